Background: an optimization exercise with open tools, aiming at small area, a short achievable clock period and few clock cycles per item. Do not read the settings as production practice. Where RTL was checked, it was by simulation tests only, not by an equivalence proof against the original. The runs stand in the order in which they began. Some may have run side by side, so a run need not build on the results above it, and the first need not be the original design. Not every run is shown, and edits may drop behaviour that the tests do not exercise. Function not checked in runs 3 to 5, 8 to 11 and 17: the RTL went through the layout flow alone.

**design/flow/config.mk**
```make
export PLATFORM = sky130hd
export DESIGN_NAME = CONV
export DESIGN_NICKNAME = CONV
export VERILOG_FILES = /design/flow/design.v
export SDC_FILE = /design/flow/constraint.sdc
export NUM_CORES = 4
export LEC_CHECK = 0
export CAP_MARGIN = 20
export CORE_MARGIN = 2
export CORE_UTILIZATION = 40
export SLEW_MARGIN = 20
```
**design/flow/constraint.sdc**
```tcl
create_clock -name core_clock -period 8.0 [get_ports {clk}]
set_input_delay 1.6000 -clock core_clock [delete_from_list [all_inputs] [get_ports {clk}]]
set_output_delay 1.6000 -clock core_clock [all_outputs]
set_load 0.01 [all_outputs]
```
**design/flow/design.v**
```verilog
module  CONV(
	input				clk,
	input				rst_n,
	input 				mode,
	input       		in_valid,
	output reg			out_valid,
	output 		[13:0] 	AWADDR,
	output		 [7:0] 	AWLEN,
	output 				AWVALID,
	input 				AWREADY,
	output reg  [31:0]	WDATA,
	output 				WVALID,
	input 				WREADY,
	output 		[13:0] 	ARADDR,
	output 		 [7:0] 	ARLEN,
	output 				ARVALID,
	input 				ARREADY,
	input		[31:0] 	RDATA,
	input 				RVALID,
	output reg			RREADY
);
localparam WEIGHT1 	= 20'hABC2E;
localparam WEIGHT2 	= 20'hB52E2;
localparam WEIGHT3 	= 20'hAF5C4;
localparam WEIGHT4 	= 20'hE5518;
localparam WEIGHT5 	= 20'h71650;
localparam WEIGHT6 	= 20'hA938B;
localparam WEIGHT7 	= 20'h5251F;
localparam WEIGHT8 	= 20'h7DFC0;
localparam WEIGHT9 	= 20'hEB885;
localparam BIAS 	= 16'h1310;
localparam IDLE 	= 4'd0;
localparam CONV_K1 	= 4'd1;
localparam CONV_K2 	= 4'd2;
localparam CONV_K3 	= 4'd3;
localparam CONV_K4 	= 4'd4;
localparam CONV_K5 	= 4'd5;
localparam CONV_K6 	= 4'd6;
localparam CONV_K7 	= 4'd7;
localparam CONV_K8 	= 4'd8;
localparam CONV_K9 	= 4'd9;
localparam RELU 	= 4'd10;
localparam MUL 		= 4'd11;
localparam READ 	= 4'd12;
localparam WRITE_L0 = 4'd13;
localparam POOL 	= 4'd14;
localparam WRITE_L1 = 4'd15;
reg  		 [3:0] 	state_r, state_w, state_tmp;
reg  		 [5:0]	cnt_x, cnt_y;
reg					mode_;
wire 			 	is_up, is_down, is_left, is_right;
wire 				skip_mul;
wire 		[11:0] 	P1, P2, P3, P4, P5, P6, P7, P8, P9;
wire 		[15:0]  data_in;
wire 		[19:0] 	weight;
reg  signed	[35:0] 	product;
reg 				mul_fin;
reg  signed [36:0]	conv_result;
wire 		[31:0]	relu_result;
reg 		[31:0] 	max_pool_result;
wire 				update_mp_result;
assign is_up 	= (cnt_y == 6'd0  || (cnt_y == 6'd1  && mode_));
assign is_down 	= (cnt_y == 6'd63 || (cnt_y == 6'd62 && mode_));
assign is_left 	= (cnt_x == 6'd0  || (cnt_x == 6'd1  && mode_));
assign is_right = (cnt_x == 6'd63 || (cnt_x == 6'd62 && mode_));
assign skip_mul   = (state_tmp == CONV_K1 && (is_up || is_left)) 	||
					(state_tmp == CONV_K2 && (is_up))				||
					(state_tmp == CONV_K3 && (is_up || is_right)) 	||
					(state_tmp == CONV_K4 && (is_left))				||
					(state_tmp == CONV_K6 && (is_right)) 			||
					(state_tmp == CONV_K7 && (is_down || is_left)) 	||
					(state_tmp == CONV_K8 && (is_down)) 			||
					(state_tmp == CONV_K9 && (is_down || is_right));
assign P1 = (mode_ == 1'b0) ? {cnt_y, cnt_x} - 7'd65 : {cnt_y, cnt_x} - 8'd130;
assign P2 = (mode_ == 1'b0) ? {cnt_y, cnt_x} - 7'd64 : {cnt_y, cnt_x} - 8'd128;
assign P3 = (mode_ == 1'b0) ? {cnt_y, cnt_x} - 6'd63 : {cnt_y, cnt_x} - 7'd126;
assign P4 = (mode_ == 1'b0) ? {cnt_y, cnt_x} - 1'd1  : {cnt_y, cnt_x} - 2'd2  ;
assign P5 = (mode_ == 1'b0) ? {cnt_y, cnt_x}		 : {cnt_y, cnt_x}         ;
assign P6 = (mode_ == 1'b0) ? {cnt_y, cnt_x} + 1'd1	 : {cnt_y, cnt_x} + 2'd2  ;
assign P7 = (mode_ == 1'b0) ? {cnt_y, cnt_x} + 6'd63 : {cnt_y, cnt_x} + 7'd126;
assign P8 = (mode_ == 1'b0) ? {cnt_y, cnt_x} + 7'd64 : {cnt_y, cnt_x} + 8'd128;
assign P9 = (mode_ == 1'b0) ? {cnt_y, cnt_x} + 7'd65 : {cnt_y, cnt_x} + 8'd130;
assign data_in = RDATA[31:16];
assign weight = (state_tmp == CONV_K1) ? WEIGHT1 :
				(state_tmp == CONV_K2) ? WEIGHT2 :
				(state_tmp == CONV_K3) ? WEIGHT3 :
				(state_tmp == CONV_K4) ? WEIGHT4 :
				(state_tmp == CONV_K5) ? WEIGHT5 :
				(state_tmp == CONV_K6) ? WEIGHT6 :
				(state_tmp == CONV_K7) ? WEIGHT7 :
				(state_tmp == CONV_K8) ? WEIGHT8 :
				(state_tmp == CONV_K9) ? WEIGHT9 : 20'd0;
assign ARADDR = (state_tmp == CONV_K1) ? P1 :
				(state_tmp == CONV_K2) ? P2 :
				(state_tmp == CONV_K3) ? P3 :
				(state_tmp == CONV_K4) ? P4 :
				(state_tmp == CONV_K5) ? P5 :
				(state_tmp == CONV_K6) ? P6 :
				(state_tmp == CONV_K7) ? P7 :
				(state_tmp == CONV_K8) ? P8 :
				(state_tmp == CONV_K9) ? P9 : 14'd0;
assign ARLEN = 8'd0;
assign ARVALID = (state_r == READ) && (~skip_mul) && (state_tmp != RELU);
assign AWADDR = (state_r == POOL) ? {4'b1000, cnt_y[5:1], cnt_x[5:1]} : {1'b1, cnt_y, cnt_x};
assign AWLEN = 8'd0;
assign AWVALID = (state_r == RELU || state_r == POOL);
assign WVALID = (state_r == WRITE_L0 || state_r == WRITE_L1);
assign relu_result = (conv_result[36]) ? 32'd0 : conv_result[31:0];
assign update_mp_result = ((WDATA > max_pool_result) && WVALID);
always @(*) begin
	case(state_r)
		IDLE: 		state_w = (in_valid) ? READ : IDLE;
		READ: 		state_w = (ARREADY && ~skip_mul) ? state_tmp : READ;
		CONV_K1: 	state_w = (skip_mul) ? READ : ((RVALID) ? MUL : CONV_K1); 
		CONV_K2: 	state_w = (skip_mul) ? READ : ((RVALID) ? MUL : CONV_K2);
		CONV_K3: 	state_w = (skip_mul) ? READ : ((RVALID) ? MUL : CONV_K3);
		CONV_K4: 	state_w = (skip_mul) ? READ : ((RVALID) ? MUL : CONV_K4);
		CONV_K5: 	state_w = (skip_mul) ? READ : ((RVALID) ? MUL : CONV_K5);
		CONV_K6: 	state_w = (skip_mul) ? READ : ((RVALID) ? MUL : CONV_K6);
		CONV_K7: 	state_w = (skip_mul) ? READ : ((RVALID) ? MUL : CONV_K7);
		CONV_K8: 	state_w = (skip_mul) ? READ : ((RVALID) ? MUL : CONV_K8);
		CONV_K9: 	state_w = (skip_mul) ? RELU : ((RVALID) ? MUL : CONV_K9);
		MUL: 		state_w = (state_tmp == CONV_K9) ? RELU : READ;
		RELU: 		state_w = (AWREADY) ? WRITE_L0 : RELU;
		WRITE_L0: 	state_w = (WREADY) ? ((cnt_x[0] && cnt_y[0]) ? POOL : READ) : WRITE_L0;
		POOL: 		state_w = (AWREADY) ? WRITE_L1 : POOL;
		WRITE_L1: 	state_w = (WREADY) ? ((cnt_x[5:1] == 5'd31 && cnt_y[5:1] == 5'd31) ? IDLE : READ) : WRITE_L1;
	endcase
end
always @(posedge clk or negedge rst_n) begin
	if (!rst_n)	state_r <= IDLE;
	else 		state_r <= state_w;
end
always @(posedge clk or negedge rst_n) begin
	if (!rst_n)								state_tmp <= CONV_K1;
	else if (state_r == RELU)				state_tmp <= CONV_K1;
	else if (state_r == MUL) 				state_tmp <= state_tmp + 4'd1;
	else if (state_r == READ && skip_mul) 	state_tmp <= state_tmp + 4'd1;
end
always @(posedge clk or negedge rst_n) begin
	if (!rst_n)	begin
		cnt_x <= 6'd0;
		cnt_y <= 6'd0;
	end
	else if (state_r == WRITE_L0 && WREADY) begin
		cnt_x <= {cnt_x[5:1], cnt_x[0] + 1'd1};
		cnt_y <= (cnt_x[0]) ? {cnt_y[5:1], cnt_y[0] + 1'd1} : cnt_y;
	end
	else if (state_r == WRITE_L1 && WREADY) begin
		cnt_x <= {cnt_x[5:1] + 5'd1, cnt_x[0]};
		cnt_y <= (cnt_x[5:1] == 5'd31) ? {cnt_y[5:1] + 1'd1, cnt_y[0]} : cnt_y;
	end
end
always @(posedge clk or negedge rst_n) begin
	if (!rst_n)			RREADY <= 1'b0;
	else if (ARVALID)	RREADY <= 1'b1;
	else if (RVALID) 	RREADY <= 1'b0;
end
always @(posedge clk or negedge rst_n) begin
	if (!rst_n)					product <= 36'd0;
	else if (state_w == MUL)	product <= $signed(data_in) * $signed(weight);
end
always @(posedge clk or negedge rst_n) begin
	if (!rst_n)					mul_fin <= 1'b0;
	else if (state_w == MUL) 	mul_fin <= 1'b1;
	else 						mul_fin <= 1'b0;
end
always @(posedge clk or negedge rst_n) begin
	if (!rst_n)					conv_result <= BIAS;
	else if (WVALID && WREADY) 	conv_result <= BIAS;
	else if (mul_fin) 			conv_result <= conv_result + product;
end
always @(posedge clk or negedge rst_n) begin
	if (!rst_n)								max_pool_result <= 32'd0;
	else if (state_r == WRITE_L1 && WREADY) max_pool_result <= 32'd0;
	else if (update_mp_result) 				max_pool_result <= WDATA;
end
always @(posedge clk or negedge rst_n) begin
	if (!rst_n)						WDATA <= 32'd0;
	else if (state_w == WRITE_L0)	WDATA <= relu_result;
	else if (state_w == WRITE_L1)	WDATA <= max_pool_result;
	else 							WDATA <= WDATA;
end
always @(posedge clk or negedge rst_n) begin
	if (!rst_n)							out_valid <= 1'b0;
	else if (WREADY && state_w == IDLE) out_valid <= 1'b1;
	else 								out_valid <= 1'b0;
end
always @(posedge clk or negedge rst_n) begin
	if (!rst_n)			mode_ <= 1'b0;
	else if (in_valid) 	mode_ <= mode;
	else 				mode_ <= mode_;
end
endmodule
```
**design/flow/run.sh**
```bash
#!/bin/bash
# synth_recipe.tcl (not shown) runs the flow's synth.tcl, then flattens the netlist and writes it again
# the make line also repeats each setting of config.mk as NAME=value (left out here)
make -C /OpenROAD-flow-scripts/flow DESIGN_CONFIG=/design/flow/config.mk WORK_HOME=/design/flow/orfs CLKGATE_MAP_FILE= SYNTH_SCRIPT=/design/flow/synth_recipe.tcl finish
```
==> results of run 1 <==
timing repair:
action / 4_1_cts / 5_1_grt
endpoints found under the hold margin: 0 / 0
resized for setup: 9 / 43
pin swaps: 2 / 17
setup endpoints to repair: 4 / 14
setup buffers: 0 / 5
hold buffers: 0 / 0
critical path, delay by kind of cell, from the launching register on:
| family | cells | cell delay [ns] |
|---|---|---|
| simple gates | 5 | 0.86 |
| fa+ha+maj | 8 | 3.63 |
| flops | 1 | 0.58 |
| buf+inv | 10 | 1.25 |
| xor+xnor | 1 | 0.20 |
| compound gates | 5 | 1.10 |
per-stage QoR:
step / hold WS (ns) / TNS, ns / instances
6_report: 0.483 / 0 / 3852
5_1_grt: 0.511 / -0.0228 / 3851
4_1_cts: 0.489 / 0 / 3846
3_5_place_dp: 0.472 / -2.08 / 3814
3_3_place_gp: 0.470 / -1.16 / 3814
2_1_floorplan: 0.456 / 0 / 2899
cells by family after synthesis:
kind of cell | after synthesis
adders and majority gates | 498
muxes | 33
DFF | 161
xor gates and xnor gates | 98
other | 1
AOI/OAI and AO/OA | 618
buffers and inverters | 640
and+or+nand+nor | 833
cell type report:
type                    count  area [um2]  share of cell area
diodes                      1        2.50           0.0000898
clock buffers              17         425              0.0153
clock inverters            15         188             0.00673
inverters                 479        1800              0.0645
multi-input cells        2098       17900               0.641
flip-flops and latches    161        4040               0.145
well taps                 782         978              0.0351
repair buffers            299        2570              0.0922
cell usage after synthesis (65+ instances only):
cell type / count
dfrtp_1: 156
xnor2_1: 65
nor2_1: 157
fa_1: 319
nand2_1: 295
ha_1: 179
a21oi_1: 227
inv_1: 474
nand3_1: 65
o21ai_0: 172
and2_1: 149
clkbuf_1: 100
flip-flops by register name, indices dropped and copies added, names as in the netlist:
register,flops
product,36
out_valid,1
mode_,1
cnt_y,6
state_tmp,4
RREADY,1
state_r,4
conv_result,37
mul_fin,1
max_pool_result,32
WDATA,32
cnt_x,6
worst paths after layout:
kind                            cells after the start    startpoint            to
worst min register to register                      1        RREADY        RREADY
worst max-delay path                               29  state_tmp[0]   product[34]
min in group asynchronous                           1         rst_n      cnt_x[3]
max in group asynchronous                           2         rst_n  state_tmp[1]
worst min-delay path                                1        RREADY        RREADY
worst max register to register                     29  state_tmp[0]   product[34]
metal layers:
| layer | vias up | track usage |
|---|---|---|
| met5 | - | 0 |
| met4 | 0 | 0.0814 |
| met3 | 124 | 0.0275 |
| met2 | 650 | 0.381 |
| met1 | 10271 | 0.311 |
| li1 | 9680 | - |
==> flow_summary_export.csv, run 1 <==
group,metric,value,unit
outcome,outcome,"timing/DRC/antenna clean",
routing,vias,20725,
placement,dp_hpwl,56300,um
sta,worst_pin_slew,0.984,ns
sta,slew_violations,0,
routing,routed_wirelength,69800,um
clocking,clock_path_buffers,2,
synth,synth_top_family_by_area,"adder cells",
clocking,cts_made_buffers,17,
sta,setup_viol,0,
routing,viasPerCell,5.38,
final_layout,nets,3594,
placement,portBuffers,86,
synth,synthTopCellsByArea,"fa_1, dfrtp_1, ha_1",
final_layout,fillerInstances,5868,
die,core-area,60000,um2
clocking,cts.sink_count,161,
synth,synth_area,24200,um2
final_layout,final_cell_mix,"inv_1, fa_1, nand2_1, a21oi_1, buf_4",
sta,hold_violations,0,
global_routing,grt_max_degree,87,
final_layout,syn2layout_area_growth,15.3,%
final_layout,final_util,0.464,
die,ios,121,
sta,maxSlewHeadroom,0.344,
global_routing,grt_usage,0.230,
placement,placed_area,27000,um2
synth,avgSynthCellArea,8.39,um2
synth,netlist_instances,2882,
clocking,clock_latency,0.45,ns
routing,firstDrtPassIters,5,
synth,ys_seq_elements,161,
routing,ant_nets,0,
global_routing,grt_pass1_vias,21559,
worst_setup_path,crit_slowest_cell,"dfstp_2",
synth,async_reset_ff_frac,1.00,
sta,fmax,129,MHz
final_layout,mostFrequentLayoutCell,"inv_1",
global_routing,grt_pass1_wl,115000,um
synth,synthMuxAreaShare,0.0142,
run,drv_cap,0,
synth,synth-simple-area-share,0.168,
worst_setup_path,worstSetupPathType,"flip-flop to flip-flop",
clocking,ctsHtreeMaxLevel,4,
clocking,clockRootBuffer,"clkbuf_16",
die,fp-row-count,90,
synth,synthDistinctLibCells,80,
routing,highest_layer,"met4",
synth,synth_edf_count,0,
placement,place_ws,-0.247,ns
synth,synth_compound_area_frac,0.153,
synth,synthFlopType,"dfrtp_1",
min_path,hp-class,"flip-flop to flip-flop",
global_routing,overflow,0,
synth,synth_area_leader_cell,"fa_1",
worst_setup_path,max_stage_delay,0.58,ns
die,fp.dieH,250,um
global_routing,antenna_found_initial,2,
worst_setup_path,end_kind,"flip-flop",
synth,yosysWarningCount,1,
die,initial_core_util,0.403,
synth,synthAdderAreaFrac,0.357,
die,die-area,62400,um2
worst_setup_path,worstPathMaxFanout,12,
final_layout,design_area,27900,um2
worst_setup_path,crit_arrival,8.07,ns
clocking,cts.clk_slew.worst_paths,0.08,ns
routing,drc_errors,0,
worst_setup_path,cp-start-kind,"flip-flop",
routing,initialDrtViolationCount,1302,
die,chipWidth,250,um
synth,ys_seq_area_frac,0.167,
synth,synth_xor_area_frac,0.0355,
worst_setup_path,critPathRequiredTime,8.33,ns
routing,wl_met2,32800,um
sta,skew,0.0181,ns
routing,wl_met1,30900,um
clocking,cts_tree,"done",
final_layout,drive_above_1_share,0.105,
worst_setup_path,rrSetupSlack,0.26,ns
sta,fin_crit,7.74,ns
sta,finalWorstSetupSlack,0.262,ns
routing,avgRoutedWirePerCell,18.1,um
placement,gp_congestion,0.951,
synth,synth_top_area_frac,0.264,
sta,min_period_over_period,0.967,
routing,wl_met3,3820,um
Testbench counts, summed over its fixed seeds: cycles 1,756,983, images 12.
Power of run 1 is not shown: default switching activity piles up to over one toggle a cycle in this logic, so the estimate is an artifact.
==> run 2, diff against run 1 <==
==> design/flow/design.v (replaced) <==
module  CONV(
	input				clk,
	input				rst_n,
	input 				mode,
	input       		in_valid,
	output reg			out_valid,
	output 		[13:0] 	AWADDR,
	output		 [7:0] 	AWLEN,
	output 				AWVALID,
	input 				AWREADY,
	output reg  [31:0]	WDATA,
	output 				WVALID,
	input 				WREADY,
	output 		[13:0] 	ARADDR,
	output 		 [7:0] 	ARLEN,
	output 				ARVALID,
	input 				ARREADY,
	input		[31:0] 	RDATA,
	input 				RVALID,
	output reg			RREADY
);
reg			mode_r;
wire [5:0]	dd = mode_r ? 6'd2 : 6'd1;
reg			ar_on;
reg  [5:0]	ar_y, ar_c;
reg  [1:0]	ar_e;		 
wire		ar_v0n = (ar_y == 6'd0) || (mode_r && ar_y == 6'd1);
wire		ar_v2  = !((ar_y == 6'd63) || (mode_r && ar_y == 6'd62));
wire		ar_v3  = ar_y[0] && ((!ar_c[0] && ar_c != 6'd0) || ar_c == 6'd63);
wire		ar_lastc = (ar_c == 6'd63);
wire		ar_lasty = (ar_y == 6'd63);
wire [5:0]	ar_y1 = ar_y + 6'd1;
wire		ar_nv0n = (ar_y1 == 6'd0) || (mode_r && ar_y1 == 6'd1);
wire		ar_newcol = (ar_e == 2'd3) || (ar_e == 2'd2 && !ar_v3) || (ar_e == 2'd1 && !ar_v2 && !ar_v3);
wire [5:0]	ar_row = (ar_e == 2'd0) ? ar_y - dd : (ar_e == 2'd2) ? ar_y + dd : ar_y;
wire [4:0]	ar_rbx = ar_c[0] ? 5'd31 : ar_c[5:1] - 5'd1;
assign ARADDR = (ar_e == 2'd3) ? {4'b1000, ar_y[5:1], ar_rbx} : {2'b00, ar_row, ar_c};
assign ARLEN = 8'd0;
assign ARVALID = ar_on;
always @(posedge clk or negedge rst_n) begin
	if (!rst_n) begin
		ar_on <= 1'b0; ar_y <= 6'd0; ar_c <= 6'd0; ar_e <= 2'd1;
	end else if (in_valid) begin
		ar_on <= 1'b1; ar_y <= 6'd0; ar_c <= 6'd0; ar_e <= 2'd1;
	end else if (ar_on && ARREADY) begin
		if (ar_newcol) begin
			if (ar_lastc) begin
				ar_c <= 6'd0;
				if (ar_lasty) ar_on <= 1'b0;
				else begin ar_y <= ar_y1; ar_e <= ar_nv0n ? 2'd1 : 2'd0; end
			end else begin
				ar_c <= ar_c + 6'd1;
				ar_e <= ar_v0n ? 2'd1 : 2'd0;
			end
		end else if (ar_e == 2'd0) ar_e <= 2'd1;
		else if (ar_e == 2'd1 && ar_v2) ar_e <= 2'd2;
		else ar_e <= 2'd3;
	end
end
reg			rs_on;
reg  [5:0]	rs_y, rs_c;
reg  [1:0]	rs_e;
wire		rs_v0n = (rs_y == 6'd0) || (mode_r && rs_y == 6'd1);
wire		rs_v2  = !((rs_y == 6'd63) || (mode_r && rs_y == 6'd62));
wire		rs_v3  = rs_y[0] && ((!rs_c[0] && rs_c != 6'd0) || rs_c == 6'd63);
wire		rs_lastc = (rs_c == 6'd63);
wire		rs_lasty = (rs_y == 6'd63);
wire [5:0]	rs_y1 = rs_y + 6'd1;
wire		rs_nv0n = (rs_y1 == 6'd0) || (mode_r && rs_y1 == 6'd1);
wire		rs_newcol = (rs_e == 2'd3) || (rs_e == 2'd2 && !rs_v3) || (rs_e == 2'd1 && !rs_v2 && !rs_v3);
wire		rs_colend = (rs_e == 2'd2) || (rs_e == 2'd1 && !rs_v2);
reg			c5f;		 
reg  [11:0]	p_n;		 
wire		e_y_odd_x_even = p_n[6] && !p_n[0];
reg			tmpf;		 
reg  [31:0]	tmp;
reg  [287:0] win;		 
always @(*) RREADY = rs_on && ((rs_e == 2'd3) ? !tmpf : !c5f);
wire		r_acc = RVALID && RREADY;
always @(posedge clk or negedge rst_n) begin
	if (!rst_n) begin
		rs_on <= 1'b0; rs_y <= 6'd0; rs_c <= 6'd0; rs_e <= 2'd1;
	end else if (in_valid) begin
		rs_on <= 1'b1; rs_y <= 6'd0; rs_c <= 6'd0; rs_e <= 2'd1;
	end else if (r_acc) begin
		if (rs_newcol) begin
			if (rs_lastc) begin
				rs_c <= 6'd0;
				if (rs_lasty) rs_on <= 1'b0;
				else begin rs_y <= rs_y1; rs_e <= rs_nv0n ? 2'd1 : 2'd0; end
			end else begin
				rs_c <= rs_c + 6'd1;
				rs_e <= rs_v0n ? 2'd1 : 2'd0;
			end
		end else if (rs_e == 2'd0) rs_e <= 2'd1;
		else if (rs_e == 2'd1 && rs_v2) rs_e <= 2'd2;
		else rs_e <= 2'd3;
	end
end
always @(posedge clk) begin
	if (r_acc && rs_e == 2'd3) tmp <= RDATA;
end
reg  [1:0]	pc;			 
reg  [1:0]	ph;			 
reg			act;		 
reg  [1:0]	j;			 
reg  [11:0]	e_n;		 
reg  [1:0]	rmask, cmask;	 
reg  [26-1:0] T;
reg			Tv, Tfirst, Tlast;
reg  [36:0]	acc;
reg			rv;			 
wire		push;
wire		frz = rv && !push && Tv && Tfirst;
wire		phantom = !rs_on && !c5f && (ph != 2'd2) && (pc == 2'd2);
wire		shift = !frz && (c5f || phantom) && (!act || j == 2'd0);
wire		start_out = shift && (pc == 2'd2);
wire [11:0]	e_n1 = e_n + 12'd1;
always @(posedge clk or negedge rst_n) begin
	if (!rst_n) c5f <= 1'b0;
	else if (in_valid) c5f <= 1'b0;
	else if (shift) c5f <= 1'b0;
	else if (r_acc && rs_e != 2'd3 && rs_colend) c5f <= 1'b1;
end
always @(posedge clk or negedge rst_n) begin
	if (!rst_n) tmpf <= 1'b0;
	else if (in_valid) tmpf <= 1'b0;
	else if (r_acc && rs_e == 2'd3) tmpf <= 1'b1;
	else if (push && e_y_odd_x_even) tmpf <= 1'b0;
end
always @(posedge clk) begin
	if (shift) win[239:0] <= win[287:48];
	if (r_acc && rs_e == 2'd0) win[255:240] <= RDATA[31:16];
	if (r_acc && rs_e == 2'd1) win[271:256] <= RDATA[31:16];
	if (r_acc && rs_e == 2'd2) win[287:272] <= RDATA[31:16];
end
always @(posedge clk or negedge rst_n) begin
	if (!rst_n) begin
		pc <= 2'd0; ph <= 2'd0; act <= 1'b0; j <= 2'd3; e_n <= 12'hfff;
		rmask <= 2'd0; cmask <= 2'd0; Tv <= 1'b0; Tfirst <= 1'b0; Tlast <= 1'b0;
	end else if (in_valid) begin
		pc <= 2'd0; ph <= 2'd0; act <= 1'b0; j <= 2'd3; e_n <= 12'hfff; Tv <= 1'b0;
	end else if (!frz) begin
		if (shift && pc != 2'd2) pc <= pc + 2'd1;
		if (shift && phantom) ph <= ph + 2'd1;
		Tv <= act;
		Tfirst <= (j == 2'd3);
		Tlast <= (j == 2'd0);
		if (act) begin
			j <= j - 2'd1;
			if (j == 2'd0) act <= start_out;
		end else if (start_out) begin
			act <= 1'b1;
		end
		if (start_out) begin
			j <= 2'd3;
			e_n <= e_n1;
			rmask[0] <= (e_n1[11:6] == 6'd0) || (mode_r && e_n1[11:6] == 6'd1);
			rmask[1] <= (e_n1[11:6] == 6'd63) || (mode_r && e_n1[11:6] == 6'd62);
			cmask[0] <= (e_n1[5:0] == 6'd0) || (mode_r && e_n1[5:0] == 6'd1);
			cmask[1] <= (e_n1[5:0] == 6'd63) || (mode_r && e_n1[5:0] == 6'd62);
		end
	end
end
wire [15:0] p0 = mode_r ? win[16*(0*3+0) +: 16] : win[16*(1*3+0) +: 16];
wire [15:0] p1 = win[16*(2*3+0) +: 16];
wire [15:0] p2 = mode_r ? win[16*(4*3+0) +: 16] : win[16*(3*3+0) +: 16];
wire [15:0] p3 = mode_r ? win[16*(0*3+1) +: 16] : win[16*(1*3+1) +: 16];
wire [15:0] p4 = win[16*(2*3+1) +: 16];
wire [15:0] p5 = mode_r ? win[16*(4*3+1) +: 16] : win[16*(3*3+1) +: 16];
wire [15:0] p6 = mode_r ? win[16*(0*3+2) +: 16] : win[16*(1*3+2) +: 16];
wire [15:0] p7 = win[16*(2*3+2) +: 16];
wire [15:0] p8 = mode_r ? win[16*(4*3+2) +: 16] : win[16*(3*3+2) +: 16];
wire m0 = rmask[0] | cmask[0], m1 = rmask[0], m2 = rmask[0] | cmask[1];
wire m3 = cmask[0], m5 = cmask[1];
wire m6 = rmask[1] | cmask[0], m7 = rmask[1], m8 = rmask[1] | cmask[1];
function [3:0] dig;
	input [15:0] p;
	input [1:0] jj;
	input mm;
	begin
		case (jj)
			2'd3: dig = mm ? 4'b1000 : {~p[15], p[14:12]};
			2'd2: dig = mm ? 4'b0000 : p[11:8];
			2'd1: dig = mm ? 4'b0000 : p[7:4];
			default: dig = mm ? 4'b0000 : p[3:0];
		endcase
	end
endfunction
wire [3:0] dg0 = dig(p0, j, m0);
wire [3:0] dg1 = dig(p1, j, m1);
wire [3:0] dg2 = dig(p2, j, m2);
wire [3:0] dg3 = dig(p3, j, m3);
wire [3:0] dg4 = dig(p4, j, 1'b0);
wire [3:0] dg5 = dig(p5, j, m5);
wire [3:0] dg6 = dig(p6, j, m6);
wire [3:0] dg7 = dig(p7, j, m7);
wire [3:0] dg8 = dig(p8, j, m8);
wire [26-1:0] tree = 26'd80
      + ({22'd0, ~dg0} << 1)
      + ({22'd0, ~dg0} << 4)
      + ({22'd0, dg0} << 6)
      + ({22'd0, ~dg0} << 10)
      + ({22'd0, ~dg0} << 14)
      + ({22'd0, ~dg0} << 16)
      + ({22'd0, ~dg0} << 18)
      + ({22'd0, dg1} << 1)
      + ({22'd0, ~dg1} << 5)
      + ({22'd0, ~dg1} << 8)
      + ({22'd0, dg1} << 10)
      + ({22'd0, dg1} << 12)
      + ({22'd0, dg1} << 14)
      + ({22'd0, ~dg1} << 16)
      + ({22'd0, ~dg1} << 18)
      + ({22'd0, dg2} << 2)
      + ({22'd0, ~dg2} << 6)
      + ({22'd0, ~dg2} << 9)
      + ({22'd0, ~dg2} << 11)
      + ({22'd0, ~dg2} << 16)
      + ({22'd0, ~dg2} << 18)
      + ({22'd0, ~dg3} << 3)
      + ({22'd0, dg3} << 5)
      + ({22'd0, dg3} << 8)
      + ({22'd0, dg3} << 10)
      + ({22'd0, dg3} << 12)
      + ({22'd0, dg3} << 14)
      + ({22'd0, ~dg3} << 17)
      + ({22'd0, dg4} << 4)
      + ({22'd0, dg4} << 6)
      + ({22'd0, ~dg4} << 9)
      + ({22'd0, ~dg4} << 11)
      + ({22'd0, dg4} << 13)
      + ({22'd0, ~dg4} << 16)
      + ({22'd0, dg4} << 19)
      + ({22'd0, ~dg5} << 0)
      + ({22'd0, ~dg5} << 2)
      + ({22'd0, dg5} << 4)
      + ({22'd0, ~dg5} << 7)
      + ({22'd0, dg5} << 10)
      + ({22'd0, dg5} << 12)
      + ({22'd0, dg5} << 15)
      + ({22'd0, dg5} << 17)
      + ({22'd0, ~dg5} << 19)
      + ({22'd0, ~dg6} << 0)
      + ({22'd0, dg6} << 5)
      + ({22'd0, dg6} << 8)
      + ({22'd0, dg6} << 10)
      + ({22'd0, dg6} << 13)
      + ({22'd0, dg6} << 16)
      + ({22'd0, dg6} << 18)
      + ({22'd0, ~dg7} << 6)
      + ({22'd0, ~dg7} << 13)
      + ({22'd0, dg7} << 19)
      + ({22'd0, dg8} << 0)
      + ({22'd0, dg8} << 2)
      + ({22'd0, dg8} << 7)
      + ({22'd0, ~dg8} << 11)
      + ({22'd0, ~dg8} << 14)
      + ({22'd0, ~dg8} << 16);
always @(posedge clk) begin
	if (!frz && act) T <= tree;
end
wire [36:0] acc_base = Tfirst ? 37'd6149136 : {acc[32:0], 4'b0000};
always @(posedge clk) begin
	if (!frz && Tv) acc <= acc_base + {{(37-26){1'b0}}, T};
end
reg			wv, pm, wm, fin;
reg  [31:0]	mx;
wire [31:0]	relu = acc[36] ? 32'd0 : acc[31:0];
wire		can_push = !pm && (!wv || WREADY) && !(e_y_odd_x_even && !tmpf);
assign		push = rv && can_push;
wire [31:0]	other = p_n[0] ? mx : tmp;
wire [31:0]	cmpv = (other > relu) ? other : relu;
wire [31:0]	mx_new = (p_n[0] || p_n[6]) ? cmpv : relu;
always @(posedge clk or negedge rst_n) begin
	if (!rst_n) rv <= 1'b0;
	else if (in_valid) rv <= 1'b0;
	else if (!frz && Tv && Tlast) rv <= 1'b1;
	else if (push) rv <= 1'b0;
end
always @(posedge clk) begin
	if (push) begin
		WDATA <= relu;
		mx <= mx_new;
	end else if (wv && WREADY && pm) WDATA <= mx;
end
always @(posedge clk or negedge rst_n) begin
	if (!rst_n) begin
		wv <= 1'b0; pm <= 1'b0; wm <= 1'b0; fin <= 1'b0; p_n <= 12'd0; out_valid <= 1'b0;
	end else begin
		out_valid <= wv && WREADY && wm && fin;
		if (in_valid) begin
			wv <= 1'b0; pm <= 1'b0; wm <= 1'b0; fin <= 1'b0; p_n <= 12'd0;
		end else if (push) begin
			wv <= 1'b1; wm <= 1'b0; pm <= p_n[0]; p_n <= p_n + 12'd1;
			if (p_n == 12'd4095) fin <= 1'b1;
		end else if (wv && WREADY) begin
			if (pm) begin pm <= 1'b0; wm <= 1'b1; end
			else wv <= 1'b0;
		end
	end
end
assign WVALID = wv;
reg			aw_on, aw_l1;
reg  [11:0]	aw_n;
assign AWVALID = aw_on;
assign AWLEN = 8'd0;
assign AWADDR = aw_l1 ? {4'b1000, aw_n[11:7], aw_n[5:1]} : {2'b01, aw_n};
always @(posedge clk or negedge rst_n) begin
	if (!rst_n) begin
		aw_on <= 1'b0; aw_l1 <= 1'b0; aw_n <= 12'd0;
	end else if (in_valid) begin
		aw_on <= 1'b1; aw_l1 <= 1'b0; aw_n <= 12'd0;
	end else if (aw_on && AWREADY) begin
		if (!aw_l1 && aw_n[0]) aw_l1 <= 1'b1;
		else begin
			aw_l1 <= 1'b0;
			aw_n <= aw_n + 12'd1;
			if (aw_n == 12'd4095) aw_on <= 1'b0;
		end
	end
end
always @(posedge clk or negedge rst_n) begin
	if (!rst_n) mode_r <= 1'b0;
	else if (in_valid) mode_r <= mode;
end
endmodule
==> run 2 against run 1 <==
  * Still clean
  * Die area rose by 29%
  * Synthesized area rose by 29%
  * Sequential share of layout area rose by 29 points
  * Global-route usage fell by 3.1 points
  * Worst hold slack got worse by 0.079 ns
  * Cell area rose by 28%
  * Critical path depth fell by 5
  * Highest routed layer unchanged
  * Setup slack improved by 0.13 ns
  * First-iteration DRC count rose by 20%
==> flow_summary_export.csv, run 2 <==
group,metric,value,unit
outcome,outcome,"timing/DRC/antenna clean",
die,fp.dieH,284,um
synth,synth_area,31300,um2
sta,tns,0,ns
worst_setup_path,cp_cell_sequence,"inv_1 -> ha_2 -> buf_4 -> a22o_1 -> mux4_2 -> a32oi_4 -> xor2_1 -> ha_1 -> inv_1 -> fa_1 -> inv_1 -> fa_1 -> inv_1 -> fa_1 -> inv_1 -> fa_1 -> fa_1 -> ha_1 -> a21o_1 -> a211oi_1 -> o21ai_0 -> nor2_1 -> o21bai_1 -> xor2_1",
final_layout,regArea,15600,um2
final_layout,mostFrequentLayoutCell,"edfxtp_1",
synth,synthFlopType,"edfxtp_1",
final_layout,top_regs,"win x288, acc x34",
sta,skew,0.0284,ns
worst_setup_path,worstPathMaxFanout,19,
final_layout,syn2layout_area_growth,14.0,%
sta,worst_pin_slew,1.01,ns
sta,whs,0.404,ns
synth,ys_seq_elements,535,
worst_setup_path,cp-start-kind,"flip-flop",
die,initial_core_util,0.404,
clocking,clockRootBuffer,"clkbuf_16",
routing,avgRoutedWirePerCell,21.3,um
synth,synth_edf_count,444,
routing,ant_nets,0,
worst_setup_path,ff2ff_path_depth,24,
global_routing,grt_pass1_wl,124000,um
worst_setup_path,end_kind,"flip-flop",
min_path,hp-class,"flip-flop to flip-flop",
run,drv_cap,0,
synth,async_reset_ff_frac,0.170,
final_layout,regMostFlops,"win",
min_path,whs_path_depth,0,
global_routing,overflow,0,
die,core-area,77500,um2
clocking,cts_tree,"done",
global_routing,grt_usage,0.199,
sta,slew_violations,0,
final_layout,largest_reg_flops,288,
placement,dp_hpwl,58800,um
worst_setup_path,rrSetupSlack,0.39,ns
placement,gp_congestion,0.946,
clocking,cts_post_setup_buffers_inserted,0,
worst_setup_path,critPathRequiredTime,8.36,ns
placement,portBuffers,103,
final_layout,final_cell_mix,"edfxtp_1, inv_1, fa_1, ha_1, nand2_1",
clocking,clock_latency,0.63,ns
die,fp-row-count,102,
global_routing,grt_pass1_vias,20800,
sta,fin_crit,7.61,ns
synth,synth_area_leader_cell,"edfxtp_1",
sta,maxSlewHeadroom,0.325,
global_routing,antenna_found_initial,1,
placement,place_inst,3624,
synth,synth.most_common_cell,"edfxtp_1",
global_routing,grt_max_degree,109,
final_layout,instances_no_fill,3734,
clocking,clock_path_buffers,3,
die,ios,121,
worst_setup_path,crit_arrival,7.97,ns
synth,yosysWarningCount,1,
routing,initialDrtViolationCount,1562,
sta,setup_viol,0,
sta,fmax,131,MHz
worst_setup_path,worstSetupPathType,"flip-flop to flip-flop",
final_layout,multi_input_area,14200,um2
sta,rsz0062_at_grt,"false",
synth,synthTopCellsByArea,"edfxtp_1, fa_1, ha_1",
clocking,cts.clk_slew.worst_paths,0.06,ns
final_layout,nets,3031,
clocking,ctsResizeCount,0,
clocking,ctsHtreeMaxLevel,2,
routing,vias,20022,
routing,routed_wirelength,79700,um
synth,avgSynthCellArea,12.4,um2
sta,hold_violations,0,
final_layout,fillerInstances,7080,
die,die-area,80500,um2
synth,synth.top_cells.by_count,"edfxtp_1, inv_1, fa_1",
routing,drc_errors,0,
clocking,cts.sink_count,535,
synth,synthDistinctLibCells,91,
final_layout,diodes,0,
routing,firstDrtPassIters,6,
synth,netlist_instances,2522,
worst_setup_path,crit_slowest_cell,"dfstp_2",
sta,min_period_over_period,0.951,
worst_setup_path,max_stage_delay,0.57,ns
die,chipWidth,284,um
clocking,cts_made_buffers,59,
routing,viasPerCell,5.36,
synth,synth_top_area_frac,0.426,
synth,ys_seq_area_frac,0.499,
final_layout,drive_above_1_share,0.107,
clocking,hold_buffers,0,
-- run 2: layout make-up --
| cell class | count | area share |
|---|---|---|
| multi-input combinational | 1610 | 0.397 |
| tap | 1040 | 0.0365 |
| timing repair buffer | 167 | 0.0445 |
| clock inverter | 36 | 0.0111 |
| inverter | 274 | 0.0288 |
| sequential | 535 | 0.438 |
| clock buffer | 72 | 0.0442 |
-- run 2: path summary, 6_finish.rpt --
path                       endpoint      from
hold reg to reg            win[232]  win[280]
setup / recovery              T[23]      j[0]
min in group asynchronous   ar_c[4]     rst_n
setup reg to reg              T[23]      j[0]
max in group asynchronous    p_n[0]     rst_n
hold / removal             win[232]  win[280]
-- run 2: critical path: cells and delay by family (launching register included) --
| kind | cells | cell delay [ns] |
|---|---|---|
| AOI/OAI and AO/OA | 6 | 1.44 |
| xor gates and xnor gates | 2 | 0.37 |
| adders and majority gates | 8 | 3.55 |
| buffers and inverters | 6 | 0.62 |
| DFF | 1 | 0.57 |
| muxes | 1 | 0.53 |
| and+or+nand+nor | 1 | 0.25 |
-- run 2: per-stage QoR --
step           instance area (um2)  setup slack, ns  utilization
6_report                     35700            0.388        0.461
5_1_grt                      35700           0.0813        0.461
4_1_cts                      35600            0.297        0.460
3_5_place_dp                 33700            0.322        0.435
3_3_place_gp                 33700            0.431        0.434
2_1_floorplan                31400            0.732            -
-- run 2: cell families (layout without fill, tap and decap cells) --
group / Yosys count / count (layout) / share of synthesized area
adder cells (fa/ha/maj): 344 / 344 / 0.183
AND/OR/NAND/NOR: 555 / 555 / 0.0900
XOR/XNOR: 83 / 83 / 0.0232
AO/OA/AOI/OAI: 462 / 462 / 0.0981
multiplexers: 149 / 149 / 0.0544
flip-flops: 535 / 535 / 0.499
buffers and inverters: 393 / 549 / 0.0513
other: 1 / 17 / 0.000120
-- run 2: routing by layer --
metal	wire length, um	up-vias	track usage
met1	35900	10228	0.277
met5	0	-	0
li1	-	9207	-
met4	2040	0	0.0544
met3	3610	97	0.0266
met2	38100	490	0.326
Testbench counts for the RTL of run 2, summed over its fixed seeds: cycles 241,174, images 12.
Power of run 2 is not shown: the default activity estimate is doubtful for this run.
==> run 3, diff against run 2 <==
==> design/flow/design.v (replaced) <==
module  CONV(
	input				clk,
	input				rst_n,
	input 				mode,
	input       		in_valid,
	output reg			out_valid,
	output 		[13:0] 	AWADDR,
	output		 [7:0] 	AWLEN,
	output 				AWVALID,
	input 				AWREADY,
	output reg  [31:0]	WDATA,
	output 				WVALID,
	input 				WREADY,
	output 		[13:0] 	ARADDR,
	output 		 [7:0] 	ARLEN,
	output 				ARVALID,
	input 				ARREADY,
	input		[31:0] 	RDATA,
	input 				RVALID,
	output reg			RREADY
);
reg			mode_r;
wire [5:0]	dd = mode_r ? 6'd2 : 6'd1;
reg			ar_on;
reg  [5:0]	ar_y, ar_c;
reg  [1:0]	ar_e;		 
reg  [13:0]	ar_a;
wire		ar_v0n = (ar_y == 6'd0) || (mode_r && ar_y == 6'd1);
wire		ar_v2  = !((ar_y == 6'd63) || (mode_r && ar_y == 6'd62));
wire		ar_v3  = ar_y[0] && ((!ar_c[0] && ar_c != 6'd0) || ar_c == 6'd63);
wire [5:0]	ar_y1 = ar_y + 6'd1;
wire		ar_nv0n = (ar_y1 == 6'd0) || (mode_r && ar_y1 == 6'd1);
wire		ar_newcol = (ar_e == 2'd3) || (ar_e == 2'd2 && !ar_v3) || (ar_e == 2'd1 && !ar_v2 && !ar_v3);
reg  [5:0]	an_y, an_c;
reg  [1:0]	an_e;
reg			an_on;
always @(*) begin
	an_y = ar_y; an_c = ar_c; an_e = ar_e; an_on = ar_on;
	if (ar_newcol) begin
		if (ar_c == 6'd63) begin
			an_c = 6'd0;
			if (ar_y == 6'd63) an_on = 1'b0;
			else begin an_y = ar_y1; an_e = ar_nv0n ? 2'd1 : 2'd0; end
		end else begin
			an_c = ar_c + 6'd1;
			an_e = ar_v0n ? 2'd1 : 2'd0;
		end
	end else if (ar_e == 2'd0) an_e = 2'd1;
	else if (ar_e == 2'd1 && ar_v2) an_e = 2'd2;
	else an_e = 2'd3;
end
wire [5:0]	an_row = (an_e == 2'd0) ? an_y - dd : (an_e == 2'd2) ? an_y + dd : an_y;
wire [4:0]	an_rbx = an_c[0] ? 5'd31 : an_c[5:1] - 5'd1;
wire [13:0]	an_a = (an_e == 2'd3) ? {4'b1000, an_y[5:1], an_rbx} : {2'b00, an_row, an_c};
assign ARADDR = ar_a;
assign ARLEN = 8'd0;
assign ARVALID = ar_on;
always @(posedge clk or negedge rst_n) begin
	if (!rst_n) begin
		ar_on <= 1'b0; ar_y <= 6'd0; ar_c <= 6'd0; ar_e <= 2'd1; ar_a <= 14'd0;
	end else if (in_valid) begin
		ar_on <= 1'b1; ar_y <= 6'd0; ar_c <= 6'd0; ar_e <= 2'd1; ar_a <= 14'd0;
	end else if (ar_on && ARREADY) begin
		ar_on <= an_on; ar_y <= an_y; ar_c <= an_c; ar_e <= an_e; ar_a <= an_a;
	end
end
reg			rs_on;
reg  [5:0]	rs_y, rs_c;
reg  [1:0]	rs_e;
wire		rs_v0n = (rs_y == 6'd0) || (mode_r && rs_y == 6'd1);
wire		rs_v2  = !((rs_y == 6'd63) || (mode_r && rs_y == 6'd62));
wire		rs_v3  = rs_y[0] && ((!rs_c[0] && rs_c != 6'd0) || rs_c == 6'd63);
wire [5:0]	rs_y1 = rs_y + 6'd1;
wire		rs_nv0n = (rs_y1 == 6'd0) || (mode_r && rs_y1 == 6'd1);
wire		rs_newcol = (rs_e == 2'd3) || (rs_e == 2'd2 && !rs_v3) || (rs_e == 2'd1 && !rs_v2 && !rs_v3);
wire		rs_colend = (rs_e == 2'd2) || (rs_e == 2'd1 && !rs_v2);
reg  [5:0]	rn_y, rn_c;
reg  [1:0]	rn_e;
reg			rn_on;
always @(*) begin
	rn_y = rs_y; rn_c = rs_c; rn_e = rs_e; rn_on = rs_on;
	if (rs_newcol) begin
		if (rs_c == 6'd63) begin
			rn_c = 6'd0;
			if (rs_y == 6'd63) rn_on = 1'b0;
			else begin rn_y = rs_y1; rn_e = rs_nv0n ? 2'd1 : 2'd0; end
		end else begin
			rn_c = rs_c + 6'd1;
			rn_e = rs_v0n ? 2'd1 : 2'd0;
		end
	end else if (rs_e == 2'd0) rn_e = 2'd1;
	else if (rs_e == 2'd1 && rs_v2) rn_e = 2'd2;
	else rn_e = 2'd3;
end
reg			c5f;		 
reg  [11:0]	p_n;		 
wire		p_oddeven = p_n[6] && !p_n[0];
reg			tmpf;		 
reg  [31:0]	tmp;
reg  [287:0] win;		 
wire		r_acc = RVALID && RREADY;
wire		r_pix = r_acc && (rs_e != 2'd3);
always @(posedge clk or negedge rst_n) begin
	if (!rst_n) begin
		rs_on <= 1'b0; rs_y <= 6'd0; rs_c <= 6'd0; rs_e <= 2'd1;
	end else if (in_valid) begin
		rs_on <= 1'b1; rs_y <= 6'd0; rs_c <= 6'd0; rs_e <= 2'd1;
	end else if (r_acc) begin
		rs_on <= rn_on; rs_y <= rn_y; rs_c <= rn_c; rs_e <= rn_e;
	end
end
always @(posedge clk) begin
	if (r_acc && rs_e == 2'd3) tmp <= RDATA;
end
reg  [1:0]	pc;			 
reg  [1:0]	ph;			 
reg			act;		 
reg  [1:0]	j;			 
reg  [11:0]	e_n;		 
reg  [1:0]	rmask, cmask;	 
reg			v0, v1;
reg  [1:0]	j0, j1;
reg  [35:0]	dgr;
reg  [26-1:0] ts, tc;
reg  [36:0]	acc;
reg			rv;			 
reg			wv, pm, wm, fin;
wire		can_push_r = !pm && !wv && !(p_oddeven && !tmpf);
wire		frz = rv && v1 && (j1 == 2'd3) && !can_push_r;
wire		phantom = !rs_on && !c5f && (ph != 2'd2) && (pc == 2'd2);
wire		shift = !frz && (c5f || phantom) && (!act || j == 2'd0);
wire		start_out = shift && (pc == 2'd2);
wire [11:0]	e_n1 = e_n + 12'd1;
wire		push;
reg			c5f_n, tmpf_n;
always @(*) begin
	c5f_n = c5f;
	if (shift) c5f_n = 1'b0;
	else if (r_pix && rs_colend) c5f_n = 1'b1;
	tmpf_n = tmpf;
	if (r_acc && rs_e == 2'd3) tmpf_n = 1'b1;
	else if (push && p_oddeven) tmpf_n = 1'b0;
end
wire		rr_n = rn_on && ((rn_e == 2'd3) ? !tmpf_n : !c5f_n);
wire		rr_keep = rs_on && ((rs_e == 2'd3) ? !tmpf_n : !c5f_n);
always @(posedge clk or negedge rst_n) begin
	if (!rst_n) begin
		c5f <= 1'b0; tmpf <= 1'b0; RREADY <= 1'b0;
	end else if (in_valid) begin
		c5f <= 1'b0; tmpf <= 1'b0; RREADY <= 1'b0;
	end else begin
		c5f <= c5f_n; tmpf <= tmpf_n;
		RREADY <= r_acc ? rr_n : rr_keep;
	end
end
always @(posedge clk) begin
	if (shift) win[239:0] <= win[287:48];
	if (r_pix && rs_e == 2'd0) win[255:240] <= RDATA[31:16];
	if (r_pix && rs_e == 2'd1) win[271:256] <= RDATA[31:16];
	if (r_pix && rs_e == 2'd2) win[287:272] <= RDATA[31:16];
end
always @(posedge clk or negedge rst_n) begin
	if (!rst_n) begin
		pc <= 2'd0; ph <= 2'd0; act <= 1'b0; j <= 2'd3; e_n <= 12'hfff;
		rmask <= 2'd0; cmask <= 2'd0; v0 <= 1'b0; v1 <= 1'b0; j0 <= 2'd0; j1 <= 2'd0;
	end else if (in_valid) begin
		pc <= 2'd0; ph <= 2'd0; act <= 1'b0; j <= 2'd3; e_n <= 12'hfff; v0 <= 1'b0; v1 <= 1'b0;
	end else if (!frz) begin
		if (shift && pc != 2'd2) pc <= pc + 2'd1;
		if (shift && phantom) ph <= ph + 2'd1;
		v0 <= act; j0 <= j;
		v1 <= v0; j1 <= j0;
		if (act) begin
			j <= j - 2'd1;
			if (j == 2'd0) act <= start_out;
		end else if (start_out) begin
			act <= 1'b1;
		end
		if (start_out) begin
			j <= 2'd3;
			e_n <= e_n1;
			rmask[0] <= (e_n1[11:6] == 6'd0) || (mode_r && e_n1[11:6] == 6'd1);
			rmask[1] <= (e_n1[11:6] == 6'd63) || (mode_r && e_n1[11:6] == 6'd62);
			cmask[0] <= (e_n1[5:0] == 6'd0) || (mode_r && e_n1[5:0] == 6'd1);
			cmask[1] <= (e_n1[5:0] == 6'd63) || (mode_r && e_n1[5:0] == 6'd62);
		end
	end
end
wire [15:0] p0 = mode_r ? win[16*(0*3+0) +: 16] : win[16*(1*3+0) +: 16];
wire [15:0] p1 = win[16*(2*3+0) +: 16];
wire [15:0] p2 = mode_r ? win[16*(4*3+0) +: 16] : win[16*(3*3+0) +: 16];
wire [15:0] p3 = mode_r ? win[16*(0*3+1) +: 16] : win[16*(1*3+1) +: 16];
wire [15:0] p4 = win[16*(2*3+1) +: 16];
wire [15:0] p5 = mode_r ? win[16*(4*3+1) +: 16] : win[16*(3*3+1) +: 16];
wire [15:0] p6 = mode_r ? win[16*(0*3+2) +: 16] : win[16*(1*3+2) +: 16];
wire [15:0] p7 = win[16*(2*3+2) +: 16];
wire [15:0] p8 = mode_r ? win[16*(4*3+2) +: 16] : win[16*(3*3+2) +: 16];
wire m0 = rmask[0] | cmask[0], m1 = rmask[0], m2 = rmask[0] | cmask[1];
wire m3 = cmask[0], m5 = cmask[1];
wire m6 = rmask[1] | cmask[0], m7 = rmask[1], m8 = rmask[1] | cmask[1];
function [3:0] dig;
	input [15:0] p;
	input [1:0] jj;
	input mm;
	begin
		case (jj)
			2'd3: dig = mm ? 4'b1000 : {~p[15], p[14:12]};
			2'd2: dig = mm ? 4'b0000 : p[11:8];
			2'd1: dig = mm ? 4'b0000 : p[7:4];
			default: dig = mm ? 4'b0000 : p[3:0];
		endcase
	end
endfunction
always @(posedge clk) begin
	if (!frz && act) dgr <= {dig(p8, j, m8), dig(p7, j, m7), dig(p6, j, m6),
	                         dig(p5, j, m5), dig(p4, j, 1'b0), dig(p3, j, m3),
	                         dig(p2, j, m2), dig(p1, j, m1), dig(p0, j, m0)};
end
wire [3:0] dg0 = dgr[3:0], dg1 = dgr[7:4], dg2 = dgr[11:8];
wire [3:0] dg3 = dgr[15:12], dg4 = dgr[19:16], dg5 = dgr[23:20];
wire [3:0] dg6 = dgr[27:24], dg7 = dgr[31:28], dg8 = dgr[35:32];
wire s1 = ~dg0[3] ^ dg1[3];
wire c2 = ~dg0[3] & dg1[3];
wire s3 = ~dg0[0] ^ dg1[2];
wire c4 = ~dg0[0] & dg1[2];
wire s5 = ~dg0[2] ^ ~dg0[0];
wire c6 = ~dg0[2] & ~dg0[0];
wire s7 = ~dg0[3] ^ ~dg0[1];
wire c8 = ~dg0[3] & ~dg0[1];
wire s9 = ~dg0[2] ^ ~dg0[0];
wire c10 = ~dg0[2] & ~dg0[0];
wire s11 = ~dg0[3] ^ ~dg0[1] ^ ~dg1[3];
wire c12 = (~dg0[3] & ~dg0[1]) | (~dg0[3] & ~dg1[3]) | (~dg0[1] & ~dg1[3]);
wire s13 = ~dg1[1] ^ ~dg2[3];
wire c14 = ~dg1[1] & ~dg2[3];
wire s15 = ~dg0[1] ^ ~dg1[0];
wire c16 = ~dg0[1] & ~dg1[0];
wire s17 = ~dg0[2] ^ dg0[0] ^ ~dg1[1];
wire c18 = (~dg0[2] & dg0[0]) | (~dg0[2] & ~dg1[1]) | (dg0[0] & ~dg1[1]);
wire s19 = ~dg2[0] ^ ~dg3[3];
wire c20 = ~dg2[0] & ~dg3[3];
wire s21 = ~dg0[3] ^ dg0[1] ^ ~dg1[2];
wire c22 = (~dg0[3] & dg0[1]) | (~dg0[3] & ~dg1[2]) | (dg0[1] & ~dg1[2]);
wire s23 = ~dg2[1] ^ dg3[2] ^ dg4[3];
wire c24 = (~dg2[1] & dg3[2]) | (~dg2[1] & dg4[3]) | (dg3[2] & dg4[3]);
wire s25 = dg4[1] ^ dg5[3];
wire c26 = dg4[1] & dg5[3];
wire s27 = dg0[2] ^ ~dg1[3] ^ ~dg1[0];
wire c28 = (dg0[2] & ~dg1[3]) | (dg0[2] & ~dg1[0]) | (~dg1[3] & ~dg1[0]);
wire s29 = ~dg2[2] ^ dg3[3] ^ dg3[0];
wire c30 = (~dg2[2] & dg3[3]) | (~dg2[2] & dg3[0]) | (dg3[3] & dg3[0]);
wire s31 = dg4[2] ^ ~dg5[1] ^ dg6[3];
wire c32 = (dg4[2] & ~dg5[1]) | (dg4[2] & dg6[3]) | (~dg5[1] & dg6[3]);
wire s33 = dg0[3] ^ ~dg1[1] ^ ~dg2[3];
wire c34 = (dg0[3] & ~dg1[1]) | (dg0[3] & ~dg2[3]) | (~dg1[1] & ~dg2[3]);
wire s35 = ~dg2[0] ^ dg3[1] ^ dg4[3];
wire c36 = (~dg2[0] & dg3[1]) | (~dg2[0] & dg4[3]) | (dg3[1] & dg4[3]);
wire s37 = ~dg4[0] ^ ~dg5[2];
wire c38 = ~dg4[0] & ~dg5[2];
wire s39 = ~dg0[0] ^ ~dg1[2] ^ dg1[0];
wire c40 = (~dg0[0] & ~dg1[2]) | (~dg0[0] & dg1[0]) | (~dg1[2] & dg1[0]);
wire s41 = ~dg2[1] ^ dg3[2] ^ dg3[0];
wire c42 = (~dg2[1] & dg3[2]) | (~dg2[1] & dg3[0]) | (dg3[2] & dg3[0]);
wire s43 = ~dg4[1] ^ ~dg5[3] ^ dg5[0];
wire c44 = (~dg4[1] & ~dg5[3]) | (~dg4[1] & dg5[0]) | (~dg5[3] & dg5[0]);
wire s45 = ~dg0[1] ^ ~dg1[3] ^ dg1[1];
wire c46 = (~dg0[1] & ~dg1[3]) | (~dg0[1] & dg1[1]) | (~dg1[3] & dg1[1]);
wire s47 = ~dg2[2] ^ ~dg2[0] ^ dg3[3];
wire c48 = (~dg2[2] & ~dg2[0]) | (~dg2[2] & dg3[3]) | (~dg2[0] & dg3[3]);
wire s49 = dg3[1] ^ ~dg4[2] ^ ~dg4[0];
wire c50 = (dg3[1] & ~dg4[2]) | (dg3[1] & ~dg4[0]) | (~dg4[2] & ~dg4[0]);
wire s51 = dg5[1] ^ dg6[3];
wire c52 = dg5[1] & dg6[3];
wire s53 = ~dg0[2] ^ dg1[2] ^ dg1[0];
wire c54 = (~dg0[2] & dg1[2]) | (~dg0[2] & dg1[0]) | (dg1[2] & dg1[0]);
wire s55 = ~dg2[3] ^ ~dg2[1] ^ dg3[2];
wire c56 = (~dg2[3] & ~dg2[1]) | (~dg2[3] & dg3[2]) | (~dg2[1] & dg3[2]);
wire s57 = dg3[0] ^ ~dg4[3] ^ ~dg4[1];
wire c58 = (dg3[0] & ~dg4[3]) | (dg3[0] & ~dg4[1]) | (~dg4[3] & ~dg4[1]);
wire s59 = dg5[2] ^ dg5[0] ^ dg6[2];
wire c60 = (dg5[2] & dg5[0]) | (dg5[2] & dg6[2]) | (dg5[0] & dg6[2]);
wire s61 = s1 ^ dg1[1] ^ ~dg2[2];
wire c62 = (s1 & dg1[1]) | (s1 & ~dg2[2]) | (dg1[1] & ~dg2[2]);
wire s63 = dg3[3] ^ dg3[1] ^ ~dg4[2];
wire c64 = (dg3[3] & dg3[1]) | (dg3[3] & ~dg4[2]) | (dg3[1] & ~dg4[2]);
wire s65 = dg4[0] ^ dg5[3] ^ dg5[1];
wire c66 = (dg4[0] & dg5[3]) | (dg4[0] & dg5[1]) | (dg5[3] & dg5[1]);
wire s67 = dg6[3] ^ dg6[0] ^ ~dg7[0];
wire c68 = (dg6[3] & dg6[0]) | (dg6[3] & ~dg7[0]) | (dg6[0] & ~dg7[0]);
wire s69 = c2 ^ s3 ^ dg1[0];
wire c70 = (c2 & s3) | (c2 & dg1[0]) | (s3 & dg1[0]);
wire s71 = ~dg2[3] ^ dg3[2] ^ dg3[0];
wire c72 = (~dg2[3] & dg3[2]) | (~dg2[3] & dg3[0]) | (dg3[2] & dg3[0]);
wire s73 = ~dg4[3] ^ dg4[1] ^ dg5[2];
wire c74 = (~dg4[3] & dg4[1]) | (~dg4[3] & dg5[2]) | (dg4[1] & dg5[2]);
wire s75 = dg6[1] ^ ~dg7[1] ^ ~dg8[3];
wire c76 = (dg6[1] & ~dg7[1]) | (dg6[1] & ~dg8[3]) | (~dg7[1] & ~dg8[3]);
wire s77 = c4 ^ ~dg0[1] ^ dg1[3];
wire c78 = (c4 & ~dg0[1]) | (c4 & dg1[3]) | (~dg0[1] & dg1[3]);
wire s79 = dg1[1] ^ dg3[3] ^ dg3[1];
wire c80 = (dg1[1] & dg3[3]) | (dg1[1] & dg3[1]) | (dg3[3] & dg3[1]);
wire s81 = dg4[2] ^ dg5[3] ^ dg5[0];
wire c82 = (dg4[2] & dg5[3]) | (dg4[2] & dg5[0]) | (dg5[3] & dg5[0]);
wire s83 = dg6[2] ^ ~dg7[2];
wire c84 = dg6[2] & ~dg7[2];
wire s85 = s5 ^ dg1[2] ^ ~dg1[0];
wire c86 = (s5 & dg1[2]) | (s5 & ~dg1[0]) | (dg1[2] & ~dg1[0]);
wire s87 = ~dg2[0] ^ dg3[2] ^ dg4[3];
wire c88 = (~dg2[0] & dg3[2]) | (~dg2[0] & dg4[3]) | (dg3[2] & dg4[3]);
wire s89 = ~dg4[0] ^ dg5[1] ^ dg6[3];
wire c90 = (~dg4[0] & dg5[1]) | (~dg4[0] & dg6[3]) | (dg5[1] & dg6[3]);
wire s91 = dg6[0] ^ ~dg7[3] ^ ~dg8[2];
wire c92 = (dg6[0] & ~dg7[3]) | (dg6[0] & ~dg8[2]) | (~dg7[3] & ~dg8[2]);
wire s93 = c6 ^ s7 ^ dg1[3];
wire c94 = (c6 & s7) | (c6 & dg1[3]) | (s7 & dg1[3]);
wire s95 = ~dg1[1] ^ ~dg2[1] ^ dg3[3];
wire c96 = (~dg1[1] & ~dg2[1]) | (~dg1[1] & dg3[3]) | (~dg2[1] & dg3[3]);
wire s97 = ~dg3[0] ^ ~dg4[1] ^ dg5[2];
wire c98 = (~dg3[0] & ~dg4[1]) | (~dg3[0] & dg5[2]) | (~dg4[1] & dg5[2]);
wire s99 = dg5[0] ^ dg6[1] ^ ~dg8[3];
wire c100 = (dg5[0] & dg6[1]) | (dg5[0] & ~dg8[3]) | (dg6[1] & ~dg8[3]);
wire s101 = c8 ^ s9 ^ ~dg1[2];
wire c102 = (c8 & s9) | (c8 & ~dg1[2]) | (s9 & ~dg1[2]);
wire s103 = ~dg1[0] ^ ~dg2[2] ^ ~dg2[0];
wire c104 = (~dg1[0] & ~dg2[2]) | (~dg1[0] & ~dg2[0]) | (~dg2[2] & ~dg2[0]);
wire s105 = ~dg3[1] ^ ~dg4[2] ^ dg5[3];
wire c106 = (~dg3[1] & ~dg4[2]) | (~dg3[1] & dg5[3]) | (~dg4[2] & dg5[3]);
wire s107 = dg5[1] ^ dg6[2] ^ dg6[0];
wire c108 = (dg5[1] & dg6[2]) | (dg5[1] & dg6[0]) | (dg6[2] & dg6[0]);
wire s109 = c10 ^ s11 ^ s13;
wire c110 = (c10 & s11) | (c10 & s13) | (s11 & s13);
wire s111 = ~dg2[1] ^ ~dg3[2] ^ ~dg4[3];
wire c112 = (~dg2[1] & ~dg3[2]) | (~dg2[1] & ~dg4[3]) | (~dg3[2] & ~dg4[3]);
wire s113 = dg4[0] ^ dg5[2] ^ ~dg5[0];
wire c114 = (dg4[0] & dg5[2]) | (dg4[0] & ~dg5[0]) | (dg5[2] & ~dg5[0]);
wire s115 = dg6[3] ^ dg6[1] ^ dg7[0];
wire c116 = (dg6[3] & dg6[1]) | (dg6[3] & dg7[0]) | (dg6[1] & dg7[0]);
wire s117 = c12 ^ c14 ^ ~dg0[2];
wire c118 = (c12 & c14) | (c12 & ~dg0[2]) | (c14 & ~dg0[2]);
wire s119 = ~dg1[2] ^ ~dg2[2] ^ ~dg3[3];
wire c120 = (~dg1[2] & ~dg2[2]) | (~dg1[2] & ~dg3[3]) | (~dg2[2] & ~dg3[3]);
wire s121 = dg4[1] ^ dg5[3] ^ ~dg5[1];
wire c122 = (dg4[1] & dg5[3]) | (dg4[1] & ~dg5[1]) | (dg5[3] & ~dg5[1]);
wire s123 = ~dg0[3] ^ ~dg1[3];
wire c124 = ~dg0[3] & ~dg1[3];
wire s125 = ~dg0[1] ^ dg1[1] ^ dg2[0];
wire c126 = (~dg0[1] & dg1[1]) | (~dg0[1] & dg2[0]) | (dg1[1] & dg2[0]);
wire s127 = ~dg0[2] ^ dg1[2] ^ dg2[1];
wire c128 = (~dg0[2] & dg1[2]) | (~dg0[2] & dg2[1]) | (dg1[2] & dg2[1]);
wire s129 = ~dg3[0] ^ ~dg5[3] ^ ~dg5[1];
wire c130 = (~dg3[0] & ~dg5[3]) | (~dg3[0] & ~dg5[1]) | (~dg5[3] & ~dg5[1]);
wire s131 = ~dg0[3] ^ ~dg0[0] ^ dg1[3];
wire c132 = (~dg0[3] & ~dg0[0]) | (~dg0[3] & dg1[3]) | (~dg0[0] & dg1[3]);
wire s133 = dg2[2] ^ ~dg3[1] ^ dg4[0];
wire c134 = (dg2[2] & ~dg3[1]) | (dg2[2] & dg4[0]) | (~dg3[1] & dg4[0]);
wire s135 = ~dg5[2] ^ dg5[0];
wire c136 = ~dg5[2] & dg5[0];
wire s137 = s15 ^ dg2[3] ^ ~dg3[2];
wire c138 = (s15 & dg2[3]) | (s15 & ~dg3[2]) | (dg2[3] & ~dg3[2]);
wire s139 = dg3[0] ^ dg4[1] ^ ~dg5[3];
wire c140 = (dg3[0] & dg4[1]) | (dg3[0] & ~dg5[3]) | (dg4[1] & ~dg5[3]);
wire s141 = dg5[1] ^ dg6[0] ^ dg8[3];
wire c142 = (dg5[1] & dg6[0]) | (dg5[1] & dg8[3]) | (dg6[0] & dg8[3]);
wire s143 = c16 ^ s17 ^ s19;
wire c144 = (c16 & s17) | (c16 & s19) | (s17 & s19);
wire s145 = dg3[1] ^ dg4[2] ^ dg4[0];
wire c146 = (dg3[1] & dg4[2]) | (dg3[1] & dg4[0]) | (dg4[2] & dg4[0]);
wire s147 = dg5[2] ^ dg6[1] ^ ~dg7[0];
wire c148 = (dg5[2] & dg6[1]) | (dg5[2] & ~dg7[0]) | (dg6[1] & ~dg7[0]);
wire s149 = c18 ^ c20 ^ s21;
wire c150 = (c18 & c20) | (c18 & s21) | (c20 & s21);
wire s151 = s23 ^ s25 ^ ~dg5[0];
wire c152 = (s23 & s25) | (s23 & ~dg5[0]) | (s25 & ~dg5[0]);
wire s153 = dg6[2] ^ ~dg7[1] ^ dg8[0];
wire c154 = (dg6[2] & ~dg7[1]) | (dg6[2] & dg8[0]) | (~dg7[1] & dg8[0]);
wire s155 = c22 ^ c24 ^ c26;
wire c156 = (c22 & c24) | (c22 & c26) | (c24 & c26);
wire s157 = s27 ^ s29 ^ s31;
wire c158 = (s27 & s29) | (s27 & s31) | (s29 & s31);
wire s159 = dg6[0] ^ ~dg7[2] ^ dg8[1];
wire c160 = (dg6[0] & ~dg7[2]) | (dg6[0] & dg8[1]) | (~dg7[2] & dg8[1]);
wire s161 = c28 ^ c30 ^ c32;
wire c162 = (c28 & c30) | (c28 & c32) | (c30 & c32);
wire s163 = s33 ^ s35 ^ s37;
wire c164 = (s33 & s35) | (s33 & s37) | (s35 & s37);
wire s165 = dg6[1] ^ ~dg7[3] ^ dg8[2];
wire c166 = (dg6[1] & ~dg7[3]) | (dg6[1] & dg8[2]) | (~dg7[3] & dg8[2]);
wire s167 = c34 ^ c36 ^ c38;
wire c168 = (c34 & c36) | (c34 & c38) | (c36 & c38);
wire s169 = s39 ^ s41 ^ s43;
wire c170 = (s39 & s41) | (s39 & s43) | (s41 & s43);
wire s171 = dg6[2] ^ dg6[0] ^ dg8[3];
wire c172 = (dg6[2] & dg6[0]) | (dg6[2] & dg8[3]) | (dg6[0] & dg8[3]);
wire s173 = c40 ^ c42 ^ c44;
wire c174 = (c40 & c42) | (c40 & c44) | (c42 & c44);
wire s175 = s45 ^ s47 ^ s49;
wire c176 = (s45 & s47) | (s45 & s49) | (s47 & s49);
wire s177 = s51 ^ dg6[1] ^ ~dg8[0];
wire c178 = (s51 & dg6[1]) | (s51 & ~dg8[0]) | (dg6[1] & ~dg8[0]);
wire s179 = c46 ^ c48 ^ c50;
wire c180 = (c46 & c48) | (c46 & c50) | (c48 & c50);
wire s181 = c52 ^ s53 ^ s55;
wire c182 = (c52 & s53) | (c52 & s55) | (s53 & s55);
wire s183 = s57 ^ s59 ^ ~dg8[1];
wire c184 = (s57 & s59) | (s57 & ~dg8[1]) | (s59 & ~dg8[1]);
wire s185 = c54 ^ c56 ^ c58;
wire c186 = (c54 & c56) | (c54 & c58) | (c56 & c58);
wire s187 = c60 ^ s61 ^ s63;
wire c188 = (c60 & s61) | (c60 & s63) | (s61 & s63);
wire s189 = s65 ^ s67 ^ ~dg8[2];
wire c190 = (s65 & s67) | (s65 & ~dg8[2]) | (s67 & ~dg8[2]);
wire s191 = c62 ^ c64 ^ c66;
wire c192 = (c62 & c64) | (c62 & c66) | (c64 & c66);
wire s193 = c68 ^ s69 ^ s71;
wire c194 = (c68 & s69) | (c68 & s71) | (s69 & s71);
wire s195 = s73 ^ s75 ^ ~dg8[0];
wire c196 = (s73 & s75) | (s73 & ~dg8[0]) | (s75 & ~dg8[0]);
wire s197 = c70 ^ c72 ^ c74;
wire c198 = (c70 & c72) | (c70 & c74) | (c72 & c74);
wire s199 = c76 ^ s77 ^ s79;
wire c200 = (c76 & s77) | (c76 & s79) | (s77 & s79);
wire s201 = s81 ^ s83 ^ ~dg8[1];
wire c202 = (s81 & s83) | (s81 & ~dg8[1]) | (s83 & ~dg8[1]);
wire s203 = c78 ^ c80 ^ c82;
wire c204 = (c78 & c80) | (c78 & c82) | (c80 & c82);
wire s205 = c84 ^ s85 ^ s87;
wire c206 = (c84 & s85) | (c84 & s87) | (s85 & s87);
wire s207 = s89 ^ s91 ^ ~dg8[0];
wire c208 = (s89 & s91) | (s89 & ~dg8[0]) | (s91 & ~dg8[0]);
wire s209 = c86 ^ c88 ^ c90;
wire c210 = (c86 & c88) | (c86 & c90) | (c88 & c90);
wire s211 = c92 ^ s93 ^ s95;
wire c212 = (c92 & s93) | (c92 & s95) | (s93 & s95);
wire s213 = s97 ^ s99 ^ ~dg8[1];
wire c214 = (s97 & s99) | (s97 & ~dg8[1]) | (s99 & ~dg8[1]);
wire s215 = c94 ^ c96 ^ c98;
wire c216 = (c94 & c96) | (c94 & c98) | (c96 & c98);
wire s217 = c100 ^ s101 ^ s103;
wire c218 = (c100 & s101) | (c100 & s103) | (s101 & s103);
wire s219 = s105 ^ s107 ^ ~dg8[2];
wire c220 = (s105 & s107) | (s105 & ~dg8[2]) | (s107 & ~dg8[2]);
wire s221 = c102 ^ c104 ^ c106;
wire c222 = (c102 & c104) | (c102 & c106) | (c104 & c106);
wire s223 = c108 ^ s109 ^ s111;
wire c224 = (c108 & s109) | (c108 & s111) | (s109 & s111);
wire s225 = s113 ^ s115 ^ ~dg8[3];
wire c226 = (s113 & s115) | (s113 & ~dg8[3]) | (s115 & ~dg8[3]);
wire s227 = c110 ^ c112 ^ c114;
wire c228 = (c110 & c112) | (c110 & c114) | (c112 & c114);
wire s229 = c116 ^ s117 ^ s119;
wire c230 = (c116 & s117) | (c116 & s119) | (s117 & s119);
wire s231 = s121 ^ dg6[2] ^ dg7[1];
wire c232 = (s121 & dg6[2]) | (s121 & dg7[1]) | (dg6[2] & dg7[1]);
wire s233 = c118 ^ c120 ^ c122;
wire c234 = (c118 & c120) | (c118 & c122) | (c120 & c122);
wire s235 = s123 ^ ~dg2[3] ^ dg4[2];
wire c236 = (s123 & ~dg2[3]) | (s123 & dg4[2]) | (~dg2[3] & dg4[2]);
wire s237 = ~dg5[2] ^ dg6[3] ^ dg7[2];
wire c238 = (~dg5[2] & dg6[3]) | (~dg5[2] & dg7[2]) | (dg6[3] & dg7[2]);
wire s239 = c124 ^ dg4[3];
wire c240 = c124 & dg4[3];
wire s241 = ~dg0[0] ^ dg1[0];
wire c242 = ~dg0[0] & dg1[0];
wire s243 = s125 ^ ~dg5[2] ^ ~dg5[0];
wire c244 = (s125 & ~dg5[2]) | (s125 & ~dg5[0]) | (~dg5[2] & ~dg5[0]);
wire s245 = ~dg6[2] ^ dg8[2];
wire c246 = ~dg6[2] & dg8[2];
wire s247 = c126 ^ s127 ^ s129;
wire c248 = (c126 & s127) | (c126 & s129) | (s127 & s129);
wire s249 = ~dg6[3] ^ dg8[3] ^ dg8[1];
wire c250 = (~dg6[3] & dg8[3]) | (~dg6[3] & dg8[1]) | (dg8[3] & dg8[1]);
wire s251 = c128 ^ c130 ^ s131;
wire c252 = (c128 & c130) | (c128 & s131) | (c130 & s131);
wire s253 = s133 ^ s135 ^ dg8[2];
wire c254 = (s133 & s135) | (s133 & dg8[2]) | (s135 & dg8[2]);
wire s255 = c132 ^ c134 ^ c136;
wire c256 = (c132 & c134) | (c132 & c136) | (c134 & c136);
wire s257 = s137 ^ s139 ^ s141;
wire c258 = (s137 & s139) | (s137 & s141) | (s139 & s141);
wire s259 = c138 ^ c140 ^ c142;
wire c260 = (c138 & c140) | (c138 & c142) | (c140 & c142);
wire s261 = s143 ^ s145 ^ s147;
wire c262 = (s143 & s145) | (s143 & s147) | (s145 & s147);
wire s263 = c144 ^ c146 ^ c148;
wire c264 = (c144 & c146) | (c144 & c148) | (c146 & c148);
wire s265 = s149 ^ s151 ^ s153;
wire c266 = (s149 & s151) | (s149 & s153) | (s151 & s153);
wire s267 = c150 ^ c152 ^ c154;
wire c268 = (c150 & c152) | (c150 & c154) | (c152 & c154);
wire s269 = s155 ^ s157 ^ s159;
wire c270 = (s155 & s157) | (s155 & s159) | (s157 & s159);
wire s271 = c156 ^ c158 ^ c160;
wire c272 = (c156 & c158) | (c156 & c160) | (c158 & c160);
wire s273 = s161 ^ s163 ^ s165;
wire c274 = (s161 & s163) | (s161 & s165) | (s163 & s165);
wire s275 = c162 ^ c164 ^ c166;
wire c276 = (c162 & c164) | (c162 & c166) | (c164 & c166);
wire s277 = s167 ^ s169 ^ s171;
wire c278 = (s167 & s169) | (s167 & s171) | (s169 & s171);
wire s279 = c168 ^ c170 ^ c172;
wire c280 = (c168 & c170) | (c168 & c172) | (c170 & c172);
wire s281 = s173 ^ s175 ^ s177;
wire c282 = (s173 & s175) | (s173 & s177) | (s175 & s177);
wire s283 = c174 ^ c176 ^ c178;
wire c284 = (c174 & c176) | (c174 & c178) | (c176 & c178);
wire s285 = s179 ^ s181 ^ s183;
wire c286 = (s179 & s181) | (s179 & s183) | (s181 & s183);
wire s287 = c180 ^ c182 ^ c184;
wire c288 = (c180 & c182) | (c180 & c184) | (c182 & c184);
wire s289 = s185 ^ s187 ^ s189;
wire c290 = (s185 & s187) | (s185 & s189) | (s187 & s189);
wire s291 = c186 ^ c188 ^ c190;
wire c292 = (c186 & c188) | (c186 & c190) | (c188 & c190);
wire s293 = s191 ^ s193 ^ s195;
wire c294 = (s191 & s193) | (s191 & s195) | (s193 & s195);
wire s295 = c192 ^ c194 ^ c196;
wire c296 = (c192 & c194) | (c192 & c196) | (c194 & c196);
wire s297 = s197 ^ s199 ^ s201;
wire c298 = (s197 & s199) | (s197 & s201) | (s199 & s201);
wire s299 = c198 ^ c200 ^ c202;
wire c300 = (c198 & c200) | (c198 & c202) | (c200 & c202);
wire s301 = s203 ^ s205 ^ s207;
wire c302 = (s203 & s205) | (s203 & s207) | (s205 & s207);
wire s303 = c204 ^ c206 ^ c208;
wire c304 = (c204 & c206) | (c204 & c208) | (c206 & c208);
wire s305 = s209 ^ s211 ^ s213;
wire c306 = (s209 & s211) | (s209 & s213) | (s211 & s213);
wire s307 = c210 ^ c212 ^ c214;
wire c308 = (c210 & c212) | (c210 & c214) | (c212 & c214);
wire s309 = s215 ^ s217 ^ s219;
wire c310 = (s215 & s217) | (s215 & s219) | (s217 & s219);
wire s311 = c216 ^ c218 ^ c220;
wire c312 = (c216 & c218) | (c216 & c220) | (c218 & c220);
wire s313 = s221 ^ s223 ^ s225;
wire c314 = (s221 & s223) | (s221 & s225) | (s223 & s225);
wire s315 = c222 ^ c224 ^ c226;
wire c316 = (c222 & c224) | (c222 & c226) | (c224 & c226);
wire s317 = s227 ^ s229 ^ s231;
wire c318 = (s227 & s229) | (s227 & s231) | (s229 & s231);
wire s319 = c228 ^ c230 ^ c232;
wire c320 = (c228 & c230) | (c228 & c232) | (c230 & c232);
wire s321 = s233 ^ s235 ^ s237;
wire c322 = (s233 & s235) | (s233 & s237) | (s235 & s237);
wire s323 = c234 ^ c236 ^ c238;
wire c324 = (c234 & c236) | (c234 & c238) | (c236 & c238);
wire s325 = s239 ^ ~dg5[3] ^ dg7[3];
wire c326 = (s239 & ~dg5[3]) | (s239 & dg7[3]) | (~dg5[3] & dg7[3]);
wire s327 = s241 ^ ~dg5[1];
wire c328 = s241 & ~dg5[1];
wire s329 = c242 ^ s243 ^ s245;
wire c330 = (c242 & s243) | (c242 & s245) | (s243 & s245);
wire s331 = c244 ^ c246 ^ s247;
wire c332 = (c244 & c246) | (c244 & s247) | (c246 & s247);
wire s333 = c248 ^ c250 ^ s251;
wire c334 = (c248 & c250) | (c248 & s251) | (c250 & s251);
wire s335 = c252 ^ c254 ^ s255;
wire c336 = (c252 & c254) | (c252 & s255) | (c254 & s255);
wire s337 = c256 ^ c258 ^ s259;
wire c338 = (c256 & c258) | (c256 & s259) | (c258 & s259);
wire s339 = c260 ^ c262 ^ s263;
wire c340 = (c260 & c262) | (c260 & s263) | (c262 & s263);
wire s341 = c264 ^ c266 ^ s267;
wire c342 = (c264 & c266) | (c264 & s267) | (c266 & s267);
wire s343 = c268 ^ c270 ^ s271;
wire c344 = (c268 & c270) | (c268 & s271) | (c270 & s271);
wire s345 = c272 ^ c274 ^ s275;
wire c346 = (c272 & c274) | (c272 & s275) | (c274 & s275);
wire s347 = c276 ^ c278 ^ s279;
wire c348 = (c276 & c278) | (c276 & s279) | (c278 & s279);
wire s349 = c280 ^ c282 ^ s283;
wire c350 = (c280 & c282) | (c280 & s283) | (c282 & s283);
wire s351 = c284 ^ c286 ^ s287;
wire c352 = (c284 & c286) | (c284 & s287) | (c286 & s287);
wire s353 = c288 ^ c290 ^ s291;
wire c354 = (c288 & c290) | (c288 & s291) | (c290 & s291);
wire s355 = c292 ^ c294 ^ s295;
wire c356 = (c292 & c294) | (c292 & s295) | (c294 & s295);
wire s357 = c296 ^ c298 ^ s299;
wire c358 = (c296 & c298) | (c296 & s299) | (c298 & s299);
wire s359 = c300 ^ c302 ^ s303;
wire c360 = (c300 & c302) | (c300 & s303) | (c302 & s303);
wire s361 = c304 ^ c306 ^ s307;
wire c362 = (c304 & c306) | (c304 & s307) | (c306 & s307);
wire s363 = c308 ^ c310 ^ s311;
wire c364 = (c308 & c310) | (c308 & s311) | (c310 & s311);
wire s365 = c312 ^ c314 ^ s315;
wire c366 = (c312 & c314) | (c312 & s315) | (c314 & s315);
wire s367 = c316 ^ c318 ^ s319;
wire c368 = (c316 & c318) | (c316 & s319) | (c318 & s319);
wire s369 = c320 ^ c322 ^ s323;
wire c370 = (c320 & c322) | (c320 & s323) | (c322 & s323);
wire s371 = c324 ^ c326;
wire c372 = c324 & c326;
wire s373 = ~dg5[0] ^ ~dg6[0];
wire c374 = ~dg5[0] & ~dg6[0];
wire s375 = s327 ^ ~dg6[1] ^ dg8[1];
wire c376 = (s327 & ~dg6[1]) | (s327 & dg8[1]) | (~dg6[1] & dg8[1]);
wire s377 = c328 ^ s329 ^ dg8[0];
wire c378 = (c328 & s329) | (c328 & dg8[0]) | (s329 & dg8[0]);
wire s379 = c330 ^ s331 ^ s249;
wire c380 = (c330 & s331) | (c330 & s249) | (s331 & s249);
wire s381 = c332 ^ s333 ^ s253;
wire c382 = (c332 & s333) | (c332 & s253) | (s333 & s253);
wire s383 = c334 ^ s335 ^ s257;
wire c384 = (c334 & s335) | (c334 & s257) | (s335 & s257);
wire s385 = c336 ^ s337 ^ s261;
wire c386 = (c336 & s337) | (c336 & s261) | (s337 & s261);
wire s387 = c338 ^ s339 ^ s265;
wire c388 = (c338 & s339) | (c338 & s265) | (s339 & s265);
wire s389 = c340 ^ s341 ^ s269;
wire c390 = (c340 & s341) | (c340 & s269) | (s341 & s269);
wire s391 = c342 ^ s343 ^ s273;
wire c392 = (c342 & s343) | (c342 & s273) | (s343 & s273);
wire s393 = c344 ^ s345 ^ s277;
wire c394 = (c344 & s345) | (c344 & s277) | (s345 & s277);
wire s395 = c346 ^ s347 ^ s281;
wire c396 = (c346 & s347) | (c346 & s281) | (s347 & s281);
wire s397 = c348 ^ s349 ^ s285;
wire c398 = (c348 & s349) | (c348 & s285) | (s349 & s285);
wire s399 = c350 ^ s351 ^ s289;
wire c400 = (c350 & s351) | (c350 & s289) | (s351 & s289);
wire s401 = c352 ^ s353 ^ s293;
wire c402 = (c352 & s353) | (c352 & s293) | (s353 & s293);
wire s403 = c354 ^ s355 ^ s297;
wire c404 = (c354 & s355) | (c354 & s297) | (s355 & s297);
wire s405 = c356 ^ s357 ^ s301;
wire c406 = (c356 & s357) | (c356 & s301) | (s357 & s301);
wire s407 = c358 ^ s359 ^ s305;
wire c408 = (c358 & s359) | (c358 & s305) | (s359 & s305);
wire s409 = c360 ^ s361 ^ s309;
wire c410 = (c360 & s361) | (c360 & s309) | (s361 & s309);
wire s411 = c362 ^ s363 ^ s313;
wire c412 = (c362 & s363) | (c362 & s313) | (s363 & s313);
wire s413 = c364 ^ s365 ^ s317;
wire c414 = (c364 & s365) | (c364 & s317) | (s365 & s317);
wire s415 = c366 ^ s367 ^ s321;
wire c416 = (c366 & s367) | (c366 & s321) | (s367 & s321);
wire s417 = c368 ^ s369 ^ s325;
wire c418 = (c368 & s369) | (c368 & s325) | (s369 & s325);
wire s419 = c370 ^ s371 ^ c240;
wire c420 = (c370 & s371) | (c370 & c240) | (s371 & c240);
wire [25:0] tree_s = {1'b0, c420, c418, c416, c414, c412, c410, c408, c406, c404, c402, c400, c398, c396, c394, c392, c390, c388, c386, c384, c382, c380, c378, c376, c374, s373};
wire [25:0] tree_c = {1'b0, c372, s419, s417, s415, s413, s411, s409, s407, s405, s403, s401, s399, s397, s395, s393, s391, s389, s387, s385, s383, s381, s379, s377, s375, dg8[0]};
always @(posedge clk) begin
	if (!frz && v0) begin ts <= tree_s; tc <= tree_c; end
end
wire [3:0]	lnib = (j1 == 2'd2) ? 4'd5 : (j1 == 2'd1) ? 4'd5 : 4'd0;
wire [36:0]	acc_base = (j1 == 2'd3) ? {33'd384326, 4'd5} : {acc[32:0], lnib};
always @(posedge clk) begin
	if (!frz && v1) acc <= acc_base + {{(37-26){1'b0}}, ts} + {{(37-26){1'b0}}, tc};
end
reg  [31:0]	mx;
wire [31:0]	relu = acc[36] ? 32'd0 : acc[31:0];
wire		can_push = !pm && (!wv || WREADY) && !(p_oddeven && !tmpf);
assign		push = rv && can_push;
wire [31:0]	other = p_n[0] ? mx : tmp;
wire [31:0]	cmpv = (other > relu) ? other : relu;
wire [31:0]	mx_new = (p_n[0] || p_n[6]) ? cmpv : relu;
always @(posedge clk or negedge rst_n) begin
	if (!rst_n) rv <= 1'b0;
	else if (in_valid) rv <= 1'b0;
	else if (!frz && v1 && j1 == 2'd0) rv <= 1'b1;
	else if (push) rv <= 1'b0;
end
always @(posedge clk) begin
	if (push) begin
		WDATA <= relu;
		mx <= mx_new;
	end else if (wv && WREADY && pm) WDATA <= mx;
end
always @(posedge clk or negedge rst_n) begin
	if (!rst_n) begin
		wv <= 1'b0; pm <= 1'b0; wm <= 1'b0; fin <= 1'b0; p_n <= 12'd0; out_valid <= 1'b0;
	end else begin
		out_valid <= wv && WREADY && wm && fin;
		if (in_valid) begin
			wv <= 1'b0; pm <= 1'b0; wm <= 1'b0; fin <= 1'b0; p_n <= 12'd0;
		end else if (push) begin
			wv <= 1'b1; wm <= 1'b0; pm <= p_n[0]; p_n <= p_n + 12'd1;
			if (p_n == 12'd4095) fin <= 1'b1;
		end else if (wv && WREADY) begin
			if (pm) begin pm <= 1'b0; wm <= 1'b1; end
			else wv <= 1'b0;
		end
	end
end
assign WVALID = wv;
reg			aw_on, aw_l1;
reg  [11:0]	aw_n;
reg  [13:0]	aw_a;
assign AWVALID = aw_on;
assign AWLEN = 8'd0;
assign AWADDR = aw_a;
wire [11:0]	aw_n1 = aw_n + 12'd1;
always @(posedge clk or negedge rst_n) begin
	if (!rst_n) begin
		aw_on <= 1'b0; aw_l1 <= 1'b0; aw_n <= 12'd0; aw_a <= 14'd0;
	end else if (in_valid) begin
		aw_on <= 1'b1; aw_l1 <= 1'b0; aw_n <= 12'd0; aw_a <= 14'h1000;
	end else if (aw_on && AWREADY) begin
		if (!aw_l1 && aw_n[0]) begin
			aw_l1 <= 1'b1;
			aw_a <= {4'b1000, aw_n[11:7], aw_n[5:1]};
		end else begin
			aw_l1 <= 1'b0;
			aw_n <= aw_n1;
			aw_a <= {2'b01, aw_n1};
			if (aw_n == 12'd4095) aw_on <= 1'b0;
		end
	end
end
always @(posedge clk or negedge rst_n) begin
	if (!rst_n) mode_r <= 1'b0;
	else if (in_valid) mode_r <= mode;
end
endmodule
--- a/design/flow/config.mk
+++ b/design/flow/config.mk
@@ -8,4 +8,5 @@
 export CAP_MARGIN = 20
 export CORE_MARGIN = 2
 export CORE_UTILIZATION = 40
+export SETUP_SLACK_MARGIN = 4.0
 export SLEW_MARGIN = 20
==> run 3 against run 2 <==
  * Highest routed layer is now met5
  * Still clean
  * Cell count up 6.2%
  * Fmax is 96% higher
  * Largest cell class unchanged
  * Utilization rose by 0.15 points
==> flow_summary_export.csv, run 3 <==
group,metric,value,unit
outcome,outcome,"timing/DRC/antenna clean",
final_layout,fillerInstances,7451,
die,initial_core_util,0.404,
routing,drc_errors,0,
clocking,clockRootBuffer,"clkbuf_16",
synth,synth.most_common_cell,"edfxtp_1",
worst_setup_path,path_common_cell,"fa_1",
routing,initialDrtViolationCount,1648,
sta,hold_violations,0,
die,fp-row-count,106,
die,chipWidth,295,um
final_layout,largest_reg_flops,288,
synth,ys_seq_area_frac,0.538,
final_layout,drive_above_1_share,0.125,
sta,fin_crit,3.88,ns
synth,ys_seq_elements,625,
die,die-area,86800,um2
synth,synthDistinctLibCells,101,
sta,worst_pin_slew,1.14,ns
die,fp.dieH,295,um
synth,synthTopCellsByArea,"edfxtp_1, fa_1, dfrtp_1",
synth,netlist_instances,2644,
synth,synth.top_cells.by_count,"edfxtp_1, inv_1, fa_1",
worst_setup_path,worstSetupPathType,"flip-flop to flip-flop",
min_path,hp-class,"flip-flop to flip-flop",
clocking,cts.clk_slew.worst_paths,0.06,ns
routing,routed_wirelength,78300,um
min_path,hold_path_end,"win[219]",
synth,async_reset_ff_frac,0.194,
die,ios,121,
routing,avgRoutedWirePerCell,19.7,um
clocking,clock_latency,0.64,ns
routing,viasPerCell,5.17,
worst_setup_path,cp-start-kind,"flip-flop",
final_layout,mostFrequentLayoutCell,"edfxtp_1",
synth,synth_area_leader_cell,"edfxtp_1",
worst_setup_path,cp.buffers_inverters,5,
min_path,whs_path_depth,0,
worst_setup_path,max_stage_delay,0.63,ns
final_layout,instances_no_fill,3965,
worst_setup_path,worstPathMaxFanout,6,
clocking,hold_buffers,0,
clocking,cts.sink_count,625,
sta,fmax,258,MHz
worst_setup_path,r2r-start,"dgr[22]",
synth,synth_area,33800,um2
global_routing,grt_pass1_vias,21378,
placement,place_inst,3792,
global_routing,overflow,0,
clocking,cts_made_buffers,72,
synth,synth_edf_count,504,
routing,firstDrtPassIters,6,
synth,synth_top_area_frac,0.448,
min_path,worstHoldStart,"win[267]",
final_layout,final_util,0.462,
sta,rsz0062_at_grt,"true",
placement,gp_congestion,0.923,
sta,setup_viol,0,
clocking,cts_tree,"done",
placement,dp_hpwl,55600,um
global_routing,grt_pass1_wl,123000,um
final_layout,diodes,0,
sta,maxSlewHeadroom,0.241,
worst_setup_path,crit_arrival,4.24,ns
worst_setup_path,end_kind,"flip-flop",
worst_setup_path,crit_slowest_cell,"edfxtp_1",
worst_setup_path,ff2ff_path_depth,10,
clocking,ctsHtreeMaxLevel,3,
placement,portBuffers,103,
worst_setup_path,rrSetupSlack,4.12,ns
worst_setup_path,r2r-end,"tc[15]",
sta,slew_violations,0,
sta,tns,0,ns
final_layout,regArea,18200,um2
final_layout,regMostFlops,"win",
worst_setup_path,cp_cell_sequence,"clkinvlp_4 -> buf_4 -> fa_1 -> inv_1 -> fa_1 -> inv_1 -> fa_1 -> fa_1 -> inv_1 -> fa_1",
worst_setup_path,critPathRequiredTime,8.36,ns
routing,ant_nets,0,
run,drv_cap,0,
global_routing,grt_max_degree,209,
sta,skew,0.0506,ns
clocking,clock_path_buffers,3,
routing,vias,20511,
synth,yosysWarningCount,1,
sta,min_period_over_period,0.485,
final_layout,final_cell_mix,"edfxtp_1, inv_1, fa_1, nand2_1, nor2_1",
final_layout,top_regs,"win x288, dgr x36, acc x34",
synth,avgSynthCellArea,12.8,um2
global_routing,antenna_found_initial,1,
die,core-area,83700,um2
final_layout,nets,3141,
final_layout,syn2layout_area_growth,14.5,%
global_routing,grt_usage,0.184,
synth,synthFlopType,"edfxtp_1",
final_layout,multi_input_area,13800,um2
worst_setup_path,critical_path.top_delay_family,"adder cells",
[run 3: changes by cell type in the layout (fill, tap and decap cells not counted), moves of 20 or more]
cell,previous run,this run
mux2_1,36,0
edfxtp_1,444,504
nor2b_1,63,36
ha_1,151,110
mux2i_1,44,17
a222oi_1,18,46
nor2_1,121,149
fa_1,191,215
a221oi_1,24,3
inv_1,271,377
dfrtp_1,73,101
o21ai_0,80,104
o21ai_1,40,13
a21oi_1,118,98
[run 3: per-layer routing]
| metal | wire [um] | track usage |
|---|---|---|
| met4 | 2020 | 0.0511 |
| met5 | 13 | 0 |
| met2 | 38900 | 0.312 |
| met1 | 33700 | 0.245 |
| met3 | 3640 | 0.0287 |
[run 3: stage by stage]
step           hold WS, ns  setup slack (ns)  instance area (um2)
2_1_floorplan        0.400             0.252                33900
3_3_place_gp         0.400              3.34                35900
3_5_place_dp         0.405              3.29                35900
4_1_cts              0.414              4.00                38400
5_1_grt              0.425              3.93                38700
6_report             0.402              4.12                38700
[run 3: kinds of logic after synthesis]
logic type,share of synthesized area
flip-flops,0.538
buffers and inverters,0.0607
AND/OR/NAND/NOR,0.0830
other,0.000111
AO/OA/AOI/OAI,0.0888
multiplexers,0.0400
XOR/XNOR,0.0189
adder cells (fa/ha/maj),0.170
[run 3: how the worst max path moves through the flow]
stage / depth (start not counted) / slack [ns] / start / to
2_1_floorplan: 11 / 0.25 / pc[0] / e_n[4]
3_3_place_gp: 11 / 3.34 / WREADY / p_n[10]
3_5_place_dp: 11 / 3.29 / WREADY / p_n[10]
4_1_cts: 12 / 4.00 / p_n[0] / mx[31]
5_1_grt: 14 / 3.93 / ar_y[0] / ar_a[11]
6_report: 10 / 4.12 / dgr[22] / tc[15]
[run 3: cell type report]
cell class              instances  area share
inverters                     384      0.0376
well taps                    1134      0.0367
repair buffers                161      0.0387
flip-flops and latches        625       0.470
repair inverters                1    0.000194
clock inverters                44      0.0118
multi-input cells            1526       0.356
clock buffers                  90      0.0489
[run 3: worst reg2reg max path, delay by kind of cell (launching register included)]
| kind | cells | cell delay [ns] |
|---|---|---|
| fa+ha+maj | 5 | 2.29 |
| flops | 1 | 0.63 |
| buf+inv | 5 | 0.71 |
[run 3: repair_timing]
item,in CTS,in global routing
buffers inserted,2,34
endpoints found under the setup margin,48,64
resized for setup,19,9
cloned,2,0
pin swaps,4,3
Power of run 3 is not shown: the default activity estimate is doubtful for this run.
==> run 4, diff against run 3 <==
--- a/design/flow/config.mk
+++ b/design/flow/config.mk
@@ -8,5 +8,5 @@
 export CAP_MARGIN = 20
 export CORE_MARGIN = 2
 export CORE_UTILIZATION = 40
-export SETUP_SLACK_MARGIN = 4.0
+export SETUP_SLACK_MARGIN = 5.0
 export SLEW_MARGIN = 20
==> run 4 against run 3 <==
  * Still clean on timing, DRC and antenna
  * Via count grew 4.0%
  * Clock-buffer cell count shrank 4
  * Fmax grew 4.5%
  * Cell area grew 6.5%
  * First-iteration DRC count grew 22%
  * Cell count grew 2.7%
  * Clock skew shrank 0.014 ns
  * Setup slack gained 0.17 ns
  * Flip-flop and latch count is the same
  * Highest routed layer is now met4
==> flow_summary_export.csv, run 4 <==
group,metric,value,unit
outcome,outcome,"timing/DRC/antenna clean",
routing,avgRoutedWirePerCell,20.5,um
die,die-area,86800,um2
sta,skew,0.0367,ns
worst_setup_path,cp-start-kind,"flip-flop",
placement,gp_congestion,0.932,
sta,min_period_over_period,0.464,
placement,portBuffers,103,
routing,vias,21333,
synth,synth_top_area_frac,0.448,
clocking,cts_tree,"done",
global_routing,overflow,0,
global_routing,grt_pass1_wl,128000,um
synth,synth.top_cells.by_count,"edfxtp_1, inv_1, fa_1",
clocking,clockRootBuffer,"clkbuf_16",
routing,initialDrtViolationCount,2004,
final_layout,top_regs,"win x288, dgr x36, acc x34",
placement,placed_area,36600,um2
die,ios,121,
placement,dp_hpwl,55800,um
final_layout,multi_input_area,15000,um2
run,drv_cap,0,
synth,ys_seq_area_frac,0.538,
die,fp.dieH,295,um
final_layout,diodes,0,
synth,synthFlopType,"edfxtp_1",
final_layout,syn2layout_area_growth,21.9,%
final_layout,largest_reg_flops,288,
final_layout,regArea,18200,um2
clocking,cts.sink_count,625,
synth,synth_edf_count,504,
synth,avgSynthCellArea,12.8,um2
sta,fmax,269,MHz
sta,maxSlewHeadroom,0.419,
worst_setup_path,worstPathMaxFanout,3,
die,initial_core_util,0.404,
synth,yosysWarningCount,1,
worst_setup_path,end_kind,"flip-flop",
synth,synth_area_leader_cell,"edfxtp_1",
final_layout,design_area,41200,um2
final_layout,final_cell_mix,"edfxtp_1, inv_1, nand2_1, nor2_1, fa_1",
worst_setup_path,critPathRequiredTime,8.35,ns
final_layout,drive_above_1_share,0.251,
sta,fin_crit,3.71,ns
min_path,hp-class,"flip-flop to flip-flop",
sta,tns,0,ns
clocking,clock_latency,0.63,ns
sta,hold_violations,0,
sta,slew_violations,0,
die,core-area,83700,um2
synth,ys_seq_elements,625,
clocking,ctsHtreeMaxLevel,3,
die,chipWidth,295,um
global_routing,grt_max_degree,95,
routing,firstDrtPassIters,9,
sta,setup_viol,0,
clocking,cts.clk_slew.worst_paths,0.06,ns
final_layout,fillerInstances,7252,
clocking,hold_buffers,0,
global_routing,grt_usage,0.192,
synth,netlist_instances,2644,
final_layout,nets,3253,
sta,worst_pin_slew,0.872,ns
clocking,clock_path_buffers,3,
routing,drc_errors,0,
final_layout,mostFrequentLayoutCell,"edfxtp_1",
synth,async_reset_ff_frac,0.194,
routing,viasPerCell,5.24,
global_routing,antenna_found_initial,1,
global_routing,grt_pass1_vias,22220,
synth,synthTopCellsByArea,"edfxtp_1, fa_1, dfrtp_1",
clocking,cts_made_buffers,71,
routing,routed_wirelength,83600,um
worst_setup_path,worstSetupPathType,"flip-flop to flip-flop",
final_layout,regMostFlops,"win",
synth,synth_area,33800,um2
synth,synthDistinctLibCells,101,
routing,ant_nets,0,
sta,whs,0.404,ns
synth,synth.most_common_cell,"edfxtp_1",
sta,rsz0062_at_grt,"true",
die,fp-row-count,106,
worst_setup_path,crit_arrival,4.07,ns
==> run 4: repair_timing <==
item / in CTS / in global routing
cloned: 10 / 4
buffers inserted: 102 / 37
setup endpoints to repair: 393 / 247
resized for setup: 229 / 80
pin swaps: 73 / 67
==> run 4: layout make-up <==
type	instances	share of cell area
clock inverters	43	0.0129
inverters	384	0.0363
well taps	1134	0.0345
multi-input cells	1528	0.364
repair inverters	1	0.000122
flip-flops and latches	625	0.442
repair buffers	272	0.0652
clock buffers	86	0.0448
==> run 4: layer usage <==
metal	global-route usage	wire, um	up-vias
met4	0.0525	1840	0
met5	0	0	-
met1	0.257	36100	10974
met3	0.0287	4200	87
met2	0.326	41400	559
li1	-	-	9713
==> run 4: cells by family after synthesis <==
group	count (synthesis)	share of synthesized area
AOI/OAI and AO/OA	436	0.0888
buffers and inverters	510	0.0607
muxes	104	0.0400
DFF	625	0.538
xor gates and xnor gates	73	0.0189
and+or+nand+nor	565	0.0830
other	1	0.000111
adders and majority gates	330	0.170
==> run 4: worst max-delay path, cell delays in order, from the launching register on <==
cell      delay (ns)
edfxtp_1        0.47
fa_2            0.50
fa_2            0.54
inv_2           0.04
fa_2            0.53
inv_2           0.04
fa_2            0.33
fa_2            0.53
inv_2           0.04
fa_2            0.42
==> run 4: worst paths after layout <==
check	from	endpoint	cells after the start	slack [ns]
min in group asynchronous	rst_n	aw_a[9]	1	1.01
max	dgr[3]	tc[20]	9	4.29
min reg2reg	win[272]	win[224]	0	0.40
max reg2reg	dgr[3]	tc[20]	9	4.29
max in group asynchronous	rst_n	ar_c[0]	2	5.87
min	win[272]	win[224]	0	0.40
==> run 4: stage by stage <==
stage,util,std cells,worst slack (ns)
detailed placement,0.438,3791,3.48
floorplan,-,2660,0.252
CTS,0.485,4032,4.32
global placement,0.438,3791,3.56
global route,0.492,4073,4.17
finish,0.492,4073,4.29
Power of run 4 is not shown: the default activity estimate is doubtful for this run.
==> run 5, diff against run 4 <==
--- a/design/flow/config.mk
+++ b/design/flow/config.mk
@@ -8,5 +8,5 @@
 export CAP_MARGIN = 20
 export CORE_MARGIN = 2
 export CORE_UTILIZATION = 40
-export SETUP_SLACK_MARGIN = 5.0
+export SETUP_SLACK_MARGIN = 4.6
 export SLEW_MARGIN = 20
==> run 5 against run 4 <==
  * Largest cell class unchanged
  * First-iteration DRC count shrank 19%
  * Setup slack improved by 0.044 ns
  * Clock-buffer cell count up 2
  * Still clean on timing, DRC and antenna
  * Non-clock buffer count decreased by 13
  * Wire length down 2.8%
  * Clock skew rose by 0.0010 ns
==> flow_summary_export.csv, run 5 <==
group,metric,value,unit
final_layout,largest_reg_flops,288,
synth,synthAdderAreaFrac,0.170,
synth,ys_seq_area_frac,0.538,
clocking,ctsHtreeMaxLevel,3,
final_layout,final_cell_mix,"edfxtp_1, inv_1, nand2_1, nor2_1, fa_1",
synth,ys_seq_elements,625,
worst_setup_path,end_kind,"flip-flop",
synth,avgSynthCellArea,12.8,um2
clocking,cts_tree,"done",
sta,rsz0062_at_grt,"true",
die,fp.dieH,295,um
routing,drc_errors,0,
sta,fmax,273,MHz
final_layout,nets,3237,
global_routing,grt_usage,0.188,
synth,synth.most_common_cell,"edfxtp_1",
sta,min_period_over_period,0.458,
clocking,clockRootBuffer,"clkbuf_16",
sta,hold_violations,0,
synth,async_reset_ff_frac,0.194,
clocking,clock_path_buffers,3,
worst_setup_path,worstSetupPathType,"flip-flop to flip-flop",
sta,skew,0.0377,ns
placement,dp_hpwl,56000,um
sta,slew_violations,0,
synth,synthFlopType,"edfxtp_1",
synth,synth_xor_area_frac,0.0189,
clocking,cts.sink_count,625,
clocking,clock_latency,0.62,ns
routing,initialDrtViolationCount,1626,
synth,synthTopCellsByArea,"edfxtp_1, fa_1, dfrtp_1",
routing,firstDrtPassIters,8,
die,core-area,83700,um2
run,drv_cap,0,
die,fp-row-count,106,
worst_setup_path,worstPathMaxFanout,2,
min_path,hp-class,"flip-flop to flip-flop",
die,chipWidth,295,um
final_layout,syn2layout_area_growth,20.5,%
die,initial_core_util,0.404,
synth,synth_top_family_by_area,"adder cells",
final_layout,final_util,0.486,
final_layout,top_regs,"win x288, dgr x36, acc x34",
final_layout,regMostFlops,"win",
synth,synthDistinctLibCells,101,
die,ios,121,
synth,synthMuxAreaShare,0.0400,
clocking,cts_made_buffers,70,
sta,tns,0,ns
synth,synth_area_leader_cell,"edfxtp_1",
final_layout,diodes,0,
outcome,outcome,"timing/DRC/antenna clean",
routing,avgRoutedWirePerCell,20.0,um
synth,yosysWarningCount,1,
final_layout,drive_above_1_share,0.225,
worst_setup_path,critPathRequiredTime,8.35,ns
sta,setup_viol,0,
synth,synth_area,33800,um2
placement,gp_congestion,0.922,
synth,synth_top_area_frac,0.448,
clocking,hold_buffers,0,
routing,ant_nets,0,
global_routing,grt_pass1_wl,125000,um
routing,vias,21116,
sta,maxSlewHeadroom,0.384,
global_routing,grt_max_degree,207,
synth,synth_compound_area_frac,0.0888,
clocking,cts.clk_slew.worst_paths,0.06,ns
synth,synth.top_cells.by_count,"edfxtp_1, inv_1, fa_1",
sta,worst_pin_slew,0.921,ns
placement,portBuffers,103,
synth,synth_edf_count,504,
global_routing,antenna_found_initial,1,
synth,synth-simple-area-share,0.0830,
global_routing,overflow,0,
sta,fin_crit,3.67,ns
worst_setup_path,rrSetupSlack,4.33,ns
worst_setup_path,cp-start-kind,"flip-flop",
die,die-area,86800,um2
routing,routed_wirelength,81200,um
final_layout,mostFrequentLayoutCell,"edfxtp_1",
global_routing,grt_pass1_vias,21772,
synth,netlist_instances,2644,
routing,viasPerCell,5.20,
worst_setup_path,crit_arrival,4.01,ns
[run 5: cell types whose count changed in the layout (fill, tap and decap cells not counted), moves of 6 or more]
cell             change
clkdlybuf4s50_1     +65
dlygate4sd2_1       -64
mux2_2              +27
mux2_4              -27
inv_2               -25
inv_1               +22
buf_6               -13
fa_1                +12
fa_2                -12
dfrtp_1              +7
dfrtp_2              -7
ha_4                 -6
[run 5: worst paths after layout]
path / start / endpoint / cells after the start
max: dgr[7] / tc[20] / 9
min: win[287] / win[239] / 0
max reg2reg: dgr[7] / tc[20] / 9
min reg2reg: win[287] / win[239] / 0
max in group asynchronous: rst_n / ar_y[0] / 2
min in group asynchronous: rst_n / aw_a[10] / 1
[run 5: routing by layer]
metal,up-vias,share of wire,wire [um],global-route usage
li1,9683,-,-,-
met1,10695,0.42,34200,0.250
met2,611,0.49,39900,0.311
met3,125,0.057,4660,0.0331
met4,2,0.031,2510,0.0656
met5,-,0.00020,16,0
[run 5: final cells by class]
class	count	area (um2)
Inverter	384	1510
Tap cell	1134	1420
Multi-Input combinational cell	1526	14600
Timing Repair Buffer	259	2600
Timing Repair inverter	1	5.00
Clock buffer	88	1900
Sequential cell	625	18200
Fill cell	7246	43000
Clock inverter	40	483
[run 5: logic make-up after synthesis]
kind of cell	count (synthesis)
buf+inv	510
mux	104
compound gates	436
other cells	1
xor+xnor	73
flops	625
fa+ha+maj	330
simple gates	565
[run 5: timing repair]
item | CTS | global route
gates cloned | 4 | 3
buffers inserted | 91 | 38
pin swaps | 53 | 78
gates resized for setup | 118 | 142
setup endpoints to repair | 130 | 219
[run 5: per-stage QoR]
step	cell area (um2)	hold slack (ns)	instances	setup slack (ns)
CTS	39700	0.411	4015	4.33
global route	40700	0.417	4057	4.24
global placement	36200	0.401	3792	3.77
floorplan	34200	0.400	2660	0.252
finish	40700	0.411	4057	4.33
detailed placement	36200	0.405	3792	3.52
[run 5: worst max-delay path, stage by stage (launching register included)]
cell	delay, ns
edfxtp_1	0.44
fa_2	0.50
fa_2	0.55
inv_2	0.04
fa_2	0.53
inv_2	0.04
fa_2	0.33
fa_2	0.54
inv_2	0.04
fa_2	0.42
Power of run 5 is not shown: the default activity estimate is doubtful for this run.
==> run 6, diff against run 5 <==
--- a/design/flow/design.v
+++ b/design/flow/design.v
@@ -27,7 +27,7 @@
 reg  [13:0]	ar_a;
 wire		ar_v0n = (ar_y == 6'd0) || (mode_r && ar_y == 6'd1);
 wire		ar_v2  = !((ar_y == 6'd63) || (mode_r && ar_y == 6'd62));
-wire		ar_v3  = ar_y[0] && ((!ar_c[0] && ar_c != 6'd0) || ar_c == 6'd63);
+wire		ar_v3  = ar_y[0] && ar_c[0];
 wire [5:0]	ar_y1 = ar_y + 6'd1;
 wire		ar_nv0n = (ar_y1 == 6'd0) || (mode_r && ar_y1 == 6'd1);
 wire		ar_newcol = (ar_e == 2'd3) || (ar_e == 2'd2 && !ar_v3) || (ar_e == 2'd1 && !ar_v2 && !ar_v3);
@@ -50,8 +50,7 @@
 	else an_e = 2'd3;
 end
 wire [5:0]	an_row = (an_e == 2'd0) ? an_y - dd : (an_e == 2'd2) ? an_y + dd : an_y;
-wire [4:0]	an_rbx = an_c[0] ? 5'd31 : an_c[5:1] - 5'd1;
-wire [13:0]	an_a = (an_e == 2'd3) ? {4'b1000, an_y[5:1], an_rbx} : {2'b00, an_row, an_c};
+wire [13:0]	an_a = (an_e == 2'd3) ? {4'b1000, an_y[5:1], an_c[5:1]} : {2'b00, an_row, an_c};
 assign ARADDR = ar_a;
 assign ARLEN = 8'd0;
 assign ARVALID = ar_on;
@@ -69,7 +68,7 @@
 reg  [1:0]	rs_e;
 wire		rs_v0n = (rs_y == 6'd0) || (mode_r && rs_y == 6'd1);
 wire		rs_v2  = !((rs_y == 6'd63) || (mode_r && rs_y == 6'd62));
-wire		rs_v3  = rs_y[0] && ((!rs_c[0] && rs_c != 6'd0) || rs_c == 6'd63);
+wire		rs_v3  = rs_y[0] && rs_c[0];
 wire [5:0]	rs_y1 = rs_y + 6'd1;
 wire		rs_nv0n = (rs_y1 == 6'd0) || (mode_r && rs_y1 == 6'd1);
 wire		rs_newcol = (rs_e == 2'd3) || (rs_e == 2'd2 && !rs_v3) || (rs_e == 2'd1 && !rs_v2 && !rs_v3);
@@ -93,10 +92,13 @@
 	else rn_e = 2'd3;
 end
 reg			c5f;		 
+reg			f3, f4;		 
 reg  [11:0]	p_n;		 
 wire		p_oddeven = p_n[6] && !p_n[0];
-reg			tmpf;		 
-reg  [31:0]	tmp;
+reg  [1:0]	tmpf;		 
+reg  [31:0]	tmp0, tmp1;
+wire		p_tf = p_n[1] ? tmpf[1] : tmpf[0];
+wire [31:0]	p_tmp = p_n[1] ? tmp1 : tmp0;
 reg  [287:0] win;		 
 wire		r_acc = RVALID && RREADY;
 wire		r_pix = r_acc && (rs_e != 2'd3);
@@ -110,7 +112,8 @@
 	end
 end
 always @(posedge clk) begin
-	if (r_acc && rs_e == 2'd3) tmp <= RDATA;
+	if (r_acc && rs_e == 2'd3 && !rs_c[1]) tmp0 <= RDATA;
+	if (r_acc && rs_e == 2'd3 && rs_c[1]) tmp1 <= RDATA;
 end
 reg  [1:0]	pc;			 
 reg  [1:0]	ph;			 
@@ -125,36 +128,55 @@
 reg  [36:0]	acc;
 reg			rv;			 
 reg			wv, pm, wm, fin;
-wire		can_push_r = !pm && !wv && !(p_oddeven && !tmpf);
+wire		can_push_r = !pm && !wv && !(p_oddeven && !p_tf);
 wire		frz = rv && v1 && (j1 == 2'd3) && !can_push_r;
-wire		phantom = !rs_on && !c5f && (ph != 2'd2) && (pc == 2'd2);
-wire		shift = !frz && (c5f || phantom) && (!act || j == 2'd0);
-wire		start_out = shift && (pc == 2'd2);
+wire [1:0]	pc_need = mode_r ? 2'd2 : 2'd1;
+wire		pc_done = (pc == pc_need);
+wire		col_rdy = mode_r ? c5f : f3;
+wire		q_empty = !c5f && (mode_r || (!f3 && !f4));
+wire		phantom = !rs_on && q_empty && (ph != pc_need) && pc_done;
+wire		shift = !frz && (col_rdy || phantom) && (!act || j == 2'd0);
+wire		start_out = shift && pc_done;
+wire		mv3 = !mode_r && f4 && (!f3 || shift);
+wire		mv4 = !mode_r && c5f && (!f4 || mv3);
+wire		en3 = mode_r ? shift : mv3;
+wire		en4 = mode_r ? shift : mv4;
 wire [11:0]	e_n1 = e_n + 12'd1;
 wire		push;
-reg			c5f_n, tmpf_n;
+reg			c5f_n;
+reg  [1:0]	tmpf_n;
 always @(*) begin
 	c5f_n = c5f;
-	if (shift) c5f_n = 1'b0;
+	if (en4) c5f_n = 1'b0;
 	else if (r_pix && rs_colend) c5f_n = 1'b1;
 	tmpf_n = tmpf;
-	if (r_acc && rs_e == 2'd3) tmpf_n = 1'b1;
-	else if (push && p_oddeven) tmpf_n = 1'b0;
+	if (push && p_oddeven) tmpf_n[p_n[1]] = 1'b0;
+	if (r_acc && rs_e == 2'd3) tmpf_n[rs_c[1]] = 1'b1;
 end
-wire		rr_n = rn_on && ((rn_e == 2'd3) ? !tmpf_n : !c5f_n);
-wire		rr_keep = rs_on && ((rs_e == 2'd3) ? !tmpf_n : !c5f_n);
+wire		f4_n = mv4 ? 1'b1 : (mv3 ? 1'b0 : f4);
+wire		act_n = frz ? act : (act ? ((j == 2'd0) ? start_out : 1'b1) : start_out);
+wire [1:0]	j_n = frz ? j : (start_out ? 2'd3 : (act ? j - 2'd1 : j));
+wire		rv_n = (!frz && v1 && j1 == 2'd0) ? 1'b1 : (push ? 1'b0 : rv);
+wire		c5go_n = mode_r ? ((!act_n || j_n == 2'd0) && !rv_n) : !f4_n;
+wire		c5free_n = !c5f_n || c5go_n;
+wire		rr_n = rn_on && ((rn_e == 2'd3) ? !(rn_c[1] ? tmpf_n[1] : tmpf_n[0]) : c5free_n);
+wire		rr_keep = rs_on && ((rs_e == 2'd3) ? !(rs_c[1] ? tmpf_n[1] : tmpf_n[0]) : c5free_n);
 always @(posedge clk or negedge rst_n) begin
 	if (!rst_n) begin
-		c5f <= 1'b0; tmpf <= 1'b0; RREADY <= 1'b0;
+		c5f <= 1'b0; tmpf <= 2'b00; RREADY <= 1'b0; f3 <= 1'b0; f4 <= 1'b0;
 	end else if (in_valid) begin
-		c5f <= 1'b0; tmpf <= 1'b0; RREADY <= 1'b0;
+		c5f <= 1'b0; tmpf <= 2'b00; RREADY <= 1'b0; f3 <= 1'b0; f4 <= 1'b0;
 	end else begin
 		c5f <= c5f_n; tmpf <= tmpf_n;
+		f3 <= mv3 ? 1'b1 : (shift ? 1'b0 : f3);
+		f4 <= mv4 ? 1'b1 : (mv3 ? 1'b0 : f4);
 		RREADY <= r_acc ? rr_n : rr_keep;
 	end
 end
 always @(posedge clk) begin
-	if (shift) win[239:0] <= win[287:48];
+	if (shift) win[143:0] <= win[191:48];
+	if (en3) win[191:144] <= win[239:192];
+	if (en4) win[239:192] <= win[287:240];
 	if (r_pix && rs_e == 2'd0) win[255:240] <= RDATA[31:16];
 	if (r_pix && rs_e == 2'd1) win[271:256] <= RDATA[31:16];
 	if (r_pix && rs_e == 2'd2) win[287:272] <= RDATA[31:16];
@@ -166,7 +188,7 @@
 	end else if (in_valid) begin
 		pc <= 2'd0; ph <= 2'd0; act <= 1'b0; j <= 2'd3; e_n <= 12'hfff; v0 <= 1'b0; v1 <= 1'b0;
 	end else if (!frz) begin
-		if (shift && pc != 2'd2) pc <= pc + 2'd1;
+		if (shift && !pc_done) pc <= pc + 2'd1;
 		if (shift && phantom) ph <= ph + 2'd1;
 		v0 <= act; j0 <= j;
 		v1 <= v0; j1 <= j0;
@@ -186,15 +208,15 @@
 		end
 	end
 end
-wire [15:0] p0 = mode_r ? win[16*(0*3+0) +: 16] : win[16*(1*3+0) +: 16];
-wire [15:0] p1 = win[16*(2*3+0) +: 16];
-wire [15:0] p2 = mode_r ? win[16*(4*3+0) +: 16] : win[16*(3*3+0) +: 16];
-wire [15:0] p3 = mode_r ? win[16*(0*3+1) +: 16] : win[16*(1*3+1) +: 16];
-wire [15:0] p4 = win[16*(2*3+1) +: 16];
-wire [15:0] p5 = mode_r ? win[16*(4*3+1) +: 16] : win[16*(3*3+1) +: 16];
-wire [15:0] p6 = mode_r ? win[16*(0*3+2) +: 16] : win[16*(1*3+2) +: 16];
-wire [15:0] p7 = win[16*(2*3+2) +: 16];
-wire [15:0] p8 = mode_r ? win[16*(4*3+2) +: 16] : win[16*(3*3+2) +: 16];
+wire [15:0] p0 = win[16*(0*3+0) +: 16];
+wire [15:0] p1 = mode_r ? win[16*(2*3+0) +: 16] : win[16*(1*3+0) +: 16];
+wire [15:0] p2 = mode_r ? win[16*(4*3+0) +: 16] : win[16*(2*3+0) +: 16];
+wire [15:0] p3 = win[16*(0*3+1) +: 16];
+wire [15:0] p4 = mode_r ? win[16*(2*3+1) +: 16] : win[16*(1*3+1) +: 16];
+wire [15:0] p5 = mode_r ? win[16*(4*3+1) +: 16] : win[16*(2*3+1) +: 16];
+wire [15:0] p6 = win[16*(0*3+2) +: 16];
+wire [15:0] p7 = mode_r ? win[16*(2*3+2) +: 16] : win[16*(1*3+2) +: 16];
+wire [15:0] p8 = mode_r ? win[16*(4*3+2) +: 16] : win[16*(2*3+2) +: 16];
 wire m0 = rmask[0] | cmask[0], m1 = rmask[0], m2 = rmask[0] | cmask[1];
 wire m3 = cmask[0], m5 = cmask[1];
 wire m6 = rmask[1] | cmask[0], m7 = rmask[1], m8 = rmask[1] | cmask[1];
@@ -651,9 +673,9 @@
 end
 reg  [31:0]	mx;
 wire [31:0]	relu = acc[36] ? 32'd0 : acc[31:0];
-wire		can_push = !pm && (!wv || WREADY) && !(p_oddeven && !tmpf);
+wire		can_push = !pm && (!wv || WREADY) && !(p_oddeven && !p_tf);
 assign		push = rv && can_push;
-wire [31:0]	other = p_n[0] ? mx : tmp;
+wire [31:0]	other = p_n[0] ? mx : p_tmp;
 wire [31:0]	cmpv = (other > relu) ? other : relu;
 wire [31:0]	mx_new = (p_n[0] || p_n[6]) ? cmpv : relu;
 always @(posedge clk or negedge rst_n) begin
==> run 6 against run 5 <==
  * Cell count rose by 4.1%
  * Register-to-register slack hardly changed
  * Clock skew fell by 0.012 ns
  * Critical endpoint is now tc[17]
  * Setup slack got worse by 0.0059 ns
  * Still clean on timing, DRC and antenna
  * Clock-buffer cell count up 4
  * Critical path type unchanged
  * Sequential share of layout area grew 1.0 points
  * Wire length up 6.2%
  * Non-clock buffer count is 3 higher
  * Global-route usage increased by 0.35 points
==> flow_summary_export.csv, run 6 <==
group,metric,value,unit
worst_setup_path,worstPathMaxFanout,3,
global_routing,grt_usage,0.191,
routing,drc_errors,0,
die,fp-row-count,108,
synth,synth_top_area_frac,0.459,
die,core-area,86900,um2
synth,async_reset_ff_frac,0.188,
global_routing,grt_pass1_wl,133000,um
synth,avgSynthCellArea,12.5,um2
die,die-area,90100,um2
die,chipWidth,300,um
routing,vias,22016,
die,ios,121,
routing,routed_wirelength,86300,um
worst_setup_path,r2r-start,"dgr[16]",
outcome,outcome,"timing/DRC/antenna clean",
synth,synth.top_cells.by_count,"edfxtp_1, inv_1, fa_1",
sta,setup_viol,0,
clocking,cts_made_buffers,72,
clocking,ctsHtreeMaxLevel,3,
synth,synth_area,35100,um2
synth,synth.most_common_cell,"edfxtp_1",
synth,netlist_instances,2799,
routing,ant_nets,0,
routing,firstDrtPassIters,7,
placement,gp_congestion,0.938,
synth,synthTopCellsByArea,"edfxtp_1, fa_1, dfrtp_1",
clocking,clock_latency,0.61,ns
sta,whs,0.405,ns
routing,initialDrtViolationCount,1710,
sta,worst_pin_slew,1.10,ns
global_routing,grt_max_degree,86,
sta,fin_crit,3.67,ns
final_layout,nets,3376,
min_path,hp-class,"flip-flop to flip-flop",
final_layout,regMostFlops,"win",
synth,synth-simple-area-share,0.0845,
worst_setup_path,crit_arrival,4.01,ns
sta,slew_violations,0,
routing,avgRoutedWirePerCell,20.4,um
final_layout,final_cell_mix,"edfxtp_1, inv_1, nand2_1, fa_1, nor2_1",
worst_setup_path,startpoint,"dgr[16]",
synth,ys_seq_elements,660,
final_layout,mostFrequentLayoutCell,"edfxtp_1",
clocking,cts.sink_count,660,
placement,dp_hpwl,58700,um
synth,synth_compound_area_frac,0.0882,
placement,portBuffers,103,
worst_setup_path,cp-start-kind,"flip-flop",
synth,synthMuxAreaShare,0.0383,
final_layout,top_regs,"win x288, dgr x36, acc x34",
synth,synthDistinctLibCells,78,
global_routing,antenna_found_initial,1,
synth,synth_area_leader_cell,"edfxtp_1",
clocking,cts.clk_slew.worst_paths,0.06,ns
clocking,clockRootBuffer,"clkbuf_16",
run,drv_cap,0,
worst_setup_path,worstSetupPathType,"flip-flop to flip-flop",
sta,finalWorstSetupSlack,4.33,ns
sta,skew,0.0257,ns
min_path,hold_path_end,"win[236]",
sta,rsz0062_at_grt,"true",
global_routing,grt_pass1_vias,22858,
sta,tns,0,ns
sta,min_period_over_period,0.459,
worst_setup_path,r2r-end,"tc[17]",
die,initial_core_util,0.404,
synth,yosysWarningCount,1,
min_path,worstHoldStart,"win[284]",
placement,place_ws,3.24,ns
final_layout,syn2layout_area_growth,19.9,%
clocking,cts_tree,"done",
synth,synthAdderAreaFrac,0.162,
worst_setup_path,end_kind,"flip-flop",
routing,viasPerCell,5.21,
die,fp.dieH,300,um
synth,synthFlopType,"edfxtp_1",
worst_setup_path,critPathRequiredTime,8.34,ns
global_routing,overflow,0,
final_layout,diodes,0,
clocking,hold_buffers,0,
sta,maxSlewHeadroom,0.268,
placement,place_inst,3961,
final_layout,drive_above_1_share,0.200,
worst_setup_path,rrSetupSlack,4.33,ns
final_layout,instances_no_fill,4222,
sta,hold_violations,0,
final_layout,largest_reg_flops,288,
synth,synth_xor_area_frac,0.0205,
clocking,clock_path_buffers,3,
min_path,whs_path_depth,0,
synth,ys_seq_area_frac,0.548,
synth,synth_edf_count,536,
worst_setup_path,ff2ff_path_depth,10,
sta,fmax,272,MHz
synth,synth_top_family_by_area,"adder cells",
==> run 6: cells by family after synthesis <==
group | count (synthesis)
AOI/OAI and AO/OA | 480
xor gates and xnor gates | 82
adders and majority gates | 326
buffers and inverters | 518
DFF | 660
muxes | 116
other | 1
and+or+nand+nor | 616
==> run 6: final cells by class <==
type                       instances  area, um2
fill                            7555      44800
clock buffer                      92       1940
clock inverter                    38        415
tap                             1155       1450
sequential                       660      19200
multi-input combinational       1637      15000
inverter                         378       1480
timing repair buffer             262       2590
==> run 6: how the worst max path moves through the flow <==
stage,end,cells past startpoint
final,tc[17],10
after detailed placement,p_n[8],11
after global placement,p_n[8],11
after floorplan,tc[20],9
after CTS,tc[19],11
after global routing,tc[20],9
==> run 6: layer usage <==
| layer | GRT usage | up-vias | wire length (um) |
|---|---|---|---|
| met3 | 0.0264 | 113 | 4020 |
| met1 | 0.256 | 11219 | 37200 |
| met4 | 0.0448 | 2 | 1650 |
| li1 | - | 10152 | - |
| met2 | 0.331 | 530 | 43400 |
| met5 | 0 | - | 13 |
==> run 6: per-stage QoR <==
stage | util | area, um2
final | 0.484 | 42100
after global routing | 0.484 | 42100
after CTS | 0.474 | 41200
after detailed placement | 0.432 | 37500
after global placement | 0.432 | 37500
after floorplan | - | 35400
==> run 6: critical path: stages (launching register included) <==
cell and delay (ns):
edfxtp_1 0.54, buf_6 0.19, buf_8 0.13, fa_1 0.52, inv_1 0.05, fa_1 0.41
fa_1 0.51, inv_1 0.05, fa_2 0.53, inv_2 0.04, fa_2 0.44
==> run 6: timing repair <==
item                       CTS  global route
setup buffers               80            45
hold endpoints to repair     0             0
setup endpoints to repair  381           256
resized for setup          150           131
pin swaps                   71            62
cloned                       3             2
Testbench counts for the RTL of run 6, summed over its fixed seeds: cycles 224,650, images 12.
Power of run 6 is not shown: the default activity estimate is doubtful for this run.
==> run 7, diff against run 6 <==
--- a/design/flow/config.mk
+++ b/design/flow/config.mk
@@ -5,6 +5,7 @@
 export SDC_FILE = /design/flow/constraint.sdc
 export NUM_CORES = 4
 export LEC_CHECK = 0
+export ABC_CLOCK_PERIOD_IN_PS = 3500
 export CAP_MARGIN = 20
 export CORE_MARGIN = 2
 export CORE_UTILIZATION = 40
==> run 7 against run 6 <==
  * Wire length stayed put
  * Global-route usage did not move
  * First-iteration DRC count is the same
  * Largest cell class unchanged
  * Flip-flop and latch count stayed put
  * Clock-buffer cell count unchanged
  * Critical endpoint unchanged
  * Setup slack stayed put
==> flow_summary_export.csv, run 7 <==
group,metric,value,unit
routing,drc_errors,0,
sta,whs,0.405,ns
die,core-area,86900,um2
worst_setup_path,ff2ff_path_depth,10,
clocking,ctsHtreeMaxLevel,3,
clocking,cts.sink_count,660,
placement,dp_hpwl,58700,um
sta,fin_crit,3.67,ns
routing,vias,22016,
synth,ys_seq_area_frac,0.548,
synth,synth.top_cells.by_count,"edfxtp_1, inv_1, fa_1",
die,fp-row-count,108,
routing,avgRoutedWirePerCell,20.4,um
placement,placed_area,37500,um2
placement,gp_congestion,0.938,
clocking,clockRootBuffer,"clkbuf_16",
routing,firstDrtPassIters,7,
final_layout,design_area,42100,um2
sta,worst_pin_slew,1.10,ns
clocking,hold_buffers,0,
die,initial_core_util,0.404,
sta,slew_violations,0,
clocking,cts_made_buffers,72,
sta,min_period_over_period,0.459,
synth,synth_area,35100,um2
die,ios,121,
synth,synthFlopType,"edfxtp_1",
final_layout,nets,3376,
worst_setup_path,cp-start-kind,"flip-flop",
sta,fmax,272,MHz
run,drv_cap,0,
die,fp.dieH,300,um
final_layout,regMostFlops,"win",
synth,synth_area_leader_cell,"edfxtp_1",
clocking,clock_path_buffers,3,
synth,synthTopCellsByArea,"edfxtp_1, fa_1, dfrtp_1",
sta,tns,0,ns
global_routing,grt_pass1_vias,22858,
final_layout,final_cell_mix,"edfxtp_1, inv_1, nand2_1, fa_1, nor2_1",
global_routing,antenna_found_initial,1,
placement,place_ws,3.24,ns
final_layout,top_regs,"win x288, dgr x36, acc x34",
worst_setup_path,end_kind,"flip-flop",
sta,skew,0.0257,ns
worst_setup_path,crit_slowest_cell,"edfxtp_1",
synth,avgSynthCellArea,12.5,um2
global_routing,grt_pass1_wl,133000,um
die,chipWidth,300,um
worst_setup_path,worstSetupPathType,"flip-flop to flip-flop",
placement,portBuffers,103,
synth,synth_top_area_frac,0.459,
worst_setup_path,cp_cell_sequence,"buf_6 -> buf_8 -> fa_1 -> inv_1 -> fa_1 -> fa_1 -> inv_1 -> fa_2 -> inv_2 -> fa_2",
final_layout,syn2layout_area_growth,19.9,%
synth,synth.most_common_cell,"edfxtp_1",
min_path,hp-class,"flip-flop to flip-flop",
outcome,outcome,"timing/DRC/antenna clean",
sta,finalWorstSetupSlack,4.33,ns
sta,rsz0062_at_grt,"true",
sta,setup_viol,0,
clocking,clock_latency,0.61,ns
sta,hold_violations,0,
synth,async_reset_ff_frac,0.188,
worst_setup_path,critPathRequiredTime,8.34,ns
synth,yosysWarningCount,1,
min_path,whs_path_depth,0,
worst_setup_path,path_common_cell,"fa_1",
worst_setup_path,max_stage_delay,0.54,ns
routing,routed_wirelength,86300,um
die,die-area,90100,um2
synth,synthDistinctLibCells,78,
final_layout,drive_above_1_share,0.200,
clocking,cts_tree,"done",
synth,synth_edf_count,536,
final_layout,largest_reg_flops,288,
global_routing,overflow,0,
sta,maxSlewHeadroom,0.268,
synth,netlist_instances,2799,
worst_setup_path,worstPathMaxFanout,3,
routing,viasPerCell,5.21,
worst_setup_path,crit_arrival,4.01,ns
synth,ys_seq_elements,660,
final_layout,mostFrequentLayoutCell,"edfxtp_1",
routing,initialDrtViolationCount,1710,
global_routing,grt_max_degree,86,
routing,ant_nets,0,
clocking,cts.clk_slew.worst_paths,0.06,ns
final_layout,diodes,0,
global_routing,grt_usage,0.191,
[run 7: cell counts after synthesis]
No cell type changed its count.
[run 7: cell type report]
cell class | count | area (um2)
flip-flops and latches | 660 | 19200
repair buffers | 262 | 2590
fillers | 7555 | 44800
clock inverters | 38 | 415
clock buffers | 92 | 1940
inverters | 378 | 1480
multi-input cells | 1637 | 15000
well taps | 1155 | 1450
[run 7: worst max-delay path, delay by kind of cell, from the launching register on]
kind,cells,cell delay [ns]
buf+inv,5,0.46
flops,1,0.54
fa+ha+maj,5,2.41
[run 7: cell families (layout without fill, tap and decap cells)]
kind of cell    count (synthesis)  count (layout)  synth area share
compound gates                480             480            0.0882
other cells                     1              17          0.000107
buf+inv                       518             770            0.0583
xor+xnor                       82              82            0.0205
simple gates                  616             616            0.0845
flops                         660             660             0.548
fa+ha+maj                     326             326             0.162
mux                           116             116            0.0383
[run 7: timing repair]
item	in CTS	in global routing
pin swaps	71	62
setup buffers	80	45
endpoints found under the setup margin	381	256
resized for setup	150	131
cloned	3	2
hold endpoints to repair	0	0
[run 7: final timing paths]
kind,start,end,slack [ns]
max,dgr[16],tc[17],4.33
min,win[284],win[236],0.41
max reg2reg,dgr[16],tc[17],4.33
min reg2reg,win[284],win[236],0.41
max in group asynchronous,rst_n,mode_r,5.77
min in group asynchronous,rst_n,ar_a[0],1.01
[run 7: metal layers]
metal / vias up / global-route usage / wire, um
li1: 10152 / - / -
met1: 11219 / 0.256 / 37200
met2: 530 / 0.331 / 43400
met3: 113 / 0.0264 / 4020
met4: 2 / 0.0448 / 1650
met5: - / 0 / 13
[run 7: stage by stage]
stage / instances / utilization
2_1_floorplan: 2815 / -
3_5_place_dp: 3961 / 0.432
4_1_cts: 4174 / 0.474
5_1_grt: 4222 / 0.484
6_report: 4222 / 0.484
3_3_place_gp: 3960 / 0.432
Power of run 7 is not shown: the default activity estimate is doubtful for this run.
==> run 8, diff against run 7 <==
--- a/design/flow/design.v
+++ b/design/flow/design.v
@@ -123,13 +123,15 @@
 reg  [1:0]	rmask, cmask;	 
 reg			v0, v1;
 reg  [1:0]	j0, j1;
+reg			f1, l1;		 
+reg  [3:0]	n1;			 
 reg  [35:0]	dgr;
 reg  [26-1:0] ts, tc;
 reg  [36:0]	acc;
 reg			rv;			 
 reg			wv, pm, wm, fin;
 wire		can_push_r = !pm && !wv && !(p_oddeven && !p_tf);
-wire		frz = rv && v1 && (j1 == 2'd3) && !can_push_r;
+wire		frz = rv && v1 && f1 && !can_push_r;
 wire [1:0]	pc_need = mode_r ? 2'd2 : 2'd1;
 wire		pc_done = (pc == pc_need);
 wire		col_rdy = mode_r ? c5f : f3;
@@ -156,7 +158,7 @@
 wire		f4_n = mv4 ? 1'b1 : (mv3 ? 1'b0 : f4);
 wire		act_n = frz ? act : (act ? ((j == 2'd0) ? start_out : 1'b1) : start_out);
 wire [1:0]	j_n = frz ? j : (start_out ? 2'd3 : (act ? j - 2'd1 : j));
-wire		rv_n = (!frz && v1 && j1 == 2'd0) ? 1'b1 : (push ? 1'b0 : rv);
+wire		rv_n = (!frz && v1 && l1) ? 1'b1 : (push ? 1'b0 : rv);
 wire		c5go_n = mode_r ? ((!act_n || j_n == 2'd0) && !rv_n) : !f4_n;
 wire		c5free_n = !c5f_n || c5go_n;
 wire		rr_n = rn_on && ((rn_e == 2'd3) ? !(rn_c[1] ? tmpf_n[1] : tmpf_n[0]) : c5free_n);
@@ -192,6 +194,8 @@
 		if (shift && phantom) ph <= ph + 2'd1;
 		v0 <= act; j0 <= j;
 		v1 <= v0; j1 <= j0;
+		f1 <= (j0 == 2'd3); l1 <= (j0 == 2'd0);
+		n1 <= (j0 == 2'd3) ? 4'd5 : (j0 == 2'd2) ? 4'd5 : (j0 == 2'd1) ? 4'd5 : 4'd0;
 		if (act) begin
 			j <= j - 2'd1;
 			if (j == 2'd0) act <= start_out;
@@ -233,28 +237,34 @@
 		endcase
 	end
 endfunction
+wire [3:0] dn0 = dig(p0, j, m0), dn1 = dig(p1, j, m1), dn2 = dig(p2, j, m2);
+wire [3:0] dn3 = dig(p3, j, m3), dn4 = dig(p4, j, 1'b0), dn5 = dig(p5, j, m5);
+wire [3:0] dn6 = dig(p6, j, m6), dn7 = dig(p7, j, m7), dn8 = dig(p8, j, m8);
+wire s1 = ~dn0[3] ^ dn1[3];
+wire c2 = ~dn0[3] & dn1[3];
+wire s3 = ~dn0[0] ^ dn1[2];
+wire c4 = ~dn0[0] & dn1[2];
+wire s5 = ~dn0[2] ^ ~dn0[0];
+wire c6 = ~dn0[2] & ~dn0[0];
+wire s7 = ~dn0[3] ^ ~dn0[1];
+wire c8 = ~dn0[3] & ~dn0[1];
+wire s9 = ~dn0[2] ^ ~dn0[0];
+wire c10 = ~dn0[2] & ~dn0[0];
+wire s11 = ~dn0[3] ^ ~dn0[1] ^ ~dn1[3];
+wire c12 = (~dn0[3] & ~dn0[1]) | (~dn0[3] & ~dn1[3]) | (~dn0[1] & ~dn1[3]);
+wire s13 = ~dn1[1] ^ ~dn2[3];
+wire c14 = ~dn1[1] & ~dn2[3];
+wire [13:0] q1_n = {c14, s13, c12, s11, c10, s9, c8, s7, c6, s5, c4, s3, c2, s1};
+reg  [14-1:0] q1;
 always @(posedge clk) begin
-	if (!frz && act) dgr <= {dig(p8, j, m8), dig(p7, j, m7), dig(p6, j, m6),
-	                         dig(p5, j, m5), dig(p4, j, 1'b0), dig(p3, j, m3),
-	                         dig(p2, j, m2), dig(p1, j, m1), dig(p0, j, m0)};
+	if (!frz && act) begin
+		dgr <= {dn8, dn7, dn6, dn5, dn4, dn3, dn2, dn1, dn0};
+		q1 <= q1_n;
+	end
 end
 wire [3:0] dg0 = dgr[3:0], dg1 = dgr[7:4], dg2 = dgr[11:8];
 wire [3:0] dg3 = dgr[15:12], dg4 = dgr[19:16], dg5 = dgr[23:20];
 wire [3:0] dg6 = dgr[27:24], dg7 = dgr[31:28], dg8 = dgr[35:32];
-wire s1 = ~dg0[3] ^ dg1[3];
-wire c2 = ~dg0[3] & dg1[3];
-wire s3 = ~dg0[0] ^ dg1[2];
-wire c4 = ~dg0[0] & dg1[2];
-wire s5 = ~dg0[2] ^ ~dg0[0];
-wire c6 = ~dg0[2] & ~dg0[0];
-wire s7 = ~dg0[3] ^ ~dg0[1];
-wire c8 = ~dg0[3] & ~dg0[1];
-wire s9 = ~dg0[2] ^ ~dg0[0];
-wire c10 = ~dg0[2] & ~dg0[0];
-wire s11 = ~dg0[3] ^ ~dg0[1] ^ ~dg1[3];
-wire c12 = (~dg0[3] & ~dg0[1]) | (~dg0[3] & ~dg1[3]) | (~dg0[1] & ~dg1[3]);
-wire s13 = ~dg1[1] ^ ~dg2[3];
-wire c14 = ~dg1[1] & ~dg2[3];
 wire s15 = ~dg0[1] ^ ~dg1[0];
 wire c16 = ~dg0[1] & ~dg1[0];
 wire s17 = ~dg0[2] ^ dg0[0] ^ ~dg1[1];
@@ -301,64 +311,64 @@
 wire c58 = (dg3[0] & ~dg4[3]) | (dg3[0] & ~dg4[1]) | (~dg4[3] & ~dg4[1]);
 wire s59 = dg5[2] ^ dg5[0] ^ dg6[2];
 wire c60 = (dg5[2] & dg5[0]) | (dg5[2] & dg6[2]) | (dg5[0] & dg6[2]);
-wire s61 = s1 ^ dg1[1] ^ ~dg2[2];
-wire c62 = (s1 & dg1[1]) | (s1 & ~dg2[2]) | (dg1[1] & ~dg2[2]);
+wire s61 = q1[0] ^ dg1[1] ^ ~dg2[2];
+wire c62 = (q1[0] & dg1[1]) | (q1[0] & ~dg2[2]) | (dg1[1] & ~dg2[2]);
 wire s63 = dg3[3] ^ dg3[1] ^ ~dg4[2];
 wire c64 = (dg3[3] & dg3[1]) | (dg3[3] & ~dg4[2]) | (dg3[1] & ~dg4[2]);
 wire s65 = dg4[0] ^ dg5[3] ^ dg5[1];
 wire c66 = (dg4[0] & dg5[3]) | (dg4[0] & dg5[1]) | (dg5[3] & dg5[1]);
 wire s67 = dg6[3] ^ dg6[0] ^ ~dg7[0];
 wire c68 = (dg6[3] & dg6[0]) | (dg6[3] & ~dg7[0]) | (dg6[0] & ~dg7[0]);
-wire s69 = c2 ^ s3 ^ dg1[0];
-wire c70 = (c2 & s3) | (c2 & dg1[0]) | (s3 & dg1[0]);
+wire s69 = q1[1] ^ q1[2] ^ dg1[0];
+wire c70 = (q1[1] & q1[2]) | (q1[1] & dg1[0]) | (q1[2] & dg1[0]);
 wire s71 = ~dg2[3] ^ dg3[2] ^ dg3[0];
 wire c72 = (~dg2[3] & dg3[2]) | (~dg2[3] & dg3[0]) | (dg3[2] & dg3[0]);
 wire s73 = ~dg4[3] ^ dg4[1] ^ dg5[2];
 wire c74 = (~dg4[3] & dg4[1]) | (~dg4[3] & dg5[2]) | (dg4[1] & dg5[2]);
 wire s75 = dg6[1] ^ ~dg7[1] ^ ~dg8[3];
 wire c76 = (dg6[1] & ~dg7[1]) | (dg6[1] & ~dg8[3]) | (~dg7[1] & ~dg8[3]);
-wire s77 = c4 ^ ~dg0[1] ^ dg1[3];
-wire c78 = (c4 & ~dg0[1]) | (c4 & dg1[3]) | (~dg0[1] & dg1[3]);
+wire s77 = q1[3] ^ ~dg0[1] ^ dg1[3];
+wire c78 = (q1[3] & ~dg0[1]) | (q1[3] & dg1[3]) | (~dg0[1] & dg1[3]);
 wire s79 = dg1[1] ^ dg3[3] ^ dg3[1];
 wire c80 = (dg1[1] & dg3[3]) | (dg1[1] & dg3[1]) | (dg3[3] & dg3[1]);
 wire s81 = dg4[2] ^ dg5[3] ^ dg5[0];
 wire c82 = (dg4[2] & dg5[3]) | (dg4[2] & dg5[0]) | (dg5[3] & dg5[0]);
 wire s83 = dg6[2] ^ ~dg7[2];
 wire c84 = dg6[2] & ~dg7[2];
-wire s85 = s5 ^ dg1[2] ^ ~dg1[0];
-wire c86 = (s5 & dg1[2]) | (s5 & ~dg1[0]) | (dg1[2] & ~dg1[0]);
+wire s85 = q1[4] ^ dg1[2] ^ ~dg1[0];
+wire c86 = (q1[4] & dg1[2]) | (q1[4] & ~dg1[0]) | (dg1[2] & ~dg1[0]);
 wire s87 = ~dg2[0] ^ dg3[2] ^ dg4[3];
 wire c88 = (~dg2[0] & dg3[2]) | (~dg2[0] & dg4[3]) | (dg3[2] & dg4[3]);
 wire s89 = ~dg4[0] ^ dg5[1] ^ dg6[3];
 wire c90 = (~dg4[0] & dg5[1]) | (~dg4[0] & dg6[3]) | (dg5[1] & dg6[3]);
 wire s91 = dg6[0] ^ ~dg7[3] ^ ~dg8[2];
 wire c92 = (dg6[0] & ~dg7[3]) | (dg6[0] & ~dg8[2]) | (~dg7[3] & ~dg8[2]);
-wire s93 = c6 ^ s7 ^ dg1[3];
-wire c94 = (c6 & s7) | (c6 & dg1[3]) | (s7 & dg1[3]);
+wire s93 = q1[5] ^ q1[6] ^ dg1[3];
+wire c94 = (q1[5] & q1[6]) | (q1[5] & dg1[3]) | (q1[6] & dg1[3]);
 wire s95 = ~dg1[1] ^ ~dg2[1] ^ dg3[3];
 wire c96 = (~dg1[1] & ~dg2[1]) | (~dg1[1] & dg3[3]) | (~dg2[1] & dg3[3]);
 wire s97 = ~dg3[0] ^ ~dg4[1] ^ dg5[2];
 wire c98 = (~dg3[0] & ~dg4[1]) | (~dg3[0] & dg5[2]) | (~dg4[1] & dg5[2]);
 wire s99 = dg5[0] ^ dg6[1] ^ ~dg8[3];
 wire c100 = (dg5[0] & dg6[1]) | (dg5[0] & ~dg8[3]) | (dg6[1] & ~dg8[3]);
-wire s101 = c8 ^ s9 ^ ~dg1[2];
-wire c102 = (c8 & s9) | (c8 & ~dg1[2]) | (s9 & ~dg1[2]);
+wire s101 = q1[7] ^ q1[8] ^ ~dg1[2];
+wire c102 = (q1[7] & q1[8]) | (q1[7] & ~dg1[2]) | (q1[8] & ~dg1[2]);
 wire s103 = ~dg1[0] ^ ~dg2[2] ^ ~dg2[0];
 wire c104 = (~dg1[0] & ~dg2[2]) | (~dg1[0] & ~dg2[0]) | (~dg2[2] & ~dg2[0]);
 wire s105 = ~dg3[1] ^ ~dg4[2] ^ dg5[3];
 wire c106 = (~dg3[1] & ~dg4[2]) | (~dg3[1] & dg5[3]) | (~dg4[2] & dg5[3]);
 wire s107 = dg5[1] ^ dg6[2] ^ dg6[0];
 wire c108 = (dg5[1] & dg6[2]) | (dg5[1] & dg6[0]) | (dg6[2] & dg6[0]);
-wire s109 = c10 ^ s11 ^ s13;
-wire c110 = (c10 & s11) | (c10 & s13) | (s11 & s13);
+wire s109 = q1[9] ^ q1[10] ^ q1[12];
+wire c110 = (q1[9] & q1[10]) | (q1[9] & q1[12]) | (q1[10] & q1[12]);
 wire s111 = ~dg2[1] ^ ~dg3[2] ^ ~dg4[3];
 wire c112 = (~dg2[1] & ~dg3[2]) | (~dg2[1] & ~dg4[3]) | (~dg3[2] & ~dg4[3]);
 wire s113 = dg4[0] ^ dg5[2] ^ ~dg5[0];
 wire c114 = (dg4[0] & dg5[2]) | (dg4[0] & ~dg5[0]) | (dg5[2] & ~dg5[0]);
 wire s115 = dg6[3] ^ dg6[1] ^ dg7[0];
 wire c116 = (dg6[3] & dg6[1]) | (dg6[3] & dg7[0]) | (dg6[1] & dg7[0]);
-wire s117 = c12 ^ c14 ^ ~dg0[2];
-wire c118 = (c12 & c14) | (c12 & ~dg0[2]) | (c14 & ~dg0[2]);
+wire s117 = q1[11] ^ q1[13] ^ ~dg0[2];
+wire c118 = (q1[11] & q1[13]) | (q1[11] & ~dg0[2]) | (q1[13] & ~dg0[2]);
 wire s119 = ~dg1[2] ^ ~dg2[2] ^ ~dg3[3];
 wire c120 = (~dg1[2] & ~dg2[2]) | (~dg1[2] & ~dg3[3]) | (~dg2[2] & ~dg3[3]);
 wire s121 = dg4[1] ^ dg5[3] ^ ~dg5[1];
@@ -666,8 +676,7 @@
 always @(posedge clk) begin
 	if (!frz && v0) begin ts <= tree_s; tc <= tree_c; end
 end
-wire [3:0]	lnib = (j1 == 2'd2) ? 4'd5 : (j1 == 2'd1) ? 4'd5 : 4'd0;
-wire [36:0]	acc_base = (j1 == 2'd3) ? {33'd384326, 4'd5} : {acc[32:0], lnib};
+wire [36:0]	acc_base = {f1 ? 33'd384326 : acc[32:0], n1};
 always @(posedge clk) begin
 	if (!frz && v1) acc <= acc_base + {{(37-26){1'b0}}, ts} + {{(37-26){1'b0}}, tc};
 end
@@ -676,12 +685,13 @@
 wire		can_push = !pm && (!wv || WREADY) && !(p_oddeven && !p_tf);
 assign		push = rv && can_push;
 wire [31:0]	other = p_n[0] ? mx : p_tmp;
-wire [31:0]	cmpv = (other > relu) ? other : relu;
+wire		o_gt = acc[36] || (other > acc[31:0]);
+wire [31:0]	cmpv = o_gt ? other : acc[31:0];
 wire [31:0]	mx_new = (p_n[0] || p_n[6]) ? cmpv : relu;
 always @(posedge clk or negedge rst_n) begin
 	if (!rst_n) rv <= 1'b0;
 	else if (in_valid) rv <= 1'b0;
-	else if (!frz && v1 && j1 == 2'd0) rv <= 1'b1;
+	else if (!frz && v1 && l1) rv <= 1'b1;
 	else if (push) rv <= 1'b0;
 end
 always @(posedge clk) begin
--- a/design/flow/config.mk
+++ b/design/flow/config.mk
@@ -5,7 +5,6 @@
 export SDC_FILE = /design/flow/constraint.sdc
 export NUM_CORES = 4
 export LEC_CHECK = 0
-export ABC_CLOCK_PERIOD_IN_PS = 3500
 export CAP_MARGIN = 20
 export CORE_MARGIN = 2
 export CORE_UTILIZATION = 40
==> run 8 against run 7 <==
  * Via count increased by 1.2%
  * Utilization is 0.59 points lower
  * First-iteration DRC count is 3.2% lower
  * Wire length up 1.7%
  * Synthesized area grew 1.4%
==> flow_summary_export.csv, run 8 <==
group,metric,value,unit
outcome,outcome,"timing/DRC/antenna clean",
clocking,cts.clk_slew.worst_paths,0.06,ns
synth,ys_seq_elements,673,
synth,synth_edf_count,551,
global_routing,grt_pass1_wl,135000,um
clocking,cts_made_buffers,74,
routing,firstDrtPassIters,6,
synth,ys_seq_area_frac,0.552,
clocking,clock_path_buffers,3,
worst_setup_path,crit_arrival,3.98,ns
worst_setup_path,worstSetupPathType,"flip-flop to flip-flop",
synth,synth.most_common_cell,"edfxtp_1",
final_layout,final_util,0.478,
final_layout,syn2layout_area_growth,18.6,%
clocking,cts_tree,"done",
global_routing,grt_usage,0.193,
clocking,cts.sink_count,673,
sta,setup_viol,0,
synth,async_reset_ff_frac,0.181,
global_routing,overflow,0,
routing,drc_errors,0,
final_layout,drive_above_1_share,0.183,
final_layout,mostFrequentLayoutCell,"edfxtp_1",
placement,gp_congestion,0.943,
die,core-area,88200,um2
final_layout,regMostFlops,"win",
global_routing,grt_max_degree,82,
synth,synthTopCellsByArea,"edfxtp_1, fa_1, dfrtp_1",
final_layout,top_regs,"win x288, dgr x36, acc x34",
clocking,clock_latency,0.63,ns
synth,avgSynthCellArea,12.7,um2
synth,synth.top_cells.by_count,"edfxtp_1, inv_1, fa_1",
final_layout,final_cell_mix,"edfxtp_1, inv_1, nand2_1, nor2_1, fa_1",
synth,netlist_instances,2808,
routing,viasPerCell,5.26,
global_routing,grt_pass1_vias,22967,
synth,synth_top_area_frac,0.465,
sta,tns,0,ns
sta,worst_pin_slew,0.981,ns
routing,ant_nets,0,
worst_setup_path,worstPathMaxFanout,5,
routing,vias,22285,
worst_setup_path,cp-start-kind,"flip-flop",
routing,routed_wirelength,87700,um
clocking,ctsHtreeMaxLevel,3,
synth,synthFlopType,"edfxtp_1",
die,ios,121,
sta,maxSlewHeadroom,0.343,
sta,rsz0062_at_grt,"true",
synth,yosysWarningCount,1,
run,drv_cap,0,
synth,synth_area_leader_cell,"edfxtp_1",
clocking,clockRootBuffer,"clkbuf_16",
worst_setup_path,critPathRequiredTime,8.37,ns
sta,fin_crit,3.61,ns
die,die-area,91300,um2
routing,avgRoutedWirePerCell,20.7,um
placement,portBuffers,103,
sta,hold_violations,0,
worst_setup_path,end_kind,"flip-flop",
sta,fmax,277,MHz
final_layout,nets,3377,
sta,slew_violations,0,
placement,dp_hpwl,60300,um
final_layout,largest_reg_flops,288,
min_path,hp-class,"flip-flop to flip-flop",
synth,synth_area,35600,um2
sta,min_period_over_period,0.452,
routing,initialDrtViolationCount,1655,
die,chipWidth,302,um
die,initial_core_util,0.403,
synth,synthDistinctLibCells,103,
die,fp.dieH,302,um
sta,skew,0.0406,ns
global_routing,antenna_found_initial,4,
clocking,hold_buffers,0,
die,fp-row-count,109,
-- run 8: cell types whose count changed after synthesis, moves of 30 or more --
cell | before | now
a32o_1 | 0 | 31
mux2_2 | 55 | 25
nor2_1 | 160 | 200
nor2b_1 | 53 | 23
o21ai_0 | 130 | 78
o31ai_1 | 8 | 38
-- run 8: cells by family (layout without fill, tap and decap cells) --
family	after synthesis	in the layout	share of synthesized area
flip-flops	673	673	0.552
AO/OA/AOI/OAI	462	462	0.0935
AND/OR/NAND/NOR	643	644	0.0860
XOR/XNOR	83	83	0.0204
buffers and inverters	532	778	0.0591
multiplexers	88	88	0.0292
adder cells (fa/ha/maj)	326	326	0.160
other	1	21	0.000105
-- run 8: what timing repair did --
action / CTS / global route
pin swaps: 88 / 98
resized for setup: 145 / 122
hold endpoints to repair: 0 / 0
setup endpoints to repair: 308 / 223
buffers inserted: 92 / 28
cloned: 2 / 1
-- run 8: path summary, 6_finish.rpt --
| path | startpoint | endpoint | slack (ns) | depth (start not counted) |
|---|---|---|---|---|
| max in group asynchronous | rst_n | p_n[0] | 5.50 | 2 |
| max reg2reg | f1 | acc[27] | 4.39 | 13 |
| min | win[240] | win[192] | 0.39 | 0 |
| max | f1 | acc[27] | 4.39 | 13 |
| min in group asynchronous | rst_n | ar_c[2] | 1.05 | 1 |
| min reg2reg | win[240] | win[192] | 0.39 | 0 |
-- run 8: metal layers --
layer | track usage | vias up | part of all wire
met4 | 0.0680 | 8 | 0.034
met3 | 0.0334 | 134 | 0.054
met5 | 0 | - | 0.00073
li1 | - | 10246 | -
met1 | 0.250 | 11330 | 0.42
met2 | 0.327 | 567 | 0.49
-- run 8: per-stage QoR --
stage          instances  hold slack, ns  instance area (um2)  setup WS [ns]
5_1_grt             4236           0.400                42200           4.23
6_report            4240           0.388                42200           4.39
3_5_place_dp        3978           0.405                37900           3.70
3_3_place_gp        3978           0.400                37900           3.67
2_1_floorplan       2824           0.400                35900           1.76
4_1_cts             4207           0.379                41500           4.43
-- run 8: layout make-up --
| class | instances | area, um2 |
|---|---|---|
| Fill cell | 7648 | 46000 |
| Multi-Input combinational cell | 1620 | 14700 |
| Clock buffer | 96 | 2010 |
| Inverter | 389 | 1490 |
| Clock inverter | 39 | 367 |
| Timing Repair Buffer | 254 | 2530 |
| Tap cell | 1165 | 1460 |
| Antenna cell | 4 | 10.0 |
| Sequential cell | 673 | 19600 |
-- run 8: critical path, cell delays in order, from the launching register on --
cell and delay (ns):
edfxtp_1 0.43, buf_12 0.18, buf_12 0.13, nor2_4 0.12
fa_1 0.47, ha_4 0.21, nor3_4 0.17, o211ai_1 0.15
a22oi_2 0.31, a21oi_4 0.10, a21bo_4 0.25, a2111oi_4 0.46
nor3_2 0.08, mux2_4 0.31
Power of run 8 is not shown: the default activity estimate is doubtful for this run.
==> run 9, diff against run 8 <==
--- a/design/flow/config.mk
+++ b/design/flow/config.mk
@@ -7,6 +7,7 @@
 export LEC_CHECK = 0
 export CAP_MARGIN = 20
 export CORE_MARGIN = 2
-export CORE_UTILIZATION = 40
+export CORE_UTILIZATION = 60
+export PLACE_DENSITY = 0.75
 export SETUP_SLACK_MARGIN = 4.6
 export SLEW_MARGIN = 20
==> run 9 against run 8 <==
  * Clock skew decreased by 0.015 ns
  * Synthesized cell count unchanged
  * Non-clock buffer count decreased by 16
  * Die area decreased by 33%
  * Largest cell class unchanged
==> flow_summary_export.csv, run 9 <==
group,metric,value,unit
routing,routed_wirelength,83800,um
sta,fmax,278,MHz
synth,synth.most_common_cell,"edfxtp_1",
sta,maxSlewHeadroom,0.271,
clocking,cts.sink_count,673,
worst_setup_path,worstPathMaxFanout,3,
sta,rsz0062_at_grt,"true",
run,drv_cap,0,
final_layout,top_regs,"win x288, dgr x36, acc x34",
die,fp.dieH,247,um
sta,skew,0.0258,ns
sta,slew_violations,0,
synth,synth_area,35600,um2
placement,gp_congestion,0.960,
final_layout,final_cell_mix,"edfxtp_1, inv_1, nand2_1, nor2_1, fa_1",
placement,placed_area,37400,um2
synth,async_reset_ff_frac,0.181,
final_layout,nets,3357,
synth,ys_seq_area_frac,0.552,
final_layout,multi_input_area,14500,um2
sta,whs,0.410,ns
sta,tns,0,ns
final_layout,regMostFlops,"win",
final_layout,fillerInstances,4033,
final_layout,mostFrequentLayoutCell,"edfxtp_1",
final_layout,drive_above_1_share,0.173,
worst_setup_path,crit_arrival,3.95,ns
die,die-area,61300,um2
routing,initialDrtViolationCount,2113,
clocking,cts_tree,"done",
global_routing,grt_usage,0.279,
die,fp-row-count,89,
placement,portBuffers,103,
final_layout,largest_reg_flops,288,
worst_setup_path,cp-start-kind,"flip-flop",
worst_setup_path,end_kind,"flip-flop",
die,ios,121,
sta,fin_crit,3.59,ns
routing,drc_errors,0,
worst_setup_path,critPathRequiredTime,8.35,ns
clocking,cts.clk_slew.worst_paths,0.06,ns
final_layout,regArea,19600,um2
die,initial_core_util,0.605,
sta,setup_viol,0,
routing,viasPerCell,5.88,
die,chipWidth,247,um
routing,firstDrtPassIters,5,
final_layout,design_area,41200,um2
clocking,clock_latency,0.63,ns
clocking,clock_path_buffers,3,
global_routing,antenna_found_initial,2,
clocking,cts_made_buffers,71,
sta,hold_violations,0,
clocking,ctsHtreeMaxLevel,3,
synth,synthDistinctLibCells,103,
global_routing,grt_pass1_vias,22876,
sta,min_period_over_period,0.449,
clocking,hold_buffers,0,
synth,synth_top_area_frac,0.465,
synth,synthTopCellsByArea,"edfxtp_1, fa_1, dfrtp_1",
synth,avgSynthCellArea,12.7,um2
synth,yosysWarningCount,1,
worst_setup_path,worstSetupPathType,"flip-flop to flip-flop",
synth,synthFlopType,"edfxtp_1",
sta,worst_pin_slew,1.09,ns
routing,vias,22458,
min_path,hp-class,"flip-flop to flip-flop",
synth,synth_area_leader_cell,"edfxtp_1",
synth,synth_edf_count,551,
global_routing,grt_pass1_wl,129000,um
placement,dp_hpwl,56700,um
synth,synth.top_cells.by_count,"edfxtp_1, inv_1, fa_1",
routing,ant_nets,0,
synth,ys_seq_elements,673,
outcome,outcome,"timing/DRC/antenna clean",
global_routing,overflow,0,
synth,netlist_instances,2808,
final_layout,syn2layout_area_growth,15.9,%
die,core-area,58800,um2
clocking,clockRootBuffer,"clkbuf_16",
global_routing,grt_max_degree,105,
routing,avgRoutedWirePerCell,21.9,um
run 9: worst paths after layout:
| kind | to | slack, ns | cells past startpoint | start |
|---|---|---|---|---|
| max | acc[19] | 4.41 | 12 | n1[0] |
| min | win[193] | 0.41 | 0 | win[241] |
| max reg2reg | acc[19] | 4.41 | 12 | n1[0] |
| min reg2reg | win[193] | 0.41 | 0 | win[241] |
| max in group asynchronous | mode_r | 5.58 | 2 | rst_n |
| min in group asynchronous | ar_a[3] | 1.07 | 1 | rst_n |
run 9: area by class of cell:
| cell class | count | share of cell area |
|---|---|---|
| diodes | 2 | 0.000121 |
| clock buffers | 85 | 0.0446 |
| clock inverters | 41 | 0.00968 |
| inverters | 389 | 0.0369 |
| multi-input cells | 1619 | 0.353 |
| flip-flops and latches | 673 | 0.476 |
| well taps | 773 | 0.0235 |
| repair buffers | 238 | 0.0564 |
run 9: per-layer routing:
metal / vias to the layer above / GRT usage / part of all wire
li1: 10191 / - / -
met1: 11277 / 0.379 / 0.41
met2: 824 / 0.455 / 0.49
met3: 164 / 0.0494 / 0.067
met4: 2 / 0.100 / 0.035
met5: - / 0 / 0.00019
run 9: what timing repair did:
| item | CTS | global route |
|---|---|---|
| pin swaps | 64 | 63 |
| cloned | 2 | 0 |
| gates resized for setup | 121 | 104 |
| buffers inserted | 76 | 28 |
| setup endpoints to repair | 336 | 107 |
run 9: logic make-up (layout without fill, tap and decap cells):
family	count (synthesis)	count (layout)	share of synthesized area
AOI/OAI and AO/OA	462	462	0.0935
muxes	88	88	0.0292
buffers and inverters	532	753	0.0591
DFF	673	673	0.552
adders and majority gates	326	326	0.160
and+or+nand+nor	643	643	0.0860
xor gates and xnor gates	83	83	0.0204
other	1	19	0.000105
run 9: stage by stage:
step	setup WS (ns)	std cells	utilization
after CTS	4.44	3790	0.693
after detailed placement	3.18	3586	0.637
after global placement	3.25	3586	0.637
after floorplan	1.76	2824	-
final	4.41	3820	0.701
after global routing	4.29	3820	0.701
run 9: worst max-delay path: stages (launching register included):
cell and delay (ns):
edfxtp_1 0.48, fa_1 0.52, fa_2 0.40, a211oi_2 0.23, o211ai_1 0.17, a22oi_2 0.31
a21oi_4 0.10, buf_4 0.15, buf_6 0.12, a221o_1 0.35, a211oi_2 0.24, o21ai_1 0.11
xor2_1 0.16
Power of run 9 is not shown: the default activity estimate is doubtful for this run.
==> run 10, diff against run 9 <==
--- a/design/flow/config.mk
+++ b/design/flow/config.mk
@@ -7,7 +7,6 @@
 export LEC_CHECK = 0
 export CAP_MARGIN = 20
 export CORE_MARGIN = 2
-export CORE_UTILIZATION = 60
-export PLACE_DENSITY = 0.75
-export SETUP_SLACK_MARGIN = 4.6
+export CORE_UTILIZATION = 40
+export SETUP_SLACK_MARGIN = 4.3
 export SLEW_MARGIN = 20
==> run 10 against run 9 <==
  * Via count down 2.8%
  * Non-clock buffer count down 42
  * Sequential share of layout area decreased by 0.067 points
  * Highest routed layer is now met4
  * Still clean on timing, DRC and antenna
  * Cell area up 0.13%
  * Worst hold slack worse by 0.0019 ns
  * Clock-buffer cell count rose by 9
==> flow_summary_export.csv, run 10 <==
group,metric,value,unit
placement,dp_hpwl,58900,um
sta,hold_violations,0,
synth,synth_area,35600,um2
synth,synth.top_cells.by_count,"edfxtp_1, inv_1, fa_1",
clocking,clock_latency,0.64,ns
synth,ys_seq_elements,673,
clocking,clockRootBuffer,"clkbuf_16",
min_path,whs_path_depth,0,
worst_setup_path,crit_slowest_cell,"fa_1",
run,drv_cap,0,
final_layout,regMostFlops,"win",
synth,synth_top_area_frac,0.465,
sta,min_period_over_period,0.467,
min_path,worstHoldStart,"win[277]",
clocking,ctsHtreeMaxLevel,3,
worst_setup_path,max_stage_delay,0.57,ns
outcome,outcome,"timing/DRC/antenna clean",
die,chipWidth,302,um
synth,netlist_instances,2808,
routing,drc_errors,0,
synth,async_reset_ff_frac,0.181,
clocking,cts_made_buffers,76,
worst_setup_path,r2r-start,"n1[0]",
die,fp-row-count,109,
synth,synth.most_common_cell,"edfxtp_1",
global_routing,grt_usage,0.185,
worst_setup_path,ff2ff_path_depth,10,
synth,synthFlopType,"edfxtp_1",
sta,whs,0.408,ns
synth,ys_seq_area_frac,0.552,
die,initial_core_util,0.403,
routing,firstDrtPassIters,6,
die,fp.dieH,302,um
worst_setup_path,cp.depth,10,
global_routing,grt_pass1_vias,22318,
die,core-area,88200,um2
synth,synth_edf_count,551,
placement,portBuffers,103,
sta,setup_viol,0,
final_layout,top_regs,"win x288, dgr x36, acc x34",
placement,gp_congestion,0.902,
worst_setup_path,worstSetupPathType,"flip-flop to flip-flop",
clocking,cts_tree,"done",
sta,slew_violations,0,
worst_setup_path,r2r-end,"acc[31]",
routing,ant_nets,0,
synth,yosysWarningCount,1,
sta,maxSlewHeadroom,0.386,
worst_setup_path,worstPathMaxFanout,4,
sta,fin_crit,3.74,ns
clocking,hold_buffers,0,
final_layout,largest_reg_flops,288,
global_routing,grt_max_degree,79,
worst_setup_path,critPathRequiredTime,8.37,ns
worst_setup_path,cp-start-kind,"flip-flop",
worst_setup_path,rrSetupSlack,4.26,ns
final_layout,diodes,0,
global_routing,overflow,0,
worst_setup_path,critical_path.top_delay_family,"compound AO/OA/AOI/OAI gates",
routing,vias,21827,
final_layout,syn2layout_area_growth,16.1,%
clocking,cts.sink_count,673,
synth,avgSynthCellArea,12.7,um2
sta,skew,0.0449,ns
clocking,cts.clk_slew.worst_paths,0.06,ns
sta,fmax,267,MHz
sta,worst_pin_slew,0.921,ns
sta,rsz0062_at_grt,"true",
worst_setup_path,end_kind,"flip-flop",
synth,synth_area_leader_cell,"edfxtp_1",
routing,avgRoutedWirePerCell,20.3,um
global_routing,grt_pass1_wl,130000,um
synth,synthTopCellsByArea,"edfxtp_1, fa_1, dfrtp_1",
final_layout,drive_above_1_share,0.122,
worst_setup_path,cp.buffers_inverters,0,
routing,initialDrtViolationCount,1666,
die,die-area,91300,um2
clocking,clock_path_buffers,3,
routing,viasPerCell,5.22,
final_layout,mostFrequentLayoutCell,"edfxtp_1",
worst_setup_path,cp_cell_sequence,"fa_1 -> fa_2 -> a211oi_2 -> o211ai_1 -> a22oi_2 -> a21oi_2 -> a21bo_4 -> a2111oi_4 -> nor4_2 -> mux2_1",
final_layout,final_cell_mix,"edfxtp_1, inv_1, fa_1, nand2_1, nor2_1",
synth,synthDistinctLibCells,103,
global_routing,antenna_found_initial,0,
sta,tns,0,ns
worst_setup_path,crit_arrival,4.11,ns
final_layout,final_util,0.468,
final_layout,nets,3320,
die,ios,121,
min_path,hp-class,"flip-flop to flip-flop",
min_path,hold_path_end,"win[229]",
routing,routed_wirelength,84900,um
-- run 10: cell counts after synthesis --
No cell type changed its count.
-- run 10: per-stage QoR --
step	cell area, um2	std cells	worst slack [ns]
global placement	37800	3981	3.55
finish	41300	4180	4.26
CTS	40600	4143	4.31
detailed placement	37800	3981	3.49
global route	41300	4180	4.19
floorplan	35700	2824	1.76
-- run 10: logic make-up after synthesis --
group,after synthesis,synth area share
multiplexers,88,0.0292
AND/OR/NAND/NOR,643,0.0860
buffers and inverters,532,0.0591
adder cells (fa/ha/maj),326,0.160
flip-flops,673,0.552
other,1,0.000105
XOR/XNOR,83,0.0204
AO/OA/AOI/OAI,462,0.0935
-- run 10: routing by layer --
layer	GRT usage	wire, um	vias to the layer above
li1	-	-	10103
met4	0.0632	2430	0
met2	0.302	41100	521
met3	0.0324	4050	128
met1	0.251	37300	11075
met5	0	0	-
-- run 10: what timing repair did --
item	in CTS	in global routing
gates resized for setup	22	70
cloned	0	2
buffers inserted	24	35
pin swaps	3	22
endpoints found under the setup margin	220	116
-- run 10: final cells by class --
class | instances | area (um2)
Timing Repair Buffer | 196 | 1860
Clock buffer | 94 | 2020
Inverter | 389 | 1480
Multi-Input combinational cell | 1619 | 14300
Fill cell | 7862 | 47000
Sequential cell | 673 | 19600
Tap cell | 1165 | 1460
Clock inverter | 44 | 532
-- run 10: worst max path at each step --
stage	from	to
2_1_floorplan	mode_r	win[192]
3_5_place_dp	WREADY	p_n[9]
6_report	n1[0]	acc[31]
5_1_grt	n1[0]	acc[31]
4_1_cts	n1[0]	acc[31]
3_3_place_gp	WREADY	p_n[11]
Power of run 10 is not shown: the default activity estimate is doubtful for this run.
==> run 11, diff against run 10 <==
--- a/design/flow/design.v
+++ b/design/flow/design.v
@@ -27,7 +27,7 @@
 reg  [13:0]	ar_a;
 wire		ar_v0n = (ar_y == 6'd0) || (mode_r && ar_y == 6'd1);
 wire		ar_v2  = !((ar_y == 6'd63) || (mode_r && ar_y == 6'd62));
-wire		ar_v3  = ar_y[0] && ar_c[0];
+wire		ar_v3  = ar_y[0] && ((!ar_c[0] && ar_c != 6'd0) || ar_c == 6'd63);
 wire [5:0]	ar_y1 = ar_y + 6'd1;
 wire		ar_nv0n = (ar_y1 == 6'd0) || (mode_r && ar_y1 == 6'd1);
 wire		ar_newcol = (ar_e == 2'd3) || (ar_e == 2'd2 && !ar_v3) || (ar_e == 2'd1 && !ar_v2 && !ar_v3);
@@ -50,7 +50,7 @@
 	else an_e = 2'd3;
 end
 wire [5:0]	an_row = (an_e == 2'd0) ? an_y - dd : (an_e == 2'd2) ? an_y + dd : an_y;
-wire [13:0]	an_a = (an_e == 2'd3) ? {4'b1000, an_y[5:1], an_c[5:1]} : {2'b00, an_row, an_c};
+wire [13:0]	an_a = (an_e == 2'd3) ? {4'b1000, an_y[5:1], an_c[0] ? 5'd31 : an_c[5:1] - 5'd1} : {2'b00, an_row, an_c};
 assign ARADDR = ar_a;
 assign ARLEN = 8'd0;
 assign ARVALID = ar_on;
@@ -68,7 +68,7 @@
 reg  [1:0]	rs_e;
 wire		rs_v0n = (rs_y == 6'd0) || (mode_r && rs_y == 6'd1);
 wire		rs_v2  = !((rs_y == 6'd63) || (mode_r && rs_y == 6'd62));
-wire		rs_v3  = rs_y[0] && rs_c[0];
+wire		rs_v3  = rs_y[0] && ((!rs_c[0] && rs_c != 6'd0) || rs_c == 6'd63);
 wire [5:0]	rs_y1 = rs_y + 6'd1;
 wire		rs_nv0n = (rs_y1 == 6'd0) || (mode_r && rs_y1 == 6'd1);
 wire		rs_newcol = (rs_e == 2'd3) || (rs_e == 2'd2 && !rs_v3) || (rs_e == 2'd1 && !rs_v2 && !rs_v3);
@@ -95,10 +95,10 @@
 reg			f3, f4;		 
 reg  [11:0]	p_n;		 
 wire		p_oddeven = p_n[6] && !p_n[0];
-reg  [1:0]	tmpf;		 
-reg  [31:0]	tmp0, tmp1;
-wire		p_tf = p_n[1] ? tmpf[1] : tmpf[0];
-wire [31:0]	p_tmp = p_n[1] ? tmp1 : tmp0;
+reg			tmpf;		 
+reg  [31:0]	tmp;
+wire		p_tf = tmpf;
+wire [31:0]	p_tmp = tmp;
 reg  [287:0] win;		 
 wire		r_acc = RVALID && RREADY;
 wire		r_pix = r_acc && (rs_e != 2'd3);
@@ -112,8 +112,7 @@
 	end
 end
 always @(posedge clk) begin
-	if (r_acc && rs_e == 2'd3 && !rs_c[1]) tmp0 <= RDATA;
-	if (r_acc && rs_e == 2'd3 && rs_c[1]) tmp1 <= RDATA;
+	if (r_acc && rs_e == 2'd3) tmp <= RDATA;
 end
 reg  [1:0]	pc;			 
 reg  [1:0]	ph;			 
@@ -127,11 +126,13 @@
 reg  [3:0]	n1;			 
 reg  [35:0]	dgr;
 reg  [26-1:0] ts, tc;
-reg  [36:0]	acc;
+reg  [36:0]	as_, ac_;	 
+reg			s3v;		 
+reg  [31:0]	res;		 
 reg			rv;			 
 reg			wv, pm, wm, fin;
-wire		can_push_r = !pm && !wv && !(p_oddeven && !p_tf);
-wire		frz = rv && v1 && f1 && !can_push_r;
+wire		can_push = !pm && (!wv || WREADY) && !(p_oddeven && !p_tf);
+wire		frz = s3v && rv && !can_push;
 wire [1:0]	pc_need = mode_r ? 2'd2 : 2'd1;
 wire		pc_done = (pc == pc_need);
 wire		col_rdy = mode_r ? c5f : f3;
@@ -146,28 +147,28 @@
 wire [11:0]	e_n1 = e_n + 12'd1;
 wire		push;
 reg			c5f_n;
-reg  [1:0]	tmpf_n;
+reg			tmpf_n;
 always @(*) begin
 	c5f_n = c5f;
 	if (en4) c5f_n = 1'b0;
 	else if (r_pix && rs_colend) c5f_n = 1'b1;
 	tmpf_n = tmpf;
-	if (push && p_oddeven) tmpf_n[p_n[1]] = 1'b0;
-	if (r_acc && rs_e == 2'd3) tmpf_n[rs_c[1]] = 1'b1;
+	if (push && p_oddeven) tmpf_n = 1'b0;
+	if (r_acc && rs_e == 2'd3) tmpf_n = 1'b1;
 end
 wire		f4_n = mv4 ? 1'b1 : (mv3 ? 1'b0 : f4);
 wire		act_n = frz ? act : (act ? ((j == 2'd0) ? start_out : 1'b1) : start_out);
 wire [1:0]	j_n = frz ? j : (start_out ? 2'd3 : (act ? j - 2'd1 : j));
-wire		rv_n = (!frz && v1 && l1) ? 1'b1 : (push ? 1'b0 : rv);
+wire		rv_n = (!frz && s3v) ? 1'b1 : (push ? 1'b0 : rv);
 wire		c5go_n = mode_r ? ((!act_n || j_n == 2'd0) && !rv_n) : !f4_n;
 wire		c5free_n = !c5f_n || c5go_n;
-wire		rr_n = rn_on && ((rn_e == 2'd3) ? !(rn_c[1] ? tmpf_n[1] : tmpf_n[0]) : c5free_n);
-wire		rr_keep = rs_on && ((rs_e == 2'd3) ? !(rs_c[1] ? tmpf_n[1] : tmpf_n[0]) : c5free_n);
+wire		rr_n = rn_on && ((rn_e == 2'd3) ? !tmpf_n : c5free_n);
+wire		rr_keep = rs_on && ((rs_e == 2'd3) ? !tmpf_n : c5free_n);
 always @(posedge clk or negedge rst_n) begin
 	if (!rst_n) begin
-		c5f <= 1'b0; tmpf <= 2'b00; RREADY <= 1'b0; f3 <= 1'b0; f4 <= 1'b0;
+		c5f <= 1'b0; tmpf <= 1'b0; RREADY <= 1'b0; f3 <= 1'b0; f4 <= 1'b0;
 	end else if (in_valid) begin
-		c5f <= 1'b0; tmpf <= 2'b00; RREADY <= 1'b0; f3 <= 1'b0; f4 <= 1'b0;
+		c5f <= 1'b0; tmpf <= 1'b0; RREADY <= 1'b0; f3 <= 1'b0; f4 <= 1'b0;
 	end else begin
 		c5f <= c5f_n; tmpf <= tmpf_n;
 		f3 <= mv3 ? 1'b1 : (shift ? 1'b0 : f3);
@@ -254,8 +255,118 @@
 wire c12 = (~dn0[3] & ~dn0[1]) | (~dn0[3] & ~dn1[3]) | (~dn0[1] & ~dn1[3]);
 wire s13 = ~dn1[1] ^ ~dn2[3];
 wire c14 = ~dn1[1] & ~dn2[3];
-wire [13:0] q1_n = {c14, s13, c12, s11, c10, s9, c8, s7, c6, s5, c4, s3, c2, s1};
-reg  [14-1:0] q1;
+wire s15 = ~dn0[1] ^ ~dn1[0];
+wire c16 = ~dn0[1] & ~dn1[0];
+wire s17 = ~dn0[2] ^ dn0[0] ^ ~dn1[1];
+wire c18 = (~dn0[2] & dn0[0]) | (~dn0[2] & ~dn1[1]) | (dn0[0] & ~dn1[1]);
+wire s19 = ~dn2[0] ^ ~dn3[3];
+wire c20 = ~dn2[0] & ~dn3[3];
+wire s21 = ~dn0[3] ^ dn0[1] ^ ~dn1[2];
+wire c22 = (~dn0[3] & dn0[1]) | (~dn0[3] & ~dn1[2]) | (dn0[1] & ~dn1[2]);
+wire s23 = ~dn2[1] ^ dn3[2] ^ dn4[3];
+wire c24 = (~dn2[1] & dn3[2]) | (~dn2[1] & dn4[3]) | (dn3[2] & dn4[3]);
+wire s25 = dn4[1] ^ dn5[3];
+wire c26 = dn4[1] & dn5[3];
+wire s27 = dn0[2] ^ ~dn1[3] ^ ~dn1[0];
+wire c28 = (dn0[2] & ~dn1[3]) | (dn0[2] & ~dn1[0]) | (~dn1[3] & ~dn1[0]);
+wire s29 = ~dn2[2] ^ dn3[3] ^ dn3[0];
+wire c30 = (~dn2[2] & dn3[3]) | (~dn2[2] & dn3[0]) | (dn3[3] & dn3[0]);
+wire s31 = dn4[2] ^ ~dn5[1] ^ dn6[3];
+wire c32 = (dn4[2] & ~dn5[1]) | (dn4[2] & dn6[3]) | (~dn5[1] & dn6[3]);
+wire s33 = dn0[3] ^ ~dn1[1] ^ ~dn2[3];
+wire c34 = (dn0[3] & ~dn1[1]) | (dn0[3] & ~dn2[3]) | (~dn1[1] & ~dn2[3]);
+wire s35 = ~dn2[0] ^ dn3[1] ^ dn4[3];
+wire c36 = (~dn2[0] & dn3[1]) | (~dn2[0] & dn4[3]) | (dn3[1] & dn4[3]);
+wire s37 = ~dn4[0] ^ ~dn5[2];
+wire c38 = ~dn4[0] & ~dn5[2];
+wire s39 = ~dn0[0] ^ ~dn1[2] ^ dn1[0];
+wire c40 = (~dn0[0] & ~dn1[2]) | (~dn0[0] & dn1[0]) | (~dn1[2] & dn1[0]);
+wire s41 = ~dn2[1] ^ dn3[2] ^ dn3[0];
+wire c42 = (~dn2[1] & dn3[2]) | (~dn2[1] & dn3[0]) | (dn3[2] & dn3[0]);
+wire s43 = ~dn4[1] ^ ~dn5[3] ^ dn5[0];
+wire c44 = (~dn4[1] & ~dn5[3]) | (~dn4[1] & dn5[0]) | (~dn5[3] & dn5[0]);
+wire s45 = ~dn0[1] ^ ~dn1[3] ^ dn1[1];
+wire c46 = (~dn0[1] & ~dn1[3]) | (~dn0[1] & dn1[1]) | (~dn1[3] & dn1[1]);
+wire s47 = ~dn2[2] ^ ~dn2[0] ^ dn3[3];
+wire c48 = (~dn2[2] & ~dn2[0]) | (~dn2[2] & dn3[3]) | (~dn2[0] & dn3[3]);
+wire s49 = dn3[1] ^ ~dn4[2] ^ ~dn4[0];
+wire c50 = (dn3[1] & ~dn4[2]) | (dn3[1] & ~dn4[0]) | (~dn4[2] & ~dn4[0]);
+wire s51 = dn5[1] ^ dn6[3];
+wire c52 = dn5[1] & dn6[3];
+wire s53 = ~dn0[2] ^ dn1[2] ^ dn1[0];
+wire c54 = (~dn0[2] & dn1[2]) | (~dn0[2] & dn1[0]) | (dn1[2] & dn1[0]);
+wire s55 = ~dn2[3] ^ ~dn2[1] ^ dn3[2];
+wire c56 = (~dn2[3] & ~dn2[1]) | (~dn2[3] & dn3[2]) | (~dn2[1] & dn3[2]);
+wire s57 = dn3[0] ^ ~dn4[3] ^ ~dn4[1];
+wire c58 = (dn3[0] & ~dn4[3]) | (dn3[0] & ~dn4[1]) | (~dn4[3] & ~dn4[1]);
+wire s59 = dn5[2] ^ dn5[0] ^ dn6[2];
+wire c60 = (dn5[2] & dn5[0]) | (dn5[2] & dn6[2]) | (dn5[0] & dn6[2]);
+wire s61 = s1 ^ dn1[1] ^ ~dn2[2];
+wire c62 = (s1 & dn1[1]) | (s1 & ~dn2[2]) | (dn1[1] & ~dn2[2]);
+wire s63 = dn3[3] ^ dn3[1] ^ ~dn4[2];
+wire c64 = (dn3[3] & dn3[1]) | (dn3[3] & ~dn4[2]) | (dn3[1] & ~dn4[2]);
+wire s65 = dn4[0] ^ dn5[3] ^ dn5[1];
+wire c66 = (dn4[0] & dn5[3]) | (dn4[0] & dn5[1]) | (dn5[3] & dn5[1]);
+wire s67 = dn6[3] ^ dn6[0] ^ ~dn7[0];
+wire c68 = (dn6[3] & dn6[0]) | (dn6[3] & ~dn7[0]) | (dn6[0] & ~dn7[0]);
+wire s69 = c2 ^ s3 ^ dn1[0];
+wire c70 = (c2 & s3) | (c2 & dn1[0]) | (s3 & dn1[0]);
+wire s71 = ~dn2[3] ^ dn3[2] ^ dn3[0];
+wire c72 = (~dn2[3] & dn3[2]) | (~dn2[3] & dn3[0]) | (dn3[2] & dn3[0]);
+wire s73 = ~dn4[3] ^ dn4[1] ^ dn5[2];
+wire c74 = (~dn4[3] & dn4[1]) | (~dn4[3] & dn5[2]) | (dn4[1] & dn5[2]);
+wire s75 = dn6[1] ^ ~dn7[1] ^ ~dn8[3];
+wire c76 = (dn6[1] & ~dn7[1]) | (dn6[1] & ~dn8[3]) | (~dn7[1] & ~dn8[3]);
+wire s77 = c4 ^ ~dn0[1] ^ dn1[3];
+wire c78 = (c4 & ~dn0[1]) | (c4 & dn1[3]) | (~dn0[1] & dn1[3]);
+wire s79 = dn1[1] ^ dn3[3] ^ dn3[1];
+wire c80 = (dn1[1] & dn3[3]) | (dn1[1] & dn3[1]) | (dn3[3] & dn3[1]);
+wire s81 = dn4[2] ^ dn5[3] ^ dn5[0];
+wire c82 = (dn4[2] & dn5[3]) | (dn4[2] & dn5[0]) | (dn5[3] & dn5[0]);
+wire s83 = dn6[2] ^ ~dn7[2];
+wire c84 = dn6[2] & ~dn7[2];
+wire s85 = s5 ^ dn1[2] ^ ~dn1[0];
+wire c86 = (s5 & dn1[2]) | (s5 & ~dn1[0]) | (dn1[2] & ~dn1[0]);
+wire s87 = ~dn2[0] ^ dn3[2] ^ dn4[3];
+wire c88 = (~dn2[0] & dn3[2]) | (~dn2[0] & dn4[3]) | (dn3[2] & dn4[3]);
+wire s89 = ~dn4[0] ^ dn5[1] ^ dn6[3];
+wire c90 = (~dn4[0] & dn5[1]) | (~dn4[0] & dn6[3]) | (dn5[1] & dn6[3]);
+wire s91 = dn6[0] ^ ~dn7[3] ^ ~dn8[2];
+wire c92 = (dn6[0] & ~dn7[3]) | (dn6[0] & ~dn8[2]) | (~dn7[3] & ~dn8[2]);
+wire s93 = c6 ^ s7 ^ dn1[3];
+wire c94 = (c6 & s7) | (c6 & dn1[3]) | (s7 & dn1[3]);
+wire s95 = ~dn1[1] ^ ~dn2[1] ^ dn3[3];
+wire c96 = (~dn1[1] & ~dn2[1]) | (~dn1[1] & dn3[3]) | (~dn2[1] & dn3[3]);
+wire s97 = ~dn3[0] ^ ~dn4[1] ^ dn5[2];
+wire c98 = (~dn3[0] & ~dn4[1]) | (~dn3[0] & dn5[2]) | (~dn4[1] & dn5[2]);
+wire s99 = dn5[0] ^ dn6[1] ^ ~dn8[3];
+wire c100 = (dn5[0] & dn6[1]) | (dn5[0] & ~dn8[3]) | (dn6[1] & ~dn8[3]);
+wire s101 = c8 ^ s9 ^ ~dn1[2];
+wire c102 = (c8 & s9) | (c8 & ~dn1[2]) | (s9 & ~dn1[2]);
+wire s103 = ~dn1[0] ^ ~dn2[2] ^ ~dn2[0];
+wire c104 = (~dn1[0] & ~dn2[2]) | (~dn1[0] & ~dn2[0]) | (~dn2[2] & ~dn2[0]);
+wire s105 = ~dn3[1] ^ ~dn4[2] ^ dn5[3];
+wire c106 = (~dn3[1] & ~dn4[2]) | (~dn3[1] & dn5[3]) | (~dn4[2] & dn5[3]);
+wire s107 = dn5[1] ^ dn6[2] ^ dn6[0];
+wire c108 = (dn5[1] & dn6[2]) | (dn5[1] & dn6[0]) | (dn6[2] & dn6[0]);
+wire s109 = c10 ^ s11 ^ s13;
+wire c110 = (c10 & s11) | (c10 & s13) | (s11 & s13);
+wire s111 = ~dn2[1] ^ ~dn3[2] ^ ~dn4[3];
+wire c112 = (~dn2[1] & ~dn3[2]) | (~dn2[1] & ~dn4[3]) | (~dn3[2] & ~dn4[3]);
+wire s113 = dn4[0] ^ dn5[2] ^ ~dn5[0];
+wire c114 = (dn4[0] & dn5[2]) | (dn4[0] & ~dn5[0]) | (dn5[2] & ~dn5[0]);
+wire s115 = dn6[3] ^ dn6[1] ^ dn7[0];
+wire c116 = (dn6[3] & dn6[1]) | (dn6[3] & dn7[0]) | (dn6[1] & dn7[0]);
+wire s117 = c12 ^ c14 ^ ~dn0[2];
+wire c118 = (c12 & c14) | (c12 & ~dn0[2]) | (c14 & ~dn0[2]);
+wire s119 = ~dn1[2] ^ ~dn2[2] ^ ~dn3[3];
+wire c120 = (~dn1[2] & ~dn2[2]) | (~dn1[2] & ~dn3[3]) | (~dn2[2] & ~dn3[3]);
+wire s121 = dn4[1] ^ dn5[3] ^ ~dn5[1];
+wire c122 = (dn4[1] & dn5[3]) | (dn4[1] & ~dn5[1]) | (dn5[3] & ~dn5[1]);
+wire s123 = ~dn0[3] ^ ~dn1[3];
+wire c124 = ~dn0[3] & ~dn1[3];
+wire [109:0] q1_n = {c124, s123, c122, c120, c118, s121, s119, s117, c116, c114, c112, c110, s115, s113, s111, s109, c108, c106, c104, c102, s107, s105, s103, s101, c100, c98, c96, c94, s99, s97, s95, s93, c92, c90, c88, c86, s91, s89, s87, s85, c84, c82, c80, c78, s83, s81, s79, s77, c76, c74, c72, c70, s75, s73, s71, s69, c68, c66, c64, c62, s67, s65, s63, s61, c60, c58, c56, c54, s59, s57, s55, s53, c52, c50, c48, c46, s51, s49, s47, s45, c44, c42, c40, s43, s41, s39, c38, c36, c34, s37, s35, s33, c32, c30, c28, s31, s29, s27, c26, c24, c22, s25, s23, s21, c20, c18, s19, s17, c16, s15};
+reg  [110-1:0] q1;
 always @(posedge clk) begin
 	if (!frz && act) begin
 		dgr <= {dn8, dn7, dn6, dn5, dn4, dn3, dn2, dn1, dn0};
@@ -265,116 +376,6 @@
 wire [3:0] dg0 = dgr[3:0], dg1 = dgr[7:4], dg2 = dgr[11:8];
 wire [3:0] dg3 = dgr[15:12], dg4 = dgr[19:16], dg5 = dgr[23:20];
 wire [3:0] dg6 = dgr[27:24], dg7 = dgr[31:28], dg8 = dgr[35:32];
-wire s15 = ~dg0[1] ^ ~dg1[0];
-wire c16 = ~dg0[1] & ~dg1[0];
-wire s17 = ~dg0[2] ^ dg0[0] ^ ~dg1[1];
-wire c18 = (~dg0[2] & dg0[0]) | (~dg0[2] & ~dg1[1]) | (dg0[0] & ~dg1[1]);
-wire s19 = ~dg2[0] ^ ~dg3[3];
-wire c20 = ~dg2[0] & ~dg3[3];
-wire s21 = ~dg0[3] ^ dg0[1] ^ ~dg1[2];
-wire c22 = (~dg0[3] & dg0[1]) | (~dg0[3] & ~dg1[2]) | (dg0[1] & ~dg1[2]);
-wire s23 = ~dg2[1] ^ dg3[2] ^ dg4[3];
-wire c24 = (~dg2[1] & dg3[2]) | (~dg2[1] & dg4[3]) | (dg3[2] & dg4[3]);
-wire s25 = dg4[1] ^ dg5[3];
-wire c26 = dg4[1] & dg5[3];
-wire s27 = dg0[2] ^ ~dg1[3] ^ ~dg1[0];
-wire c28 = (dg0[2] & ~dg1[3]) | (dg0[2] & ~dg1[0]) | (~dg1[3] & ~dg1[0]);
-wire s29 = ~dg2[2] ^ dg3[3] ^ dg3[0];
-wire c30 = (~dg2[2] & dg3[3]) | (~dg2[2] & dg3[0]) | (dg3[3] & dg3[0]);
-wire s31 = dg4[2] ^ ~dg5[1] ^ dg6[3];
-wire c32 = (dg4[2] & ~dg5[1]) | (dg4[2] & dg6[3]) | (~dg5[1] & dg6[3]);
-wire s33 = dg0[3] ^ ~dg1[1] ^ ~dg2[3];
-wire c34 = (dg0[3] & ~dg1[1]) | (dg0[3] & ~dg2[3]) | (~dg1[1] & ~dg2[3]);
-wire s35 = ~dg2[0] ^ dg3[1] ^ dg4[3];
-wire c36 = (~dg2[0] & dg3[1]) | (~dg2[0] & dg4[3]) | (dg3[1] & dg4[3]);
-wire s37 = ~dg4[0] ^ ~dg5[2];
-wire c38 = ~dg4[0] & ~dg5[2];
-wire s39 = ~dg0[0] ^ ~dg1[2] ^ dg1[0];
-wire c40 = (~dg0[0] & ~dg1[2]) | (~dg0[0] & dg1[0]) | (~dg1[2] & dg1[0]);
-wire s41 = ~dg2[1] ^ dg3[2] ^ dg3[0];
-wire c42 = (~dg2[1] & dg3[2]) | (~dg2[1] & dg3[0]) | (dg3[2] & dg3[0]);
-wire s43 = ~dg4[1] ^ ~dg5[3] ^ dg5[0];
-wire c44 = (~dg4[1] & ~dg5[3]) | (~dg4[1] & dg5[0]) | (~dg5[3] & dg5[0]);
-wire s45 = ~dg0[1] ^ ~dg1[3] ^ dg1[1];
-wire c46 = (~dg0[1] & ~dg1[3]) | (~dg0[1] & dg1[1]) | (~dg1[3] & dg1[1]);
-wire s47 = ~dg2[2] ^ ~dg2[0] ^ dg3[3];
-wire c48 = (~dg2[2] & ~dg2[0]) | (~dg2[2] & dg3[3]) | (~dg2[0] & dg3[3]);
-wire s49 = dg3[1] ^ ~dg4[2] ^ ~dg4[0];
-wire c50 = (dg3[1] & ~dg4[2]) | (dg3[1] & ~dg4[0]) | (~dg4[2] & ~dg4[0]);
-wire s51 = dg5[1] ^ dg6[3];
-wire c52 = dg5[1] & dg6[3];
-wire s53 = ~dg0[2] ^ dg1[2] ^ dg1[0];
-wire c54 = (~dg0[2] & dg1[2]) | (~dg0[2] & dg1[0]) | (dg1[2] & dg1[0]);
-wire s55 = ~dg2[3] ^ ~dg2[1] ^ dg3[2];
-wire c56 = (~dg2[3] & ~dg2[1]) | (~dg2[3] & dg3[2]) | (~dg2[1] & dg3[2]);
-wire s57 = dg3[0] ^ ~dg4[3] ^ ~dg4[1];
-wire c58 = (dg3[0] & ~dg4[3]) | (dg3[0] & ~dg4[1]) | (~dg4[3] & ~dg4[1]);
-wire s59 = dg5[2] ^ dg5[0] ^ dg6[2];
-wire c60 = (dg5[2] & dg5[0]) | (dg5[2] & dg6[2]) | (dg5[0] & dg6[2]);
-wire s61 = q1[0] ^ dg1[1] ^ ~dg2[2];
-wire c62 = (q1[0] & dg1[1]) | (q1[0] & ~dg2[2]) | (dg1[1] & ~dg2[2]);
-wire s63 = dg3[3] ^ dg3[1] ^ ~dg4[2];
-wire c64 = (dg3[3] & dg3[1]) | (dg3[3] & ~dg4[2]) | (dg3[1] & ~dg4[2]);
-wire s65 = dg4[0] ^ dg5[3] ^ dg5[1];
-wire c66 = (dg4[0] & dg5[3]) | (dg4[0] & dg5[1]) | (dg5[3] & dg5[1]);
-wire s67 = dg6[3] ^ dg6[0] ^ ~dg7[0];
-wire c68 = (dg6[3] & dg6[0]) | (dg6[3] & ~dg7[0]) | (dg6[0] & ~dg7[0]);
-wire s69 = q1[1] ^ q1[2] ^ dg1[0];
-wire c70 = (q1[1] & q1[2]) | (q1[1] & dg1[0]) | (q1[2] & dg1[0]);
-wire s71 = ~dg2[3] ^ dg3[2] ^ dg3[0];
-wire c72 = (~dg2[3] & dg3[2]) | (~dg2[3] & dg3[0]) | (dg3[2] & dg3[0]);
-wire s73 = ~dg4[3] ^ dg4[1] ^ dg5[2];
-wire c74 = (~dg4[3] & dg4[1]) | (~dg4[3] & dg5[2]) | (dg4[1] & dg5[2]);
-wire s75 = dg6[1] ^ ~dg7[1] ^ ~dg8[3];
-wire c76 = (dg6[1] & ~dg7[1]) | (dg6[1] & ~dg8[3]) | (~dg7[1] & ~dg8[3]);
-wire s77 = q1[3] ^ ~dg0[1] ^ dg1[3];
-wire c78 = (q1[3] & ~dg0[1]) | (q1[3] & dg1[3]) | (~dg0[1] & dg1[3]);
-wire s79 = dg1[1] ^ dg3[3] ^ dg3[1];
-wire c80 = (dg1[1] & dg3[3]) | (dg1[1] & dg3[1]) | (dg3[3] & dg3[1]);
-wire s81 = dg4[2] ^ dg5[3] ^ dg5[0];
-wire c82 = (dg4[2] & dg5[3]) | (dg4[2] & dg5[0]) | (dg5[3] & dg5[0]);
-wire s83 = dg6[2] ^ ~dg7[2];
-wire c84 = dg6[2] & ~dg7[2];
-wire s85 = q1[4] ^ dg1[2] ^ ~dg1[0];
-wire c86 = (q1[4] & dg1[2]) | (q1[4] & ~dg1[0]) | (dg1[2] & ~dg1[0]);
-wire s87 = ~dg2[0] ^ dg3[2] ^ dg4[3];
-wire c88 = (~dg2[0] & dg3[2]) | (~dg2[0] & dg4[3]) | (dg3[2] & dg4[3]);
-wire s89 = ~dg4[0] ^ dg5[1] ^ dg6[3];
-wire c90 = (~dg4[0] & dg5[1]) | (~dg4[0] & dg6[3]) | (dg5[1] & dg6[3]);
-wire s91 = dg6[0] ^ ~dg7[3] ^ ~dg8[2];
-wire c92 = (dg6[0] & ~dg7[3]) | (dg6[0] & ~dg8[2]) | (~dg7[3] & ~dg8[2]);
-wire s93 = q1[5] ^ q1[6] ^ dg1[3];
-wire c94 = (q1[5] & q1[6]) | (q1[5] & dg1[3]) | (q1[6] & dg1[3]);
-wire s95 = ~dg1[1] ^ ~dg2[1] ^ dg3[3];
-wire c96 = (~dg1[1] & ~dg2[1]) | (~dg1[1] & dg3[3]) | (~dg2[1] & dg3[3]);
-wire s97 = ~dg3[0] ^ ~dg4[1] ^ dg5[2];
-wire c98 = (~dg3[0] & ~dg4[1]) | (~dg3[0] & dg5[2]) | (~dg4[1] & dg5[2]);
-wire s99 = dg5[0] ^ dg6[1] ^ ~dg8[3];
-wire c100 = (dg5[0] & dg6[1]) | (dg5[0] & ~dg8[3]) | (dg6[1] & ~dg8[3]);
-wire s101 = q1[7] ^ q1[8] ^ ~dg1[2];
-wire c102 = (q1[7] & q1[8]) | (q1[7] & ~dg1[2]) | (q1[8] & ~dg1[2]);
-wire s103 = ~dg1[0] ^ ~dg2[2] ^ ~dg2[0];
-wire c104 = (~dg1[0] & ~dg2[2]) | (~dg1[0] & ~dg2[0]) | (~dg2[2] & ~dg2[0]);
-wire s105 = ~dg3[1] ^ ~dg4[2] ^ dg5[3];
-wire c106 = (~dg3[1] & ~dg4[2]) | (~dg3[1] & dg5[3]) | (~dg4[2] & dg5[3]);
-wire s107 = dg5[1] ^ dg6[2] ^ dg6[0];
-wire c108 = (dg5[1] & dg6[2]) | (dg5[1] & dg6[0]) | (dg6[2] & dg6[0]);
-wire s109 = q1[9] ^ q1[10] ^ q1[12];
-wire c110 = (q1[9] & q1[10]) | (q1[9] & q1[12]) | (q1[10] & q1[12]);
-wire s111 = ~dg2[1] ^ ~dg3[2] ^ ~dg4[3];
-wire c112 = (~dg2[1] & ~dg3[2]) | (~dg2[1] & ~dg4[3]) | (~dg3[2] & ~dg4[3]);
-wire s113 = dg4[0] ^ dg5[2] ^ ~dg5[0];
-wire c114 = (dg4[0] & dg5[2]) | (dg4[0] & ~dg5[0]) | (dg5[2] & ~dg5[0]);
-wire s115 = dg6[3] ^ dg6[1] ^ dg7[0];
-wire c116 = (dg6[3] & dg6[1]) | (dg6[3] & dg7[0]) | (dg6[1] & dg7[0]);
-wire s117 = q1[11] ^ q1[13] ^ ~dg0[2];
-wire c118 = (q1[11] & q1[13]) | (q1[11] & ~dg0[2]) | (q1[13] & ~dg0[2]);
-wire s119 = ~dg1[2] ^ ~dg2[2] ^ ~dg3[3];
-wire c120 = (~dg1[2] & ~dg2[2]) | (~dg1[2] & ~dg3[3]) | (~dg2[2] & ~dg3[3]);
-wire s121 = dg4[1] ^ dg5[3] ^ ~dg5[1];
-wire c122 = (dg4[1] & dg5[3]) | (dg4[1] & ~dg5[1]) | (dg5[3] & ~dg5[1]);
-wire s123 = ~dg0[3] ^ ~dg1[3];
-wire c124 = ~dg0[3] & ~dg1[3];
 wire s125 = ~dg0[1] ^ dg1[1] ^ dg2[0];
 wire c126 = (~dg0[1] & dg1[1]) | (~dg0[1] & dg2[0]) | (dg1[1] & dg2[0]);
 wire s127 = ~dg0[2] ^ dg1[2] ^ dg2[1];
@@ -387,110 +388,110 @@
 wire c134 = (dg2[2] & ~dg3[1]) | (dg2[2] & dg4[0]) | (~dg3[1] & dg4[0]);
 wire s135 = ~dg5[2] ^ dg5[0];
 wire c136 = ~dg5[2] & dg5[0];
-wire s137 = s15 ^ dg2[3] ^ ~dg3[2];
-wire c138 = (s15 & dg2[3]) | (s15 & ~dg3[2]) | (dg2[3] & ~dg3[2]);
+wire s137 = q1[0] ^ dg2[3] ^ ~dg3[2];
+wire c138 = (q1[0] & dg2[3]) | (q1[0] & ~dg3[2]) | (dg2[3] & ~dg3[2]);
 wire s139 = dg3[0] ^ dg4[1] ^ ~dg5[3];
 wire c140 = (dg3[0] & dg4[1]) | (dg3[0] & ~dg5[3]) | (dg4[1] & ~dg5[3]);
 wire s141 = dg5[1] ^ dg6[0] ^ dg8[3];
 wire c142 = (dg5[1] & dg6[0]) | (dg5[1] & dg8[3]) | (dg6[0] & dg8[3]);
-wire s143 = c16 ^ s17 ^ s19;
-wire c144 = (c16 & s17) | (c16 & s19) | (s17 & s19);
+wire s143 = q1[1] ^ q1[2] ^ q1[3];
+wire c144 = (q1[1] & q1[2]) | (q1[1] & q1[3]) | (q1[2] & q1[3]);
 wire s145 = dg3[1] ^ dg4[2] ^ dg4[0];
 wire c146 = (dg3[1] & dg4[2]) | (dg3[1] & dg4[0]) | (dg4[2] & dg4[0]);
 wire s147 = dg5[2] ^ dg6[1] ^ ~dg7[0];
 wire c148 = (dg5[2] & dg6[1]) | (dg5[2] & ~dg7[0]) | (dg6[1] & ~dg7[0]);
-wire s149 = c18 ^ c20 ^ s21;
-wire c150 = (c18 & c20) | (c18 & s21) | (c20 & s21);
-wire s151 = s23 ^ s25 ^ ~dg5[0];
-wire c152 = (s23 & s25) | (s23 & ~dg5[0]) | (s25 & ~dg5[0]);
+wire s149 = q1[4] ^ q1[5] ^ q1[6];
+wire c150 = (q1[4] & q1[5]) | (q1[4] & q1[6]) | (q1[5] & q1[6]);
+wire s151 = q1[7] ^ q1[8] ^ ~dg5[0];
+wire c152 = (q1[7] & q1[8]) | (q1[7] & ~dg5[0]) | (q1[8] & ~dg5[0]);
 wire s153 = dg6[2] ^ ~dg7[1] ^ dg8[0];
 wire c154 = (dg6[2] & ~dg7[1]) | (dg6[2] & dg8[0]) | (~dg7[1] & dg8[0]);
-wire s155 = c22 ^ c24 ^ c26;
-wire c156 = (c22 & c24) | (c22 & c26) | (c24 & c26);
-wire s157 = s27 ^ s29 ^ s31;
-wire c158 = (s27 & s29) | (s27 & s31) | (s29 & s31);
+wire s155 = q1[9] ^ q1[10] ^ q1[11];
+wire c156 = (q1[9] & q1[10]) | (q1[9] & q1[11]) | (q1[10] & q1[11]);
+wire s157 = q1[12] ^ q1[13] ^ q1[14];
+wire c158 = (q1[12] & q1[13]) | (q1[12] & q1[14]) | (q1[13] & q1[14]);
 wire s159 = dg6[0] ^ ~dg7[2] ^ dg8[1];
 wire c160 = (dg6[0] & ~dg7[2]) | (dg6[0] & dg8[1]) | (~dg7[2] & dg8[1]);
-wire s161 = c28 ^ c30 ^ c32;
-wire c162 = (c28 & c30) | (c28 & c32) | (c30 & c32);
-wire s163 = s33 ^ s35 ^ s37;
-wire c164 = (s33 & s35) | (s33 & s37) | (s35 & s37);
+wire s161 = q1[15] ^ q1[16] ^ q1[17];
+wire c162 = (q1[15] & q1[16]) | (q1[15] & q1[17]) | (q1[16] & q1[17]);
+wire s163 = q1[18] ^ q1[19] ^ q1[20];
+wire c164 = (q1[18] & q1[19]) | (q1[18] & q1[20]) | (q1[19] & q1[20]);
 wire s165 = dg6[1] ^ ~dg7[3] ^ dg8[2];
 wire c166 = (dg6[1] & ~dg7[3]) | (dg6[1] & dg8[2]) | (~dg7[3] & dg8[2]);
-wire s167 = c34 ^ c36 ^ c38;
-wire c168 = (c34 & c36) | (c34 & c38) | (c36 & c38);
-wire s169 = s39 ^ s41 ^ s43;
-wire c170 = (s39 & s41) | (s39 & s43) | (s41 & s43);
+wire s167 = q1[21] ^ q1[22] ^ q1[23];
+wire c168 = (q1[21] & q1[22]) | (q1[21] & q1[23]) | (q1[22] & q1[23]);
+wire s169 = q1[24] ^ q1[25] ^ q1[26];
+wire c170 = (q1[24] & q1[25]) | (q1[24] & q1[26]) | (q1[25] & q1[26]);
 wire s171 = dg6[2] ^ dg6[0] ^ dg8[3];
 wire c172 = (dg6[2] & dg6[0]) | (dg6[2] & dg8[3]) | (dg6[0] & dg8[3]);
-wire s173 = c40 ^ c42 ^ c44;
-wire c174 = (c40 & c42) | (c40 & c44) | (c42 & c44);
-wire s175 = s45 ^ s47 ^ s49;
-wire c176 = (s45 & s47) | (s45 & s49) | (s47 & s49);
-wire s177 = s51 ^ dg6[1] ^ ~dg8[0];
-wire c178 = (s51 & dg6[1]) | (s51 & ~dg8[0]) | (dg6[1] & ~dg8[0]);
-wire s179 = c46 ^ c48 ^ c50;
-wire c180 = (c46 & c48) | (c46 & c50) | (c48 & c50);
-wire s181 = c52 ^ s53 ^ s55;
-wire c182 = (c52 & s53) | (c52 & s55) | (s53 & s55);
-wire s183 = s57 ^ s59 ^ ~dg8[1];
-wire c184 = (s57 & s59) | (s57 & ~dg8[1]) | (s59 & ~dg8[1]);
-wire s185 = c54 ^ c56 ^ c58;
-wire c186 = (c54 & c56) | (c54 & c58) | (c56 & c58);
-wire s187 = c60 ^ s61 ^ s63;
-wire c188 = (c60 & s61) | (c60 & s63) | (s61 & s63);
-wire s189 = s65 ^ s67 ^ ~dg8[2];
-wire c190 = (s65 & s67) | (s65 & ~dg8[2]) | (s67 & ~dg8[2]);
-wire s191 = c62 ^ c64 ^ c66;
-wire c192 = (c62 & c64) | (c62 & c66) | (c64 & c66);
-wire s193 = c68 ^ s69 ^ s71;
-wire c194 = (c68 & s69) | (c68 & s71) | (s69 & s71);
-wire s195 = s73 ^ s75 ^ ~dg8[0];
-wire c196 = (s73 & s75) | (s73 & ~dg8[0]) | (s75 & ~dg8[0]);
-wire s197 = c70 ^ c72 ^ c74;
-wire c198 = (c70 & c72) | (c70 & c74) | (c72 & c74);
-wire s199 = c76 ^ s77 ^ s79;
-wire c200 = (c76 & s77) | (c76 & s79) | (s77 & s79);
-wire s201 = s81 ^ s83 ^ ~dg8[1];
-wire c202 = (s81 & s83) | (s81 & ~dg8[1]) | (s83 & ~dg8[1]);
-wire s203 = c78 ^ c80 ^ c82;
-wire c204 = (c78 & c80) | (c78 & c82) | (c80 & c82);
-wire s205 = c84 ^ s85 ^ s87;
-wire c206 = (c84 & s85) | (c84 & s87) | (s85 & s87);
-wire s207 = s89 ^ s91 ^ ~dg8[0];
-wire c208 = (s89 & s91) | (s89 & ~dg8[0]) | (s91 & ~dg8[0]);
-wire s209 = c86 ^ c88 ^ c90;
-wire c210 = (c86 & c88) | (c86 & c90) | (c88 & c90);
-wire s211 = c92 ^ s93 ^ s95;
-wire c212 = (c92 & s93) | (c92 & s95) | (s93 & s95);
-wire s213 = s97 ^ s99 ^ ~dg8[1];
-wire c214 = (s97 & s99) | (s97 & ~dg8[1]) | (s99 & ~dg8[1]);
-wire s215 = c94 ^ c96 ^ c98;
-wire c216 = (c94 & c96) | (c94 & c98) | (c96 & c98);
-wire s217 = c100 ^ s101 ^ s103;
-wire c218 = (c100 & s101) | (c100 & s103) | (s101 & s103);
-wire s219 = s105 ^ s107 ^ ~dg8[2];
-wire c220 = (s105 & s107) | (s105 & ~dg8[2]) | (s107 & ~dg8[2]);
-wire s221 = c102 ^ c104 ^ c106;
-wire c222 = (c102 & c104) | (c102 & c106) | (c104 & c106);
-wire s223 = c108 ^ s109 ^ s111;
-wire c224 = (c108 & s109) | (c108 & s111) | (s109 & s111);
-wire s225 = s113 ^ s115 ^ ~dg8[3];
-wire c226 = (s113 & s115) | (s113 & ~dg8[3]) | (s115 & ~dg8[3]);
-wire s227 = c110 ^ c112 ^ c114;
-wire c228 = (c110 & c112) | (c110 & c114) | (c112 & c114);
-wire s229 = c116 ^ s117 ^ s119;
-wire c230 = (c116 & s117) | (c116 & s119) | (s117 & s119);
-wire s231 = s121 ^ dg6[2] ^ dg7[1];
-wire c232 = (s121 & dg6[2]) | (s121 & dg7[1]) | (dg6[2] & dg7[1]);
-wire s233 = c118 ^ c120 ^ c122;
-wire c234 = (c118 & c120) | (c118 & c122) | (c120 & c122);
-wire s235 = s123 ^ ~dg2[3] ^ dg4[2];
-wire c236 = (s123 & ~dg2[3]) | (s123 & dg4[2]) | (~dg2[3] & dg4[2]);
+wire s173 = q1[27] ^ q1[28] ^ q1[29];
+wire c174 = (q1[27] & q1[28]) | (q1[27] & q1[29]) | (q1[28] & q1[29]);
+wire s175 = q1[30] ^ q1[31] ^ q1[32];
+wire c176 = (q1[30] & q1[31]) | (q1[30] & q1[32]) | (q1[31] & q1[32]);
+wire s177 = q1[33] ^ dg6[1] ^ ~dg8[0];
+wire c178 = (q1[33] & dg6[1]) | (q1[33] & ~dg8[0]) | (dg6[1] & ~dg8[0]);
+wire s179 = q1[34] ^ q1[35] ^ q1[36];
+wire c180 = (q1[34] & q1[35]) | (q1[34] & q1[36]) | (q1[35] & q1[36]);
+wire s181 = q1[37] ^ q1[38] ^ q1[39];
+wire c182 = (q1[37] & q1[38]) | (q1[37] & q1[39]) | (q1[38] & q1[39]);
+wire s183 = q1[40] ^ q1[41] ^ ~dg8[1];
+wire c184 = (q1[40] & q1[41]) | (q1[40] & ~dg8[1]) | (q1[41] & ~dg8[1]);
+wire s185 = q1[42] ^ q1[43] ^ q1[44];
+wire c186 = (q1[42] & q1[43]) | (q1[42] & q1[44]) | (q1[43] & q1[44]);
+wire s187 = q1[45] ^ q1[46] ^ q1[47];
+wire c188 = (q1[45] & q1[46]) | (q1[45] & q1[47]) | (q1[46] & q1[47]);
+wire s189 = q1[48] ^ q1[49] ^ ~dg8[2];
+wire c190 = (q1[48] & q1[49]) | (q1[48] & ~dg8[2]) | (q1[49] & ~dg8[2]);
+wire s191 = q1[50] ^ q1[51] ^ q1[52];
+wire c192 = (q1[50] & q1[51]) | (q1[50] & q1[52]) | (q1[51] & q1[52]);
+wire s193 = q1[53] ^ q1[54] ^ q1[55];
+wire c194 = (q1[53] & q1[54]) | (q1[53] & q1[55]) | (q1[54] & q1[55]);
+wire s195 = q1[56] ^ q1[57] ^ ~dg8[0];
+wire c196 = (q1[56] & q1[57]) | (q1[56] & ~dg8[0]) | (q1[57] & ~dg8[0]);
+wire s197 = q1[58] ^ q1[59] ^ q1[60];
+wire c198 = (q1[58] & q1[59]) | (q1[58] & q1[60]) | (q1[59] & q1[60]);
+wire s199 = q1[61] ^ q1[62] ^ q1[63];
+wire c200 = (q1[61] & q1[62]) | (q1[61] & q1[63]) | (q1[62] & q1[63]);
+wire s201 = q1[64] ^ q1[65] ^ ~dg8[1];
+wire c202 = (q1[64] & q1[65]) | (q1[64] & ~dg8[1]) | (q1[65] & ~dg8[1]);
+wire s203 = q1[66] ^ q1[67] ^ q1[68];
+wire c204 = (q1[66] & q1[67]) | (q1[66] & q1[68]) | (q1[67] & q1[68]);
+wire s205 = q1[69] ^ q1[70] ^ q1[71];
+wire c206 = (q1[69] & q1[70]) | (q1[69] & q1[71]) | (q1[70] & q1[71]);
+wire s207 = q1[72] ^ q1[73] ^ ~dg8[0];
+wire c208 = (q1[72] & q1[73]) | (q1[72] & ~dg8[0]) | (q1[73] & ~dg8[0]);
+wire s209 = q1[74] ^ q1[75] ^ q1[76];
+wire c210 = (q1[74] & q1[75]) | (q1[74] & q1[76]) | (q1[75] & q1[76]);
+wire s211 = q1[77] ^ q1[78] ^ q1[79];
+wire c212 = (q1[77] & q1[78]) | (q1[77] & q1[79]) | (q1[78] & q1[79]);
+wire s213 = q1[80] ^ q1[81] ^ ~dg8[1];
+wire c214 = (q1[80] & q1[81]) | (q1[80] & ~dg8[1]) | (q1[81] & ~dg8[1]);
+wire s215 = q1[82] ^ q1[83] ^ q1[84];
+wire c216 = (q1[82] & q1[83]) | (q1[82] & q1[84]) | (q1[83] & q1[84]);
+wire s217 = q1[85] ^ q1[86] ^ q1[87];
+wire c218 = (q1[85] & q1[86]) | (q1[85] & q1[87]) | (q1[86] & q1[87]);
+wire s219 = q1[88] ^ q1[89] ^ ~dg8[2];
+wire c220 = (q1[88] & q1[89]) | (q1[88] & ~dg8[2]) | (q1[89] & ~dg8[2]);
+wire s221 = q1[90] ^ q1[91] ^ q1[92];
+wire c222 = (q1[90] & q1[91]) | (q1[90] & q1[92]) | (q1[91] & q1[92]);
+wire s223 = q1[93] ^ q1[94] ^ q1[95];
+wire c224 = (q1[93] & q1[94]) | (q1[93] & q1[95]) | (q1[94] & q1[95]);
+wire s225 = q1[96] ^ q1[97] ^ ~dg8[3];
+wire c226 = (q1[96] & q1[97]) | (q1[96] & ~dg8[3]) | (q1[97] & ~dg8[3]);
+wire s227 = q1[98] ^ q1[99] ^ q1[100];
+wire c228 = (q1[98] & q1[99]) | (q1[98] & q1[100]) | (q1[99] & q1[100]);
+wire s229 = q1[101] ^ q1[102] ^ q1[103];
+wire c230 = (q1[101] & q1[102]) | (q1[101] & q1[103]) | (q1[102] & q1[103]);
+wire s231 = q1[104] ^ dg6[2] ^ dg7[1];
+wire c232 = (q1[104] & dg6[2]) | (q1[104] & dg7[1]) | (dg6[2] & dg7[1]);
+wire s233 = q1[105] ^ q1[106] ^ q1[107];
+wire c234 = (q1[105] & q1[106]) | (q1[105] & q1[107]) | (q1[106] & q1[107]);
+wire s235 = q1[108] ^ ~dg2[3] ^ dg4[2];
+wire c236 = (q1[108] & ~dg2[3]) | (q1[108] & dg4[2]) | (~dg2[3] & dg4[2]);
 wire s237 = ~dg5[2] ^ dg6[3] ^ dg7[2];
 wire c238 = (~dg5[2] & dg6[3]) | (~dg5[2] & dg7[2]) | (dg6[3] & dg7[2]);
-wire s239 = c124 ^ dg4[3];
-wire c240 = c124 & dg4[3];
+wire s239 = q1[109] ^ dg4[3];
+wire c240 = q1[109] & dg4[3];
 wire s241 = ~dg0[0] ^ dg1[0];
 wire c242 = ~dg0[0] & dg1[0];
 wire s243 = s125 ^ ~dg5[2] ^ ~dg5[0];
@@ -676,22 +677,36 @@
 always @(posedge clk) begin
 	if (!frz && v0) begin ts <= tree_s; tc <= tree_c; end
 end
-wire [36:0]	acc_base = {f1 ? 33'd384326 : acc[32:0], n1};
+wire [36:0]	b_s = {f1 ? 33'd384326 : as_[32:0], n1};
+wire [36:0]	b_c = f1 ? 37'd0 : {ac_[32:0], 4'b0000};
+wire [36:0]	e_s = {{(37-26){1'b0}}, ts};
+wire [36:0]	e_c = {{(37-26){1'b0}}, tc};
+wire [36:0]	x1 = b_s ^ b_c ^ e_s;
+wire [36:0]	k1 = {(b_s[35:0] & b_c[35:0]) | (b_s[35:0] & e_s[35:0]) | (b_c[35:0] & e_s[35:0]), 1'b0};
+wire [36:0]	x2 = x1 ^ k1 ^ e_c;
+wire [36:0]	k2 = {(x1[35:0] & k1[35:0]) | (x1[35:0] & e_c[35:0]) | (k1[35:0] & e_c[35:0]), 1'b0};
+always @(posedge clk) begin
+	if (!frz && v1) begin as_ <= x2; ac_ <= k2; end
+end
+wire [36:0]	sum = as_ + ac_;
 always @(posedge clk) begin
-	if (!frz && v1) acc <= acc_base + {{(37-26){1'b0}}, ts} + {{(37-26){1'b0}}, tc};
+	if (!frz && s3v) res <= sum[36] ? 32'd0 : sum[31:0];
+end
+always @(posedge clk or negedge rst_n) begin
+	if (!rst_n) s3v <= 1'b0;
+	else if (in_valid) s3v <= 1'b0;
+	else if (!frz) s3v <= v1 && l1;
 end
 reg  [31:0]	mx;
-wire [31:0]	relu = acc[36] ? 32'd0 : acc[31:0];
-wire		can_push = !pm && (!wv || WREADY) && !(p_oddeven && !p_tf);
+wire [31:0]	relu = res;
 assign		push = rv && can_push;
 wire [31:0]	other = p_n[0] ? mx : p_tmp;
-wire		o_gt = acc[36] || (other > acc[31:0]);
-wire [31:0]	cmpv = o_gt ? other : acc[31:0];
+wire [31:0]	cmpv = (other > res) ? other : res;
 wire [31:0]	mx_new = (p_n[0] || p_n[6]) ? cmpv : relu;
 always @(posedge clk or negedge rst_n) begin
 	if (!rst_n) rv <= 1'b0;
 	else if (in_valid) rv <= 1'b0;
-	else if (!frz && v1 && l1) rv <= 1'b1;
+	else if (!frz && s3v) rv <= 1'b1;
 	else if (push) rv <= 1'b0;
 end
 always @(posedge clk) begin
--- a/design/flow/config.mk
+++ b/design/flow/config.mk
@@ -8,5 +8,5 @@
 export CAP_MARGIN = 20
 export CORE_MARGIN = 2
 export CORE_UTILIZATION = 40
-export SETUP_SLACK_MARGIN = 4.3
+export SETUP_SLACK_MARGIN = 4.6
 export SLEW_MARGIN = 20
==> run 11 against run 10 <==
  * Clock-buffer cell count grew 14
  * Critical path depth up 3
  * Global-route usage is 0.83 points lower
  * Critical path type unchanged
  * Non-clock buffer count down 30
  * Still clean on timing, DRC and antenna
  * Utilization fell by 0.094 points
==> flow_summary_export.csv, run 11 <==
group,metric,value,unit
outcome,outcome,"timing/DRC/antenna clean",
die,core-area,100000,um2
synth,synth_area_leader_cell,"edfxtp_1",
clocking,clockRootBuffer,"clkbuf_16",
worst_setup_path,critical_path.top_delay_family,"simple AND/OR/NAND/NOR gates",
clocking,cts_made_buffers,87,
worst_setup_path,crit_slowest_cell,"dfrtp_2",
global_routing,grt_pass1_wl,139000,um
synth,synth.top_cells.by_count,"edfxtp_1, inv_1, fa_1",
routing,routed_wirelength,92500,um
final_layout,mostFrequentLayoutCell,"edfxtp_1",
placement,gp_congestion,0.828,
synth,synth_top_area_frac,0.507,
clocking,ctsHtreeMaxLevel,3,
final_layout,final_cell_mix,"edfxtp_1, inv_1, fa_1, nand2_1, ha_1",
die,chipWidth,323,um
worst_setup_path,cp.buffers_inverters,5,
synth,netlist_instances,3047,
worst_setup_path,rrSetupSlack,4.62,ns
min_path,worstHoldStart,"win[177]",
clocking,cts_tree,"done",
routing,viasPerCell,5.04,
clocking,cts.clk_slew.worst_paths,0.06,ns
final_layout,multi_input_area,15100,um2
worst_setup_path,ff2ff_path_depth,13,
sta,slew_violations,0,
final_layout,nets,3626,
worst_setup_path,worstSetupPathType,"flip-flop to flip-flop",
sta,hold_violations,0,
sta,maxSlewHeadroom,0.325,
synth,yosysWarningCount,1,
global_routing,grt_max_degree,145,
routing,ant_nets,0,
die,fp.dieH,323,um
final_layout,fillerInstances,8958,
global_routing,overflow,0,
routing,vias,23308,
final_layout,largest_reg_flops,288,
placement,dp_hpwl,64000,um
worst_setup_path,max_stage_delay,0.42,ns
die,die-area,104000,um2
synth,ys_seq_elements,808,
final_layout,drive_above_1_share,0.121,
worst_setup_path,cp_cell_sequence,"buf_12 -> buf_8 -> buf_4 -> mux2_2 -> ha_1 -> nand4_1 -> nor2_2 -> nand4_1 -> or3_4 -> o22ai_4 -> buf_12 -> clkbuf_16 -> mux2_2",
die,ios,121,
clocking,cts.sink_count,808,
sta,min_period_over_period,0.423,
worst_setup_path,crit_arrival,3.77,ns
synth,synth_edf_count,686,
final_layout,regMostFlops,"win",
final_layout,syn2layout_area_growth,15.5,%
sta,fmax,296,MHz
synth,synthFlopType,"edfxtp_1",
synth,synth_area,40600,um2
worst_setup_path,critPathRequiredTime,8.39,ns
synth,async_reset_ff_frac,0.151,
final_layout,top_regs,"win x288, q1 x109, as_ x37",
sta,tns,0,ns
min_path,hold_path_end,"win[129]",
run,drv_cap,0,
final_layout,regArea,23700,um2
sta,fin_crit,3.38,ns
synth,synth.most_common_cell,"edfxtp_1",
min_path,hp-class,"flip-flop to flip-flop",
synth,ys_seq_area_frac,0.583,
die,initial_core_util,0.404,
sta,setup_viol,0,
global_routing,grt_pass1_vias,23555,
worst_setup_path,r2r-start,"p_n[0]",
die,fp-row-count,116,
synth,synthTopCellsByArea,"edfxtp_1, fa_1, dfrtp_1",
min_path,whs_path_depth,0,
worst_setup_path,cp-start-kind,"flip-flop",
sta,whs,0.415,ns
sta,rsz0062_at_grt,"true",
sta,skew,0.0219,ns
clocking,hold_buffers,0,
synth,avgSynthCellArea,13.3,um2
global_routing,antenna_found_initial,7,
placement,portBuffers,103,
routing,avgRoutedWirePerCell,20.0,um
routing,initialDrtViolationCount,1773,
sta,worst_pin_slew,1.01,ns
clocking,clock_path_buffers,3,
worst_setup_path,end_kind,"flip-flop",
worst_setup_path,r2r-end,"mx[8]",
routing,firstDrtPassIters,6,
routing,drc_errors,0,
global_routing,grt_usage,0.177,
clocking,clock_latency,0.65,ns
worst_setup_path,worstPathMaxFanout,10,
synth,synthDistinctLibCells,81,
[run 11: changes by cell type after synthesis, sizes merged, moves of 29 or more]
cell,before,now
ha,109,149
mux2,27,71
o31ai,40,8
a32o,31,2
o21ai,86,140
nand2b,22,55
inv,389,462
edfxtp,551,686
nor2,202,148
[run 11: final cells by class]
cell class | instances | share of cell area
diodes | 1 | 0.0000534
clock buffers | 108 | 0.0506
clock inverters | 48 | 0.0113
inverters | 463 | 0.0379
multi-input cells | 1675 | 0.321
flip-flops and latches | 808 | 0.505
well taps | 1357 | 0.0362
repair buffers | 166 | 0.0377
repair inverters | 1 | 0.000160
[run 11: worst max-delay path by stage]
stage	from	to	slack [ns]	cells after the start
after floorplan	WREADY	rmask[1]	2.20	7
after global placement	WREADY	p_n[8]	2.96	11
after detailed placement	WREADY	p_n[8]	2.93	11
after CTS	ac_[1]	res[27]	4.45	11
after global routing	ac_[1]	res[27]	4.53	11
final	p_n[0]	mx[8]	4.62	13
[run 11: routing by layer]
layer	global-route usage	vias to the layer above	wire, um
met4	0.0539	12	2540
met1	0.237	11706	40200
met3	0.0332	159	4710
met2	0.293	522	45000
li1	-	10909	-
met5	0	-	69
[run 11: cell families (layout without fill, tap and decap cells)]
group | Yosys count | in the layout | share of synthesized area
AO/OA/AOI/OAI | 451 | 454 | 0.0738
flip-flops | 808 | 808 | 0.583
XOR/XNOR | 72 | 72 | 0.0155
other | 1 | 18 | 0.0000923
adder cells (fa/ha/maj) | 385 | 385 | 0.162
AND/OR/NAND/NOR | 635 | 635 | 0.0760
buffers and inverters | 583 | 786 | 0.0559
multiplexers | 112 | 112 | 0.0338
[run 11: what timing repair did]
action / 4_1_cts / 5_1_grt
pin swaps: 3 / 7
buffers inserted: 11 / 15
resized for setup: 55 / 51
setup endpoints to repair: 559 / 524
gates cloned: 5 / 4
[run 11: through the flow]
stage,worst slack [ns],utilization,std cells,cell area (um2)
6_report,4.62,0.467,4627,46900
5_1_grt,4.53,0.467,4626,46900
4_1_cts,4.45,0.463,4607,46500
3_5_place_dp,2.93,0.430,4435,43200
3_3_place_gp,2.96,0.430,4435,43200
2_1_floorplan,2.20,-,3063,40800
Power of run 11 is not shown: the default activity estimate is doubtful for this run.
==> run 12, diff against run 11 <==
--- a/design/flow/design.v
+++ b/design/flow/design.v
@@ -126,13 +126,11 @@
 reg  [3:0]	n1;			 
 reg  [35:0]	dgr;
 reg  [26-1:0] ts, tc;
-reg  [36:0]	as_, ac_;	 
-reg			s3v;		 
-reg  [31:0]	res;		 
+reg  [36:0]	acc;
 reg			rv;			 
 reg			wv, pm, wm, fin;
 wire		can_push = !pm && (!wv || WREADY) && !(p_oddeven && !p_tf);
-wire		frz = s3v && rv && !can_push;
+wire		frz = rv && v1 && f1 && !can_push;
 wire [1:0]	pc_need = mode_r ? 2'd2 : 2'd1;
 wire		pc_done = (pc == pc_need);
 wire		col_rdy = mode_r ? c5f : f3;
@@ -159,7 +157,7 @@
 wire		f4_n = mv4 ? 1'b1 : (mv3 ? 1'b0 : f4);
 wire		act_n = frz ? act : (act ? ((j == 2'd0) ? start_out : 1'b1) : start_out);
 wire [1:0]	j_n = frz ? j : (start_out ? 2'd3 : (act ? j - 2'd1 : j));
-wire		rv_n = (!frz && s3v) ? 1'b1 : (push ? 1'b0 : rv);
+wire		rv_n = (!frz && v1 && l1) ? 1'b1 : (push ? 1'b0 : rv);
 wire		c5go_n = mode_r ? ((!act_n || j_n == 2'd0) && !rv_n) : !f4_n;
 wire		c5free_n = !c5f_n || c5go_n;
 wire		rr_n = rn_on && ((rn_e == 2'd3) ? !tmpf_n : c5free_n);
@@ -255,118 +253,8 @@
 wire c12 = (~dn0[3] & ~dn0[1]) | (~dn0[3] & ~dn1[3]) | (~dn0[1] & ~dn1[3]);
 wire s13 = ~dn1[1] ^ ~dn2[3];
 wire c14 = ~dn1[1] & ~dn2[3];
-wire s15 = ~dn0[1] ^ ~dn1[0];
-wire c16 = ~dn0[1] & ~dn1[0];
-wire s17 = ~dn0[2] ^ dn0[0] ^ ~dn1[1];
-wire c18 = (~dn0[2] & dn0[0]) | (~dn0[2] & ~dn1[1]) | (dn0[0] & ~dn1[1]);
-wire s19 = ~dn2[0] ^ ~dn3[3];
-wire c20 = ~dn2[0] & ~dn3[3];
-wire s21 = ~dn0[3] ^ dn0[1] ^ ~dn1[2];
-wire c22 = (~dn0[3] & dn0[1]) | (~dn0[3] & ~dn1[2]) | (dn0[1] & ~dn1[2]);
-wire s23 = ~dn2[1] ^ dn3[2] ^ dn4[3];
-wire c24 = (~dn2[1] & dn3[2]) | (~dn2[1] & dn4[3]) | (dn3[2] & dn4[3]);
-wire s25 = dn4[1] ^ dn5[3];
-wire c26 = dn4[1] & dn5[3];
-wire s27 = dn0[2] ^ ~dn1[3] ^ ~dn1[0];
-wire c28 = (dn0[2] & ~dn1[3]) | (dn0[2] & ~dn1[0]) | (~dn1[3] & ~dn1[0]);
-wire s29 = ~dn2[2] ^ dn3[3] ^ dn3[0];
-wire c30 = (~dn2[2] & dn3[3]) | (~dn2[2] & dn3[0]) | (dn3[3] & dn3[0]);
-wire s31 = dn4[2] ^ ~dn5[1] ^ dn6[3];
-wire c32 = (dn4[2] & ~dn5[1]) | (dn4[2] & dn6[3]) | (~dn5[1] & dn6[3]);
-wire s33 = dn0[3] ^ ~dn1[1] ^ ~dn2[3];
-wire c34 = (dn0[3] & ~dn1[1]) | (dn0[3] & ~dn2[3]) | (~dn1[1] & ~dn2[3]);
-wire s35 = ~dn2[0] ^ dn3[1] ^ dn4[3];
-wire c36 = (~dn2[0] & dn3[1]) | (~dn2[0] & dn4[3]) | (dn3[1] & dn4[3]);
-wire s37 = ~dn4[0] ^ ~dn5[2];
-wire c38 = ~dn4[0] & ~dn5[2];
-wire s39 = ~dn0[0] ^ ~dn1[2] ^ dn1[0];
-wire c40 = (~dn0[0] & ~dn1[2]) | (~dn0[0] & dn1[0]) | (~dn1[2] & dn1[0]);
-wire s41 = ~dn2[1] ^ dn3[2] ^ dn3[0];
-wire c42 = (~dn2[1] & dn3[2]) | (~dn2[1] & dn3[0]) | (dn3[2] & dn3[0]);
-wire s43 = ~dn4[1] ^ ~dn5[3] ^ dn5[0];
-wire c44 = (~dn4[1] & ~dn5[3]) | (~dn4[1] & dn5[0]) | (~dn5[3] & dn5[0]);
-wire s45 = ~dn0[1] ^ ~dn1[3] ^ dn1[1];
-wire c46 = (~dn0[1] & ~dn1[3]) | (~dn0[1] & dn1[1]) | (~dn1[3] & dn1[1]);
-wire s47 = ~dn2[2] ^ ~dn2[0] ^ dn3[3];
-wire c48 = (~dn2[2] & ~dn2[0]) | (~dn2[2] & dn3[3]) | (~dn2[0] & dn3[3]);
-wire s49 = dn3[1] ^ ~dn4[2] ^ ~dn4[0];
-wire c50 = (dn3[1] & ~dn4[2]) | (dn3[1] & ~dn4[0]) | (~dn4[2] & ~dn4[0]);
-wire s51 = dn5[1] ^ dn6[3];
-wire c52 = dn5[1] & dn6[3];
-wire s53 = ~dn0[2] ^ dn1[2] ^ dn1[0];
-wire c54 = (~dn0[2] & dn1[2]) | (~dn0[2] & dn1[0]) | (dn1[2] & dn1[0]);
-wire s55 = ~dn2[3] ^ ~dn2[1] ^ dn3[2];
-wire c56 = (~dn2[3] & ~dn2[1]) | (~dn2[3] & dn3[2]) | (~dn2[1] & dn3[2]);
-wire s57 = dn3[0] ^ ~dn4[3] ^ ~dn4[1];
-wire c58 = (dn3[0] & ~dn4[3]) | (dn3[0] & ~dn4[1]) | (~dn4[3] & ~dn4[1]);
-wire s59 = dn5[2] ^ dn5[0] ^ dn6[2];
-wire c60 = (dn5[2] & dn5[0]) | (dn5[2] & dn6[2]) | (dn5[0] & dn6[2]);
-wire s61 = s1 ^ dn1[1] ^ ~dn2[2];
-wire c62 = (s1 & dn1[1]) | (s1 & ~dn2[2]) | (dn1[1] & ~dn2[2]);
-wire s63 = dn3[3] ^ dn3[1] ^ ~dn4[2];
-wire c64 = (dn3[3] & dn3[1]) | (dn3[3] & ~dn4[2]) | (dn3[1] & ~dn4[2]);
-wire s65 = dn4[0] ^ dn5[3] ^ dn5[1];
-wire c66 = (dn4[0] & dn5[3]) | (dn4[0] & dn5[1]) | (dn5[3] & dn5[1]);
-wire s67 = dn6[3] ^ dn6[0] ^ ~dn7[0];
-wire c68 = (dn6[3] & dn6[0]) | (dn6[3] & ~dn7[0]) | (dn6[0] & ~dn7[0]);
-wire s69 = c2 ^ s3 ^ dn1[0];
-wire c70 = (c2 & s3) | (c2 & dn1[0]) | (s3 & dn1[0]);
-wire s71 = ~dn2[3] ^ dn3[2] ^ dn3[0];
-wire c72 = (~dn2[3] & dn3[2]) | (~dn2[3] & dn3[0]) | (dn3[2] & dn3[0]);
-wire s73 = ~dn4[3] ^ dn4[1] ^ dn5[2];
-wire c74 = (~dn4[3] & dn4[1]) | (~dn4[3] & dn5[2]) | (dn4[1] & dn5[2]);
-wire s75 = dn6[1] ^ ~dn7[1] ^ ~dn8[3];
-wire c76 = (dn6[1] & ~dn7[1]) | (dn6[1] & ~dn8[3]) | (~dn7[1] & ~dn8[3]);
-wire s77 = c4 ^ ~dn0[1] ^ dn1[3];
-wire c78 = (c4 & ~dn0[1]) | (c4 & dn1[3]) | (~dn0[1] & dn1[3]);
-wire s79 = dn1[1] ^ dn3[3] ^ dn3[1];
-wire c80 = (dn1[1] & dn3[3]) | (dn1[1] & dn3[1]) | (dn3[3] & dn3[1]);
-wire s81 = dn4[2] ^ dn5[3] ^ dn5[0];
-wire c82 = (dn4[2] & dn5[3]) | (dn4[2] & dn5[0]) | (dn5[3] & dn5[0]);
-wire s83 = dn6[2] ^ ~dn7[2];
-wire c84 = dn6[2] & ~dn7[2];
-wire s85 = s5 ^ dn1[2] ^ ~dn1[0];
-wire c86 = (s5 & dn1[2]) | (s5 & ~dn1[0]) | (dn1[2] & ~dn1[0]);
-wire s87 = ~dn2[0] ^ dn3[2] ^ dn4[3];
-wire c88 = (~dn2[0] & dn3[2]) | (~dn2[0] & dn4[3]) | (dn3[2] & dn4[3]);
-wire s89 = ~dn4[0] ^ dn5[1] ^ dn6[3];
-wire c90 = (~dn4[0] & dn5[1]) | (~dn4[0] & dn6[3]) | (dn5[1] & dn6[3]);
-wire s91 = dn6[0] ^ ~dn7[3] ^ ~dn8[2];
-wire c92 = (dn6[0] & ~dn7[3]) | (dn6[0] & ~dn8[2]) | (~dn7[3] & ~dn8[2]);
-wire s93 = c6 ^ s7 ^ dn1[3];
-wire c94 = (c6 & s7) | (c6 & dn1[3]) | (s7 & dn1[3]);
-wire s95 = ~dn1[1] ^ ~dn2[1] ^ dn3[3];
-wire c96 = (~dn1[1] & ~dn2[1]) | (~dn1[1] & dn3[3]) | (~dn2[1] & dn3[3]);
-wire s97 = ~dn3[0] ^ ~dn4[1] ^ dn5[2];
-wire c98 = (~dn3[0] & ~dn4[1]) | (~dn3[0] & dn5[2]) | (~dn4[1] & dn5[2]);
-wire s99 = dn5[0] ^ dn6[1] ^ ~dn8[3];
-wire c100 = (dn5[0] & dn6[1]) | (dn5[0] & ~dn8[3]) | (dn6[1] & ~dn8[3]);
-wire s101 = c8 ^ s9 ^ ~dn1[2];
-wire c102 = (c8 & s9) | (c8 & ~dn1[2]) | (s9 & ~dn1[2]);
-wire s103 = ~dn1[0] ^ ~dn2[2] ^ ~dn2[0];
-wire c104 = (~dn1[0] & ~dn2[2]) | (~dn1[0] & ~dn2[0]) | (~dn2[2] & ~dn2[0]);
-wire s105 = ~dn3[1] ^ ~dn4[2] ^ dn5[3];
-wire c106 = (~dn3[1] & ~dn4[2]) | (~dn3[1] & dn5[3]) | (~dn4[2] & dn5[3]);
-wire s107 = dn5[1] ^ dn6[2] ^ dn6[0];
-wire c108 = (dn5[1] & dn6[2]) | (dn5[1] & dn6[0]) | (dn6[2] & dn6[0]);
-wire s109 = c10 ^ s11 ^ s13;
-wire c110 = (c10 & s11) | (c10 & s13) | (s11 & s13);
-wire s111 = ~dn2[1] ^ ~dn3[2] ^ ~dn4[3];
-wire c112 = (~dn2[1] & ~dn3[2]) | (~dn2[1] & ~dn4[3]) | (~dn3[2] & ~dn4[3]);
-wire s113 = dn4[0] ^ dn5[2] ^ ~dn5[0];
-wire c114 = (dn4[0] & dn5[2]) | (dn4[0] & ~dn5[0]) | (dn5[2] & ~dn5[0]);
-wire s115 = dn6[3] ^ dn6[1] ^ dn7[0];
-wire c116 = (dn6[3] & dn6[1]) | (dn6[3] & dn7[0]) | (dn6[1] & dn7[0]);
-wire s117 = c12 ^ c14 ^ ~dn0[2];
-wire c118 = (c12 & c14) | (c12 & ~dn0[2]) | (c14 & ~dn0[2]);
-wire s119 = ~dn1[2] ^ ~dn2[2] ^ ~dn3[3];
-wire c120 = (~dn1[2] & ~dn2[2]) | (~dn1[2] & ~dn3[3]) | (~dn2[2] & ~dn3[3]);
-wire s121 = dn4[1] ^ dn5[3] ^ ~dn5[1];
-wire c122 = (dn4[1] & dn5[3]) | (dn4[1] & ~dn5[1]) | (dn5[3] & ~dn5[1]);
-wire s123 = ~dn0[3] ^ ~dn1[3];
-wire c124 = ~dn0[3] & ~dn1[3];
-wire [109:0] q1_n = {c124, s123, c122, c120, c118, s121, s119, s117, c116, c114, c112, c110, s115, s113, s111, s109, c108, c106, c104, c102, s107, s105, s103, s101, c100, c98, c96, c94, s99, s97, s95, s93, c92, c90, c88, c86, s91, s89, s87, s85, c84, c82, c80, c78, s83, s81, s79, s77, c76, c74, c72, c70, s75, s73, s71, s69, c68, c66, c64, c62, s67, s65, s63, s61, c60, c58, c56, c54, s59, s57, s55, s53, c52, c50, c48, c46, s51, s49, s47, s45, c44, c42, c40, s43, s41, s39, c38, c36, c34, s37, s35, s33, c32, c30, c28, s31, s29, s27, c26, c24, c22, s25, s23, s21, c20, c18, s19, s17, c16, s15};
-reg  [110-1:0] q1;
+wire [13:0] q1_n = {c14, s13, c12, s11, c10, s9, c8, s7, c6, s5, c4, s3, c2, s1};
+reg  [14-1:0] q1;
 always @(posedge clk) begin
 	if (!frz && act) begin
 		dgr <= {dn8, dn7, dn6, dn5, dn4, dn3, dn2, dn1, dn0};
@@ -376,6 +264,116 @@
 wire [3:0] dg0 = dgr[3:0], dg1 = dgr[7:4], dg2 = dgr[11:8];
 wire [3:0] dg3 = dgr[15:12], dg4 = dgr[19:16], dg5 = dgr[23:20];
 wire [3:0] dg6 = dgr[27:24], dg7 = dgr[31:28], dg8 = dgr[35:32];
+wire s15 = ~dg0[1] ^ ~dg1[0];
+wire c16 = ~dg0[1] & ~dg1[0];
+wire s17 = ~dg0[2] ^ dg0[0] ^ ~dg1[1];
+wire c18 = (~dg0[2] & dg0[0]) | (~dg0[2] & ~dg1[1]) | (dg0[0] & ~dg1[1]);
+wire s19 = ~dg2[0] ^ ~dg3[3];
+wire c20 = ~dg2[0] & ~dg3[3];
+wire s21 = ~dg0[3] ^ dg0[1] ^ ~dg1[2];
+wire c22 = (~dg0[3] & dg0[1]) | (~dg0[3] & ~dg1[2]) | (dg0[1] & ~dg1[2]);
+wire s23 = ~dg2[1] ^ dg3[2] ^ dg4[3];
+wire c24 = (~dg2[1] & dg3[2]) | (~dg2[1] & dg4[3]) | (dg3[2] & dg4[3]);
+wire s25 = dg4[1] ^ dg5[3];
+wire c26 = dg4[1] & dg5[3];
+wire s27 = dg0[2] ^ ~dg1[3] ^ ~dg1[0];
+wire c28 = (dg0[2] & ~dg1[3]) | (dg0[2] & ~dg1[0]) | (~dg1[3] & ~dg1[0]);
+wire s29 = ~dg2[2] ^ dg3[3] ^ dg3[0];
+wire c30 = (~dg2[2] & dg3[3]) | (~dg2[2] & dg3[0]) | (dg3[3] & dg3[0]);
+wire s31 = dg4[2] ^ ~dg5[1] ^ dg6[3];
+wire c32 = (dg4[2] & ~dg5[1]) | (dg4[2] & dg6[3]) | (~dg5[1] & dg6[3]);
+wire s33 = dg0[3] ^ ~dg1[1] ^ ~dg2[3];
+wire c34 = (dg0[3] & ~dg1[1]) | (dg0[3] & ~dg2[3]) | (~dg1[1] & ~dg2[3]);
+wire s35 = ~dg2[0] ^ dg3[1] ^ dg4[3];
+wire c36 = (~dg2[0] & dg3[1]) | (~dg2[0] & dg4[3]) | (dg3[1] & dg4[3]);
+wire s37 = ~dg4[0] ^ ~dg5[2];
+wire c38 = ~dg4[0] & ~dg5[2];
+wire s39 = ~dg0[0] ^ ~dg1[2] ^ dg1[0];
+wire c40 = (~dg0[0] & ~dg1[2]) | (~dg0[0] & dg1[0]) | (~dg1[2] & dg1[0]);
+wire s41 = ~dg2[1] ^ dg3[2] ^ dg3[0];
+wire c42 = (~dg2[1] & dg3[2]) | (~dg2[1] & dg3[0]) | (dg3[2] & dg3[0]);
+wire s43 = ~dg4[1] ^ ~dg5[3] ^ dg5[0];
+wire c44 = (~dg4[1] & ~dg5[3]) | (~dg4[1] & dg5[0]) | (~dg5[3] & dg5[0]);
+wire s45 = ~dg0[1] ^ ~dg1[3] ^ dg1[1];
+wire c46 = (~dg0[1] & ~dg1[3]) | (~dg0[1] & dg1[1]) | (~dg1[3] & dg1[1]);
+wire s47 = ~dg2[2] ^ ~dg2[0] ^ dg3[3];
+wire c48 = (~dg2[2] & ~dg2[0]) | (~dg2[2] & dg3[3]) | (~dg2[0] & dg3[3]);
+wire s49 = dg3[1] ^ ~dg4[2] ^ ~dg4[0];
+wire c50 = (dg3[1] & ~dg4[2]) | (dg3[1] & ~dg4[0]) | (~dg4[2] & ~dg4[0]);
+wire s51 = dg5[1] ^ dg6[3];
+wire c52 = dg5[1] & dg6[3];
+wire s53 = ~dg0[2] ^ dg1[2] ^ dg1[0];
+wire c54 = (~dg0[2] & dg1[2]) | (~dg0[2] & dg1[0]) | (dg1[2] & dg1[0]);
+wire s55 = ~dg2[3] ^ ~dg2[1] ^ dg3[2];
+wire c56 = (~dg2[3] & ~dg2[1]) | (~dg2[3] & dg3[2]) | (~dg2[1] & dg3[2]);
+wire s57 = dg3[0] ^ ~dg4[3] ^ ~dg4[1];
+wire c58 = (dg3[0] & ~dg4[3]) | (dg3[0] & ~dg4[1]) | (~dg4[3] & ~dg4[1]);
+wire s59 = dg5[2] ^ dg5[0] ^ dg6[2];
+wire c60 = (dg5[2] & dg5[0]) | (dg5[2] & dg6[2]) | (dg5[0] & dg6[2]);
+wire s61 = q1[0] ^ dg1[1] ^ ~dg2[2];
+wire c62 = (q1[0] & dg1[1]) | (q1[0] & ~dg2[2]) | (dg1[1] & ~dg2[2]);
+wire s63 = dg3[3] ^ dg3[1] ^ ~dg4[2];
+wire c64 = (dg3[3] & dg3[1]) | (dg3[3] & ~dg4[2]) | (dg3[1] & ~dg4[2]);
+wire s65 = dg4[0] ^ dg5[3] ^ dg5[1];
+wire c66 = (dg4[0] & dg5[3]) | (dg4[0] & dg5[1]) | (dg5[3] & dg5[1]);
+wire s67 = dg6[3] ^ dg6[0] ^ ~dg7[0];
+wire c68 = (dg6[3] & dg6[0]) | (dg6[3] & ~dg7[0]) | (dg6[0] & ~dg7[0]);
+wire s69 = q1[1] ^ q1[2] ^ dg1[0];
+wire c70 = (q1[1] & q1[2]) | (q1[1] & dg1[0]) | (q1[2] & dg1[0]);
+wire s71 = ~dg2[3] ^ dg3[2] ^ dg3[0];
+wire c72 = (~dg2[3] & dg3[2]) | (~dg2[3] & dg3[0]) | (dg3[2] & dg3[0]);
+wire s73 = ~dg4[3] ^ dg4[1] ^ dg5[2];
+wire c74 = (~dg4[3] & dg4[1]) | (~dg4[3] & dg5[2]) | (dg4[1] & dg5[2]);
+wire s75 = dg6[1] ^ ~dg7[1] ^ ~dg8[3];
+wire c76 = (dg6[1] & ~dg7[1]) | (dg6[1] & ~dg8[3]) | (~dg7[1] & ~dg8[3]);
+wire s77 = q1[3] ^ ~dg0[1] ^ dg1[3];
+wire c78 = (q1[3] & ~dg0[1]) | (q1[3] & dg1[3]) | (~dg0[1] & dg1[3]);
+wire s79 = dg1[1] ^ dg3[3] ^ dg3[1];
+wire c80 = (dg1[1] & dg3[3]) | (dg1[1] & dg3[1]) | (dg3[3] & dg3[1]);
+wire s81 = dg4[2] ^ dg5[3] ^ dg5[0];
+wire c82 = (dg4[2] & dg5[3]) | (dg4[2] & dg5[0]) | (dg5[3] & dg5[0]);
+wire s83 = dg6[2] ^ ~dg7[2];
+wire c84 = dg6[2] & ~dg7[2];
+wire s85 = q1[4] ^ dg1[2] ^ ~dg1[0];
+wire c86 = (q1[4] & dg1[2]) | (q1[4] & ~dg1[0]) | (dg1[2] & ~dg1[0]);
+wire s87 = ~dg2[0] ^ dg3[2] ^ dg4[3];
+wire c88 = (~dg2[0] & dg3[2]) | (~dg2[0] & dg4[3]) | (dg3[2] & dg4[3]);
+wire s89 = ~dg4[0] ^ dg5[1] ^ dg6[3];
+wire c90 = (~dg4[0] & dg5[1]) | (~dg4[0] & dg6[3]) | (dg5[1] & dg6[3]);
+wire s91 = dg6[0] ^ ~dg7[3] ^ ~dg8[2];
+wire c92 = (dg6[0] & ~dg7[3]) | (dg6[0] & ~dg8[2]) | (~dg7[3] & ~dg8[2]);
+wire s93 = q1[5] ^ q1[6] ^ dg1[3];
+wire c94 = (q1[5] & q1[6]) | (q1[5] & dg1[3]) | (q1[6] & dg1[3]);
+wire s95 = ~dg1[1] ^ ~dg2[1] ^ dg3[3];
+wire c96 = (~dg1[1] & ~dg2[1]) | (~dg1[1] & dg3[3]) | (~dg2[1] & dg3[3]);
+wire s97 = ~dg3[0] ^ ~dg4[1] ^ dg5[2];
+wire c98 = (~dg3[0] & ~dg4[1]) | (~dg3[0] & dg5[2]) | (~dg4[1] & dg5[2]);
+wire s99 = dg5[0] ^ dg6[1] ^ ~dg8[3];
+wire c100 = (dg5[0] & dg6[1]) | (dg5[0] & ~dg8[3]) | (dg6[1] & ~dg8[3]);
+wire s101 = q1[7] ^ q1[8] ^ ~dg1[2];
+wire c102 = (q1[7] & q1[8]) | (q1[7] & ~dg1[2]) | (q1[8] & ~dg1[2]);
+wire s103 = ~dg1[0] ^ ~dg2[2] ^ ~dg2[0];
+wire c104 = (~dg1[0] & ~dg2[2]) | (~dg1[0] & ~dg2[0]) | (~dg2[2] & ~dg2[0]);
+wire s105 = ~dg3[1] ^ ~dg4[2] ^ dg5[3];
+wire c106 = (~dg3[1] & ~dg4[2]) | (~dg3[1] & dg5[3]) | (~dg4[2] & dg5[3]);
+wire s107 = dg5[1] ^ dg6[2] ^ dg6[0];
+wire c108 = (dg5[1] & dg6[2]) | (dg5[1] & dg6[0]) | (dg6[2] & dg6[0]);
+wire s109 = q1[9] ^ q1[10] ^ q1[12];
+wire c110 = (q1[9] & q1[10]) | (q1[9] & q1[12]) | (q1[10] & q1[12]);
+wire s111 = ~dg2[1] ^ ~dg3[2] ^ ~dg4[3];
+wire c112 = (~dg2[1] & ~dg3[2]) | (~dg2[1] & ~dg4[3]) | (~dg3[2] & ~dg4[3]);
+wire s113 = dg4[0] ^ dg5[2] ^ ~dg5[0];
+wire c114 = (dg4[0] & dg5[2]) | (dg4[0] & ~dg5[0]) | (dg5[2] & ~dg5[0]);
+wire s115 = dg6[3] ^ dg6[1] ^ dg7[0];
+wire c116 = (dg6[3] & dg6[1]) | (dg6[3] & dg7[0]) | (dg6[1] & dg7[0]);
+wire s117 = q1[11] ^ q1[13] ^ ~dg0[2];
+wire c118 = (q1[11] & q1[13]) | (q1[11] & ~dg0[2]) | (q1[13] & ~dg0[2]);
+wire s119 = ~dg1[2] ^ ~dg2[2] ^ ~dg3[3];
+wire c120 = (~dg1[2] & ~dg2[2]) | (~dg1[2] & ~dg3[3]) | (~dg2[2] & ~dg3[3]);
+wire s121 = dg4[1] ^ dg5[3] ^ ~dg5[1];
+wire c122 = (dg4[1] & dg5[3]) | (dg4[1] & ~dg5[1]) | (dg5[3] & ~dg5[1]);
+wire s123 = ~dg0[3] ^ ~dg1[3];
+wire c124 = ~dg0[3] & ~dg1[3];
 wire s125 = ~dg0[1] ^ dg1[1] ^ dg2[0];
 wire c126 = (~dg0[1] & dg1[1]) | (~dg0[1] & dg2[0]) | (dg1[1] & dg2[0]);
 wire s127 = ~dg0[2] ^ dg1[2] ^ dg2[1];
@@ -388,110 +386,110 @@
 wire c134 = (dg2[2] & ~dg3[1]) | (dg2[2] & dg4[0]) | (~dg3[1] & dg4[0]);
 wire s135 = ~dg5[2] ^ dg5[0];
 wire c136 = ~dg5[2] & dg5[0];
-wire s137 = q1[0] ^ dg2[3] ^ ~dg3[2];
-wire c138 = (q1[0] & dg2[3]) | (q1[0] & ~dg3[2]) | (dg2[3] & ~dg3[2]);
+wire s137 = s15 ^ dg2[3] ^ ~dg3[2];
+wire c138 = (s15 & dg2[3]) | (s15 & ~dg3[2]) | (dg2[3] & ~dg3[2]);
 wire s139 = dg3[0] ^ dg4[1] ^ ~dg5[3];
 wire c140 = (dg3[0] & dg4[1]) | (dg3[0] & ~dg5[3]) | (dg4[1] & ~dg5[3]);
 wire s141 = dg5[1] ^ dg6[0] ^ dg8[3];
 wire c142 = (dg5[1] & dg6[0]) | (dg5[1] & dg8[3]) | (dg6[0] & dg8[3]);
-wire s143 = q1[1] ^ q1[2] ^ q1[3];
-wire c144 = (q1[1] & q1[2]) | (q1[1] & q1[3]) | (q1[2] & q1[3]);
+wire s143 = c16 ^ s17 ^ s19;
+wire c144 = (c16 & s17) | (c16 & s19) | (s17 & s19);
 wire s145 = dg3[1] ^ dg4[2] ^ dg4[0];
 wire c146 = (dg3[1] & dg4[2]) | (dg3[1] & dg4[0]) | (dg4[2] & dg4[0]);
 wire s147 = dg5[2] ^ dg6[1] ^ ~dg7[0];
 wire c148 = (dg5[2] & dg6[1]) | (dg5[2] & ~dg7[0]) | (dg6[1] & ~dg7[0]);
-wire s149 = q1[4] ^ q1[5] ^ q1[6];
-wire c150 = (q1[4] & q1[5]) | (q1[4] & q1[6]) | (q1[5] & q1[6]);
-wire s151 = q1[7] ^ q1[8] ^ ~dg5[0];
-wire c152 = (q1[7] & q1[8]) | (q1[7] & ~dg5[0]) | (q1[8] & ~dg5[0]);
+wire s149 = c18 ^ c20 ^ s21;
+wire c150 = (c18 & c20) | (c18 & s21) | (c20 & s21);
+wire s151 = s23 ^ s25 ^ ~dg5[0];
+wire c152 = (s23 & s25) | (s23 & ~dg5[0]) | (s25 & ~dg5[0]);
 wire s153 = dg6[2] ^ ~dg7[1] ^ dg8[0];
 wire c154 = (dg6[2] & ~dg7[1]) | (dg6[2] & dg8[0]) | (~dg7[1] & dg8[0]);
-wire s155 = q1[9] ^ q1[10] ^ q1[11];
-wire c156 = (q1[9] & q1[10]) | (q1[9] & q1[11]) | (q1[10] & q1[11]);
-wire s157 = q1[12] ^ q1[13] ^ q1[14];
-wire c158 = (q1[12] & q1[13]) | (q1[12] & q1[14]) | (q1[13] & q1[14]);
+wire s155 = c22 ^ c24 ^ c26;
+wire c156 = (c22 & c24) | (c22 & c26) | (c24 & c26);
+wire s157 = s27 ^ s29 ^ s31;
+wire c158 = (s27 & s29) | (s27 & s31) | (s29 & s31);
 wire s159 = dg6[0] ^ ~dg7[2] ^ dg8[1];
 wire c160 = (dg6[0] & ~dg7[2]) | (dg6[0] & dg8[1]) | (~dg7[2] & dg8[1]);
-wire s161 = q1[15] ^ q1[16] ^ q1[17];
-wire c162 = (q1[15] & q1[16]) | (q1[15] & q1[17]) | (q1[16] & q1[17]);
-wire s163 = q1[18] ^ q1[19] ^ q1[20];
-wire c164 = (q1[18] & q1[19]) | (q1[18] & q1[20]) | (q1[19] & q1[20]);
+wire s161 = c28 ^ c30 ^ c32;
+wire c162 = (c28 & c30) | (c28 & c32) | (c30 & c32);
+wire s163 = s33 ^ s35 ^ s37;
+wire c164 = (s33 & s35) | (s33 & s37) | (s35 & s37);
 wire s165 = dg6[1] ^ ~dg7[3] ^ dg8[2];
 wire c166 = (dg6[1] & ~dg7[3]) | (dg6[1] & dg8[2]) | (~dg7[3] & dg8[2]);
-wire s167 = q1[21] ^ q1[22] ^ q1[23];
-wire c168 = (q1[21] & q1[22]) | (q1[21] & q1[23]) | (q1[22] & q1[23]);
-wire s169 = q1[24] ^ q1[25] ^ q1[26];
-wire c170 = (q1[24] & q1[25]) | (q1[24] & q1[26]) | (q1[25] & q1[26]);
+wire s167 = c34 ^ c36 ^ c38;
+wire c168 = (c34 & c36) | (c34 & c38) | (c36 & c38);
+wire s169 = s39 ^ s41 ^ s43;
+wire c170 = (s39 & s41) | (s39 & s43) | (s41 & s43);
 wire s171 = dg6[2] ^ dg6[0] ^ dg8[3];
 wire c172 = (dg6[2] & dg6[0]) | (dg6[2] & dg8[3]) | (dg6[0] & dg8[3]);
-wire s173 = q1[27] ^ q1[28] ^ q1[29];
-wire c174 = (q1[27] & q1[28]) | (q1[27] & q1[29]) | (q1[28] & q1[29]);
-wire s175 = q1[30] ^ q1[31] ^ q1[32];
-wire c176 = (q1[30] & q1[31]) | (q1[30] & q1[32]) | (q1[31] & q1[32]);
-wire s177 = q1[33] ^ dg6[1] ^ ~dg8[0];
-wire c178 = (q1[33] & dg6[1]) | (q1[33] & ~dg8[0]) | (dg6[1] & ~dg8[0]);
-wire s179 = q1[34] ^ q1[35] ^ q1[36];
-wire c180 = (q1[34] & q1[35]) | (q1[34] & q1[36]) | (q1[35] & q1[36]);
-wire s181 = q1[37] ^ q1[38] ^ q1[39];
-wire c182 = (q1[37] & q1[38]) | (q1[37] & q1[39]) | (q1[38] & q1[39]);
-wire s183 = q1[40] ^ q1[41] ^ ~dg8[1];
-wire c184 = (q1[40] & q1[41]) | (q1[40] & ~dg8[1]) | (q1[41] & ~dg8[1]);
-wire s185 = q1[42] ^ q1[43] ^ q1[44];
-wire c186 = (q1[42] & q1[43]) | (q1[42] & q1[44]) | (q1[43] & q1[44]);
-wire s187 = q1[45] ^ q1[46] ^ q1[47];
-wire c188 = (q1[45] & q1[46]) | (q1[45] & q1[47]) | (q1[46] & q1[47]);
-wire s189 = q1[48] ^ q1[49] ^ ~dg8[2];
-wire c190 = (q1[48] & q1[49]) | (q1[48] & ~dg8[2]) | (q1[49] & ~dg8[2]);
-wire s191 = q1[50] ^ q1[51] ^ q1[52];
-wire c192 = (q1[50] & q1[51]) | (q1[50] & q1[52]) | (q1[51] & q1[52]);
-wire s193 = q1[53] ^ q1[54] ^ q1[55];
-wire c194 = (q1[53] & q1[54]) | (q1[53] & q1[55]) | (q1[54] & q1[55]);
-wire s195 = q1[56] ^ q1[57] ^ ~dg8[0];
-wire c196 = (q1[56] & q1[57]) | (q1[56] & ~dg8[0]) | (q1[57] & ~dg8[0]);
-wire s197 = q1[58] ^ q1[59] ^ q1[60];
-wire c198 = (q1[58] & q1[59]) | (q1[58] & q1[60]) | (q1[59] & q1[60]);
-wire s199 = q1[61] ^ q1[62] ^ q1[63];
-wire c200 = (q1[61] & q1[62]) | (q1[61] & q1[63]) | (q1[62] & q1[63]);
-wire s201 = q1[64] ^ q1[65] ^ ~dg8[1];
-wire c202 = (q1[64] & q1[65]) | (q1[64] & ~dg8[1]) | (q1[65] & ~dg8[1]);
-wire s203 = q1[66] ^ q1[67] ^ q1[68];
-wire c204 = (q1[66] & q1[67]) | (q1[66] & q1[68]) | (q1[67] & q1[68]);
-wire s205 = q1[69] ^ q1[70] ^ q1[71];
-wire c206 = (q1[69] & q1[70]) | (q1[69] & q1[71]) | (q1[70] & q1[71]);
-wire s207 = q1[72] ^ q1[73] ^ ~dg8[0];
-wire c208 = (q1[72] & q1[73]) | (q1[72] & ~dg8[0]) | (q1[73] & ~dg8[0]);
-wire s209 = q1[74] ^ q1[75] ^ q1[76];
-wire c210 = (q1[74] & q1[75]) | (q1[74] & q1[76]) | (q1[75] & q1[76]);
-wire s211 = q1[77] ^ q1[78] ^ q1[79];
-wire c212 = (q1[77] & q1[78]) | (q1[77] & q1[79]) | (q1[78] & q1[79]);
-wire s213 = q1[80] ^ q1[81] ^ ~dg8[1];
-wire c214 = (q1[80] & q1[81]) | (q1[80] & ~dg8[1]) | (q1[81] & ~dg8[1]);
-wire s215 = q1[82] ^ q1[83] ^ q1[84];
-wire c216 = (q1[82] & q1[83]) | (q1[82] & q1[84]) | (q1[83] & q1[84]);
-wire s217 = q1[85] ^ q1[86] ^ q1[87];
-wire c218 = (q1[85] & q1[86]) | (q1[85] & q1[87]) | (q1[86] & q1[87]);
-wire s219 = q1[88] ^ q1[89] ^ ~dg8[2];
-wire c220 = (q1[88] & q1[89]) | (q1[88] & ~dg8[2]) | (q1[89] & ~dg8[2]);
-wire s221 = q1[90] ^ q1[91] ^ q1[92];
-wire c222 = (q1[90] & q1[91]) | (q1[90] & q1[92]) | (q1[91] & q1[92]);
-wire s223 = q1[93] ^ q1[94] ^ q1[95];
-wire c224 = (q1[93] & q1[94]) | (q1[93] & q1[95]) | (q1[94] & q1[95]);
-wire s225 = q1[96] ^ q1[97] ^ ~dg8[3];
-wire c226 = (q1[96] & q1[97]) | (q1[96] & ~dg8[3]) | (q1[97] & ~dg8[3]);
-wire s227 = q1[98] ^ q1[99] ^ q1[100];
-wire c228 = (q1[98] & q1[99]) | (q1[98] & q1[100]) | (q1[99] & q1[100]);
-wire s229 = q1[101] ^ q1[102] ^ q1[103];
-wire c230 = (q1[101] & q1[102]) | (q1[101] & q1[103]) | (q1[102] & q1[103]);
-wire s231 = q1[104] ^ dg6[2] ^ dg7[1];
-wire c232 = (q1[104] & dg6[2]) | (q1[104] & dg7[1]) | (dg6[2] & dg7[1]);
-wire s233 = q1[105] ^ q1[106] ^ q1[107];
-wire c234 = (q1[105] & q1[106]) | (q1[105] & q1[107]) | (q1[106] & q1[107]);
-wire s235 = q1[108] ^ ~dg2[3] ^ dg4[2];
-wire c236 = (q1[108] & ~dg2[3]) | (q1[108] & dg4[2]) | (~dg2[3] & dg4[2]);
+wire s173 = c40 ^ c42 ^ c44;
+wire c174 = (c40 & c42) | (c40 & c44) | (c42 & c44);
+wire s175 = s45 ^ s47 ^ s49;
+wire c176 = (s45 & s47) | (s45 & s49) | (s47 & s49);
+wire s177 = s51 ^ dg6[1] ^ ~dg8[0];
+wire c178 = (s51 & dg6[1]) | (s51 & ~dg8[0]) | (dg6[1] & ~dg8[0]);
+wire s179 = c46 ^ c48 ^ c50;
+wire c180 = (c46 & c48) | (c46 & c50) | (c48 & c50);
+wire s181 = c52 ^ s53 ^ s55;
+wire c182 = (c52 & s53) | (c52 & s55) | (s53 & s55);
+wire s183 = s57 ^ s59 ^ ~dg8[1];
+wire c184 = (s57 & s59) | (s57 & ~dg8[1]) | (s59 & ~dg8[1]);
+wire s185 = c54 ^ c56 ^ c58;
+wire c186 = (c54 & c56) | (c54 & c58) | (c56 & c58);
+wire s187 = c60 ^ s61 ^ s63;
+wire c188 = (c60 & s61) | (c60 & s63) | (s61 & s63);
+wire s189 = s65 ^ s67 ^ ~dg8[2];
+wire c190 = (s65 & s67) | (s65 & ~dg8[2]) | (s67 & ~dg8[2]);
+wire s191 = c62 ^ c64 ^ c66;
+wire c192 = (c62 & c64) | (c62 & c66) | (c64 & c66);
+wire s193 = c68 ^ s69 ^ s71;
+wire c194 = (c68 & s69) | (c68 & s71) | (s69 & s71);
+wire s195 = s73 ^ s75 ^ ~dg8[0];
+wire c196 = (s73 & s75) | (s73 & ~dg8[0]) | (s75 & ~dg8[0]);
+wire s197 = c70 ^ c72 ^ c74;
+wire c198 = (c70 & c72) | (c70 & c74) | (c72 & c74);
+wire s199 = c76 ^ s77 ^ s79;
+wire c200 = (c76 & s77) | (c76 & s79) | (s77 & s79);
+wire s201 = s81 ^ s83 ^ ~dg8[1];
+wire c202 = (s81 & s83) | (s81 & ~dg8[1]) | (s83 & ~dg8[1]);
+wire s203 = c78 ^ c80 ^ c82;
+wire c204 = (c78 & c80) | (c78 & c82) | (c80 & c82);
+wire s205 = c84 ^ s85 ^ s87;
+wire c206 = (c84 & s85) | (c84 & s87) | (s85 & s87);
+wire s207 = s89 ^ s91 ^ ~dg8[0];
+wire c208 = (s89 & s91) | (s89 & ~dg8[0]) | (s91 & ~dg8[0]);
+wire s209 = c86 ^ c88 ^ c90;
+wire c210 = (c86 & c88) | (c86 & c90) | (c88 & c90);
+wire s211 = c92 ^ s93 ^ s95;
+wire c212 = (c92 & s93) | (c92 & s95) | (s93 & s95);
+wire s213 = s97 ^ s99 ^ ~dg8[1];
+wire c214 = (s97 & s99) | (s97 & ~dg8[1]) | (s99 & ~dg8[1]);
+wire s215 = c94 ^ c96 ^ c98;
+wire c216 = (c94 & c96) | (c94 & c98) | (c96 & c98);
+wire s217 = c100 ^ s101 ^ s103;
+wire c218 = (c100 & s101) | (c100 & s103) | (s101 & s103);
+wire s219 = s105 ^ s107 ^ ~dg8[2];
+wire c220 = (s105 & s107) | (s105 & ~dg8[2]) | (s107 & ~dg8[2]);
+wire s221 = c102 ^ c104 ^ c106;
+wire c222 = (c102 & c104) | (c102 & c106) | (c104 & c106);
+wire s223 = c108 ^ s109 ^ s111;
+wire c224 = (c108 & s109) | (c108 & s111) | (s109 & s111);
+wire s225 = s113 ^ s115 ^ ~dg8[3];
+wire c226 = (s113 & s115) | (s113 & ~dg8[3]) | (s115 & ~dg8[3]);
+wire s227 = c110 ^ c112 ^ c114;
+wire c228 = (c110 & c112) | (c110 & c114) | (c112 & c114);
+wire s229 = c116 ^ s117 ^ s119;
+wire c230 = (c116 & s117) | (c116 & s119) | (s117 & s119);
+wire s231 = s121 ^ dg6[2] ^ dg7[1];
+wire c232 = (s121 & dg6[2]) | (s121 & dg7[1]) | (dg6[2] & dg7[1]);
+wire s233 = c118 ^ c120 ^ c122;
+wire c234 = (c118 & c120) | (c118 & c122) | (c120 & c122);
+wire s235 = s123 ^ ~dg2[3] ^ dg4[2];
+wire c236 = (s123 & ~dg2[3]) | (s123 & dg4[2]) | (~dg2[3] & dg4[2]);
 wire s237 = ~dg5[2] ^ dg6[3] ^ dg7[2];
 wire c238 = (~dg5[2] & dg6[3]) | (~dg5[2] & dg7[2]) | (dg6[3] & dg7[2]);
-wire s239 = q1[109] ^ dg4[3];
-wire c240 = q1[109] & dg4[3];
+wire s239 = c124 ^ dg4[3];
+wire c240 = c124 & dg4[3];
 wire s241 = ~dg0[0] ^ dg1[0];
 wire c242 = ~dg0[0] & dg1[0];
 wire s243 = s125 ^ ~dg5[2] ^ ~dg5[0];
@@ -677,36 +675,21 @@
 always @(posedge clk) begin
 	if (!frz && v0) begin ts <= tree_s; tc <= tree_c; end
 end
-wire [36:0]	b_s = {f1 ? 33'd384326 : as_[32:0], n1};
-wire [36:0]	b_c = f1 ? 37'd0 : {ac_[32:0], 4'b0000};
-wire [36:0]	e_s = {{(37-26){1'b0}}, ts};
-wire [36:0]	e_c = {{(37-26){1'b0}}, tc};
-wire [36:0]	x1 = b_s ^ b_c ^ e_s;
-wire [36:0]	k1 = {(b_s[35:0] & b_c[35:0]) | (b_s[35:0] & e_s[35:0]) | (b_c[35:0] & e_s[35:0]), 1'b0};
-wire [36:0]	x2 = x1 ^ k1 ^ e_c;
-wire [36:0]	k2 = {(x1[35:0] & k1[35:0]) | (x1[35:0] & e_c[35:0]) | (k1[35:0] & e_c[35:0]), 1'b0};
+wire [36:0]	acc_base = {f1 ? 33'd384326 : acc[32:0], n1};
 always @(posedge clk) begin
-	if (!frz && v1) begin as_ <= x2; ac_ <= k2; end
-end
-wire [36:0]	sum = as_ + ac_;
-always @(posedge clk) begin
-	if (!frz && s3v) res <= sum[36] ? 32'd0 : sum[31:0];
-end
-always @(posedge clk or negedge rst_n) begin
-	if (!rst_n) s3v <= 1'b0;
-	else if (in_valid) s3v <= 1'b0;
-	else if (!frz) s3v <= v1 && l1;
+	if (!frz && v1) acc <= acc_base + {{(37-26){1'b0}}, ts} + {{(37-26){1'b0}}, tc};
 end
 reg  [31:0]	mx;
-wire [31:0]	relu = res;
+wire [31:0]	relu = acc[36] ? 32'd0 : acc[31:0];
 assign		push = rv && can_push;
 wire [31:0]	other = p_n[0] ? mx : p_tmp;
-wire [31:0]	cmpv = (other > res) ? other : res;
+wire		o_gt = acc[36] || (other > acc[31:0]);
+wire [31:0]	cmpv = o_gt ? other : acc[31:0];
 wire [31:0]	mx_new = (p_n[0] || p_n[6]) ? cmpv : relu;
 always @(posedge clk or negedge rst_n) begin
 	if (!rst_n) rv <= 1'b0;
 	else if (in_valid) rv <= 1'b0;
-	else if (!frz && s3v) rv <= 1'b1;
+	else if (!frz && v1 && l1) rv <= 1'b1;
 	else if (push) rv <= 1'b0;
 end
 always @(posedge clk) begin
==> run 12 against run 11 <==
  * Setup slack got worse by 0.18 ns
  * Cell count decreased by 11%
  * Critical endpoint is now tc[20]
  * Highest routed layer unchanged
  * Synthesized cell count decreased by 12%
  * Clock-buffer cell count decreased by 12
  * Cell area decreased by 13%
  * Critical path type unchanged
  * Wire length decreased by 10%
==> flow_summary_export.csv, run 12 <==
group,metric,value,unit
clocking,cts.sink_count,640,
worst_setup_path,end_kind,"flip-flop",
die,chipWidth,295,um
synth,synth_area_leader_cell,"edfxtp_1",
sta,skew,0.0400,ns
global_routing,overflow,0,
worst_setup_path,ff2ff_path_depth,9,
clocking,hold_buffers,0,
global_routing,grt_usage,0.191,
synth,synth.most_common_cell,"edfxtp_1",
sta,tns,0,ns
final_layout,regMostFlops,"win",
clocking,cts_made_buffers,71,
clocking,cts_tree,"done",
sta,fin_crit,3.56,ns
routing,vias,21310,
sta,slew_violations,0,
sta,worst_pin_slew,0.987,ns
synth,synth_top_area_frac,0.461,
placement,dp_hpwl,57100,um
worst_setup_path,cp-start-kind,"flip-flop",
sta,hold_violations,0,
synth,avgSynthCellArea,12.6,um2
worst_setup_path,r2r-start,"dgr[22]",
synth,netlist_instances,2680,
final_layout,top_regs,"win x288, dgr x36, acc x34",
sta,fmax,281,MHz
sta,whs,0.406,ns
min_path,hold_path_end,"win[97]",
synth,synthFlopType,"edfxtp_1",
worst_setup_path,critPathRequiredTime,8.33,ns
final_layout,final_cell_mix,"edfxtp_1, inv_1, nand2_1, nor2_1, fa_1",
global_routing,grt_max_degree,94,
synth,synth.top_cells.by_count,"edfxtp_1, inv_1, fa_1",
synth,synthDistinctLibCells,95,
run,drv_cap,0,
synth,ys_seq_elements,640,
placement,gp_congestion,0.927,
routing,ant_nets,0,
routing,avgRoutedWirePerCell,20.2,um
synth,synth_edf_count,519,
global_routing,grt_pass1_wl,127000,um
final_layout,multi_input_area,14100,um2
worst_setup_path,r2r-end,"tc[20]",
synth,async_reset_ff_frac,0.189,
min_path,whs_path_depth,0,
routing,drc_errors,0,
routing,firstDrtPassIters,8,
sta,rsz0062_at_grt,"true",
outcome,outcome,"timing/DRC/antenna clean",
final_layout,largest_reg_flops,288,
final_layout,syn2layout_area_growth,20.2,%
synth,ys_seq_area_frac,0.551,
global_routing,antenna_found_initial,6,
die,fp.dieH,295,um
min_path,hp-class,"flip-flop to flip-flop",
worst_setup_path,rrSetupSlack,4.44,ns
final_layout,mostFrequentLayoutCell,"edfxtp_1",
clocking,clock_latency,0.63,ns
clocking,cts.clk_slew.worst_paths,0.06,ns
routing,routed_wirelength,83000,um
die,fp-row-count,106,
final_layout,regArea,18600,um2
sta,setup_viol,0,
worst_setup_path,crit_arrival,3.90,ns
clocking,ctsHtreeMaxLevel,3,
synth,synth_area,33800,um2
final_layout,nets,3280,
synth,yosysWarningCount,1,
clocking,clock_path_buffers,3,
die,die-area,86800,um2
worst_setup_path,worstSetupPathType,"flip-flop to flip-flop",
final_layout,fillerInstances,7321,
sta,maxSlewHeadroom,0.342,
die,core-area,83700,um2
global_routing,grt_pass1_vias,22072,
sta,min_period_over_period,0.445,
die,ios,121,
clocking,clockRootBuffer,"clkbuf_16",
routing,initialDrtViolationCount,1564,
routing,viasPerCell,5.20,
placement,portBuffers,103,
worst_setup_path,worstPathMaxFanout,4,
synth,synthTopCellsByArea,"edfxtp_1, fa_1, dfrtp_1",
min_path,worstHoldStart,"win[145]",
die,initial_core_util,0.404,
final_layout,drive_above_1_share,0.192,
## run 12: changes by cell type in the layout (fill, tap and decap cells not counted), sizes merged, moves of 19 or more
cell	before	now
edfxtp	686	519
buf	61	151
mux2	71	21
inv	464	416
o21ai	140	93
nand2b	55	11
ha	149	112
o31ai	8	42
o2bb2ai	1	33
nor2	148	172
mux2i	28	51
nor2b	38	18
fa	235	216
## run 12: cell families (layout without fill, tap and decap cells)
group	Yosys count	count (layout)	synth area share
simple gates	551	551	0.0764
compound gates	468	472	0.0967
flops	640	640	0.551
other cells	1	18	0.000111
xor+xnor	79	79	0.0205
buf+inv	539	805	0.0626
fa+ha+maj	329	329	0.170
mux	73	73	0.0228
## run 12: cell type report
type,count,area share
multi-input combinational,1521,0.347
antenna,1,0.0000616
timing repair inverter,1,0.000185
clock inverter,31,0.00724
clock buffer,96,0.0483
tap,1134,0.0349
timing repair buffer,259,0.0644
inverter,418,0.0395
sequential,640,0.459
## run 12: worst max-delay path, cell delays in order, from the launching register on
cell and delay [ns]:
edfxtp_1 0.53, clkinvlp_4 0.27, fa_1 0.57, inv_2 0.05
fa_2 0.52, inv_2 0.04, fa_2 0.34, fa_2 0.54
inv_2 0.04, fa_2 0.39
## run 12: stage by stage
stage	setup slack (ns)	utilization	instances	instance area [um2]
6_report	4.44	0.486	4101	40600
3_3_place_gp	3.11	0.431	3836	36100
3_5_place_dp	3.03	0.431	3836	36100
5_1_grt	4.35	0.486	4100	40600
4_1_cts	4.43	0.474	4045	39700
2_1_floorplan	2.04	-	2696	34000
## run 12: how the worst max path moves through the flow
stage	start	endpoint	slack, ns	cells past startpoint
detailed placement	WREADY	win[30]	3.03	7
finish	dgr[22]	tc[20]	4.44	9
global placement	WREADY	win[22]	3.11	7
CTS	f1	acc[31]	4.43	13
floorplan	WREADY	cmask[0]	2.04	7
global route	f1	acc[31]	4.35	13
## run 12: repair_timing
action                     4_1_cts  5_1_grt
setup buffers                   73       49
pin swaps                       75       81
gates resized for setup        174      132
setup endpoints to repair      390      124
gates cloned                     9        4
## run 12: metal layers
| metal | up-vias | track usage | routed length [um] |
|---|---|---|---|
| li1 | 9801 | - | - |
| met1 | 10837 | 0.248 | 35400 |
| met2 | 536 | 0.332 | 41800 |
| met3 | 124 | 0.0320 | 3920 |
| met4 | 12 | 0.0485 | 1750 |
| met5 | - | 0 | 79 |
Testbench counts for the RTL of run 12, summed over its fixed seeds: cycles 224,425, images 12.
Power of run 12 is not shown: the default activity estimate is doubtful for this run.
==> run 13, diff against run 12 <==
--- a/design/flow/config.mk
+++ b/design/flow/config.mk
@@ -7,6 +7,8 @@
 export LEC_CHECK = 0
 export CAP_MARGIN = 20
 export CORE_MARGIN = 2
-export CORE_UTILIZATION = 40
+export CORE_UTILIZATION = 60
+export CTS_BUF_LIST = sky130_fd_sc_hd__clkbuf_4 sky130_fd_sc_hd__clkbuf_8
+export PLACE_DENSITY = 0.75
 export SETUP_SLACK_MARGIN = 4.6
 export SLEW_MARGIN = 20
==> run 13 against run 12 <==
  * Utilization increased by 23 points
  * Largest cell class unchanged
  * Critical path type unchanged
  * Non-clock buffer count is 39 lower
  * Still clean on timing, DRC and antenna
  * Highest routed layer is now met4
  * Global-route usage increased by 9.1 points
  * Sequential share of layout area grew 1.4 points
==> flow_summary_export.csv, run 13 <==
group,metric,value,unit
outcome,outcome,"timing/DRC/antenna clean",
synth,synthFlopType,"edfxtp_1",
worst_setup_path,critPathRequiredTime,8.41,ns
clocking,cts_made_buffers,102,
synth,synthDistinctLibCells,95,
routing,drc_errors,0,
synth,avgSynthCellArea,12.6,um2
final_layout,regMostFlops,"win",
worst_setup_path,startpoint,"dgr[17]",
clocking,ctsHtreeMaxLevel,3,
clocking,clock_path_buffers,3,
synth,ys_seq_elements,640,
sta,setup_viol,0,
sta,worst_pin_slew,0.886,ns
die,die-area,58200,um2
min_path,worstHoldStart,"win[262]",
sta,maxSlewHeadroom,0.409,
sta,min_period_over_period,0.448,
routing,avgRoutedWirePerCell,21.5,um
clocking,clock_latency,0.74,ns
clocking,clockRootBuffer,"clkbuf_8",
sta,fmax,279,MHz
final_layout,top_regs,"win x288, dgr x36, acc x34",
final_layout,syn2layout_area_growth,16.7,%
final_layout,fillerInstances,3751,
worst_setup_path,ff2ff_path_depth,9,
global_routing,overflow,0,
synth,async_reset_ff_frac,0.189,
min_path,hp-class,"flip-flop to flip-flop",
placement,portBuffers,103,
routing,firstDrtPassIters,6,
synth,synthTopCellsByArea,"edfxtp_1, fa_1, dfrtp_1",
die,core-area,55400,um2
global_routing,grt_usage,0.282,
final_layout,largest_reg_flops,288,
final_layout,multi_input_area,13900,um2
routing,routed_wirelength,80500,um
final_layout,regArea,18600,um2
final_layout,drive_above_1_share,0.193,
synth,yosysWarningCount,1,
die,fp-row-count,86,
min_path,whs_path_depth,0,
die,fp.dieH,241,um
sta,skew,0.0718,ns
sta,rsz0062_at_grt,"true",
synth,synth.top_cells.by_count,"edfxtp_1, inv_1, fa_1",
worst_setup_path,cp-start-kind,"flip-flop",
worst_setup_path,worstPathMaxFanout,5,
global_routing,grt_pass1_vias,21915,
synth,synth.most_common_cell,"edfxtp_1",
run,drv_cap,0,
die,ios,121,
sta,hold_violations,0,
routing,viasPerCell,5.79,
global_routing,antenna_found_initial,1,
routing,vias,21630,
synth,synth_area,33800,um2
sta,slew_violations,0,
final_layout,final_cell_mix,"edfxtp_1, inv_1, nand2_1, nor2_1, fa_1",
clocking,cts.clk_slew.worst_paths,0.06,ns
final_layout,final_util,0.712,
clocking,cts_tree,"done",
sta,fin_crit,3.58,ns
clocking,hold_buffers,0,
die,chipWidth,241,um
sta,tns,0,ns
global_routing,grt_max_degree,69,
final_layout,nets,3271,
worst_setup_path,crit_arrival,3.99,ns
placement,place_ws,2.96,ns
die,initial_core_util,0.610,
sta,whs,0.412,ns
synth,netlist_instances,2680,
placement,gp_congestion,0.942,
synth,synth_top_area_frac,0.461,
synth,synth_area_leader_cell,"edfxtp_1",
worst_setup_path,r2r-start,"dgr[17]",
routing,initialDrtViolationCount,2218,
worst_setup_path,worstSetupPathType,"flip-flop to flip-flop",
global_routing,grt_pass1_wl,123000,um
routing,ant_nets,0,
clocking,cts.sink_count,640,
synth,synth_edf_count,519,
synth,ys_seq_area_frac,0.551,
final_layout,mostFrequentLayoutCell,"edfxtp_1",
worst_setup_path,end_kind,"flip-flop",
sta,finalWorstSetupSlack,4.42,ns
placement,dp_hpwl,55300,um
==> run 13: cell counts after synthesis <==
No cell type changed its count.
==> run 13: logic make-up after synthesis <==
group                      count (synthesis)  synth area share
AOI/OAI and AO/OA                        468            0.0967
xor gates and xnor gates                  79            0.0205
adders and majority gates                329             0.170
buffers and inverters                    539            0.0626
DFF                                      640             0.551
muxes                                     73            0.0228
other                                      1          0.000111
and+or+nand+nor                          551            0.0764
==> run 13: per-layer routing <==
metal	up-vias	share of wire	global-route usage
li1	9791	-	-
met3	172	0.063	0.0431
met4	0	0.036	0.0984
met2	832	0.49	0.465
met1	10835	0.41	0.387
met5	-	0	0
==> run 13: final timing paths <==
check / slack, ns / end
worst min register to register: 0.41 / win[214]
min in group asynchronous: 0.73 / ar_a[13]
worst max-delay path: 4.42 / tc[15]
max in group asynchronous: 6.00 / p_n[0]
worst max register to register: 4.42 / tc[15]
worst min-delay path: 0.41 / win[214]
==> run 13: area by class of cell <==
type                       instances  area share
antenna                            1   0.0000634
clock buffer                     145      0.0441
clock inverter                    44     0.00872
inverter                         418      0.0407
multi-input combinational       1520       0.352
sequential                       640       0.473
tap                              748      0.0237
timing repair buffer             220      0.0581
timing repair inverter             1    0.000190
==> run 13: what timing repair did <==
action	in CTS	in global routing
resized for setup	147	120
setup buffers	69	20
cloned	7	2
setup endpoints to repair	449	117
hold endpoints to repair	0	0
pin swaps	71	65
==> run 13: stage by stage <==
stage	cells	cell area, um2
after global routing	3737	39500
final	3737	39500
after floorplan	2696	34000
after CTS	3712	38800
after detailed placement	3447	35600
after global placement	3447	35600
==> run 13: critical path: stages, from the launching register on <==
cell and delay [ns]:
edfxtp_1 0.40, clkinvlp_4 0.23, fa_1 0.60, inv_2 0.05, fa_2 0.52, inv_2 0.04, fa_2 0.37, fa_2 0.54
inv_2 0.04, fa_2 0.48
Power of run 13 is not shown: the default activity estimate is doubtful for this run.
==> run 14, diff against run 13 <==
--- a/design/flow/config.mk
+++ b/design/flow/config.mk
@@ -7,8 +7,7 @@
 export LEC_CHECK = 0
 export CAP_MARGIN = 20
 export CORE_MARGIN = 2
-export CORE_UTILIZATION = 60
+export CORE_UTILIZATION = 40
 export CTS_BUF_LIST = sky130_fd_sc_hd__clkbuf_4 sky130_fd_sc_hd__clkbuf_8
-export PLACE_DENSITY = 0.75
-export SETUP_SLACK_MARGIN = 4.6
+export SETUP_SLACK_MARGIN = 4.8
 export SLEW_MARGIN = 20
==> run 14 against run 13 <==
  * First-iteration DRC count is 32% lower
  * Die area grew 49%
  * Global-route usage fell by 9.2 points
  * Setup slack better by 0.068 ns
  * Synthesized cell count is the same
  * Critical path depth increased by 5
  * Sequential share of layout area fell by 2.0 points
  * Worst hold slack improved by 0.00074 ns
  * Non-clock buffer count rose by 45
  * Cell count grew 12%
  * Synthesized area did not move
  * Highest routed layer is now met5
==> flow_summary_export.csv, run 14 <==
group,metric,value,unit
synth,synth_edf_count,519,
synth,ys_seq_area_frac,0.551,
global_routing,grt.busiest_layer,"met2",
sta,fin_crit,3.52,ns
die,initial_core_util,0.404,
final_layout,nets,3324,
global_routing,grt_max_degree,68,
final_layout,mostFrequentLayoutCell,"edfxtp_1",
worst_setup_path,cp_cell_sequence,"buf_12 -> buf_12 -> nor2_1 -> fa_1 -> ha_4 -> a21o_1 -> a211o_4 -> o32ai_4 -> buf_12 -> nor3b_4 -> a31oi_4 -> o31ai_1 -> a21oi_1 -> xnor2_1",
die,fp-row-count,106,
routing,viasPerCell,5.14,
worst_setup_path,end_kind,"flip-flop",
sta,min_period_over_period,0.439,
clocking,clockRootBuffer,"clkbuf_8",
global_routing,grt_pass1_vias,22154,
global_routing,antenna_found_initial,1,
routing,ant_nets,0,
synth,avgSynthCellArea,12.6,um2
synth,synth.top_cells.by_count,"edfxtp_1, inv_1, fa_1",
die,ios,121,
worst_setup_path,crit_slowest_cell,"fa_1",
clocking,cts.sink_count,640,
die,fp.dieH,295,um
worst_setup_path,path_common_cell,"buf_12",
synth,synthTopCellsByArea,"edfxtp_1, fa_1, dfrtp_1",
run,drv_cap,0,
synth,netlist_instances,2680,
clocking,ctsHtreeMaxLevel,3,
clocking,clock_path_buffers,3,
final_layout,syn2layout_area_growth,22.0,%
synth,synth_top_area_frac,0.461,
worst_setup_path,cp-start-kind,"flip-flop",
worst_setup_path,cp.buffers_inverters,3,
synth,async_reset_ff_frac,0.189,
final_layout,diodes,0,
sta,tns,0,ns
sta,hold_violations,0,
synth,synth_area,33800,um2
global_routing,grt_util_met3,0.0349,
outcome,outcome,"timing/DRC/antenna clean",
sta,slew_violations,0,
routing,routed_wirelength,83200,um
synth,synth.most_common_cell,"edfxtp_1",
final_layout,largest_reg_flops,288,
routing,firstDrtPassIters,8,
final_layout,drive_above_1_share,0.244,
worst_setup_path,max_stage_delay,0.47,ns
final_layout,top_regs,"win x288, dgr x36, acc x34",
global_routing,met1_usage,0.241,
synth,synth_area_leader_cell,"edfxtp_1",
synth,synthFlopType,"edfxtp_1",
worst_setup_path,crit_arrival,3.94,ns
placement,portBuffers,103,
synth,ys_seq_elements,640,
global_routing,grt_pass1_wl,126000,um
final_layout,regMostFlops,"win",
sta,fmax,284,MHz
worst_setup_path,worstSetupPathType,"flip-flop to flip-flop",
global_routing,overflow,0,
clocking,cts.clk_slew.worst_paths,0.06,ns
clocking,cts_tree,"done",
routing,vias,21464,
routing,initialDrtViolationCount,1508,
clocking,cts_made_buffers,105,
synth,synthDistinctLibCells,95,
die,core-area,83700,um2
placement,dp_hpwl,56600,um
sta,rsz0062_at_grt,"true",
global_routing,grt_util_met2,0.328,
worst_setup_path,worstPathMaxFanout,8,
min_path,hp-class,"flip-flop to flip-flop",
worst_setup_path,critical_path.top_delay_family,"compound AO/OA/AOI/OAI gates",
final_layout,final_cell_mix,"edfxtp_1, inv_1, nand2_1, nor2_1, fa_1",
routing,avgRoutedWirePerCell,19.9,um
placement,gp_congestion,0.915,
sta,setup_viol,0,
clocking,clock_latency,0.72,ns
sta,maxSlewHeadroom,0.297,
routing,drc_errors,0,
sta,worst_pin_slew,1.05,ns
synth,yosysWarningCount,1,
sta,skew,0.0471,ns
global_routing,grt_usage,0.190,
die,die-area,86800,um2
worst_setup_path,critPathRequiredTime,8.43,ns
die,chipWidth,295,um
==> run 14: cell counts after synthesis <==
No cell type changed its count.
==> run 14: through the flow <==
step           cells  area, um2  hold slack [ns]   util  worst slack, ns
2_1_floorplan   2696      34300            0.400      -             2.04
3_3_place_gp    3835      36300            0.403  0.434             3.10
3_5_place_dp    3836      36300            0.405  0.434             3.04
4_1_cts         4125      39800            0.407  0.476             4.57
5_1_grt         4177      41200            0.418  0.493             4.35
6_report        4177      41200            0.413  0.493             4.48
==> run 14: layout make-up <==
class / count / area, um2
tap: 1134 / 1420
clock buffer: 137 / 1710
inverter: 418 / 1610
timing repair inverter: 1 / 7.51
clock inverter: 57 / 408
fill: 7245 / 42500
multi-input combinational: 1525 / 14700
sequential: 640 / 18600
timing repair buffer: 265 / 2700
==> run 14: cells by family after synthesis <==
family                     Yosys count  synth area share
DFF                                640             0.551
and+or+nand+nor                    551            0.0764
buffers and inverters              539            0.0626
AOI/OAI and AO/OA                  468            0.0967
adders and majority gates          329             0.170
xor gates and xnor gates            79            0.0205
muxes                               73            0.0228
other                                1          0.000111
==> run 14: final timing paths <==
check,cells past startpoint,slack (ns),start,endpoint
setup / recovery,14,4.48,f1,acc[23]
min in group asynchronous,1,0.86,rst_n,ar_a[1]
max in group asynchronous,2,6.10,rst_n,ar_c[3]
hold reg to reg,0,0.41,win[284],win[236]
setup reg to reg,14,4.48,f1,acc[23]
hold / removal,0,0.41,win[284],win[236]
==> run 14: layer usage <==
layer / vias up / wire length [um] / part of all wire
li1: 9930 / - / -
met1: 10795 / 34400 / 0.41
met2: 593 / 41700 / 0.50
met3: 144 / 4500 / 0.054
met4: 2 / 2590 / 0.031
met5: - / 13 / 0.00016
==> run 14: what timing repair did <==
item | 4_1_cts | 5_1_grt
pin swaps | 67 | 105
endpoints found under the setup margin | 451 | 180
buffers inserted | 82 | 46
hold endpoints to repair | 0 | 0
resized for setup | 226 | 215
cloned | 13 | 5
hold buffers | 0 | 0
Power of run 14 is not shown: the default activity estimate is doubtful for this run.
==> run 15, diff against run 14 <==
==> design/flow/config.mk (replaced) <==
export PLATFORM = sky130hd
export DESIGN_NAME = CONV
export DESIGN_NICKNAME = CONV
export VERILOG_FILES = /design/flow/design.v
export SDC_FILE = /design/flow/constraint.sdc
export NUM_CORES = 4
export LEC_CHECK = 0
export ABC_AREA = 1
export CAP_MARGIN = 20
export CORE_MARGIN = 2
export CORE_UTILIZATION = 40
export CTS_BUF_LIST = sky130_fd_sc_hd__clkbuf_4
export SETUP_SLACK_MARGIN = 4.6
export SLEW_MARGIN = 20
==> run 15 against run 14 <==
  * Non-clock buffer count fell by 61
  * Global-route usage rose by 0.43 points
  * Critical path depth fell by 4
  * Register-to-register slack barely moved
  * First-iteration DRC count rose by 15%
  * Cell count rose by 14%
  * Clock-buffer cell count rose by 119
  * Synthesized cell count rose by 19%
  * Critical path type unchanged
  * Largest cell class unchanged
==> flow_summary_export.csv, run 15 <==
group,metric,value,unit
worst_setup_path,setup.worst_path.end,"tc[13]",
routing,drc_errors,0,
worst_setup_path,startpoint,"dgr[22]",
synth,async_reset_ff_frac,0.189,
die,ios,121,
sta,slew_violations,0,
synth,netlist_instances,3180,
synth,synth_area_leader_cell,"edfxtp_1",
worst_setup_path,critPathRequiredTime,8.70,ns
worst_setup_path,r2r-end,"tc[13]",
worst_setup_path,end_kind,"flip-flop",
sta,setup_viol,0,
clocking,clock_path_buffers,3,
die,fp.dieH,296,um
worst_setup_path,worstSetupPathType,"flip-flop to flip-flop",
global_routing,overflow,0,
worst_setup_path,r2r-start,"dgr[22]",
placement,gp_congestion,0.910,
min_path,hp-class,"flip-flop to flip-flop",
final_layout,final_cell_mix,"nand2_1, edfxtp_1, inv_1, clkbuf_4, nor2_1",
routing,avgRoutedWirePerCell,17.8,um
worst_setup_path,rrSetupSlack,4.48,ns
worst_setup_path,cp-start-kind,"flip-flop",
final_layout,regMostFlops,"win",
clocking,cts_made_buffers,169,
synth,ys_seq_elements,640,
placement,dp_hpwl,58600,um
clocking,cts.clk_slew.worst_paths,0.06,ns
final_layout,syn2layout_area_growth,17.5,%
clocking,cts_tree,"done",
sta,maxSlewHeadroom,0.300,
global_routing,antenna_found_initial,3,
global_routing,grt_pass1_wl,130000,um
die,die-area,87700,um2
worst_setup_path,crit_arrival,4.21,ns
sta,tns,0,ns
routing,vias,23397,
final_layout,nets,3852,
routing,firstDrtPassIters,5,
sta,fin_crit,3.52,ns
die,fp-row-count,107,
synth,synth_area,34100,um2
final_layout,mostFrequentLayoutCell,"nand2_1",
clocking,cts.sink_count,640,
global_routing,grt_pass1_vias,23639,
clocking,clockRootBuffer,"clkbuf_4",
global_routing,grt_usage,0.194,
sta,rsz0062_at_grt,"true",
synth,synthFlopType,"edfxtp_1",
final_layout,drive_above_1_share,0.161,
sta,skew,0.0714,ns
synth,synth_edf_count,519,
clocking,clock_latency,1.01,ns
run,drv_cap,0,
routing,initialDrtViolationCount,1732,
clocking,ctsHtreeMaxLevel,4,
min_path,worstHoldStart,"win[248]",
global_routing,grt_max_degree,75,
sta,fmax,284,MHz
sta,hold_violations,0,
synth,synthDistinctLibCells,53,
die,core-area,84900,um2
worst_setup_path,worstPathMaxFanout,6,
sta,min_period_over_period,0.439,
synth,synth.top_cells.by_count,"nand2_1, inv_1, edfxtp_1",
placement,portBuffers,103,
die,initial_core_util,0.402,
routing,ant_nets,0,
worst_setup_path,ff2ff_path_depth,10,
routing,routed_wirelength,85000,um
synth,ys_seq_area_frac,0.546,
synth,synth_top_area_frac,0.456,
routing,viasPerCell,4.91,
synth,yosysWarningCount,1,
synth,avgSynthCellArea,10.7,um2
final_layout,top_regs,"win x288, dgr x36, acc x34",
outcome,outcome,"timing/DRC/antenna clean",
die,chipWidth,296,um
final_layout,largest_reg_flops,288,
sta,worst_pin_slew,1.05,ns
synth,synth.most_common_cell,"nand2_1",
synth,synthTopCellsByArea,"edfxtp_1, fa_1, dfrtp_1",
-- run 15: changes by cell type after synthesis, moves of 36 or more --
cell,previous run,this run
nand2_1,172,620
a222oi_1,36,0
o31ai_1,42,6
nor2_1,172,231
inv_1,416,554
a21oi_1,109,161
mux2i_1,51,0
o21ai_0,89,182
nand3_1,37,123
-- run 15: routing by layer --
| metal | vias to the layer above | part of all wire | global-route usage |
|---|---|---|---|
| met5 | - | 0.00015 | 0 |
| met4 | 2 | 0.022 | 0.0680 |
| met3 | 123 | 0.052 | 0.0378 |
| met2 | 657 | 0.49 | 0.320 |
| met1 | 11458 | 0.44 | 0.257 |
| li1 | 11157 | - | - |
-- run 15: logic make-up after synthesis --
group                      count (synthesis)  synth area share
and+or+nand+nor                         1048             0.125
buffers and inverters                    657            0.0744
adders and majority gates                328             0.168
xor gates and xnor gates                  47            0.0121
other                                      1          0.000110
AOI/OAI and AO/OA                        459            0.0751
DFF                                      640             0.546
-- run 15: final cells by class --
cell class	count	area, um2
fill	7966	44800
sequential	640	18600
multi-input combinational	1902	13500
inverter	562	2170
timing repair buffer	204	2020
clock buffer	256	1920
tap	1144	1430
clock inverter	47	355
timing repair inverter	5	31.3
antenna	4	10.0
-- run 15: timing repair --
action | CTS | global route
gates resized for setup | 192 | 98
endpoints found under the hold margin | 0 | 0
pin swaps | 52 | 47
setup buffers | 49 | 24
cloned | 1 | 12
setup endpoints to repair | 351 | 349
hold buffers | 0 | 0
-- run 15: worst min-delay path by stage --
stage / slack (ns) / to / cells past startpoint
floorplan: 0.40 / win[100] / 0
global placement: 0.40 / win[115] / 0
detailed placement: 0.40 / win[111] / 0
CTS: 0.36 / win[200] / 0
global route: 0.39 / win[206] / 0
finish: 0.38 / win[200] / 0
-- run 15: stage by stage --
step | area, um2 | worst slack [ns] | util | hold slack [ns] | std cells
6_report | 40100 | 4.48 | 0.473 | 0.381 | 4764
5_1_grt | 40100 | 4.40 | 0.473 | 0.386 | 4763
4_1_cts | 39400 | 4.42 | 0.464 | 0.361 | 4724
3_5_place_dp | 36500 | 3.18 | 0.430 | 0.405 | 4371
3_3_place_gp | 36500 | 3.23 | 0.430 | 0.400 | 4371
2_1_floorplan | 34200 | 2.67 | - | 0.400 | 3196
-- run 15: critical path, stage by stage, from the launching register on --
cell and delay (ns):
edfxtp_1 0.48, clkinvlp_4 0.16, buf_6 0.15, fa_1 0.53, inv_2 0.05, fa_2 0.52, inv_2 0.04, fa_2 0.34
fa_1 0.47, inv_1 0.08, fa_2 0.42
Power of run 15 is not shown: the default activity estimate is doubtful for this run.
==> run 16, diff against run 15 <==
==> design/flow/config.mk (replaced) <==
export PLATFORM = sky130hd
export DESIGN_NAME = CONV
export DESIGN_NICKNAME = CONV
export VERILOG_FILES = /design/flow/design.v
export SDC_FILE = /design/flow/constraint.sdc
export NUM_CORES = 4
export LEC_CHECK = 0
export CAP_MARGIN = 20
export CORE_MARGIN = 2
export CORE_UTILIZATION = 40
export CTS_BUF_LIST = sky130_fd_sc_hd__clkbuf_4 sky130_fd_sc_hd__clkbuf_8
export SETUP_SLACK_MARGIN = 4.6
export SLEW_MARGIN = 20
==> run 16 against run 15 <==
  * Highest routed layer unchanged
  * Clock-buffer cell count shrank 112
  * Worst hold slack gained 0.027 ns
  * Critical path type unchanged
  * Critical path depth grew 1
  * Cell area grew 0.64%
  * Register-to-register slack gained 0.02 ns
  * Largest cell class unchanged
  * Flip-flop and latch count is the same
==> flow_summary_export.csv, run 16 <==
group,metric,value,unit
final_layout,mostFrequentLayoutCell,"edfxtp_1",
min_path,hp-class,"flip-flop to flip-flop",
sta,min_period_over_period,0.437,
worst_setup_path,path_common_cell,"nor3_4",
clocking,clock_latency,0.73,ns
worst_setup_path,cp_cell_sequence,"buf_6 -> bufbuf_16 -> nor2_1 -> fa_1 -> ha_4 -> nand4_1 -> or3_4 -> nor3_4 -> nor3_4 -> a211oi_2 -> mux2_2",
global_routing,grt_usage,0.191,
sta,skew,0.0615,ns
worst_setup_path,worstSetupPathType,"flip-flop to flip-flop",
worst_setup_path,ff2ff_path_depth,11,
final_layout,final_util,0.482,
synth,synth.most_common_cell,"edfxtp_1",
worst_setup_path,crit_arrival,3.92,ns
die,fp.dieH,295,um
synth,synth_area,33800,um2
placement,gp_congestion,0.927,
global_routing,grt_pass1_wl,127000,um
die,fp-row-count,106,
clocking,ctsHtreeMaxLevel,3,
worst_setup_path,cp-start-kind,"flip-flop",
clocking,cts.sink_count,640,
clocking,cts.clk_slew.worst_paths,0.06,ns
final_layout,nets,3300,
outcome,outcome,"timing/DRC/antenna clean",
clocking,clock_path_buffers,3,
worst_setup_path,worstPathMaxFanout,17,
die,die-area,86800,um2
worst_setup_path,startpoint,"f1",
sta,fin_crit,3.49,ns
synth,synth.top_cells.by_count,"edfxtp_1, inv_1, fa_1",
synth,synthFlopType,"edfxtp_1",
worst_setup_path,crit_slowest_cell,"fa_1",
sta,fmax,286,MHz
synth,avgSynthCellArea,12.6,um2
final_layout,regMostFlops,"win",
sta,tns,0,ns
sta,rsz0062_at_grt,"true",
final_layout,final_cell_mix,"edfxtp_1, inv_1, nand2_1, nor2_1, fa_1",
worst_setup_path,max_stage_delay,0.47,ns
placement,place_ws,3.03,ns
worst_setup_path,critPathRequiredTime,8.42,ns
synth,synth_area_leader_cell,"edfxtp_1",
worst_setup_path,end_kind,"flip-flop",
synth,synth_edf_count,519,
sta,finalWorstSetupSlack,4.51,ns
worst_setup_path,setup.worst_path.end,"acc[31]",
synth,synth_top_area_frac,0.461,
final_layout,top_regs,"win x288, dgr x36, acc x34",
synth,async_reset_ff_frac,0.189,
routing,viasPerCell,5.17,
global_routing,overflow,0,
synth,ys_seq_elements,640,
global_routing,grt_max_degree,94,
synth,synthTopCellsByArea,"edfxtp_1, fa_1, dfrtp_1",
clocking,hold_buffers,0,
die,core-area,83700,um2
sta,slew_violations,0,
routing,avgRoutedWirePerCell,20.1,um
synth,yosysWarningCount,1,
clocking,cts_made_buffers,106,
routing,drc_errors,0,
synth,synthDistinctLibCells,95,
die,ios,121,
die,chipWidth,295,um
placement,portBuffers,103,
routing,routed_wirelength,83500,um
routing,vias,21500,
worst_setup_path,r2r-end,"acc[31]",
routing,initialDrtViolationCount,1581,
sta,worst_pin_slew,0.990,ns
final_layout,syn2layout_area_growth,19.4,%
placement,dp_hpwl,57100,um
sta,maxSlewHeadroom,0.340,
run,drv_cap,0,
worst_setup_path,r2r-start,"f1",
clocking,clockRootBuffer,"clkbuf_8",
routing,ant_nets,0,
final_layout,drive_above_1_share,0.203,
synth,ys_seq_area_frac,0.551,
final_layout,largest_reg_flops,288,
global_routing,grt_pass1_vias,22304,
synth,netlist_instances,2680,
global_routing,antenna_found_initial,5,
worst_setup_path,rrSetupSlack,4.51,ns
die,initial_core_util,0.404,
sta,setup_viol,0,
sta,hold_violations,0,
clocking,cts_tree,"done",
routing,firstDrtPassIters,6,
run 16: changes by cell type in the layout (fill, tap and decap cells not counted), moves of 61 or more:
| cell | change |
|---|---|
| inv_1 | -148 |
| nor2_1 | -61 |
| o21ai_0 | -100 |
| clkbuf_4 | -220 |
| nand2_1 | -441 |
| nand3_1 | -88 |
| clkbuf_8 | +108 |
run 16: critical path, delay by kind of cell (launching register included):
| kind | cells | cell delay [ns] |
|---|---|---|
| and+or+nand+nor | 5 | 1.07 |
| adders and majority gates | 2 | 0.78 |
| buffers and inverters | 2 | 0.45 |
| DFF | 1 | 0.37 |
| muxes | 1 | 0.35 |
| AOI/OAI and AO/OA | 1 | 0.23 |
run 16: layout make-up:
class,count,area [um2]
fillers,7337,43300
repair buffers,243,2500
flip-flops and latches,640,18600
diodes,1,2.50
well taps,1134,1420
inverters,418,1600
multi-input cells,1522,14100
clock inverters,57,318
repair inverters,1,7.51
clock buffers,144,1760
run 16: how the worst min path moves through the flow:
stage,endpoint,start,depth (start not counted),slack [ns]
final,win[222],win[270],0,0.41
after global routing,win[140],win[188],0,0.42
after CTS,win[222],win[270],0,0.41
after detailed placement,win[111],win[159],0,0.40
after global placement,win[119],win[167],0,0.40
after floorplan,win[100],win[148],0,0.40
run 16: cells by family (layout without fill, tap and decap cells):
family / Yosys count / count (layout) / share of synthesized area
simple gates: 551 / 551 / 0.0764
fa+ha+maj: 329 / 329 / 0.170
xor+xnor: 79 / 79 / 0.0205
other cells: 1 / 18 / 0.000111
compound gates: 468 / 473 / 0.0967
flops: 640 / 640 / 0.551
mux: 73 / 73 / 0.0228
buf+inv: 539 / 863 / 0.0626
run 16: timing repair:
item | CTS | global route
gates resized for setup | 159 | 149
endpoints found under the hold margin | 0 | 0
setup buffers | 62 | 42
endpoints found under the setup margin | 378 | 277
pin swaps | 68 | 87
cloned | 11 | 5
run 16: metrics by stage:
step | hold WS, ns | cell area (um2) | instances
final | 0.409 | 40400 | 4160
after detailed placement | 0.405 | 36100 | 3836
after CTS | 0.411 | 39300 | 4110
after floorplan | 0.400 | 34000 | 2696
after global placement | 0.402 | 36100 | 3836
after global routing | 0.417 | 40400 | 4159
run 16: per-layer routing:
metal  wire, um  global-route usage  vias to the layer above
met5         65                   0                        -
met2      42200               0.332                      619
li1           -                   -                     9874
met3       4510              0.0376                      138
met4       1880              0.0490                       10
met1      34900               0.243                    10859
Power of run 16 is not shown: the default activity estimate is doubtful for this run.
==> run 17, diff against run 16 <==
--- a/design/flow/design.v
+++ b/design/flow/design.v
@@ -717,24 +717,21 @@
 assign WVALID = wv;
 reg			aw_on, aw_l1;
 reg  [11:0]	aw_n;
-reg  [13:0]	aw_a;
 assign AWVALID = aw_on;
 assign AWLEN = 8'd0;
-assign AWADDR = aw_a;
+assign AWADDR = aw_l1 ? {4'b1000, aw_n[11:7], aw_n[5:1]} : {2'b01, aw_n};
 wire [11:0]	aw_n1 = aw_n + 12'd1;
 always @(posedge clk or negedge rst_n) begin
 	if (!rst_n) begin
-		aw_on <= 1'b0; aw_l1 <= 1'b0; aw_n <= 12'd0; aw_a <= 14'd0;
+		aw_on <= 1'b0; aw_l1 <= 1'b0; aw_n <= 12'd0;
 	end else if (in_valid) begin
-		aw_on <= 1'b1; aw_l1 <= 1'b0; aw_n <= 12'd0; aw_a <= 14'h1000;
+		aw_on <= 1'b1; aw_l1 <= 1'b0; aw_n <= 12'd0;
 	end else if (aw_on && AWREADY) begin
 		if (!aw_l1 && aw_n[0]) begin
 			aw_l1 <= 1'b1;
-			aw_a <= {4'b1000, aw_n[11:7], aw_n[5:1]};
 		end else begin
 			aw_l1 <= 1'b0;
 			aw_n <= aw_n1;
-			aw_a <= {2'b01, aw_n1};
 			if (aw_n == 12'd4095) aw_on <= 1'b0;
 		end
 	end
==> run 17 against run 16 <==
  * Highest routed layer is now met4
  * Critical endpoint is now tc[13]
  * Critical path type unchanged
  * Register-to-register slack lost 0.13 ns
  * Largest cell class unchanged
  * Clock skew is 0.0068 ns higher
  * Synthesized cell count increased by 4.1%
  * Via count is 4.1% higher
  * Global-route usage up 0.57 points
==> flow_summary_export.csv, run 17 <==
group,metric,value,unit
min_path,whs_path_depth,0,
routing,highest_layer,"met4",
worst_setup_path,cp-start-kind,"flip-flop",
sta,setup_viol,0,
die,die-area,87200,um2
global_routing,overflow,0,
routing,vias,22380,
synth,yosysWarningCount,1,
worst_setup_path,crit_arrival,4.03,ns
synth,async_reset_ff_frac,0.172,
placement,dp_hpwl,57900,um
run,drv_cap,0,
min_path,hp-class,"flip-flop to flip-flop",
worst_setup_path,worstSetupPathType,"flip-flop to flip-flop",
synth,synth_area_leader_cell,"edfxtp_1",
routing,wl_met1,35900,um
synth,ys_seq_area_frac,0.539,
min_path,hold_path_end,"win[213]",
synth,synthFlopType,"edfxtp_1",
global_routing,grt_pass1_wl,132000,um
synth,synth_edf_count,519,
synth,synth.top_cells.by_count,"edfxtp_1, inv_1, nor2_1",
routing,firstDrtPassIters,8,
synth,avgSynthCellArea,12.2,um2
final_layout,fillerInstances,7395,
die,core-area,83800,um2
worst_setup_path,ff2ff_path_depth,9,
synth,synth.most_common_cell,"edfxtp_1",
routing,viasPerCell,5.23,
sta,hold_violations,0,
global_routing,grt_pass1_vias,22892,
sta,maxSlewHeadroom,0.379,
global_routing,grt_max_degree,92,
final_layout,final_util,0.489,
sta,skew,0.0683,ns
final_layout,largest_reg_flops,288,
placement,gp_congestion,0.930,
synth,synthTopCellsByArea,"edfxtp_1, fa_1, dfrtp_1",
final_layout,mostFrequentLayoutCell,"edfxtp_1",
clocking,cts_made_buffers,105,
worst_setup_path,critPathRequiredTime,8.40,ns
min_path,worstHoldStart,"win[261]",
final_layout,final_cell_mix,"edfxtp_1, inv_1, nor2_1, nand2_1, fa_1",
sta,fin_crit,3.63,ns
synth,synth_area,33900,um2
clocking,clock_path_buffers,3,
die,fp-row-count,106,
die,chipWidth,295,um
routing,avgRoutedWirePerCell,20.2,um
routing,wl_met2,42500,um
die,ios,121,
routing,ant_nets,0,
synth,synthDistinctLibCells,88,
clocking,cts_tree,"done",
global_routing,antenna_found_initial,1,
routing,wl_met3,5690,um
routing,drc_errors,0,
synth,ys_seq_elements,627,
worst_setup_path,r2r-start,"dgr[22]",
worst_setup_path,end_kind,"flip-flop",
final_layout,diodes,0,
synth,netlist_instances,2790,
final_layout,top_regs,"win x288, dgr x36, acc x34",
die,initial_core_util,0.405,
outcome,outcome,"timing/DRC/antenna clean",
clocking,ctsHtreeMaxLevel,3,
placement,portBuffers,103,
sta,rsz0062_at_grt,"true",
synth,synth_top_area_frac,0.459,
sta,tns,0,ns
clocking,clockRootBuffer,"clkbuf_8",
sta,worst_pin_slew,0.919,ns
clocking,hold_buffers,0,
clocking,cts.clk_slew.worst_paths,0.06,ns
sta,slew_violations,0,
final_layout,regMostFlops,"win",
die,fp.dieH,295,um
sta,min_period_over_period,0.453,
final_layout,syn2layout_area_growth,20.7,%
worst_setup_path,r2r-end,"tc[13]",
final_layout,drive_above_1_share,0.214,
final_layout,nets,3430,
routing,routed_wirelength,86600,um
worst_setup_path,rrSetupSlack,4.37,ns
routing,initialDrtViolationCount,1826,
sta,fmax,276,MHz
clocking,cts.sink_count,627,
worst_setup_path,worstPathMaxFanout,5,
clocking,clock_latency,0.73,ns
global_routing,grt_usage,0.196,
-- run 17: changes by cell type after synthesis, moves of 6 or more --
cell	before	now
nor2_1	172	228
o21ai_0	89	126
a41oi_1	1	33
o2bb2ai_1	33	1
nand2b_1	11	40
clkbuf_1	73	100
xnor2_1	44	27
dfrtp_1	105	92
a211oi_1	18	9
nor3_1	29	37
xor2_1	35	43
inv_1	416	423
nand4_1	31	24
buf_1	18	12
-- run 17: area by class of cell --
class                           count  area [um2]  share of cell area
Sequential cell                   627       18300               0.447
Timing Repair Buffer              281        2870              0.0699
Tap cell                         1134        1420              0.0346
Inverter                          425        1630              0.0397
Clock inverter                     38         244             0.00596
Timing Repair inverter              3        22.5            0.000550
Multi-Input combinational cell   1619       14600               0.356
Clock buffer                      154        1880              0.0458
-- run 17: metrics by stage --
stage	hold slack (ns)	area, um2	instances	setup WS, ns
final	0.389	41000	4281	4.37
after global routing	0.392	41000	4281	4.32
after CTS	0.375	39800	4233	4.37
after detailed placement	0.405	36300	3933	2.84
after global placement	0.403	36300	3933	2.92
after floorplan	0.400	34300	2806	4.22
-- run 17: worst max-delay path by stage --
stage / slack (ns) / from / endpoint / cells past startpoint
2_1_floorplan: 4.22 / WREADY / win[144] / 6
5_1_grt: 4.32 / dgr[22] / tc[13] / 9
4_1_cts: 4.37 / dgr[22] / tc[13] / 9
3_5_place_dp: 2.84 / WREADY / e_n[10] / 10
3_3_place_gp: 2.92 / WREADY / e_n[10] / 10
6_report: 4.37 / dgr[22] / tc[13] / 9
-- run 17: routing by layer --
| layer | vias to the layer above | GRT usage |
|---|---|---|
| met3 | 163 | 0.0356 |
| met5 | - | 0 |
| met1 | 11190 | 0.256 |
| met2 | 790 | 0.333 |
| li1 | 10237 | - |
| met4 | 0 | 0.0620 |
-- run 17: logic make-up after synthesis --
family | count (synthesis) | share of synthesized area
AND/OR/NAND/NOR | 633 | 0.0865
flip-flops | 627 | 0.539
buffers and inverters | 561 | 0.0646
AO/OA/AOI/OAI | 493 | 0.0988
adder cells (fa/ha/maj) | 329 | 0.169
multiplexers | 76 | 0.0236
XOR/XNOR | 70 | 0.0181
other | 1 | 0.000110
-- run 17: repair_timing --
item	in CTS	in global routing
endpoints found under the setup margin	398	91
pin swaps	63	63
gates cloned	9	6
buffers inserted	99	40
gates resized for setup	224	154
-- run 17: worst max-delay path, stage by stage (launching register included) --
cell,delay (ns)
edfxtp_1,0.52
clkinvlp_4,0.26
fa_1,0.55
inv_1,0.06
fa_2,0.52
inv_2,0.04
fa_2,0.36
fa_1,0.54
inv_2,0.05
fa_2,0.43
Power of run 17 is not shown: the default activity estimate is doubtful for this run.
==> run 18, diff against run 17 <==
--- a/design/flow/design.v
+++ b/design/flow/design.v
@@ -717,21 +717,24 @@
 assign WVALID = wv;
 reg			aw_on, aw_l1;
 reg  [11:0]	aw_n;
+reg  [13:0]	aw_a;
 assign AWVALID = aw_on;
 assign AWLEN = 8'd0;
-assign AWADDR = aw_l1 ? {4'b1000, aw_n[11:7], aw_n[5:1]} : {2'b01, aw_n};
+assign AWADDR = aw_a;
 wire [11:0]	aw_n1 = aw_n + 12'd1;
 always @(posedge clk or negedge rst_n) begin
 	if (!rst_n) begin
-		aw_on <= 1'b0; aw_l1 <= 1'b0; aw_n <= 12'd0;
+		aw_on <= 1'b0; aw_l1 <= 1'b0; aw_n <= 12'd0; aw_a <= 14'd0;
 	end else if (in_valid) begin
-		aw_on <= 1'b1; aw_l1 <= 1'b0; aw_n <= 12'd0;
+		aw_on <= 1'b1; aw_l1 <= 1'b0; aw_n <= 12'd0; aw_a <= 14'h1000;
 	end else if (aw_on && AWREADY) begin
 		if (!aw_l1 && aw_n[0]) begin
 			aw_l1 <= 1'b1;
+			aw_a <= {4'b1000, aw_n[11:7], aw_n[5:1]};
 		end else begin
 			aw_l1 <= 1'b0;
 			aw_n <= aw_n1;
+			aw_a <= {2'b01, aw_n1};
 			if (aw_n == 12'd4095) aw_on <= 1'b0;
 		end
 	end
==> design/flow/config.mk (replaced) <==
export PLATFORM = sky130hd
export DESIGN_NAME = CONV
export DESIGN_NICKNAME = CONV
export VERILOG_FILES = /design/flow/design.v
export SDC_FILE = /design/flow/constraint.sdc
export NUM_CORES = 4
export LEC_CHECK = 0
export CAP_MARGIN = 5
export CORE_MARGIN = 2
export CORE_UTILIZATION = 40
export CTS_BUF_LIST = sky130_fd_sc_hd__clkbuf_4 sky130_fd_sc_hd__clkbuf_8
export SETUP_SLACK_MARGIN = 4.6
export SLEW_MARGIN = 5
==> run 18 against run 17 <==
  * Setup slack gained 0.16 ns
  * Cell count shrank 3.2%
  * First-iteration DRC count shrank 15%
  * Critical path depth is the same
  * Via count shrank 4.5%
  * Non-clock buffer count shrank 47
==> flow_summary_export.csv, run 18 <==
group,metric,value,unit
outcome,outcome,"timing/DRC/antenna clean",
worst_setup_path,end_kind,"flip-flop",
die,chipWidth,295,um
synth,ys_seq_elements,640,
synth,synth_edf_count,519,
clocking,clock_path_buffers,3,
global_routing,antenna_found_initial,6,
worst_setup_path,startpoint,"dgr[8]",
clocking,clockRootBuffer,"clkbuf_8",
final_layout,mostFrequentLayoutCell,"edfxtp_1",
worst_setup_path,worstSetupPathType,"flip-flop to flip-flop",
die,core-area,83700,um2
synth,synth_area_leader_cell,"edfxtp_1",
synth,synthDistinctLibCells,95,
final_layout,top_regs,"win x288, dgr x36, acc x34",
sta,worst_pin_slew,1.16,ns
final_layout,nets,3292,
synth,synthTopCellsByArea,"edfxtp_1, fa_1, dfrtp_1",
worst_setup_path,critPathRequiredTime,8.44,ns
final_layout,instances_no_fill,4143,
global_routing,grt_pass1_vias,22217,
clocking,cts.sink_count,640,
synth,synth_area,33800,um2
sta,hold_violations,0,
synth,synth.top_cells.by_count,"edfxtp_1, inv_1, fa_1",
sta,rsz0062_at_grt,"true",
final_layout,diodes,0,
routing,ant_nets,0,
synth,ys_seq_area_frac,0.551,
synth,async_reset_ff_frac,0.189,
worst_setup_path,worstPathMaxFanout,4,
sta,fin_crit,3.46,ns
routing,drc_errors,0,
placement,portBuffers,103,
clocking,hold_buffers,0,
clocking,cts.clk_slew.worst_paths,0.06,ns
routing,vias,21375,
clocking,cts_made_buffers,107,
synth,avgSynthCellArea,12.6,um2
clocking,cts_tree,"done",
synth,synthFlopType,"edfxtp_1",
clocking,ctsHtreeMaxLevel,3,
sta,fmax,289,MHz
placement,place_inst,3836,
placement,dp_hpwl,57100,um
sta,whs,0.405,ns
routing,viasPerCell,5.16,
die,ios,121,
sta,tns,0,ns
sta,slew_violations,0,
worst_setup_path,cp-start-kind,"flip-flop",
routing,routed_wirelength,82100,um
worst_setup_path,r2r-start,"dgr[8]",
final_layout,largest_reg_flops,288,
min_path,hp-class,"flip-flop to flip-flop",
die,die-area,86800,um2
min_path,worstHoldStart,"win[144]",
sta,setup_viol,0,
global_routing,grt_pass1_wl,127000,um
global_routing,grt_usage,0.189,
clocking,clock_latency,0.78,ns
routing,avgRoutedWirePerCell,19.8,um
die,fp-row-count,106,
synth,yosysWarningCount,1,
sta,maxSlewHeadroom,0.226,
final_layout,syn2layout_area_growth,18.6,%
synth,netlist_instances,2680,
routing,initialDrtViolationCount,1551,
synth,synth_top_area_frac,0.461,
global_routing,grt_max_degree,94,
final_layout,drive_above_1_share,0.189,
final_layout,regMostFlops,"win",
placement,gp_congestion,0.927,
die,initial_core_util,0.404,
worst_setup_path,crit_arrival,3.90,ns
global_routing,overflow,0,
sta,min_period_over_period,0.433,
final_layout,final_cell_mix,"edfxtp_1, inv_1, nand2_1, nor2_1, fa_1",
synth,synth.most_common_cell,"edfxtp_1",
run,drv_cap,0,
routing,firstDrtPassIters,6,
die,fp.dieH,295,um
sta,skew,0.0822,ns
[run 18: final timing paths]
path,slack (ns),end,cells after the start
worst max-delay path,4.54,tc[17],9
worst min-delay path,0.40,win[96],0
worst max register to register,4.54,tc[17],9
worst min register to register,0.40,win[96],0
max in group asynchronous,6.19,wv,2
min in group asynchronous,0.75,rs_y[2],1
[run 18: cell families after synthesis]
logic type	share of synthesized area
compound gates	0.0967
flops	0.551
buf+inv	0.0626
fa+ha+maj	0.170
mux	0.0228
other cells	0.000111
simple gates	0.0764
xor+xnor	0.0205
[run 18: critical path: stages (launching register included)]
cell and delay [ns]:
edfxtp_1 0.53, buf_6 0.18, fa_1 0.53, inv_1 0.05
fa_2 0.37, fa_1 0.52, inv_1 0.05, fa_1 0.50
inv_1 0.05, fa_2 0.41
[run 18: final cells by class]
cell class	instances	area, um2
Sequential cell	640	18600
Multi-Input combinational cell	1522	13900
Clock buffer	144	1780
Tap cell	1134	1420
Inverter	418	1610
Clock inverter	50	455
Fill cell	7342	43600
Timing Repair Buffer	234	2320
Timing Repair inverter	1	7.51
[run 18: timing repair]
item | 4_1_cts | 5_1_grt
resized for setup | 140 | 110
buffers inserted | 73 | 27
pin swaps | 50 | 43
cloned | 9 | 3
endpoints found under the hold margin | 0 | 0
setup endpoints to repair | 367 | 247
[run 18: stage by stage]
step	area (um2)	setup WS [ns]	util
final	40100	4.54	0.479
after global routing	40100	4.44	0.479
after CTS	39400	4.47	0.471
after detailed placement	36100	3.02	0.431
after global placement	36100	3.11	0.431
after floorplan	34000	2.04	-
[run 18: layer usage]
layer  vias up  GRT usage  wire, um
met5         -          0        77
met2       543      0.330     41600
met1     10841      0.242     34800
li1       9850          -         -
met3       129     0.0340      3820
met4        12     0.0501      1840
Testbench counts for the RTL of run 18, summed over its fixed seeds: cycles 224,425, images 12.
Power of run 18 is not shown: the default activity estimate is doubtful for this run.
==> run 19, diff against run 18 <==
==> design/flow/config.mk (replaced) <==
export PLATFORM = sky130hd
export DESIGN_NAME = CONV
export DESIGN_NICKNAME = CONV
export VERILOG_FILES = /design/flow/design.v
export SDC_FILE = /design/flow/constraint.sdc
export NUM_CORES = 4
export LEC_CHECK = 0
export CAP_MARGIN = 0
export CORE_MARGIN = 2
export CORE_UTILIZATION = 40
export CTS_BUF_LIST = sky130_fd_sc_hd__clkbuf_4 sky130_fd_sc_hd__clkbuf_8
export SETUP_SLACK_MARGIN = 4.6
export SLEW_MARGIN = 0
==> run 19 against run 18 <==
  * Wire length about the same
  * Flip-flop and latch count unchanged
  * Non-clock buffer count is 1 lower
  * First-iteration DRC count is 1.2% higher
  * Sequential share of layout area is essentially flat
  * Register-to-register slack is essentially flat
  * Die area unchanged
  * Critical endpoint is now acc[31]
==> flow_summary_export.csv, run 19 <==
group,metric,value,unit
synth,synthFlopType,"edfxtp_1",
final_layout,regMostFlops,"win",
routing,firstDrtPassIters,7,
synth,async_reset_ff_frac,0.189,
sta,tns,0,ns
die,chipWidth,295,um
synth,avgSynthCellArea,12.6,um2
global_routing,antenna_found_initial,6,
sta,hold_violations,0,
sta,worst_pin_slew,1.24,ns
routing,ant_nets,0,
clocking,cts.sink_count,640,
synth,ys_seq_area_frac,0.551,
synth,ys_seq_elements,640,
synth,netlist_instances,2680,
worst_setup_path,end_kind,"flip-flop",
placement,place_ws,3.02,ns
worst_setup_path,crit_arrival,3.93,ns
synth,synthDistinctLibCells,95,
synth,synth.most_common_cell,"edfxtp_1",
worst_setup_path,cp.buffers_inverters,3,
clocking,clock_path_buffers,3,
final_layout,syn2layout_area_growth,18.6,%
worst_setup_path,critPathRequiredTime,8.46,ns
outcome,outcome,"timing/DRC/antenna clean",
sta,finalWorstSetupSlack,4.53,ns
final_layout,design_area,40100,um2
min_path,hp-class,"flip-flop to flip-flop",
final_layout,largest_reg_flops,288,
routing,avgRoutedWirePerCell,19.8,um
worst_setup_path,cp-start-kind,"flip-flop",
worst_setup_path,critical_path.top_delay_family,"compound AO/OA/AOI/OAI gates",
worst_setup_path,crit_slowest_cell,"edfxtp_1",
synth,synth_top_area_frac,0.461,
global_routing,grt_pass1_vias,22217,
die,initial_core_util,0.404,
synth,synth_area_leader_cell,"edfxtp_1",
synth,synth_area,33800,um2
sta,min_period_over_period,0.434,
routing,vias,21398,
final_layout,nets,3291,
final_layout,diodes,0,
final_layout,mostFrequentLayoutCell,"edfxtp_1",
placement,gp_congestion,0.927,
worst_setup_path,cp_cell_sequence,"buf_12 -> nor2_2 -> fa_1 -> inv_1 -> ha_1 -> a21o_1 -> a211o_4 -> o32ai_4 -> buf_12 -> nor3_4 -> nor3_4 -> a211oi_2 -> mux2_2",
global_routing,grt_usage,0.189,
die,fp-row-count,106,
placement,placed_area,36100,um2
die,fp.dieH,295,um
final_layout,final_cell_mix,"edfxtp_1, inv_1, nand2_1, nor2_1, fa_1",
routing,initialDrtViolationCount,1569,
worst_setup_path,worstSetupPathType,"flip-flop to flip-flop",
worst_setup_path,worstPathMaxFanout,17,
sta,fin_crit,3.47,ns
clocking,clock_latency,0.78,ns
sta,maxSlewHeadroom,0.171,
clocking,clockRootBuffer,"clkbuf_8",
synth,synth.top_cells.by_count,"edfxtp_1, inv_1, fa_1",
sta,rsz0062_at_grt,"true",
placement,dp_hpwl,57100,um
synth,synth_edf_count,519,
routing,drc_errors,0,
placement,place_inst,3836,
placement,portBuffers,103,
run,drv_cap,0,
routing,routed_wirelength,82000,um
global_routing,overflow,0,
final_layout,top_regs,"win x288, dgr x36, acc x34",
sta,fmax,288,MHz
final_layout,drive_above_1_share,0.189,
synth,synthTopCellsByArea,"edfxtp_1, fa_1, dfrtp_1",
clocking,cts.clk_slew.worst_paths,0.06,ns
sta,skew,0.0812,ns
worst_setup_path,max_stage_delay,0.42,ns
clocking,cts_made_buffers,107,
routing,viasPerCell,5.17,
final_layout,fillerInstances,7343,
global_routing,grt_pass1_wl,127000,um
die,ios,121,
clocking,ctsHtreeMaxLevel,3,
final_layout,instances_no_fill,4142,
global_routing,grt_max_degree,94,
synth,yosysWarningCount,1,
die,die-area,86800,um2
die,core-area,83700,um2
sta,setup_viol,0,
clocking,cts_tree,"done",
sta,slew_violations,0,
[run 19: cell counts after synthesis]
No cell type changed its count.
[run 19: path summary, 6_finish.rpt]
kind	endpoint	cells past startpoint	slack (ns)	from
max reg2reg	acc[31]	13	4.53	f1
min in group asynchronous	rs_y[2]	1	0.75	rst_n
min reg2reg	win[96]	0	0.41	win[144]
max	acc[31]	13	4.53	f1
max in group asynchronous	wv	2	6.19	rst_n
min	win[96]	0	0.41	win[144]
[run 19: cells by family after synthesis]
group / share of synthesized area
xor+xnor: 0.0205
simple gates: 0.0764
compound gates: 0.0967
mux: 0.0228
other cells: 0.000111
fa+ha+maj: 0.170
buf+inv: 0.0626
flops: 0.551
[run 19: metrics by stage]
stage                     hold slack, ns   util
after floorplan                    0.400      -
after global placement             0.402  0.431
after detailed placement           0.405  0.431
after CTS                          0.405  0.471
after global routing               0.411  0.479
final                              0.406  0.479
[run 19: what timing repair did]
action | 4_1_cts | 5_1_grt
setup buffers | 73 | 27
cloned | 9 | 3
hold endpoints to repair | 0 | 0
resized for setup | 140 | 110
endpoints found under the setup margin | 367 | 247
pin swaps | 50 | 43
hold buffers | 0 | 0
[run 19: area by class of cell]
type                       instances  area, um2  area share
multi-input combinational       1522      13900       0.346
timing repair buffer             233       2300      0.0575
inverter                         418       1610      0.0402
sequential                       640      18600       0.465
tap                             1134       1420      0.0354
timing repair inverter             1       7.51    0.000187
clock buffer                     144       1780      0.0445
clock inverter                    50        455      0.0114
[run 19: layer usage]
layer	vias up	wire, um	global-route usage
met3	129	4090	0.0340
li1	9856	-	-
met4	12	1860	0.0501
met2	604	41500	0.330
met1	10797	34500	0.242
met5	-	77	0
Power of run 19 is not shown: the default activity estimate is doubtful for this run.
==> run 20, diff against run 19 <==
==> design/flow/config.mk (replaced) <==
export PLATFORM = sky130hd
export DESIGN_NAME = CONV
export DESIGN_NICKNAME = CONV
export VERILOG_FILES = /design/flow/design.v
export SDC_FILE = /design/flow/constraint.sdc
export NUM_CORES = 4
export LEC_CHECK = 0
export CAP_MARGIN = 5
export CORE_MARGIN = 2
export CORE_UTILIZATION = 55
export CTS_BUF_LIST = sky130_fd_sc_hd__clkbuf_4 sky130_fd_sc_hd__clkbuf_8
export PLACE_DENSITY = 0.7
export SETUP_SLACK_MARGIN = 4.6
export SLEW_MARGIN = 5
==> run 20 against run 19 <==
  * Cell area down 0.78%
  * Setup slack got worse by 0.063 ns
  * Clock skew is 0.024 ns lower
  * Die area decreased by 27%
  * Via count up 1.0%
  * Critical path depth decreased by 4
  * Global-route usage rose by 6.5 points
  * Fmax fell by 1.8%
  * Worst hold slack got worse by 0.017 ns
==> flow_summary_export.csv, run 20 <==
group,metric,value,unit
final_layout,fillerInstances,4410,
min_path,hp-class,"flip-flop to flip-flop",
synth,netlist_instances,2680,
final_layout,final_cell_mix,"edfxtp_1, inv_1, nand2_1, fa_1, nor2_1",
sta,setup_viol,0,
sta,slew_violations,0,
final_layout,syn2layout_area_growth,17.7,%
routing,viasPerCell,5.70,
sta,hold_violations,0,
clocking,ctsHtreeMaxLevel,3,
clocking,cts.clk_slew.worst_paths,0.07,ns
die,initial_core_util,0.558,
global_routing,grt_pass1_vias,21969,
sta,worst_pin_slew,1.17,ns
global_routing,overflow,0,
routing,drc_errors,0,
sta,tns,0,ns
global_routing,grt_max_degree,71,
clocking,cts.sink_count,640,
worst_setup_path,worstSetupPathType,"flip-flop to flip-flop",
clocking,cts_tree,"done",
synth,synth_area_leader_cell,"edfxtp_1",
synth,synthDistinctLibCells,95,
final_layout,largest_reg_flops,288,
worst_setup_path,max_stage_delay,0.56,ns
clocking,cts_made_buffers,104,
die,die-area,63500,um2
routing,firstDrtPassIters,8,
die,fp-row-count,90,
worst_setup_path,cp_cell_sequence,"buf_4 -> buf_6 -> fa_1 -> fa_2 -> fa_1 -> inv_1 -> fa_1 -> inv_1 -> fa_1",
synth,synth_top_area_frac,0.461,
sta,fin_crit,3.53,ns
synth,ys_seq_elements,640,
routing,vias,21614,
worst_setup_path,critPathRequiredTime,8.41,ns
die,chipWidth,252,um
worst_setup_path,r2r-start,"dgr[22]",
clocking,hold_buffers,0,
routing,routed_wirelength,80600,um
clocking,clockRootBuffer,"clkbuf_8",
worst_setup_path,ff2ff_path_depth,9,
routing,initialDrtViolationCount,1924,
synth,yosysWarningCount,1,
final_layout,top_regs,"win x288, dgr x36, acc x34",
worst_setup_path,worstPathMaxFanout,2,
die,ios,121,
synth,synthFlopType,"edfxtp_1",
sta,rsz0062_at_grt,"true",
outcome,outcome,"timing/DRC/antenna clean",
final_layout,drive_above_1_share,0.195,
synth,synth.top_cells.by_count,"edfxtp_1, inv_1, fa_1",
worst_setup_path,crit_arrival,3.94,ns
synth,synth_edf_count,519,
worst_setup_path,end_kind,"flip-flop",
worst_setup_path,rrSetupSlack,4.47,ns
synth,synthTopCellsByArea,"edfxtp_1, fa_1, dfrtp_1",
worst_setup_path,crit_slowest_cell,"fa_1",
worst_setup_path,r2r-end,"tc[18]",
clocking,clock_path_buffers,3,
global_routing,grt_usage,0.255,
final_layout,regMostFlops,"win",
worst_setup_path,setup.worst_path.end,"tc[18]",
placement,portBuffers,103,
clocking,clock_latency,0.75,ns
worst_setup_path,path_common_cell,"fa_1",
run,drv_cap,0,
synth,synth.most_common_cell,"edfxtp_1",
placement,gp_congestion,0.974,
final_layout,nets,3293,
die,fp.dieH,252,um
synth,ys_seq_area_frac,0.551,
routing,avgRoutedWirePerCell,21.2,um
final_layout,mostFrequentLayoutCell,"edfxtp_1",
sta,maxSlewHeadroom,0.217,
global_routing,antenna_found_initial,1,
die,core-area,60600,um2
routing,ant_nets,0,
synth,synth_area,33800,um2
sta,skew,0.0567,ns
sta,fmax,283,MHz
global_routing,grt_pass1_wl,124000,um
synth,async_reset_ff_frac,0.189,
synth,avgSynthCellArea,12.6,um2
worst_setup_path,cp-start-kind,"flip-flop",
sta,min_period_over_period,0.442,
placement,dp_hpwl,54100,um
worst_setup_path,startpoint,"dgr[22]",
## run 20: layer usage
layer / up-vias / track usage / part of all wire
li1: 9850 / - / -
met1: 10794 / 0.346 / 0.42
met3: 165 / 0.0403 / 0.068
met4: 0 / 0.0845 / 0.031
met2: 805 / 0.423 / 0.48
met5: - / 0 / 0
## run 20: what timing repair did
action                                  CTS  global route
endpoints found under the hold margin     0             0
pin swaps                                83            52
gates cloned                              6             5
endpoints found under the setup margin  324           212
setup buffers                            75            32
resized for setup                       161           106
## run 20: how the worst min path moves through the flow
| stage | start | endpoint | depth (start not counted) |
|---|---|---|---|
| floorplan | win[148] | win[100] | 0 |
| global placement | win[163] | win[115] | 0 |
| detailed placement | win[153] | win[105] | 0 |
| CTS | win[175] | win[127] | 0 |
| global route | win[175] | win[127] | 0 |
| finish | win[175] | win[127] | 0 |
## run 20: logic make-up (layout without fill, tap and decap cells)
| family | after synthesis | in the layout | synth area share |
|---|---|---|---|
| other | 1 | 18 | 0.000111 |
| AOI/OAI and AO/OA | 468 | 472 | 0.0967 |
| muxes | 73 | 73 | 0.0228 |
| xor gates and xnor gates | 79 | 79 | 0.0205 |
| adders and majority gates | 329 | 329 | 0.170 |
| DFF | 640 | 640 | 0.551 |
| buffers and inverters | 539 | 851 | 0.0626 |
| and+or+nand+nor | 551 | 551 | 0.0764 |
## run 20: final cells by class
type / instances / area (um2) / share of cell area
sequential: 640 / 18600 / 0.469
multi-input combinational: 1521 / 14000 / 0.352
timing repair buffer: 239 / 2410 / 0.0605
clock buffer: 138 / 1710 / 0.0430
inverter: 418 / 1600 / 0.0403
tap: 782 / 978 / 0.0246
clock inverter: 55 / 410 / 0.0103
timing repair inverter: 1 / 7.51 / 0.000189
antenna: 1 / 2.50 / 0.0000629
## run 20: per-stage QoR
step	hold slack, ns	cells	utilization	setup slack, ns	area, um2
detailed placement	0.405	3483	0.588	3.03	35600
global route	0.381	3795	0.656	4.42	39800
CTS	0.388	3757	0.645	4.48	39000
finish	0.389	3795	0.656	4.47	39800
floorplan	0.400	2696	-	2.04	34000
global placement	0.401	3483	0.588	3.10	35600
## run 20: critical path, delay by kind of cell (launching register included)
kind | cells | cell delay (ns)
adder cells (fa/ha/maj) | 5 | 2.32
buffers and inverters | 4 | 0.43
flip-flops | 1 | 0.49
Power of run 20 is not shown: the default activity estimate is doubtful for this run.

## separate check: timing with driven ports
No port has a modelled driver above. Below, the same layouts with a new extraction and two added sets of constraints.
Step 1, drivers: a clkbuf_16 drives clk and a buf_2 each remaining input, both assumed.
Step 2 adds t to the input delays and takes it off the output delays; t is the mean of the earliest and latest rising clock arrival at the registers after step 1. Input paths then give back, and output paths get back, about the clock's delay inside the block.
Slacks: no drivers / after step 1 / after step 2; pairs: no drivers / after step 1.
run	t (ns)	slack for setup (ns)	worst register clock-pin slew, ns	worst slew at a driven data input, ns
run 1	0.488	0.262 / 0.262 / -0.186	0.08 / 0.08	0.04
run 2	0.680	0.388 / 0.388 / 0.388	0.06 / 0.06	0.05
run 3	0.679	4.120 / 4.120 / 3.808	0.07 / 0.07	0.08
run 4	0.683	4.289 / 4.289 / 4.289	0.07 / 0.07	0.07
run 5	0.674	4.333 / 4.333 / 4.130	0.06 / 0.06	0.06
run 6	0.665	4.327 / 4.327 / 4.015	0.07 / 0.07	0.07
run 7	0.665	4.327 / 4.327 / 4.015	0.07 / 0.07	0.07
run 8	0.671	4.387 / 4.387 / 4.061	0.06 / 0.06	0.08
run 9	0.680	4.405 / 4.405 / 4.181	0.07 / 0.07	0.07
run 10	0.679	4.261 / 4.261 / 3.956	0.07 / 0.07	0.07
run 11	0.701	4.619 / 4.619 / 4.064	0.06 / 0.06	0.06
run 12	0.673	4.439 / 4.439 / 4.029	0.07 / 0.07	0.08
run 13	0.768	4.417 / 4.417 / 4.206	0.07 / 0.07	0.06
run 14	0.760	4.485 / 4.485 / 4.029	0.07 / 0.07	0.06
run 15	1.033	4.485 / 4.485 / 3.545	0.08 / 0.08	0.07
run 16	0.768	4.505 / 4.505 / 4.130	0.07 / 0.07	0.08
run 17	0.764	4.375 / 4.375 / 3.966	0.07 / 0.07	0.08
run 18	0.793	4.536 / 4.536 / 3.950	0.08 / 0.08	0.08
run 19	0.795	4.529 / 4.529 / 3.934	0.08 / 0.08	0.08
run 20	0.770	4.466 / 4.466 / 3.865	0.07 / 0.07	0.07
Met with ideal ports but missed after step 2: setup timing in run 1. For run 15, which loses most, drivers alone change the setup slack by 0.000 ns; drivers and shift together by -0.940 ns.
